Source: an optimization exercise on an open RTL-to-GDS flow (aim: small area). Production flows keep margins and buffers that such runs may drop.
RTL that was checked went through simulation tests only; none was proved equivalent to the original.
Order is by start time. A run may have started before the one above it ended, and the first run may already hold edits.
Some runs may be left out. An edit can pass the tests and still lose a function that they never use.
No functional check of the RTL was part of runs 2, 4, 5, 9, 10, 13 and 14.
Power is estimated from default activity; no workload was simulated.

<file path="design/flow/run.sh">
#!/bin/bash
# synth_recipe.tcl (not shown) runs the flow's synth.tcl, then flattens the netlist and writes it again
# the make line also repeats each setting of config.mk as NAME=value (left out here)
make -C /OpenROAD-flow-scripts/flow DESIGN_CONFIG=/design/flow/config.mk WORK_HOME=/design/flow/orfs CLKGATE_MAP_FILE= SYNTH_SCRIPT=/design/flow/synth_recipe.tcl finish
</file>
<file path="design/flow/constraint.sdc">
create_clock -name core_clock -period 7.5 [get_ports {pClk}]
set_input_delay 1.5000 -clock core_clock [delete_from_list [all_inputs] [get_ports {pClk}]]
set_output_delay 1.5000 -clock core_clock [all_outputs]
set_load 0.01 [all_outputs]
</file>
<file path="design/flow/design.v">
module current_filter
               (
                pClk ,
                pRst    ,
                pFilterIn,
                pFilterOut
                );
   input                   pClk  ; 
  input                   pRst     ;
  input [15:0] pFilterIn ; 
  output[15:0] pFilterOut;  
  wire [11:0] coeff1 = 12'd2874;
  wire [11:0] coeff2 = 12'd2946;
  wire [11:0] coeff3 = 12'd3011;
  wire [11:0] coeff4 = 12'd3070;
  wire [11:0] coeff5 = 12'd3121;
  wire [11:0] coeff6 = 12'd3165;
  wire [11:0] coeff7 = 12'd3202;
  wire [11:0] coeff8 = 12'd3230;
  wire [11:0] coeff9 = 12'd3251;
  wire [11:0] coeff10 = 12'd3263;
  wire [11:0] coeff11 = 12'd3267;
reg [15:0] delay_pipeline1 ;
reg [15:0] delay_pipeline2 ;
reg [15:0] delay_pipeline3 ;
reg [15:0] delay_pipeline4 ;
reg [15:0] delay_pipeline5 ;
reg [15:0] delay_pipeline6 ;
reg [15:0] delay_pipeline7 ;
reg [15:0] delay_pipeline8 ;
reg [15:0] delay_pipeline9 ;
reg [15:0] delay_pipeline10;
reg [15:0] delay_pipeline11;
reg [15:0] delay_pipeline12;
reg [15:0] delay_pipeline13;
reg [15:0] delay_pipeline14;
reg [15:0] delay_pipeline15;
reg [15:0] delay_pipeline16;
reg [15:0] delay_pipeline17;
reg [15:0] delay_pipeline18;
reg [15:0] delay_pipeline19;
reg [15:0] delay_pipeline20;
always@(posedge pClk )
       if(!pRst)
                begin
                    delay_pipeline1 <= 16'b0 ;
                     delay_pipeline2 <= 16'b0 ;
                     delay_pipeline3 <= 16'b0 ;
                     delay_pipeline4 <= 16'b0 ;
                     delay_pipeline5 <= 16'b0 ;
                     delay_pipeline6 <= 16'b0 ;
                     delay_pipeline7 <= 16'b0 ;
                     delay_pipeline8 <= 16'b0 ;
					 delay_pipeline9 <= 16'b0 ;
					 delay_pipeline10 <= 16'b0 ;
					 delay_pipeline11 <= 16'b0 ;
					 delay_pipeline12 <= 16'b0 ;
					 delay_pipeline13 <= 16'b0 ;
					 delay_pipeline14 <= 16'b0 ;
					 delay_pipeline15 <= 16'b0 ;
					 delay_pipeline16 <= 16'b0 ;
					 delay_pipeline17 <= 16'b0 ;
					 delay_pipeline18 <= 16'b0 ;
					 delay_pipeline19 <= 16'b0 ;
					 delay_pipeline20 <= 16'b0 ;
                end
       else
                begin
                     delay_pipeline1 <= pFilterIn     ;
                     delay_pipeline2 <= delay_pipeline1 ;
                     delay_pipeline3 <= delay_pipeline2 ;
                     delay_pipeline4 <= delay_pipeline3 ;
                     delay_pipeline5 <= delay_pipeline4 ;
                     delay_pipeline6 <= delay_pipeline5 ;
                     delay_pipeline7 <= delay_pipeline6 ;
                     delay_pipeline8 <= delay_pipeline7 ;
					 delay_pipeline9 <= delay_pipeline8 ;
					 delay_pipeline10 <= delay_pipeline9 ;
					 delay_pipeline11 <= delay_pipeline10 ;
					 delay_pipeline12 <= delay_pipeline11 ;
					 delay_pipeline13 <= delay_pipeline12 ;
					 delay_pipeline14 <= delay_pipeline13 ;
					 delay_pipeline15 <= delay_pipeline14 ;
					 delay_pipeline16 <= delay_pipeline15 ;
					 delay_pipeline17 <= delay_pipeline16 ;
					 delay_pipeline18 <= delay_pipeline17 ;
					 delay_pipeline19 <= delay_pipeline18 ;
					 delay_pipeline20 <= delay_pipeline19 ;
                end
reg [16:0] add_data1 ;
reg [16:0] add_data2 ;
reg [16:0] add_data3 ;
reg [16:0] add_data4 ;
reg [16:0] add_data5 ;
reg [16:0] add_data6 ;
reg [16:0] add_data7 ;
reg [16:0] add_data8 ;
reg [16:0] add_data9 ;
reg [16:0] add_data10 ;
reg [16:0] add_data11 ;
always@(posedge pClk ) 
       if(!pRst)
		   begin
           add_data1 <= 16'b0 ;
		   add_data2 <= 16'b0 ;
		   add_data3 <= 16'b0 ;
		   add_data4 <= 16'b0 ;
		   add_data5 <= 16'b0 ;
		   add_data6 <= 16'b0 ;
		   add_data7 <= 16'b0 ;
		   add_data8 <= 16'b0 ;
		   add_data9 <= 16'b0 ;
		   add_data10 <= 16'b0 ;
		   add_data11 <= 16'b0 ;
		   end
       else
	       begin
           add_data1 <= pFilterIn + delay_pipeline20 ;      
		   add_data2 <= delay_pipeline1 + delay_pipeline19 ; 
		   add_data3 <= delay_pipeline2 + delay_pipeline18 ; 
		   add_data4 <= delay_pipeline3 + delay_pipeline17 ; 
		   add_data5 <= delay_pipeline4 + delay_pipeline16 ; 
		   add_data6 <= delay_pipeline5 + delay_pipeline15 ; 
		   add_data7 <= delay_pipeline6 + delay_pipeline14 ; 
		   add_data8 <= delay_pipeline7 + delay_pipeline13 ; 
		   add_data9 <= delay_pipeline8 + delay_pipeline12 ; 
		   add_data10 <= delay_pipeline9 + delay_pipeline11 ; 
		   add_data11 <= {delay_pipeline10[15],delay_pipeline10} ; 
		   end
reg [28:0] multi_data1 ;
reg [28:0] multi_data2 ;
reg [28:0] multi_data3 ;
reg [28:0] multi_data4 ;
reg [28:0] multi_data5 ;
reg [28:0] multi_data6 ;
reg [28:0] multi_data7 ;
reg [28:0] multi_data8 ;
reg [28:0] multi_data9 ;
reg [28:0] multi_data10;
reg [28:0] multi_data11;
always@(posedge pClk) 
       if(!pRst)      
           begin                             
           multi_data1 <= 29'b0 ;
		   multi_data2 <= 29'b0 ;
		   multi_data3 <= 29'b0 ;
		   multi_data4 <= 29'b0 ;
		   multi_data5 <= 29'b0 ;
		   multi_data6 <= 29'b0 ;
		   multi_data7 <= 29'b0 ;
		   multi_data8 <= 29'b0 ;
		   multi_data9 <= 29'b0 ;
		   multi_data10 <= 29'b0 ;
		   multi_data11 <= 29'b0 ;
		   end
       else
	       begin
           multi_data1 <= add_data1*coeff1 ; 
		   multi_data2 <= add_data2*coeff2 ; 
		   multi_data3 <= add_data3*coeff3 ; 
		   multi_data4 <= add_data4*coeff4 ; 
		   multi_data5 <= add_data5*coeff5 ; 
		   multi_data6 <= add_data6*coeff6 ; 
		   multi_data7 <= add_data7*coeff7 ; 
		   multi_data8 <= add_data8*coeff8 ; 
		   multi_data9 <= add_data9*coeff9 ; 
		   multi_data10 <= add_data10*coeff10 ; 
		   multi_data11 <= add_data11*coeff11 ; 
		   end
reg [31:0] multi_add;
always@(posedge pClk) 
       if(!pRst)          
           begin                         
           multi_add <= 32'd0;
		   end
       else
           begin
           multi_add <= multi_data1+multi_data2+multi_data3+multi_data4+multi_data5+multi_data6 
		               +multi_data7+multi_data8+multi_data9+multi_data10+multi_data11;
		   end
assign pFilterOut = multi_add>>16;
endmodule
</file>
<file path="design/flow/config.mk">
export PLATFORM = sky130hd
export DESIGN_NAME = current_filter
export DESIGN_NICKNAME = current_filter
export VERILOG_FILES = /design/flow/design.v
export SDC_FILE = /design/flow/constraint.sdc
export NUM_CORES = 4
export LEC_CHECK = 0
export CAP_MARGIN = 20
export CORE_MARGIN = 2
export CORE_UTILIZATION = 40
export SLEW_MARGIN = 20
</file>
==> results of run 1 <==
[power by group through the flow]
| stage | Clock, mW | Sequential, mW | Combinational, mW |
|---|---|---|---|
| after CTS | 5.07 | 4.62 | 3.35 |
| after floorplan | 0 | 4.66 | 2.30 |
| final | 4.96 | 4.61 | 3.31 |
| after global routing | 5.24 | 4.62 | 3.75 |
| after global placement | 0 | 4.71 | 3.28 |
| after detailed placement | 0 | 4.71 | 3.26 |
[worst paths after layout]
check | slack, ns | startpoint | endpoint
setup reg to reg | 2.06 | multi_data4[15]$_SDFF_PN0_ | multi_add[25]$_SDFF_PN0_
hold / removal | 0.43 | delay_pipeline10[6]$_SDFF_PN0_ | add_data11[6]$_SDFF_PN0_
hold reg to reg | 0.43 | delay_pipeline10[6]$_SDFF_PN0_ | add_data11[6]$_SDFF_PN0_
setup / recovery | 2.06 | multi_data4[15]$_SDFF_PN0_ | multi_add[25]$_SDFF_PN0_
[critical path, stage by stage, from the launching register on]
cell and delay [ns]:
dfxtp_1 0.46, inv_1 0.10, fa_1 0.55, inv_1 0.07
fa_1 0.44, fa_1 0.43, fa_1 0.54, inv_1 0.06
fa_1 0.47, inv_1 0.04, ha_1 0.34, nand2_1 0.08
o21ai_0 0.24, o21ai_0 0.13, a21oi_1 0.47, nor4_1 0.15
o31ai_1 0.37, a21oi_1 0.14, xor2_1 0.15, nor2_1 0.05
[cell usage in the layout, fill, tap and decap left out, types with 29 or more instances in the layout]
cell type / synthesis / layout
nand2b_1: 52 / 52
a211oi_1: 31 / 31
nor3_1: 89 / 89
o21bai_1: 40 / 40
and2_1: 401 / 401
nand2_1: 166 / 166
clkbuf_16: 0 / 95
clkdlybuf4s50_1: 0 / 32
xnor2_1: 167 / 167
fa_1: 912 / 912
dfxtp_1: 819 / 819
xor2_1: 164 / 164
nand4_1: 42 / 42
ha_1: 1214 / 1214
a21oi_1: 271 / 271
nor2_1: 510 / 510
and3_1: 44 / 44
inv_1: 1607 / 1607
nor2b_1: 63 / 63
o21ai_0: 169 / 169
a21o_1: 169 / 169
a31oi_1: 42 / 42
o21a_1: 29 / 29
nand3_1: 93 / 93
[cells by family (layout without fill, tap and decap cells)]
| group | count (synthesis) | after routing | share of synthesized area (%) |
|---|---|---|---|
| flops | 819 | 819 | 22.4 |
| other cells | 0 | 5 | 0 |
| simple gates | 1545 | 1545 | 10.7 |
| fa+ha+maj | 2126 | 2126 | 45.6 |
| buf+inv | 1724 | 1833 | 8.85 |
| xor+xnor | 331 | 331 | 3.96 |
| mux | 8 | 8 | 0.111 |
| compound gates | 942 | 942 | 8.39 |
[flip-flops by register name, indices dropped and copies added, names as in the netlist, 17 cells and up]
| signal | flops |
|---|---|
| multi_data10 | 29 |
| multi_data11 | 29 |
| multi_data3 | 29 |
| multi_data5 | 29 |
| multi_data6 | 29 |
| multi_data9 | 29 |
| multi_data1 | 28 |
| multi_data2 | 28 |
| multi_data4 | 28 |
| multi_data7 | 28 |
| multi_data8 | 28 |
| add_data10 | 17 |
| add_data1 | 17 |
| add_data2 | 17 |
| add_data3 | 17 |
| add_data4 | 17 |
| add_data5 | 17 |
| add_data6 | 17 |
| add_data7 | 17 |
| add_data8 | 17 |
| add_data9 | 17 |
[through the flow]
| step | cell area (um2) | hold WS (ns) | total power, mW | util, % | cells |
|---|---|---|---|---|---|
| 4_1_cts | 79600 | 0.429 | 13.0 | 43.6 | 9989 |
| 2_1_floorplan | 73300 | 0.412 | 6.96 | - | 7495 |
| 3_5_place_dp | 76300 | 0.418 | 7.97 | 41.8 | 9810 |
| 6_report | 79600 | 0.430 | 12.9 | 43.6 | 9994 |
| 3_3_place_gp | 76300 | 0.414 | 7.99 | 41.8 | 9810 |
| 5_1_grt | 79600 | 0.440 | 13.6 | 43.6 | 9990 |
[final cells by class]
cell class | count | area share (%)
clock buffers | 117 | 3.24
diodes | 5 | 0.0157
flip-flops and latches | 819 | 20.6
inverters | 1608 | 7.59
clock inverters | 62 | 0.987
well taps | 2385 | 3.75
multi-input cells | 4952 | 63.3
repair buffers | 46 | 0.559
[routing by layer]
metal / vias to the layer above / GRT usage (%) / share of wire (%)
li1: 23900 / - / -
met1: 24300 / 28.8 / 46
met2: 1011 / 33.7 / 46
met3: 231 / 2.11 / 4.3
met4: 0 / 6.65 / 3.4
met5: - / 0 / 0
==> metrics.md, run 1 <==
| Metric | Value |
|---|---|
| Status | complete, no violations |
| CTS tree | done |
| Number of global-route vias before repair | 51700 |
| PortBufs | 33 |
| Initial core utilization | 40.2% |
| Total GRT Usage | 20.7% |
| Post-synth EDFFs | 0 |
| Power per cell area | 162 mW/mm2 |
| Tmin final | 5.44 ns |
| Yosys top cell area share | 24.9% |
| Clock share of power | 38.5% |
| Cells resized by post-CTS repair | 0 |
| Drt drc | 0 |
| Hold depth | 1 |
| Most frequent cell after synthesis | inv_1 |
| Worst slack, placed | 2.06 ns |
| Area of the multi-input gates | 0.0504 mm2 |
| Setup Viol. Count Final | 0 |
| DR WL/cell | 19.1 um |
| Hold Vio Cnt, Final | 0 |
| Cts bufs inserted | 95 |
| Clock Latency Late Sink | 0.72 ns |
| Async set-reset flop share out of synthesis | 0% |
| Top_reg_cell synth | dfxtp_1 |
| Period utilization | 72.6% |
| Crit. End Element | flop |
| Cell variety after synth | 89 |
| Iteration-0 DRC Markers | 2893 |
| HPWL Detailed | 163000 um |
| First-pass GRT wire length | 297000 um |
| Number of fill cells | 17400 |
| Max transition margin | 40.2% |
| Drt total wl | 191000 um |
| Final max-slew violation count | 0 |
| Largest net degree at the start of global routing | 107 |
| Vias per inst | 4.95 |
| Psw | 4.19 mW |
| Synth area leader | fa_1 |
| Slew of the pin with the lowest slew margin | 0.887 ns |
| Initial antenna violation count | 20 |
| Logic pwr share | 25.7% |
| IO Count | 34 |
| Synth Instances | 7495 |
| Routability Congestion | 0.915 |
| Fmax achieved | 184 MHz |
| First-pass DRT Iterations | 7 |
| Critical path class | flop to flop |
| Syn_area_per_cell | 9.78 um2 |
| Min-delay worst type | flop to flop |
| Setup_tns | 0 ns |
| Row count | 157 |
| Worst Path Required | 8.08 ns |
| Synth Cell Area | 0.0733 mm2 |
| Leakage | 42.0 nW |
| Cell Int Power | 8.69 mW |
| Post-CTS Hold Buffers | 0 |
| R2R depth | 19 |
| Net Sw Frac | 32.5% |
| #FFs+latches synth | 819 |
| Layout cell share with drive strength beyond 1 | 3.04% |
| Clock-pin slew on the worst setup and hold paths | 0.07 ns |
| Post-route ant nets | 0 |
| Via count | 49400 |
| GRT Residual Overflow | 0 |
| Yosys warns | 1 |
| Post-CTS Repair Setup Buffers | 0 |
| Crit path max fanout | 5 |
| Max_cap viols | 0 |
| Clk sink count | 819 |
| Clock tree buffer depth | 3 |
| Die Y | 432 um |
| Top post-synthesis cells by area | fa_1 (25%), dfxtp_1 (22%), ha_1 (21%), inv_1 (8.2%), and2_1 (3.4%) |
| Unrepaired setup endpoints after global routing | false |
| Synth cell count leaders | inv_1 (1607), ha_1 (1214), fa_1 (912) |
| Register area share after synthesis | 22.4% |
| Die Span X | 432 um |
| CP Launch Type | flop |
| PnR worst setup slack | 2.06 ns |
| Clock root cell | clkbuf_16 |
| NumNets Final | 9666 |
| Clock skew | 0.0251 ns |
| Peak VDD IR | 0.183 mV |
| Reg area | 0.0164 mm2 |
| Worst path arrival time | 6.02 ns |
| Die area | 0.187 mm2 |
| Flop pwr share | 35.8% |
| H-tree Lvls | 3 |
| Core box area | 0.182 mm2 |
| Area Growth Syn to Fin | 8.69% |
## Run 2: large edit since run 1, in outline
design/flow/design.v: 182 -> 2256 lines; modules unchanged: 0
  current_filter: edited, 182 -> 2256 lines, shown in part
==> module current_filter as of run 2, first 98 of 2256 lines <==
module current_filter (pClk, pRst, pFilterIn, pFilterOut);
  input         pClk;
  input         pRst;
  input  [15:0] pFilterIn;
  output [15:0] pFilterOut;
  reg [15:0] r1;
  reg [15:0] r2;
  reg [15:0] r3;
  reg [15:0] r4;
  reg [15:0] r5;
  reg [15:0] r6;
  reg [15:0] r7;
  reg [15:0] r8;
  reg [15:0] r9;
  reg [15:0] r10;
  reg [15:0] r11;
  reg [15:0] r12;
  reg [15:0] r13;
  reg [15:0] r14;
  reg [15:0] r15;
  reg [15:0] r16;
  reg [15:0] r17;
  reg [15:0] r18;
  reg [15:0] r19;
  reg [15:0] r20;
  reg [15:0] r21;
  reg [15:0] r22;
  reg [15:0] r23;
  wire s1, c2;
  wire s3, c4;
  wire s5, c6;
  wire s7, c8;
  wire s9, c10;
  wire s11, c12;
  wire s13, c14;
  wire s15, c16;
  wire s17, c18;
  wire s19, c20;
  wire s21, c22;
  wire s23, c24;
  wire s25, c26;
  wire s27, c28;
  wire s29, c30;
  wire s31, c32;
  wire s33, c34;
  wire s35, c36;
  wire s37, c38;
  wire s39, c40;
  wire s41, c42;
  wire s43, c44;
  wire s45, c46;
  wire s47, c48;
  wire s49, c50;
  wire s51, c52;
  wire s53, c54;
  wire s55, c56;
  wire s57, c58;
  wire s59, c60;
  wire s61, c62;
  wire s63, c64;
  wire s65, c66;
  wire s67, c68;
  wire s69, c70;
  wire s71, c72;
  wire s73, c74;
  wire s75, c76;
  wire s77, c78;
  wire s79, c80;
  wire s81, c82;
  wire s83, c84;
  wire s85, c86;
  wire s87, c88;
  wire s89, c90;
  wire s91, c92;
  wire s93, c94;
  wire s95, c96;
  wire s97, c98;
  wire s99, c100;
  wire s101, c102;
  wire s103, c104;
  wire s105, c106;
  wire s107, c108;
  wire s109, c110;
  wire s111, c112;
  wire s113, c114;
  wire s115, c116;
  wire s117, c118;
  wire s119, c120;
  wire s121, c122;
  wire s123, c124;
  wire s125, c126;
  wire s127, c128;
  wire s129, c130;
  wire s131, c132;
  wire s133, c134;
  wire s135, c136;
  wire s137, c138;
  wire s139, c140;
==> metrics.md, run 2 <==
| Metric | Value |
|---|---|
| Post-CTS Repair Setup Buffers | 0 |
| Top_reg_cell synth | dfxtp_1 |
| Die Span X | 278 um |
| Fmax achieved | 151 MHz |
| Worst R2R Start | r2[0]$_SDFF_PN0_ |
| R2R depth | 21 |
| Cell variety after synth | 60 |
| Register area share after synthesis | 30.5% |
| Slew of the pin with the lowest slew margin | 0.990 ns |
| Routability Congestion | 0.843 |
| R2R Setup Slk | 0.88 ns |
| Setup_tns | 0 ns |
| Initial core utilization | 40.3% |
| Crit. End Element | flop |
| Final max-slew violation count | 0 |
| CP Launch Type | flop |
| Total GRT Usage | 17.5% |
| Reg2reg end | wm[9]$_SDFF_PN0_ |
| Die Y | 278 um |
| Post-CTS Hold Buffers | 0 |
| Crit path max fanout | 7 |
| DR WL/cell | 16.4 um |
| Clock root cell | clkbuf_16 |
| Synth cell count leaders | inv_1 (821), fa_1 (632), dfxtp_1 (457) |
| Number of global-route vias before repair | 19300 |
| Top post-synthesis cells by area | fa_1 (42%), dfxtp_1 (31%), inv_1 (10%), ha_1 (4.5%), nand2_1 (2.9%) |
| Antenna cells | 0 |
| Unrepaired setup endpoints after global routing | false |
| Drt total wl | 62900 um |
| PortBufs | 33 |
| NumNets Final | 3577 |
| Clock-pin slew on the worst setup and hold paths | 0.07 ns |
| GRT Residual Overflow | 0 |
| Cts bufs inserted | 50 |
| Most Frequent Cell on Critical Path | fa_1 |
| Hold depth | 1 |
| Tmin final | 6.62 ns |
| IO Count | 34 |
| Clock tree buffer depth | 3 |
| HP Start | r6[14]$_SDFF_PN0_ |
| Yosys warns | 1 |
| Min-delay worst type | flop to flop |
| Layout cell share with drive strength beyond 1 | 4.13% |
| Initial antenna violation count | 0 |
| Syn_area_per_cell | 10.7 um2 |
| H-tree Lvls | 2 |
| Core box area | 0.0743 mm2 |
| Biggest register | s |
| Via count | 17000 |
| Post-route ant nets | 0 |
| Synth Instances | 2799 |
| Most common cell after layout, fill and taps aside | inv_1 |
| Worst path arrival time | 7.08 ns |
| Max transition margin | 34.0% |
| Iteration-0 DRC Markers | 773 |
| Vias per inst | 4.43 |
| Hold Vio Cnt, Final | 0 |
| First-pass DRT Iterations | 5 |
| Yosys top cell area share | 42.2% |
| Area Growth Syn to Fin | 10.2% |
| Drt drc | 0 |
| HPWL Detailed | 50600 um |
| CP cell instances | inv_1 -> fa_1 -> fa_1 -> fa_1 -> inv_1 -> fa_1 -> inv_1 -> fa_1 -> inv_1 -> fa_1 -> fa_1 -> inv_1 -> fa_1 -> fa_1 -> fa_1 -> inv_1 -> fa_1 -> inv_1 -> fa_1 -> fa_1 -> nor2_1 |
| Clock Latency Late Sink | 0.62 ns |
| Status | complete, no violations |
| Most frequent cells in the layout | inv_1 (820), fa_1 (632), dfxtp_1 (457), nand2_1 (233), nor2_1 (229) |
| Critical path class | flop to flop |
| Async set-reset flop share out of synthesis | 0% |
| Largest register FFs | 32 |
| Clk sink count | 457 |
| Row count | 100 |
| Setup Viol. Count Final | 0 |
| #FFs+latches synth | 457 |
| Synth area leader | fa_1 |
| Slowest stage delay, CP | 0.66 ns |
| Period utilization | 88.2% |
| Most frequent cell after synthesis | inv_1 |
| Largest net degree at the start of global routing | 115 |
| Slowest stage cell, crit path | dfxtp_1 |
| Max_cap viols | 0 |
| Synth Cell Area | 0.0300 mm2 |
| CTS tree | done |
| Hold Path Sink | r7[14]$_SDFF_PN1_ |
| Clock skew | 0.0332 ns |
| Cells resized by post-CTS repair | 0 |
| Post-synth EDFFs | 0 |
| Die area | 0.0771 mm2 |
| Largest registers | s (32), vm (27), wm (26) |
| Worst Path Required | 7.96 ns |
| First-pass GRT wire length | 105000 um |
run 2: final cells by class:
type / count / area, um2
Fill cell: 7046 / 41300
Tap cell: 969 / 1210
Clock inverter: 30 / 390
Inverter: 821 / 3090
Sequential cell: 457 / 9150
Clock buffer: 61 / 1360
Multi-Input combinational cell: 1440 / 17400
Timing Repair Buffer: 50 / 462
run 2: cells by family (layout without fill, tap and decap cells):
logic type	after synthesis	in the layout	share of synthesized area (%)
multiplexers	8	8	0.267
AO/OA/AOI/OAI	114	114	2.62
flip-flops	457	457	30.5
XOR/XNOR	17	17	0.497
adder cells (fa/ha/maj)	739	739	46.7
AND/OR/NAND/NOR	562	562	7.88
buffers and inverters	902	962	11.5
run 2: worst max path at each step:
stage,to,cells past startpoint,slack [ns],from
3_5_place_dp,wm[9]$_SDFF_PN0_,21,0.80,r2[0]$_SDFF_PN0_
2_1_floorplan,wm[9]$_SDFF_PN0_,21,1.10,r2[1]$_SDFF_PN0_
6_report,wm[9]$_SDFF_PN0_,21,0.88,r2[0]$_SDFF_PN0_
3_3_place_gp,wm[9]$_SDFF_PN0_,21,0.87,r2[0]$_SDFF_PN0_
4_1_cts,wm[9]$_SDFF_PN0_,21,0.80,r2[0]$_SDFF_PN0_
5_1_grt,wm[9]$_SDFF_PN0_,21,0.48,r2[0]$_SDFF_PN0_
run 2: worst max-delay path, delay by kind of cell, from the launching register on:
family / cells / cell delay (ns)
adders and majority gates: 13 / 5.14
DFF: 1 / 0.66
buffers and inverters: 7 / 0.62
and+or+nand+nor: 1 / 0.04
run 2: per-layer routing:
layer  vias to the layer above  part of all wire (%)  global-route usage, %
li1                       7982                     -                      -
met1                      8657                    45                   23.8
met2                       258                    48                   29.7
met3                        78                   4.3                   2.69
met4                         0                   2.1                   3.89
met5                         -                     0                      0
run 2: metrics by stage:
stage	instance area (um2)	cells	util [%]	setup WS (ns)	hold WS [ns]
after detailed placement	31300	3737	42.1	0.805	0.349
after floorplan	30000	2799	-	1.10	0.343
after global placement	31300	3737	42.1	0.873	0.344
final	33000	3828	44.4	0.883	0.358
after global routing	33000	3828	44.4	0.481	0.369
after CTS	33000	3828	44.4	0.797	0.362
Power of run 2 is left out: the tool's default activity adds up to more than one toggle a clock period on the data nets, which glitch-free logic cannot reach.
==> run 3: too many edits to list; what changed since run 2 <==
design/flow/design.v: 2256 -> 1655 lines; modules unchanged: 0
  current_filter: edited, 2256 -> 1643 lines, shown in part
  cf_fa: new, 6 lines
  cf_ha: new, 6 lines
==> module current_filter, changes in run 3, first 71 of 2324 lines <==
@@ -737,1436 +737,823 @@
   wire s1417, c1418;
   wire s1419, c1420;
   wire s1421, c1422;
+  wire s1423, c1424;
+  wire s1425, c1426;
+  wire s1427, c1428;
+  wire s1429, c1430;
+  wire s1431, c1432;
+  wire s1433, c1434;
+  wire s1435, c1436;
+  wire s1437, c1438;
+  wire s1439, c1440;
+  wire s1441, c1442;
+  wire s1443, c1444;
+  wire s1445, c1446;
+  wire s1447, c1448;
+  wire s1449, c1450;
+  wire s1451, c1452;
+  wire s1453, c1454;
+  wire s1455, c1456;
+  wire s1457, c1458;
+  wire s1459, c1460;
+  wire s1461, c1462;
+  wire s1463, c1464;
+  wire s1465, c1466;
+  wire s1467, c1468;
+  wire s1469, c1470;
+  wire s1471, c1472;
+  wire s1473, c1474;
+  wire s1475, c1476;
+  wire s1477, c1478;
+  wire s1479, c1480;
+  wire s1481, c1482;
+  wire s1483, c1484;
+  wire s1485, c1486;
+  wire s1487, c1488;
+  wire s1489, c1490;
+  wire s1491, c1492;
+  wire s1493, c1494;
+  wire s1495, c1496;
+  wire s1497, c1498;
+  wire s1499, c1500;
+  wire s1501, c1502;
+  wire s1503, c1504;
+  wire s1505, c1506;
+  wire s1507, c1508;
+  wire s1509, c1510;
+  wire s1511, c1512;
+  wire s1513, c1514;
+  wire s1515, c1516;
+  wire s1517, c1518;
+  wire s1519, c1520;
   wire [31:0] sra, srb, snext;
   reg [25:0] wm;
-  reg [2:0] wc;
+  reg [3:0] wc;
   reg [26:0] vm;
   reg [0:0] vc;
   reg [31:0] s;
-  assign s1 = wm[3] ^ ~r1[0];
-  assign c2 = wm[3] & ~r1[0];
-  assign s3 = wm[4] ^ ~r1[1] ^ r2[4];
-  assign c4 = (wm[4] & ~r1[1]) | (wm[4] & r2[4]) | (~r1[1] & r2[4]);
-  assign s5 = r2[0] ^ r3[4];
-  assign c6 = r2[0] | r3[4];
-  assign s7 = r1[2] ^ r2[1] ^ r3[5];
-  assign c8 = (r1[2] & r2[1]) | (r1[2] & r3[5]) | (r2[1] & r3[5]);
-  assign s9 = ~r2[5] ^ r4[4] ^ r5[5];
-  assign c10 = (~r2[5] & r4[4]) | (~r2[5] & r5[5]) | (r4[4] & r5[5]);
-  assign s11 = ~wm[6] ^ r1[3] ^ r1[0];
==> module cf_fa as of run 3 <==
module cf_fa (a, b, c, s, co);
  input a, b, c;
  output s, co;
  assign s = a ^ b ^ c;
  assign co = (a & b) | (a & c) | (b & c);
endmodule
==> module cf_ha as of run 3 <==
module cf_ha (a, b, s, co);
  input a, b;
  output s, co;
  assign s = a ^ b;
  assign co = a & b;
endmodule
--- a/design/flow/config.mk
+++ b/design/flow/config.mk
@@ -9,3 +9,4 @@
 export CORE_MARGIN = 2
 export CORE_UTILIZATION = 40
 export SLEW_MARGIN = 20
+export SYNTH_HIERARCHICAL = 1
==> metrics.md, run 3 <==
| Metric | Value |
|---|---|
| Layout cell share with drive strength beyond 1 | 5.58% |
| IO Count | 34 |
| Post-synth EDFFs | 0 |
| PortBufs | 33 |
| Biggest register | s |
| Total GRT Usage | 17.3% |
| R2R depth | 15 |
| #FFs+latches synth | 458 |
| Async set-reset flop share out of synthesis | 0% |
| Synth Area in XOR/XNOR | 0.624% |
| Synth Cell Area | 0.0281 mm2 |
| Setup Viol. Count Final | 0 |
| Register area share after synthesis | 32.7% |
| Worst R2R Start | r2[1]$_SDFF_PN0_ |
| Largest family of logic cells by synthesized area | adder cells |
| Via count | 14300 |
| Period utilization | 86.2% |
| Clk sink count | 458 |
| Largest register FFs | 32 |
| Drt drc | 0 |
| Post-CTS Hold Buffers | 0 |
| Fin cells | 3018 |
| Post-synthesis compound-gate area fraction | 2.56% |
| Yosys top cell area share | 49.9% |
| Termination of the worst setup path | wm[25]$_SDFF_PN0_ |
| Post-CTS Repair Setup Buffers | 0 |
| Most frequent cell after synthesis | fa_1 |
| Area Growth Syn to Fin | 11.0% |
| Top_reg_cell synth | dfxtp_1 |
| Number of fill cells | 6253 |
| Clock-pin slew on the worst setup and hold paths | 0.06 ns |
| Fmax achieved | 155 MHz |
| Antenna cells | 0 |
| CTS tree | done |
| Top post-synthesis cells by area | fa_1 (50%), dfxtp_1 (33%), ha_1 (4.1%), nand2_1 (2.5%), nor2_1 (2.4%) |
| Worst path arrival time | 6.97 ns |
| Unrepaired setup endpoints after global routing | false |
| Yosys warns | 7 |
| Drt total wl | 57000 um |
| Critical path class | primary input to flop |
| Critical path startpoint | pFilterIn[12] |
| Core box area | 0.0698 mm2 |
| Cts bufs inserted | 49 |
| Row count | 97 |
| Post-synthesis simple-gate area fraction | 8.52% |
| Die Span X | 269 um |
| Initial antenna violation count | 0 |
| Die Y | 269 um |
| Largest registers | s (32), vm (27), wm (26) |
| HPWL Detailed | 44700 um |
| Tmin final | 6.47 ns |
| Cell variety after synth | 50 |
| Most common cell after layout, fill and taps aside | fa_1 |
| Min-delay worst type | flop to flop |
| Clock root cell | clkbuf_16 |
| CP Launch Type | primary input |
| Synth cell count leaders | fa_1 (699), dfxtp_1 (458), nand2_1 (187) |
| First-pass GRT wire length | 94800 um |
| Die area | 0.0723 mm2 |
| Reg area | 0.00917 mm2 |
| Synth Instances | 1992 |
| Largest net degree at the start of global routing | 114 |
| Vias per inst | 4.75 |
| GRT Residual Overflow | 0 |
| Max_cap viols | 0 |
| DR WL/cell | 18.9 um |
| Status | complete, no violations |
| Clock tree buffer depth | 3 |
| Most frequent cells in the layout | fa_1 (699), dfxtp_1 (458), nand2_1 (187), nor2_1 (176), ha_1 (92) |
| Max transition margin | 34.1% |
| Multiplexer share of the synthesized area | 0.250% |
| Final max-slew violation count | 0 |
| Synth area leader | fa_1 |
| Clock Latency Late Sink | 0.61 ns |
| Cells resized by post-CTS repair | 0 |
| H-tree Lvls | 2 |
| Initial core utilization | 40.2% |
| Post-route ant nets | 0 |
| Iteration-0 DRC Markers | 795 |
| Crit. End Element | flop |
| Syn_area_per_cell | 14.1 um2 |
| Slew of the pin with the lowest slew margin | 0.988 ns |
| NumNets Final | 2850 |
| Clock skew | 0.0400 ns |
| First-pass DRT Iterations | 5 |
| Cell count after placement | 2930 |
| R2R Setup Slk | 1.07 ns |
| Hold Vio Cnt, Final | 0 |
| Area of the multi-input gates | 0.0186 mm2 |
| Setup_tns | 0 ns |
| Post-Synth Adder-Cell Area | 54.0% |
| Reg2reg end | wm[9]$_SDFF_PN0_ |
| Crit path max fanout | 3 |
| Number of global-route vias before repair | 17100 |
| Worst Path Required | 8.00 ns |
| Routability Congestion | 0.849 |
-- run 3: cell types whose count changed after synthesis, moves of 9 or more --
cell,change
nor2_1,-53
nand2b_1,+48
ha_1,-15
nand2_1,-46
inv_1,-815
nor3_1,-9
fa_1,+67
and2_1,+39
-- run 3: layout make-up --
type | count | share of cell area [%]
Clock buffer | 68 | 4.42
Clock inverter | 20 | 0.964
Inverter | 7 | 0.100
Multi-Input combinational cell | 1471 | 59.7
Sequential cell | 458 | 29.4
Tap cell | 940 | 3.78
Timing Repair Buffer | 54 | 1.58
-- run 3: worst max-delay path: stages --
cell and delay, ns:
clkdlybuf4s50_1 0.58, fa_1 0.47, fa_1 0.39, fa_1 0.41, fa_1 0.46, fa_1 0.39, fa_1 0.38, ha_1 0.22
fa_1 0.38, fa_1 0.39, fa_1 0.39, fa_1 0.40, fa_1 0.43, and2_1 0.16
-- run 3: per-module statistics from Yosys (local to each module, per instance) --
module	cell area (um2)	cells inside	copies in the design	flip-flops and latches
current_filter	13300	1232	1	458
cf_ha	12.5	1	61	0
cf_fa	20.0	1	699	0
-- run 3: per-layer routing --
metal | track usage [%] | up-vias | wire, um
li1 | - | 6327 | -
met1 | 23.5 | 7729 | 24700
met2 | 29.1 | 190 | 29000
met3 | 2.34 | 83 | 1840
met4 | 4.67 | 0 | 1390
met5 | 0 | - | 0
-- run 3: worst min path at each step --
stage / from / endpoint / slack [ns] / cells past startpoint
floorplan: r12[0]$_SDFF_PN0_ / r13[0]$_SDFF_PN1_ / 0.34 / 1
global placement: r12[13]$_SDFF_PN0_ / r13[13]$_SDFF_PN1_ / 0.35 / 1
detailed placement: r12[14]$_SDFF_PN0_ / r13[14]$_SDFF_PN1_ / 0.35 / 1
CTS: r12[13]$_SDFF_PN0_ / r13[13]$_SDFF_PN1_ / 0.36 / 1
global route: r12[2]$_SDFF_PN0_ / r13[2]$_SDFF_PN1_ / 0.37 / 1
finish: r12[13]$_SDFF_PN0_ / r13[13]$_SDFF_PN1_ / 0.36 / 1
-- run 3: per-stage QoR --
stage / hold WS, ns / util, % / worst slack, ns / instance area, um2
6_report: 0.360 / 44.6 / 1.03 / 31100
5_1_grt: 0.367 / 44.6 / 0.865 / 31100
2_1_floorplan: 0.343 / - / 1.19 / 28100
3_3_place_gp: 0.346 / 42.2 / 0.446 / 29500
4_1_cts: 0.364 / 44.6 / 1.02 / 31100
3_5_place_dp: 0.348 / 42.2 / 0.360 / 29500
-- run 3: cells by family after synthesis --
family | after synthesis
AOI/OAI and AO/OA | 99
adders and majority gates | 791
DFF | 458
muxes | 7
and+or+nand+nor | 529
other | 1
xor gates and xnor gates | 20
buffers and inverters | 87
Power of run 3 is left out for the same reason.
==> run 4: too many edits to list; what changed since run 3 <==
design/flow/design.v: 1655 -> 1535 lines; modules unchanged: 2
  current_filter: edited, 1643 -> 1523 lines, shown in part
==> module current_filter as of run 4, first 98 of 1523 lines <==
module current_filter (pClk, pRst, pFilterIn, pFilterOut);
  input         pClk;
  input         pRst;
  input  [15:0] pFilterIn;
  output [15:0] pFilterOut;
  reg [15:0] r1;
  reg [15:0] r2;
  reg [15:0] r3;
  reg [15:0] r4;
  reg [15:0] r5;
  reg [15:0] r6;
  reg [15:0] r7;
  reg [15:0] r8;
  reg [15:0] r9;
  reg [15:0] r10;
  reg [15:0] r11;
  reg [15:0] r12;
  reg [15:0] r13;
  reg [15:0] r14;
  reg [15:0] r15;
  reg [15:0] r16;
  reg [15:0] r17;
  reg [15:0] r18;
  reg [15:0] r19;
  reg [15:0] r20;
  reg [15:0] r21;
  reg [15:0] r22;
  reg [15:0] r23;
  wire s1, c2;
  wire s3, c4;
  wire s5, c6;
  wire s7, c8;
  wire s9, c10;
  wire s11, c12;
  wire s13, c14;
  wire s15, c16;
  wire s17, c18;
  wire s19, c20;
  wire s21, c22;
  wire s23, c24;
  wire s25, c26;
  wire s27, c28;
  wire s29, c30;
  wire s31, c32;
  wire s33, c34;
  wire s35, c36;
  wire s37, c38;
  wire s39, c40;
  wire s41, c42;
  wire s43, c44;
  wire s45, c46;
  wire s47, c48;
  wire s49, c50;
  wire s51, c52;
  wire s53, c54;
  wire s55, c56;
  wire s57, c58;
  wire s59, c60;
  wire s61, c62;
  wire s63, c64;
  wire s65, c66;
  wire s67, c68;
  wire s69, c70;
  wire s71, c72;
  wire s73, c74;
  wire s75, c76;
  wire s77, c78;
  wire s79, c80;
  wire s81, c82;
  wire s83, c84;
  wire s85, c86;
  wire s87, c88;
  wire s89, c90;
  wire s91, c92;
  wire s93, c94;
  wire s95, c96;
  wire s97, c98;
  wire s99, c100;
  wire s101, c102;
  wire s103, c104;
  wire s105, c106;
  wire s107, c108;
  wire s109, c110;
  wire s111, c112;
  wire s113, c114;
  wire s115, c116;
  wire s117, c118;
  wire s119, c120;
  wire s121, c122;
  wire s123, c124;
  wire s125, c126;
  wire s127, c128;
  wire s129, c130;
  wire s131, c132;
  wire s133, c134;
  wire s135, c136;
  wire s137, c138;
  wire s139, c140;
--- a/design/flow/config.mk
+++ b/design/flow/config.mk
@@ -8,5 +8,6 @@
 export CAP_MARGIN = 20
 export CORE_MARGIN = 2
 export CORE_UTILIZATION = 40
+export CTS_BUF_LIST = sky130_fd_sc_hd__clkbuf_8
 export SLEW_MARGIN = 20
 export SYNTH_HIERARCHICAL = 1
==> metrics.md, run 4 <==
| Metric | Value |
|---|---|
| Status | complete, no violations |
| Via count | 13000 |
| Setup Viol. Count Final | 0 |
| Clk sink count | 460 |
| Cells resized by post-CTS repair | 0 |
| Post-synthesis simple-gate area fraction | 10.1% |
| Largest family of logic cells by synthesized area | adder cells |
| Area of the multi-input gates | 0.0165 mm2 |
| Synth Instances | 1903 |
| CP Launch Type | flop |
| Core box area | 0.0656 mm2 |
| Most frequent cell after synthesis | fa_1 |
| Slew of the pin with the lowest slew margin | 1.01 ns |
| DR WL/cell | 17.6 um |
| Reg area | 0.00921 mm2 |
| Period utilization | 89.8% |
| Area Growth Syn to Fin | 11.2% |
| Post-CTS Repair Setup Buffers | 0 |
| Unrepaired setup endpoints after global routing | false |
| Post-route ant nets | 0 |
| Max transition margin | 33.0% |
| Setup_tns | 0 ns |
| Layout cell share with drive strength beyond 1 | 6.51% |
| Die Y | 261 um |
| Multiplexer share of the synthesized area | 0% |
| WHS | 0.361 ns |
| Number of global-route vias before repair | 15700 |
| Max_cap viols | 0 |
| Worst Path Required | 8.04 ns |
| Syn_area_per_cell | 13.9 um2 |
| Cts bufs inserted | 78 |
| Cell variety after synth | 31 |
| Clock Latency Late Sink | 0.67 ns |
| Most common cell after layout, fill and taps aside | fa_1 |
| Drt total wl | 51500 um |
| Yosys top cell area share | 47.8% |
| Iteration-0 DRC Markers | 482 |
| Crit. End Element | flop |
| Routability Congestion | 0.832 |
| Die Span X | 261 um |
| Fmax achieved | 148 MHz |
| Drt drc | 0 |
| Worst slack, placed | 0.717 ns |
| CTS tree | done |
| Async set-reset flop share out of synthesis | 0% |
| Most frequent cells in the layout | fa_1 (632), dfxtp_1 (460), inv_1 (204), nand2_1 (149), nor2b_1 (148) |
| Synth area leader | fa_1 |
| Biggest register | s |
| Register area share after synthesis | 34.8% |
| Number of fill cells | 5988 |
| Synth Area in XOR/XNOR | 0.430% |
| Largest registers | s (32), vm (27), wm (26) |
| Initial antenna violation count | 1 |
| Critical path class | flop to flop |
| Tmin final | 6.74 ns |
| Row count | 94 |
| Total GRT Usage | 16.6% |
| Synth Cell Area | 0.0265 mm2 |
| GRT Residual Overflow | 0 |
| #FFs+latches synth | 460 |
| Post-Synth Adder-Cell Area | 51.0% |
| Vias per inst | 4.46 |
| Top_reg_cell synth | dfxtp_1 |
| Die area | 0.0683 mm2 |
| First-pass DRT Iterations | 4 |
| Worst path arrival time | 7.28 ns |
| Yosys warns | 7 |
| Clock tree buffer depth | 3 |
| Clock-pin slew on the worst setup and hold paths | 0.06 ns |
| Hold Vio Cnt, Final | 0 |
| Synth cell count leaders | fa_1 (632), dfxtp_1 (460), inv_1 (183) |
| Post-synthesis compound-gate area fraction | 0.260% |
| NumNets Final | 2722 |
| Final max-slew violation count | 0 |
| Post-CTS Hold Buffers | 0 |
| Crit path max fanout | 8 |
| PnR worst setup slack | 0.762 ns |
| PortBufs | 33 |
| Initial core utilization | 40.4% |
| IO Count | 34 |
| Largest net degree at the start of global routing | 233 |
| HPWL Detailed | 40900 um |
| Largest register FFs | 32 |
| Min-delay worst type | flop to flop |
| First-pass GRT wire length | 85800 um |
| Post-synth EDFFs | 0 |
| Top post-synthesis cells by area | fa_1 (48%), dfxtp_1 (35%), nor2b_1 (3.5%), ha_1 (3.3%), and2_1 (3.2%) |
| H-tree Lvls | 3 |
| Clock root cell | clkbuf_8 |
| Clock skew | 0.0466 ns |
## run 4: critical path, cell delays in order, from the launching register on
cell and delay, ns:
dfxtp_1 0.82, fa_1 0.57, fa_1 0.52, inv_1 0.05, fa_1 0.52, fa_1 0.45, fa_1 0.41, fa_1 0.52
inv_1 0.05, fa_1 0.48, inv_1 0.05, fa_1 0.39, fa_1 0.39, fa_1 0.40, fa_1 0.40, fa_1 0.42
and2_1 0.16
## run 4: final timing paths
path	start	to	slack [ns]	depth (start not counted)
max reg2reg	r2[9]$_SDFF_PN1_	wm[14]$_SDFF_PN0_	0.76	16
max	r2[9]$_SDFF_PN1_	wm[14]$_SDFF_PN0_	0.76	16
min reg2reg	r12[14]$_SDFF_PN0_	r13[14]$_SDFF_PN1_	0.36	1
min	r12[14]$_SDFF_PN0_	r13[14]$_SDFF_PN1_	0.36	1
## run 4: kinds of logic after synthesis
logic type,count (synthesis)
AOI/OAI and AO/OA,8
buffers and inverters,234
and+or+nand+nor,486
xor gates and xnor gates,13
other,1
adders and majority gates,701
DFF,460
## run 4: cell type report
class	count	share of cell area, %
clock buffers	94	4.39
flip-flops and latches	460	31.3
diodes	2	0.0170
inverters	183	2.33
clock inverters	40	0.862
repair buffers	47	1.54
well taps	864	3.67
multi-input cells	1233	55.9
## run 4: per-module statistics from Yosys (local to each module, per instance)
module | cells inside | flops+latches | copies in the design | area, um2
current_filter | 1204 | 460 | 1 | 13000
cf_fa | 1 | 0 | 632 | 20.0
cf_ha | 1 | 0 | 67 | 12.5
## run 4: through the flow
step | utilization [%] | instances | cell area (um2)
3_5_place_dp | 42.5 | 2787 | 27900
2_1_floorplan | - | 1927 | 26600
3_3_place_gp | 42.5 | 2787 | 27900
6_report | 44.9 | 2923 | 29500
4_1_cts | 44.9 | 2921 | 29500
5_1_grt | 44.9 | 2923 | 29500
## run 4: routing by layer
layer | track usage, % | vias up | wire length [um]
met2 | 28.2 | 200 | 26500
met1 | 21.5 | 6916 | 21700
met3 | 3.29 | 91 | 2140
met4 | 5.29 | 0 | 1250
li1 | - | 5837 | -
met5 | 0 | - | 0
Power of run 4 is not shown: the default activity estimate is doubtful for this run.
==> inputs of run 5 (changes only) <==
--- a/design/flow/config.mk
+++ b/design/flow/config.mk
@@ -8,6 +8,8 @@
 export CAP_MARGIN = 20
 export CORE_MARGIN = 2
 export CORE_UTILIZATION = 40
-export CTS_BUF_LIST = sky130_fd_sc_hd__clkbuf_8
+export CTS_BUF_LIST = sky130_fd_sc_hd__clkbuf_4 sky130_fd_sc_hd__clkbuf_8
+export CTS_CLUSTER_DIAMETER = 50
+export CTS_CLUSTER_SIZE = 20
 export SLEW_MARGIN = 20
 export SYNTH_HIERARCHICAL = 1
==> metrics.md, run 5 <==
| Metric | Value |
|---|---|
| Met3 WL post-DR | 1930 um |
| Number of fill cells | 6008 |
| Layout cell share with drive strength beyond 1 | 5.23% |
| Yosys warns | 7 |
| Most frequent cells in the layout | fa_1 (632), dfxtp_1 (460), inv_1 (183), nand2_1 (149), nor2b_1 (148) |
| Core box area | 0.0656 mm2 |
| Async set-reset flop share out of synthesis | 0% |
| PortBufs | 33 |
| IO Count | 34 |
| Routability Congestion | 0.832 |
| Die Span X | 261 um |
| Fmax achieved | 148 MHz |
| Top_reg_cell synth | dfxtp_1 |
| Synth cell count leaders | fa_1 (632), dfxtp_1 (460), inv_1 (183) |
| Vias per inst | 4.47 |
| Uppermost layer routed | met4 |
| Total GRT Usage | 16.5% |
| WHS | 0.355 ns |
| Post-synth EDFFs | 0 |
| Synth Area in XOR/XNOR | 0.430% |
| Initial core utilization | 40.4% |
| Synth Instances | 1903 |
| DP Area | 0.0279 mm2 |
| Post-synthesis compound-gate area fraction | 0.260% |
| Largest net degree at the start of global routing | 233 |
| Most Frequent Cell on Critical Path | fa_1 |
| Max transition margin | 31.6% |
| Slew of the pin with the lowest slew margin | 1.03 ns |
| NumNets Final | 2690 |
| R2R depth | 16 |
| Cells resized by post-CTS repair | 0 |
| Most common cell after layout, fill and taps aside | fa_1 |
| Clk sink count | 460 |
| Largest register FFs | 32 |
| Period utilization | 89.8% |
| Setup Viol. Count Final | 0 |
| Clock Latency Late Sink | 0.69 ns |
| Largest registers | s (32), vm (27), wm (26) |
| Most frequent cell after synthesis | fa_1 |
| Register area share after synthesis | 34.8% |
| First-pass GRT wire length | 85300 um |
| Multiplexer share of the synthesized area | 0% |
| Status | complete, no violations |
| Syn_area_per_cell | 13.9 um2 |
| CP cell instances | fa_1 -> fa_1 -> inv_1 -> fa_1 -> fa_1 -> fa_1 -> fa_1 -> inv_1 -> fa_1 -> inv_1 -> fa_1 -> fa_1 -> fa_1 -> fa_1 -> fa_1 -> and2_1 |
| Slowest stage cell, crit path | dfxtp_1 |
| Clock root cell | clkbuf_8 |
| Drt total wl | 51300 um |
| Clock tree buffer depth | 3 |
| Number of global-route vias before repair | 15300 |
| GRT Residual Overflow | 0 |
| Critical path class | flop to flop |
| Wire length on met1 | 21800 um |
| Tmin final | 6.74 ns |
| Final max-slew violation count | 0 |
| Post-CTS Hold Buffers | 0 |
| H-tree Lvls | 2 |
| Synth area leader | fa_1 |
| Die area | 0.0683 mm2 |
| Post-CTS Repair Setup Buffers | 0 |
| Unrepaired setup endpoints after global routing | false |
| Post-synthesis simple-gate area fraction | 10.1% |
| Iteration-0 DRC Markers | 470 |
| Area Growth Syn to Fin | 9.64% |
| Worst path arrival time | 7.31 ns |
| Synth Cell Area | 0.0265 mm2 |
| Clock-pin slew on the worst setup and hold paths | 0.12 ns |
| #FFs+latches synth | 460 |
| Cell variety after synth | 31 |
| Crit path max fanout | 8 |
| Crit. End Element | flop |
| Max_cap viols | 0 |
| Min-delay worst type | flop to flop |
| Biggest register | s |
| HPWL Detailed | 40900 um |
| Initial antenna violation count | 1 |
| Cts bufs inserted | 46 |
| DR WL/cell | 17.8 um |
| Slowest stage delay, CP | 0.84 ns |
| Post-route ant nets | 0 |
| CTS tree | done |
| Hold depth | 1 |
| Hold Vio Cnt, Final | 0 |
| Metal2 WL | 26300 um |
| Drt drc | 0 |
| Worst Path Required | 8.07 ns |
| Via count | 12800 |
| Post-Synth Adder-Cell Area | 51.0% |
| Row count | 94 |
| Final instance area | 0.0290 mm2 |
| Yosys top cell area share | 47.8% |
| Die Y | 261 um |
| Clock skew | 0.0592 ns |
| First-pass DRT Iterations | 5 |
| CP Launch Type | flop |
| Largest family of logic cells by synthesized area | adder cells |
| Setup_tns | 0 ns |
| Top post-synthesis cells by area | fa_1 (48%), dfxtp_1 (35%), nor2b_1 (3.5%), ha_1 (3.3%), and2_1 (3.2%) |
-- run 5: changes by cell type in the layout (fill, tap and decap cells not counted), moves of 5 or more --
cell	previous run	this run
inv_1	204	183
clkbuf_4	0	5
clkbuf_8	94	49
clkinv_2	11	1
-- run 5: metal layers --
layer	global-route usage, %	vias up
met5	0	-
met4	4.47	0
met3	2.81	81
met2	28.3	183
met1	21.7	6816
li1	-	5762
-- run 5: worst max-delay path: cells and delay by family, from the launching register on --
family / cells / cell delay (ns)
fa+ha+maj: 12 / 5.48
flops: 1 / 0.84
simple gates: 1 / 0.17
buf+inv: 3 / 0.16
-- run 5: path summary, 6_finish.rpt --
path                        end               start  slack (ns)
max           wm[14]$_SDFF_PN0_    r2[9]$_SDFF_PN1_        0.76
min          r13[14]$_SDFF_PN1_  r12[14]$_SDFF_PN0_        0.35
max reg2reg   wm[14]$_SDFF_PN0_    r2[9]$_SDFF_PN1_        0.76
min reg2reg  r13[14]$_SDFF_PN1_  r12[14]$_SDFF_PN0_        0.35
-- run 5: area by class of cell --
cell class / count / area, um2 / share of cell area [%]
Sequential cell: 460 / 9210 / 31.7
Clock buffer: 54 / 712 / 2.45
Tap cell: 864 / 1080 / 3.72
Antenna cell: 2 / 5.00 / 0.0172
Inverter: 183 / 687 / 2.37
Timing Repair Buffer: 47 / 453 / 1.56
Multi-Input combinational cell: 1233 / 16500 / 56.7
Clock inverter: 30 / 418 / 1.44
-- run 5: kinds of logic after synthesis --
group / Yosys count
compound gates: 8
xor+xnor: 13
fa+ha+maj: 701
buf+inv: 234
flops: 460
other cells: 1
simple gates: 486
-- run 5: metrics by stage --
stage | cells | util, % | setup slack [ns]
5_1_grt | 2873 | 44.2 | 0.452
4_1_cts | 2871 | 44.2 | 0.689
3_3_place_gp | 2787 | 42.5 | 0.800
2_1_floorplan | 1927 | - | 1.22
6_report | 2873 | 44.2 | 0.763
3_5_place_dp | 2787 | 42.5 | 0.717
-- run 5: per-module statistics from Yosys, one instance, submodules excluded --
module | flip-flops and latches | times used | cells | area [um2]
cf_fa | 0 | 632 | 1 | 20.0
cf_ha | 0 | 67 | 1 | 12.5
current_filter | 460 | 1 | 1204 | 13000
Power of run 5 is not shown: the default activity estimate is doubtful for this run.
--- run 6: outline of the changes from run 5 ---
design/flow/design.v: 1535 -> 1409 lines; modules unchanged: 2
  current_filter: edited, 1523 -> 1397 lines, shown in part
==> module current_filter as of run 6, first 98 of 1397 lines <==
module current_filter (pClk, pRst, pFilterIn, pFilterOut);
  input         pClk;
  input         pRst;
  input  [15:0] pFilterIn;
  output [15:0] pFilterOut;
  reg [15:0] r1;
  reg [15:0] r2;
  reg [15:0] r3;
  reg [15:0] r4;
  reg [15:0] r5;
  reg [15:0] r6;
  reg [15:0] r7;
  reg [15:0] r8;
  reg [15:0] r9;
  reg [15:0] r10;
  reg [15:0] r11;
  reg [15:0] r12;
  reg [15:0] r13;
  reg [15:0] r14;
  reg [15:0] r15;
  reg [15:0] r16;
  reg [15:0] r17;
  reg [15:0] r18;
  reg [15:0] r19;
  reg [15:0] r20;
  reg [15:0] r21;
  reg [15:0] r22;
  reg [15:0] r23;
  wire s1, c2;
  wire s3, c4;
  wire s5, c6;
  wire s7, c8;
  wire s9, c10;
  wire s11, c12;
  wire s13, c14;
  wire s15, c16;
  wire s17, c18;
  wire s19, c20;
  wire s21, c22;
  wire s23, c24;
  wire s25, c26;
  wire s27, c28;
  wire s29, c30;
  wire s31, c32;
  wire s33, c34;
  wire s35, c36;
  wire s37, c38;
  wire s39, c40;
  wire s41, c42;
  wire s43, c44;
  wire s45, c46;
  wire s47, c48;
  wire s49, c50;
  wire s51, c52;
  wire s53, c54;
  wire s55, c56;
  wire s57, c58;
  wire s59, c60;
  wire s61, c62;
  wire s63, c64;
  wire s65, c66;
  wire s67, c68;
  wire s69, c70;
  wire s71, c72;
  wire s73, c74;
  wire s75, c76;
  wire s77, c78;
  wire s79, c80;
  wire s81, c82;
  wire s83, c84;
  wire s85, c86;
  wire s87, c88;
  wire s89, c90;
  wire s91, c92;
  wire s93, c94;
  wire s95, c96;
  wire s97, c98;
  wire s99, c100;
  wire s101, c102;
  wire s103, c104;
  wire s105, c106;
  wire s107, c108;
  wire s109, c110;
  wire s111, c112;
  wire s113, c114;
  wire s115, c116;
  wire s117, c118;
  wire s119, c120;
  wire s121, c122;
  wire s123, c124;
  wire s125, c126;
  wire s127, c128;
  wire s129, c130;
  wire s131, c132;
  wire s133, c134;
  wire s135, c136;
  wire s137, c138;
  wire s139, c140;
--- a/design/flow/config.mk
+++ b/design/flow/config.mk
@@ -8,8 +8,8 @@
 export CAP_MARGIN = 20
 export CORE_MARGIN = 2
 export CORE_UTILIZATION = 40
-export CTS_BUF_LIST = sky130_fd_sc_hd__clkbuf_4 sky130_fd_sc_hd__clkbuf_8
-export CTS_CLUSTER_DIAMETER = 50
-export CTS_CLUSTER_SIZE = 20
+export CTS_BUF_LIST = sky130_fd_sc_hd__clkbuf_16
+export CTS_CLUSTER_DIAMETER = 80
+export CTS_CLUSTER_SIZE = 30
 export SLEW_MARGIN = 20
 export SYNTH_HIERARCHICAL = 1
==> metrics.md, run 6 <==
| Metric | Value |
|---|---|
| Status | complete, no violations |
| Cts bufs inserted | 24 |
| Synth cell count leaders | fa_1 (579), dfxtp_1 (461), inv_1 (185) |
| Clock root cell | clkbuf_16 |
| Antenna cells | 0 |
| Synth Instances | 1844 |
| Drt drc | 0 |
| Setup Viol. Count Final | 0 |
| DR WL/cell | 16.6 um |
| Die Y | 256 um |
| DP Area | 0.0268 mm2 |
| Multiplexer share of the synthesized area | 0% |
| Post-CTS Hold Buffers | 0 |
| Clock skew | 0.0303 ns |
| Max transition margin | 27.9% |
| Initial antenna violation count | 0 |
| Synth Cell Area | 0.0254 mm2 |
| Slew of the pin with the lowest slew margin | 1.08 ns |
| PnR worst setup slack | 1.03 ns |
| Clk sink count | 461 |
| Area Growth Syn to Fin | 8.63% |
| Area of the multi-input gates | 0.0154 mm2 |
| Post-synthesis compound-gate area fraction | 0.270% |
| Layout cell share with drive strength beyond 1 | 3.06% |
| Core box area | 0.0630 mm2 |
| Post-route ant nets | 0 |
| Register area share after synthesis | 36.3% |
| Most Frequent Cell on Critical Path | fa_1 |
| Syn_area_per_cell | 13.8 um2 |
| Worst Path Required | 7.97 ns |
| Slowest stage cell, crit path | dfxtp_1 |
| Die Span X | 256 um |
| Slowest stage delay, CP | 0.45 ns |
| Most frequent cells in the layout | fa_1 (579), dfxtp_1 (461), inv_1 (187), and2_1 (153), nand2b_1 (114) |
| Largest family of logic cells by synthesized area | adder cells |
| CP Launch Type | flop |
| CP cell instances | ha_1 -> fa_1 -> fa_1 -> fa_1 -> fa_1 -> fa_1 -> ha_1 -> fa_1 -> fa_1 -> fa_1 -> fa_1 -> fa_1 -> fa_1 -> fa_1 -> fa_1 -> and2_1 |
| CTS tree | done |
| First-pass GRT wire length | 77300 um |
| Largest net degree at the start of global routing | 275 |
| Yosys top cell area share | 45.6% |
| Biggest register | s |
| Crit path max fanout | 2 |
| Routability Congestion | 0.843 |
| Final max-slew violation count | 0 |
| IO Count | 34 |
| Initial core utilization | 40.4% |
| Clock-pin slew on the worst setup and hold paths | 0.11 ns |
| Reg area | 0.00923 mm2 |
| GRT Residual Overflow | 0 |
| Die area | 0.0656 mm2 |
| PortBufs | 33 |
| Hold Vio Cnt, Final | 0 |
| Total GRT Usage | 15.0% |
| Clock tree buffer depth | 3 |
| Most frequent cell after synthesis | fa_1 |
| Crit. End Element | flop |
| Unrepaired setup endpoints after global routing | false |
| Largest register FFs | 32 |
| Critical path class | flop to flop |
| Drt total wl | 45600 um |
| Number of fill cells | 5740 |
| Iteration-0 DRC Markers | 566 |
| Yosys warns | 7 |
| Via count | 12100 |
| Tmin final | 6.47 ns |
| Post-Synth Adder-Cell Area | 48.5% |
| Vias per inst | 4.42 |
| Row count | 92 |
| Synth Area in XOR/XNOR | 0.448% |
| Most common cell after layout, fill and taps aside | fa_1 |
| Number of global-route vias before repair | 14100 |
| Worst path arrival time | 6.94 ns |
| First-pass DRT Iterations | 4 |
| Clock Latency Late Sink | 0.59 ns |
| H-tree Lvls | 1 |
| Post-CTS Repair Setup Buffers | 0 |
| HPWL Detailed | 36700 um |
| Synth area leader | fa_1 |
| Final instance area | 0.0276 mm2 |
| Setup_tns | 0 ns |
| Post-synthesis simple-gate area fraction | 11.0% |
| Cells resized by post-CTS repair | 0 |
| Fmax achieved | 155 MHz |
| Cell variety after synth | 31 |
| Largest registers | s (32), vm (27), wm (27) |
| Worst slack, placed | 0.463 ns |
| Min-delay worst type | flop to flop |
| Top_reg_cell synth | dfxtp_1 |
| Max_cap viols | 0 |
| #FFs+latches synth | 461 |
| Post-synth EDFFs | 0 |
| NumNets Final | 2536 |
| Period utilization | 86.3% |
| Async set-reset flop share out of synthesis | 0% |
| Top post-synthesis cells by area | fa_1 (46%), dfxtp_1 (36%), and2_1 (3.8%), ha_1 (2.9%), nand2b_1 (2.8%) |
run 6: cell types whose count changed after synthesis, sizes merged, moves of 2 or more:
cell | previous run | this run
nand2b | 34 | 114
fa | 632 | 579
nor2b | 148 | 98
nand2 | 149 | 104
and2 | 137 | 153
ha | 69 | 59
buf | 15 | 11
clkbuf | 36 | 40
inv | 183 | 185
run 6: logic make-up after synthesis:
| family | Yosys count |
|---|---|
| AND/OR/NAND/NOR | 487 |
| AO/OA/AOI/OAI | 8 |
| flip-flops | 461 |
| adder cells (fa/ha/maj) | 638 |
| buffers and inverters | 236 |
| other | 1 |
| XOR/XNOR | 13 |
run 6: critical path, delay by kind of cell (launching register included):
family | cells | cell delay (ns)
adder cells (fa/ha/maj) | 15 | 5.76
flip-flops | 1 | 0.45
AND/OR/NAND/NOR | 1 | 0.17
run 6: per-module statistics from Yosys, one instance, submodules excluded:
module	flops+latches	area (um2)
cf_fa	0	20.0
current_filter	461	13100
cf_ha	0	12.5
run 6: final cells by class:
| cell class | count | area share [%] |
|---|---|---|
| Clock inverter | 18 | 0.801 |
| Multi-Input combinational cell | 1164 | 55.6 |
| Sequential cell | 461 | 33.4 |
| Clock buffer | 25 | 2.26 |
| Tap cell | 846 | 3.83 |
| Timing Repair Buffer | 44 | 1.56 |
| Inverter | 185 | 2.51 |
run 6: worst paths after layout:
| check | slack, ns | endpoint | startpoint | cells after the start |
|---|---|---|---|---|
| setup / recovery | 1.03 | vm[26]$_SDFF_PN0_ | vm[14]$_SDFF_PN0_ | 16 |
| hold / removal | 0.36 | r7[10]$_SDFF_PN1_ | r6[10]$_SDFF_PN0_ | 1 |
| setup reg to reg | 1.03 | vm[26]$_SDFF_PN0_ | vm[14]$_SDFF_PN0_ | 16 |
| hold reg to reg | 0.36 | r7[10]$_SDFF_PN1_ | r6[10]$_SDFF_PN0_ | 1 |
run 6: per-stage QoR:
stage / utilization (%) / hold WS [ns] / cells
2_1_floorplan: - / 0.343 / 1861
3_3_place_gp: 42.6 / 0.345 / 2700
3_5_place_dp: 42.6 / 0.348 / 2700
4_1_cts: 43.9 / 0.365 / 2743
5_1_grt: 43.9 / 0.380 / 2743
6_report: 43.9 / 0.362 / 2743
run 6: metal layers:
layer / global-route usage, % / wire length (um) / up-vias
met5: 0 / 0 / -
met3: 1.90 / 1590 / 43
met4: 2.94 / 879 / 0
met1: 20.8 / 20100 / 6466
met2: 25.5 / 23000 / 123
li1: - / - / 5493
Power of run 6 is not shown: the default activity estimate is doubtful for this run.
==> inputs of run 7 (changes only) <==
--- a/design/flow/config.mk
+++ b/design/flow/config.mk
@@ -8,8 +8,8 @@
 export CAP_MARGIN = 20
 export CORE_MARGIN = 2
 export CORE_UTILIZATION = 40
-export CTS_BUF_LIST = sky130_fd_sc_hd__clkbuf_16
-export CTS_CLUSTER_DIAMETER = 80
-export CTS_CLUSTER_SIZE = 30
+export CTS_BUF_LIST = sky130_fd_sc_hd__clkbuf_8
+export CTS_CLUSTER_DIAMETER = 60
+export CTS_CLUSTER_SIZE = 18
 export SLEW_MARGIN = 20
 export SYNTH_HIERARCHICAL = 1
==> metrics.md, run 7 <==
| Metric | Value |
|---|---|
| Post-synth EDFFs | 0 |
| Area Growth Syn to Fin | 8.62% |
| Met1 Use GR | 21.0% |
| Top_reg_cell synth | dfxtp_1 |
| Final max-slew violation count | 0 |
| Setup_tns | 0 ns |
| Via count | 12300 |
| Largest registers | s (32), vm (27), wm (27) |
| Cell variety after synth | 31 |
| Drt total wl | 46300 um |
| Reg2reg end | vm[26]$_SDFF_PN0_ |
| Reg area | 0.00923 mm2 |
| Clock tree buffer depth | 3 |
| CP cell instances | ha_1 -> fa_1 -> fa_1 -> fa_1 -> fa_1 -> fa_1 -> ha_1 -> fa_1 -> fa_1 -> fa_1 -> fa_1 -> fa_1 -> fa_1 -> fa_1 -> fa_1 -> and2_1 |
| IO Count | 34 |
| Max transition margin | 28.9% |
| Met3 usage | 2.36% |
| Initial core utilization | 40.4% |
| Worst R2R Start | vm[14]$_SDFF_PN0_ |
| Met2 usage | 25.5% |
| NumNets Final | 2552 |
| R2R Setup Slk | 1.01 ns |
| Clock skew | 0.0352 ns |
| Clock Latency Late Sink | 0.65 ns |
| Worst Path Required | 8.04 ns |
| Iteration-0 DRC Markers | 499 |
| Slowest stage cell, crit path | dfxtp_1 |
| Biggest register | s |
| Routability Congestion | 0.843 |
| Critical path class | flop to flop |
| Finished Core Util | 43.9% |
| Crit path max fanout | 2 |
| Clock-pin slew on the worst setup and hold paths | 0.11 ns |
| Slew of the pin with the lowest slew margin | 1.07 ns |
| Largest register FFs | 32 |
| Die Span X | 256 um |
| Fmax achieved | 154 MHz |
| PortBufs | 33 |
| HP Start | r17[13]$_SDFF_PN0_ |
| Number of fill cells | 5760 |
| Hold depth | 1 |
| Vias per inst | 4.43 |
| Tmin final | 6.49 ns |
| Period utilization | 86.6% |
| Clock root cell | clkbuf_8 |
| Post-CTS Repair Setup Buffers | 0 |
| Hold Path Sink | r18[13]$_SDFF_PN1_ |
| Cts bufs inserted | 39 |
| Max_cap viols | 0 |
| Top post-synthesis cells by area | fa_1 (46%), dfxtp_1 (36%), and2_1 (3.8%), ha_1 (2.9%), nand2b_1 (2.8%) |
| Area of the multi-input gates | 0.0154 mm2 |
| Cell count after placement | 2700 |
| First-pass DRT Iterations | 4 |
| Core box area | 0.0630 mm2 |
| CTS tree | done |
| CP Launch Type | flop |
| Synth Cell Area | 0.0254 mm2 |
| Most frequent cells in the layout | fa_1 (579), dfxtp_1 (461), inv_1 (190), and2_1 (153), nand2b_1 (114) |
| Largest net degree at the start of global routing | 275 |
| Initial antenna violation count | 1 |
| GRT Residual Overflow | 0 |
| Most Frequent Cell on Critical Path | fa_1 |
| First-pass GRT wire length | 78100 um |
| Yosys warns | 7 |
| Min-delay worst type | flop to flop |
| Clk sink count | 461 |
| R2R depth | 16 |
| Worst path buffer plus inverter count | 0 |
| Status | complete, no violations |
| DR WL/cell | 16.7 um |
| #FFs+latches synth | 461 |
| HPWL Detailed | 36700 um |
| Syn_area_per_cell | 13.8 um2 |
| Die Y | 256 um |
| Most common cell after layout, fill and taps aside | fa_1 |
| Worst path arrival time | 7.03 ns |
| Die area | 0.0656 mm2 |
| Row count | 92 |
| H-tree Lvls | 2 |
| Synth cell count leaders | fa_1 (579), dfxtp_1 (461), inv_1 (185) |
| Cells resized by post-CTS repair | 0 |
| Post-route ant nets | 0 |
| Setup Viol. Count Final | 0 |
| Unrepaired setup endpoints after global routing | false |
| Yosys top cell area share | 45.6% |
| Synth Instances | 1844 |
| Most frequent cell after synthesis | fa_1 |
| Async set-reset flop share out of synthesis | 0% |
| Global route hottest layer | met2 |
| Register area share after synthesis | 36.3% |
| Fin cells | 2766 |
| Drt drc | 0 |
| Worst path top cell family by delay | adder cells |
| Total GRT Usage | 15.3% |
| Synth area leader | fa_1 |
| Crit. End Element | flop |
| Layout cell share with drive strength beyond 1 | 4.06% |
| Slowest stage delay, CP | 0.46 ns |
| Number of global-route vias before repair | 14300 |
| Hold Vio Cnt, Final | 0 |
| Post-CTS Hold Buffers | 0 |
-- run 7: cell counts after synthesis --
No cell type changed its count.
-- run 7: worst max path at each step --
stage          depth (start not counted)                end         startpoint  slack [ns]
2_1_floorplan                         13  wm[26]$_SDFF_PN1_      pFilterIn[12]        1.13
4_1_cts                               16  vm[26]$_SDFF_PN0_  vm[14]$_SDFF_PN0_        0.94
6_report                              16  vm[26]$_SDFF_PN0_  vm[14]$_SDFF_PN0_        1.01
3_3_place_gp                          14  wm[26]$_SDFF_PN1_      pFilterIn[12]        0.49
3_5_place_dp                          14  wm[26]$_SDFF_PN1_      pFilterIn[12]        0.46
5_1_grt                               16  vm[26]$_SDFF_PN0_  vm[14]$_SDFF_PN0_        0.83
-- run 7: logic make-up after synthesis --
kind of cell    synth area share [%]
other cells                   0.0147
compound gates                 0.270
buf+inv                         3.53
simple gates                    11.0
flops                           36.3
fa+ha+maj                       48.5
xor+xnor                       0.448
-- run 7: per-layer routing --
| metal | share of wire, % | vias to the layer above |
|---|---|---|
| met3 | 3.3 | 54 |
| met2 | 50 | 141 |
| met5 | 0 | - |
| met1 | 45 | 6533 |
| met4 | 2.2 | 0 |
| li1 | - | 5528 |
-- run 7: worst reg2reg max path, delay by kind of cell (launching register included) --
family                   cells  cell delay, ns
adder cells (fa/ha/maj)     15            5.76
flip-flops                   1            0.46
AND/OR/NAND/NOR              1            0.17
-- run 7: area by class of cell --
class / instances / share of cell area, %
Multi-Input combinational cell: 1164 / 55.7
Antenna cell: 1 / 0.00906
Clock buffer: 41 / 2.04
Inverter: 185 / 2.51
Sequential cell: 461 / 33.4
Timing Repair Buffer: 45 / 1.66
Clock inverter: 23 / 0.901
Tap cell: 846 / 3.83
-- run 7: metrics by stage --
| stage | area [um2] | hold slack, ns | worst slack (ns) |
|---|---|---|---|
| finish | 27600 | 0.359 | 1.01 |
| global route | 27600 | 0.368 | 0.827 |
| CTS | 27600 | 0.361 | 0.938 |
| detailed placement | 26800 | 0.348 | 0.463 |
| global placement | 26800 | 0.345 | 0.491 |
| floorplan | 25500 | 0.343 | 1.13 |
-- run 7: per-module statistics from Yosys (local to each module, per instance) --
module / area, um2 / flip-flops and latches / times used / cells
cf_ha: 12.5 / 0 / 57 / 1
cf_fa: 20.0 / 0 / 579 / 1
current_filter: 13100 / 461 / 1 / 1208
Power of run 7 is not shown: the default activity estimate is doubtful for this run.
==> inputs of run 8 (changes only) <==
--- a/design/flow/config.mk
+++ b/design/flow/config.mk
@@ -7,7 +7,7 @@
 export LEC_CHECK = 0
 export CAP_MARGIN = 20
 export CORE_MARGIN = 2
-export CORE_UTILIZATION = 40
+export CORE_UTILIZATION = 65
 export CTS_BUF_LIST = sky130_fd_sc_hd__clkbuf_8
 export CTS_CLUSTER_DIAMETER = 60
 export CTS_CLUSTER_SIZE = 18
==> metrics.md, run 8 <==
| Metric | Value |
|---|---|
| Area Growth Syn to Fin | 6.61% |
| Synth Area in XOR/XNOR | 0.448% |
| Drt total wl | 45800 um |
| Post-route ant nets | 0 |
| Total GRT Usage | 25.2% |
| Tmin final | 6.68 ns |
| Largest family of logic cells by synthesized area | adder cells |
| Min-delay worst type | flop to flop |
| Initial antenna violation count | 0 |
| Max transition margin | 38.8% |
| Clock tree buffer depth | 3 |
| Status | complete, no violations |
| IO Count | 34 |
| Largest registers | s (32), vm (27), wm (27) |
| Most Frequent Cell on Critical Path | fa_1 |
| Worst path arrival time | 7.20 ns |
| Clock Latency Late Sink | 0.63 ns |
| Setup_tns | 0 ns |
| HPWL Detailed | 37100 um |
| Largest net degree at the start of global routing | 171 |
| Yosys top cell area share | 45.6% |
| Max_cap viols | 0 |
| First-pass GRT wire length | 77100 um |
| Clk sink count | 461 |
| Post-CTS Hold Buffers | 0 |
| Multiplexer share of the synthesized area | 0% |
| Biggest register | s |
| Antenna cells | 0 |
| Core box area | 0.0386 mm2 |
| Slew of the pin with the lowest slew margin | 0.918 ns |
| Worst Path Required | 8.01 ns |
| Largest register FFs | 32 |
| Yosys warns | 7 |
| Clock root cell | clkbuf_8 |
| Cells resized by post-CTS repair | 0 |
| Most common cell after layout, fill and taps aside | fa_1 |
| Post-synth EDFFs | 0 |
| Clock-pin slew on the worst setup and hold paths | 0.11 ns |
| PortBufs | 33 |
| Most frequent cell after synthesis | fa_1 |
| Layout cell share with drive strength beyond 1 | 3.87% |
| Setup Viol. Count Final | 0 |
| Via count | 12200 |
| Post-CTS Repair Setup Buffers | 0 |
| Crit. End Element | flop |
| Most frequent cells in the layout | fa_1 (579), dfxtp_1 (461), inv_1 (187), and2_1 (153), nand2b_1 (114) |
| Vias per inst | 5.04 |
| DR WL/cell | 18.8 um |
| Post-synthesis simple-gate area fraction | 11.0% |
| CTS tree | done |
| Post-Synth Adder-Cell Area | 48.5% |
| Period utilization | 89.1% |
| Final max-slew violation count | 0 |
| CP cell instances | fa_1 -> fa_1 -> fa_1 -> fa_1 -> fa_1 -> ha_1 -> fa_1 -> fa_1 -> fa_1 -> fa_1 -> fa_1 -> fa_1 -> fa_1 -> fa_1 -> and2_1 |
| Cell count after placement | 2373 |
| Post-synthesis compound-gate area fraction | 0.270% |
| Crit path max fanout | 6 |
| Synth cell count leaders | fa_1 (579), dfxtp_1 (461), inv_1 (185) |
| Async set-reset flop share out of synthesis | 0% |
| First-pass DRT Iterations | 4 |
| Unrepaired setup endpoints after global routing | false |
| Top_reg_cell synth | dfxtp_1 |
| Routability Congestion | 0.892 |
| Drt drc | 0 |
| Register area share after synthesis | 36.3% |
| Top post-synthesis cells by area | fa_1 (46%), dfxtp_1 (36%), and2_1 (3.8%), ha_1 (2.9%), nand2b_1 (2.8%) |
| Cell variety after synth | 31 |
| Fin cells | 2430 |
| Iteration-0 DRC Markers | 453 |
| Synth Cell Area | 0.0254 mm2 |
| Cts bufs inserted | 36 |
| Number of global-route vias before repair | 14600 |
| NumNets Final | 2549 |
| Synth Instances | 1844 |
| Worst slack, placed | 0.398 ns |
| Die Y | 202 um |
| Slowest stage delay, CP | 0.70 ns |
| WHS | 0.358 ns |
| Clock skew | 0.0262 ns |
| PnR worst setup slack | 0.817 ns |
| Die area | 0.0407 mm2 |
| CP Launch Type | flop |
| #FFs+latches synth | 461 |
| Critical path class | flop to flop |
| Hold Vio Cnt, Final | 0 |
| Synth area leader | fa_1 |
| Slowest stage cell, crit path | dfxtp_1 |
| H-tree Lvls | 2 |
| Fmax achieved | 150 MHz |
| Worst path buffer plus inverter count | 0 |
| Worst path top cell family by delay | adder cells |
| GRT Residual Overflow | 0 |
| Die Span X | 202 um |
| Syn_area_per_cell | 13.8 um2 |
| Initial core utilization | 65.8% |
| Row count | 72 |
[run 8: Yosys stat by module (local to each module, per instance)]
module          cells  cell area, um2  copies in the design  flops+latches
cf_ha               1            12.5                    57              0
cf_fa               1            20.0                   579              0
current_filter   1208           13100                     1            461
[run 8: final timing paths]
path                      startpoint            endpoint  slack, ns  depth (start not counted)
setup / recovery  r13[15]$_SDFF_PN1_   vm[26]$_SDFF_PN0_       0.82                         15
hold / removal     r9[12]$_SDFF_PN0_  r10[12]$_SDFF_PN1_       0.36                          1
setup reg to reg  r13[15]$_SDFF_PN1_   vm[26]$_SDFF_PN0_       0.82                         15
hold reg to reg    r9[12]$_SDFF_PN0_  r10[12]$_SDFF_PN1_       0.36                          1
[run 8: stage by stage]
| step | cell area (um2) | util (%) |
|---|---|---|
| floorplan | 25500 | - |
| global placement | 26400 | 68.2 |
| detailed placement | 26400 | 68.2 |
| CTS | 27100 | 70.2 |
| global route | 27100 | 70.2 |
| finish | 27100 | 70.2 |
[run 8: area by class of cell]
cell class	instances	area [um2]
clock buffer	41	564
clock inverter	16	184
fill	2766	11500
inverter	185	694
multi-input combinational	1164	15400
sequential	461	9230
tap	518	648
timing repair buffer	45	425
[run 8: cell families (layout without fill, tap and decap cells)]
kind of cell,Yosys count,in the layout
fa+ha+maj,638,638
simple gates,487,487
flops,461,461
buf+inv,236,287
xor+xnor,13,13
compound gates,8,8
other cells,1,18
[run 8: layer usage]
layer / up-vias / GRT usage, % / wire, um
li1: 5521 / - / -
met1: 6465 / 33.7 / 18700
met2: 182 / 43.7 / 24000
met3: 71 / 3.40 / 1720
met4: 0 / 7.51 / 1350
met5: - / 0 / 0
Power of run 8 is not shown: the default activity estimate is doubtful for this run.
## Run 9: large edit since run 8, in outline
design/flow/design.v: 1409 -> 1387 lines; modules unchanged: 2
  current_filter: edited, 1397 -> 1370 lines, shown in part
  cf_inv: new, 5 lines
==> module current_filter, changes in run 9, first 27 of 781 lines <==
@@ -671,28 +671,28 @@
   wire [31:0] sres;
   cf_fa us1 (.a(wm[6]), .b(r1[3]), .c(~r1[0]), .s(s1), .co(c2));
   cf_fa us3 (.a(1'b1), .b(wm[7]), .c(r1[4]), .s(s3), .co(c4));
-  cf_fa us5 (.a(r1[1]), .b(r2[7]), .c(r21[7]), .s(s5), .co(c6));
+  cf_fa us5 (.a(r1[1]), .b(r2[7]), .c(~r2[3]), .s(s5), .co(c6));
   cf_fa us7 (.a(wm[8]), .b(r1[5]), .c(~r1[2]), .s(s7), .co(c8));
-  cf_fa us9 (.a(r2[8]), .b(~r2[4]), .c(r21[8]), .s(s9), .co(c10));
+  cf_fa us9 (.a(~r2[8]), .b(r2[4]), .c(r21[8]), .s(s9), .co(c10));
   cf_fa us11 (.a(wm[9]), .b(r1[6]), .c(~r1[3]), .s(s11), .co(c12));
-  cf_fa us13 (.a(r2[9]), .b(~r2[5]), .c(r21[9]), .s(s13), .co(c14));
+  cf_fa us13 (.a(~r2[9]), .b(r2[5]), .c(r21[9]), .s(s13), .co(c14));
   cf_fa us15 (.a(wm[10]), .b(r1[7]), .c(~r1[4]), .s(s15), .co(c16));
-  cf_fa us17 (.a(r2[10]), .b(~r2[6]), .c(r21[10]), .s(s17), .co(c18));
+  cf_fa us17 (.a(~r2[10]), .b(r2[6]), .c(r21[10]), .s(s17), .co(c18));
   cf_fa us19 (.a(wm[11]), .b(r1[8]), .c(~r1[5]), .s(s19), .co(c20));
-  cf_fa us21 (.a(r2[11]), .b(~r2[7]), .c(r21[11]), .s(s21), .co(c22));
+  cf_fa us21 (.a(~r2[11]), .b(r2[7]), .c(r21[11]), .s(s21), .co(c22));
   cf_fa us23 (.a(wm[12]), .b(r1[9]), .c(~r1[6]), .s(s23), .co(c24));
-  cf_fa us25 (.a(r2[12]), .b(~r2[8]), .c(r21[12]), .s(s25), .co(c26));
+  cf_fa us25 (.a(~r2[12]), .b(r2[8]), .c(r21[12]), .s(s25), .co(c26));
   cf_fa us27 (.a(wm[13]), .b(wc[0]), .c(r1[10]), .s(s27), .co(c28));
-  cf_fa us29 (.a(r1[7]), .b(r2[13]), .c(r21[13]), .s(s29), .co(c30));
-  cf_ha us31 (.a(r2[9]), .b(r21[9]), .s(s31), .co(c32));
+  cf_fa us29 (.a(r1[7]), .b(r2[13]), .c(~r2[9]), .s(s29), .co(c30));
+  cf_ha us31 (.a(r21[13]), .b(~r21[9]), .s(s31), .co(c32));
   cf_fa us33 (.a(wm[14]), .b(r1[11]), .c(~r1[8]), .s(s33), .co(c34));
==> module cf_inv as of run 9 <==
module cf_inv (a, y);
  input a;
  output y;
  assign y = ~a;
endmodule
==> metrics.md, run 9 <==
| Metric | Value |
|---|---|
| Status | complete, no violations |
| Critical path class | flop to flop |
| Cells resized by post-CTS repair | 0 |
| DR WL/cell | 19.7 um |
| Synth Cell Area | 0.0250 mm2 |
| Cts bufs inserted | 38 |
| Tmin final | 6.56 ns |
| Worst Path Required | 8.01 ns |
| Initial antenna violation count | 0 |
| R2R Setup Slk | 0.94 ns |
| NumNets Final | 2549 |
| Clock Latency Late Sink | 0.63 ns |
| DP Area | 0.0260 mm2 |
| Clock tree buffer depth | 3 |
| HPWL Detailed | 38100 um |
| Max_cap viols | 0 |
| Most frequent cells in the layout | fa_1 (579), dfxtp_1 (461), inv_1 (187), nand2_1 (135), and2_1 (130) |
| Routability Congestion | 0.958 |
| Slowest stage delay, CP | 0.60 ns |
| Drt drc | 0 |
| Hold Vio Cnt, Final | 0 |
| Iteration-0 DRC Markers | 502 |
| First-pass DRT Iterations | 5 |
| Yosys warns | 7 |
| Crit. End Element | flop |
| Fmax achieved | 152 MHz |
| Unrepaired setup endpoints after global routing | false |
| Yosys top cell area share | 46.3% |
| Die area | 0.0401 mm2 |
| H-tree Lvls | 2 |
| Post-route ant nets | 0 |
| CP Launch Type | flop |
| Post-synth EDFFs | 0 |
| Number of global-route vias before repair | 14600 |
| Clock skew | 0.0312 ns |
| Synth cell count leaders | fa_1 (579), dfxtp_1 (461), inv_1 (184) |
| Synth Instances | 1839 |
| Clock root cell | clkbuf_8 |
| Slew of the pin with the lowest slew margin | 0.870 ns |
| Antenna cells | 0 |
| Syn_area_per_cell | 13.6 um2 |
| Register area share after synthesis | 36.9% |
| #FFs+latches synth | 461 |
| PortBufs | 33 |
| Largest net degree at the start of global routing | 120 |
| Die Y | 200 um |
| Max transition margin | 42.0% |
| Drt total wl | 47800 um |
| Die Span X | 200 um |
| Final max-slew violation count | 0 |
| Most frequent cell after synthesis | fa_1 |
| Setup_tns | 0 ns |
| GRT Residual Overflow | 0 |
| Cell variety after synth | 26 |
| First-pass GRT wire length | 79900 um |
| IO Count | 34 |
| Final instance area | 0.0268 mm2 |
| Post-CTS Hold Buffers | 0 |
| Largest register FFs | 32 |
| Top post-synthesis cells by area | fa_1 (46%), dfxtp_1 (37%), and2_1 (3.2%), ha_1 (2.9%), inv_1 (2.8%) |
| Via count | 12400 |
| Clock-pin slew on the worst setup and hold paths | 0.11 ns |
| Biggest register | s |
| Total GRT Usage | 26.6% |
| CTS tree | done |
| Period utilization | 87.4% |
| Top_reg_cell synth | dfxtp_1 |
| Crit path max fanout | 5 |
| Core box area | 0.0378 mm2 |
| Layout cell share with drive strength beyond 1 | 8.26% |
| Area Growth Syn to Fin | 7.10% |
| Vias per inst | 5.10 |
| Most common cell after layout, fill and taps aside | fa_1 |
| WHS | 0.359 ns |
| Number of fill cells | 2670 |
| Slowest stage cell, crit path | dfxtp_1 |
| CP cell instances | fa_1 -> fa_1 -> fa_1 -> fa_1 -> fa_1 -> ha_1 -> fa_1 -> fa_1 -> fa_1 -> fa_1 -> fa_1 -> fa_1 -> fa_1 -> fa_1 -> and2_1 |
| Min-delay worst type | flop to flop |
| Synth area leader | fa_1 |
| Async set-reset flop share out of synthesis | 0% |
| Largest registers | s (32), vm (27), wm (27) |
| Initial core utilization | 66.3% |
| Setup Viol. Count Final | 0 |
| Clk sink count | 461 |
| Worst path arrival time | 7.07 ns |
| Most Frequent Cell on Critical Path | fa_1 |
| Row count | 71 |
| Post-CTS Repair Setup Buffers | 0 |
[run 9: cell count changes after synthesis, sizes merged, moves of 23 or more]
cell	previous run	this run
and2	153	130
nand2	104	135
nand2b	114	1
nor2	6	122
nor2b	98	0
or2	1	82
[run 9: Yosys stat by module, one instance, submodules excluded]
module / cells inside / flops+latches
cf_fa: 1 / 0
current_filter: 1202 / 461
cf_ha: 1 / 0
cf_inv: 1 / 0
[run 9: logic make-up (layout without fill, tap and decap cells)]
kind of cell	Yosys count	in the layout	share of synthesized area (%)
and+or+nand+nor	485	485	9.63
xor gates and xnor gates	15	15	0.555
buffers and inverters	236	292	3.57
other	1	18	0.0150
adders and majority gates	638	638	49.3
AOI/OAI and AO/OA	3	3	0.105
DFF	461	461	36.9
[run 9: worst paths after layout]
kind	from	cells past startpoint	end
worst max-delay path	r12[15]$_DFF_P_	15	vm[26]$_DFF_P_
worst min-delay path	r9[10]$_DFF_P_	1	r10[10]$_DFF_P_
worst max register to register	r12[15]$_DFF_P_	15	vm[26]$_DFF_P_
worst min register to register	r9[10]$_DFF_P_	1	r10[10]$_DFF_P_
[run 9: routing by layer]
layer  share of wire [%]  GRT usage [%]
met2                  53           46.4
met3                 3.5           3.17
met4                 4.7           12.0
met5                   0              0
met1                  38           33.8
[run 9: critical path: cells and delay by family, from the launching register on]
family	cells	cell delay [ns]
simple gates	1	0.16
flops	1	0.60
fa+ha+maj	14	5.68
[run 9: final cells by class]
type	instances	area [um2]	area share, %
clock buffer	39	537	2.00
tap	511	639	2.38
timing repair buffer	49	452	1.68
clock inverter	20	285	1.06
multi-input combinational	1159	15000	55.8
inverter	184	696	2.59
sequential	461	9230	34.4
[run 9: through the flow]
| step | std cells | worst slack (ns) | utilization [%] |
|---|---|---|---|
| after global placement | 2364 | 0.393 | 68.8 |
| after CTS | 2423 | 0.877 | 71.0 |
| final | 2423 | 0.941 | 71.0 |
| after global routing | 2423 | 0.721 | 71.0 |
| after detailed placement | 2364 | 0.322 | 68.8 |
| after floorplan | 1856 | 0.986 | - |
Power of run 9 is not shown: the default activity estimate is doubtful for this run.
==> inputs of run 10 (changes only) <==
--- a/design/flow/config.mk
+++ b/design/flow/config.mk
@@ -7,7 +7,7 @@
 export LEC_CHECK = 0
 export CAP_MARGIN = 20
 export CORE_MARGIN = 2
-export CORE_UTILIZATION = 65
+export CORE_UTILIZATION = 80
 export CTS_BUF_LIST = sky130_fd_sc_hd__clkbuf_8
 export CTS_CLUSTER_DIAMETER = 60
 export CTS_CLUSTER_SIZE = 18
==> metrics.md, run 10 <==
| Metric | Value |
|---|---|
| Crit. End Element | flop |
| Number of global-route vias before repair | 15600 |
| Most frequent cell after synthesis | fa_1 |
| Initial antenna violation count | 0 |
| Final max-slew violation count | 0 |
| CTS tree | done |
| Fmax achieved | 148 MHz |
| Die Span X | 181 um |
| Vias per inst | 5.57 |
| PnR worst setup slack | 0.765 ns |
| Worst path arrival time | 7.18 ns |
| Routability Congestion | 0.936 |
| Period utilization | 89.8% |
| Hold depth | 1 |
| GRT Residual Overflow | 0 |
| Via count | 12800 |
| #FFs+latches synth | 461 |
| Post-CTS Hold Buffers | 0 |
| Status | complete, no violations |
| Register area share after synthesis | 36.9% |
| HP Start | r9[12]$_DFF_P_ |
| Critical path class | primary input to flop |
| Clock-pin slew on the worst setup and hold paths | 0.10 ns |
| Max transition margin | 39.3% |
| Drt total wl | 49500 um |
| Synth Cell Area | 0.0250 mm2 |
| Hold Vio Cnt, Final | 0 |
| IO Count | 34 |
| Layout cell share with drive strength beyond 1 | 7.88% |
| Largest registers | s (32), vm (27), wm (27) |
| Slew of the pin with the lowest slew margin | 0.910 ns |
| First-pass GRT wire length | 82600 um |
| Syn_area_per_cell | 13.6 um2 |
| Synth Instances | 1839 |
| Max_cap viols | 0 |
| Clock root cell | clkbuf_8 |
| Post-route ant nets | 0 |
| Cts bufs inserted | 36 |
| Synth area leader | fa_1 |
| Min-delay worst type | flop to flop |
| R2R Setup Slk | 0.85 ns |
| Cells resized by post-CTS repair | 0 |
| Die area | 0.0327 mm2 |
| Reg2reg end | vm[26]$_DFF_P_ |
| Clk sink count | 461 |
| Most frequent cells in the layout | fa_1 (579), dfxtp_1 (461), inv_1 (187), nand2_1 (135), and2_1 (130) |
| NumNets Final | 2542 |
| Area Growth Syn to Fin | 6.00% |
| Worst R2R Start | r12[15]$_DFF_P_ |
| Yosys top cell area share | 46.3% |
| Hold Path Sink | r10[12]$_DFF_P_ |
| Setup Viol. Count Final | 0 |
| Tmin final | 6.73 ns |
| Post-CTS Repair Setup Buffers | 0 |
| Unrepaired setup endpoints after global routing | false |
| Antenna cells | 0 |
| Iteration-0 DRC Markers | 719 |
| First-pass DRT Iterations | 5 |
| Worst Path Required | 7.95 ns |
| R2R depth | 15 |
| Synth cell count leaders | fa_1 (579), dfxtp_1 (461), inv_1 (184) |
| H-tree Lvls | 2 |
| Worst slack, placed | 0.208 ns |
| Largest register FFs | 32 |
| Top post-synthesis cells by area | fa_1 (46%), dfxtp_1 (37%), and2_1 (3.2%), ha_1 (2.9%), inv_1 (2.8%) |
| Post-synth EDFFs | 0 |
| Clock tree buffer depth | 3 |
| Die Y | 181 um |
| Clock skew | 0.0551 ns |
| Total GRT Usage | 33.8% |
| DR WL/cell | 21.5 um |
| Drt drc | 0 |
| Most common cell after layout, fill and taps aside | fa_1 |
| Core box area | 0.0307 mm2 |
| Largest net degree at the start of global routing | 117 |
| Top_reg_cell synth | dfxtp_1 |
| Initial core utilization | 81.6% |
| HPWL Detailed | 38700 um |
| Setup_tns | 0 ns |
| Yosys warns | 7 |
| Biggest register | s |
| Async set-reset flop share out of synthesis | 0% |
| CP Launch Type | primary input |
| Row count | 64 |
| PortBufs | 33 |
| Cell variety after synth | 26 |
| Clock Latency Late Sink | 0.60 ns |
| Crit path max fanout | 2 |
[run 10: cell counts after synthesis]
Identical to the previous run, type by type.
[run 10: metrics by stage]
step / instance area [um2] / cells / util (%) / hold slack, ns
finish: 26500 / 2300 / 86.5 / 0.376
global route: 26500 / 2300 / 86.5 / 0.388
CTS: 26500 / 2300 / 86.5 / 0.373
detailed placement: 25800 / 2244 / 84.1 / 0.356
global placement: 25800 / 2244 / 84.1 / 0.353
floorplan: 25100 / 1856 / - / 0.352
[run 10: per-module statistics from Yosys (local to each module, per instance)]
module          times used  area, um2  cells
cf_ha                   57       12.5      1
current_filter           1      12700   1202
cf_fa                  579       20.0      1
cf_inv                   1       3.75      1
[run 10: cell type report]
class / instances / area, um2
Clock buffer: 36 / 495
Clock inverter: 20 / 231
Fill cell: 1464 / 4140
Inverter: 184 / 696
Multi-Input combinational cell: 1159 / 15000
Sequential cell: 461 / 9230
Tap cell: 396 / 495
Timing Repair Buffer: 44 / 414
[run 10: worst max-delay path by stage]
stage                  start  cells after the start        endpoint  slack (ns)
2_1_floorplan  pFilterIn[12]                     13  wm[26]$_DFF_P_        0.99
3_3_place_gp   pFilterIn[12]                     16  wm[26]$_DFF_P_        0.42
3_5_place_dp   pFilterIn[12]                     16  wm[26]$_DFF_P_        0.21
4_1_cts        pFilterIn[12]                     16  wm[26]$_DFF_P_        0.80
5_1_grt        pFilterIn[12]                     16  wm[26]$_DFF_P_        0.63
6_report       pFilterIn[12]                     16  wm[26]$_DFF_P_        0.77
[run 10: critical path, cell delays in order]
cell and delay, ns:
clkdlybuf4s50_1 0.51, fa_1 0.44, fa_1 0.39, inv_1 0.09, fa_1 0.43, inv_1 0.10, fa_1 0.42, ha_1 0.21
fa_1 0.40, fa_1 0.39, fa_1 0.40, fa_1 0.39, fa_1 0.39, fa_1 0.40, fa_1 0.44, or2_2 0.28
[run 10: layer usage]
layer	share of wire (%)	vias to the layer above	global-route usage, %
met5	0	-	0
met4	7.1	0	19.3
met3	3.9	204	4.62
met2	53	361	58.5
met1	36	6754	41.5
li1	-	5497	-
[run 10: kinds of logic after synthesis]
group	synth area share [%]
adders and majority gates	49.3
and+or+nand+nor	9.63
DFF	36.9
buffers and inverters	3.57
xor gates and xnor gates	0.555
AOI/OAI and AO/OA	0.105
other	0.0150
Power of run 10 is not shown: the default activity estimate is doubtful for this run.
==> inputs of run 11 (changes only) <==
--- a/design/flow/design.v
+++ b/design/flow/design.v
@@ -669,163 +669,163 @@
   reg [31:0] s;
   reg [2:0] sc;
   wire [31:0] sres;
-  cf_fa us1 (.a(wm[6]), .b(r1[3]), .c(~r1[0]), .s(s1), .co(c2));
-  cf_fa us3 (.a(1'b1), .b(wm[7]), .c(r1[4]), .s(s3), .co(c4));
-  cf_fa us5 (.a(r1[1]), .b(r2[7]), .c(~r2[3]), .s(s5), .co(c6));
-  cf_fa us7 (.a(wm[8]), .b(r1[5]), .c(~r1[2]), .s(s7), .co(c8));
-  cf_fa us9 (.a(~r2[8]), .b(r2[4]), .c(r21[8]), .s(s9), .co(c10));
-  cf_fa us11 (.a(wm[9]), .b(r1[6]), .c(~r1[3]), .s(s11), .co(c12));
-  cf_fa us13 (.a(~r2[9]), .b(r2[5]), .c(r21[9]), .s(s13), .co(c14));
-  cf_fa us15 (.a(wm[10]), .b(r1[7]), .c(~r1[4]), .s(s15), .co(c16));
-  cf_fa us17 (.a(~r2[10]), .b(r2[6]), .c(r21[10]), .s(s17), .co(c18));
-  cf_fa us19 (.a(wm[11]), .b(r1[8]), .c(~r1[5]), .s(s19), .co(c20));
-  cf_fa us21 (.a(~r2[11]), .b(r2[7]), .c(r21[11]), .s(s21), .co(c22));
-  cf_fa us23 (.a(wm[12]), .b(r1[9]), .c(~r1[6]), .s(s23), .co(c24));
-  cf_fa us25 (.a(~r2[12]), .b(r2[8]), .c(r21[12]), .s(s25), .co(c26));
+  cf_fa us1 (.a(wm[6]), .b(r1[3]), .c(r2[2]), .s(s1), .co(c2));
+  cf_fa us3 (.a(wm[7]), .b(r1[4]), .c(r2[3]), .s(s3), .co(c4));
+  cf_fa us5 (.a(r1[1]), .b(r2[7]), .c(r21[3]), .s(s5), .co(c6));
+  cf_fa us7 (.a(wm[8]), .b(r1[5]), .c(r2[4]), .s(s7), .co(c8));
+  cf_fa us9 (.a(r1[2]), .b(r2[8]), .c(r21[4]), .s(s9), .co(c10));
+  cf_fa us11 (.a(wm[9]), .b(r1[6]), .c(r2[5]), .s(s11), .co(c12));
+  cf_fa us13 (.a(r1[3]), .b(r2[9]), .c(r21[5]), .s(s13), .co(c14));
+  cf_fa us15 (.a(wm[10]), .b(r1[7]), .c(r2[6]), .s(s15), .co(c16));
+  cf_fa us17 (.a(r1[4]), .b(r2[10]), .c(r21[6]), .s(s17), .co(c18));
+  cf_fa us19 (.a(wm[11]), .b(r1[8]), .c(r2[7]), .s(s19), .co(c20));
+  cf_fa us21 (.a(r1[5]), .b(r2[11]), .c(r21[7]), .s(s21), .co(c22));
+  cf_fa us23 (.a(wm[12]), .b(r1[9]), .c(r2[8]), .s(s23), .co(c24));
+  cf_fa us25 (.a(r1[6]), .b(r2[12]), .c(r21[8]), .s(s25), .co(c26));
   cf_fa us27 (.a(wm[13]), .b(wc[0]), .c(r1[10]), .s(s27), .co(c28));
-  cf_fa us29 (.a(r1[7]), .b(r2[13]), .c(~r2[9]), .s(s29), .co(c30));
-  cf_ha us31 (.a(r21[13]), .b(~r21[9]), .s(s31), .co(c32));
-  cf_fa us33 (.a(wm[14]), .b(r1[11]), .c(~r1[8]), .s(s33), .co(c34));
-  cf_fa us35 (.a(~r2[14]), .b(r2[10]), .c(r21[14]), .s(s35), .co(c36));
-  cf_ha us37 (.a(~r21[10]), .b(~r22[11]), .s(s37), .co(c38));
-  cf_fa us39 (.a(wm[15]), .b(r1[12]), .c(~r1[9]), .s(s39), .co(c40));
-  cf_fa us41 (.a(~r2[15]), .b(r2[11]), .c(r21[15]), .s(s41), .co(c42));
-  cf_ha us43 (.a(~r21[11]), .b(~r22[12]), .s(s43), .co(c44));
-  cf_fa us45 (.a(1'b1), .b(wm[16]), .c(r1[13]), .s(s45), .co(c46));
+  cf_fa us29 (.a(r1[7]), .b(r2[13]), .c(r21[9]), .s(s29), .co(c30));
+  cf_ha us31 (.a(r2[9]), .b(r21[13]), .s(s31), .co(c32));
+  cf_fa us33 (.a(wm[14]), .b(r1[11]), .c(r2[10]), .s(s33), .co(c34));
+  cf_fa us35 (.a(r1[8]), .b(r2[14]), .c(r21[10]), .s(s35), .co(c36));
+  cf_ha us37 (.a(r21[14]), .b(~r22[11]), .s(s37), .co(c38));
+  cf_fa us39 (.a(wm[15]), .b(r1[12]), .c(r2[11]), .s(s39), .co(c40));
+  cf_fa us41 (.a(r1[9]), .b(r2[15]), .c(r21[11]), .s(s41), .co(c42));
+  cf_ha us43 (.a(r21[15]), .b(~r22[12]), .s(s43), .co(c44));
+  cf_fa us45 (.a(wm[16]), .b(r1[13]), .c(r2[12]), .s(s45), .co(c46));
   cf_fa us47 (.a(r1[10]), .b(r21[12]), .c(r22[13]), .s(s47), .co(c48));
-  cf_fa us49 (.a(1'b1), .b(wm[17]), .c(r1[14]), .s(s49), .co(c50));
-  cf_ha us51 (.a(~r1[11]), .b(r2[13]), .s(s51), .co(c52));
-  cf_fa us53 (.a(1'b1), .b(wm[18]), .c(r1[15]), .s(s53), .co(c54));
-  cf_ha us55 (.a(~r1[12]), .b(r2[14]), .s(s55), .co(c56));
+  cf_fa us49 (.a(wm[17]), .b(r1[14]), .c(r2[13]), .s(s49), .co(c50));
+  cf_ha us51 (.a(~r1[11]), .b(~r21[13]), .s(s51), .co(c52));
+  cf_fa us53 (.a(wm[18]), .b(r1[15]), .c(r2[14]), .s(s53), .co(c54));
+  cf_ha us55 (.a(~r1[12]), .b(~r21[14]), .s(s55), .co(c56));
   cf_ha us57 (.a(wm[19]), .b(wc[1]), .s(s57), .co(c58));
-  cf_fa us59 (.a(1'b1), .b(wm[4]), .c(r1[1]), .s(s59), .co(c60));
+  cf_fa us59 (.a(wm[4]), .b(r1[1]), .c(r2[0]), .s(s59), .co(c60));
   cf_fa us61 (.a(wm[5]), .b(r1[2]), .c(r2[1]), .s(s61), .co(c62));
-  cf_fa us63 (.a(~r2[6]), .b(r2[2]), .c(r21[6]), .s(s63), .co(c64));
-  cf_fa us65 (.a(r21[2]), .b(r22[3]), .c(~r22[0]), .s(s65), .co(c66));
-  cf_fa us67 (.a(~r21[7]), .b(r21[3]), .c(r22[4]), .s(s67), .co(c68));
-  cf_fa us69 (.a(r22[1]), .b(r23[1]), .c(c2), .s(s69), .co(c70));
-  cf_ha us71 (.a(s3), .b(~s5), .s(s71), .co(c72));
-  cf_fa us73 (.a(r21[4]), .b(r22[5]), .c(~r22[2]), .s(s73), .co(c74));
-  cf_fa us75 (.a(r23[2]), .b(c4), .c(s7), .s(s75), .co(c76));
-  cf_fa us77 (.a(~c6), .b(s9), .c(pFilterIn[2]), .s(s77), .co(c78));
-  cf_fa us79 (.a(r21[5]), .b(r22[6]), .c(~r22[3]), .s(s79), .co(c80));
-  cf_fa us81 (.a(r23[3]), .b(c8), .c(c10), .s(s81), .co(c82));
-  cf_fa us83 (.a(s11), .b(s13), .c(pFilterIn[3]), .s(s83), .co(c84));
-  cf_fa us85 (.a(r21[6]), .b(r22[7]), .c(~r22[4]), .s(s85), .co(c86));
-  cf_fa us87 (.a(r23[4]), .b(c12), .c(c14), .s(s87), .co(c88));
-  cf_fa us89 (.a(s15), .b(s17), .c(pFilterIn[4]), .s(s89), .co(c90));
-  cf_fa us91 (.a(r21[7]), .b(r22[8]), .c(~r22[5]), .s(s91), .co(c92));
-  cf_fa us93 (.a(r23[5]), .b(c16), .c(c18), .s(s93), .co(c94));
-  cf_fa us95 (.a(s19), .b(s21), .c(pFilterIn[5]), .s(s95), .co(c96));
-  cf_fa us97 (.a(r21[8]), .b(r22[9]), .c(~r22[6]), .s(s97), .co(c98));
-  cf_fa us99 (.a(r23[6]), .b(c20), .c(c22), .s(s99), .co(c100));
-  cf_fa us101 (.a(s23), .b(s25), .c(pFilterIn[6]), .s(s101), .co(c102));
+  cf_fa us63 (.a(r1[0]), .b(r2[6]), .c(r21[2]), .s(s63), .co(c64));
+  cf_fa us65 (.a(r21[6]), .b(r22[0]), .c(r23[0]), .s(s65), .co(c66));
+  cf_fa us67 (.a(r21[7]), .b(r22[1]), .c(r23[1]), .s(s67), .co(c68));
+  cf_fa us69 (.a(1'b1), .b(c2), .c(s3), .s(s69), .co(c70));
+  cf_ha us71 (.a(~r22[4]), .b(~s5), .s(s71), .co(c72));
+  cf_fa us73 (.a(r21[8]), .b(r22[2]), .c(r23[2]), .s(s73), .co(c74));
+  cf_fa us75 (.a(r22[5]), .b(c6), .c(s9), .s(s75), .co(c76));
+  cf_fa us77 (.a(c4), .b(s7), .c(pFilterIn[2]), .s(s77), .co(c78));
+  cf_fa us79 (.a(r21[9]), .b(r22[3]), .c(r23[3]), .s(s79), .co(c80));
+  cf_fa us81 (.a(r22[6]), .b(c10), .c(s13), .s(s81), .co(c82));
+  cf_fa us83 (.a(c8), .b(s11), .c(pFilterIn[3]), .s(s83), .co(c84));
+  cf_fa us85 (.a(r21[10]), .b(r22[4]), .c(r23[4]), .s(s85), .co(c86));
+  cf_fa us87 (.a(r22[7]), .b(c14), .c(s17), .s(s87), .co(c88));
+  cf_fa us89 (.a(c12), .b(s15), .c(pFilterIn[4]), .s(s89), .co(c90));
+  cf_fa us91 (.a(r21[11]), .b(r22[5]), .c(r23[5]), .s(s91), .co(c92));
+  cf_fa us93 (.a(r22[8]), .b(c18), .c(s21), .s(s93), .co(c94));
+  cf_fa us95 (.a(c16), .b(s19), .c(pFilterIn[5]), .s(s95), .co(c96));
+  cf_fa us97 (.a(r21[12]), .b(r22[6]), .c(r23[6]), .s(s97), .co(c98));
+  cf_fa us99 (.a(r22[9]), .b(c22), .c(s25), .s(s99), .co(c100));
+  cf_fa us101 (.a(c20), .b(s23), .c(pFilterIn[6]), .s(s101), .co(c102));
   cf_fa us103 (.a(r22[7]), .b(r23[7]), .c(s31), .s(s103), .co(c104));
-  cf_fa us105 (.a(c24), .b(c26), .c(s27), .s(s105), .co(c106));
-  cf_fa us107 (.a(r22[10]), .b(s29), .c(~pFilterIn[7]), .s(s107), .co(c108));
+  cf_fa us105 (.a(r22[10]), .b(c26), .c(s29), .s(s105), .co(c106));
+  cf_fa us107 (.a(c24), .b(s27), .c(pFilterIn[7]), .s(s107), .co(c108));
   cf_fa us109 (.a(r22[8]), .b(r23[8]), .c(c32), .s(s109), .co(c110));
   cf_fa us111 (.a(s37), .b(c28), .c(s33), .s(s111), .co(c112));
-  cf_fa us113 (.a(~c30), .b(s35), .c(pFilterIn[8]), .s(s113), .co(c114));
+  cf_fa us113 (.a(c30), .b(s35), .c(~pFilterIn[8]), .s(s113), .co(c114));
   cf_fa us115 (.a(r22[9]), .b(r23[9]), .c(c38), .s(s115), .co(c116));
-  cf_fa us117 (.a(s43), .b(c34), .c(c36), .s(s117), .co(c118));
-  cf_fa us119 (.a(s39), .b(s41), .c(pFilterIn[9]), .s(s119), .co(c120));
-  cf_fa us121 (.a(r2[12]), .b(r22[10]), .c(r23[10]), .s(s121), .co(c122));
-  cf_fa us123 (.a(c44), .b(c40), .c(c42), .s(s123), .co(c124));
-  cf_fa us125 (.a(s45), .b(~s47), .c(pFilterIn[10]), .s(s125), .co(c126));
-  cf_fa us127 (.a(r21[13]), .b(r22[14]), .c(~r22[11]), .s(s127), .co(c128));
-  cf_fa us129 (.a(r23[11]), .b(s51), .c(c46), .s(s129), .co(c130));
-  cf_fa us131 (.a(~c48), .b(s49), .c(pFilterIn[11]), .s(s131), .co(c132));
-  cf_fa us133 (.a(r21[14]), .b(r22[15]), .c(~r22[12]), .s(s133), .co(c134));
-  cf_fa us135 (.a(r23[12]), .b(c52), .c(s55), .s(s135), .co(c136));
-  cf_fa us137 (.a(c50), .b(s53), .c(pFilterIn[12]), .s(s137), .co(c138));
-  cf_fa us139 (.a(r1[13]), .b(~r2[15]), .c(r21[15]), .s(s139), .co(c140));
-  cf_fa us141 (.a(r22[13]), .b(r23[13]), .c(c56), .s(s141), .co(c142));
-  cf_fa us143 (.a(s57), .b(c54), .c(pFilterIn[13]), .s(s143), .co(c144));
+  cf_fa us117 (.a(s43), .b(c34), .c(s39), .s(s117), .co(c118));
+  cf_fa us119 (.a(c36), .b(s41), .c(~pFilterIn[9]), .s(s119), .co(c120));
+  cf_fa us121 (.a(1'b1), .b(r22[10]), .c(r23[10]), .s(s121), .co(c122));
+  cf_fa us123 (.a(c44), .b(c40), .c(s45), .s(s123), .co(c124));
+  cf_fa us125 (.a(c42), .b(s47), .c(~pFilterIn[10]), .s(s125), .co(c126));
+  cf_fa us127 (.a(1'b1), .b(r22[11]), .c(r23[11]), .s(s127), .co(c128));
+  cf_fa us129 (.a(s51), .b(c46), .c(s49), .s(s129), .co(c130));
+  cf_fa us131 (.a(r22[14]), .b(c48), .c(~pFilterIn[11]), .s(s131), .co(c132));
+  cf_fa us133 (.a(1'b1), .b(r22[12]), .c(r23[12]), .s(s133), .co(c134));
+  cf_fa us135 (.a(c52), .b(s55), .c(c50), .s(s135), .co(c136));
+  cf_fa us137 (.a(~r22[15]), .b(s53), .c(pFilterIn[12]), .s(s137), .co(c138));
+  cf_fa us139 (.a(r2[15]), .b(r22[13]), .c(r23[13]), .s(s139), .co(c140));
+  cf_fa us141 (.a(c56), .b(s57), .c(c54), .s(s141), .co(c142));
+  cf_fa us143 (.a(r1[13]), .b(r21[15]), .c(~pFilterIn[13]), .s(s143), .co(c144));
   cf_fa us145 (.a(wm[20]), .b(r22[14]), .c(r23[14]), .s(s145), .co(c146));
   cf_ha us147 (.a(~r1[14]), .b(c58), .s(s147), .co(c148));
-  cf_fa us149 (.a(1'b1), .b(wm[21]), .c(r22[15]), .s(s149), .co(c150));
-  cf_fa us151 (.a(1'b1), .b(wm[3]), .c(r1[0]), .s(s151), .co(c152));
-  cf_fa us153 (.a(~r2[4]), .b(r2[0]), .c(r21[4]), .s(s153), .co(c154));
-  cf_ha us155 (.a(~r21[0]), .b(~r22[1]), .s(s155), .co(c156));
+  cf_fa us149 (.a(wm[21]), .b(r22[15]), .c(r23[15]), .s(s149), .co(c150));
+  cf_fa us151 (.a(wm[3]), .b(r1[0]), .c(r21[3]), .s(s151), .co(c152));
+  cf_fa us153 (.a(r2[4]), .b(r21[0]), .c(r22[1]), .s(s153), .co(c154));
+  cf_ha us155 (.a(r21[4]), .b(s59), .s(s155), .co(c156));
   cf_fa us157 (.a(r2[5]), .b(r21[1]), .c(r22[2]), .s(s157), .co(c158));
   cf_fa us159 (.a(r21[5]), .b(c60), .c(s61), .s(s159), .co(c160));
-  cf_fa us161 (.a(r23[0]), .b(c62), .c(s63), .s(s161), .co(c162));
-  cf_fa us163 (.a(~s65), .b(s1), .c(pFilterIn[0]), .s(s163), .co(c164));
-  cf_fa us165 (.a(~c64), .b(c66), .c(s67), .s(s165), .co(c166));
-  cf_fa us167 (.a(s71), .b(s69), .c(pFilterIn[1]), .s(s167), .co(c168));
-  cf_fa us169 (.a(c68), .b(s73), .c(~c72), .s(s169), .co(c170));
-  cf_fa us171 (.a(c70), .b(s75), .c(s77), .s(s171), .co(c172));
+  cf_fa us161 (.a(c62), .b(s65), .c(s1), .s(s161), .co(c162));
+  cf_fa us163 (.a(r22[3]), .b(s63), .c(~pFilterIn[0]), .s(s163), .co(c164));
+  cf_fa us165 (.a(c66), .b(s67), .c(s71), .s(s165), .co(c166));
+  cf_fa us167 (.a(~c64), .b(s69), .c(pFilterIn[1]), .s(s167), .co(c168));
+  cf_fa us169 (.a(c68), .b(s73), .c(c72), .s(s169), .co(c170));
+  cf_fa us171 (.a(c70), .b(~s75), .c(s77), .s(s171), .co(c172));
   cf_fa us173 (.a(c74), .b(s79), .c(~c76), .s(s173), .co(c174));
-  cf_fa us175 (.a(s81), .b(c78), .c(s83), .s(s175), .co(c176));
+  cf_fa us175 (.a(~s81), .b(c78), .c(s83), .s(s175), .co(c176));
   cf_fa us177 (.a(c80), .b(s85), .c(~c82), .s(s177), .co(c178));
-  cf_fa us179 (.a(s87), .b(c84), .c(s89), .s(s179), .co(c180));
+  cf_fa us179 (.a(~s87), .b(c84), .c(s89), .s(s179), .co(c180));
   cf_fa us181 (.a(c86), .b(s91), .c(~c88), .s(s181), .co(c182));
-  cf_fa us183 (.a(s93), .b(c90), .c(s95), .s(s183), .co(c184));
+  cf_fa us183 (.a(~s93), .b(c90), .c(s95), .s(s183), .co(c184));
   cf_fa us185 (.a(c92), .b(s97), .c(~c94), .s(s185), .co(c186));
-  cf_fa us187 (.a(s99), .b(c96), .c(s101), .s(s187), .co(c188));
-  cf_fa us189 (.a(s103), .b(c100), .c(s105), .s(s189), .co(c190));
-  cf_fa us191 (.a(c98), .b(~c102), .c(s107), .s(s191), .co(c192));
-  cf_fa us193 (.a(c104), .b(s109), .c(c106), .s(s193), .co(c194));
-  cf_fa us195 (.a(s111), .b(~c108), .c(s113), .s(s195), .co(c196));
+  cf_fa us187 (.a(~s99), .b(c96), .c(s101), .s(s187), .co(c188));
+  cf_fa us189 (.a(c98), .b(s103), .c(~c100), .s(s189), .co(c190));
+  cf_fa us191 (.a(~s105), .b(c102), .c(s107), .s(s191), .co(c192));
+  cf_fa us193 (.a(c104), .b(s109), .c(s111), .s(s193), .co(c194));
+  cf_fa us195 (.a(c106), .b(~c108), .c(s113), .s(s195), .co(c196));
   cf_fa us197 (.a(c110), .b(s115), .c(c112), .s(s197), .co(c198));
-  cf_fa us199 (.a(s117), .b(c114), .c(s119), .s(s199), .co(c200));
+  cf_fa us199 (.a(~s117), .b(c114), .c(s119), .s(s199), .co(c200));
   cf_fa us201 (.a(s121), .b(c116), .c(c118), .s(s201), .co(c202));
-  cf_fa us203 (.a(s123), .b(c120), .c(s125), .s(s203), .co(c204));
-  cf_fa us205 (.a(c122), .b(c124), .c(s129), .s(s205), .co(c206));
-  cf_fa us207 (.a(~s127), .b(c126), .c(s131), .s(s207), .co(c208));
-  cf_fa us209 (.a(c128), .b(s133), .c(~s135), .s(s209), .co(c210));
-  cf_fa us211 (.a(c130), .b(c132), .c(s137), .s(s211), .co(c212));
-  cf_fa us213 (.a(c134), .b(s139), .c(~c136), .s(s213), .co(c214));
-  cf_fa us215 (.a(s141), .b(c138), .c(s143), .s(s215), .co(c216));
-  cf_fa us217 (.a(s145), .b(s147), .c(c142), .s(s217), .co(c218));
-  cf_fa us219 (.a(~c140), .b(pFilterIn[14]), .c(c144), .s(s219), .co(c220));
-  cf_fa us221 (.a(r23[15]), .b(c146), .c(c148), .s(s221), .co(c222));
-  cf_fa us223 (.a(~r1[15]), .b(s149), .c(pFilterIn[15]), .s(s223), .co(c224));
+  cf_fa us203 (.a(~s123), .b(c120), .c(s125), .s(s203), .co(c204));
+  cf_fa us205 (.a(c122), .b(s127), .c(c124), .s(s205), .co(c206));
+  cf_fa us207 (.a(~s129), .b(c126), .c(s131), .s(s207), .co(c208));
+  cf_fa us209 (.a(c128), .b(s133), .c(c130), .s(s209), .co(c210));
+  cf_fa us211 (.a(s135), .b(~c132), .c(s137), .s(s211), .co(c212));
+  cf_fa us213 (.a(c134), .b(s139), .c(c136), .s(s213), .co(c214));
+  cf_fa us215 (.a(s141), .b(c138), .c(~s143), .s(s215), .co(c216));
+  cf_fa us217 (.a(c140), .b(s145), .c(s147), .s(s217), .co(c218));
+  cf_fa us219 (.a(c142), .b(pFilterIn[14]), .c(~c144), .s(s219), .co(c220));
+  cf_fa us221 (.a(c146), .b(c148), .c(s149), .s(s221), .co(c222));
+  cf_fa us223 (.a(1'b1), .b(~r1[15]), .c(pFilterIn[15]), .s(s223), .co(c224));
   cf_ha us225 (.a(wm[22]), .b(c150), .s(s225), .co(c226));
   cf_ha us227 (.a(wm[0]), .b(~r2[0]), .s(s227), .co(c228));
   cf_ha us229 (.a(wm[1]), .b(~r2[1]), .s(s229), .co(c230));
   cf_ha us231 (.a(wm[2]), .b(~r2[2]), .s(s231), .co(c232));
-  cf_fa us233 (.a(r2[3]), .b(~r21[3]), .c(r22[0]), .s(s233), .co(c234));
-  cf_fa us235 (.a(s155), .b(c152), .c(s153), .s(s235), .co(c236));
-  cf_fa us237 (.a(c156), .b(c154), .c(~s157), .s(s237), .co(c238));
+  cf_fa us233 (.a(1'b0), .b(r2[3]), .c(r22[0]), .s(s233), .co(c234));
+  cf_fa us235 (.a(1'b1), .b(c152), .c(s155), .s(s235), .co(c236));
+  cf_fa us237 (.a(c154), .b(s157), .c(~c156), .s(s237), .co(c238));
   cf_fa us239 (.a(~c158), .b(c160), .c(s161), .s(s239), .co(c240));
-  cf_fa us241 (.a(c162), .b(c164), .c(s167), .s(s241), .co(c242));
-  cf_fa us243 (.a(c166), .b(s169), .c(~c168), .s(s243), .co(c244));
-  cf_fa us245 (.a(c170), .b(s173), .c(~c172), .s(s245), .co(c246));
-  cf_fa us247 (.a(c174), .b(s177), .c(~c176), .s(s247), .co(c248));
-  cf_fa us249 (.a(c178), .b(s181), .c(~c180), .s(s249), .co(c250));
-  cf_fa us251 (.a(c182), .b(s185), .c(~c184), .s(s251), .co(c252));
-  cf_fa us253 (.a(~c186), .b(s189), .c(c188), .s(s253), .co(c254));
-  cf_fa us255 (.a(c190), .b(s193), .c(s195), .s(s255), .co(c256));
-  cf_fa us257 (.a(c194), .b(s197), .c(c196), .s(s257), .co(c258));
-  cf_fa us259 (.a(c198), .b(s201), .c(c200), .s(s259), .co(c260));
-  cf_fa us261 (.a(c202), .b(s205), .c(c204), .s(s261), .co(c262));
-  cf_fa us263 (.a(c206), .b(c208), .c(s211), .s(s263), .co(c264));
-  cf_fa us265 (.a(c210), .b(s213), .c(~c212), .s(s265), .co(c266));
-  cf_fa us267 (.a(s217), .b(c216), .c(s219), .s(s267), .co(c268));
-  cf_fa us269 (.a(s221), .b(c218), .c(s223), .s(s269), .co(c270));
+  cf_fa us241 (.a(c162), .b(s165), .c(s167), .s(s241), .co(c242));
+  cf_fa us243 (.a(c166), .b(s169), .c(c168), .s(s243), .co(c244));
+  cf_fa us245 (.a(c170), .b(s173), .c(c172), .s(s245), .co(c246));
+  cf_fa us247 (.a(c174), .b(s177), .c(c176), .s(s247), .co(c248));
+  cf_fa us249 (.a(c178), .b(s181), .c(c180), .s(s249), .co(c250));
+  cf_fa us251 (.a(c182), .b(s185), .c(c184), .s(s251), .co(c252));
+  cf_fa us253 (.a(c186), .b(s189), .c(c188), .s(s253), .co(c254));
+  cf_fa us255 (.a(c190), .b(s193), .c(c192), .s(s255), .co(c256));
+  cf_fa us257 (.a(c194), .b(s197), .c(~c196), .s(s257), .co(c258));
+  cf_fa us259 (.a(c198), .b(s201), .c(~c200), .s(s259), .co(c260));
+  cf_fa us261 (.a(c202), .b(s205), .c(~c204), .s(s261), .co(c262));
+  cf_fa us263 (.a(c206), .b(s209), .c(s211), .s(s263), .co(c264));
+  cf_fa us265 (.a(c210), .b(s213), .c(c212), .s(s265), .co(c266));
+  cf_fa us267 (.a(s217), .b(c214), .c(c216), .s(s267), .co(c268));
+  cf_fa us269 (.a(c218), .b(s221), .c(s223), .s(s269), .co(c270));
   cf_fa us271 (.a(1'b1), .b(s225), .c(c222), .s(s271), .co(c272));
   cf_ha us273 (.a(r21[0]), .b(s227), .s(s273), .co(c274));
   cf_fa us275 (.a(r21[1]), .b(c228), .c(s229), .s(s275), .co(c276));
   cf_fa us277 (.a(r21[2]), .b(c230), .c(s231), .s(s277), .co(c278));
   cf_fa us279 (.a(c232), .b(~s233), .c(s151), .s(s279), .co(c280));
-  cf_fa us281 (.a(~c234), .b(s59), .c(s235), .s(s281), .co(c282));
-  cf_fa us283 (.a(c236), .b(s237), .c(s159), .s(s283), .co(c284));
-  cf_fa us285 (.a(c238), .b(s239), .c(s163), .s(s285), .co(c286));
-  cf_fa us287 (.a(~s165), .b(c240), .c(s241), .s(s287), .co(c288));
-  cf_fa us289 (.a(c242), .b(~s243), .c(s171), .s(s289), .co(c290));
-  cf_fa us291 (.a(c244), .b(~s175), .c(s245), .s(s291), .co(c292));
-  cf_fa us293 (.a(~s179), .b(c246), .c(s247), .s(s293), .co(c294));
-  cf_fa us295 (.a(~s183), .b(c248), .c(s249), .s(s295), .co(c296));
-  cf_fa us297 (.a(~s187), .b(c250), .c(s251), .s(s297), .co(c298));
-  cf_fa us299 (.a(s191), .b(c252), .c(~s253), .s(s299), .co(c300));
-  cf_fa us301 (.a(~c192), .b(c254), .c(s255), .s(s301), .co(c302));
-  cf_fa us303 (.a(s199), .b(c256), .c(s257), .s(s303), .co(c304));
-  cf_fa us305 (.a(s203), .b(c258), .c(s259), .s(s305), .co(c306));
-  cf_fa us307 (.a(s207), .b(c260), .c(s261), .s(s307), .co(c308));
-  cf_fa us309 (.a(~s209), .b(c262), .c(s263), .s(s309), .co(c310));
-  cf_fa us311 (.a(s215), .b(c264), .c(~s265), .s(s311), .co(c312));
-  cf_fa us313 (.a(c214), .b(c266), .c(~s267), .s(s313), .co(c314));
+  cf_fa us281 (.a(c234), .b(s153), .c(~s235), .s(s281), .co(c282));
+  cf_fa us283 (.a(s159), .b(c236), .c(~s237), .s(s283), .co(c284));
+  cf_fa us285 (.a(c238), .b(~s239), .c(s163), .s(s285), .co(c286));
+  cf_fa us287 (.a(c240), .b(~c164), .c(s241), .s(s287), .co(c288));
+  cf_fa us289 (.a(c242), .b(s243), .c(s171), .s(s289), .co(c290));
+  cf_fa us291 (.a(c244), .b(s175), .c(s245), .s(s291), .co(c292));
+  cf_fa us293 (.a(s179), .b(c246), .c(s247), .s(s293), .co(c294));
+  cf_fa us295 (.a(s183), .b(c248), .c(s249), .s(s295), .co(c296));
+  cf_fa us297 (.a(s187), .b(c250), .c(s251), .s(s297), .co(c298));
+  cf_fa us299 (.a(s191), .b(c252), .c(s253), .s(s299), .co(c300));
+  cf_fa us301 (.a(~s195), .b(c254), .c(s255), .s(s301), .co(c302));
+  cf_fa us303 (.a(~s199), .b(c256), .c(s257), .s(s303), .co(c304));
+  cf_fa us305 (.a(~s203), .b(c258), .c(s259), .s(s305), .co(c306));
+  cf_fa us307 (.a(~s207), .b(c260), .c(s261), .s(s307), .co(c308));
+  cf_fa us309 (.a(~c208), .b(c262), .c(s263), .s(s309), .co(c310));
+  cf_fa us311 (.a(s215), .b(c264), .c(s265), .s(s311), .co(c312));
+  cf_fa us313 (.a(s219), .b(c266), .c(s267), .s(s313), .co(c314));
   cf_fa us315 (.a(c220), .b(s269), .c(c268), .s(s315), .co(c316));
   cf_fa us317 (.a(s271), .b(c224), .c(c270), .s(s317), .co(c318));
   cf_fa us319 (.a(wm[23]), .b(c226), .c(c272), .s(s319), .co(c320));
@@ -835,24 +835,24 @@
   cf_fa us327 (.a(c274), .b(s275), .c(s273), .s(s327), .co(c328));
   cf_fa us329 (.a(c276), .b(s277), .c(c328), .s(s329), .co(c330));
   cf_fa us331 (.a(c278), .b(s279), .c(c330), .s(s331), .co(c332));
-  cf_fa us333 (.a(c280), .b(s281), .c(c332), .s(s333), .co(c334));
-  cf_fa us335 (.a(c282), .b(s283), .c(c334), .s(s335), .co(c336));
-  cf_fa us337 (.a(c284), .b(s285), .c(c336), .s(s337), .co(c338));
-  cf_fa us339 (.a(c286), .b(s287), .c(c338), .s(s339), .co(c340));
+  cf_fa us333 (.a(c280), .b(~s281), .c(c332), .s(s333), .co(c334));
+  cf_fa us335 (.a(~c282), .b(s283), .c(c334), .s(s335), .co(c336));
+  cf_fa us337 (.a(c284), .b(~s285), .c(c336), .s(s337), .co(c338));
+  cf_fa us339 (.a(~c286), .b(s287), .c(c338), .s(s339), .co(c340));
   cf_fa us341 (.a(c288), .b(s289), .c(c340), .s(s341), .co(c342));
-  cf_fa us343 (.a(c290), .b(~s291), .c(c342), .s(s343), .co(c344));
-  cf_fa us345 (.a(c292), .b(s293), .c(~c344), .s(s345), .co(c346));
+  cf_fa us343 (.a(c290), .b(s291), .c(c342), .s(s343), .co(c344));
+  cf_fa us345 (.a(c292), .b(s293), .c(c344), .s(s345), .co(c346));
   cf_fa us347 (.a(c294), .b(s295), .c(c346), .s(s347), .co(c348));
   cf_fa us349 (.a(c296), .b(s297), .c(c348), .s(s349), .co(c350));
-  cf_ha us351 (.a(~c298), .b(~s299), .s(s351), .co(c352));
-  cf_fa us353 (.a(~c300), .b(s301), .c(c352), .s(s353), .co(c354));
+  cf_ha us351 (.a(c298), .b(s299), .s(s351), .co(c352));
+  cf_fa us353 (.a(c300), .b(s301), .c(c352), .s(s353), .co(c354));
   cf_fa us355 (.a(c302), .b(s303), .c(c354), .s(s355), .co(c356));
   cf_fa us357 (.a(c304), .b(s305), .c(c356), .s(s357), .co(c358));
   cf_fa us359 (.a(c306), .b(s307), .c(c358), .s(s359), .co(c360));
   cf_fa us361 (.a(c308), .b(s309), .c(c360), .s(s361), .co(c362));
   cf_ha us363 (.a(c310), .b(s311), .s(s363), .co(c364));
-  cf_fa us365 (.a(c312), .b(~s313), .c(c364), .s(s365), .co(c366));
-  cf_fa us367 (.a(~c314), .b(s315), .c(c366), .s(s367), .co(c368));
+  cf_fa us365 (.a(c312), .b(s313), .c(c364), .s(s365), .co(c366));
+  cf_fa us367 (.a(c314), .b(s315), .c(c366), .s(s367), .co(c368));
   cf_fa us369 (.a(c316), .b(s317), .c(c368), .s(s369), .co(c370));
   cf_fa us371 (.a(c318), .b(s319), .c(c370), .s(s371), .co(c372));
   cf_fa us373 (.a(c320), .b(s321), .c(c372), .s(s373), .co(c374));
@@ -1086,24 +1086,24 @@
   cf_fa us829 (.a(s[10]), .b(vm[10]), .c(vc[0]), .s(s829), .co(c830));
   cf_fa us831 (.a(s[11]), .b(vm[11]), .c(r2[8]), .s(s831), .co(c832));
   cf_fa us833 (.a(s[12]), .b(vm[12]), .c(r2[9]), .s(s833), .co(c834));
-  cf_fa us835 (.a(~r2[11]), .b(r2[4]), .c(r2[2]), .s(s835), .co(c836));
+  cf_fa us835 (.a(r2[11]), .b(r2[0]), .c(r23[9]), .s(s835), .co(c836));
   cf_fa us837 (.a(s[13]), .b(vm[13]), .c(r2[10]), .s(s837), .co(c838));
-  cf_fa us839 (.a(~r2[12]), .b(r2[5]), .c(r2[3]), .s(s839), .co(c840));
-  cf_fa us841 (.a(r2[1]), .b(r23[10]), .c(r23[5]), .s(s841), .co(c842));
+  cf_fa us839 (.a(r2[12]), .b(r2[1]), .c(r23[10]), .s(s839), .co(c840));
+  cf_fa us841 (.a(r2[5]), .b(r2[3]), .c(r23[12]), .s(s841), .co(c842));
   cf_fa us843 (.a(s[14]), .b(vm[14]), .c(r2[11]), .s(s843), .co(c844));
-  cf_fa us845 (.a(~r2[13]), .b(r2[6]), .c(r2[4]), .s(s845), .co(c846));
-  cf_fa us847 (.a(r2[2]), .b(r23[11]), .c(r23[6]), .s(s847), .co(c848));
+  cf_fa us845 (.a(r2[13]), .b(r2[2]), .c(r23[11]), .s(s845), .co(c846));
+  cf_fa us847 (.a(r2[6]), .b(r2[4]), .c(r23[13]), .s(s847), .co(c848));
   cf_fa us849 (.a(s[15]), .b(vm[15]), .c(r2[12]), .s(s849), .co(c850));
-  cf_fa us851 (.a(~r2[14]), .b(r2[7]), .c(r2[5]), .s(s851), .co(c852));
-  cf_fa us853 (.a(r2[3]), .b(r23[12]), .c(r23[7]), .s(s853), .co(c854));
+  cf_fa us851 (.a(r2[14]), .b(r2[3]), .c(r23[12]), .s(s851), .co(c852));
+  cf_fa us853 (.a(r2[7]), .b(r2[5]), .c(r23[14]), .s(s853), .co(c854));
   cf_fa us855 (.a(r2[13]), .b(r2[8]), .c(r2[6]), .s(s855), .co(c856));
   cf_fa us857 (.a(r2[15]), .b(r2[4]), .c(r23[13]), .s(s857), .co(c858));
-  cf_fa us859 (.a(~r23[15]), .b(r23[8]), .c(r23[6]), .s(s859), .co(c860));
-  cf_ha us861 (.a(r23[4]), .b(~r12[15]), .s(s861), .co(c862));
+  cf_fa us859 (.a(r23[15]), .b(r23[4]), .c(r13[15]), .s(s859), .co(c860));
+  cf_ha us861 (.a(~r23[8]), .b(~r23[6]), .s(s861), .co(c862));
   cf_fa us863 (.a(s[17]), .b(vm[17]), .c(r2[14]), .s(s863), .co(c864));
-  cf_fa us865 (.a(r2[9]), .b(r2[7]), .c(~r2[5]), .s(s865), .co(c866));
-  cf_fa us867 (.a(r23[14]), .b(r23[9]), .c(r23[7]), .s(s867), .co(c868));
-  cf_fa us869 (.a(r23[5]), .b(r13[15]), .c(c828), .s(s869), .co(c870));
+  cf_fa us865 (.a(r2[5]), .b(r23[14]), .c(r23[9]), .s(s865), .co(c866));
+  cf_fa us867 (.a(r2[9]), .b(r2[7]), .c(r23[5]), .s(s867), .co(c868));
+  cf_fa us869 (.a(r23[7]), .b(r12[15]), .c(~r13[15]), .s(s869), .co(c870));
   cf_fa us871 (.a(s[18]), .b(vm[18]), .c(vc[1]), .s(s871), .co(c872));
   cf_fa us873 (.a(r2[15]), .b(r2[10]), .c(r2[8]), .s(s873), .co(c874));
   cf_fa us875 (.a(r2[6]), .b(r23[15]), .c(r23[10]), .s(s875), .co(c876));
@@ -1118,39 +1118,39 @@
   cf_fa us893 (.a(r2[7]), .b(r2[2]), .c(r2[0]), .s(s893), .co(c894));
   cf_fa us895 (.a(r2[9]), .b(r23[7]), .c(r23[2]), .s(s895), .co(c896));
   cf_ha us897 (.a(r23[9]), .b(~r23[0]), .s(s897), .co(c898));
-  cf_fa us899 (.a(r2[3]), .b(r2[1]), .c(r23[10]), .s(s899), .co(c900));
-  cf_fa us901 (.a(r2[10]), .b(r23[8]), .c(r23[3]), .s(s901), .co(c902));
+  cf_fa us899 (.a(r2[10]), .b(r23[8]), .c(r23[3]), .s(s899), .co(c900));
+  cf_fa us901 (.a(r2[3]), .b(r2[1]), .c(r23[10]), .s(s901), .co(c902));
   cf_fa us903 (.a(~r23[1]), .b(c830), .c(s831), .s(s903), .co(c904));
-  cf_fa us905 (.a(r2[0]), .b(r23[9]), .c(r23[4]), .s(s905), .co(c906));
-  cf_fa us907 (.a(r23[11]), .b(~r23[2]), .c(r23[0]), .s(s907), .co(c908));
-  cf_fa us909 (.a(c832), .b(s833), .c(s835), .s(s909), .co(c910));
-  cf_fa us911 (.a(r23[12]), .b(r23[1]), .c(sc[0]), .s(s911), .co(c912));
-  cf_fa us913 (.a(c834), .b(c836), .c(s837), .s(s913), .co(c914));
-  cf_fa us915 (.a(r23[3]), .b(~s839), .c(s841), .s(s915), .co(c916));
-  cf_fa us917 (.a(r23[13]), .b(~r23[4]), .c(r23[2]), .s(s917), .co(c918));
-  cf_fa us919 (.a(c838), .b(c840), .c(s843), .s(s919), .co(c920));
-  cf_fa us921 (.a(c842), .b(~s845), .c(s847), .s(s921), .co(c922));
-  cf_fa us923 (.a(r23[14]), .b(~r23[5]), .c(r23[3]), .s(s923), .co(c924));
-  cf_fa us925 (.a(c844), .b(c846), .c(s849), .s(s925), .co(c926));
-  cf_fa us927 (.a(c848), .b(~s851), .c(s853), .s(s927), .co(c928));
-  cf_fa us929 (.a(r13[15]), .b(s861), .c(s827), .s(s929), .co(c930));
-  cf_fa us931 (.a(c850), .b(c852), .c(s855), .s(s931), .co(c932));
-  cf_fa us933 (.a(c854), .b(s857), .c(s859), .s(s933), .co(c934));
-  cf_fa us935 (.a(~r12[15]), .b(c862), .c(c856), .s(s935), .co(c936));
-  cf_fa us937 (.a(c858), .b(c860), .c(~s863), .s(s937), .co(c938));
-  cf_fa us939 (.a(s865), .b(~s867), .c(s869), .s(s939), .co(c940));
-  cf_fa us941 (.a(r23[6]), .b(c864), .c(c866), .s(s941), .co(c942));
-  cf_fa us943 (.a(r23[8]), .b(c868), .c(~s871), .s(s943), .co(c944));
-  cf_fa us945 (.a(s873), .b(~s875), .c(c870), .s(s945), .co(c946));
+  cf_fa us905 (.a(r2[4]), .b(r2[2]), .c(r23[11]), .s(s905), .co(c906));
+  cf_fa us907 (.a(r23[4]), .b(r23[2]), .c(s835), .s(s907), .co(c908));
+  cf_fa us909 (.a(r23[0]), .b(c832), .c(s833), .s(s909), .co(c910));
+  cf_fa us911 (.a(r23[5]), .b(r23[3]), .c(c836), .s(s911), .co(c912));
+  cf_fa us913 (.a(r23[1]), .b(sc[0]), .c(c834), .s(s913), .co(c914));
+  cf_fa us915 (.a(s837), .b(~s839), .c(s841), .s(s915), .co(c916));
+  cf_fa us917 (.a(r23[6]), .b(r23[4]), .c(c840), .s(s917), .co(c918));
+  cf_fa us919 (.a(r23[2]), .b(c838), .c(c842), .s(s919), .co(c920));
+  cf_fa us921 (.a(s843), .b(~s845), .c(s847), .s(s921), .co(c922));
+  cf_fa us923 (.a(r23[7]), .b(r23[5]), .c(c846), .s(s923), .co(c924));
+  cf_fa us925 (.a(r23[3]), .b(c844), .c(c848), .s(s925), .co(c926));
+  cf_fa us927 (.a(s849), .b(~s851), .c(s853), .s(s927), .co(c928));
+  cf_fa us929 (.a(s861), .b(s827), .c(c850), .s(s929), .co(c930));
+  cf_fa us931 (.a(r12[15]), .b(c852), .c(s857), .s(s931), .co(c932));
+  cf_fa us933 (.a(c854), .b(s855), .c(s859), .s(s933), .co(c934));
+  cf_fa us935 (.a(c862), .b(c828), .c(c856), .s(s935), .co(c936));
+  cf_fa us937 (.a(c858), .b(s865), .c(s869), .s(s937), .co(c938));
+  cf_fa us939 (.a(c860), .b(s863), .c(s867), .s(s939), .co(c940));
+  cf_fa us941 (.a(r23[8]), .b(c866), .c(c870), .s(s941), .co(c942));
+  cf_fa us943 (.a(r23[6]), .b(c864), .c(c868), .s(s943), .co(c944));
+  cf_fa us945 (.a(s871), .b(s873), .c(~s875), .s(s945), .co(c946));
   cf_fa us947 (.a(r2[7]), .b(r23[11]), .c(r23[9]), .s(s947), .co(c948));
   cf_fa us949 (.a(r2[9]), .b(r23[7]), .c(c872), .s(s949), .co(c950));
   cf_fa us951 (.a(c874), .b(~c876), .c(s877), .s(s951), .co(c952));
-  cf_fa us953 (.a(1'b1), .b(r2[12]), .c(r2[10]), .s(s953), .co(c954));
-  cf_fa us955 (.a(r2[8]), .b(r23[12]), .c(r23[10]), .s(s955), .co(c956));
-  cf_fa us957 (.a(r23[8]), .b(s879), .c(c878), .s(s957), .co(c958));
-  cf_fa us959 (.a(~r2[11]), .b(r2[9]), .c(r23[13]), .s(s959), .co(c960));
-  cf_fa us961 (.a(1'b1), .b(r23[9]), .c(sc[1]), .s(s961), .co(c962));
-  cf_fa us963 (.a(~r23[11]), .b(c880), .c(s881), .s(s963), .co(c964));
+  cf_fa us953 (.a(r2[8]), .b(r23[12]), .c(r23[10]), .s(s953), .co(c954));
+  cf_fa us955 (.a(r2[12]), .b(r2[10]), .c(r23[8]), .s(s955), .co(c956));
+  cf_fa us957 (.a(1'b1), .b(s879), .c(c878), .s(s957), .co(c958));
+  cf_fa us959 (.a(r2[9]), .b(r23[13]), .c(r23[11]), .s(s959), .co(c960));
+  cf_fa us961 (.a(r2[11]), .b(r23[9]), .c(sc[1]), .s(s961), .co(c962));
+  cf_fa us963 (.a(1'b1), .b(c880), .c(s881), .s(s963), .co(c964));
   cf_fa us965 (.a(r2[10]), .b(r23[14]), .c(r23[12]), .s(s965), .co(c966));
   cf_fa us967 (.a(r2[12]), .b(r23[10]), .c(r13[15]), .s(s967), .co(c968));
   cf_fa us969 (.a(~r12[15]), .b(c882), .c(s883), .s(s969), .co(c970));
@@ -1161,7 +1161,7 @@
   cf_fa us979 (.a(r2[12]), .b(r23[14]), .c(~r23[12]), .s(s979), .co(c980));
   cf_fa us981 (.a(s[25]), .b(vm[25]), .c(r2[15]), .s(s981), .co(c982));
   cf_ha us983 (.a(~r2[13]), .b(~r23[15]), .s(s983), .co(c984));
-  cf_fa us985 (.a(~s[26]), .b(vm[26]), .c(r2[14]), .s(s985), .co(c986));
+  cf_fa us985 (.a(s[26]), .b(r23[14]), .c(r13[15]), .s(s985), .co(c986));
   cf_ha us987 (.a(s[27]), .b(~r2[15]), .s(s987), .co(c988));
   cf_fa us989 (.a(s[3]), .b(vm[3]), .c(r2[0]), .s(s989), .co(c990));
   cf_fa us991 (.a(s[4]), .b(vm[4]), .c(r2[1]), .s(s991), .co(c992));
@@ -1172,46 +1172,46 @@
   cf_fa us1001 (.a(r2[5]), .b(~r23[5]), .c(r23[3]), .s(s1001), .co(c1002));
   cf_fa us1003 (.a(s[7]), .b(vm[7]), .c(r2[4]), .s(s1003), .co(c1004));
   cf_fa us1005 (.a(r2[6]), .b(~r23[6]), .c(r23[4]), .s(s1005), .co(c1006));
-  cf_fa us1007 (.a(~r2[7]), .b(r2[0]), .c(r23[7]), .s(s1007), .co(c1008));
-  cf_fa us1009 (.a(r23[5]), .b(r23[0]), .c(~s887), .s(s1009), .co(c1010));
-  cf_fa us1011 (.a(~r23[8]), .b(r23[6]), .c(r23[1]), .s(s1011), .co(c1012));
-  cf_fa us1013 (.a(s891), .b(c888), .c(s889), .s(s1013), .co(c1014));
+  cf_fa us1007 (.a(r2[7]), .b(r23[5]), .c(r23[0]), .s(s1007), .co(c1008));
+  cf_fa us1009 (.a(r2[0]), .b(r23[7]), .c(s887), .s(s1009), .co(c1010));
+  cf_fa us1011 (.a(r23[8]), .b(s891), .c(c888), .s(s1011), .co(c1012));
+  cf_fa us1013 (.a(r23[6]), .b(r23[1]), .c(~s889), .s(s1013), .co(c1014));
   cf_fa us1015 (.a(c892), .b(s897), .c(c890), .s(s1015), .co(c1016));
   cf_fa us1017 (.a(s893), .b(~s895), .c(s829), .s(s1017), .co(c1018));
-  cf_fa us1019 (.a(c898), .b(c894), .c(s899), .s(s1019), .co(c1020));
-  cf_fa us1021 (.a(c896), .b(s901), .c(~s903), .s(s1021), .co(c1022));
-  cf_fa us1023 (.a(~c900), .b(c902), .c(s905), .s(s1023), .co(c1024));
-  cf_fa us1025 (.a(s907), .b(c904), .c(s909), .s(s1025), .co(c1026));
-  cf_fa us1027 (.a(~c906), .b(c908), .c(s911), .s(s1027), .co(c1028));
-  cf_fa us1029 (.a(c910), .b(s913), .c(~s915), .s(s1029), .co(c1030));
-  cf_fa us1031 (.a(c912), .b(s917), .c(c914), .s(s1031), .co(c1032));
-  cf_fa us1033 (.a(c916), .b(~s919), .c(s921), .s(s1033), .co(c1034));
-  cf_fa us1035 (.a(c918), .b(s923), .c(c920), .s(s1035), .co(c1036));
-  cf_fa us1037 (.a(c922), .b(~s925), .c(s927), .s(s1037), .co(c1038));
-  cf_fa us1039 (.a(c924), .b(s929), .c(c926), .s(s1039), .co(c1040));
-  cf_fa us1041 (.a(c928), .b(~s931), .c(s933), .s(s1041), .co(c1042));
-  cf_fa us1043 (.a(c930), .b(c932), .c(s935), .s(s1043), .co(c1044));
-  cf_fa us1045 (.a(c934), .b(s937), .c(~s939), .s(s1045), .co(c1046));
-  cf_fa us1047 (.a(c936), .b(~c938), .c(s941), .s(s1047), .co(c1048));
-  cf_fa us1049 (.a(~s943), .b(c940), .c(s945), .s(s1049), .co(c1050));
-  cf_fa us1051 (.a(s947), .b(~c942), .c(c944), .s(s1051), .co(c1052));
-  cf_fa us1053 (.a(s949), .b(s951), .c(c946), .s(s1053), .co(c1054));
-  cf_fa us1055 (.a(c948), .b(~s953), .c(s955), .s(s1055), .co(c1056));
-  cf_fa us1057 (.a(c950), .b(c952), .c(s957), .s(s1057), .co(c1058));
-  cf_fa us1059 (.a(~c954), .b(c956), .c(s959), .s(s1059), .co(c1060));
-  cf_fa us1061 (.a(s961), .b(c958), .c(s963), .s(s1061), .co(c1062));
-  cf_fa us1063 (.a(c960), .b(~c962), .c(s965), .s(s1063), .co(c1064));
-  cf_fa us1065 (.a(s967), .b(c964), .c(s969), .s(s1065), .co(c1066));
-  cf_fa us1067 (.a(c966), .b(~c968), .c(s971), .s(s1067), .co(c1068));
-  cf_fa us1069 (.a(s973), .b(c970), .c(s975), .s(s1069), .co(c1070));
+  cf_fa us1019 (.a(c898), .b(c894), .c(s901), .s(s1019), .co(c1020));
+  cf_fa us1021 (.a(c896), .b(s899), .c(~s903), .s(s1021), .co(c1022));
+  cf_fa us1023 (.a(c902), .b(s905), .c(c904), .s(s1023), .co(c1024));
+  cf_fa us1025 (.a(c900), .b(s907), .c(~s909), .s(s1025), .co(c1026));
+  cf_fa us1027 (.a(c906), .b(c910), .c(s913), .s(s1027), .co(c1028));
+  cf_fa us1029 (.a(c908), .b(s911), .c(~s915), .s(s1029), .co(c1030));
+  cf_fa us1031 (.a(c914), .b(c916), .c(s919), .s(s1031), .co(c1032));
+  cf_fa us1033 (.a(c912), .b(s917), .c(~s921), .s(s1033), .co(c1034));
+  cf_fa us1035 (.a(c920), .b(c922), .c(s925), .s(s1035), .co(c1036));
+  cf_fa us1037 (.a(c918), .b(s923), .c(~s927), .s(s1037), .co(c1038));
+  cf_fa us1039 (.a(c926), .b(c928), .c(s929), .s(s1039), .co(c1040));
+  cf_fa us1041 (.a(c924), .b(s931), .c(~s933), .s(s1041), .co(c1042));
+  cf_fa us1043 (.a(c930), .b(c934), .c(s935), .s(s1043), .co(c1044));
+  cf_fa us1045 (.a(c932), .b(s937), .c(~s939), .s(s1045), .co(c1046));
+  cf_fa us1047 (.a(c936), .b(c940), .c(s943), .s(s1047), .co(c1048));
+  cf_fa us1049 (.a(c938), .b(s941), .c(~s945), .s(s1049), .co(c1050));
+  cf_fa us1051 (.a(c944), .b(c946), .c(s949), .s(s1051), .co(c1052));
+  cf_fa us1053 (.a(s947), .b(c942), .c(~s951), .s(s1053), .co(c1054));
+  cf_fa us1055 (.a(s955), .b(c950), .c(c952), .s(s1055), .co(c1056));
+  cf_fa us1057 (.a(c948), .b(s953), .c(~s957), .s(s1057), .co(c1058));
+  cf_fa us1059 (.a(c956), .b(s961), .c(c958), .s(s1059), .co(c1060));
+  cf_fa us1061 (.a(c954), .b(s959), .c(~s963), .s(s1061), .co(c1062));
+  cf_fa us1063 (.a(c962), .b(s967), .c(c964), .s(s1063), .co(c1064));
+  cf_fa us1065 (.a(c960), .b(s965), .c(~s969), .s(s1065), .co(c1066));
+  cf_fa us1067 (.a(c968), .b(s973), .c(c970), .s(s1067), .co(c1068));
+  cf_fa us1069 (.a(c966), .b(s971), .c(~s975), .s(s1069), .co(c1070));
   cf_fa us1071 (.a(c974), .b(c886), .c(s977), .s(s1071), .co(c1072));
   cf_fa us1073 (.a(c972), .b(s979), .c(~c976), .s(s1073), .co(c1074));
   cf_fa us1075 (.a(1'b1), .b(r23[13]), .c(s983), .s(s1075), .co(c1076));
   cf_fa us1077 (.a(c978), .b(~c980), .c(s981), .s(s1077), .co(c1078));
-  cf_fa us1079 (.a(r23[14]), .b(r13[15]), .c(c984), .s(s1079), .co(c1080));
-  cf_fa us1081 (.a(r12[15]), .b(~c982), .c(s985), .s(s1081), .co(c1082));
+  cf_fa us1079 (.a(vm[26]), .b(r2[14]), .c(r12[15]), .s(s1079), .co(c1080));
+  cf_fa us1081 (.a(c984), .b(c982), .c(s985), .s(s1081), .co(c1082));
   cf_fa us1083 (.a(1'b1), .b(r23[15]), .c(r13[15]), .s(s1083), .co(c1084));
-  cf_fa us1085 (.a(r12[15]), .b(~s987), .c(c986), .s(s1085), .co(c1086));
+  cf_fa us1085 (.a(~r12[15]), .b(s987), .c(c986), .s(s1085), .co(c1086));
   cf_ha us1087 (.a(s[28]), .b(c988), .s(s1087), .co(c1088));
   cf_ha us1089 (.a(s[1]), .b(vm[1]), .s(s1089), .co(c1090));
   cf_fa us1091 (.a(s[2]), .b(vm[2]), .c(r23[1]), .s(s1091), .co(c1092));
@@ -1220,26 +1220,26 @@
   cf_fa us1097 (.a(c994), .b(c992), .c(s995), .s(s1097), .co(c1098));
   cf_fa us1099 (.a(c996), .b(~c998), .c(s999), .s(s1099), .co(c1100));
   cf_fa us1101 (.a(c1000), .b(~c1002), .c(s1003), .s(s1101), .co(c1102));
-  cf_fa us1103 (.a(c1004), .b(~c1006), .c(s1007), .s(s1103), .co(c1104));
-  cf_fa us1105 (.a(~c1008), .b(s1011), .c(c1010), .s(s1105), .co(c1106));
-  cf_fa us1107 (.a(c1014), .b(s1015), .c(s1017), .s(s1107), .co(c1108));
+  cf_fa us1103 (.a(~c1004), .b(c1006), .c(s1007), .s(s1103), .co(c1104));
+  cf_fa us1105 (.a(~c1008), .b(c1010), .c(s1011), .s(s1105), .co(c1106));
+  cf_fa us1107 (.a(c1012), .b(s1015), .c(s1017), .s(s1107), .co(c1108));
   cf_fa us1109 (.a(c1016), .b(c1018), .c(s1019), .s(s1109), .co(c1110));
-  cf_fa us1111 (.a(~c1020), .b(s1023), .c(c1022), .s(s1111), .co(c1112));
-  cf_fa us1113 (.a(s1027), .b(c1026), .c(s1029), .s(s1113), .co(c1114));
-  cf_fa us1115 (.a(c1028), .b(c1030), .c(s1031), .s(s1115), .co(c1116));
+  cf_fa us1111 (.a(c1020), .b(~c1022), .c(s1023), .s(s1111), .co(c1112));
+  cf_fa us1113 (.a(c1024), .b(~c1026), .c(s1027), .s(s1113), .co(c1114));
+  cf_fa us1115 (.a(c1028), .b(~c1030), .c(s1031), .s(s1115), .co(c1116));
   cf_fa us1117 (.a(c1032), .b(~c1034), .c(s1035), .s(s1117), .co(c1118));
   cf_fa us1119 (.a(c1036), .b(~c1038), .c(s1039), .s(s1119), .co(c1120));
   cf_fa us1121 (.a(c1040), .b(~c1042), .c(s1043), .s(s1121), .co(c1122));
-  cf_fa us1123 (.a(c1044), .b(s1047), .c(s1049), .s(s1123), .co(c1124));
-  cf_fa us1125 (.a(c1048), .b(c1050), .c(s1053), .s(s1125), .co(c1126));
-  cf_fa us1127 (.a(s1055), .b(c1052), .c(~s1057), .s(s1127), .co(c1128));
-  cf_fa us1129 (.a(c1056), .b(s1059), .c(~c1058), .s(s1129), .co(c1130));
-  cf_fa us1131 (.a(c1060), .b(s1063), .c(~c1062), .s(s1131), .co(c1132));
-  cf_fa us1133 (.a(c1064), .b(s1067), .c(~c1066), .s(s1133), .co(c1134));
-  cf_fa us1135 (.a(~c1068), .b(s1071), .c(c1070), .s(s1135), .co(c1136));
+  cf_fa us1123 (.a(c1044), .b(~c1046), .c(s1047), .s(s1123), .co(c1124));
+  cf_fa us1125 (.a(c1048), .b(~c1050), .c(s1051), .s(s1125), .co(c1126));
+  cf_fa us1127 (.a(c1052), .b(~c1054), .c(s1055), .s(s1127), .co(c1128));
+  cf_fa us1129 (.a(c1056), .b(~c1058), .c(s1059), .s(s1129), .co(c1130));
+  cf_fa us1131 (.a(c1060), .b(~c1062), .c(s1063), .s(s1131), .co(c1132));
+  cf_fa us1133 (.a(c1064), .b(~c1066), .c(s1067), .s(s1133), .co(c1134));
+  cf_fa us1135 (.a(s1071), .b(c1068), .c(~c1070), .s(s1135), .co(c1136));
   cf_fa us1137 (.a(s1075), .b(c1072), .c(s1077), .s(s1137), .co(c1138));
-  cf_fa us1139 (.a(c1076), .b(s1079), .c(c1078), .s(s1139), .co(c1140));
-  cf_fa us1141 (.a(s1083), .b(c1080), .c(~c1082), .s(s1141), .co(c1142));
+  cf_fa us1139 (.a(c1076), .b(c1078), .c(s1081), .s(s1139), .co(c1140));
+  cf_fa us1141 (.a(s1083), .b(c1082), .c(s1085), .s(s1141), .co(c1142));
   cf_fa us1143 (.a(1'b1), .b(c1084), .c(s1087), .s(s1143), .co(c1144));
   cf_ha us1145 (.a(s[29]), .b(sc[2]), .s(s1145), .co(c1146));
   cf_ha us1147 (.a(~r2[0]), .b(r23[0]), .s(s1147), .co(c1148));
@@ -1249,27 +1249,27 @@
   cf_fa us1155 (.a(~s997), .b(c1096), .c(s1097), .s(s1155), .co(c1156));
   cf_fa us1157 (.a(~s1001), .b(c1098), .c(s1099), .s(s1157), .co(c1158));
   cf_fa us1159 (.a(~s1005), .b(c1100), .c(s1101), .s(s1159), .co(c1160));
-  cf_fa us1161 (.a(c1102), .b(s1103), .c(~s1009), .s(s1161), .co(c1162));
+  cf_fa us1161 (.a(c1102), .b(~s1103), .c(s1009), .s(s1161), .co(c1162));
   cf_fa us1163 (.a(c1104), .b(s1013), .c(~s1105), .s(s1163), .co(c1164));
-  cf_fa us1165 (.a(c1012), .b(c1106), .c(~s1107), .s(s1165), .co(c1166));
+  cf_fa us1165 (.a(~c1014), .b(c1106), .c(s1107), .s(s1165), .co(c1166));
   cf_fa us1167 (.a(c1108), .b(s1109), .c(~s1021), .s(s1167), .co(c1168));
-  cf_fa us1169 (.a(c1110), .b(s1025), .c(~s1111), .s(s1169), .co(c1170));
-  cf_fa us1171 (.a(c1024), .b(c1112), .c(~s1113), .s(s1171), .co(c1172));
+  cf_fa us1169 (.a(c1110), .b(~s1025), .c(s1111), .s(s1169), .co(c1170));
+  cf_fa us1171 (.a(~s1029), .b(c1112), .c(s1113), .s(s1171), .co(c1172));
   cf_fa us1173 (.a(~s1033), .b(c1114), .c(s1115), .s(s1173), .co(c1174));
   cf_fa us1175 (.a(~s1037), .b(c1116), .c(s1117), .s(s1175), .co(c1176));
   cf_fa us1177 (.a(~s1041), .b(c1118), .c(s1119), .s(s1177), .co(c1178));
   cf_fa us1179 (.a(~s1045), .b(c1120), .c(s1121), .s(s1179), .co(c1180));
-  cf_fa us1181 (.a(~c1046), .b(c1122), .c(s1123), .s(s1181), .co(c1182));
-  cf_fa us1183 (.a(~s1051), .b(c1124), .c(s1125), .s(s1183), .co(c1184));
-  cf_fa us1185 (.a(c1054), .b(~s1127), .c(c1126), .s(s1185), .co(c1186));
+  cf_fa us1181 (.a(~s1049), .b(c1122), .c(s1123), .s(s1181), .co(c1182));
+  cf_fa us1183 (.a(~s1053), .b(c1124), .c(s1125), .s(s1183), .co(c1184));
+  cf_fa us1185 (.a(~s1057), .b(c1126), .c(s1127), .s(s1185), .co(c1186));
   cf_fa us1187 (.a(~s1061), .b(c1128), .c(s1129), .s(s1187), .co(c1188));
   cf_fa us1189 (.a(~s1065), .b(c1130), .c(s1131), .s(s1189), .co(c1190));
   cf_fa us1191 (.a(~s1069), .b(c1132), .c(s1133), .s(s1191), .co(c1192));
-  cf_fa us1193 (.a(s1073), .b(c1134), .c(~s1135), .s(s1193), .co(c1194));
+  cf_fa us1193 (.a(~s1073), .b(c1134), .c(s1135), .s(s1193), .co(c1194));
   cf_fa us1195 (.a(~c1074), .b(s1137), .c(c1136), .s(s1195), .co(c1196));
-  cf_fa us1197 (.a(~s1081), .b(c1138), .c(s1139), .s(s1197), .co(c1198));
-  cf_fa us1199 (.a(~s1085), .b(c1140), .c(s1141), .s(s1199), .co(c1200));
-  cf_fa us1201 (.a(~c1086), .b(s1143), .c(c1142), .s(s1201), .co(c1202));
+  cf_fa us1197 (.a(~s1079), .b(c1138), .c(s1139), .s(s1197), .co(c1198));
+  cf_fa us1199 (.a(~c1080), .b(c1140), .c(s1141), .s(s1199), .co(c1200));
+  cf_fa us1201 (.a(c1086), .b(s1143), .c(c1142), .s(s1201), .co(c1202));
   cf_fa us1203 (.a(s1145), .b(c1088), .c(c1144), .s(s1203), .co(c1204));
   cf_fa us1205 (.a(1'b1), .b(s[30]), .c(c1146), .s(s1205), .co(c1206));
   cf_ha us1207 (.a(s[31]), .b(1'b1), .s(s1207), .co(c1208));
@@ -1282,24 +1282,24 @@
   cf_fa us1221 (.a(c1156), .b(s1157), .c(c1220), .s(s1221), .co(c1222));
   cf_fa us1223 (.a(c1158), .b(s1159), .c(c1222), .s(s1223), .co(c1224));
   cf_fa us1225 (.a(c1160), .b(s1161), .c(c1224), .s(s1225), .co(c1226));
-  cf_fa us1227 (.a(c1162), .b(s1163), .c(c1226), .s(s1227), .co(c1228));
-  cf_fa us1229 (.a(c1164), .b(~s1165), .c(c1228), .s(s1229), .co(c1230));
-  cf_fa us1231 (.a(~c1166), .b(s1167), .c(c1230), .s(s1231), .co(c1232));
+  cf_fa us1227 (.a(c1162), .b(~s1163), .c(c1226), .s(s1227), .co(c1228));
+  cf_fa us1229 (.a(~c1164), .b(s1165), .c(c1228), .s(s1229), .co(c1230));
+  cf_fa us1231 (.a(c1166), .b(s1167), .c(c1230), .s(s1231), .co(c1232));
   cf_fa us1233 (.a(c1168), .b(s1169), .c(c1232), .s(s1233), .co(c1234));
-  cf_ha us1235 (.a(c1170), .b(~s1171), .s(s1235), .co(c1236));
-  cf_fa us1237 (.a(~c1172), .b(s1173), .c(c1236), .s(s1237), .co(c1238));
+  cf_ha us1235 (.a(c1170), .b(s1171), .s(s1235), .co(c1236));
+  cf_fa us1237 (.a(c1172), .b(s1173), .c(c1236), .s(s1237), .co(c1238));
   cf_fa us1239 (.a(c1174), .b(s1175), .c(c1238), .s(s1239), .co(c1240));
   cf_fa us1241 (.a(c1176), .b(s1177), .c(c1240), .s(s1241), .co(c1242));
   cf_fa us1243 (.a(c1178), .b(s1179), .c(c1242), .s(s1243), .co(c1244));
   cf_fa us1245 (.a(c1180), .b(s1181), .c(c1244), .s(s1245), .co(c1246));
   cf_fa us1247 (.a(c1182), .b(s1183), .c(c1246), .s(s1247), .co(c1248));
   cf_fa us1249 (.a(c1184), .b(s1185), .c(c1248), .s(s1249), .co(c1250));
-  cf_ha us1251 (.a(c1186), .b(~s1187), .s(s1251), .co(c1252));
-  cf_fa us1253 (.a(c1188), .b(s1189), .c(~c1252), .s(s1253), .co(c1254));
+  cf_ha us1251 (.a(c1186), .b(s1187), .s(s1251), .co(c1252));
+  cf_fa us1253 (.a(c1188), .b(s1189), .c(c1252), .s(s1253), .co(c1254));
   cf_fa us1255 (.a(c1190), .b(s1191), .c(c1254), .s(s1255), .co(c1256));
   cf_fa us1257 (.a(c1192), .b(s1193), .c(c1256), .s(s1257), .co(c1258));
-  cf_fa us1259 (.a(c1194), .b(~s1195), .c(c1258), .s(s1259), .co(c1260));
-  cf_fa us1261 (.a(c1196), .b(s1197), .c(~c1260), .s(s1261), .co(c1262));
+  cf_fa us1259 (.a(c1194), .b(s1195), .c(c1258), .s(s1259), .co(c1260));
+  cf_fa us1261 (.a(c1196), .b(s1197), .c(c1260), .s(s1261), .co(c1262));
   cf_fa us1263 (.a(c1198), .b(s1199), .c(c1262), .s(s1263), .co(c1264));
   cf_fa us1265 (.a(c1200), .b(s1201), .c(c1264), .s(s1265), .co(c1266));
   cf_ha us1267 (.a(c1202), .b(s1203), .s(s1267), .co(c1268));
@@ -1355,15 +1355,15 @@
   always @(posedge pClk)
     r23 <= {~(r22[15] & pRst), ~(r22[14] & pRst), ~(r22[13] & pRst), ~(r22[12] & pRst), ~(r22[11] & pRst), ~(r22[10] & pRst), ~(r22[9] & pRst), ~(r22[8] & pRst), ~(r22[7] & pRst), ~(r22[6] & pRst), ~(r22[5] & pRst), ~(r22[4] & pRst), ~(r22[3] & pRst), ~(r22[2] & pRst), ~(r22[1] & pRst), ~(r22[0] & pRst)};
   always @(posedge pClk)
-    wm <= {(s377 | rst), (s375 | rst), (s373 | rst), (s371 | rst), (s369 | rst), (s367 | rst), (s365 | rst), (s363 & pRst), (s361 & pRst), (s359 | rst), (s357 | rst), (s355 & pRst), (s353 & pRst), (s351 & pRst), ~(s349 | rst), ~(s347 | rst), ~(s345 | rst), (s343 & pRst), (s341 & pRst), (s339 & pRst), (s337 & pRst), (s335 & pRst), (s333 & pRst), (s331 | rst), (s329 | rst), (s327 & pRst), ~(s273 & pRst)};
+    wm <= {(s377 | rst), (s375 | rst), (s373 | rst), (s371 | rst), (s369 | rst), (s367 | rst), (s365 | rst), (s363 & pRst), (s361 & pRst), (s359 | rst), (s357 | rst), (s355 & pRst), (s353 & pRst), (s351 & pRst), (s349 & pRst), (s347 & pRst), (s345 & pRst), (s343 & pRst), (s341 & pRst), (s339 & pRst), (s337 & pRst), (s335 & pRst), (s333 & pRst), (s331 | rst), (s329 | rst), (s327 & pRst), ~(s273 & pRst)};
   always @(posedge pClk)
-    wc <= {(c362 & pRst), ~(c350 | rst)};
+    wc <= {(c362 & pRst), (c350 & pRst)};
   always @(posedge pClk)
     vm <= {(s825 & pRst), (s823 & pRst), (s821 & pRst), (s819 & pRst), (s817 & pRst), (s815 & pRst), (s813 & pRst), (s811 & pRst), (s809 & pRst), (s807 | rst), (s805 | rst), (s803 & pRst), (s801 & pRst), (s799 & pRst), (s797 | rst), (s795 & pRst), (s793 | rst), (s791 & pRst), (s789 | rst), (s787 & pRst), (s785 & pRst), (s783 & pRst), (s781 & pRst), (s779 | rst), (s777 & pRst), (s775 | rst), (s773 & pRst)};
   always @(posedge pClk)
     vc <= {(c808 & pRst), (c792 & pRst)};
   always @(posedge pClk)
-    s <= {(s1271 & pRst), (s1269 & pRst), (s1267 & pRst), (s1265 & pRst), (s1263 & pRst), (s1261 & pRst), ~(s1259 | rst), ~(s1257 | rst), ~(s1255 | rst), ~(s1253 | rst), (s1251 & pRst), (s1249 & pRst), (s1247 & pRst), (s1245 & pRst), (s1243 & pRst), (s1241 & pRst), (s1239 & pRst), (s1237 & pRst), (s1235 & pRst), (s1233 & pRst), (s1231 & pRst), (s1229 & pRst), (s1227 & pRst), (s1225 & pRst), (s1223 & pRst), (s1221 & pRst), (s1219 & pRst), (s1217 & pRst), (s1215 & pRst), (s1213 & pRst), (s1211 & pRst), (s1209 & pRst)};
+    s <= {(s1271 & pRst), (s1269 & pRst), (s1267 & pRst), (s1265 & pRst), (s1263 & pRst), (s1261 & pRst), (s1259 & pRst), (s1257 & pRst), (s1255 & pRst), (s1253 & pRst), (s1251 & pRst), (s1249 & pRst), (s1247 & pRst), (s1245 & pRst), (s1243 & pRst), (s1241 & pRst), (s1239 & pRst), (s1237 & pRst), (s1235 & pRst), (s1233 & pRst), (s1231 & pRst), (s1229 & pRst), (s1227 & pRst), (s1225 & pRst), (s1223 & pRst), (s1221 & pRst), (s1219 & pRst), (s1217 & pRst), (s1215 & pRst), (s1213 & pRst), (s1211 & pRst), (s1209 & pRst)};
   always @(posedge pClk)
     sc <= {(c1266 & pRst), (c1250 & pRst), (c1234 & pRst)};
   assign pFilterOut = sres[31:16];
==> metrics.md, run 11 <==
| Metric | Value |
|---|---|
| Max_cap viols | 0 |
| Post-route ant nets | 0 |
| Clock tree buffer depth | 3 |
| PortBufs | 33 |
| Syn_area_per_cell | 13.8 um2 |
| Unrepaired setup endpoints after global routing | false |
| Clock root cell | clkbuf_8 |
| Fmax achieved | 149 MHz |
| Status | complete, no violations |
| Reg area | 0.00923 mm2 |
| Period utilization | 89.5% |
| Final max-slew violation count | 0 |
| Top_reg_cell synth | dfxtp_1 |
| Routability Congestion | 0.908 |
| Initial antenna violation count | 0 |
| Drt total wl | 48600 um |
| NumNets Final | 2510 |
| Min-delay worst type | flop to flop |
| Worst Path Required | 7.96 ns |
| Max transition margin | 33.5% |
| First-pass DRT Iterations | 4 |
| Die area | 0.0325 mm2 |
| Drt drc | 0 |
| Hold depth | 1 |
| Crit. End Element | flop |
| Slew of the pin with the lowest slew margin | 0.998 ns |
| Number of global-route vias before repair | 15100 |
| Area Growth Syn to Fin | 6.44% |
| Clk sink count | 461 |
| Most frequent cell after synthesis | fa_1 |
| Setup Viol. Count Final | 0 |
| Layout cell share with drive strength beyond 1 | 8.50% |
| GRT Residual Overflow | 0 |
| Synth area leader | fa_1 |
| Largest registers | s (32), vm (27), wm (27) |
| Critical path class | primary input to flop |
| Clock skew | 0.0376 ns |
| Vias per inst | 5.61 |
| Biggest register | s |
| First-pass GRT wire length | 80300 um |
| Setup_tns | 0 ns |
| Reg2reg end | vm[26]$_DFF_P_ |
| Iteration-0 DRC Markers | 664 |
| HP Start | r9[12]$_DFF_P_ |
| Worst R2R Start | vm[14]$_DFF_P_ |
| Hold Path Sink | r10[12]$_DFF_P_ |
| Post-synth EDFFs | 0 |
| Register area share after synthesis | 37.1% |
| Post-CTS Hold Buffers | 0 |
| Total GRT Usage | 33.0% |
| Via count | 12700 |
| R2R depth | 16 |
| Largest register FFs | 32 |
| Clock-pin slew on the worst setup and hold paths | 0.11 ns |
| R2R Setup Slk | 0.83 ns |
| Top post-synthesis cells by area | fa_1 (47%), dfxtp_1 (37%), and2_1 (3.5%), ha_1 (3.0%), inv_1 (2.2%) |
| Hold Vio Cnt, Final | 0 |
| Crit path max fanout | 2 |
| Cells resized by post-CTS repair | 0 |
| Cts bufs inserted | 36 |
| Async set-reset flop share out of synthesis | 0% |
| Core box area | 0.0306 mm2 |
| Most frequent cells in the layout | fa_1 (579), dfxtp_1 (461), inv_1 (144), and2_1 (138), nand2_1 (135) |
| Area of the multi-input gates | 0.0150 mm2 |
| Yosys top cell area share | 46.6% |
| Most common cell after layout, fill and taps aside | fa_1 |
| Row count | 64 |
| DR WL/cell | 21.5 um |
| CTS tree | done |
| Post-CTS Repair Setup Buffers | 0 |
| Synth Instances | 1799 |
| HPWL Detailed | 37300 um |
| Largest net degree at the start of global routing | 112 |
| Synth cell count leaders | fa_1 (579), dfxtp_1 (461), inv_1 (144) |
| IO Count | 34 |
| H-tree Lvls | 2 |
| Initial core utilization | 81.4% |
| Die Y | 180 um |
| Die Span X | 180 um |
| Tmin final | 6.71 ns |
| Antenna cells | 0 |
| Synth Cell Area | 0.0249 mm2 |
| Clock Latency Late Sink | 0.58 ns |
| Worst path arrival time | 7.18 ns |
| Cell variety after synth | 24 |
| Yosys warns | 7 |
| Number of fill cells | 1442 |
| #FFs+latches synth | 461 |
| CP Launch Type | primary input |
==> run 11: cells by family (layout without fill, tap and decap cells) <==
group / Yosys count / after routing / synth area share, %
adder cells (fa/ha/maj): 638 / 638 / 49.5
AND/OR/NAND/NOR: 482 / 482 / 9.67
flip-flops: 461 / 461 / 37.1
buffers and inverters: 196 / 251 / 2.97
XOR/XNOR: 16 / 16 / 0.563
AO/OA/AOI/OAI: 4 / 4 / 0.166
other: 2 / 18 / 0.0302
==> run 11: worst max-delay path by stage <==
stage | startpoint | endpoint | slack, ns | depth (start not counted)
after floorplan | pFilterIn[12] | wm[26]$_DFF_P_ | 0.99 | 13
after global placement | pFilterIn[11] | wm[26]$_DFF_P_ | 0.40 | 16
after detailed placement | pFilterIn[11] | wm[26]$_DFF_P_ | 0.22 | 16
after CTS | pFilterIn[11] | wm[26]$_DFF_P_ | 0.82 | 16
after global routing | pFilterIn[11] | wm[26]$_DFF_P_ | 0.64 | 16
final | pFilterIn[11] | wm[26]$_DFF_P_ | 0.79 | 16
==> run 11: modules after synthesis, one instance, submodules excluded <==
module,times used,flops+latches,cells inside
cf_fa,579,0,1
cf_ha,57,0,1
cf_inv,1,0,1
current_filter,1,461,1162
==> run 11: cell type report <==
| type | count | share of cell area, % |
|---|---|---|
| Inverter | 144 | 2.05 |
| Tap cell | 396 | 1.87 |
| Clock inverter | 13 | 0.741 |
| Clock buffer | 41 | 2.13 |
| Multi-Input combinational cell | 1158 | 56.6 |
| Sequential cell | 461 | 34.8 |
| Timing Repair Buffer | 53 | 1.82 |
==> run 11: worst max-delay path, cell delays in order <==
cell	delay, ns
clkdlybuf4s50_1	0.52
inv_1	0.09
fa_1	0.36
inv_1	0.08
fa_1	0.43
fa_1	0.42
fa_1	0.49
ha_1	0.21
fa_1	0.38
fa_1	0.40
fa_1	0.39
fa_1	0.39
fa_1	0.40
fa_1	0.40
fa_1	0.44
or2_2	0.28
==> run 11: stage by stage <==
stage,cell area (um2),worst slack (ns),util [%],std cells,hold slack (ns)
2_1_floorplan,25000,0.986,-,1815,0.352
3_3_place_gp,25700,0.400,84.1,2212,0.353
3_5_place_dp,25700,0.217,84.1,2212,0.355
4_1_cts,26500,0.823,86.6,2266,0.375
5_1_grt,26500,0.643,86.6,2266,0.385
6_report,26500,0.788,86.6,2266,0.376
==> run 11: metal layers <==
metal | wire length, um | global-route usage, %
met1 | 18200 | 42.5
met2 | 25600 | 56.4
met3 | 2100 | 4.75
met4 | 2670 | 15.4
met5 | 0 | 0
Power of run 11 is not shown: the default activity estimate is doubtful for this run.
==> inputs of run 12 (changes only) <==
--- a/design/flow/config.mk
+++ b/design/flow/config.mk
@@ -7,9 +7,10 @@
 export LEC_CHECK = 0
 export CAP_MARGIN = 20
 export CORE_MARGIN = 2
-export CORE_UTILIZATION = 80
-export CTS_BUF_LIST = sky130_fd_sc_hd__clkbuf_8
+export CORE_UTILIZATION = 85
+export CTS_BUF_LIST = sky130_fd_sc_hd__clkbuf_16
 export CTS_CLUSTER_DIAMETER = 60
-export CTS_CLUSTER_SIZE = 18
+export CTS_CLUSTER_SIZE = 32
+export GPL_TIMING_DRIVEN = 0
 export SLEW_MARGIN = 20
 export SYNTH_HIERARCHICAL = 1
==> metrics.md, run 12 <==
| Metric | Value |
|---|---|
| Status | aborted with a tool error |
| Synth cell count leaders | fa_1 (579), dfxtp_1 (461), inv_1 (144) |
| Error msg | [ERROR DPL-0033] detailed placement checks failed during check placement. |
| Post-CTS Repair Setup Buffers | 0 |
| Top_reg_cell synth | dfxtp_1 |
| Worst slack, placed | 0.249 ns |
| H-tree Lvls | 1 |
| Row count | 62 |
| Synth area leader | fa_1 |
| Die Span X | 175 um |
| HPWL Detailed | 49400 um |
| Async set-reset flop share out of synthesis | 0% |
| Yosys warns | 7 |
| Clk sink count | 461 |
| Post-synth EDFFs | 0 |
| Top post-synthesis cells by area | fa_1 (47%), dfxtp_1 (37%), and2_1 (3.5%), ha_1 (3.0%), inv_1 (2.2%) |
| #FFs+latches synth | 461 |
| Clock root cell | clkbuf_16 |
| Routability Congestion | 0.930 |
| Yosys top cell area share | 46.6% |
| Cell variety after synth | 24 |
| Synth Cell Area | 0.0249 mm2 |
| Syn_area_per_cell | 13.8 um2 |
| Register area share after synthesis | 37.1% |
| Most frequent cell after synthesis | fa_1 |
| Exit stage | clock tree synthesis |
| Initial core utilization | 86.5% |
| Post-CTS Hold Buffers | 0 |
| Clock tree buffer depth | 3 |
| PortBufs | 33 |
| Synth Instances | 1799 |
| Cells resized by post-CTS repair | 0 |
| Cts bufs inserted | 30 |
| Cell count after placement | 2232 |
| Die Y | 175 um |
| IO Count | 34 |
run 12: cell counts after synthesis:
Identical to the previous run, type by type.
run 12: worst min path at each step:
stage                         startpoint              to  slack [ns]  cells after the start
after detailed placement   r7[4]$_DFF_P_   r8[4]$_DFF_P_        0.36                      1
after floorplan            r9[0]$_DFF_P_  r10[0]$_DFF_P_        0.35                      1
after global placement    r18[2]$_DFF_P_  r19[2]$_DFF_P_        0.35                      1
run 12: cells by family after synthesis:
kind of cell / Yosys count / share of synthesized area (%)
fa+ha+maj: 638 / 49.5
flops: 461 / 37.1
simple gates: 482 / 9.67
other cells: 2 / 0.0302
compound gates: 4 / 0.166
xor+xnor: 16 / 0.563
buf+inv: 196 / 2.97
run 12: Yosys stat by module (local to each module, per instance):
module | flip-flops and latches | cells inside | times used | area [um2]
current_filter | 461 | 1162 | 1 | 12600
cf_fa | 0 | 1 | 579 | 20.0
cf_ha | 0 | 1 | 57 | 12.5
cf_inv | 0 | 1 | 1 | 3.75
run 12: stage by stage:
step | util (%) | instance area, um2 | hold WS [ns]
detailed placement | 89.5 | 25800 | 0.356
global placement | 89.5 | 25800 | 0.353
floorplan | - | 25000 | 0.352
==> run 13: too many edits to list; what changed since run 12 <==
design/flow/design.v: 1387 -> 1339 lines; modules unchanged: 3
  current_filter: edited, 1370 -> 1322 lines, shown in part
==> module current_filter as of run 13, first 98 of 1322 lines <==
module current_filter (pClk, pRst, pFilterIn, pFilterOut);
  input         pClk;
  input         pRst;
  input  [15:0] pFilterIn;
  output [15:0] pFilterOut;
  reg [15:0] r1;
  reg [15:0] r2;
  reg [15:0] r3;
  reg [15:0] r4;
  reg [15:0] r5;
  reg [15:0] r6;
  reg [15:0] r7;
  reg [15:0] r8;
  reg [15:0] r9;
  reg [15:0] r10;
  reg [15:0] r11;
  reg [15:0] r12;
  reg [15:0] r13;
  reg [15:0] r14;
  reg [15:0] r15;
  reg [15:0] r16;
  reg [15:0] r17;
  reg [15:0] r18;
  reg [15:0] r19;
  reg [15:0] r20;
  reg [15:0] r21;
  reg [15:0] r22;
  reg [15:0] r23;
  wire s1, c2;
  wire s3, c4;
  wire s5, c6;
  wire s7, c8;
  wire s9, c10;
  wire s11, c12;
  wire s13, c14;
  wire s15, c16;
  wire s17, c18;
  wire s19, c20;
  wire s21, c22;
  wire s23, c24;
  wire s25, c26;
  wire s27, c28;
  wire s29, c30;
  wire s31, c32;
  wire s33, c34;
  wire s35, c36;
  wire s37, c38;
  wire s39, c40;
  wire s41, c42;
  wire s43, c44;
  wire s45, c46;
  wire s47, c48;
  wire s49, c50;
  wire s51, c52;
  wire s53, c54;
  wire s55, c56;
  wire s57, c58;
  wire s59, c60;
  wire s61, c62;
  wire s63, c64;
  wire s65, c66;
  wire s67, c68;
  wire s69, c70;
  wire s71, c72;
  wire s73, c74;
  wire s75, c76;
  wire s77, c78;
  wire s79, c80;
  wire s81, c82;
  wire s83, c84;
  wire s85, c86;
  wire s87, c88;
  wire s89, c90;
  wire s91, c92;
  wire s93, c94;
  wire s95, c96;
  wire s97, c98;
  wire s99, c100;
  wire s101, c102;
  wire s103, c104;
  wire s105, c106;
  wire s107, c108;
  wire s109, c110;
  wire s111, c112;
  wire s113, c114;
  wire s115, c116;
  wire s117, c118;
  wire s119, c120;
  wire s121, c122;
  wire s123, c124;
  wire s125, c126;
  wire s127, c128;
  wire s129, c130;
  wire s131, c132;
  wire s133, c134;
  wire s135, c136;
  wire s137, c138;
  wire s139, c140;
==> design/flow/config.mk (replaced) <==
export PLATFORM = sky130hd
export DESIGN_NAME = current_filter
export DESIGN_NICKNAME = current_filter
export VERILOG_FILES = /design/flow/design.v
export SDC_FILE = /design/flow/constraint.sdc
export NUM_CORES = 4
export LEC_CHECK = 0
export CAP_MARGIN = 20
export CORE_MARGIN = 2
export CORE_UTILIZATION = 80
export CTS_BUF_LIST = sky130_fd_sc_hd__clkbuf_8
export CTS_CLUSTER_DIAMETER = 45
export CTS_CLUSTER_SIZE = 24
export SLEW_MARGIN = 20
export SYNTH_HIERARCHICAL = 1
==> metrics.md, run 13 <==
| Metric | Value |
|---|---|
| Status | complete, no violations |
| Slowest stage cell, crit path | dfxtp_1 |
| IO Count | 34 |
| Period utilization | 84.5% |
| Worst Path Required | 7.96 ns |
| Unrepaired setup endpoints after global routing | false |
| Hold Vio Cnt, Final | 0 |
| Cells resized by post-CTS repair | 0 |
| Iteration-0 DRC Markers | 793 |
| First-pass DRT Iterations | 5 |
| First-pass GRT wire length | 82100 um |
| NumNets Final | 2422 |
| Post-synth EDFFs | 0 |
| Biggest register | s |
| Slowest stage delay, CP | 0.82 ns |
| Clock skew | 0.0469 ns |
| Die Span X | 179 um |
| Routability Congestion | 0.929 |
| Clock Latency Late Sink | 0.60 ns |
| Cell variety after synth | 24 |
| Number of global-route vias before repair | 15300 |
| Hold depth | 1 |
| Max transition margin | 27.2% |
| R2R depth | 14 |
| DR WL/cell | 22.9 um |
| Vias per inst | 5.73 |
| Synth Cell Area | 0.0244 mm2 |
| Register area share after synthesis | 37.8% |
| Largest register FFs | 32 |
| #FFs+latches synth | 460 |
| Initial antenna violation count | 0 |
| Die Y | 179 um |
| Cts bufs inserted | 41 |
| Largest registers | s (32), vm (27), wm (27) |
| Drt total wl | 50500 um |
| Tmin final | 6.33 ns |
| CTS tree | done |
| Drt drc | 0 |
| Crit path max fanout | 8 |
| Initial core utilization | 81.8% |
| Setup_tns | 0 ns |
| Clock root cell | clkbuf_8 |
| Post-route ant nets | 0 |
| Row count | 63 |
| Antenna cells | 0 |
| Clk sink count | 460 |
| CP Launch Type | flop |
| Total GRT Usage | 35.6% |
| Max_cap viols | 0 |
| Syn_area_per_cell | 14.0 um2 |
| H-tree Lvls | 2 |
| Most frequent cells in the layout | fa_1 (578), dfxtp_1 (460), nand2_1 (148), nor2_1 (135), inv_1 (119) |
| Layout cell share with drive strength beyond 1 | 9.17% |
| Setup Viol. Count Final | 0 |
| Core box area | 0.0298 mm2 |
| Crit. End Element | flop |
| Post-CTS Hold Buffers | 0 |
| Area Growth Syn to Fin | 6.77% |
| Yosys top cell area share | 47.5% |
| Fmax achieved | 158 MHz |
| Number of fill cells | 1330 |
| HPWL Detailed | 38300 um |
| Most Frequent Cell on Critical Path | fa_1 |
| Clock tree buffer depth | 3 |
| PortBufs | 33 |
| Final max-slew violation count | 0 |
| Post-CTS Repair Setup Buffers | 0 |
| Most frequent cell after synthesis | fa_1 |
| Yosys warns | 7 |
| Clock-pin slew on the worst setup and hold paths | 0.13 ns |
| Most common cell after layout, fill and taps aside | fa_1 |
| Largest net degree at the start of global routing | 109 |
| Async set-reset flop share out of synthesis | 0% |
| Top_reg_cell synth | dfxtp_1 |
| Synth Instances | 1740 |
| Min-delay worst type | flop to flop |
| Slew of the pin with the lowest slew margin | 1.09 ns |
| Critical path class | flop to flop |
| Via count | 12700 |
| Synth area leader | fa_1 |
| Synth cell count leaders | fa_1 (578), dfxtp_1 (460), nand2_1 (148) |
| Die area | 0.0319 mm2 |
| GRT Residual Overflow | 0 |
| Top post-synthesis cells by area | fa_1 (47%), dfxtp_1 (38%), and2_1 (2.6%), nand2_1 (2.3%), or2_2 (2.1%) |
| Worst path arrival time | 6.79 ns |
| CP cell instances | fa_1 -> fa_1 -> fa_1 -> fa_1 -> fa_1 -> fa_1 -> fa_1 -> ha_1 -> fa_1 -> fa_1 -> ha_1 -> fa_1 -> fa_1 -> and2_1 |
## run 13: changes by cell type after synthesis, sizes merged, moves of 13 or more
cell and change:
nand2 +13, inv -29, clkbuf -23, ha -24
buf +21, and2 -35, nor2 +20
## run 13: layout make-up
type / count / area (um2) / share of cell area (%)
Multi-Input combinational cell: 1130 / 14600 / 56.0
Timing Repair Buffer: 43 / 407 / 1.56
Clock buffer: 44 / 606 / 2.33
Inverter: 115 / 437 / 1.68
Tap cell: 390 / 488 / 1.87
Sequential cell: 460 / 9210 / 35.4
Clock inverter: 29 / 302 / 1.16
## run 13: layer usage
layer	wire [um]	global-route usage, %	vias up
met5	0	0	-
met4	3860	22.2	0
met3	2040	4.80	217
met2	26900	61.5	414
met1	17700	42.7	6796
li1	-	-	5248
## run 13: critical path, delay by kind of cell, from the launching register on
| family | cells | cell delay (ns) |
|---|---|---|
| adders and majority gates | 13 | 5.20 |
| DFF | 1 | 0.82 |
| and+or+nand+nor | 1 | 0.17 |
## run 13: worst paths after layout
check                                   start              to  slack, ns
worst max register to register  r2[6]$_DFF_P_   s[23]$_DFF_P_       1.17
worst min-delay path            r9[2]$_DFF_P_  r10[2]$_DFF_P_       0.36
worst max-delay path            r2[6]$_DFF_P_   s[23]$_DFF_P_       1.17
worst min register to register  r9[2]$_DFF_P_  r10[2]$_DFF_P_       0.36
## run 13: modules after synthesis, one instance, submodules excluded
module / cells inside / area, um2 / flops+latches
cf_ha: 1 / 12.5 / 0
cf_inv: 1 / 3.75 / 0
cf_fa: 1 / 20.0 / 0
current_filter: 1127 / 12400 / 460
## run 13: per-stage QoR
stage | utilization, % | area, um2 | hold WS (ns) | cells | worst slack, ns
3_5_place_dp | 84.3 | 25100 | 0.355 | 2138 | 1.18
5_1_grt | 87.4 | 26000 | 0.381 | 2211 | 0.967
3_3_place_gp | 84.3 | 25100 | 0.353 | 2138 | 1.27
4_1_cts | 87.4 | 26000 | 0.362 | 2211 | 1.17
6_report | 87.4 | 26000 | 0.364 | 2211 | 1.17
2_1_floorplan | - | 24400 | 0.351 | 1755 | 1.52
## run 13: logic make-up after synthesis
logic type | after synthesis | synth area share, %
fa+ha+maj | 613 | 49.3
simple gates | 479 | 9.57
flops | 460 | 37.8
buf+inv | 165 | 2.64
xor+xnor | 16 | 0.575
compound gates | 5 | 0.144
other cells | 2 | 0.0308
Power of run 13 is not shown: the default activity estimate is doubtful for this run.
==> inputs of run 14 (changes only) <==
--- a/design/flow/config.mk
+++ b/design/flow/config.mk
@@ -8,8 +8,8 @@
 export CAP_MARGIN = 20
 export CORE_MARGIN = 2
 export CORE_UTILIZATION = 80
-export CTS_BUF_LIST = sky130_fd_sc_hd__clkbuf_8
-export CTS_CLUSTER_DIAMETER = 45
-export CTS_CLUSTER_SIZE = 24
+export CTS_BUF_LIST = sky130_fd_sc_hd__clkbuf_16
+export CTS_CLUSTER_DIAMETER = 60
+export CTS_CLUSTER_SIZE = 32
 export SLEW_MARGIN = 20
 export SYNTH_HIERARCHICAL = 1
==> metrics.md, run 14 <==
| Metric | Value |
|---|---|
| Status | complete, no violations |
| Clock Latency Late Sink | 0.59 ns |
| Yosys top cell area share | 47.5% |
| Crit path max fanout | 8 |
| Die Y | 179 um |
| Biggest register | s |
| Fin cells | 2186 |
| Largest net degree at the start of global routing | 109 |
| First-pass DRT Iterations | 5 |
| Top_reg_cell synth | dfxtp_1 |
| Min-delay worst type | flop to flop |
| Synth cell count leaders | fa_1 (578), dfxtp_1 (460), nand2_1 (148) |
| CTS tree | done |
| IO Count | 34 |
| PortBufs | 33 |
| Top post-synthesis cells by area | fa_1 (47%), dfxtp_1 (38%), and2_1 (2.6%), nand2_1 (2.3%), or2_2 (2.1%) |
| Iteration-0 DRC Markers | 832 |
| Initial core utilization | 81.8% |
| Setup_tns | 0 ns |
| Slowest stage delay, CP | 0.71 ns |
| Post-CTS Repair Setup Buffers | 0 |
| Largest registers | s (32), vm (27), wm (27) |
| Clk sink count | 460 |
| Termination of the worst setup path | s[23]$_DFF_P_ |
| Most Frequent Cell on Critical Path | fa_1 |
| Syn_area_per_cell | 14.0 um2 |
| HP Start | r7[3]$_DFF_P_ |
| Post-route ant nets | 0 |
| Worst R2R Start | r2[11]$_DFF_P_ |
| Worst Path Required | 7.98 ns |
| Layout cell share with drive strength beyond 1 | 8.18% |
| Initial antenna violation count | 0 |
| Synth Instances | 1740 |
| Hold depth | 1 |
| Area of the multi-input gates | 0.0146 mm2 |
| Period utilization | 85.1% |
| Max transition margin | 24.4% |
| Slew of the pin with the lowest slew margin | 1.13 ns |
| Fmax achieved | 157 MHz |
| Clock tree buffer depth | 3 |
| Levels on crit path | 15 |
| Number of fill cells | 1242 |
| Worst path top cell family by delay | adder cells |
| Max_cap viols | 0 |
| GRT Residual Overflow | 0 |
| Cell count after placement | 2138 |
| CP cell instances | fa_1 -> fa_1 -> fa_1 -> fa_1 -> fa_1 -> fa_1 -> fa_1 -> ha_1 -> ha_1 -> fa_1 -> fa_1 -> ha_1 -> fa_1 -> fa_1 -> and2_1 |
| Async set-reset flop share out of synthesis | 0% |
| Clock root cell | clkbuf_16 |
| Most frequent cell after synthesis | fa_1 |
| Cell variety after synth | 24 |
| Setup Viol. Count Final | 0 |
| Drt total wl | 55600 um |
| Drt drc | 0 |
| Most frequent cells in the layout | fa_1 (578), dfxtp_1 (460), nand2_1 (148), nor2_1 (135), inv_1 (114) |
| Reg2reg end | s[23]$_DFF_P_ |
| Tmin final | 6.38 ns |
| Hold Vio Cnt, Final | 0 |
| H-tree Lvls | 1 |
| WHS | 0.381 ns |
| Clock skew | 0.0243 ns |
| Worst path arrival time | 6.86 ns |
| Number of global-route vias before repair | 15700 |
| #FFs+latches synth | 460 |
| DR WL/cell | 25.4 um |
| Vias per inst | 5.93 |
| First-pass GRT wire length | 88000 um |
| Reg area | 0.00921 mm2 |
| Post-CTS Hold Buffers | 0 |
| HPWL Detailed | 38300 um |
| R2R Setup Slk | 1.12 ns |
| Crit. End Element | flop |
| R2R depth | 15 |
| Critical path class | flop to flop |
| Antenna cells | 0 |
| Post-synth EDFFs | 0 |
| Synth area leader | fa_1 |
| CP Launch Type | flop |
| Clock-pin slew on the worst setup and hold paths | 0.11 ns |
| Most common cell after layout, fill and taps aside | fa_1 |
| Cells resized by post-CTS repair | 0 |
| Total GRT Usage | 38.7% |
| Final max-slew violation count | 0 |
| Synth Cell Area | 0.0244 mm2 |
| Register area share after synthesis | 37.8% |
| Yosys warns | 7 |
| Worst path buffer plus inverter count | 0 |
| Row count | 63 |
| Core box area | 0.0298 mm2 |
| NumNets Final | 2408 |
| Largest register FFs | 32 |
| Area Growth Syn to Fin | 7.35% |
| Critical path startpoint | r2[11]$_DFF_P_ |
| Via count | 13000 |
| Cts bufs inserted | 27 |
| Finished Core Util | 87.8% |
| Slowest stage cell, crit path | dfxtp_1 |
| Unrepaired setup endpoints after global routing | false |
| Die area | 0.0319 mm2 |
| Routability Congestion | 0.929 |
| Die Span X | 179 um |
## run 14: cell count changes in the layout (fill, tap and decap cells not counted), moves of 4 or more
| cell | before | now |
|---|---|---|
| clkbuf_16 | 0 | 27 |
| clkbuf_8 | 44 | 0 |
| clkinv_16 | 0 | 4 |
| clkinvlp_4 | 5 | 1 |
| inv_1 | 119 | 114 |
| inv_16 | 0 | 5 |
| inv_6 | 5 | 1 |
## run 14: worst min-delay path by stage
| stage | to | slack (ns) |
|---|---|---|
| 3_3_place_gp | r8[12]$_DFF_P_ | 0.35 |
| 5_1_grt | r19[12]$_DFF_P_ | 0.39 |
| 4_1_cts | r8[3]$_DFF_P_ | 0.38 |
| 2_1_floorplan | r10[0]$_DFF_P_ | 0.35 |
| 3_5_place_dp | r8[3]$_DFF_P_ | 0.35 |
| 6_report | r8[3]$_DFF_P_ | 0.38 |
## run 14: worst register-to-register path, cell delays in order (launching register included)
cell and delay, ns:
dfxtp_1 0.71, fa_1 0.55, fa_1 0.45, fa_1 0.45, fa_1 0.51, fa_1 0.40, fa_1 0.39, fa_1 0.39
ha_1 0.23, ha_1 0.21, fa_1 0.39, fa_1 0.39, ha_1 0.21, fa_1 0.38, fa_1 0.46, and2_1 0.19
## run 14: layout make-up
type,instances,share of cell area (%)
clock buffers,27,2.58
clock inverters,21,1.43
inverters,115,1.67
multi-input cells,1130,55.7
flip-flops and latches,460,35.2
well taps,390,1.86
repair buffers,43,1.55
## run 14: kinds of logic (layout without fill, tap and decap cells)
logic type	count (synthesis)	count (layout)	share of synthesized area, %
AOI/OAI and AO/OA	5	5	0.144
xor gates and xnor gates	16	16	0.575
adders and majority gates	613	613	49.3
buffers and inverters	165	206	2.64
DFF	460	460	37.8
other	2	17	0.0308
and+or+nand+nor	479	479	9.57
## run 14: routing by layer
layer  track usage (%)  share of wire, %
met1              45.1                34
met5                 0                 0
met3              5.52               4.4
met4              25.6               8.2
met2              67.3                53
## run 14: Yosys stat by module, one instance, submodules excluded
module	cells	times used	flip-flops and latches	cell area (um2)
cf_fa	1	578	0	20.0
cf_ha	1	34	0	12.5
cf_inv	1	1	0	3.75
current_filter	1127	1	460	12400
## run 14: metrics by stage
step | area, um2 | setup WS (ns)
after floorplan | 24400 | 1.52
after global routing | 26200 | 0.898
after CTS | 26200 | 1.08
final | 26200 | 1.12
after global placement | 25100 | 1.27
after detailed placement | 25100 | 1.18
Power of run 14 is not shown: the default activity estimate is doubtful for this run.
==> run 15: too many edits to list; what changed since run 14 <==
design/flow/design.v: 1339 -> 1333 lines; modules unchanged: 3
  current_filter: edited, 1322 -> 1316 lines, shown in part
==> module current_filter as of run 15, first 98 of 1316 lines <==
module current_filter (pClk, pRst, pFilterIn, pFilterOut);
  input         pClk;
  input         pRst;
  input  [15:0] pFilterIn;
  output [15:0] pFilterOut;
  reg [15:0] r1;
  reg [15:0] r2;
  reg [15:0] r3;
  reg [15:0] r4;
  reg [15:0] r5;
  reg [15:0] r6;
  reg [15:0] r7;
  reg [15:0] r8;
  reg [15:0] r9;
  reg [15:0] r10;
  reg [15:0] r11;
  reg [15:0] r12;
  reg [15:0] r13;
  reg [15:0] r14;
  reg [15:0] r15;
  reg [15:0] r16;
  reg [15:0] r17;
  reg [15:0] r18;
  reg [15:0] r19;
  reg [15:0] r20;
  reg [15:0] r21;
  reg [15:0] r22;
  reg [15:0] r23;
  wire s1, c2;
  wire s3, c4;
  wire s5, c6;
  wire s7, c8;
  wire s9, c10;
  wire s11, c12;
  wire s13, c14;
  wire s15, c16;
  wire s17, c18;
  wire s19, c20;
  wire s21, c22;
  wire s23, c24;
  wire s25, c26;
  wire s27, c28;
  wire s29, c30;
  wire s31, c32;
  wire s33, c34;
  wire s35, c36;
  wire s37, c38;
  wire s39, c40;
  wire s41, c42;
  wire s43, c44;
  wire s45, c46;
  wire s47, c48;
  wire s49, c50;
  wire s51, c52;
  wire s53, c54;
  wire s55, c56;
  wire s57, c58;
  wire s59, c60;
  wire s61, c62;
  wire s63, c64;
  wire s65, c66;
  wire s67, c68;
  wire s69, c70;
  wire s71, c72;
  wire s73, c74;
  wire s75, c76;
  wire s77, c78;
  wire s79, c80;
  wire s81, c82;
  wire s83, c84;
  wire s85, c86;
  wire s87, c88;
  wire s89, c90;
  wire s91, c92;
  wire s93, c94;
  wire s95, c96;
  wire s97, c98;
  wire s99, c100;
  wire s101, c102;
  wire s103, c104;
  wire s105, c106;
  wire s107, c108;
  wire s109, c110;
  wire s111, c112;
  wire s113, c114;
  wire s115, c116;
  wire s117, c118;
  wire s119, c120;
  wire s121, c122;
  wire s123, c124;
  wire s125, c126;
  wire s127, c128;
  wire s129, c130;
  wire s131, c132;
  wire s133, c134;
  wire s135, c136;
  wire s137, c138;
  wire s139, c140;
--- a/design/flow/config.mk
+++ b/design/flow/config.mk
@@ -8,8 +8,8 @@
 export CAP_MARGIN = 20
 export CORE_MARGIN = 2
 export CORE_UTILIZATION = 80
-export CTS_BUF_LIST = sky130_fd_sc_hd__clkbuf_16
+export CTS_BUF_LIST = sky130_fd_sc_hd__clkbuf_8
 export CTS_CLUSTER_DIAMETER = 60
-export CTS_CLUSTER_SIZE = 32
+export CTS_CLUSTER_SIZE = 18
 export SLEW_MARGIN = 20
 export SYNTH_HIERARCHICAL = 1
==> metrics.md, run 15 <==
| Metric | Value |
|---|---|
| Syn_area_per_cell | 14.0 um2 |
| Area Growth Syn to Fin | 5.92% |
| Most common cell after layout, fill and taps aside | fa_1 |
| Biggest register | s |
| Synth cell count leaders | fa_1 (576), dfxtp_1 (458), nand2_1 (149) |
| Period utilization | 83.5% |
| Unrepaired setup endpoints after global routing | false |
| Post-CTS Repair Setup Buffers | 0 |
| Die Span X | 178 um |
| Via count | 12200 |
| DR WL/cell | 21.6 um |
| Max_cap viols | 0 |
| Synth area leader | fa_1 |
| Number of fill cells | 1394 |
| GRT Residual Overflow | 0 |
| Iteration-0 DRC Markers | 653 |
| CP cell instances | fa_1 -> fa_1 -> fa_1 -> fa_1 -> fa_1 -> fa_1 -> fa_1 -> ha_1 -> ha_1 -> fa_1 -> fa_1 -> ha_1 -> fa_1 -> fa_1 -> and2_1 |
| Tmin final | 6.26 ns |
| Top_reg_cell synth | dfxtp_1 |
| Setup Viol. Count Final | 0 |
| Drt drc | 0 |
| Clock Latency Late Sink | 0.58 ns |
| Yosys warns | 7 |
| IO Count | 34 |
| Slowest stage cell, crit path | dfxtp_1 |
| R2R Setup Slk | 1.24 ns |
| Cell variety after synth | 20 |
| H-tree Lvls | 2 |
| Vias per inst | 5.60 |
| First-pass DRT Iterations | 5 |
| Register area share after synthesis | 37.9% |
| Clock tree buffer depth | 3 |
| Post-synth EDFFs | 0 |
| PortBufs | 33 |
| Yosys top cell area share | 47.7% |
| Clock skew | 0.0238 ns |
| Largest net degree at the start of global routing | 196 |
| Largest register FFs | 32 |
| Number of global-route vias before repair | 14700 |
| Cts bufs inserted | 35 |
| Initial antenna violation count | 0 |
| Routability Congestion | 0.909 |
| Hold Vio Cnt, Final | 0 |
| Total GRT Usage | 33.3% |
| Setup_tns | 0 ns |
| Most frequent cell after synthesis | fa_1 |
| Status | complete, no violations |
| Worst Path Required | 7.98 ns |
| Min-delay worst type | flop to flop |
| Most Frequent Cell on Critical Path | fa_1 |
| #FFs+latches synth | 458 |
| Initial core utilization | 81.4% |
| Post-route ant nets | 0 |
| Clock-pin slew on the worst setup and hold paths | 0.10 ns |
| Largest registers | s (32), vm (26), wm (26) |
| Core box area | 0.0297 mm2 |
| HPWL Detailed | 37000 um |
| CTS tree | done |
| First-pass GRT wire length | 77000 um |
| Async set-reset flop share out of synthesis | 0% |
| Crit. End Element | flop |
| NumNets Final | 2398 |
| Slowest stage delay, CP | 0.76 ns |
| Top post-synthesis cells by area | fa_1 (48%), dfxtp_1 (38%), and2_1 (2.6%), nand2_1 (2.3%), nor2_1 (2.1%) |
| Die area | 0.0316 mm2 |
| Critical path class | flop to flop |
| Drt total wl | 46900 um |
| Worst path top cell family by delay | adder cells |
| Final max-slew violation count | 0 |
| Clock root cell | clkbuf_8 |
| Crit path max fanout | 8 |
| Worst path arrival time | 6.74 ns |
| Post-CTS Hold Buffers | 0 |
| Fmax achieved | 160 MHz |
| Synth Cell Area | 0.0242 mm2 |
| Cells resized by post-CTS repair | 0 |
| Synth Instances | 1730 |
| Most frequent cells in the layout | fa_1 (576), dfxtp_1 (458), nand2_1 (149), nor2_1 (136), inv_1 (114) |
| Slew of the pin with the lowest slew margin | 0.845 ns |
| Antenna cells | 0 |
| Max transition margin | 43.6% |
| Die Y | 178 um |
| Row count | 63 |
| Layout cell share with drive strength beyond 1 | 7.73% |
| Worst path buffer plus inverter count | 0 |
| Clk sink count | 458 |
| CP Launch Type | flop |
## run 15: cell count changes after synthesis, moves of 2 or more
cell,delta
nand4_1,+2
and3_1,-2
fa_1,-2
inv_1,-2
nand4_4,-2
dfxtp_1,-2
buf_1,-3
buf_2,-20
clkbuf_1,+23
## run 15: routing by layer
| metal | GRT usage [%] | routed length (um) | up-vias |
|---|---|---|---|
| met4 | 15.3 | 2480 | 0 |
| met5 | 0 | 0 | - |
| met2 | 58.6 | 25200 | 298 |
| li1 | - | - | 5181 |
| met1 | 41.8 | 17500 | 6562 |
| met3 | 4.09 | 1680 | 137 |
## run 15: final cells by class
cell class | count | area (um2) | share of cell area (%)
repair buffers | 38 | 382 | 1.49
well taps | 390 | 488 | 1.91
flip-flops and latches | 458 | 9170 | 35.8
inverters | 113 | 429 | 1.68
clock buffers | 38 | 523 | 2.04
multi-input cells | 1124 | 14500 | 56.4
clock inverters | 14 | 166 | 0.650
## run 15: final timing paths
path,depth (start not counted),to,from
setup / recovery,15,s[23]$_DFF_P_,r2[11]$_DFF_P_
hold / removal,1,r4[4]$_DFF_P_,r3[4]$_DFF_P_
setup reg to reg,15,s[23]$_DFF_P_,r2[11]$_DFF_P_
hold reg to reg,1,r4[4]$_DFF_P_,r3[4]$_DFF_P_
## run 15: per-module statistics from Yosys, one instance, submodules excluded
module	cells	times used	area [um2]	flip-flops and latches
current_filter	1120	1	12200	458
cf_inv	1	1	3.75	0
cf_ha	1	33	12.5	0
cf_fa	1	576	20.0	0
## run 15: kinds of logic after synthesis
| logic type | synth area share, % |
|---|---|
| xor+xnor | 0.579 |
| flops | 37.9 |
| compound gates | 0.0880 |
| buf+inv | 2.53 |
| fa+ha+maj | 49.4 |
| simple gates | 9.41 |
| other cells | 0.0311 |
## run 15: metrics by stage
step           cell area (um2)  instances  util (%)  setup WS [ns]  hold slack [ns]
2_1_floorplan            24200       1745         -           1.52            0.352
3_5_place_dp             24900       2123      83.9           1.20            0.357
5_1_grt                  25600       2175      86.2          0.967            0.372
6_report                 25600       2175      86.2           1.24            0.362
3_3_place_gp             24900       2123      83.9           1.29            0.353
4_1_cts                  25600       2175      86.2           1.20            0.360
Power of run 15 is not shown: the default activity estimate is doubtful for this run.
==> inputs of run 16 (changes only) <==
--- a/design/flow/config.mk
+++ b/design/flow/config.mk
@@ -9,7 +9,7 @@
 export CORE_MARGIN = 2
 export CORE_UTILIZATION = 80
 export CTS_BUF_LIST = sky130_fd_sc_hd__clkbuf_8
-export CTS_CLUSTER_DIAMETER = 60
-export CTS_CLUSTER_SIZE = 18
+export CTS_CLUSTER_DIAMETER = 70
+export CTS_CLUSTER_SIZE = 16
 export SLEW_MARGIN = 20
 export SYNTH_HIERARCHICAL = 1
==> metrics.md, run 16 <==
| Metric | Value |
|---|---|
| Status | complete, no violations |
| Largest registers | s (32), vm (26), wm (26) |
| Fin cells | 2167 |
| Post-Synth Adder-Cell Area | 49.4% |
| Synth area leader | fa_1 |
| Most common cell after layout, fill and taps aside | fa_1 |
| Clock-pin slew on the worst setup and hold paths | 0.10 ns |
| Largest net degree at the start of global routing | 196 |
| Tmin final | 6.25 ns |
| Cell variety after synth | 20 |
| Die Span X | 178 um |
| Area of the multi-input gates | 0.0145 mm2 |
| Slowest stage delay, CP | 0.75 ns |
| WHS | 0.367 ns |
| Routability Congestion | 0.909 |
| Max transition margin | 43.7% |
| Post-CTS Repair Setup Buffers | 0 |
| Largest register FFs | 32 |
| Antenna cells | 0 |
| Fmax achieved | 160 MHz |
| Slew of the pin with the lowest slew margin | 0.844 ns |
| DR WL/cell | 21.4 um |
| Post-synth EDFFs | 0 |
| Final max-slew violation count | 0 |
| Crit. End Element | flop |
| Post-CTS Hold Buffers | 0 |
| PortBufs | 33 |
| Die area | 0.0316 mm2 |
| CP cell instances | fa_1 -> fa_1 -> fa_1 -> fa_1 -> fa_1 -> fa_1 -> fa_1 -> ha_1 -> ha_1 -> fa_1 -> fa_1 -> ha_1 -> fa_1 -> fa_1 -> and2_1 |
| Die Y | 178 um |
| Yosys warns | 7 |
| Worst path arrival time | 6.73 ns |
| Area Growth Syn to Fin | 5.37% |
| Post-route ant nets | 0 |
| Largest family of logic cells by synthesized area | adder cells |
| Yosys top cell area share | 47.7% |
| Cells resized by post-CTS repair | 0 |
| First-pass GRT wire length | 76400 um |
| CTS tree | done |
| Hold Vio Cnt, Final | 0 |
| Cell count after placement | 2123 |
| Setup_tns | 0 ns |
| Unrepaired setup endpoints after global routing | false |
| Drt total wl | 46300 um |
| Min-delay worst type | flop to flop |
| Clk sink count | 458 |
| Clock skew | 0.0212 ns |
| Worst path top cell family by delay | adder cells |
| Initial core utilization | 81.4% |
| Drt drc | 0 |
| GRT Residual Overflow | 0 |
| Most frequent cell after synthesis | fa_1 |
| Iteration-0 DRC Markers | 663 |
| Number of fill cells | 1432 |
| Initial antenna violation count | 0 |
| Syn_area_per_cell | 14.0 um2 |
| Finished Core Util | 85.7% |
| Synth Instances | 1730 |
| Post-synthesis compound-gate area fraction | 0.0880% |
| Cts bufs inserted | 35 |
| Post-synthesis simple-gate area fraction | 9.41% |
| Critical path class | flop to flop |
| First-pass DRT Iterations | 5 |
| Worst path buffer plus inverter count | 0 |
| Worst Path Required | 7.97 ns |
| NumNets Final | 2398 |
| Layout cell share with drive strength beyond 1 | 7.32% |
| IO Count | 34 |
| Row count | 63 |
| Via count | 12100 |
| Clock Latency Late Sink | 0.57 ns |
| Top post-synthesis cells by area | fa_1 (48%), dfxtp_1 (38%), and2_1 (2.6%), nand2_1 (2.3%), nor2_1 (2.1%) |
| CP Launch Type | flop |
| Max_cap viols | 0 |
| Most frequent cells in the layout | fa_1 (576), dfxtp_1 (458), nand2_1 (149), nor2_1 (136), inv_1 (114) |
| Core box area | 0.0297 mm2 |
| Vias per inst | 5.58 |
| Synth Cell Area | 0.0242 mm2 |
| Reg area | 0.00917 mm2 |
| #FFs+latches synth | 458 |
| Total GRT Usage | 32.9% |
| Top_reg_cell synth | dfxtp_1 |
| Slowest stage cell, crit path | dfxtp_1 |
| Period utilization | 83.4% |
| Biggest register | s |
| Crit path max fanout | 8 |
| Synth cell count leaders | fa_1 (576), dfxtp_1 (458), nand2_1 (149) |
| Async set-reset flop share out of synthesis | 0% |
| Setup Viol. Count Final | 0 |
| HPWL Detailed | 37000 um |
| Register area share after synthesis | 37.9% |
| H-tree Lvls | 2 |
| Synth Area in XOR/XNOR | 0.580% |
| Multiplexer share of the synthesized area | 0% |
| Clock tree buffer depth | 3 |
| Number of global-route vias before repair | 14600 |
| Clock root cell | clkbuf_8 |
| Most Frequent Cell on Critical Path | fa_1 |
run 16: cell counts after synthesis:
Identical to the previous run, type by type.
run 16: modules after synthesis (local to each module, per instance):
module / area [um2] / flip-flops and latches / copies in the design / cells
cf_ha: 12.5 / 0 / 33 / 1
cf_inv: 3.75 / 0 / 1 / 1
current_filter: 12200 / 458 / 1 / 1120
cf_fa: 20.0 / 0 / 576 / 1
run 16: worst register-to-register path, cell delays in order (launching register included):
cell and delay [ns]:
dfxtp_1 0.75, fa_1 0.54, fa_1 0.43, fa_1 0.45
fa_1 0.45, fa_1 0.42, fa_1 0.40, fa_1 0.38
ha_1 0.21, ha_1 0.19, fa_1 0.37, fa_1 0.37
ha_1 0.20, fa_1 0.39, fa_1 0.44, and2_1 0.17
run 16: cell type report:
cell class | count | area share [%]
flip-flops and latches | 458 | 36.0
well taps | 390 | 1.92
inverters | 113 | 1.68
multi-input cells | 1124 | 56.7
clock buffers | 37 | 2.00
clock inverters | 7 | 0.182
repair buffers | 38 | 1.50
run 16: per-stage QoR:
stage          instance area [um2]  worst slack [ns]
2_1_floorplan                24200              1.52
3_3_place_gp                 24900              1.29
3_5_place_dp                 24900              1.20
4_1_cts                      25500              1.22
5_1_grt                      25500             0.942
6_report                     25500              1.25
run 16: cell families (layout without fill, tap and decap cells):
| logic type | Yosys count | after routing |
|---|---|---|
| compound gates | 3 | 3 |
| other cells | 2 | 17 |
| buf+inv | 163 | 195 |
| fa+ha+maj | 610 | 610 |
| simple gates | 478 | 478 |
| flops | 458 | 458 |
| xor+xnor | 16 | 16 |
run 16: final timing paths:
| path | cells after the start | endpoint | slack (ns) | startpoint |
|---|---|---|---|---|
| max reg2reg | 15 | s[23]$_DFF_P_ | 1.25 | r2[10]$_DFF_P_ |
| min | 1 | r19[4]$_DFF_P_ | 0.37 | r18[4]$_DFF_P_ |
| min reg2reg | 1 | r19[4]$_DFF_P_ | 0.37 | r18[4]$_DFF_P_ |
| max | 15 | s[23]$_DFF_P_ | 1.25 | r2[10]$_DFF_P_ |
run 16: metal layers:
| metal | part of all wire [%] | vias up | track usage (%) | wire length, um |
|---|---|---|---|---|
| met5 | 0 | - | 0 | 0 |
| met4 | 5.5 | 0 | 14.4 | 2540 |
| met3 | 4.2 | 147 | 4.31 | 1940 |
| met2 | 53 | 307 | 58.0 | 24700 |
| met1 | 37 | 6472 | 41.3 | 17100 |
| li1 | - | 5174 | - | - |
Power of run 16 is not shown: the default activity estimate is doubtful for this run.
==> inputs of run 17 (changes only) <==
--- a/design/flow/config.mk
+++ b/design/flow/config.mk
@@ -10,6 +10,6 @@
 export CORE_UTILIZATION = 80
 export CTS_BUF_LIST = sky130_fd_sc_hd__clkbuf_8
 export CTS_CLUSTER_DIAMETER = 70
-export CTS_CLUSTER_SIZE = 16
+export CTS_CLUSTER_SIZE = 13
 export SLEW_MARGIN = 20
 export SYNTH_HIERARCHICAL = 1
==> metrics.md, run 17 <==
| Metric | Value |
|---|---|
| WHS | 0.362 ns |
| Yosys warns | 7 |
| Min-delay worst type | flop to flop |
| Total GRT Usage | 32.8% |
| Iteration-0 DRC Markers | 633 |
| Slew of the pin with the lowest slew margin | 0.969 ns |
| Setup_tns | 0 ns |
| Clock root cell | clkbuf_8 |
| Synth cell count leaders | fa_1 (576), dfxtp_1 (458), nand2_1 (149) |
| Core box area | 0.0297 mm2 |
| Synth Cell Area | 0.0242 mm2 |
| Cells resized by post-CTS repair | 0 |
| Met3 usage | 4.18% |
| Most frequent cell after synthesis | fa_1 |
| Largest register FFs | 32 |
| Register area share after synthesis | 37.9% |
| Vias per inst | 5.59 |
| Syn_area_per_cell | 14.0 um2 |
| First-pass GRT wire length | 76300 um |
| Fmax achieved | 160 MHz |
| Crit path max fanout | 8 |
| Crit. End Element | flop |
| Largest net degree at the start of global routing | 196 |
| Clk sink count | 458 |
| Post-route ant nets | 0 |
| First-pass DRT Iterations | 5 |
| H-tree Lvls | 2 |
| Clock-pin slew on the worst setup and hold paths | 0.08 ns |
| Cell variety after synth | 20 |
| Final max-slew violation count | 0 |
| GRT Residual Overflow | 0 |
| Die Span X | 178 um |
| Setup Viol. Count Final | 0 |
| Cts bufs inserted | 42 |
| HPWL Detailed | 37000 um |
| NumNets Final | 2405 |
| Post-CTS Repair Setup Buffers | 0 |
| Layout cell share with drive strength beyond 1 | 7.63% |
| Top_reg_cell synth | dfxtp_1 |
| Row count | 63 |
| Most common cell after layout, fill and taps aside | fa_1 |
| Clock tree buffer depth | 3 |
| Hold Vio Cnt, Final | 0 |
| Max_cap viols | 0 |
| Yosys top cell area share | 47.7% |
| IO Count | 34 |
| DR WL/cell | 21.3 um |
| Clock skew | 0.0314 ns |
| #FFs+latches synth | 458 |
| Period utilization | 83.5% |
| Post-CTS Hold Buffers | 0 |
| Worst slack, placed | 1.20 ns |
| Largest registers | s (32), vm (26), wm (26) |
| Via count | 12100 |
| Die Y | 178 um |
| Worst path arrival time | 6.71 ns |
| Top post-synthesis cells by area | fa_1 (48%), dfxtp_1 (38%), and2_1 (2.6%), nand2_1 (2.3%), nor2_1 (2.1%) |
| Met1 Use GR | 41.5% |
| Critical path class | flop to flop |
| PortBufs | 33 |
| Antenna cells | 0 |
| Most frequent cells in the layout | fa_1 (576), dfxtp_1 (458), nand2_1 (149), nor2_1 (136), inv_1 (113) |
| Synth area leader | fa_1 |
| Global route hottest layer | met2 |
| Routability Congestion | 0.909 |
| Drt drc | 0 |
| PnR worst setup slack | 1.24 ns |
| Area Growth Syn to Fin | 5.69% |
| Biggest register | s |
| Post-synth EDFFs | 0 |
| Tmin final | 6.26 ns |
| Number of global-route vias before repair | 14600 |
| CTS tree | done |
| Die area | 0.0316 mm2 |
| Async set-reset flop share out of synthesis | 0% |
| Met2 usage | 58.0% |
| CP Launch Type | flop |
| Unrepaired setup endpoints after global routing | false |
| Max transition margin | 35.4% |
| Initial core utilization | 81.4% |
| Synth Instances | 1730 |
| Worst Path Required | 7.95 ns |
| Clock Latency Late Sink | 0.57 ns |
| Drt total wl | 46200 um |
| Initial antenna violation count | 0 |
| Status | complete, no violations |
## run 17: cell types whose count changed in the layout (fill, tap and decap cells not counted), sizes merged
cell,previous run,this run
clkinvlp,1,2
inv,118,116
clkbuf,37,43
## run 17: per-module statistics from Yosys, one instance, submodules excluded
| module | copies in the design | area, um2 | cells inside | flops+latches |
|---|---|---|---|---|
| cf_ha | 33 | 12.5 | 1 | 0 |
| cf_fa | 576 | 20.0 | 1 | 0 |
| cf_inv | 1 | 3.75 | 1 | 0 |
| current_filter | 1 | 12200 | 1120 | 458 |
## run 17: cell type report
| class | instances | area [um2] |
|---|---|---|
| multi-input cells | 1124 | 14500 |
| inverters | 113 | 429 |
| clock inverters | 6 | 41.3 |
| repair buffers | 38 | 382 |
| flip-flops and latches | 458 | 9170 |
| fillers | 1407 | 4160 |
| well taps | 390 | 488 |
| clock buffers | 43 | 592 |
## run 17: per-stage QoR
step	instances	utilization, %	cell area [um2]
final	2172	86.0	25600
after global routing	2172	86.0	25600
after CTS	2172	86.0	25600
after detailed placement	2123	83.9	24900
after global placement	2123	83.9	24900
after floorplan	1745	-	24200
## run 17: worst paths after layout
path,start,cells after the start,to,slack [ns]
min reg2reg,r3[9]$_DFF_P_,1,r4[9]$_DFF_P_,0.36
max,r2[15]$_DFF_P_,14,s[23]$_DFF_P_,1.24
max reg2reg,r2[15]$_DFF_P_,14,s[23]$_DFF_P_,1.24
min,r3[9]$_DFF_P_,1,r4[9]$_DFF_P_,0.36
## run 17: cells by family (layout without fill, tap and decap cells)
logic type               after synthesis  count (layout)  share of synthesized area [%]
AND/OR/NAND/NOR                      478             478                           9.41
flip-flops                           458             458                           37.9
AO/OA/AOI/OAI                          3               3                         0.0880
other                                  2              17                         0.0311
adder cells (fa/ha/maj)              610             610                           49.4
XOR/XNOR                              16              16                          0.579
buffers and inverters                163             200                           2.53
## run 17: critical path, cell delays in order (launching register included)
cell and delay [ns]:
dfxtp_1 0.72, fa_1 0.54, fa_1 0.53, fa_1 0.46, fa_1 0.50, fa_1 0.40, fa_1 0.41, fa_1 0.44
ha_1 0.22, fa_1 0.37, fa_1 0.37, ha_1 0.20, fa_1 0.39, fa_1 0.44, and2_1 0.17
## run 17: per-layer routing
layer,vias to the layer above,part of all wire (%)
li1,5181,-
met1,6509,37
met2,322,54
met3,131,4.1
met4,0,5.1
met5,-,0
Power of run 17 is not shown: the default activity estimate is doubtful for this run.
==> inputs of run 18 (changes only) <==
--- a/design/flow/config.mk
+++ b/design/flow/config.mk
@@ -9,7 +9,7 @@
 export CORE_MARGIN = 2
 export CORE_UTILIZATION = 80
 export CTS_BUF_LIST = sky130_fd_sc_hd__clkbuf_8
-export CTS_CLUSTER_DIAMETER = 70
-export CTS_CLUSTER_SIZE = 13
+export CTS_CLUSTER_DIAMETER = 150
+export CTS_CLUSTER_SIZE = 16
 export SLEW_MARGIN = 20
 export SYNTH_HIERARCHICAL = 1
==> metrics.md, run 18 <==
| Metric | Value |
|---|---|
| Syn_area_per_cell | 14.0 um2 |
| HPWL Detailed | 37000 um |
| Top post-synthesis cells by area | fa_1 (48%), dfxtp_1 (38%), and2_1 (2.6%), nand2_1 (2.3%), nor2_1 (2.1%) |
| First-pass GRT wire length | 76100 um |
| Synth Cell Area | 0.0242 mm2 |
| Post-route ant nets | 0 |
| Largest registers | s (32), vm (26), wm (26) |
| Crit path max fanout | 8 |
| Area Growth Syn to Fin | 5.14% |
| Slowest stage cell, crit path | dfxtp_1 |
| Die Span X | 178 um |
| Most frequent cell after synthesis | fa_1 |
| Register area share after synthesis | 37.9% |
| Iteration-0 DRC Markers | 696 |
| Max transition margin | 36.7% |
| Worst path top cell family by delay | adder cells |
| Clock skew | 0.0171 ns |
| Most frequent cells in the layout | fa_1 (576), dfxtp_1 (458), nand2_1 (149), nor2_1 (136), inv_1 (112) |
| Yosys top cell area share | 47.7% |
| Die Y | 178 um |
| Yosys warns | 7 |
| Tmin final | 6.25 ns |
| Synth area leader | fa_1 |
| Worst path arrival time | 6.72 ns |
| Unrepaired setup endpoints after global routing | false |
| Antenna cells | 0 |
| Hold Vio Cnt, Final | 0 |
| Clock tree buffer depth | 3 |
| Layout cell share with drive strength beyond 1 | 7.11% |
| Drt drc | 0 |
| Largest net degree at the start of global routing | 196 |
| Post-synth EDFFs | 0 |
| Cells resized by post-CTS repair | 0 |
| Most Frequent Cell on Critical Path | fa_1 |
| Die area | 0.0316 mm2 |
| Worst Path Required | 7.96 ns |
| Slew of the pin with the lowest slew margin | 0.949 ns |
| Total GRT Usage | 32.8% |
| Largest register FFs | 32 |
| Drt total wl | 45900 um |
| Cts bufs inserted | 34 |
| Row count | 63 |
| Core box area | 0.0297 mm2 |
| NumNets Final | 2397 |
| CP cell instances | fa_1 -> fa_1 -> inv_1 -> fa_1 -> inv_1 -> fa_1 -> fa_1 -> fa_1 -> fa_1 -> ha_1 -> ha_1 -> fa_1 -> fa_1 -> ha_1 -> fa_1 -> fa_1 -> and2_1 |
| Biggest register | s |
| Setup Viol. Count Final | 0 |
| Synth cell count leaders | fa_1 (576), dfxtp_1 (458), nand2_1 (149) |
| GRT Residual Overflow | 0 |
| Critical path class | flop to flop |
| H-tree Lvls | 2 |
| Via count | 12000 |
| Clock Latency Late Sink | 0.57 ns |
| Min-delay worst type | flop to flop |
| Final max-slew violation count | 0 |
| Vias per inst | 5.57 |
| HP Start | r15[12]$_DFF_P_ |
| Worst R2R Start | r2[4]$_DFF_P_ |
| Post-CTS Repair Setup Buffers | 0 |
| Slowest stage delay, CP | 0.68 ns |
| Number of global-route vias before repair | 14500 |
| Clk sink count | 458 |
| Critical path startpoint | r2[4]$_DFF_P_ |
| Max_cap viols | 0 |
| Period utilization | 83.4% |
| First-pass DRT Iterations | 5 |
| #FFs+latches synth | 458 |
| Initial core utilization | 81.4% |
| Fmax achieved | 160 MHz |
| Worst path buffer plus inverter count | 2 |
| Initial antenna violation count | 0 |
| CP Launch Type | flop |
| Synth Instances | 1730 |
| Top_reg_cell synth | dfxtp_1 |
| Post-CTS Hold Buffers | 0 |
| IO Count | 34 |
| DR WL/cell | 21.2 um |
| Most common cell after layout, fill and taps aside | fa_1 |
| Crit. End Element | flop |
| Clock-pin slew on the worst setup and hold paths | 0.10 ns |
| Setup_tns | 0 ns |
| Routability Congestion | 0.909 |
| Cell variety after synth | 20 |
| Status | complete, no violations |
| Async set-reset flop share out of synthesis | 0% |
| Clock root cell | clkbuf_8 |
| PortBufs | 33 |
| CTS tree | done |
run 18: cell types whose count changed in the layout (fill, tap and decap cells not counted), sizes merged:
cell | previous run | this run
clkbuf | 43 | 34
inv | 116 | 114
run 18: metal layers:
layer,vias to the layer above,global-route usage [%],part of all wire (%)
met2,291,57.2,53
met5,-,0,0
met4,0,15.7,5.8
met1,6458,41.2,37
met3,141,4.37,3.6
li1,5157,-,-
run 18: stage by stage:
step / instances / util [%] / hold WS (ns) / setup slack, ns / area, um2
after floorplan: 1745 / - / 0.352 / 1.52 / 24200
after global placement: 2123 / 83.9 / 0.353 / 1.29 / 24900
after detailed placement: 2123 / 83.9 / 0.357 / 1.20 / 24900
after CTS: 2161 / 85.6 / 0.373 / 1.20 / 25400
after global routing: 2161 / 85.6 / 0.383 / 0.934 / 25400
final: 2161 / 85.6 / 0.373 / 1.25 / 25400
run 18: cell type report:
cell class              instances  area, um2
multi-input cells            1124      14500
flip-flops and latches        458       9170
fillers                      1439       4290
well taps                     390        488
clock buffers                  34        468
inverters                     113        429
repair buffers                 38        382
clock inverters                 4       32.5
run 18: logic make-up after synthesis:
group           share of synthesized area [%]
fa+ha+maj                                49.4
simple gates                             9.41
flops                                    37.9
buf+inv                                  2.53
xor+xnor                                0.579
compound gates                         0.0880
other cells                            0.0311
run 18: Yosys stat by module (local to each module, per instance):
module	copies in the design	cell area, um2	cells inside	flip-flops and latches
cf_fa	576	20.0	1	0
cf_inv	1	3.75	1	0
cf_ha	33	12.5	1	0
current_filter	1	12200	1120	458
run 18: final timing paths:
kind,end,slack (ns),cells after the start
max,s[23]$_DFF_P_,1.25,17
min,r16[12]$_DFF_P_,0.37,1
max reg2reg,s[23]$_DFF_P_,1.25,17
min reg2reg,r16[12]$_DFF_P_,0.37,1
Power of run 18 is not shown: the default activity estimate is doubtful for this run.
==> inputs of run 19 (changes only) <==
--- a/design/flow/config.mk
+++ b/design/flow/config.mk
@@ -9,7 +9,7 @@
 export CORE_MARGIN = 2
 export CORE_UTILIZATION = 80
 export CTS_BUF_LIST = sky130_fd_sc_hd__clkbuf_8
-export CTS_CLUSTER_DIAMETER = 150
+export CTS_CLUSTER_DIAMETER = 100
 export CTS_CLUSTER_SIZE = 16
 export SLEW_MARGIN = 20
 export SYNTH_HIERARCHICAL = 1
==> metrics.md, run 19 <==
| Metric | Value |
|---|---|
| Routability Congestion | 0.909 |
| Tmin final | 6.25 ns |
| Row count | 63 |
| Clock Latency Late Sink | 0.57 ns |
| HP Start | r15[12]$_DFF_P_ |
| Synth Cell Area | 0.0242 mm2 |
| Slowest stage delay, CP | 0.68 ns |
| Status | complete, no violations |
| Drt drc | 0 |
| Synth area leader | fa_1 |
| Reg area | 0.00917 mm2 |
| Post-route ant nets | 0 |
| Most frequent cell after synthesis | fa_1 |
| Yosys warns | 7 |
| Antenna cells | 0 |
| #FFs+latches synth | 458 |
| Synth cell count leaders | fa_1 (576), dfxtp_1 (458), nand2_1 (149) |
| HPWL Detailed | 37000 um |
| Initial antenna violation count | 0 |
| Number of fill cells | 1439 |
| Slew of the pin with the lowest slew margin | 0.949 ns |
| Critical path class | flop to flop |
| Top_reg_cell synth | dfxtp_1 |
| Critical path startpoint | r2[4]$_DFF_P_ |
| Top post-synthesis cells by area | fa_1 (48%), dfxtp_1 (38%), and2_1 (2.6%), nand2_1 (2.3%), nor2_1 (2.1%) |
| Most frequent cells in the layout | fa_1 (576), dfxtp_1 (458), nand2_1 (149), nor2_1 (136), inv_1 (112) |
| Number of global-route vias before repair | 14500 |
| Max_cap viols | 0 |
| Most Frequent Cell on Critical Path | fa_1 |
| Die area | 0.0316 mm2 |
| Cells resized by post-CTS repair | 0 |
| Post-CTS Repair Setup Buffers | 0 |
| Clock root cell | clkbuf_8 |
| First-pass GRT wire length | 76100 um |
| Worst path arrival time | 6.72 ns |
| Worst Path Required | 7.96 ns |
| Fmax achieved | 160 MHz |
| Layout cell share with drive strength beyond 1 | 7.11% |
| Setup_tns | 0 ns |
| Clock-pin slew on the worst setup and hold paths | 0.10 ns |
| H-tree Lvls | 2 |
| Via count | 12000 |
| First-pass DRT Iterations | 5 |
| Post-synth EDFFs | 0 |
| Slowest stage cell, crit path | dfxtp_1 |
| Async set-reset flop share out of synthesis | 0% |
| Clk sink count | 458 |
| Die Y | 178 um |
| IO Count | 34 |
| Final instance area | 0.0254 mm2 |
| Finished Core Util | 85.6% |
| Clock skew | 0.0171 ns |
| Crit path max fanout | 8 |
| CP Launch Type | flop |
| Max transition margin | 36.7% |
| Hold Vio Cnt, Final | 0 |
| Post-CTS Hold Buffers | 0 |
| Initial core utilization | 81.4% |
| Unrepaired setup endpoints after global routing | false |
| Register area share after synthesis | 37.9% |
| Synth Instances | 1730 |
| Largest register FFs | 32 |
| CTS tree | done |
| NumNets Final | 2397 |
| PortBufs | 33 |
| Core box area | 0.0297 mm2 |
| Cell variety after synth | 20 |
| Largest net degree at the start of global routing | 196 |
| R2R Setup Slk | 1.25 ns |
| Area of the multi-input gates | 0.0145 mm2 |
| Worst R2R Start | r2[4]$_DFF_P_ |
| Iteration-0 DRC Markers | 696 |
| DR WL/cell | 21.2 um |
| Crit. End Element | flop |
| Yosys top cell area share | 47.7% |
| Largest registers | s (32), vm (26), wm (26) |
| Min-delay worst type | flop to flop |
| Setup Viol. Count Final | 0 |
| Die Span X | 178 um |
| Period utilization | 83.4% |
| Most common cell after layout, fill and taps aside | fa_1 |
| Syn_area_per_cell | 14.0 um2 |
| Vias per inst | 5.57 |
| DP Area | 0.0249 mm2 |
| CP cell instances | fa_1 -> fa_1 -> inv_1 -> fa_1 -> inv_1 -> fa_1 -> fa_1 -> fa_1 -> fa_1 -> ha_1 -> ha_1 -> fa_1 -> fa_1 -> ha_1 -> fa_1 -> fa_1 -> and2_1 |
| GRT Residual Overflow | 0 |
| Cts bufs inserted | 34 |
| Clock tree buffer depth | 3 |
| Drt total wl | 45900 um |
| Biggest register | s |
| Total GRT Usage | 32.8% |
| Area Growth Syn to Fin | 5.14% |
| Final max-slew violation count | 0 |
run 19: cell counts in the layout (fill, tap and decap cells not counted):
No cell type changed its count.
run 19: per-module statistics from Yosys, one instance, submodules excluded:
module	area (um2)	flops+latches	times used	cells
current_filter	12200	458	1	1120
cf_fa	20.0	0	576	1
cf_ha	12.5	0	33	1
cf_inv	3.75	0	1	1
run 19: per-stage QoR:
stage	cells	setup WS (ns)	hold WS, ns
final	2161	1.25	0.373
after global routing	2161	0.934	0.383
after CTS	2161	1.20	0.373
after detailed placement	2123	1.20	0.357
after global placement	2123	1.29	0.353
after floorplan	1745	1.52	0.352
run 19: final timing paths:
check / endpoint / cells after the start
hold / removal: r16[12]$_DFF_P_ / 1
hold reg to reg: r16[12]$_DFF_P_ / 1
setup reg to reg: s[23]$_DFF_P_ / 17
setup / recovery: s[23]$_DFF_P_ / 17
run 19: cell families after synthesis:
kind of cell    share of synthesized area (%)
other cells                            0.0311
buf+inv                                  2.53
simple gates                             9.41
compound gates                         0.0880
fa+ha+maj                                49.4
flops                                    37.9
xor+xnor                                0.579
run 19: layout make-up:
class	count	share of cell area [%]
clock buffers	34	1.84
clock inverters	4	0.128
repair buffers	38	1.50
multi-input cells	1124	56.9
flip-flops and latches	458	36.1
inverters	113	1.69
well taps	390	1.92
run 19: per-layer routing:
layer / share of wire [%] / track usage [%]
met1: 37 / 41.2
met2: 53 / 57.2
met3: 3.6 / 4.37
met4: 5.8 / 15.7
met5: 0 / 0
run 19: worst max-delay path: cells and delay by family, from the launching register on:
| family | cells | cell delay (ns) |
|---|---|---|
| adder cells (fa/ha/maj) | 14 | 5.18 |
| buffers and inverters | 2 | 0.13 |
| flip-flops | 1 | 0.68 |
| AND/OR/NAND/NOR | 1 | 0.17 |
Power of run 19 is not shown: the default activity estimate is doubtful for this run.
==> inputs of run 20 (changes only) <==
==> design/flow/flow/run.sh (new file) <==
#!/bin/bash
# The standard layout (standard.sh, all ORFS steps), with the port buffers that
# ORFS's buffer_ports inserts made of the smallest buffer cell instead of its default choice.
set -euo pipefail
bash standard.sh "BUFFER_PORTS_ARGS=-buffer_cell sky130_fd_sc_hd__buf_1" finish > standard.log 2>&1
==> design/flow/standard.sh (new file) <==
#!/bin/bash
# synth_recipe.tcl (not shown) runs the flow's synth.tcl, then flattens the netlist and writes it again
# the make line also repeats each setting of config.mk as NAME=value (left out here)
make -C /OpenROAD-flow-scripts/flow DESIGN_CONFIG=/design/flow/config.mk WORK_HOME=/design/flow/orfs CLKGATE_MAP_FILE= SYNTH_SCRIPT=/design/flow/synth_recipe.tcl "${@:-finish}"
removed: design/flow/run.sh
==> metrics.md, run 20 <==
| Metric | Value |
|---|---|
| Status | complete, no violations |
| Synth cell count leaders | fa_1 (576), dfxtp_1 (458), nand2_1 (149) |
| Slew of the pin with the lowest slew margin | 1.03 ns |
| Post-CTS Repair Setup Buffers | 0 |
| Die Span X | 178 um |
| Iteration-0 DRC Markers | 617 |
| Worst path arrival time | 6.96 ns |
| Max_cap viols | 0 |
| Clock Latency Late Sink | 0.59 ns |
| Clock-pin slew on the worst setup and hold paths | 0.11 ns |
| Area Growth Syn to Fin | 4.38% |
| First-pass GRT wire length | 75600 um |
| Termination of the worst setup path | s[23]$_DFF_P_ |
| Post-CTS Hold Buffers | 0 |
| HPWL Detailed | 35700 um |
| Row count | 63 |
| DP Area | 0.0247 mm2 |
| Unrepaired setup endpoints after global routing | false |
| Initial core utilization | 81.4% |
| Most common cell after layout, fill and taps aside | fa_1 |
| H-tree Lvls | 2 |
| Yosys warns | 7 |
| Cells resized by post-CTS repair | 0 |
| Final max-slew violation count | 0 |
| Setup_tns | 0 ns |
| Cell variety after synth | 20 |
| Largest family of logic cells by synthesized area | adder cells |
| Initial antenna violation count | 0 |
| DR WL/cell | 21.0 um |
| R2R depth | 17 |
| Syn_area_per_cell | 14.0 um2 |
| Most frequent cells in the layout | fa_1 (576), dfxtp_1 (458), nand2_1 (149), nor2_1 (136), inv_1 (113) |
| Tmin final | 6.49 ns |
| R2R Setup Slk | 1.01 ns |
| Crit. End Element | flop |
| Biggest register | s |
| Clock root cell | clkbuf_8 |
| Max transition margin | 31.4% |
| Yosys top cell area share | 47.7% |
| Post-Synth Adder-Cell Area | 49.4% |
| Register area share after synthesis | 37.9% |
| Hold Vio Cnt, Final | 0 |
| Worst Path Required | 7.98 ns |
| Post-synthesis compound-gate area fraction | 0.0880% |
| Total GRT Usage | 32.5% |
| Setup Viol. Count Final | 0 |
| First-pass DRT Iterations | 5 |
| NumNets Final | 2398 |
| Clock skew | 0.0321 ns |
| Worst R2R Start | r2[2]$_DFF_P_ |
| Most frequent cell after synthesis | fa_1 |
| Top_reg_cell synth | dfxtp_1 |
| Top post-synthesis cells by area | fa_1 (48%), dfxtp_1 (38%), and2_1 (2.6%), nand2_1 (2.3%), nor2_1 (2.1%) |
| Clk sink count | 458 |
| Drt drc | 0 |
| Largest registers | s (32), vm (26), wm (26) |
| PortBufs | 33 |
| Multiplexer share of the synthesized area | 0% |
| Post-route ant nets | 0 |
| Critical path class | flop to flop |
| Clock tree buffer depth | 3 |
| Die area | 0.0316 mm2 |
| Final instance area | 0.0252 mm2 |
| Via count | 12000 |
| Cts bufs inserted | 34 |
| IO Count | 34 |
| Crit path max fanout | 8 |
| Async set-reset flop share out of synthesis | 0% |
| #FFs+latches synth | 458 |
| Largest net degree at the start of global routing | 216 |
| Routability Congestion | 0.914 |
| Fmax achieved | 154 MHz |
| Min-delay worst type | flop to flop |
| Post-synth EDFFs | 0 |
| Reg2reg end | s[23]$_DFF_P_ |
| GRT Residual Overflow | 0 |
| Number of global-route vias before repair | 14500 |
| Period utilization | 86.5% |
| Post-synthesis simple-gate area fraction | 9.41% |
| Synth Instances | 1730 |
| Largest register FFs | 32 |
| Layout cell share with drive strength beyond 1 | 7.16% |
| CP Launch Type | flop |
| Vias per inst | 5.57 |
| Critical path startpoint | r2[2]$_DFF_P_ |
| Drt total wl | 45500 um |
| Synth area leader | fa_1 |
| Die Y | 178 um |
| Finished Core Util | 84.9% |
| Synth Cell Area | 0.0242 mm2 |
| Synth Area in XOR/XNOR | 0.580% |
| Core box area | 0.0297 mm2 |
| CTS tree | done |
| Antenna cells | 0 |
run 20: metal layers:
layer | up-vias | GRT usage [%] | part of all wire [%]
met2 | 308 | 56.3 | 54
met5 | - | 0 | 0
met4 | 0 | 15.7 | 5.7
met3 | 149 | 4.07 | 3.7
met1 | 6429 | 41.4 | 37
li1 | 5160 | - | -
run 20: modules after synthesis, one instance, submodules excluded:
| module | cells | flops+latches | copies in the design |
|---|---|---|---|
| cf_fa | 1 | 0 | 576 |
| cf_inv | 1 | 0 | 1 |
| cf_ha | 1 | 0 | 33 |
| current_filter | 1120 | 458 | 1 |
run 20: logic make-up after synthesis:
kind of cell / count (synthesis)
fa+ha+maj: 610
simple gates: 478
xor+xnor: 16
flops: 458
buf+inv: 163
other cells: 2
compound gates: 3
run 20: through the flow:
step / hold WS (ns) / instances / worst slack [ns]
6_report: 0.369 / 2163 / 1.01
5_1_grt: 0.384 / 2163 / 0.743
4_1_cts: 0.363 / 2163 / 0.997
3_5_place_dp: 0.355 / 2124 / 1.07
3_3_place_gp: 0.353 / 2124 / 1.28
2_1_floorplan: 0.352 / 1745 / 1.52
run 20: critical path: stages, from the launching register on:
cell and delay, ns:
dfxtp_1 0.69, fa_1 0.56, fa_1 0.51, inv_1 0.06, fa_1 0.38, inv_1 0.13, fa_1 0.47, fa_1 0.41
fa_1 0.42, fa_1 0.38, ha_1 0.23, ha_1 0.20, fa_1 0.39, fa_1 0.39, ha_1 0.20, fa_1 0.38
fa_1 0.42, and2_1 0.16
run 20: final cells by class:
cell class	count	area, um2
clock buffers	34	468
clock inverters	5	45.0
fillers	1479	4480
inverters	113	429
multi-input cells	1124	14500
flip-flops and latches	458	9170
well taps	390	488
repair buffers	39	185
run 20: how the worst min path moves through the flow:
stage | from | endpoint | cells past startpoint
6_report | r9[10]$_DFF_P_ | r10[10]$_DFF_P_ | 1
3_3_place_gp | r7[13]$_DFF_P_ | r8[13]$_DFF_P_ | 1
4_1_cts | r9[10]$_DFF_P_ | r10[10]$_DFF_P_ | 1
3_5_place_dp | r9[15]$_DFF_P_ | r10[15]$_DFF_P_ | 1
2_1_floorplan | r9[0]$_DFF_P_ | r10[0]$_DFF_P_ | 1
5_1_grt | r9[10]$_DFF_P_ | r10[10]$_DFF_P_ | 1
Power of run 20 is not shown: the default activity estimate is doubtful for this run.
==> run 21: too many edits to list; what changed since run 20 <==
design/flow/design.v: 1333 -> 1231 lines; modules unchanged: 3
  current_filter: edited, 1316 -> 1214 lines, shown in part
==> module current_filter as of run 21, first 98 of 1214 lines <==
module current_filter (pClk, pRst, pFilterIn, pFilterOut);
  input         pClk;
  input         pRst;
  input  [15:0] pFilterIn;
  output [15:0] pFilterOut;
  reg [15:0] r1;
  reg [15:0] r2;
  reg [15:0] r3;
  reg [15:0] r4;
  reg [15:0] r5;
  reg [15:0] r6;
  reg [15:0] r7;
  reg [15:0] r8;
  reg [15:0] r9;
  reg [15:0] r10;
  reg [15:0] r11;
  reg [15:0] r12;
  reg [15:0] r13;
  reg [15:0] r14;
  reg [15:0] r15;
  reg [15:0] r16;
  reg [15:0] r17;
  reg [15:0] r18;
  reg [15:0] r19;
  reg [15:0] r20;
  reg [15:0] r21;
  reg [15:0] r22;
  reg [15:0] r23;
  wire s1, c2;
  wire s3, c4;
  wire s5, c6;
  wire s7, c8;
  wire s9, c10;
  wire s11, c12;
  wire s13, c14;
  wire s15, c16;
  wire s17, c18;
  wire s19, c20;
  wire s21, c22;
  wire s23, c24;
  wire s25, c26;
  wire s27, c28;
  wire s29, c30;
  wire s31, c32;
  wire s33, c34;
  wire s35, c36;
  wire s37, c38;
  wire s39, c40;
  wire s41, c42;
  wire s43, c44;
  wire s45, c46;
  wire s47, c48;
  wire s49, c50;
  wire s51, c52;
  wire s53, c54;
  wire s55, c56;
  wire s57, c58;
  wire s59, c60;
  wire s61, c62;
  wire s63, c64;
  wire s65, c66;
  wire s67, c68;
  wire s69, c70;
  wire s71, c72;
  wire s73, c74;
  wire s75, c76;
  wire s77, c78;
  wire s79, c80;
  wire s81, c82;
  wire s83, c84;
  wire s85, c86;
  wire s87, c88;
  wire s89, c90;
  wire s91, c92;
  wire s93, c94;
  wire s95, c96;
  wire s97, c98;
  wire s99, c100;
  wire s101, c102;
  wire s103, c104;
  wire s105, c106;
  wire s107, c108;
  wire s109, c110;
  wire s111, c112;
  wire s113, c114;
  wire s115, c116;
  wire s117, c118;
  wire s119, c120;
  wire s121, c122;
  wire s123, c124;
  wire s125, c126;
  wire s127, c128;
  wire s129, c130;
  wire s131, c132;
  wire s133, c134;
  wire s135, c136;
  wire s137, c138;
  wire s139, c140;
removed: design/flow/flow/run.sh
removed: design/flow/standard.sh
==> design/flow/run.sh (new file) <==
#!/bin/bash
# synth_recipe.tcl (not shown) runs the flow's synth.tcl, then flattens the netlist and writes it again
# the make line also repeats each setting of config.mk as NAME=value (left out here)
make -C /OpenROAD-flow-scripts/flow DESIGN_CONFIG=/design/flow/config.mk WORK_HOME=/design/flow/orfs CLKGATE_MAP_FILE= SYNTH_SCRIPT=/design/flow/synth_recipe.tcl finish
==> metrics.md, run 21 <==
| Metric | Value |
|---|---|
| Top post-synthesis cells by area | fa_1 (44%), dfxtp_1 (40%), and2_1 (4.6%), or2_2 (2.5%), ha_1 (1.9%) |
| Register area share after synthesis | 40.2% |
| Tmin final | 6.27 ns |
| Slew of the pin with the lowest slew margin | 0.925 ns |
| Post-CTS Repair Setup Buffers | 0 |
| CTS tree | done |
| Setup Viol. Count Final | 0 |
| Synth Area in XOR/XNOR | 0.554% |
| Global route hottest layer | met2 |
| First-pass DRT Iterations | 4 |
| GRT Residual Overflow | 0 |
| Worst Path Required | 7.97 ns |
| Via count | 11600 |
| Largest family of logic cells by synthesized area | adder cells |
| Post-route ant nets | 0 |
| Top_reg_cell synth | dfxtp_1 |
| Layout cell share with drive strength beyond 1 | 8.40% |
| Synth Instances | 1688 |
| Syn_area_per_cell | 14.1 um2 |
| Vias per inst | 5.46 |
| Synth cell count leaders | fa_1 (521), dfxtp_1 (476), and2_1 (175) |
| Critical path class | flop to flop |
| Clock tree buffer depth | 3 |
| Fmax achieved | 160 MHz |
| Die Span X | 176 um |
| Cell variety after synth | 24 |
| Biggest register | s |
| Most common cell after layout, fill and taps aside | fa_1 |
| Iteration-0 DRC Markers | 557 |
| Initial core utilization | 80.7% |
| Post-CTS Hold Buffers | 0 |
| Period utilization | 83.6% |
| H-tree Lvls | 2 |
| #FFs+latches synth | 476 |
| Area of the multi-input gates | 0.0137 mm2 |
| Largest net degree at the start of global routing | 235 |
| Synth Cell Area | 0.0237 mm2 |
| NumNets Final | 2300 |
| Post-synth EDFFs | 0 |
| Row count | 63 |
| Unrepaired setup endpoints after global routing | false |
| Status | complete, no violations |
| Yosys warns | 7 |
| Cell count after placement | 2078 |
| DR WL/cell | 20.7 um |
| Drt total wl | 43900 um |
| Post-synthesis compound-gate area fraction | 0.158% |
| Number of global-route vias before repair | 13900 |
| Final max-slew violation count | 0 |
| CP Launch Type | flop |
| HPWL Detailed | 34800 um |
| Max transition margin | 38.3% |
| Cells resized by post-CTS repair | 0 |
| Clock root cell | clkbuf_8 |
| Number of fill cells | 1437 |
| Min-delay worst type | flop to flop |
| Async set-reset flop share out of synthesis | 0% |
| First-pass GRT wire length | 73000 um |
| PortBufs | 33 |
| Yosys top cell area share | 44.0% |
| Core box area | 0.0294 mm2 |
| Die Y | 176 um |
| Crit. End Element | flop |
| Post-Synth Adder-Cell Area | 45.9% |
| Setup_tns | 0 ns |
| Met1 Use GR | 39.1% |
| Clk sink count | 476 |
| Met2 usage | 55.4% |
| Largest registers | s (32), vm (26), wm (26) |
| Cts bufs inserted | 35 |
| Clock skew | 0.0254 ns |
| Largest register FFs | 32 |
| Clock Latency Late Sink | 0.59 ns |
| Crit path max fanout | 5 |
| Initial antenna violation count | 0 |
| Clock-pin slew on the worst setup and hold paths | 0.10 ns |
| Antenna cells | 0 |
| Worst path arrival time | 6.74 ns |
| Fin cells | 2117 |
| Total GRT Usage | 31.7% |
| Multiplexer share of the synthesized area | 0% |
| IO Count | 34 |
| Most frequent cell after synthesis | fa_1 |
| Synth area leader | fa_1 |
| Reg area | 0.00953 mm2 |
| Most frequent cells in the layout | fa_1 (521), dfxtp_1 (476), and2_1 (175), nand2_1 (115), nor2_1 (99) |
| Die area | 0.0311 mm2 |
| Max_cap viols | 0 |
| Finished Core Util | 84.9% |
| Routability Congestion | 0.886 |
| Area Growth Syn to Fin | 5.24% |
| Drt drc | 0 |
| Post-synthesis simple-gate area fraction | 10.9% |
| Met3 usage | 4.46% |
| Hold Vio Cnt, Final | 0 |
[run 21: cell types whose count changed after synthesis, moves of 3 or more]
| cell | change |
|---|---|
| nand4_1 | -3 |
| or2_2 | +12 |
| dfxtp_1 | +18 |
| nand2_1 | -34 |
| inv_1 | -26 |
| xnor2_1 | -7 |
| fa_1 | -55 |
| nor2_1 | -37 |
| and3_1 | +5 |
| clkbuf_1 | -15 |
| xor2_1 | +6 |
| and2_1 | +73 |
| buf_2 | +17 |
[run 21: per-module statistics from Yosys, one instance, submodules excluded]
module	flops+latches	area, um2	times used	cells
current_filter	476	12900	1	1132
cf_fa	0	20.0	521	1
cf_ha	0	12.5	34	1
cf_inv	0	3.75	1	1
[run 21: path summary, 6_finish.rpt]
path,cells past startpoint,to,slack (ns),from
max,16,s[24]$_DFF_P_,1.23,yv[11]$_DFF_P_
min,1,r19[10]$_DFF_P_,0.38,r18[10]$_DFF_P_
max reg2reg,16,s[24]$_DFF_P_,1.23,yv[11]$_DFF_P_
min reg2reg,1,r19[10]$_DFF_P_,0.38,r18[10]$_DFF_P_
[run 21: metrics by stage]
stage / hold slack, ns / instance area, um2 / setup WS [ns]
detailed placement: 0.356 / 24400 / 0.975
floorplan: 0.351 / 23800 / 1.60
finish: 0.377 / 25000 / 1.23
global placement: 0.353 / 24400 / 1.04
CTS: 0.378 / 25000 / 1.25
global route: 0.382 / 25000 / 1.11
[run 21: cell type report]
| class | instances | area share (%) |
|---|---|---|
| tap | 390 | 1.95 |
| clock inverter | 3 | 0.185 |
| sequential | 476 | 38.2 |
| clock buffer | 36 | 1.98 |
| inverter | 87 | 1.32 |
| multi-input combinational | 1089 | 54.9 |
| timing repair buffer | 36 | 1.47 |
[run 21: routing by layer]
metal	share of wire [%]	vias to the layer above	routed length, um
met1	37	6115	16100
met5	0	-	0
met3	3.8	137	1690
met4	6.0	0	2620
li1	-	5057	-
met2	53	256	23400
[run 21: worst max-delay path, stage by stage (launching register included)]
cell,delay [ns]
dfxtp_1,0.59
fa_1,0.50
fa_1,0.39
fa_1,0.47
fa_1,0.46
fa_1,0.41
ha_1,0.23
fa_1,0.37
fa_1,0.37
ha_1,0.21
fa_1,0.38
fa_1,0.38
fa_1,0.39
ha_1,0.20
ha_1,0.20
fa_1,0.41
and2_1,0.17
[run 21: kinds of logic after synthesis]
logic type	Yosys count
flip-flops	476
AO/OA/AOI/OAI	2
XOR/XNOR	15
buffers and inverters	139
AND/OR/NAND/NOR	497
other	2
adder cells (fa/ha/maj)	557
Power of run 21 is not shown: the default activity estimate is doubtful for this run.
--- run 22: outline of the changes from run 21 ---
design/flow/design.v: 1231 -> 1193 lines; modules unchanged: 3
  current_filter: edited, 1214 -> 1176 lines, shown in part
==> module current_filter as of run 22, first 98 of 1176 lines <==
module current_filter (pClk, pRst, pFilterIn, pFilterOut);
  input         pClk;
  input         pRst;
  input  [15:0] pFilterIn;
  output [15:0] pFilterOut;
  reg [15:0] r1;
  reg [15:0] r2;
  reg [15:0] r3;
  reg [15:0] r4;
  reg [15:0] r5;
  reg [15:0] r6;
  reg [15:0] r7;
  reg [15:0] r8;
  reg [15:0] r9;
  reg [15:0] r10;
  reg [15:0] r11;
  reg [15:0] r12;
  reg [15:0] r13;
  reg [15:0] r14;
  reg [15:0] r15;
  reg [15:0] r16;
  reg [15:0] r17;
  reg [15:0] r18;
  reg [15:0] r19;
  reg [15:0] r20;
  reg [15:0] r21;
  reg [15:0] r22;
  reg [15:0] r23;
  wire s1, c2;
  wire s3, c4;
  wire s5, c6;
  wire s7, c8;
  wire s9, c10;
  wire s11, c12;
  wire s13, c14;
  wire s15, c16;
  wire s17, c18;
  wire s19, c20;
  wire s21, c22;
  wire s23, c24;
  wire s25, c26;
  wire s27, c28;
  wire s29, c30;
  wire s31, c32;
  wire s33, c34;
  wire s35, c36;
  wire s37, c38;
  wire s39, c40;
  wire s41, c42;
  wire s43, c44;
  wire s45, c46;
  wire s47, c48;
  wire s49, c50;
  wire s51, c52;
  wire s53, c54;
  wire s55, c56;
  wire s57, c58;
  wire s59, c60;
  wire s61, c62;
  wire s63, c64;
  wire s65, c66;
  wire s67, c68;
  wire s69, c70;
  wire s71, c72;
  wire s73, c74;
  wire s75, c76;
  wire s77, c78;
  wire s79, c80;
  wire s81, c82;
  wire s83, c84;
  wire s85, c86;
  wire s87, c88;
  wire s89, c90;
  wire s91, c92;
  wire s93, c94;
  wire s95, c96;
  wire s97, c98;
  wire s99, c100;
  wire s101, c102;
  wire s103, c104;
  wire s105, c106;
  wire s107, c108;
  wire s109, c110;
  wire s111, c112;
  wire s113, c114;
  wire s115, c116;
  wire s117, c118;
  wire s119, c120;
  wire s121, c122;
  wire s123, c124;
  wire s125, c126;
  wire s127, c128;
  wire s129, c130;
  wire s131, c132;
  wire s133, c134;
  wire s135, c136;
  wire s137, c138;
  wire s139, c140;
==> metrics.md, run 22 <==
| Metric | Value |
|---|---|
| Via count | 11900 |
| Worst path arrival time | 6.70 ns |
| NumNets Final | 2300 |
| Initial core utilization | 81.8% |
| Most common cell after layout, fill and taps aside | dfxtp_1 |
| Most frequent cell after synthesis | dfxtp_1 |
| Largest net degree at the start of global routing | 247 |
| Synth Cell Area | 0.0236 mm2 |
| Largest register FFs | 32 |
| Fmax achieved | 161 MHz |
| Routability Congestion | 0.849 |
| Total GRT Usage | 31.9% |
| #FFs+latches synth | 495 |
| Slowest stage delay, CP | 0.53 ns |
| Status | complete, no violations |
| Worst Path Required | 7.99 ns |
| Layout cell share with drive strength beyond 1 | 7.33% |
| Clock Latency Late Sink | 0.60 ns |
| Clock root cell | clkbuf_8 |
| CTS tree | done |
| Register area share after synthesis | 42.0% |
| Synth cell count leaders | dfxtp_1 (495), fa_1 (491), nand2_1 (151) |
| Post-synth EDFFs | 0 |
| Max transition margin | 35.1% |
| Initial antenna violation count | 0 |
| DP Area | 0.0243 mm2 |
| Final max-slew violation count | 0 |
| Unrepaired setup endpoints after global routing | false |
| IO Count | 34 |
| DR WL/cell | 20.9 um |
| Met1 Use GR | 39.4% |
| Top_reg_cell synth | dfxtp_1 |
| Setup Viol. Count Final | 0 |
| Antenna cells | 0 |
| Number of global-route vias before repair | 14100 |
| Tmin final | 6.20 ns |
| Cells resized by post-CTS repair | 0 |
| Clock-pin slew on the worst setup and hold paths | 0.12 ns |
| Setup_tns | 0 ns |
| Area Growth Syn to Fin | 5.06% |
| Yosys warns | 7 |
| HPWL Detailed | 34500 um |
| Clock skew | 0.0502 ns |
| Slowest stage cell, crit path | fa_1 |
| Most frequent cells in the layout | dfxtp_1 (495), fa_1 (491), nand2_1 (151), and2_1 (141), nor2_1 (131) |
| Final instance area | 0.0248 mm2 |
| CP cell instances | fa_1 -> fa_1 -> fa_1 -> fa_1 -> fa_1 -> fa_1 -> fa_1 -> ha_1 -> ha_1 -> ha_1 -> fa_1 -> fa_1 -> fa_1 -> fa_1 -> and2_1 |
| Period utilization | 82.7% |
| Drt drc | 0 |
| First-pass GRT wire length | 73500 um |
| Cell variety after synth | 34 |
| Die Y | 176 um |
| GRT Residual Overflow | 0 |
| Drt total wl | 44500 um |
| Row count | 62 |
| Top post-synthesis cells by area | dfxtp_1 (42%), fa_1 (42%), and2_1 (3.7%), ha_1 (2.4%), nand2_1 (2.4%) |
| Synth area leader | dfxtp_1 |
| Synth Instances | 1711 |
| Die Span X | 176 um |
| CP Launch Type | flop |
| Most Frequent Cell on Critical Path | fa_1 |
| PortBufs | 33 |
| Core box area | 0.0289 mm2 |
| Biggest register | s |
| Syn_area_per_cell | 13.8 um2 |
| Post-CTS Hold Buffers | 0 |
| Min-delay worst type | flop to flop |
| Crit path max fanout | 2 |
| Die area | 0.0309 mm2 |
| Met2 usage | 57.9% |
| Post-route ant nets | 0 |
| First-pass DRT Iterations | 5 |
| Clock tree buffer depth | 3 |
| Hold Vio Cnt, Final | 0 |
| Iteration-0 DRC Markers | 633 |
| Cts bufs inserted | 36 |
| Max_cap viols | 0 |
| Yosys top cell area share | 42.0% |
| H-tree Lvls | 2 |
| Slew of the pin with the lowest slew margin | 0.974 ns |
| Met3 usage | 4.03% |
| Crit. End Element | flop |
| Post-CTS Repair Setup Buffers | 0 |
| Global route hottest layer | met2 |
| Vias per inst | 5.57 |
| Largest registers | s (32), vm (26), wm (26) |
| Async set-reset flop share out of synthesis | 0% |
| Clk sink count | 495 |
| Critical path class | flop to flop |
run 22: changes by cell type after synthesis, sizes merged, moves of 10 or more:
cell,previous run,this run
and2,176,142
dfxtp,476,495
fa,521,491
ha,36,46
nand2,115,152
nor2,99,131
or2,93,81
run 22: modules after synthesis (local to each module, per instance):
| module | times used | cells inside | flops+latches |
|---|---|---|---|
| current_filter | 1 | 1177 | 495 |
| cf_fa | 491 | 1 | 0 |
| cf_ha | 42 | 1 | 0 |
| cf_inv | 1 | 1 | 0 |
run 22: metal layers:
metal / vias to the layer above / wire length, um
met3: 137 / 1450
met1: 6315 / 16600
met2: 250 / 24400
met5: - / 0
met4: 0 / 2010
li1: 5153 / -
run 22: critical path: cells and delay by family (launching register included):
family	cells	cell delay, ns
DFF	1	0.45
and+or+nand+nor	1	0.17
adders and majority gates	14	5.46
run 22: area by class of cell:
| cell class | instances | area [um2] |
|---|---|---|
| repair buffers | 36 | 369 |
| well taps | 384 | 480 |
| flip-flops and latches | 495 | 9910 |
| clock buffers | 36 | 495 |
| clock inverters | 3 | 20.0 |
| multi-input cells | 1095 | 13200 |
| inverters | 81 | 309 |
| fillers | 1397 | 4070 |
run 22: logic make-up (layout without fill, tap and decap cells):
| group | after synthesis | in the layout | share of synthesized area, % |
|---|---|---|---|
| flip-flops | 495 | 495 | 42.0 |
| adder cells (fa/ha/maj) | 537 | 537 | 44.1 |
| XOR/XNOR | 11 | 11 | 0.408 |
| multiplexers | 1 | 1 | 0.0424 |
| AO/OA/AOI/OAI | 9 | 9 | 0.260 |
| buffers and inverters | 136 | 156 | 2.28 |
| AND/OR/NAND/NOR | 521 | 521 | 10.9 |
| other | 1 | 16 | 0.0159 |
run 22: per-stage QoR:
| step | util (%) | hold WS, ns | cells | setup slack, ns |
|---|---|---|---|---|
| 6_report | 85.9 | 0.355 | 2130 | 1.30 |
| 5_1_grt | 85.9 | 0.381 | 2130 | 1.15 |
| 4_1_cts | 85.9 | 0.353 | 2130 | 1.28 |
| 3_5_place_dp | 84.1 | 0.355 | 2091 | 0.896 |
| 3_3_place_gp | 84.1 | 0.353 | 2091 | 1.01 |
| 2_1_floorplan | - | 0.351 | 1726 | 1.60 |
run 22: final timing paths:
check / start / end / slack (ns) / cells after the start
hold reg to reg: r22[8]$_DFF_P_ / r23[8]$_DFF_P_ / 0.36 / 1
setup reg to reg: wm[11]$_DFF_P_ / vm[19]$_DFF_P_ / 1.30 / 15
setup / recovery: wm[11]$_DFF_P_ / vm[19]$_DFF_P_ / 1.30 / 15
hold / removal: r22[8]$_DFF_P_ / r23[8]$_DFF_P_ / 0.36 / 1
Power of run 22 is not shown: the default activity estimate is doubtful for this run.
==> inputs of run 23 (changes only) <==
==> design/flow/flow/run.sh (new file) <==
#!/bin/bash
# The standard layout (standard.sh, all ORFS steps), with the port buffers that
# ORFS's buffer_ports inserts made of the smallest buffer cell instead of its default choice.
set -euo pipefail
bash standard.sh "BUFFER_PORTS_ARGS=-buffer_cell sky130_fd_sc_hd__buf_1" finish > standard.log 2>&1
==> design/flow/standard.sh (new file) <==
#!/bin/bash
# synth_recipe.tcl (not shown) runs the flow's synth.tcl, then flattens the netlist and writes it again
# the make line also repeats each setting of config.mk as NAME=value (left out here)
make -C /OpenROAD-flow-scripts/flow DESIGN_CONFIG=/design/flow/config.mk WORK_HOME=/design/flow/orfs CLKGATE_MAP_FILE= SYNTH_SCRIPT=/design/flow/synth_recipe.tcl "${@:-finish}"
removed: design/flow/run.sh
==> metrics.md, run 23 <==
| Metric | Value |
|---|---|
| Period utilization | 82.5% |
| Via count | 11900 |
| Row count | 62 |
| Worst slack, placed | 1.22 ns |
| Initial core utilization | 81.8% |
| Synth Instances | 1711 |
| Area Growth Syn to Fin | 4.28% |
| Drt drc | 0 |
| Critical path class | flop to flop |
| Drt total wl | 44300 um |
| Clk sink count | 495 |
| Synth area leader | dfxtp_1 |
| Yosys top cell area share | 42.0% |
| Number of fill cells | 1446 |
| GRT Residual Overflow | 0 |
| Routability Congestion | 0.901 |
| Final max-slew violation count | 0 |
| Biggest register | s |
| CP Launch Type | flop |
| Post-route ant nets | 0 |
| Die area | 0.0309 mm2 |
| Clock Latency Late Sink | 0.58 ns |
| Async set-reset flop share out of synthesis | 0% |
| H-tree Lvls | 2 |
| IO Count | 34 |
| Wire length on met1 | 16700 um |
| Die Y | 176 um |
| Core box area | 0.0289 mm2 |
| Fmax achieved | 162 MHz |
| Min-delay worst type | flop to flop |
| Hold Vio Cnt, Final | 0 |
| Worst path arrival time | 6.65 ns |
| Post-CTS Hold Buffers | 0 |
| Yosys warns | 7 |
| First-pass GRT wire length | 74000 um |
| Total GRT Usage | 32.0% |
| Most frequent cell after synthesis | dfxtp_1 |
| Top_reg_cell synth | dfxtp_1 |
| Largest net degree at the start of global routing | 153 |
| Clock tree buffer depth | 3 |
| Antenna cells | 0 |
| HPWL Detailed | 34000 um |
| PnR worst setup slack | 1.31 ns |
| Hold depth | 1 |
| CTS tree | done |
| Clock root cell | clkbuf_8 |
| Max transition margin | 27.3% |
| Setup_tns | 0 ns |
| Metal2 WL | 24000 um |
| Max_cap viols | 0 |
| Post-synth EDFFs | 0 |
| Crit. End Element | flop |
| DR WL/cell | 20.8 um |
| Crit path max fanout | 2 |
| Clock-pin slew on the worst setup and hold paths | 0.10 ns |
| Initial antenna violation count | 0 |
| Most frequent cells in the layout | dfxtp_1 (495), fa_1 (491), nand2_1 (151), and2_1 (141), nor2_1 (131) |
| Largest registers | s (32), vm (26), wm (26) |
| Iteration-0 DRC Markers | 701 |
| Cells resized by post-CTS repair | 0 |
| Cell variety after synth | 34 |
| Top post-synthesis cells by area | dfxtp_1 (42%), fa_1 (42%), and2_1 (3.7%), ha_1 (2.4%), nand2_1 (2.4%) |
| Most common cell after layout, fill and taps aside | dfxtp_1 |
| Syn_area_per_cell | 13.8 um2 |
| Vias per inst | 5.56 |
| NumNets Final | 2302 |
| Largest register FFs | 32 |
| Uppermost layer routed | met4 |
| Register area share after synthesis | 42.0% |
| Met3 WL post-DR | 1540 um |
| Synth cell count leaders | dfxtp_1 (495), fa_1 (491), nand2_1 (151) |
| Tmin final | 6.19 ns |
| Slew of the pin with the lowest slew margin | 1.09 ns |
| Die Span X | 176 um |
| First-pass DRT Iterations | 5 |
| Layout cell share with drive strength beyond 1 | 7.49% |
| Number of global-route vias before repair | 14000 |
| Unrepaired setup endpoints after global routing | false |
| Setup Viol. Count Final | 0 |
| Worst Path Required | 7.96 ns |
| Cts bufs inserted | 36 |
| R2R depth | 15 |
| Post-CTS Repair Setup Buffers | 0 |
| Status | complete, no violations |
| PortBufs | 33 |
| Clock skew | 0.0277 ns |
| Synth Cell Area | 0.0236 mm2 |
| #FFs+latches synth | 495 |
## run 23: worst paths after layout
kind / end / startpoint / slack, ns
min: r16[10]$_DFF_P_ / r15[10]$_DFF_P_ / 0.37
max reg2reg: vm[19]$_DFF_P_ / vm[11]$_DFF_P_ / 1.31
min reg2reg: r16[10]$_DFF_P_ / r15[10]$_DFF_P_ / 0.37
max: vm[19]$_DFF_P_ / vm[11]$_DFF_P_ / 1.31
## run 23: cells by family after synthesis
family,share of synthesized area (%)
XOR/XNOR,0.408
flip-flops,42.0
multiplexers,0.0424
AO/OA/AOI/OAI,0.260
buffers and inverters,2.28
adder cells (fa/ha/maj),44.1
other,0.0159
AND/OR/NAND/NOR,10.9
## run 23: metal layers
layer  GRT usage [%]  up-vias
met1            40.3     6294
met2            56.7      273
met3            4.20      126
met4            13.7        0
met5               0        -
li1                -     5158
## run 23: layout make-up
cell class | instances | area, um2 | share of cell area (%)
Multi-Input combinational cell | 1095 | 13200 | 53.7
Sequential cell | 495 | 9910 | 40.3
Inverter | 81 | 309 | 1.26
Clock buffer | 38 | 523 | 2.13
Tap cell | 384 | 480 | 1.95
Timing Repair Buffer | 38 | 165 | 0.671
Clock inverter | 2 | 12.5 | 0.0509
## run 23: worst max-delay path: stages (launching register included)
cell and delay [ns]:
dfxtp_1 0.35, fa_1 0.56, fa_1 0.44, fa_1 0.49
fa_1 0.54, fa_1 0.43, fa_1 0.44, fa_1 0.40
ha_1 0.23, ha_1 0.21, ha_1 0.21, fa_1 0.39
fa_1 0.40, fa_1 0.39, fa_1 0.42, and2_1 0.16
## run 23: per-module statistics from Yosys (local to each module, per instance)
module,area (um2),copies in the design
cf_fa,20.0,491
cf_ha,12.5,42
cf_inv,3.75,1
current_filter,13200,1
## run 23: metrics by stage
step,instance area [um2],hold WS [ns],util [%],instances
after floorplan,23700,0.351,-,1726
after global placement,24100,0.353,83.4,2093
after detailed placement,24100,0.357,83.4,2093
after CTS,24600,0.369,85.3,2133
after global routing,24600,0.379,85.3,2133
final,24600,0.373,85.3,2133
Power of run 23 is not shown: the default activity estimate is doubtful for this run.
--- run 24: outline of the changes from run 23 ---
design/flow/design.v: 1193 -> 1219 lines; modules unchanged: 3
  current_filter: edited, 1176 -> 1202 lines, shown in part
==> module current_filter, changes in run 24, first 53 of 1147 lines <==
@@ -24,8 +24,6 @@
   reg [15:0] r19;
   reg [15:0] r20;
   reg [15:0] r21;
-  reg [15:0] r22;
-  reg [15:0] r23;
   wire s1, c2;
   wire s3, c4;
   wire s5, c6;
@@ -559,6 +557,22 @@
   wire s1061, c1062;
   wire s1063, c1064;
   wire s1065, c1066;
+  wire s1067, c1068;
+  wire s1069, c1070;
+  wire s1071, c1072;
+  wire s1073, c1074;
+  wire s1075, c1076;
+  wire s1077, c1078;
+  wire s1079, c1080;
+  wire s1081, c1082;
+  wire s1083, c1084;
+  wire s1085, c1086;
+  wire s1087, c1088;
+  wire s1089, c1090;
+  wire s1091, c1092;
+  wire s1093, c1094;
+  wire s1095, c1096;
+  wire s1097, c1098;
   reg [25:0] wm;
   reg [1:0] wc;
   reg [25:0] vm;
@@ -568,7 +582,7 @@
   reg [0:0] yc;
   reg [0:0] yc2;
   reg [31:0] s;
-  reg [2:0] sc;
+  reg [1:0] sc;
   wire [31:0] sres;
   cf_fa us1 (.a(pFilterIn[0]), .b(r21[0]), .c(1'b1), .s(s1), .co(c2));
   cf_fa us3 (.a(pFilterIn[1]), .b(r21[1]), .c(c2), .s(s3), .co(c4));
@@ -586,534 +600,550 @@
   cf_fa us27 (.a(pFilterIn[13]), .b(r21[13]), .c(c26), .s(s27), .co(c28));
   cf_fa us29 (.a(pFilterIn[14]), .b(r21[14]), .c(c28), .s(s29), .co(c30));
   cf_fa us31 (.a(pFilterIn[15]), .b(r21[15]), .c(c30), .s(s31), .co(c32));
-  cf_fa us33 (.a(wm[7]), .b(r2[7]), .c(r21[7]), .s(s33), .co(c34));
-  cf_fa us35 (.a(wm[8]), .b(r2[8]), .c(r21[8]), .s(s35), .co(c36));
-  cf_fa us37 (.a(wm[9]), .b(r2[9]), .c(r21[9]), .s(s37), .co(c38));
-  cf_fa us39 (.a(wm[10]), .b(r2[10]), .c(r21[10]), .s(s39), .co(c40));
-  cf_fa us41 (.a(wm[11]), .b(r2[11]), .c(r21[11]), .s(s41), .co(c42));
-  cf_fa us43 (.a(wm[12]), .b(r2[12]), .c(r21[12]), .s(s43), .co(c44));
-  cf_fa us45 (.a(wm[13]), .b(wc[0]), .c(r2[13]), .s(s45), .co(c46));
-  cf_fa us47 (.a(r21[13]), .b(r23[7]), .c(yv[10]), .s(s47), .co(c48));
removed: design/flow/flow/run.sh
removed: design/flow/standard.sh
==> design/flow/run.sh (new file) <==
#!/bin/bash
# synth_recipe.tcl (not shown) runs the flow's synth.tcl, then flattens the netlist and writes it again
# the make line also repeats each setting of config.mk as NAME=value (left out here)
make -C /OpenROAD-flow-scripts/flow DESIGN_CONFIG=/design/flow/config.mk WORK_HOME=/design/flow/orfs CLKGATE_MAP_FILE= SYNTH_SCRIPT=/design/flow/synth_recipe.tcl finish
==> metrics.md, run 24 <==
| Metric | Value |
|---|---|
| HP Start | r7[8]$_DFF_P_ |
| Hold Vio Cnt, Final | 0 |
| Period utilization | 81.7% |
| Most frequent cells in the layout | fa_1 (508), dfxtp_1 (462), and2_1 (171), nand2_1 (118), nor2_1 (102) |
| Worst path arrival time | 6.60 ns |
| Finished Core Util | 85.0% |
| Slowest stage cell, crit path | dfxtp_1 |
| CP cell instances | fa_1 -> fa_1 -> fa_1 -> fa_1 -> ha_1 -> fa_1 -> fa_1 -> ha_1 -> ha_1 -> fa_1 -> ha_1 -> fa_1 -> fa_1 -> ha_1 -> ha_1 -> ha_1 -> and2_1 |
| Crit path max fanout | 6 |
| GRT Residual Overflow | 0 |
| IO Count | 34 |
| Final max-slew violation count | 0 |
| Async set-reset flop share out of synthesis | 0% |
| Largest registers | s (32), vm (26), wm (26) |
| Clock Latency Late Sink | 0.56 ns |
| Core box area | 0.0285 mm2 |
| Top post-synthesis cells by area | fa_1 (44%), dfxtp_1 (40%), and2_1 (4.6%), ha_1 (2.4%), or2_2 (2.2%) |
| Die area | 0.0303 mm2 |
| Most Frequent Cell on Critical Path | fa_1 |
| Number of fill cells | 1405 |
| Synth Instances | 1642 |
| Biggest register | s |
| Clock root cell | clkbuf_8 |
| PortBufs | 33 |
| Critical path startpoint | yv2[11]$_DFF_P_ |
| Setup Viol. Count Final | 0 |
| Cts bufs inserted | 34 |
| Top_reg_cell synth | dfxtp_1 |
| Drt total wl | 42700 um |
| Tmin final | 6.13 ns |
| First-pass DRT Iterations | 6 |
| Worst path buffer plus inverter count | 0 |
| CTS tree | done |
| Clock-pin slew on the worst setup and hold paths | 0.12 ns |
| Synth Cell Area | 0.0231 mm2 |
| Most common cell after layout, fill and taps aside | fa_1 |
| Yosys warns | 7 |
| Routability Congestion | 0.895 |
| Max transition margin | 42.0% |
| Largest family of logic cells by synthesized area | adder cells |
| R2R depth | 17 |
| Initial core utilization | 80.9% |
| #FFs+latches synth | 462 |
| Multiplexer share of the synthesized area | 0% |
| Number of global-route vias before repair | 13600 |
| Post-synthesis simple-gate area fraction | 10.7% |
| Post-CTS Repair Setup Buffers | 0 |
| Post-synthesis compound-gate area fraction | 0.152% |
| Row count | 62 |
| DR WL/cell | 20.7 um |
| Post-route ant nets | 0 |
| Die Span X | 174 um |
| H-tree Lvls | 2 |
| Fmax achieved | 163 MHz |
| Setup_tns | 0 ns |
| Hold depth | 1 |
| Worst R2R Start | yv2[11]$_DFF_P_ |
| Most frequent cell after synthesis | fa_1 |
| Yosys top cell area share | 44.0% |
| Status | complete, no violations |
| Max_cap viols | 0 |
| Fin cells | 2062 |
| Largest net degree at the start of global routing | 102 |
| Vias per inst | 5.48 |
| Via count | 11300 |
| Worst path top cell family by delay | adder cells |
| Cell count after placement | 2025 |
| Synth area leader | fa_1 |
| Cell variety after synth | 20 |
| R2R Setup Slk | 1.37 ns |
| Unrepaired setup endpoints after global routing | false |
| Clk sink count | 462 |
| HPWL Detailed | 33500 um |
| NumNets Final | 2247 |
| WHS | 0.375 ns |
| Iteration-0 DRC Markers | 649 |
| Post-CTS Hold Buffers | 0 |
| Total GRT Usage | 31.6% |
| Slew of the pin with the lowest slew margin | 0.870 ns |
| Clock skew | 0.0295 ns |
| Area Growth Syn to Fin | 5.07% |
| First-pass GRT wire length | 71300 um |
| Post-Synth Adder-Cell Area | 46.4% |
| Post-synth EDFFs | 0 |
| Cells resized by post-CTS repair | 0 |
| Slowest stage delay, CP | 0.66 ns |
| Die Y | 174 um |
| Levels on crit path | 17 |
| Critical path class | flop to flop |
| Clock tree buffer depth | 3 |
| Drt drc | 0 |
| CP Launch Type | flop |
| Worst Path Required | 7.97 ns |
| Synth Area in XOR/XNOR | 0.493% |
| Syn_area_per_cell | 14.1 um2 |
| Layout cell share with drive strength beyond 1 | 7.57% |
| Largest register FFs | 32 |
| Antenna cells | 0 |
| Register area share after synthesis | 40.0% |
| Synth cell count leaders | fa_1 (508), dfxtp_1 (462), and2_1 (171) |
| Min-delay worst type | flop to flop |
| Initial antenna violation count | 0 |
| Crit. End Element | flop |
## run 24: changes by cell type after synthesis, sizes merged, moves of 2 or more
| cell | previous run | this run |
|---|---|---|
| a21oi | 2 | 0 |
| xnor2 | 6 | 9 |
| and2 | 142 | 171 |
| nor2 | 131 | 102 |
| fa | 491 | 508 |
| ha | 46 | 44 |
| clkbuf | 35 | 31 |
| dfxtp | 495 | 462 |
| a31oi | 2 | 0 |
| inv | 81 | 79 |
| nand2 | 152 | 118 |
| nor3b | 3 | 0 |
| and4 | 3 | 1 |
## run 24: logic make-up after synthesis
kind of cell,Yosys count
adders and majority gates,552
and+or+nand+nor,481
DFF,462
buffers and inverters,131
xor gates and xnor gates,13
AOI/OAI and AO/OA,2
other,1
## run 24: routing by layer
layer / track usage (%) / share of wire, %
met1: 39.4 / 37
met2: 55.1 / 53
met3: 4.48 / 4.0
met4: 15.8 / 6.2
met5: 0 / 0
## run 24: final timing paths
| path | to |
|---|---|
| worst max register to register | s[31]$_DFF_P_ |
| worst min-delay path | r8[8]$_DFF_P_ |
| worst min register to register | r8[8]$_DFF_P_ |
| worst max-delay path | s[31]$_DFF_P_ |
## run 24: per-module statistics from Yosys, one instance, submodules excluded
module	cell area [um2]	cells	flip-flops and latches
cf_fa	20.0	1	0
cf_inv	3.75	1	0
current_filter	12400	1092	462
cf_ha	12.5	1	0
## run 24: layout make-up
| cell class | count | area [um2] | area share, % |
|---|---|---|---|
| Clock buffer | 36 | 495 | 2.04 |
| Clock inverter | 1 | 7.51 | 0.0309 |
| Inverter | 79 | 299 | 1.23 |
| Multi-Input combinational cell | 1064 | 13400 | 55.2 |
| Sequential cell | 462 | 9250 | 38.1 |
| Tap cell | 384 | 480 | 1.98 |
| Timing Repair Buffer | 36 | 354 | 1.46 |
## run 24: metrics by stage
step                worst slack [ns]  area (um2)
floorplan                       1.69       23200
global placement                1.25       23800
detailed placement              1.15       23800
CTS                             1.32       24300
global route                    1.14       24300
finish                          1.37       24300
## run 24: worst register-to-register path: stages, from the launching register on
cell     delay, ns
dfxtp_1       0.66
fa_1          0.51
fa_1          0.41
fa_1          0.52
fa_1          0.43
ha_1          0.23
fa_1          0.38
fa_1          0.38
ha_1          0.21
ha_1          0.19
fa_1          0.37
ha_1          0.21
fa_1          0.38
fa_1          0.37
ha_1          0.19
ha_1          0.18
ha_1          0.26
and2_1        0.15
Power of run 24 is not shown: the default activity estimate is doubtful for this run.
==> inputs of run 25 (changes only) <==
==> design/flow/flow/run.sh (new file) <==
#!/bin/bash
# The standard layout (standard.sh, all ORFS steps), with the port buffers that
# ORFS's buffer_ports inserts made of the smallest buffer cell instead of its default choice.
set -euo pipefail
bash standard.sh "BUFFER_PORTS_ARGS=-buffer_cell sky130_fd_sc_hd__buf_1" finish > standard.log 2>&1
==> design/flow/standard.sh (new file) <==
#!/bin/bash
# synth_recipe.tcl (not shown) runs the flow's synth.tcl, then flattens the netlist and writes it again
# the make line also repeats each setting of config.mk as NAME=value (left out here)
make -C /OpenROAD-flow-scripts/flow DESIGN_CONFIG=/design/flow/config.mk WORK_HOME=/design/flow/orfs CLKGATE_MAP_FILE= SYNTH_SCRIPT=/design/flow/synth_recipe.tcl "${@:-finish}"
removed: design/flow/run.sh
==> metrics.md, run 25 <==
| Metric | Value |
|---|---|
| Status | complete, no violations |
| Area Growth Syn to Fin | 4.23% |
| R2R Setup Slk | 1.33 ns |
| Tmin final | 6.17 ns |
| Most frequent cells in the layout | fa_1 (508), dfxtp_1 (462), and2_1 (171), nand2_1 (118), nor2_1 (102) |
| Layout cell share with drive strength beyond 1 | 7.68% |
| Hold Path Sink | r16[8]$_DFF_P_ |
| Min-delay worst type | flop to flop |
| Synth Area in XOR/XNOR | 0.493% |
| Iteration-0 DRC Markers | 604 |
| Drt total wl | 42700 um |
| Number of fill cells | 1442 |
| Post-Synth Adder-Cell Area | 46.4% |
| Multiplexer share of the synthesized area | 0% |
| Cell variety after synth | 20 |
| Post-synth EDFFs | 0 |
| #FFs+latches synth | 462 |
| Biggest register | s |
| HPWL Detailed | 34100 um |
| Clock-pin slew on the worst setup and hold paths | 0.12 ns |
| Initial antenna violation count | 0 |
| IO Count | 34 |
| Max transition margin | 28.4% |
| Hold depth | 1 |
| DR WL/cell | 20.7 um |
| Crit. End Element | flop |
| Most frequent cell after synthesis | fa_1 |
| H-tree Lvls | 2 |
| Largest register FFs | 32 |
| Top_reg_cell synth | dfxtp_1 |
| R2R depth | 17 |
| Clock skew | 0.0408 ns |
| NumNets Final | 2248 |
| Clk sink count | 462 |
| Die area | 0.0303 mm2 |
| Synth Cell Area | 0.0231 mm2 |
| CTS tree | done |
| First-pass GRT wire length | 71500 um |
| Vias per inst | 5.50 |
| Yosys top cell area share | 44.0% |
| PortBufs | 33 |
| Cts bufs inserted | 34 |
| Worst R2R Start | yv2[10]$_DFF_P_ |
| Setup_tns | 0 ns |
| Synth area leader | fa_1 |
| HP Start | r15[8]$_DFF_P_ |
| Post-synthesis compound-gate area fraction | 0.152% |
| Clock Latency Late Sink | 0.60 ns |
| Drt drc | 0 |
| GRT Residual Overflow | 0 |
| Post-CTS Hold Buffers | 0 |
| First-pass DRT Iterations | 4 |
| Worst path arrival time | 6.66 ns |
| Clock root cell | clkbuf_8 |
| Syn_area_per_cell | 14.1 um2 |
| Number of global-route vias before repair | 13600 |
| Die Span X | 174 um |
| Total GRT Usage | 31.6% |
| Core box area | 0.0285 mm2 |
| Post-CTS Repair Setup Buffers | 0 |
| Row count | 62 |
| Most common cell after layout, fill and taps aside | fa_1 |
| Async set-reset flop share out of synthesis | 0% |
| Max_cap viols | 0 |
| Cells resized by post-CTS repair | 0 |
| Yosys warns | 7 |
| Clock tree buffer depth | 3 |
| Setup Viol. Count Final | 0 |
| Worst Path Required | 7.99 ns |
| Post-route ant nets | 0 |
| Antenna cells | 0 |
| Fmax achieved | 162 MHz |
| Largest net degree at the start of global routing | 115 |
| Hold Vio Cnt, Final | 0 |
| Routability Congestion | 0.897 |
| Crit path max fanout | 6 |
| Via count | 11400 |
| Post-synthesis simple-gate area fraction | 10.7% |
| CP Launch Type | flop |
| Initial core utilization | 80.9% |
| Reg2reg end | s[31]$_DFF_P_ |
| Top post-synthesis cells by area | fa_1 (44%), dfxtp_1 (40%), and2_1 (4.6%), ha_1 (2.4%), or2_2 (2.2%) |
| Final max-slew violation count | 0 |
| Period utilization | 82.3% |
| Die Y | 174 um |
| Synth cell count leaders | fa_1 (508), dfxtp_1 (462), and2_1 (171) |
| Synth Instances | 1642 |
| Register area share after synthesis | 40.0% |
| Critical path class | flop to flop |
| Largest family of logic cells by synthesized area | adder cells |
| Largest registers | s (32), vm (26), wm (26) |
| Unrepaired setup endpoints after global routing | false |
| Slew of the pin with the lowest slew margin | 1.07 ns |
-- run 25: layer usage --
metal	wire [um]	part of all wire (%)	global-route usage (%)
met1	15700	37	39.3
met3	1470	3.4	4.00
met5	0	0	0
met4	2500	5.9	15.2
met2	23100	54	55.9
-- run 25: how the worst max path moves through the flow --
stage	from	to	slack, ns	cells after the start
finish	yv2[10]$_DFF_P_	s[31]$_DFF_P_	1.33	17
global route	yv2[10]$_DFF_P_	s[31]$_DFF_P_	1.16	17
CTS	yv2[10]$_DFF_P_	s[31]$_DFF_P_	1.29	17
detailed placement	yv2[10]$_DFF_P_	s[31]$_DFF_P_	1.33	17
global placement	wm[2]$_DFF_P_	vm[10]$_DFF_P_	1.53	14
floorplan	vm[2]$_DFF_P_	vm[10]$_DFF_P_	1.69	14
-- run 25: cell families (layout without fill, tap and decap cells) --
| group | after synthesis | in the layout |
|---|---|---|
| adders and majority gates | 552 | 552 |
| and+or+nand+nor | 481 | 481 |
| DFF | 462 | 462 |
| buffers and inverters | 131 | 154 |
| xor gates and xnor gates | 13 | 13 |
| AOI/OAI and AO/OA | 2 | 2 |
| other | 1 | 16 |
-- run 25: modules after synthesis (local to each module, per instance) --
| module | cells inside | area, um2 | flops+latches |
|---|---|---|---|
| cf_fa | 1 | 20.0 | 0 |
| current_filter | 1092 | 12400 | 462 |
| cf_inv | 1 | 3.75 | 0 |
| cf_ha | 1 | 12.5 | 0 |
-- run 25: layout make-up --
| cell class | count | area (um2) | share of cell area, % |
|---|---|---|---|
| clock buffers | 35 | 482 | 2.00 |
| clock inverters | 3 | 23.8 | 0.0987 |
| inverters | 79 | 299 | 1.24 |
| multi-input cells | 1064 | 13400 | 55.6 |
| flip-flops and latches | 462 | 9250 | 38.4 |
| well taps | 384 | 480 | 2.00 |
| repair buffers | 37 | 158 | 0.655 |
-- run 25: worst max-delay path: stages (launching register included) --
cell	delay, ns
dfxtp_1	0.59
fa_1	0.51
fa_1	0.53
fa_1	0.45
fa_1	0.43
ha_1	0.22
fa_1	0.38
fa_1	0.37
ha_1	0.21
ha_1	0.20
fa_1	0.36
ha_1	0.20
fa_1	0.38
fa_1	0.38
ha_1	0.20
ha_1	0.20
ha_1	0.28
and2_1	0.16
-- run 25: metrics by stage --
stage	hold WS (ns)	utilization (%)	instances	area [um2]	worst slack, ns
3_5_place_dp	0.357	82.6	2026	23600	1.33
2_1_floorplan	0.351	-	1657	23200	1.69
3_3_place_gp	0.353	82.6	2026	23600	1.53
4_1_cts	0.359	84.4	2064	24100	1.29
6_report	0.359	84.4	2064	24100	1.33
5_1_grt	0.381	84.4	2064	24100	1.16
Power of run 25 is not shown: the default activity estimate is doubtful for this run.
==> inputs of run 26 (changes only) <==
--- a/design/flow/design.v
+++ b/design/flow/design.v
@@ -602,69 +602,69 @@
   cf_fa us31 (.a(pFilterIn[15]), .b(r21[15]), .c(c30), .s(s31), .co(c32));
   cf_fa us33 (.a(wm[6]), .b(r2[2]), .c(r2[0]), .s(s33), .co(c34));
   cf_fa us35 (.a(wm[7]), .b(r2[3]), .c(r2[1]), .s(s35), .co(c36));
-  cf_fa us37 (.a(r2[7]), .b(r21[3]), .c(yv[1]), .s(s37), .co(c38));
+  cf_fa us37 (.a(r2[7]), .b(r21[3]), .c(yv[4]), .s(s37), .co(c38));
   cf_fa us39 (.a(wm[8]), .b(r2[4]), .c(r2[2]), .s(s39), .co(c40));
-  cf_fa us41 (.a(r2[8]), .b(r21[4]), .c(yv[2]), .s(s41), .co(c42));
+  cf_fa us41 (.a(r2[8]), .b(r21[4]), .c(yv[5]), .s(s41), .co(c42));
   cf_fa us43 (.a(wm[9]), .b(r2[5]), .c(r2[3]), .s(s43), .co(c44));
-  cf_fa us45 (.a(r2[9]), .b(r21[5]), .c(yv[3]), .s(s45), .co(c46));
+  cf_fa us45 (.a(r2[9]), .b(r21[5]), .c(yv[6]), .s(s45), .co(c46));
   cf_fa us47 (.a(wm[10]), .b(r2[6]), .c(r2[4]), .s(s47), .co(c48));
-  cf_fa us49 (.a(r2[10]), .b(r21[6]), .c(yv[4]), .s(s49), .co(c50));
+  cf_fa us49 (.a(r2[10]), .b(r21[6]), .c(yv[7]), .s(s49), .co(c50));
   cf_fa us51 (.a(wm[11]), .b(r2[7]), .c(r2[5]), .s(s51), .co(c52));
-  cf_fa us53 (.a(r2[11]), .b(r21[7]), .c(yv[5]), .s(s53), .co(c54));
+  cf_fa us53 (.a(r2[11]), .b(r21[7]), .c(yv[8]), .s(s53), .co(c54));
   cf_fa us55 (.a(wm[12]), .b(r2[8]), .c(r2[6]), .s(s55), .co(c56));
-  cf_fa us57 (.a(r2[12]), .b(r21[8]), .c(yv[6]), .s(s57), .co(c58));
+  cf_fa us57 (.a(r2[12]), .b(r21[8]), .c(yv[9]), .s(s57), .co(c58));
   cf_fa us59 (.a(wm[13]), .b(r2[9]), .c(r2[7]), .s(s59), .co(c60));
-  cf_fa us61 (.a(r2[13]), .b(r21[9]), .c(yv[7]), .s(s61), .co(c62));
+  cf_fa us61 (.a(r2[13]), .b(r21[9]), .c(yv[10]), .s(s61), .co(c62));
   cf_fa us63 (.a(wm[14]), .b(wc[0]), .c(r2[10]), .s(s63), .co(c64));
-  cf_fa us65 (.a(r2[14]), .b(r21[10]), .c(yv[8]), .s(s65), .co(c66));
+  cf_fa us65 (.a(r2[14]), .b(r21[10]), .c(yv[11]), .s(s65), .co(c66));
   cf_fa us67 (.a(wm[15]), .b(r2[11]), .c(r2[9]), .s(s67), .co(c68));
-  cf_fa us69 (.a(r2[15]), .b(r21[11]), .c(yv[9]), .s(s69), .co(c70));
+  cf_fa us69 (.a(r2[15]), .b(r21[11]), .c(yv[12]), .s(s69), .co(c70));
   cf_fa us71 (.a(wm[16]), .b(r2[12]), .c(r2[10]), .s(s71), .co(c72));
-  cf_fa us73 (.a(r21[12]), .b(yv[10]), .c(yc[0]), .s(s73), .co(c74));
+  cf_fa us73 (.a(r21[12]), .b(yv[13]), .c(yc[0]), .s(s73), .co(c74));
   cf_fa us75 (.a(wm[17]), .b(r2[13]), .c(r2[11]), .s(s75), .co(c76));
   cf_fa us77 (.a(wm[18]), .b(r2[14]), .c(r2[12]), .s(s77), .co(c78));
   cf_fa us79 (.a(wm[4]), .b(r2[0]), .c(r21[4]), .s(s79), .co(c80));
   cf_fa us81 (.a(wm[5]), .b(r2[1]), .c(r21[5]), .s(s81), .co(c82));
-  cf_fa us83 (.a(r2[6]), .b(r21[2]), .c(yv[0]), .s(s83), .co(c84));
-  cf_fa us85 (.a(r21[6]), .b(yv[3]), .c(yv2[0]), .s(s85), .co(c86));
-  cf_fa us87 (.a(r21[7]), .b(yv[4]), .c(yv2[1]), .s(s87), .co(c88));
+  cf_fa us83 (.a(r2[6]), .b(r21[2]), .c(yv[3]), .s(s83), .co(c84));
+  cf_fa us85 (.a(r21[6]), .b(yv[0]), .c(yv2[0]), .s(s85), .co(c86));
+  cf_fa us87 (.a(r21[7]), .b(yv[1]), .c(yv2[1]), .s(s87), .co(c88));
   cf_fa us89 (.a(1'b1), .b(c34), .c(s35), .s(s89), .co(c90));
-  cf_fa us91 (.a(r21[8]), .b(yv[5]), .c(yv2[2]), .s(s91), .co(c92));
+  cf_fa us91 (.a(r21[8]), .b(yv[2]), .c(yv2[2]), .s(s91), .co(c92));
   cf_fa us93 (.a(c36), .b(~c38), .c(s39), .s(s93), .co(c94));
-  cf_fa us95 (.a(r21[9]), .b(yv[6]), .c(yv2[3]), .s(s95), .co(c96));
+  cf_fa us95 (.a(r21[9]), .b(yv[3]), .c(yv2[3]), .s(s95), .co(c96));
   cf_fa us97 (.a(c40), .b(~c42), .c(s43), .s(s97), .co(c98));
-  cf_fa us99 (.a(r21[10]), .b(yv[7]), .c(yv2[4]), .s(s99), .co(c100));
+  cf_fa us99 (.a(r21[10]), .b(yv[4]), .c(yv2[4]), .s(s99), .co(c100));
   cf_fa us101 (.a(c44), .b(~c46), .c(s47), .s(s101), .co(c102));
-  cf_fa us103 (.a(r21[11]), .b(yv[8]), .c(yv2[5]), .s(s103), .co(c104));
+  cf_fa us103 (.a(r21[11]), .b(yv[5]), .c(yv2[5]), .s(s103), .co(c104));
   cf_fa us105 (.a(c48), .b(~c50), .c(s51), .s(s105), .co(c106));
-  cf_fa us107 (.a(r21[12]), .b(yv[9]), .c(yv2[6]), .s(s107), .co(c108));
+  cf_fa us107 (.a(r21[12]), .b(yv[6]), .c(yv2[6]), .s(s107), .co(c108));
   cf_fa us109 (.a(c52), .b(~c54), .c(s55), .s(s109), .co(c110));
-  cf_fa us111 (.a(r21[13]), .b(yv[10]), .c(yc[0]), .s(s111), .co(c112));
+  cf_fa us111 (.a(r21[13]), .b(yc[0]), .c(yv[7]), .s(s111), .co(c112));
   cf_fa us113 (.a(yv2[7]), .b(c56), .c(s59), .s(s113), .co(c114));
   cf_fa us115 (.a(c58), .b(s61), .c(~pFilterIn[7]), .s(s115), .co(c116));
-  cf_fa us117 (.a(r2[8]), .b(r21[14]), .c(yv[11]), .s(s117), .co(c118));
+  cf_fa us117 (.a(r2[8]), .b(r21[14]), .c(yv[8]), .s(s117), .co(c118));
   cf_fa us119 (.a(yv2[8]), .b(c60), .c(s63), .s(s119), .co(c120));
   cf_fa us121 (.a(c62), .b(s65), .c(~pFilterIn[8]), .s(s121), .co(c122));
-  cf_fa us123 (.a(r21[15]), .b(yv[12]), .c(yv2[9]), .s(s123), .co(c124));
+  cf_fa us123 (.a(r21[15]), .b(yv[9]), .c(yv2[9]), .s(s123), .co(c124));
   cf_fa us125 (.a(c64), .b(~c66), .c(s67), .s(s125), .co(c126));
   cf_fa us127 (.a(~s69), .b(pFilterIn[9]), .c(c118), .s(s127), .co(c128));
-  cf_fa us129 (.a(yv[13]), .b(yv2[10]), .c(yc2[0]), .s(s129), .co(c130));
+  cf_fa us129 (.a(yv[10]), .b(yv2[10]), .c(yc2[0]), .s(s129), .co(c130));
   cf_fa us131 (.a(c68), .b(~c70), .c(s71), .s(s131), .co(c132));
   cf_fa us133 (.a(~s73), .b(pFilterIn[10]), .c(c124), .s(s133), .co(c134));
-  cf_fa us135 (.a(1'b1), .b(yv[14]), .c(yv2[11]), .s(s135), .co(c136));
-  cf_fa us137 (.a(r21[13]), .b(yv[11]), .c(c74), .s(s137), .co(c138));
+  cf_fa us135 (.a(1'b1), .b(yv[11]), .c(yv2[11]), .s(s135), .co(c136));
+  cf_fa us137 (.a(r21[13]), .b(yv[14]), .c(c74), .s(s137), .co(c138));
   cf_fa us139 (.a(c72), .b(s75), .c(pFilterIn[11]), .s(s139), .co(c140));
-  cf_fa us141 (.a(1'b1), .b(yv[15]), .c(yv2[12]), .s(s141), .co(c142));
-  cf_fa us143 (.a(r21[14]), .b(yv[12]), .c(~c76), .s(s143), .co(c144));
+  cf_fa us141 (.a(1'b1), .b(yv[12]), .c(yv2[12]), .s(s141), .co(c142));
+  cf_fa us143 (.a(r21[14]), .b(yv[15]), .c(~c76), .s(s143), .co(c144));
   cf_fa us145 (.a(s77), .b(pFilterIn[12]), .c(c136), .s(s145), .co(c146));
   cf_fa us147 (.a(wm[19]), .b(r2[15]), .c(r2[13]), .s(s147), .co(c148));
-  cf_fa us149 (.a(yv[16]), .b(yv2[13]), .c(c78), .s(s149), .co(c150));
-  cf_fa us151 (.a(r21[15]), .b(yv[13]), .c(~pFilterIn[13]), .s(s151), .co(c152));
+  cf_fa us149 (.a(yv[13]), .b(yv2[13]), .c(c78), .s(s149), .co(c150));
+  cf_fa us151 (.a(r21[15]), .b(yv[16]), .c(~pFilterIn[13]), .s(s151), .co(c152));
   cf_fa us153 (.a(wm[20]), .b(wc[1]), .c(r2[14]), .s(s153), .co(c154));
-  cf_fa us155 (.a(~yv[14]), .b(yv2[14]), .c(pFilterIn[14]), .s(s155), .co(c156));
-  cf_fa us157 (.a(wm[21]), .b(r2[15]), .c(yv2[15]), .s(s157), .co(c158));
-  cf_fa us159 (.a(1'b1), .b(yv[1]), .c(s79), .s(s159), .co(c160));
-  cf_fa us161 (.a(yv[2]), .b(c80), .c(s81), .s(s161), .co(c162));
+  cf_fa us155 (.a(yv[14]), .b(yv2[14]), .c(pFilterIn[14]), .s(s155), .co(c156));
+  cf_fa us157 (.a(wm[21]), .b(r2[15]), .c(yv[15]), .s(s157), .co(c158));
+  cf_fa us159 (.a(r2[4]), .b(r21[0]), .c(yv[1]), .s(s159), .co(c160));
+  cf_fa us161 (.a(r2[5]), .b(r21[1]), .c(yv[2]), .s(s161), .co(c162));
   cf_fa us163 (.a(c82), .b(s85), .c(s33), .s(s163), .co(c164));
   cf_fa us165 (.a(c86), .b(s87), .c(s89), .s(s165), .co(c166));
   cf_fa us167 (.a(c84), .b(s37), .c(~pFilterIn[1]), .s(s167), .co(c168));
@@ -694,16 +694,16 @@
   cf_fa us215 (.a(c144), .b(~c146), .c(s151), .s(s215), .co(c216));
   cf_fa us217 (.a(c148), .b(s153), .c(c150), .s(s217), .co(c218));
   cf_fa us219 (.a(~c152), .b(s155), .c(c214), .s(s219), .co(c220));
-  cf_fa us221 (.a(1'b1), .b(c154), .c(s157), .s(s221), .co(c222));
-  cf_fa us223 (.a(~yv[15]), .b(pFilterIn[15]), .c(c156), .s(s223), .co(c224));
-  cf_fa us225 (.a(wm[22]), .b(yv2[16]), .c(c158), .s(s225), .co(c226));
+  cf_fa us221 (.a(yv2[15]), .b(c154), .c(s157), .s(s221), .co(c222));
+  cf_fa us223 (.a(1'b1), .b(pFilterIn[15]), .c(c156), .s(s223), .co(c224));
+  cf_fa us225 (.a(wm[22]), .b(yv[16]), .c(yv2[16]), .s(s225), .co(c226));
   cf_fa us227 (.a(1'b1), .b(wm[0]), .c(r21[0]), .s(s227), .co(c228));
   cf_fa us229 (.a(wm[1]), .b(~r2[1]), .c(r21[1]), .s(s229), .co(c230));
   cf_fa us231 (.a(wm[2]), .b(~r2[2]), .c(r21[2]), .s(s231), .co(c232));
-  cf_fa us233 (.a(wm[3]), .b(r21[3]), .c(yv[0]), .s(s233), .co(c234));
-  cf_fa us235 (.a(r2[4]), .b(r21[0]), .c(~s159), .s(s235), .co(c236));
-  cf_fa us237 (.a(r2[5]), .b(r21[1]), .c(~c160), .s(s237), .co(c238));
-  cf_fa us239 (.a(c162), .b(s163), .c(pFilterIn[0]), .s(s239), .co(c240));
+  cf_fa us233 (.a(wm[3]), .b(~r2[3]), .c(r21[3]), .s(s233), .co(c234));
+  cf_fa us235 (.a(1'b1), .b(~s159), .c(s79), .s(s235), .co(c236));
+  cf_fa us237 (.a(c160), .b(~c80), .c(s161), .s(s237), .co(c238));
+  cf_fa us239 (.a(c162), .b(s83), .c(~s163), .s(s239), .co(c240));
   cf_fa us241 (.a(c164), .b(s165), .c(~s167), .s(s241), .co(c242));
   cf_fa us243 (.a(c166), .b(s169), .c(s171), .s(s243), .co(c244));
   cf_fa us245 (.a(c170), .b(s173), .c(c172), .s(s245), .co(c246));
@@ -719,12 +719,12 @@
   cf_fa us265 (.a(~c210), .b(s213), .c(c212), .s(s265), .co(c266));
   cf_fa us267 (.a(s217), .b(~c216), .c(s219), .s(s267), .co(c268));
   cf_fa us269 (.a(s221), .b(c218), .c(c220), .s(s269), .co(c270));
-  cf_fa us271 (.a(~yv[16]), .b(c222), .c(s225), .s(s271), .co(c272));
-  cf_fa us273 (.a(~r2[3]), .b(c232), .c(s233), .s(s273), .co(c274));
-  cf_fa us275 (.a(c234), .b(~s235), .c(c274), .s(s275), .co(c276));
-  cf_fa us277 (.a(~s161), .b(c236), .c(s237), .s(s277), .co(c278));
-  cf_fa us279 (.a(s83), .b(c238), .c(~s239), .s(s279), .co(c280));
-  cf_fa us281 (.a(c240), .b(s241), .c(~c280), .s(s281), .co(c282));
+  cf_fa us271 (.a(c158), .b(s225), .c(c222), .s(s271), .co(c272));
+  cf_fa us273 (.a(~yv[0]), .b(c232), .c(s233), .s(s273), .co(c274));
+  cf_fa us275 (.a(c234), .b(s235), .c(c274), .s(s275), .co(c276));
+  cf_fa us277 (.a(s81), .b(c236), .c(~s237), .s(s277), .co(c278));
+  cf_fa us279 (.a(c238), .b(s239), .c(~pFilterIn[0]), .s(s279), .co(c280));
+  cf_fa us281 (.a(c240), .b(~s241), .c(c280), .s(s281), .co(c282));
   cf_fa us283 (.a(~c168), .b(c242), .c(s243), .s(s283), .co(c284));
   cf_fa us285 (.a(s175), .b(c244), .c(s245), .s(s285), .co(c286));
   cf_fa us287 (.a(s179), .b(c246), .c(s247), .s(s287), .co(c288));
@@ -748,10 +748,10 @@
   cf_fa us323 (.a(c230), .b(s231), .c(c322), .s(s323), .co(c324));
   cf_ha us325 (.a(s273), .b(c324), .s(s325), .co(c326));
   cf_ha us327 (.a(s275), .b(c326), .s(s327), .co(c328));
-  cf_fa us329 (.a(c276), .b(~s277), .c(c328), .s(s329), .co(c330));
-  cf_fa us331 (.a(c278), .b(s279), .c(~c330), .s(s331), .co(c332));
-  cf_ha us333 (.a(s281), .b(~c332), .s(s333), .co(c334));
-  cf_fa us335 (.a(c282), .b(s283), .c(c334), .s(s335), .co(c336));
+  cf_fa us329 (.a(c276), .b(s277), .c(c328), .s(s329), .co(c330));
+  cf_fa us331 (.a(c278), .b(~s279), .c(c330), .s(s331), .co(c332));
+  cf_ha us333 (.a(~s281), .b(c332), .s(s333), .co(c334));
+  cf_fa us335 (.a(~c282), .b(s283), .c(c334), .s(s335), .co(c336));
   cf_fa us337 (.a(c284), .b(s285), .c(c336), .s(s337), .co(c338));
   cf_fa us339 (.a(c286), .b(s287), .c(c338), .s(s339), .co(c340));
   cf_fa us341 (.a(c288), .b(s289), .c(c340), .s(s341), .co(c342));
@@ -1179,7 +1179,7 @@
   always @(posedge pClk)
     r21 <= {~(r20[15] & pRst), ~(r20[14] & pRst), ~(r20[13] & pRst), ~(r20[12] & pRst), ~(r20[11] & pRst), ~(r20[10] & pRst), ~(r20[9] & pRst), ~(r20[8] & pRst), ~(r20[7] & pRst), ~(r20[6] & pRst), ~(r20[5] & pRst), ~(r20[4] & pRst), ~(r20[3] & pRst), ~(r20[2] & pRst), ~(r20[1] & pRst), ~(r20[0] & pRst)};
   always @(posedge pClk)
-    wm <= {(s367 | rst), (s365 | rst), (s363 | rst), (s361 | rst), (s359 | rst), (s307 | rst), (s357 & pRst), (s355 & pRst), (s353 | rst), (s351 | rst), (s349 & pRst), (s347 & pRst), (s345 & pRst), (s343 & pRst), (s341 & pRst), (s339 & pRst), (s337 & pRst), (s335 & pRst), (s333 & pRst), ~(s331 | rst), (s329 & pRst), (s327 & pRst), (s325 | rst), (s323 | rst), (s321 & pRst), (s319 | rst)};
+    wm <= {(s367 | rst), (s365 | rst), (s363 | rst), (s361 | rst), (s359 | rst), (s307 | rst), (s357 & pRst), (s355 & pRst), (s353 | rst), (s351 | rst), (s349 & pRst), (s347 & pRst), (s345 & pRst), (s343 & pRst), (s341 & pRst), (s339 & pRst), (s337 & pRst), (s335 & pRst), (s333 & pRst), (s331 & pRst), (s329 & pRst), (s327 & pRst), (s325 | rst), (s323 | rst), (s321 & pRst), (s319 | rst)};
   always @(posedge pClk)
     wc <= {(c358 & pRst), (c346 & pRst)};
   always @(posedge pClk)
@@ -1187,9 +1187,9 @@
   always @(posedge pClk)
     vc <= {(c778 & pRst), (c768 & pRst)};
   always @(posedge pClk)
-    yv <= {(c32 | rst), (s31 & pRst), (s29 & pRst), (s27 & pRst), (s25 & pRst), (s23 & pRst), (s21 & pRst), (s19 & pRst), (s17 & pRst), (s15 & pRst), (s13 & pRst), (s11 & pRst), (s9 & pRst), (s7 & pRst), (s5 & pRst), (s3 & pRst), (s1 & pRst)};
+    yv <= {~(c32 | rst), ~(s31 & pRst), ~(s29 & pRst), ~(s27 & pRst), ~(s25 & pRst), ~(s23 & pRst), ~(s21 & pRst), ~(s19 & pRst), ~(s17 & pRst), ~(s15 & pRst), ~(s13 & pRst), ~(s11 & pRst), ~(s9 & pRst), ~(s7 & pRst), ~(s5 & pRst), ~(s3 & pRst), ~(s1 & pRst)};
   always @(posedge pClk)
-    yv2 <= {(yv[16] | rst), (yv[15] & pRst), (yv[14] & pRst), (yv[13] & pRst), (yv[12] & pRst), (yv[11] & pRst), (yv[10] & pRst), (yv[9] & pRst), (yv[8] & pRst), (yv[7] & pRst), (yv[6] & pRst), (yv[5] & pRst), (yv[4] & pRst), (yv[3] & pRst), (yv[2] & pRst), (yv[1] & pRst), (yv[0] & pRst)};
+    yv2 <= {~(yv[16] & pRst), ~(yv[15] | rst), ~(yv[14] | rst), ~(yv[13] | rst), ~(yv[12] | rst), ~(yv[11] | rst), ~(yv[10] | rst), ~(yv[9] | rst), ~(yv[8] | rst), ~(yv[7] | rst), ~(yv[6] | rst), ~(yv[5] | rst), ~(yv[4] | rst), ~(yv[3] | rst), ~(yv[2] | rst), ~(yv[1] | rst), ~(yv[0] | rst)};
   always @(posedge pClk)
     yc <= {(c20 & pRst)};
   always @(posedge pClk)
--- a/design/flow/config.mk
+++ b/design/flow/config.mk
@@ -10,6 +10,6 @@
 export CORE_UTILIZATION = 80
 export CTS_BUF_LIST = sky130_fd_sc_hd__clkbuf_8
 export CTS_CLUSTER_DIAMETER = 100
-export CTS_CLUSTER_SIZE = 16
+export CTS_CLUSTER_SIZE = 14
 export SLEW_MARGIN = 20
 export SYNTH_HIERARCHICAL = 1
==> metrics.md, run 26 <==
| Metric | Value |
|---|---|
| Largest registers | s (32), vm (26), wm (26) |
| Routability Congestion | 0.925 |
| Layout cell share with drive strength beyond 1 | 7.79% |
| Via count | 11400 |
| Post-route ant nets | 0 |
| IO Count | 34 |
| Yosys warns | 7 |
| Worst path arrival time | 6.61 ns |
| Syn_area_per_cell | 14.0 um2 |
| Clock skew | 0.0270 ns |
| Most frequent cells in the layout | fa_1 (508), dfxtp_1 (462), and2_1 (140), nand2_1 (135), nor2_1 (118) |
| Post-CTS Repair Setup Buffers | 0 |
| Crit. End Element | flop |
| Yosys top cell area share | 44.2% |
| Unrepaired setup endpoints after global routing | false |
| Clock tree buffer depth | 3 |
| Initial core utilization | 80.6% |
| R2R Setup Slk | 1.39 ns |
| Iteration-0 DRC Markers | 625 |
| Top post-synthesis cells by area | fa_1 (44%), dfxtp_1 (40%), and2_1 (3.8%), ha_1 (2.4%), nand2_1 (2.2%) |
| Initial antenna violation count | 0 |
| PortBufs | 33 |
| Period utilization | 81.5% |
| Area of the multi-input gates | 0.0133 mm2 |
| Synth area leader | fa_1 |
| Biggest register | s |
| Cts bufs inserted | 38 |
| Die Span X | 174 um |
| Crit path max fanout | 6 |
| Clock root cell | clkbuf_8 |
| Number of global-route vias before repair | 13600 |
| Antenna cells | 0 |
| DR WL/cell | 20.8 um |
| Hold Vio Cnt, Final | 0 |
| Clock-pin slew on the worst setup and hold paths | 0.10 ns |
| Largest net degree at the start of global routing | 106 |
| Area Growth Syn to Fin | 4.59% |
| Die Y | 174 um |
| H-tree Lvls | 2 |
| First-pass GRT wire length | 71500 um |
| Setup_tns | 0 ns |
| Row count | 62 |
| Total GRT Usage | 31.8% |
| Drt total wl | 43000 um |
| Most frequent cell after synthesis | fa_1 |
| Post-synth EDFFs | 0 |
| Register area share after synthesis | 40.2% |
| Clock Latency Late Sink | 0.59 ns |
| Async set-reset flop share out of synthesis | 0% |
| Cell variety after synth | 20 |
| Synth cell count leaders | fa_1 (508), dfxtp_1 (462), and2_1 (140) |
| Tmin final | 6.11 ns |
| Drt drc | 0 |
| Vias per inst | 5.52 |
| First-pass DRT Iterations | 6 |
| Clk sink count | 462 |
| Core box area | 0.0285 mm2 |
| Slew of the pin with the lowest slew margin | 0.969 ns |
| Die area | 0.0301 mm2 |
| CP Launch Type | flop |
| Synth Instances | 1639 |
| Top_reg_cell synth | dfxtp_1 |
| Critical path class | flop to flop |
| Number of fill cells | 1442 |
| Min-delay worst type | flop to flop |
| Largest register FFs | 32 |
| Final max-slew violation count | 0 |
| GRT Residual Overflow | 0 |
| Worst Path Required | 7.99 ns |
| HPWL Detailed | 33900 um |
| Status | complete, no violations |
| NumNets Final | 2251 |
| Max transition margin | 35.4% |
| #FFs+latches synth | 462 |
| CTS tree | done |
| Max_cap viols | 0 |
| Setup Viol. Count Final | 0 |
| Fmax achieved | 164 MHz |
| Cells resized by post-CTS repair | 0 |
| Most common cell after layout, fill and taps aside | fa_1 |
| Post-CTS Hold Buffers | 0 |
| Reg area | 0.00925 mm2 |
| Synth Cell Area | 0.0230 mm2 |
run 26: cell count changes in the layout (fill, tap and decap cells not counted), sizes merged, moves of 2 or more:
cell    before  now
nor2       102  118
or2         82   80
inv         80   78
nand2      118  135
clkbuf      36   40
and2       171  140
run 26: cell type report:
type                            count  area share [%]
Clock buffer                       39            2.23
Inverter                           77            1.21
Tap cell                          384            2.00
Clock inverter                      2          0.0780
Timing Repair Buffer               38           0.769
Multi-Input combinational cell   1064            55.3
Sequential cell                   462            38.4
run 26: final timing paths:
kind                   startpoint              end  depth (start not counted)
setup / recovery  yv2[10]$_DFF_P_    s[31]$_DFF_P_                         17
hold / removal    r15[14]$_DFF_P_  r16[14]$_DFF_P_                          1
setup reg to reg  yv2[10]$_DFF_P_    s[31]$_DFF_P_                         17
hold reg to reg   r15[14]$_DFF_P_  r16[14]$_DFF_P_                          1
run 26: through the flow:
| step | instance area (um2) | utilization, % | instances | hold slack, ns | worst slack (ns) |
|---|---|---|---|---|---|
| 2_1_floorplan | 23100 | - | 1654 | 0.351 | 1.69 |
| 3_3_place_gp | 23500 | 82.3 | 2024 | 0.352 | 1.48 |
| 3_5_place_dp | 23500 | 82.3 | 2024 | 0.355 | 1.30 |
| 4_1_cts | 24000 | 84.2 | 2065 | 0.375 | 1.38 |
| 5_1_grt | 24100 | 84.3 | 2066 | 0.376 | 1.13 |
| 6_report | 24100 | 84.3 | 2066 | 0.372 | 1.39 |
run 26: routing by layer:
layer	global-route usage (%)	up-vias	wire length, um
met5	0	-	0
li1	-	4930	-
met1	40.1	6056	15800
met3	4.78	143	1770
met2	54.9	281	22900
met4	15.9	0	2510
run 26: kinds of logic after synthesis:
group / after synthesis / share of synthesized area (%)
adders and majority gates: 552 / 46.6
xor gates and xnor gates: 13 / 0.495
AOI/OAI and AO/OA: 2 / 0.152
DFF: 462 / 40.2
other: 1 / 0.0163
and+or+nand+nor: 481 / 10.3
buffers and inverters: 128 / 2.23
run 26: critical path: stages, from the launching register on:
cell and delay [ns]:
dfxtp_1 0.58, fa_1 0.50, fa_1 0.52, fa_1 0.45
fa_1 0.42, ha_1 0.20, fa_1 0.37, fa_1 0.37
ha_1 0.22, ha_1 0.20, fa_1 0.39, ha_1 0.22
fa_1 0.38, fa_1 0.39, ha_1 0.20, ha_1 0.19
ha_1 0.26, and2_1 0.15
run 26: modules after synthesis, one instance, submodules excluded:
module / flops+latches / area, um2 / cells / times used
current_filter: 462 / 12300 / 1089 / 1
cf_fa: 0 / 20.0 / 1 / 508
cf_ha: 0 / 12.5 / 1 / 41
cf_inv: 0 / 3.75 / 1 / 1
Power of run 26 is not shown: the default activity estimate is doubtful for this run.
==> inputs of run 27 (changes only) <==
--- a/design/flow/config.mk
+++ b/design/flow/config.mk
@@ -10,6 +10,6 @@
 export CORE_UTILIZATION = 80
 export CTS_BUF_LIST = sky130_fd_sc_hd__clkbuf_8
 export CTS_CLUSTER_DIAMETER = 100
-export CTS_CLUSTER_SIZE = 14
+export CTS_CLUSTER_SIZE = 16
 export SLEW_MARGIN = 20
 export SYNTH_HIERARCHICAL = 1
==> metrics.md, run 27 <==
| Metric | Value |
|---|---|
| Register area share after synthesis | 40.2% |
| Cell count after placement | 2024 |
| Yosys top cell area share | 44.2% |
| Final max-slew violation count | 0 |
| Async set-reset flop share out of synthesis | 0% |
| Slowest stage delay, CP | 0.60 ns |
| DP Area | 0.0235 mm2 |
| CP cell instances | fa_1 -> fa_1 -> fa_1 -> fa_1 -> ha_1 -> fa_1 -> fa_1 -> ha_1 -> ha_1 -> fa_1 -> ha_1 -> fa_1 -> fa_1 -> ha_1 -> ha_1 -> ha_1 -> and2_1 |
| #FFs+latches synth | 462 |
| Iteration-0 DRC Markers | 603 |
| Crit. End Element | flop |
| Hold Vio Cnt, Final | 0 |
| CP Launch Type | flop |
| Post-route ant nets | 0 |
| Die Y | 174 um |
| Max_cap viols | 0 |
| Final instance area | 0.0240 mm2 |
| Largest register FFs | 32 |
| Clock Latency Late Sink | 0.59 ns |
| Period utilization | 81.4% |
| Synth area leader | fa_1 |
| NumNets Final | 2247 |
| WHS | 0.367 ns |
| Initial core utilization | 80.6% |
| Row count | 62 |
| Via count | 11300 |
| DR WL/cell | 20.7 um |
| GRT Residual Overflow | 0 |
| Routability Congestion | 0.925 |
| Syn_area_per_cell | 14.0 um2 |
| Clock skew | 0.0362 ns |
| Worst Path Required | 7.98 ns |
| Cts bufs inserted | 34 |
| Slowest stage cell, crit path | dfxtp_1 |
| Post-CTS Hold Buffers | 0 |
| Max transition margin | 35.3% |
| Worst path arrival time | 6.59 ns |
| CTS tree | done |
| Setup Viol. Count Final | 0 |
| First-pass GRT wire length | 70800 um |
| Slew of the pin with the lowest slew margin | 0.970 ns |
| Die Span X | 174 um |
| Area Growth Syn to Fin | 4.37% |
| Synth Cell Area | 0.0230 mm2 |
| Clk sink count | 462 |
| Cell variety after synth | 20 |
| Status | complete, no violations |
| Critical path class | flop to flop |
| Top_reg_cell synth | dfxtp_1 |
| Core box area | 0.0285 mm2 |
| Crit path max fanout | 6 |
| Drt drc | 0 |
| Synth cell count leaders | fa_1 (508), dfxtp_1 (462), and2_1 (140) |
| Layout cell share with drive strength beyond 1 | 7.62% |
| H-tree Lvls | 2 |
| Critical path startpoint | yv2[11]$_DFF_P_ |
| PortBufs | 33 |
| Most Frequent Cell on Critical Path | fa_1 |
| Setup_tns | 0 ns |
| First-pass DRT Iterations | 5 |
| Clock root cell | clkbuf_8 |
| Tmin final | 6.10 ns |
| Synth Instances | 1639 |
| Die area | 0.0301 mm2 |
| Total GRT Usage | 31.5% |
| Number of global-route vias before repair | 13400 |
| Most common cell after layout, fill and taps aside | fa_1 |
| Worst R2R Start | yv2[11]$_DFF_P_ |
| HPWL Detailed | 33900 um |
| IO Count | 34 |
| Unrepaired setup endpoints after global routing | false |
| Initial antenna violation count | 0 |
| Clock-pin slew on the worst setup and hold paths | 0.11 ns |
| Antenna cells | 0 |
| Min-delay worst type | flop to flop |
| Post-CTS Repair Setup Buffers | 0 |
| Cells resized by post-CTS repair | 0 |
| Post-synth EDFFs | 0 |
| Vias per inst | 5.48 |
| Yosys warns | 7 |
| Fmax achieved | 164 MHz |
| Fin cells | 2063 |
| Drt total wl | 42700 um |
| Biggest register | s |
| Most frequent cells in the layout | fa_1 (508), dfxtp_1 (462), and2_1 (140), nand2_1 (135), nor2_1 (118) |
| HP Start | r1[11]$_DFF_P_ |
| Largest registers | s (32), vm (26), wm (26) |
| Most frequent cell after synthesis | fa_1 |
| Top post-synthesis cells by area | fa_1 (44%), dfxtp_1 (40%), and2_1 (3.8%), ha_1 (2.4%), nand2_1 (2.2%) |
| Largest net degree at the start of global routing | 106 |
| Clock tree buffer depth | 3 |
run 27: final timing paths:
check,endpoint,slack [ns],cells after the start
worst min register to register,r2[11]$_DFF_P_,0.37,1
worst min-delay path,r2[11]$_DFF_P_,0.37,1
worst max register to register,s[31]$_DFF_P_,1.40,17
worst max-delay path,s[31]$_DFF_P_,1.40,17
run 27: stage by stage:
step                setup slack (ns)  utilization (%)
global route                    1.11             84.1
finish                          1.40             84.1
global placement                1.48             82.3
detailed placement              1.30             82.3
floorplan                       1.69                -
CTS                             1.36             84.0
run 27: routing by layer:
| layer | up-vias | track usage, % | routed length [um] |
|---|---|---|---|
| met1 | 5994 | 39.6 | 15600 |
| met3 | 128 | 4.23 | 1760 |
| li1 | 4922 | - | - |
| met4 | 0 | 14.3 | 2270 |
| met5 | - | 0 | 0 |
| met2 | 267 | 55.4 | 23100 |
run 27: logic make-up (layout without fill, tap and decap cells):
| logic type | after synthesis | in the layout | synth area share [%] |
|---|---|---|---|
| other | 1 | 16 | 0.0163 |
| and+or+nand+nor | 481 | 481 | 10.3 |
| buffers and inverters | 128 | 153 | 2.23 |
| DFF | 462 | 462 | 40.2 |
| AOI/OAI and AO/OA | 2 | 2 | 0.152 |
| adders and majority gates | 552 | 552 | 46.6 |
| xor gates and xnor gates | 13 | 13 | 0.495 |
run 27: Yosys stat by module, one instance, submodules excluded:
module	cells inside	flops+latches	area, um2	times used
cf_ha	1	0	12.5	41
cf_inv	1	0	3.75	1
current_filter	1089	462	12300	1
cf_fa	1	0	20.0	508
run 27: final cells by class:
type / instances / area [um2]
multi-input cells: 1064 / 13300
flip-flops and latches: 462 / 9250
fillers: 1460 / 4530
clock buffers: 35 / 482
well taps: 384 / 480
inverters: 77 / 292
repair buffers: 38 / 185
clock inverters: 3 / 23.8
run 27: critical path, delay by kind of cell (launching register included):
family,cells,cell delay [ns]
and+or+nand+nor,1,0.15
DFF,1,0.60
adders and majority gates,16,5.23
Power of run 27 is not shown: the default activity estimate is doubtful for this run.
==> inputs of run 28 (changes only) <==
==> design/flow/run.sh (new file) <==
#!/bin/bash
# synth_recipe.tcl (not shown) runs the flow's synth.tcl, then flattens the netlist and writes it again
# the make line also repeats each setting of config.mk as NAME=value (left out here)
make -C /OpenROAD-flow-scripts/flow DESIGN_CONFIG=/design/flow/config.mk WORK_HOME=/design/flow/orfs CLKGATE_MAP_FILE= SYNTH_SCRIPT=/design/flow/synth_recipe.tcl finish
removed: design/flow/flow/run.sh
removed: design/flow/standard.sh
==> metrics.md, run 28 <==
| Metric | Value |
|---|---|
| Status | complete, no violations |
| Max_cap viols | 0 |
| Register area share after synthesis | 40.2% |
| CP Launch Type | flop |
| #FFs+latches synth | 462 |
| Largest register FFs | 32 |
| Yosys top cell area share | 44.2% |
| Yosys warns | 7 |
| H-tree Lvls | 2 |
| Via count | 11200 |
| Total GRT Usage | 31.8% |
| Clk sink count | 462 |
| Reg2reg end | s[31]$_DFF_P_ |
| Clock root cell | clkbuf_8 |
| Largest registers | s (32), vm (26), wm (26) |
| GRT Residual Overflow | 0 |
| Crit path max fanout | 6 |
| Critical path class | flop to flop |
| Number of fill cells | 1456 |
| Post-route ant nets | 0 |
| Iteration-0 DRC Markers | 634 |
| Termination of the worst setup path | s[31]$_DFF_P_ |
| Async set-reset flop share out of synthesis | 0% |
| IO Count | 34 |
| Cells resized by post-CTS repair | 0 |
| Min-delay worst type | flop to flop |
| Synth cell count leaders | fa_1 (508), dfxtp_1 (462), and2_1 (140) |
| Drt drc | 0 |
| Top_reg_cell synth | dfxtp_1 |
| Synth area leader | fa_1 |
| Die area | 0.0301 mm2 |
| Max transition margin | 43.9% |
| Period utilization | 81.2% |
| Crit. End Element | flop |
| NumNets Final | 2245 |
| Routability Congestion | 0.926 |
| R2R Setup Slk | 1.41 ns |
| R2R depth | 17 |
| Cts bufs inserted | 34 |
| Clock skew | 0.0529 ns |
| First-pass DRT Iterations | 4 |
| Unrepaired setup endpoints after global routing | false |
| Top post-synthesis cells by area | fa_1 (44%), dfxtp_1 (40%), and2_1 (3.8%), ha_1 (2.4%), nand2_1 (2.2%) |
| Drt total wl | 42800 um |
| Biggest register | s |
| CTS tree | done |
| Most frequent cells in the layout | fa_1 (508), dfxtp_1 (462), and2_1 (140), nand2_1 (135), nor2_1 (118) |
| Fmax achieved | 164 MHz |
| Post-CTS Repair Setup Buffers | 0 |
| Critical path startpoint | yv2[10]$_DFF_P_ |
| Initial core utilization | 80.6% |
| Die Span X | 174 um |
| Synth Instances | 1639 |
| Clock Latency Late Sink | 0.59 ns |
| Largest net degree at the start of global routing | 201 |
| Tmin final | 6.09 ns |
| Antenna cells | 0 |
| Clock-pin slew on the worst setup and hold paths | 0.11 ns |
| Synth Cell Area | 0.0230 mm2 |
| Most common cell after layout, fill and taps aside | fa_1 |
| Final max-slew violation count | 0 |
| Vias per inst | 5.46 |
| Syn_area_per_cell | 14.0 um2 |
| Die Y | 174 um |
| Worst R2R Start | yv2[10]$_DFF_P_ |
| Row count | 62 |
| Post-synth EDFFs | 0 |
| Worst path arrival time | 6.58 ns |
| Worst Path Required | 7.99 ns |
| Core box area | 0.0285 mm2 |
| Clock tree buffer depth | 3 |
| Area Growth Syn to Fin | 5.15% |
| Post-CTS Hold Buffers | 0 |
| PortBufs | 33 |
| Cell variety after synth | 20 |
| Most frequent cell after synthesis | fa_1 |
| Setup_tns | 0 ns |
| Layout cell share with drive strength beyond 1 | 7.46% |
| Initial antenna violation count | 0 |
| First-pass GRT wire length | 71400 um |
| Setup Viol. Count Final | 0 |
| HPWL Detailed | 33400 um |
| Hold Vio Cnt, Final | 0 |
| DR WL/cell | 20.8 um |
| Slew of the pin with the lowest slew margin | 0.841 ns |
| Number of global-route vias before repair | 13600 |
[run 28: final cells by class]
class	instances	area, um2	share of cell area [%]
repair buffers	36	367	1.51
well taps	384	480	1.99
inverters	77	292	1.20
clock buffers	36	495	2.05
multi-input cells	1064	13300	55.0
flip-flops and latches	462	9250	38.2
clock inverters	1	7.51	0.0310
[run 28: how the worst min path moves through the flow]
stage / startpoint / end / slack [ns] / cells after the start
2_1_floorplan: r1[0]$_DFF_P_ / r2[0]$_DFF_P_ / 0.35 / 1
3_3_place_gp: r18[7]$_DFF_P_ / r19[7]$_DFF_P_ / 0.35 / 1
3_5_place_dp: r1[12]$_DFF_P_ / r2[12]$_DFF_P_ / 0.36 / 1
4_1_cts: r9[15]$_DFF_P_ / r10[15]$_DFF_P_ / 0.35 / 1
5_1_grt: r9[15]$_DFF_P_ / r10[15]$_DFF_P_ / 0.37 / 1
6_report: r9[15]$_DFF_P_ / r10[15]$_DFF_P_ / 0.33 / 1
[run 28: kinds of logic (layout without fill, tap and decap cells)]
group / after synthesis / in the layout / share of synthesized area [%]
adder cells (fa/ha/maj): 552 / 552 / 46.6
AND/OR/NAND/NOR: 481 / 481 / 10.3
flip-flops: 462 / 462 / 40.2
buffers and inverters: 128 / 150 / 2.23
XOR/XNOR: 13 / 13 / 0.495
AO/OA/AOI/OAI: 2 / 2 / 0.152
other: 1 / 16 / 0.0163
[run 28: layer usage]
metal	global-route usage [%]	wire length, um
met4	13.7	2140
met5	0	0
met2	56.4	23100
met1	39.6	15800
met3	4.56	1720
[run 28: stage by stage]
step | std cells | hold WS (ns) | area, um2 | setup slack (ns) | util [%]
2_1_floorplan | 1654 | 0.351 | 23100 | 1.69 | -
3_3_place_gp | 2023 | 0.353 | 23700 | 1.11 | 83.0
3_5_place_dp | 2023 | 0.355 | 23700 | 1.09 | 83.0
4_1_cts | 2060 | 0.346 | 24200 | 1.36 | 84.8
5_1_grt | 2060 | 0.370 | 24200 | 1.20 | 84.8
6_report | 2060 | 0.333 | 24200 | 1.41 | 84.8
[run 28: per-module statistics from Yosys, one instance, submodules excluded]
module	area, um2	cells	times used	flip-flops and latches
cf_fa	20.0	1	508	0
cf_inv	3.75	1	1	0
current_filter	12300	1089	1	462
cf_ha	12.5	1	41	0
[run 28: critical path: stages (launching register included)]
cell,delay [ns]
dfxtp_1,0.64
fa_1,0.51
fa_1,0.48
fa_1,0.42
fa_1,0.47
ha_1,0.22
fa_1,0.37
fa_1,0.37
ha_1,0.21
ha_1,0.19
fa_1,0.36
ha_1,0.20
fa_1,0.37
fa_1,0.37
ha_1,0.20
ha_1,0.18
ha_1,0.27
and2_1,0.15
Power of run 28 is not shown: the default activity estimate is doubtful for this run.
==> inputs of run 29 (changes only) <==
==> design/flow/flow/run.sh (new file) <==
#!/bin/bash
# The standard layout (standard.sh, all ORFS steps), with the port buffers that
# ORFS's buffer_ports inserts made of the smallest buffer cell instead of its default choice.
set -euo pipefail
bash standard.sh "BUFFER_PORTS_ARGS=-buffer_cell sky130_fd_sc_hd__buf_1" finish > standard.log 2>&1
==> design/flow/standard.sh (new file) <==
#!/bin/bash
# synth_recipe.tcl (not shown) runs the flow's synth.tcl, then flattens the netlist and writes it again
# the make line also repeats each setting of config.mk as NAME=value (left out here)
make -C /OpenROAD-flow-scripts/flow DESIGN_CONFIG=/design/flow/config.mk WORK_HOME=/design/flow/orfs CLKGATE_MAP_FILE= SYNTH_SCRIPT=/design/flow/synth_recipe.tcl "${@:-finish}"
--- a/design/flow/config.mk
+++ b/design/flow/config.mk
@@ -7,7 +7,7 @@
 export LEC_CHECK = 0
 export CAP_MARGIN = 20
 export CORE_MARGIN = 2
-export CORE_UTILIZATION = 80
+export CORE_UTILIZATION = 84
 export CTS_BUF_LIST = sky130_fd_sc_hd__clkbuf_8
 export CTS_CLUSTER_DIAMETER = 100
 export CTS_CLUSTER_SIZE = 16
removed: design/flow/run.sh
==> metrics.md, run 29 <==
| Metric | Value |
|---|---|
| NumNets Final | 2245 |
| Async set-reset flop share out of synthesis | 0% |
| Synth cell count leaders | fa_1 (508), dfxtp_1 (462), and2_1 (140) |
| Yosys top cell area share | 44.2% |
| Post-CTS Hold Buffers | 0 |
| Max transition margin | 39.9% |
| Most frequent cell after synthesis | fa_1 |
| Die Span X | 170 um |
| Unrepaired setup endpoints after global routing | false |
| Slew of the pin with the lowest slew margin | 0.901 ns |
| Clock skew | 0.0373 ns |
| Max_cap viols | 0 |
| Antenna cells | 0 |
| Synth Cell Area | 0.0230 mm2 |
| Syn_area_per_cell | 14.0 um2 |
| Setup_tns | 0 ns |
| Largest family of logic cells by synthesized area | adder cells |
| Multiplexer share of the synthesized area | 0% |
| GRT Residual Overflow | 0 |
| Iteration-0 DRC Markers | 698 |
| Post-synthesis simple-gate area fraction | 10.3% |
| Row count | 60 |
| Routability Congestion | 0.936 |
| CTS tree | done |
| CP Launch Type | flop |
| Crit path max fanout | 6 |
| Clk sink count | 462 |
| Top post-synthesis cells by area | fa_1 (44%), dfxtp_1 (40%), and2_1 (3.8%), ha_1 (2.4%), nand2_1 (2.2%) |
| #FFs+latches synth | 462 |
| Layout cell share with drive strength beyond 1 | 7.46% |
| Yosys warns | 7 |
| Initial core utilization | 85.4% |
| Post-synth EDFFs | 0 |
| Worst path arrival time | 6.66 ns |
| Post-route ant nets | 0 |
| Number of fill cells | 1094 |
| Fmax achieved | 162 MHz |
| H-tree Lvls | 2 |
| Min-delay worst type | flop to flop |
| Number of global-route vias before repair | 14300 |
| Most frequent cells in the layout | fa_1 (508), dfxtp_1 (462), and2_1 (140), nand2_1 (135), nor2_1 (118) |
| Cts bufs inserted | 34 |
| Top_reg_cell synth | dfxtp_1 |
| Synth Instances | 1639 |
| Clock-pin slew on the worst setup and hold paths | 0.12 ns |
| Clock tree buffer depth | 3 |
| Area Growth Syn to Fin | 3.99% |
| IO Count | 34 |
| Setup Viol. Count Final | 0 |
| Core box area | 0.0270 mm2 |
| Post-CTS Repair Setup Buffers | 0 |
| Die area | 0.0287 mm2 |
| Synth area leader | fa_1 |
| First-pass GRT wire length | 75600 um |
| Post-synthesis compound-gate area fraction | 0.152% |
| Cells resized by post-CTS repair | 0 |
| First-pass DRT Iterations | 5 |
| Register area share after synthesis | 40.2% |
| Reg area | 0.00925 mm2 |
| Largest register FFs | 32 |
| Synth Area in XOR/XNOR | 0.495% |
| Drt drc | 0 |
| Hold Vio Cnt, Final | 0 |
| Worst Path Required | 7.97 ns |
| Status | complete, no violations |
| Fin cells | 2017 |
| Critical path class | flop to flop |
| Tmin final | 6.19 ns |
| Cell variety after synth | 20 |
| PortBufs | 33 |
| Clock root cell | clkbuf_8 |
| Largest registers | s (32), vm (26), wm (26) |
| Die Y | 170 um |
| Vias per inst | 5.82 |
| HPWL Detailed | 35700 um |
| Total GRT Usage | 36.2% |
| Cell count after placement | 1980 |
| Clock Latency Late Sink | 0.57 ns |
| Crit. End Element | flop |
| Largest net degree at the start of global routing | 125 |
| Drt total wl | 46900 um |
| Period utilization | 82.5% |
| Most common cell after layout, fill and taps aside | fa_1 |
| Area of the multi-input gates | 0.0133 mm2 |
| DR WL/cell | 23.3 um |
| Initial antenna violation count | 0 |
| Biggest register | s |
| Final max-slew violation count | 0 |
| Post-Synth Adder-Cell Area | 46.6% |
| Via count | 11700 |
## run 29: cell counts after synthesis
Identical to the previous run, type by type.
## run 29: kinds of logic after synthesis
family	after synthesis
compound gates	2
fa+ha+maj	552
buf+inv	128
simple gates	481
xor+xnor	13
flops	462
other cells	1
## run 29: final timing paths
kind             startpoint              to  slack (ns)  cells after the start
min          r1[13]$_DFF_P_  r2[13]$_DFF_P_        0.37                      1
max reg2reg  yv2[0]$_DFF_P_   s[16]$_DFF_P_        1.31                     18
min reg2reg  r1[13]$_DFF_P_  r2[13]$_DFF_P_        0.37                      1
max          yv2[0]$_DFF_P_   s[16]$_DFF_P_        1.31                     18
## run 29: final cells by class
| class | count | area share [%] |
|---|---|---|
| clock buffer | 36 | 2.07 |
| inverter | 77 | 1.22 |
| sequential | 462 | 38.6 |
| clock inverter | 1 | 0.0314 |
| tap | 341 | 1.78 |
| timing repair buffer | 36 | 0.643 |
| multi-input combinational | 1064 | 55.6 |
## run 29: modules after synthesis (local to each module, per instance)
module / area [um2] / cells / times used / flops+latches
cf_ha: 12.5 / 1 / 41 / 0
current_filter: 12300 / 1089 / 1 / 462
cf_fa: 20.0 / 1 / 508 / 0
cf_inv: 3.75 / 1 / 1 / 0
## run 29: layer usage
metal / part of all wire [%] / GRT usage (%)
met1: 34 / 41.8
met2: 54 / 63.9
met3: 4.1 / 5.08
met4: 8.0 / 23.9
met5: 0 / 0
## run 29: critical path: stages (launching register included)
cell	delay (ns)
dfxtp_1	0.58
fa_1	0.53
ha_1	0.26
fa_1	0.40
ha_1	0.22
fa_1	0.41
fa_1	0.41
fa_1	0.40
fa_1	0.39
ha_1	0.20
ha_1	0.21
fa_1	0.38
ha_1	0.24
ha_1	0.21
fa_1	0.36
ha_1	0.23
ha_1	0.21
ha_1	0.29
and2_1	0.15
## run 29: stage by stage
stage	utilization (%)	hold slack (ns)	area [um2]	worst slack, ns
2_1_floorplan	-	0.351	23100	1.69
5_1_grt	88.8	0.379	23900	1.12
4_1_cts	88.8	0.368	23900	1.28
3_3_place_gp	86.9	0.353	23400	1.44
3_5_place_dp	86.9	0.356	23400	1.34
6_report	88.8	0.365	23900	1.31
Power of run 29 is not shown: the default activity estimate is doubtful for this run.
==> inputs of run 30 (changes only) <==
==> design/flow/config.mk (replaced) <==
export PLATFORM = sky130hd
export DESIGN_NAME = current_filter
export DESIGN_NICKNAME = current_filter
export VERILOG_FILES = /design/flow/design.v
export SDC_FILE = /design/flow/constraint.sdc
export NUM_CORES = 4
export LEC_CHECK = 0
export CAP_MARGIN = 20
export CORE_MARGIN = 2
export CORE_UTILIZATION = 80
export CTS_BUF_LIST = sky130_fd_sc_hd__clkbuf_4
export CTS_CLUSTER_DIAMETER = 60
export CTS_CLUSTER_SIZE = 10
export SLEW_MARGIN = 20
export SYNTH_HIERARCHICAL = 1
==> metrics.md, run 30 <==
| Metric | Value |
|---|---|
| Min-delay worst type | flop to flop |
| Clk sink count | 462 |
| Vias per inst | 5.48 |
| CP cell instances | fa_1 -> fa_1 -> fa_1 -> fa_1 -> ha_1 -> fa_1 -> fa_1 -> ha_1 -> ha_1 -> fa_1 -> ha_1 -> fa_1 -> fa_1 -> ha_1 -> ha_1 -> ha_1 -> and2_1 |
| Core box area | 0.0285 mm2 |
| Slowest stage cell, crit path | dfxtp_1 |
| Largest registers | s (32), vm (26), wm (26) |
| Async set-reset flop share out of synthesis | 0% |
| HPWL Detailed | 33900 um |
| Largest register FFs | 32 |
| Synth Cell Area | 0.0230 mm2 |
| Post-synth EDFFs | 0 |
| Synth cell count leaders | fa_1 (508), dfxtp_1 (462), and2_1 (140) |
| Clock skew | 0.0408 ns |
| Total GRT Usage | 31.5% |
| HP Start | r15[14]$_DFF_P_ |
| Crit path max fanout | 6 |
| Cts bufs inserted | 52 |
| PortBufs | 33 |
| Hold Path Sink | r16[14]$_DFF_P_ |
| Synth Instances | 1639 |
| Worst path buffer plus inverter count | 0 |
| Number of global-route vias before repair | 13700 |
| Post-route ant nets | 0 |
| R2R depth | 17 |
| Register area share after synthesis | 40.2% |
| Die Y | 174 um |
| Slew of the pin with the lowest slew margin | 0.959 ns |
| Row count | 62 |
| Most frequent cells in the layout | fa_1 (508), dfxtp_1 (462), and2_1 (140), nand2_1 (135), nor2_1 (118) |
| Cell variety after synth | 20 |
| Fmax achieved | 163 MHz |
| Worst path arrival time | 6.76 ns |
| Most frequent cell after synthesis | fa_1 |
| DR WL/cell | 20.5 um |
| Most Frequent Cell on Critical Path | fa_1 |
| IO Count | 34 |
| Iteration-0 DRC Markers | 564 |
| #FFs+latches synth | 462 |
| Area Growth Syn to Fin | 4.04% |
| Status | complete, no violations |
| Unrepaired setup endpoints after global routing | false |
| CTS tree | done |
| Syn_area_per_cell | 14.0 um2 |
| Max transition margin | 36.0% |
| Die Span X | 174 um |
| Hold depth | 1 |
| Via count | 11400 |
| Layout cell share with drive strength beyond 1 | 8.65% |
| Clock root cell | clkbuf_4 |
| Cells resized by post-CTS repair | 0 |
| Worst path top cell family by delay | adder cells |
| Yosys warns | 7 |
| GRT Residual Overflow | 0 |
| Drt total wl | 42700 um |
| Drt drc | 0 |
| Top post-synthesis cells by area | fa_1 (44%), dfxtp_1 (40%), and2_1 (3.8%), ha_1 (2.4%), nand2_1 (2.2%) |
| Top_reg_cell synth | dfxtp_1 |
| Clock tree buffer depth | 3 |
| First-pass GRT wire length | 71300 um |
| Post-CTS Hold Buffers | 0 |
| H-tree Lvls | 2 |
| Critical path class | flop to flop |
| First-pass DRT Iterations | 4 |
| Crit. End Element | flop |
| Period utilization | 81.6% |
| Clock-pin slew on the worst setup and hold paths | 0.11 ns |
| Tmin final | 6.12 ns |
| Final max-slew violation count | 0 |
| Biggest register | s |
| Slowest stage delay, CP | 0.59 ns |
| Clock Latency Late Sink | 0.75 ns |
| Most common cell after layout, fill and taps aside | fa_1 |
| Initial antenna violation count | 1 |
| Yosys top cell area share | 44.2% |
| Hold Vio Cnt, Final | 0 |
| Worst Path Required | 8.14 ns |
| NumNets Final | 2265 |
| Setup Viol. Count Final | 0 |
| Setup_tns | 0 ns |
| Post-CTS Repair Setup Buffers | 0 |
| Max_cap viols | 0 |
| CP Launch Type | flop |
| Die area | 0.0301 mm2 |
| Worst R2R Start | yv2[10]$_DFF_P_ |
| Largest net degree at the start of global routing | 106 |
| Reg2reg end | s[31]$_DFF_P_ |
| Synth area leader | fa_1 |
| R2R Setup Slk | 1.38 ns |
| Initial core utilization | 80.6% |
| Routability Congestion | 0.925 |
run 30: cell types whose count changed in the layout (fill, tap and decap cells not counted):
cell / before / now
clkinvlp_4: 1 / 0
clkbuf_4: 1 / 54
clkinv_4: 0 / 1
buf_4: 2 / 4
inv_2: 0 / 2
clkinv_1: 0 / 2
clkbuf_8: 36 / 0
diode_2: 0 / 1
buf_6: 1 / 0
buf_16: 0 / 1
clkinv_2: 0 / 1
run 30: metrics by stage:
step	util, %	setup slack [ns]	area, um2	cells	hold WS, ns
after floorplan	-	1.69	23100	1654	0.351
after global placement	82.3	1.48	23500	2024	0.352
after detailed placement	82.3	1.30	23500	2024	0.355
after CTS	83.8	1.32	23900	2083	0.356
after global routing	83.9	1.08	23900	2085	0.373
final	83.9	1.38	23900	2085	0.367
run 30: cells by family after synthesis:
family / after synthesis / share of synthesized area, %
AOI/OAI and AO/OA: 2 / 0.152
xor gates and xnor gates: 13 / 0.495
adders and majority gates: 552 / 46.6
buffers and inverters: 128 / 2.23
DFF: 462 / 40.2
other: 1 / 0.0163
and+or+nand+nor: 481 / 10.3
run 30: worst reg2reg max path, cell delays in order, from the launching register on:
cell and delay (ns):
dfxtp_1 0.59, fa_1 0.50, fa_1 0.52, fa_1 0.45, fa_1 0.42, ha_1 0.20, fa_1 0.37, fa_1 0.37
ha_1 0.22, ha_1 0.20, fa_1 0.39, ha_1 0.22, fa_1 0.38, fa_1 0.39, ha_1 0.20, ha_1 0.19
ha_1 0.26, and2_1 0.15
run 30: worst max-delay path by stage:
| stage | from | end | slack (ns) | cells past startpoint |
|---|---|---|---|---|
| after floorplan | vm[2]$_DFF_P_ | vm[10]$_DFF_P_ | 1.69 | 14 |
| after global placement | pFilterIn[1] | wm[13]$_DFF_P_ | 1.48 | 16 |
| after detailed placement | pFilterIn[1] | wm[13]$_DFF_P_ | 1.30 | 16 |
| after CTS | yv2[10]$_DFF_P_ | s[31]$_DFF_P_ | 1.32 | 17 |
| after global routing | yv2[10]$_DFF_P_ | s[31]$_DFF_P_ | 1.08 | 17 |
| final | yv2[10]$_DFF_P_ | s[31]$_DFF_P_ | 1.38 | 17 |
run 30: Yosys stat by module (local to each module, per instance):
module          times used  area [um2]  cells inside  flip-flops and latches
current_filter           1       12300          1089                     462
cf_fa                  508        20.0             1                       0
cf_ha                   41        12.5             1                       0
cf_inv                   1        3.75             1                       0
run 30: per-layer routing:
metal,global-route usage (%),routed length [um],up-vias
li1,-,-,4988
met3,4.30,1550,144
met5,0,0,-
met2,54.2,22700,260
met1,40.1,15900,6037
met4,16.2,2530,0
run 30: final cells by class:
type                    instances  area, um2
diodes                          1       2.50
clock inverters                 6       28.8
flip-flops and latches        462       9250
repair buffers                 38        185
clock buffers                  53        398
well taps                     384        480
multi-input cells            1064      13300
fillers                      1472       4600
inverters                      77        292
Power of run 30 is not shown: the default activity estimate is doubtful for this run.
==> inputs of run 31 (changes only) <==
--- a/design/flow/config.mk
+++ b/design/flow/config.mk
@@ -9,7 +9,7 @@
 export CORE_MARGIN = 2
 export CORE_UTILIZATION = 80
 export CTS_BUF_LIST = sky130_fd_sc_hd__clkbuf_4
-export CTS_CLUSTER_DIAMETER = 60
-export CTS_CLUSTER_SIZE = 10
+export CTS_CLUSTER_DIAMETER = 50
+export CTS_CLUSTER_SIZE = 8
 export SLEW_MARGIN = 20
 export SYNTH_HIERARCHICAL = 1
==> metrics.md, run 31 <==
| Metric | Value |
|---|---|
| Initial core utilization | 80.6% |
| Hold depth | 1 |
| Post-route ant nets | 0 |
| Worst path top cell family by delay | adder cells |
| First-pass DRT Iterations | 7 |
| Synth Area in XOR/XNOR | 0.495% |
| Top_reg_cell synth | dfxtp_1 |
| Fmax achieved | 163 MHz |
| Setup Viol. Count Final | 0 |
| Crit path max fanout | 6 |
| Die area | 0.0301 mm2 |
| Period utilization | 82.0% |
| Most frequent cell after synthesis | fa_1 |
| Worst slack, placed | 1.30 ns |
| Layout cell share with drive strength beyond 1 | 9.98% |
| Die Span X | 174 um |
| DR WL/cell | 21.1 um |
| Max_cap viols | 0 |
| Post-CTS Hold Buffers | 0 |
| Initial antenna violation count | 1 |
| PnR worst setup slack | 1.35 ns |
| Synth area leader | fa_1 |
| Crit. End Element | flop |
| Worst Path Required | 8.10 ns |
| Async set-reset flop share out of synthesis | 0% |
| Row count | 62 |
| Biggest register | s |
| Worst path arrival time | 6.75 ns |
| Clock Latency Late Sink | 0.72 ns |
| Min-delay worst type | flop to flop |
| Routability Congestion | 0.925 |
| Final max-slew violation count | 0 |
| CP cell instances | fa_1 -> fa_1 -> fa_1 -> fa_1 -> ha_1 -> fa_1 -> fa_1 -> ha_1 -> ha_1 -> fa_1 -> ha_1 -> fa_1 -> fa_1 -> ha_1 -> ha_1 -> ha_1 -> and2_1 |
| Most frequent cells in the layout | fa_1 (508), dfxtp_1 (462), and2_1 (140), nand2_1 (135), nor2_1 (118) |
| IO Count | 34 |
| Clock skew | 0.0542 ns |
| Post-synth EDFFs | 0 |
| Yosys warns | 7 |
| Number of global-route vias before repair | 13900 |
| Slowest stage delay, CP | 0.58 ns |
| Top post-synthesis cells by area | fa_1 (44%), dfxtp_1 (40%), and2_1 (3.8%), ha_1 (2.4%), nand2_1 (2.2%) |
| Syn_area_per_cell | 14.0 um2 |
| CTS tree | done |
| R2R depth | 17 |
| Hold Path Sink | r16[14]$_DFF_P_ |
| #FFs+latches synth | 462 |
| GRT Residual Overflow | 0 |
| Synth Instances | 1639 |
| Worst path buffer plus inverter count | 0 |
| Unrepaired setup endpoints after global routing | false |
| Cells resized by post-CTS repair | 0 |
| Post-Synth Adder-Cell Area | 46.6% |
| HPWL Detailed | 33900 um |
| First-pass GRT wire length | 73000 um |
| H-tree Lvls | 3 |
| Clock-pin slew on the worst setup and hold paths | 0.10 ns |
| Via count | 11700 |
| Drt total wl | 44600 um |
| Critical path class | flop to flop |
| Drt drc | 0 |
| Tmin final | 6.15 ns |
| Max transition margin | 33.6% |
| R2R Setup Slk | 1.35 ns |
| Iteration-0 DRC Markers | 580 |
| PortBufs | 33 |
| Clk sink count | 462 |
| Post-synthesis simple-gate area fraction | 10.3% |
| Largest registers | s (32), vm (26), wm (26) |
| Cts bufs inserted | 69 |
| Largest net degree at the start of global routing | 106 |
| Core box area | 0.0285 mm2 |
| Hold Vio Cnt, Final | 0 |
| Setup_tns | 0 ns |
| Area Growth Syn to Fin | 5.01% |
| Synth cell count leaders | fa_1 (508), dfxtp_1 (462), and2_1 (140) |
| Cell variety after synth | 20 |
| Slowest stage cell, crit path | dfxtp_1 |
| Die Y | 174 um |
| NumNets Final | 2282 |
| Reg2reg end | s[31]$_DFF_P_ |
| Number of fill cells | 1447 |
| Slew of the pin with the lowest slew margin | 0.996 ns |
| CP Launch Type | flop |
| Status | complete, no violations |
| Most common cell after layout, fill and taps aside | fa_1 |
| Register area share after synthesis | 40.2% |
| Post-CTS Repair Setup Buffers | 0 |
| Most Frequent Cell on Critical Path | fa_1 |
| Multiplexer share of the synthesized area | 0% |
| Total GRT Usage | 32.5% |
| Vias per inst | 5.55 |
| Clock root cell | clkbuf_4 |
| Finished Core Util | 84.7% |
| Synth Cell Area | 0.0230 mm2 |
| HP Start | r15[14]$_DFF_P_ |
| Largest register FFs | 32 |
| Worst R2R Start | yv2[10]$_DFF_P_ |
| Yosys top cell area share | 44.2% |
| Post-synthesis compound-gate area fraction | 0.152% |
| Largest family of logic cells by synthesized area | adder cells |
| Clock tree buffer depth | 3 |
==> run 31: cell counts after synthesis <==
Identical to the previous run, type by type.
==> run 31: metal layers <==
layer	up-vias	share of wire, %	GRT usage (%)
li1	5028	-	-
met1	6187	36	40.0
met2	321	54	56.7
met3	168	3.7	5.35
met4	0	6.0	16.4
met5	-	0	0
==> run 31: per-stage QoR <==
step	std cells	hold slack, ns	instance area [um2]
2_1_floorplan	1654	0.351	23100
3_3_place_gp	2024	0.352	23500
3_5_place_dp	2024	0.355	23500
4_1_cts	2106	0.354	24100
5_1_grt	2108	0.372	24200
6_report	2108	0.368	24200
==> run 31: logic make-up (layout without fill, tap and decap cells) <==
kind of cell	count (synthesis)	after routing
buffers and inverters	128	197
adder cells (fa/ha/maj)	552	552
other	1	17
AND/OR/NAND/NOR	481	481
XOR/XNOR	13	13
AO/OA/AOI/OAI	2	2
flip-flops	462	462
==> run 31: area by class of cell <==
| class | instances | area, um2 | area share (%) |
|---|---|---|---|
| multi-input cells | 1064 | 13300 | 55.1 |
| clock buffers | 72 | 541 | 2.24 |
| clock inverters | 10 | 109 | 0.450 |
| well taps | 384 | 480 | 1.99 |
| flip-flops and latches | 462 | 9250 | 38.3 |
| diodes | 1 | 2.50 | 0.0104 |
| repair buffers | 38 | 185 | 0.766 |
| inverters | 77 | 292 | 1.21 |
==> run 31: how the worst max path moves through the flow <==
stage                    startpoint             end  slack (ns)  cells after the start
global placement       pFilterIn[1]  wm[13]$_DFF_P_        1.48                     16
global route        yv2[10]$_DFF_P_   s[31]$_DFF_P_        1.08                     17
detailed placement     pFilterIn[1]  wm[13]$_DFF_P_        1.30                     16
CTS                 yv2[10]$_DFF_P_   s[31]$_DFF_P_        1.35                     17
floorplan             vm[2]$_DFF_P_  vm[10]$_DFF_P_        1.69                     14
finish              yv2[10]$_DFF_P_   s[31]$_DFF_P_        1.35                     17
==> run 31: modules after synthesis (local to each module, per instance) <==
module | flip-flops and latches | cell area [um2]
cf_inv | 0 | 3.75
cf_ha | 0 | 12.5
current_filter | 462 | 12300
cf_fa | 0 | 20.0
==> run 31: worst reg2reg max path: stages (launching register included) <==
cell and delay, ns:
dfxtp_1 0.58, fa_1 0.50, fa_1 0.52, fa_1 0.45, fa_1 0.42, ha_1 0.20
fa_1 0.37, fa_1 0.37, ha_1 0.22, ha_1 0.20, fa_1 0.39, ha_1 0.21
fa_1 0.39, fa_1 0.39, ha_1 0.21, ha_1 0.20, ha_1 0.26, and2_1 0.15
Power of run 31 is not shown: the default activity estimate is doubtful for this run.
==> inputs of run 32 (changes only) <==
==> design/flow/config.mk (replaced) <==
export PLATFORM = sky130hd
export DESIGN_NAME = current_filter
export DESIGN_NICKNAME = current_filter
export VERILOG_FILES = /design/flow/design.v
export SDC_FILE = /design/flow/constraint.sdc
export NUM_CORES = 4
export LEC_CHECK = 0
export CAP_MARGIN = 20
export CORE_MARGIN = 2
export CORE_UTILIZATION = 82
export CTS_BUF_LIST = sky130_fd_sc_hd__clkbuf_8
export CTS_CLUSTER_DIAMETER = 100
export CTS_CLUSTER_SIZE = 16
export SLEW_MARGIN = 20
export SYNTH_HIERARCHICAL = 1
==> metrics.md, run 32 <==
| Metric | Value |
|---|---|
| Status | complete, no violations |
| Finished Core Util | 86.6% |
| First-pass GRT wire length | 70100 um |
| First-pass DRT Iterations | 4 |
| Syn_area_per_cell | 14.0 um2 |
| PortBufs | 33 |
| Post-route ant nets | 0 |
| Fmax achieved | 164 MHz |
| DP Area | 0.0235 mm2 |
| Clk sink count | 462 |
| Setup_tns | 0 ns |
| Area of the multi-input gates | 0.0133 mm2 |
| CP Launch Type | flop |
| Slew of the pin with the lowest slew margin | 1.03 ns |
| Top post-synthesis cells by area | fa_1 (44%), dfxtp_1 (40%), and2_1 (3.8%), ha_1 (2.4%), nand2_1 (2.2%) |
| Drt total wl | 42600 um |
| Yosys top cell area share | 44.2% |
| Cell variety after synth | 20 |
| Largest registers | s (32), vm (26), wm (26) |
| Largest net degree at the start of global routing | 230 |
| Core box area | 0.0277 mm2 |
| Synth cell count leaders | fa_1 (508), dfxtp_1 (462), and2_1 (140) |
| Crit. End Element | flop |
| Clock skew | 0.0269 ns |
| Top_reg_cell synth | dfxtp_1 |
| Hold Vio Cnt, Final | 0 |
| Worst path arrival time | 6.57 ns |
| Max transition margin | 31.4% |
| Clock Latency Late Sink | 0.56 ns |
| Cells resized by post-CTS repair | 0 |
| Biggest register | s |
| Die Span X | 172 um |
| DR WL/cell | 20.7 um |
| Reg area | 0.00925 mm2 |
| Routability Congestion | 0.928 |
| Via count | 11200 |
| Tmin final | 6.11 ns |
| Worst Path Required | 7.96 ns |
| Clock root cell | clkbuf_8 |
| Crit path max fanout | 2 |
| Initial antenna violation count | 0 |
| HPWL Detailed | 34000 um |
| Antenna cells | 0 |
| Setup Viol. Count Final | 0 |
| Synth Cell Area | 0.0230 mm2 |
| Clock tree buffer depth | 3 |
| Die Y | 172 um |
| Min-delay worst type | flop to flop |
| Post-synth EDFFs | 0 |
| Area Growth Syn to Fin | 4.23% |
| Cts bufs inserted | 34 |
| Most common cell after layout, fill and taps aside | fa_1 |
| Post-CTS Hold Buffers | 0 |
| Most frequent cells in the layout | fa_1 (508), dfxtp_1 (462), and2_1 (140), nand2_1 (135), nor2_1 (118) |
| Register area share after synthesis | 40.2% |
| Row count | 61 |
| #FFs+latches synth | 462 |
| Initial core utilization | 83.1% |
| Async set-reset flop share out of synthesis | 0% |
| H-tree Lvls | 2 |
| Total GRT Usage | 32.7% |
| Die area | 0.0294 mm2 |
| Max_cap viols | 0 |
| Clock-pin slew on the worst setup and hold paths | 0.10 ns |
| Final max-slew violation count | 0 |
| Most frequent cell after synthesis | fa_1 |
| IO Count | 34 |
| Yosys warns | 7 |
| GRT Residual Overflow | 0 |
| Synth area leader | fa_1 |
| Drt drc | 0 |
| Post-CTS Repair Setup Buffers | 0 |
| Critical path class | flop to flop |
| Largest register FFs | 32 |
| CTS tree | done |
| Period utilization | 81.5% |
| Iteration-0 DRC Markers | 618 |
| WHS | 0.367 ns |
| Final instance area | 0.0240 mm2 |
| NumNets Final | 2245 |
| Number of global-route vias before repair | 13400 |
| Number of fill cells | 1261 |
| Vias per inst | 5.47 |
| Synth Instances | 1639 |
| Layout cell share with drive strength beyond 1 | 7.46% |
| Unrepaired setup endpoints after global routing | false |
run 32: cell type report:
class / count / share of cell area [%]
Clock buffer: 36 / 2.07
Clock inverter: 1 / 0.0313
Inverter: 77 / 1.22
Multi-Input combinational cell: 1064 / 55.5
Sequential cell: 462 / 38.6
Tap cell: 378 / 1.97
Timing Repair Buffer: 36 / 0.678
run 32: logic make-up (layout without fill, tap and decap cells):
logic type,count (synthesis),in the layout,synth area share [%]
fa+ha+maj,552,552,46.6
simple gates,481,481,10.3
flops,462,462,40.2
buf+inv,128,150,2.23
xor+xnor,13,13,0.495
compound gates,2,2,0.152
other cells,1,16,0.0163
run 32: final timing paths:
path	start	to	slack [ns]	cells after the start
hold / removal	r1[2]$_DFF_P_	r2[2]$_DFF_P_	0.37	1
setup reg to reg	wm[1]$_DFF_P_	vm[10]$_DFF_P_	1.39	14
hold reg to reg	r1[2]$_DFF_P_	r2[2]$_DFF_P_	0.37	1
setup / recovery	wm[1]$_DFF_P_	vm[10]$_DFF_P_	1.39	14
run 32: metal layers:
metal / routed length, um / vias up / share of wire, % / GRT usage, %
met5: 0 / - / 0 / 0
met4: 2860 / 0 / 6.7 / 17.7
met3: 1660 / 146 / 3.9 / 4.81
met2: 22400 / 252 / 53 / 56.3
met1: 15700 / 5910 / 37 / 40.6
li1: - / 4929 / - / -
run 32: metrics by stage:
| stage | std cells | setup slack, ns |
|---|---|---|
| 2_1_floorplan | 1654 | 1.69 |
| 3_3_place_gp | 2017 | 1.48 |
| 3_5_place_dp | 2017 | 1.36 |
| 4_1_cts | 2054 | 1.35 |
| 5_1_grt | 2054 | 1.19 |
| 6_report | 2054 | 1.39 |
run 32: per-module statistics from Yosys (local to each module, per instance):
| module | flip-flops and latches | cells inside | area [um2] |
|---|---|---|---|
| cf_fa | 0 | 1 | 20.0 |
| cf_ha | 0 | 1 | 12.5 |
| cf_inv | 0 | 1 | 3.75 |
| current_filter | 462 | 1089 | 12300 |
run 32: critical path, cell delays in order (launching register included):
cell     delay [ns]
dfxtp_1        0.41
fa_1           0.48
fa_1           0.46
fa_1           0.56
fa_1           0.44
fa_1           0.43
fa_1           0.39
ha_1           0.22
fa_1           0.40
fa_1           0.41
fa_1           0.39
fa_1           0.41
fa_1           0.40
fa_1           0.44
and2_1         0.16
Power of run 32 is not shown: the default activity estimate is doubtful for this run.
==> inputs of run 33 (changes only) <==
--- a/design/flow/design.v
+++ b/design/flow/design.v
@@ -562,17 +562,6 @@
   wire s1071, c1072;
   wire s1073, c1074;
   wire s1075, c1076;
-  wire s1077, c1078;
-  wire s1079, c1080;
-  wire s1081, c1082;
-  wire s1083, c1084;
-  wire s1085, c1086;
-  wire s1087, c1088;
-  wire s1089, c1090;
-  wire s1091, c1092;
-  wire s1093, c1094;
-  wire s1095, c1096;
-  wire s1097, c1098;
   reg [25:0] wm;
   reg [1:0] wc;
   reg [25:0] vm;
@@ -584,6 +573,7 @@
   reg [31:0] s;
   reg [1:0] sc;
   wire [31:0] sres;
+  wire qb;
   cf_fa us1 (.a(pFilterIn[0]), .b(r21[0]), .c(1'b1), .s(s1), .co(c2));
   cf_fa us3 (.a(pFilterIn[1]), .b(r21[1]), .c(c2), .s(s3), .co(c4));
   cf_fa us5 (.a(pFilterIn[2]), .b(r21[2]), .c(c4), .s(s5), .co(c6));
@@ -978,162 +968,152 @@
   cf_ha us783 (.a(s749), .b(c782), .s(s783), .co(c784));
   cf_ha us785 (.a(s751), .b(c784), .s(s785), .co(c786));
   cf_ha us787 (.a(s753), .b(c786), .s(s787), .co(c788));
-  cf_fa us789 (.a(s[17]), .b(vm[17]), .c(yv2[16]), .s(s789), .co(c790));
-  cf_fa us791 (.a(s[11]), .b(vm[11]), .c(vc[0]), .s(s791), .co(c792));
-  cf_fa us793 (.a(yv2[10]), .b(yc2[0]), .c(yv2[3]), .s(s793), .co(c794));
-  cf_fa us795 (.a(s[12]), .b(vm[12]), .c(yv2[11]), .s(s795), .co(c796));
-  cf_fa us797 (.a(yv2[4]), .b(yv2[3]), .c(yv2[1]), .s(s797), .co(c798));
-  cf_fa us799 (.a(s[13]), .b(vm[13]), .c(yv2[12]), .s(s799), .co(c800));
-  cf_fa us801 (.a(yv2[5]), .b(yv2[4]), .c(yv2[2]), .s(s801), .co(c802));
-  cf_fa us803 (.a(s[14]), .b(vm[14]), .c(yv2[13]), .s(s803), .co(c804));
-  cf_fa us805 (.a(yv2[6]), .b(yv2[5]), .c(yv2[3]), .s(s805), .co(c806));
-  cf_fa us807 (.a(s[15]), .b(vm[15]), .c(yv2[14]), .s(s807), .co(c808));
-  cf_fa us809 (.a(yv2[7]), .b(yv2[6]), .c(yv2[4]), .s(s809), .co(c810));
-  cf_fa us811 (.a(s[16]), .b(vm[16]), .c(yv2[15]), .s(s811), .co(c812));
-  cf_fa us813 (.a(yv2[8]), .b(yv2[7]), .c(yv2[5]), .s(s813), .co(c814));
-  cf_fa us815 (.a(yv2[13]), .b(r12[15]), .c(~r13[15]), .s(s815), .co(c816));
-  cf_fa us817 (.a(yv2[9]), .b(yv2[8]), .c(yv2[6]), .s(s817), .co(c818));
-  cf_fa us819 (.a(r13[15]), .b(sc[0]), .c(s789), .s(s819), .co(c820));
-  cf_fa us821 (.a(yv2[14]), .b(r12[15]), .c(~c812), .s(s821), .co(c822));
-  cf_fa us823 (.a(s[18]), .b(vm[18]), .c(yv2[10]), .s(s823), .co(c824));
-  cf_fa us825 (.a(yc2[0]), .b(yv2[9]), .c(yv2[7]), .s(s825), .co(c826));
-  cf_fa us827 (.a(~yv2[15]), .b(c790), .c(c818), .s(s827), .co(c828));
-  cf_fa us829 (.a(s[19]), .b(vm[19]), .c(vc[1]), .s(s829), .co(c830));
-  cf_fa us831 (.a(yv2[11]), .b(yv2[10]), .c(yc2[0]), .s(s831), .co(c832));
-  cf_fa us833 (.a(~yv2[16]), .b(yv2[8]), .c(c824), .s(s833), .co(c834));
-  cf_fa us835 (.a(s[20]), .b(vm[20]), .c(yv2[12]), .s(s835), .co(c836));
-  cf_fa us837 (.a(1'b1), .b(yv2[11]), .c(yv2[9]), .s(s837), .co(c838));
-  cf_fa us839 (.a(s[21]), .b(vm[21]), .c(yv2[13]), .s(s839), .co(c840));
-  cf_fa us841 (.a(yv2[12]), .b(yv2[10]), .c(yc2[0]), .s(s841), .co(c842));
-  cf_fa us843 (.a(s[22]), .b(vm[22]), .c(yv2[14]), .s(s843), .co(c844));
-  cf_fa us845 (.a(yv2[13]), .b(yv2[11]), .c(r13[15]), .s(s845), .co(c846));
-  cf_fa us847 (.a(s[23]), .b(vm[23]), .c(yv2[15]), .s(s847), .co(c848));
-  cf_fa us849 (.a(yv2[14]), .b(yv2[12]), .c(r13[15]), .s(s849), .co(c850));
-  cf_fa us851 (.a(s[24]), .b(vm[24]), .c(yv2[16]), .s(s851), .co(c852));
-  cf_fa us853 (.a(s[8]), .b(vm[8]), .c(yv2[7]), .s(s853), .co(c854));
-  cf_fa us855 (.a(s[9]), .b(vm[9]), .c(yv2[8]), .s(s855), .co(c856));
-  cf_fa us857 (.a(~yv2[6]), .b(yv2[1]), .c(yv2[0]), .s(s857), .co(c858));
-  cf_fa us859 (.a(s[10]), .b(vm[10]), .c(yv2[9]), .s(s859), .co(c860));
-  cf_fa us861 (.a(~yv2[7]), .b(yv2[2]), .c(yv2[1]), .s(s861), .co(c862));
-  cf_fa us863 (.a(yv2[2]), .b(yv2[0]), .c(s791), .s(s863), .co(c864));
-  cf_fa us865 (.a(~yv2[8]), .b(s793), .c(c860), .s(s865), .co(c866));
-  cf_fa us867 (.a(c792), .b(c794), .c(s795), .s(s867), .co(c868));
-  cf_fa us869 (.a(~yv2[9]), .b(s797), .c(c864), .s(s869), .co(c870));
-  cf_fa us871 (.a(c796), .b(c798), .c(s799), .s(s871), .co(c872));
-  cf_fa us873 (.a(yv2[10]), .b(yc2[0]), .c(~s801), .s(s873), .co(c874));
-  cf_fa us875 (.a(c800), .b(c802), .c(s803), .s(s875), .co(c876));
-  cf_fa us877 (.a(~yv2[11]), .b(s805), .c(c872), .s(s877), .co(c878));
-  cf_fa us879 (.a(c804), .b(c806), .c(s807), .s(s879), .co(c880));
-  cf_fa us881 (.a(~yv2[12]), .b(s809), .c(c876), .s(s881), .co(c882));
-  cf_fa us883 (.a(c808), .b(c810), .c(s811), .s(s883), .co(c884));
-  cf_fa us885 (.a(s813), .b(~s815), .c(c880), .s(s885), .co(c886));
-  cf_fa us887 (.a(c814), .b(s817), .c(s819), .s(s887), .co(c888));
-  cf_fa us889 (.a(c816), .b(s821), .c(~c884), .s(s889), .co(c890));
-  cf_fa us891 (.a(s823), .b(s825), .c(c820), .s(s891), .co(c892));
-  cf_fa us893 (.a(c822), .b(~s827), .c(c890), .s(s893), .co(c894));
-  cf_fa us895 (.a(c826), .b(s829), .c(s831), .s(s895), .co(c896));
-  cf_fa us897 (.a(c828), .b(s833), .c(s895), .s(s897), .co(c898));
-  cf_fa us899 (.a(c830), .b(c832), .c(s835), .s(s899), .co(c900));
-  cf_fa us901 (.a(s837), .b(c834), .c(c896), .s(s901), .co(c902));
-  cf_fa us903 (.a(c836), .b(c838), .c(s839), .s(s903), .co(c904));
-  cf_fa us905 (.a(1'b1), .b(s841), .c(c900), .s(s905), .co(c906));
-  cf_fa us907 (.a(c840), .b(c842), .c(s843), .s(s907), .co(c908));
-  cf_fa us909 (.a(~r12[15]), .b(s845), .c(c904), .s(s909), .co(c910));
-  cf_fa us911 (.a(sc[1]), .b(c844), .c(c846), .s(s911), .co(c912));
-  cf_fa us913 (.a(~r12[15]), .b(s847), .c(s849), .s(s913), .co(c914));
-  cf_fa us915 (.a(yv2[15]), .b(yv2[13]), .c(c848), .s(s915), .co(c916));
-  cf_fa us917 (.a(c850), .b(s851), .c(c912), .s(s917), .co(c918));
-  cf_fa us919 (.a(s[25]), .b(yv2[16]), .c(yv2[14]), .s(s919), .co(c920));
-  cf_fa us921 (.a(1'b1), .b(~vm[25]), .c(c852), .s(s921), .co(c922));
-  cf_fa us923 (.a(s[26]), .b(yv2[15]), .c(r13[15]), .s(s923), .co(c924));
-  cf_fa us925 (.a(1'b1), .b(~r12[15]), .c(c920), .s(s925), .co(c926));
-  cf_fa us927 (.a(s[27]), .b(yv2[16]), .c(r13[15]), .s(s927), .co(c928));
-  cf_fa us929 (.a(s[3]), .b(vm[3]), .c(yv2[2]), .s(s929), .co(c930));
-  cf_fa us931 (.a(s[4]), .b(vm[4]), .c(yv2[3]), .s(s931), .co(c932));
-  cf_fa us933 (.a(s[5]), .b(vm[5]), .c(yv2[4]), .s(s933), .co(c934));
-  cf_fa us935 (.a(s[6]), .b(vm[6]), .c(yv2[5]), .s(s935), .co(c936));
-  cf_fa us937 (.a(s[7]), .b(vm[7]), .c(yv2[6]), .s(s937), .co(c938));
-  cf_fa us939 (.a(~yv2[5]), .b(yv2[0]), .c(s853), .s(s939), .co(c940));
-  cf_fa us941 (.a(c854), .b(s855), .c(s857), .s(s941), .co(c942));
-  cf_fa us943 (.a(c856), .b(c858), .c(s859), .s(s943), .co(c944));
-  cf_fa us945 (.a(c862), .b(s863), .c(s865), .s(s945), .co(c946));
-  cf_fa us947 (.a(c866), .b(s867), .c(s869), .s(s947), .co(c948));
-  cf_fa us949 (.a(c868), .b(s871), .c(c870), .s(s949), .co(c950));
-  cf_fa us951 (.a(~c874), .b(s875), .c(s877), .s(s951), .co(c952));
-  cf_fa us953 (.a(s879), .b(c878), .c(s881), .s(s953), .co(c954));
-  cf_fa us955 (.a(s883), .b(c882), .c(s885), .s(s955), .co(c956));
-  cf_fa us957 (.a(c886), .b(~s889), .c(s887), .s(s957), .co(c958));
-  cf_fa us959 (.a(c888), .b(s891), .c(~s893), .s(s959), .co(c960));
-  cf_fa us961 (.a(c892), .b(s897), .c(~c894), .s(s961), .co(c962));
-  cf_fa us963 (.a(s899), .b(c898), .c(s901), .s(s963), .co(c964));
-  cf_fa us965 (.a(s903), .b(c902), .c(s905), .s(s965), .co(c966));
-  cf_fa us967 (.a(s907), .b(c906), .c(s909), .s(s967), .co(c968));
-  cf_fa us969 (.a(c908), .b(s911), .c(s913), .s(s969), .co(c970));
-  cf_fa us971 (.a(c914), .b(s915), .c(s917), .s(s971), .co(c972));
-  cf_fa us973 (.a(s919), .b(c916), .c(s921), .s(s973), .co(c974));
-  cf_fa us975 (.a(s923), .b(c922), .c(s925), .s(s975), .co(c976));
-  cf_fa us977 (.a(c924), .b(s927), .c(c926), .s(s977), .co(c978));
-  cf_fa us979 (.a(s[1]), .b(vm[1]), .c(yv2[0]), .s(s979), .co(c980));
-  cf_fa us981 (.a(s[2]), .b(vm[2]), .c(yv2[1]), .s(s981), .co(c982));
-  cf_fa us983 (.a(s929), .b(~yv2[0]), .c(c982), .s(s983), .co(c984));
-  cf_fa us985 (.a(~yv2[1]), .b(c930), .c(s931), .s(s985), .co(c986));
-  cf_fa us987 (.a(~yv2[2]), .b(c932), .c(s933), .s(s987), .co(c988));
-  cf_fa us989 (.a(~yv2[3]), .b(c934), .c(s935), .s(s989), .co(c990));
-  cf_fa us991 (.a(~yv2[4]), .b(c936), .c(s937), .s(s991), .co(c992));
-  cf_fa us993 (.a(c938), .b(s939), .c(c992), .s(s993), .co(c994));
-  cf_fa us995 (.a(c940), .b(s941), .c(c994), .s(s995), .co(c996));
-  cf_fa us997 (.a(s861), .b(c942), .c(s943), .s(s997), .co(c998));
-  cf_fa us999 (.a(c944), .b(s945), .c(c998), .s(s999), .co(c1000));
-  cf_fa us1001 (.a(c946), .b(s947), .c(c1000), .s(s1001), .co(c1002));
-  cf_fa us1003 (.a(~s873), .b(c948), .c(s949), .s(s1003), .co(c1004));
-  cf_fa us1005 (.a(c950), .b(s951), .c(c1004), .s(s1005), .co(c1006));
-  cf_fa us1007 (.a(c952), .b(s953), .c(c1006), .s(s1007), .co(c1008));
-  cf_fa us1009 (.a(c954), .b(s955), .c(c1008), .s(s1009), .co(c1010));
-  cf_fa us1011 (.a(c956), .b(s957), .c(c1010), .s(s1011), .co(c1012));
-  cf_fa us1013 (.a(c958), .b(s959), .c(c1012), .s(s1013), .co(c1014));
-  cf_fa us1015 (.a(c960), .b(s961), .c(c1014), .s(s1015), .co(c1016));
-  cf_ha us1017 (.a(s963), .b(c962), .s(s1017), .co(c1018));
-  cf_fa us1019 (.a(c964), .b(s965), .c(c1018), .s(s1019), .co(c1020));
-  cf_fa us1021 (.a(c966), .b(s967), .c(c1020), .s(s1021), .co(c1022));
-  cf_fa us1023 (.a(c910), .b(s969), .c(c968), .s(s1023), .co(c1024));
-  cf_fa us1025 (.a(c970), .b(s971), .c(c1024), .s(s1025), .co(c1026));
-  cf_fa us1027 (.a(c918), .b(s973), .c(c972), .s(s1027), .co(c1028));
-  cf_fa us1029 (.a(c974), .b(s975), .c(c1028), .s(s1029), .co(c1030));
-  cf_fa us1031 (.a(~r12[15]), .b(c976), .c(s977), .s(s1031), .co(c1032));
-  cf_fa us1033 (.a(s[28]), .b(c928), .c(c978), .s(s1033), .co(c1034));
-  cf_fa us1035 (.a(s[29]), .b(1'b1), .c(c1034), .s(s1035), .co(c1036));
-  cf_fa us1037 (.a(s[30]), .b(1'b1), .c(c1036), .s(s1037), .co(c1038));
-  cf_fa us1039 (.a(s[31]), .b(1'b1), .c(c1038), .s(s1039), .co(c1040));
-  cf_ha us1041 (.a(s[0]), .b(vm[0]), .s(s1041), .co(c1042));
+  cf_fa us789 (.a(s[11]), .b(vm[11]), .c(vc[0]), .s(s789), .co(c790));
+  cf_fa us791 (.a(yv2[10]), .b(yc2[0]), .c(yv2[3]), .s(s791), .co(c792));
+  cf_fa us793 (.a(s[12]), .b(vm[12]), .c(yv2[11]), .s(s793), .co(c794));
+  cf_fa us795 (.a(yv2[4]), .b(yv2[3]), .c(yv2[1]), .s(s795), .co(c796));
+  cf_fa us797 (.a(s[13]), .b(vm[13]), .c(yv2[12]), .s(s797), .co(c798));
+  cf_fa us799 (.a(yv2[5]), .b(yv2[4]), .c(yv2[2]), .s(s799), .co(c800));
+  cf_fa us801 (.a(s[14]), .b(vm[14]), .c(yv2[13]), .s(s801), .co(c802));
+  cf_fa us803 (.a(yv2[6]), .b(yv2[5]), .c(yv2[3]), .s(s803), .co(c804));
+  cf_fa us805 (.a(s[15]), .b(vm[15]), .c(yv2[14]), .s(s805), .co(c806));
+  cf_fa us807 (.a(yv2[7]), .b(yv2[6]), .c(yv2[4]), .s(s807), .co(c808));
+  cf_fa us809 (.a(s[16]), .b(vm[16]), .c(yv2[15]), .s(s809), .co(c810));
+  cf_fa us811 (.a(yv2[8]), .b(yv2[7]), .c(yv2[5]), .s(s811), .co(c812));
+  cf_fa us813 (.a(s[17]), .b(vm[17]), .c(yv2[16]), .s(s813), .co(c814));
+  cf_fa us815 (.a(yv2[9]), .b(yv2[8]), .c(yv2[6]), .s(s815), .co(c816));
+  cf_fa us817 (.a(s[18]), .b(vm[18]), .c(yv2[10]), .s(s817), .co(c818));
+  cf_fa us819 (.a(yc2[0]), .b(yv2[9]), .c(yv2[7]), .s(s819), .co(c820));
+  cf_fa us821 (.a(s[19]), .b(vm[19]), .c(vc[1]), .s(s821), .co(c822));
+  cf_fa us823 (.a(yv2[11]), .b(yv2[10]), .c(yc2[0]), .s(s823), .co(c824));
+  cf_fa us825 (.a(s[20]), .b(vm[20]), .c(yv2[12]), .s(s825), .co(c826));
+  cf_fa us827 (.a(s[21]), .b(vm[21]), .c(yv2[13]), .s(s827), .co(c828));
+  cf_fa us829 (.a(s[22]), .b(vm[22]), .c(yv2[14]), .s(s829), .co(c830));
+  cf_fa us831 (.a(s[23]), .b(vm[23]), .c(yv2[15]), .s(s831), .co(c832));
+  cf_fa us833 (.a(s[8]), .b(vm[8]), .c(yv2[7]), .s(s833), .co(c834));
+  cf_fa us835 (.a(s[9]), .b(vm[9]), .c(yv2[8]), .s(s835), .co(c836));
+  cf_fa us837 (.a(~yv2[6]), .b(yv2[1]), .c(yv2[0]), .s(s837), .co(c838));
+  cf_fa us839 (.a(s[10]), .b(vm[10]), .c(yv2[9]), .s(s839), .co(c840));
+  cf_fa us841 (.a(~yv2[7]), .b(yv2[2]), .c(yv2[1]), .s(s841), .co(c842));
+  cf_fa us843 (.a(yv2[2]), .b(yv2[0]), .c(s789), .s(s843), .co(c844));
+  cf_fa us845 (.a(~yv2[8]), .b(s791), .c(c840), .s(s845), .co(c846));
+  cf_fa us847 (.a(c790), .b(c792), .c(s793), .s(s847), .co(c848));
+  cf_fa us849 (.a(~yv2[9]), .b(s795), .c(c844), .s(s849), .co(c850));
+  cf_fa us851 (.a(c794), .b(c796), .c(s797), .s(s851), .co(c852));
+  cf_fa us853 (.a(yv2[10]), .b(yc2[0]), .c(~s799), .s(s853), .co(c854));
+  cf_fa us855 (.a(c798), .b(c800), .c(s801), .s(s855), .co(c856));
+  cf_fa us857 (.a(~yv2[11]), .b(s803), .c(c852), .s(s857), .co(c858));
+  cf_fa us859 (.a(c802), .b(c804), .c(s805), .s(s859), .co(c860));
+  cf_fa us861 (.a(~yv2[12]), .b(s807), .c(c856), .s(s861), .co(c862));
+  cf_fa us863 (.a(c806), .b(c808), .c(s809), .s(s863), .co(c864));
+  cf_fa us865 (.a(~yv2[13]), .b(s811), .c(c860), .s(s865), .co(c866));
+  cf_fa us867 (.a(sc[0]), .b(c810), .c(c812), .s(s867), .co(c868));
+  cf_fa us869 (.a(~yv2[14]), .b(s813), .c(s815), .s(s869), .co(c870));
+  cf_fa us871 (.a(c814), .b(c816), .c(s817), .s(s871), .co(c872));
+  cf_fa us873 (.a(~yv2[15]), .b(s819), .c(c868), .s(s873), .co(c874));
+  cf_fa us875 (.a(yv2[8]), .b(c818), .c(c820), .s(s875), .co(c876));
+  cf_fa us877 (.a(~yv2[16]), .b(s821), .c(s823), .s(s877), .co(c878));
+  cf_fa us879 (.a(1'b1), .b(yv2[11]), .c(yv2[9]), .s(s879), .co(c880));
+  cf_fa us881 (.a(c822), .b(c824), .c(s825), .s(s881), .co(c882));
+  cf_fa us883 (.a(yv2[12]), .b(yv2[10]), .c(yc2[0]), .s(s883), .co(c884));
+  cf_fa us885 (.a(1'b1), .b(c826), .c(s827), .s(s885), .co(c886));
+  cf_fa us887 (.a(1'b1), .b(yv2[13]), .c(yv2[11]), .s(s887), .co(c888));
+  cf_fa us889 (.a(c828), .b(s829), .c(c884), .s(s889), .co(c890));
+  cf_fa us891 (.a(yv2[14]), .b(yv2[12]), .c(sc[1]), .s(s891), .co(c892));
+  cf_fa us893 (.a(1'b1), .b(c830), .c(s831), .s(s893), .co(c894));
+  cf_fa us895 (.a(s[24]), .b(vm[24]), .c(yv2[16]), .s(s895), .co(c896));
+  cf_fa us897 (.a(yv2[15]), .b(yv2[13]), .c(c832), .s(s897), .co(c898));
+  cf_fa us899 (.a(s[25]), .b(yv2[16]), .c(yv2[14]), .s(s899), .co(c900));
+  cf_fa us901 (.a(1'b1), .b(~vm[25]), .c(c896), .s(s901), .co(c902));
+  cf_fa us903 (.a(s[3]), .b(vm[3]), .c(yv2[2]), .s(s903), .co(c904));
+  cf_fa us905 (.a(s[4]), .b(vm[4]), .c(yv2[3]), .s(s905), .co(c906));
+  cf_fa us907 (.a(s[5]), .b(vm[5]), .c(yv2[4]), .s(s907), .co(c908));
+  cf_fa us909 (.a(s[6]), .b(vm[6]), .c(yv2[5]), .s(s909), .co(c910));
+  cf_fa us911 (.a(s[7]), .b(vm[7]), .c(yv2[6]), .s(s911), .co(c912));
+  cf_fa us913 (.a(~yv2[5]), .b(yv2[0]), .c(s833), .s(s913), .co(c914));
+  cf_fa us915 (.a(c834), .b(s835), .c(s837), .s(s915), .co(c916));
+  cf_fa us917 (.a(c836), .b(c838), .c(s839), .s(s917), .co(c918));
+  cf_fa us919 (.a(c842), .b(s843), .c(s845), .s(s919), .co(c920));
+  cf_fa us921 (.a(c846), .b(s847), .c(s849), .s(s921), .co(c922));
+  cf_fa us923 (.a(c848), .b(s851), .c(c850), .s(s923), .co(c924));
+  cf_fa us925 (.a(~c854), .b(s855), .c(s857), .s(s925), .co(c926));
+  cf_fa us927 (.a(s859), .b(c858), .c(s861), .s(s927), .co(c928));
+  cf_fa us929 (.a(s863), .b(c862), .c(s865), .s(s929), .co(c930));
+  cf_fa us931 (.a(c864), .b(s867), .c(s869), .s(s931), .co(c932));
+  cf_fa us933 (.a(c870), .b(s871), .c(s873), .s(s933), .co(c934));
+  cf_fa us935 (.a(c872), .b(s875), .c(s877), .s(s935), .co(c936));
+  cf_fa us937 (.a(s879), .b(c876), .c(c878), .s(s937), .co(c938));
+  cf_fa us939 (.a(c880), .b(s883), .c(c882), .s(s939), .co(c940));
+  cf_fa us941 (.a(s887), .b(c886), .c(s889), .s(s941), .co(c942));
+  cf_fa us943 (.a(c888), .b(s891), .c(c890), .s(s943), .co(c944));
+  cf_fa us945 (.a(c892), .b(s895), .c(c894), .s(s945), .co(c946));
+  cf_fa us947 (.a(s899), .b(c898), .c(s901), .s(s947), .co(c948));
+  cf_fa us949 (.a(s[26]), .b(yv2[15]), .c(c900), .s(s949), .co(c950));
+  cf_fa us951 (.a(s[1]), .b(vm[1]), .c(yv2[0]), .s(s951), .co(c952));
+  cf_fa us953 (.a(s[2]), .b(vm[2]), .c(yv2[1]), .s(s953), .co(c954));
+  cf_fa us955 (.a(s903), .b(~yv2[0]), .c(c954), .s(s955), .co(c956));
+  cf_fa us957 (.a(~yv2[1]), .b(c904), .c(s905), .s(s957), .co(c958));
+  cf_fa us959 (.a(~yv2[2]), .b(c906), .c(s907), .s(s959), .co(c960));
+  cf_fa us961 (.a(~yv2[3]), .b(c908), .c(s909), .s(s961), .co(c962));
+  cf_fa us963 (.a(~yv2[4]), .b(c910), .c(s911), .s(s963), .co(c964));
+  cf_fa us965 (.a(c912), .b(s913), .c(c964), .s(s965), .co(c966));
+  cf_fa us967 (.a(c914), .b(s915), .c(c966), .s(s967), .co(c968));
+  cf_fa us969 (.a(s841), .b(c916), .c(s917), .s(s969), .co(c970));
+  cf_fa us971 (.a(c918), .b(s919), .c(c970), .s(s971), .co(c972));
+  cf_fa us973 (.a(c920), .b(s921), .c(c972), .s(s973), .co(c974));
+  cf_fa us975 (.a(~s853), .b(c922), .c(s923), .s(s975), .co(c976));
+  cf_fa us977 (.a(c924), .b(s925), .c(c976), .s(s977), .co(c978));
+  cf_fa us979 (.a(c926), .b(s927), .c(c978), .s(s979), .co(c980));
+  cf_fa us981 (.a(c928), .b(s929), .c(c980), .s(s981), .co(c982));
+  cf_fa us983 (.a(c866), .b(s931), .c(c930), .s(s983), .co(c984));
+  cf_fa us985 (.a(c932), .b(s933), .c(c984), .s(s985), .co(c986));
+  cf_fa us987 (.a(c874), .b(s935), .c(c934), .s(s987), .co(c988));
+  cf_fa us989 (.a(s881), .b(c936), .c(s937), .s(s989), .co(c990));
+  cf_fa us991 (.a(s885), .b(c938), .c(s939), .s(s991), .co(c992));
+  cf_fa us993 (.a(c940), .b(s941), .c(c992), .s(s993), .co(c994));
+  cf_fa us995 (.a(s893), .b(c942), .c(s943), .s(s995), .co(c996));
+  cf_fa us997 (.a(s897), .b(c944), .c(s945), .s(s997), .co(c998));
+  cf_fa us999 (.a(c946), .b(s947), .c(c998), .s(s999), .co(c1000));
+  cf_fa us1001 (.a(c902), .b(s949), .c(c948), .s(s1001), .co(c1002));
+  cf_fa us1003 (.a(s[27]), .b(yv2[16]), .c(c950), .s(s1003), .co(c1004));
+  cf_fa us1005 (.a(s[28]), .b(1'b1), .c(c1004), .s(s1005), .co(c1006));
+  cf_fa us1007 (.a(s[29]), .b(1'b1), .c(c1006), .s(s1007), .co(c1008));
+  cf_fa us1009 (.a(s[30]), .b(1'b1), .c(c1008), .s(s1009), .co(c1010));
+  cf_fa us1011 (.a(s[31]), .b(1'b1), .c(c1010), .s(s1011), .co(c1012));
+  cf_ha us1013 (.a(s[0]), .b(vm[0]), .s(s1013), .co(c1014));
+  cf_ha us1015 (.a(s951), .b(c1014), .s(s1015), .co(c1016));
+  cf_fa us1017 (.a(c952), .b(s953), .c(c1016), .s(s1017), .co(c1018));
+  cf_ha us1019 (.a(s955), .b(c1018), .s(s1019), .co(c1020));
+  cf_fa us1021 (.a(c956), .b(s957), .c(c1020), .s(s1021), .co(c1022));
+  cf_fa us1023 (.a(c958), .b(s959), .c(c1022), .s(s1023), .co(c1024));
+  cf_fa us1025 (.a(c960), .b(s961), .c(c1024), .s(s1025), .co(c1026));
+  cf_fa us1027 (.a(c962), .b(s963), .c(c1026), .s(s1027), .co(c1028));
+  cf_ha us1029 (.a(s965), .b(c1028), .s(s1029), .co(c1030));
+  cf_ha us1031 (.a(s967), .b(c1030), .s(s1031), .co(c1032));
+  cf_fa us1033 (.a(c968), .b(s969), .c(c1032), .s(s1033), .co(c1034));
+  cf_ha us1035 (.a(s971), .b(c1034), .s(s1035), .co(c1036));
+  cf_ha us1037 (.a(s973), .b(c1036), .s(s1037), .co(c1038));
+  cf_fa us1039 (.a(c974), .b(s975), .c(c1038), .s(s1039), .co(c1040));
+  cf_ha us1041 (.a(s977), .b(c1040), .s(s1041), .co(c1042));
   cf_ha us1043 (.a(s979), .b(c1042), .s(s1043), .co(c1044));
-  cf_fa us1045 (.a(c980), .b(s981), .c(c1044), .s(s1045), .co(c1046));
-  cf_ha us1047 (.a(s983), .b(c1046), .s(s1047), .co(c1048));
-  cf_fa us1049 (.a(c984), .b(s985), .c(c1048), .s(s1049), .co(c1050));
+  cf_ha us1045 (.a(s981), .b(c1044), .s(s1045), .co(c1046));
+  cf_ha us1047 (.a(c982), .b(s983), .s(s1047), .co(c1048));
+  cf_ha us1049 (.a(s985), .b(c1048), .s(s1049), .co(c1050));
   cf_fa us1051 (.a(c986), .b(s987), .c(c1050), .s(s1051), .co(c1052));
   cf_fa us1053 (.a(c988), .b(s989), .c(c1052), .s(s1053), .co(c1054));
   cf_fa us1055 (.a(c990), .b(s991), .c(c1054), .s(s1055), .co(c1056));
   cf_ha us1057 (.a(s993), .b(c1056), .s(s1057), .co(c1058));
-  cf_ha us1059 (.a(s995), .b(c1058), .s(s1059), .co(c1060));
+  cf_ha us1059 (.a(c994), .b(s995), .s(s1059), .co(c1060));
   cf_fa us1061 (.a(c996), .b(s997), .c(c1060), .s(s1061), .co(c1062));
   cf_ha us1063 (.a(s999), .b(c1062), .s(s1063), .co(c1064));
-  cf_ha us1065 (.a(s1001), .b(c1064), .s(s1065), .co(c1066));
+  cf_fa us1065 (.a(c1000), .b(s1001), .c(c1064), .s(s1065), .co(c1066));
   cf_fa us1067 (.a(c1002), .b(s1003), .c(c1066), .s(s1067), .co(c1068));
   cf_ha us1069 (.a(s1005), .b(c1068), .s(s1069), .co(c1070));
   cf_ha us1071 (.a(s1007), .b(c1070), .s(s1071), .co(c1072));
   cf_ha us1073 (.a(s1009), .b(c1072), .s(s1073), .co(c1074));
-  cf_ha us1075 (.a(c1016), .b(s1017), .s(s1075), .co(c1076));
-  cf_ha us1077 (.a(s1019), .b(c1076), .s(s1077), .co(c1078));
-  cf_ha us1079 (.a(s1021), .b(c1078), .s(s1079), .co(c1080));
-  cf_ha us1081 (.a(c1022), .b(s1023), .s(s1081), .co(c1082));
-  cf_ha us1083 (.a(s1025), .b(c1082), .s(s1083), .co(c1084));
-  cf_fa us1085 (.a(c1026), .b(s1027), .c(c1084), .s(s1085), .co(c1086));
-  cf_ha us1087 (.a(s1029), .b(c1086), .s(s1087), .co(c1088));
-  cf_fa us1089 (.a(c1030), .b(s1031), .c(c1088), .s(s1089), .co(c1090));
-  cf_fa us1091 (.a(c1032), .b(s1033), .c(c1090), .s(s1091), .co(c1092));
-  cf_ha us1093 (.a(s1035), .b(c1092), .s(s1093), .co(c1094));
-  cf_ha us1095 (.a(s1037), .b(c1094), .s(s1095), .co(c1096));
-  cf_ha us1097 (.a(s1039), .b(c1096), .s(s1097), .co(c1098));
-  assign sres = s + {1'b0, 1'b0, 1'b0, 1'b0, 1'b0, 1'b0, 1'b0, 1'b0, sc[1], 1'b0, 1'b0, 1'b0, 1'b0, 1'b0, sc[0], 1'b0, 1'b0, 1'b0, 1'b0, 1'b0, 1'b0, 1'b0, 1'b0, 1'b0, 1'b0, 1'b0, 1'b0, 1'b0, 1'b0, 1'b0, 1'b0, 1'b0};
+  cf_ha us1075 (.a(s1011), .b(c1074), .s(s1075), .co(c1076));
+  assign qb = ~r13[15];
+  assign sres = s + {1'b0, 1'b0, 1'b0, 1'b0, 1'b0, 1'b0, 1'b0, 1'b0, sc[1], 1'b0, 1'b0, 1'b0, 1'b0, 1'b0, sc[0], 1'b0, 1'b0, 1'b0, 1'b0, 1'b0, 1'b0, 1'b0, 1'b0, 1'b0, 1'b0, 1'b0, 1'b0, 1'b0, 1'b0, 1'b0, 1'b0, 1'b0} + {4'b0, {12{qb}} & 12'd3267, 16'b0};
   wire rst;
   cf_inv u_rst (.a(pRst), .y(rst));
   always @(posedge pClk)
@@ -1183,7 +1163,7 @@
   always @(posedge pClk)
     wc <= {(c358 & pRst), (c346 & pRst)};
   always @(posedge pClk)
-    vm <= {(s787 & pRst), (s785 & pRst), (s783 & pRst), (s781 & pRst), (s779 & pRst), (s743 & pRst), (s741 & pRst), (s777 & pRst), (s775 | rst), (s773 & pRst), (s771 | rst), (s769 | rst), (s729 | rst), (s727 & pRst), (s725 & pRst), (s767 & pRst), (s765 & pRst), (s763 & pRst), (s761 & pRst), (s759 & pRst), (s757 & pRst), (s755 & pRst), (s709 | rst), (s707 & pRst), (s705 & pRst), (s703 & pRst)};
+    vm <= {(s787 & pRst), (s785 & pRst), (s783 & pRst), (s781 & pRst), (s779 & pRst), (s743 & pRst), (s741 & pRst), (s777 | rst), (s775 & pRst), (s773 | rst), (s771 | rst), (s769 | rst), (s729 | rst), (s727 & pRst), (s725 & pRst), (s767 & pRst), (s765 & pRst), (s763 & pRst), (s761 & pRst), (s759 & pRst), (s757 & pRst), (s755 & pRst), (s709 | rst), (s707 & pRst), (s705 & pRst), (s703 & pRst)};
   always @(posedge pClk)
     vc <= {(c778 & pRst), (c768 & pRst)};
   always @(posedge pClk)
@@ -1195,9 +1175,9 @@
   always @(posedge pClk)
     yc2 <= {(yc[0] & pRst)};
   always @(posedge pClk)
-    s <= {(s1097 & pRst), (s1095 & pRst), (s1093 & pRst), (s1091 & pRst), (s1089 & pRst), (s1087 & pRst), (s1085 & pRst), (s1083 & pRst), (s1081 & pRst), (s1079 & pRst), (s1077 & pRst), (s1075 & pRst), (s1015 & pRst), (s1013 & pRst), (s1011 & pRst), (s1073 & pRst), (s1071 & pRst), (s1069 & pRst), (s1067 & pRst), (s1065 & pRst), (s1063 & pRst), (s1061 & pRst), (s1059 & pRst), (s1057 & pRst), (s1055 & pRst), (s1053 & pRst), (s1051 & pRst), (s1049 & pRst), (s1047 & pRst), (s1045 & pRst), (s1043 & pRst), (s1041 & pRst)};
+    s <= {(s1075 & pRst), (s1073 & pRst), (s1071 & pRst), (s1069 & pRst), (s1067 & pRst), (s1065 & pRst), (s1063 & pRst), (s1061 & pRst), (s1059 & pRst), (s1057 & pRst), (s1055 & pRst), (s1053 & pRst), (s1051 & pRst), (s1049 & pRst), (s1047 & pRst), (s1045 & pRst), (s1043 & pRst), (s1041 & pRst), (s1039 & pRst), (s1037 & pRst), (s1035 & pRst), (s1033 & pRst), (s1031 & pRst), (s1029 & pRst), (s1027 & pRst), (s1025 & pRst), (s1023 & pRst), (s1021 & pRst), (s1019 & pRst), (s1017 & pRst), (s1015 & pRst), (s1013 & pRst)};
   always @(posedge pClk)
-    sc <= {(c1080 & pRst), (c1074 & pRst)};
+    sc <= {(c1058 & pRst), (c1046 & pRst)};
   assign pFilterOut = sres[31:16];
 endmodule
 module cf_fa (a, b, c, s, co);
==> metrics.md, run 33 <==
| Metric | Value |
|---|---|
| Status | complete, no violations |
| Initial core utilization | 83.0% |
| #FFs+latches synth | 462 |
| Register area share after synthesis | 40.3% |
| Vias per inst | 5.60 |
| IO Count | 34 |
| Total GRT Usage | 33.5% |
| HP Start | r1[10]$_DFF_P_ |
| Clock skew | 0.0269 ns |
| Crit. End Element | flop |
| Final max-slew violation count | 0 |
| R2R depth | 14 |
| Row count | 61 |
| Fmax achieved | 164 MHz |
| PortBufs | 33 |
| Biggest register | s |
| Clock-pin slew on the worst setup and hold paths | 0.10 ns |
| Hold depth | 1 |
| Layout cell share with drive strength beyond 1 | 7.46% |
| Met1 Use GR | 40.2% |
| Async set-reset flop share out of synthesis | 0% |
| Met3 usage | 5.25% |
| Largest registers | s (32), vm (26), wm (26) |
| Setup Viol. Count Final | 0 |
| Post-route ant nets | 0 |
| Worst Path Required | 7.97 ns |
| Syn_area_per_cell | 14.0 um2 |
| Tmin final | 6.10 ns |
| Final instance area | 0.0239 mm2 |
| Max transition margin | 27.5% |
| Number of fill cells | 1271 |
| Period utilization | 81.3% |
| Unrepaired setup endpoints after global routing | false |
| Clock root cell | clkbuf_8 |
| DR WL/cell | 21.4 um |
| Cells resized by post-CTS repair | 0 |
| Clock Latency Late Sink | 0.57 ns |
| Hold Path Sink | r2[10]$_DFF_P_ |
| Die Span X | 171 um |
| CTS tree | done |
| Iteration-0 DRC Markers | 600 |
| Synth Cell Area | 0.0229 mm2 |
| Die Y | 171 um |
| Hold Vio Cnt, Final | 0 |
| Top post-synthesis cells by area | fa_1 (44%), dfxtp_1 (40%), and2_1 (3.8%), ha_1 (2.7%), or2_2 (2.2%) |
| Via count | 11500 |
| Yosys top cell area share | 43.8% |
| Post-synth EDFFs | 0 |
| Most frequent cells in the layout | fa_1 (501), dfxtp_1 (462), and2_1 (139), nand2_1 (134), nor2_1 (117) |
| Cell variety after synth | 25 |
| Die area | 0.0293 mm2 |
| Clock tree buffer depth | 3 |
| NumNets Final | 2244 |
| Min-delay worst type | flop to flop |
| DP Area | 0.0234 mm2 |
| Post-CTS Repair Setup Buffers | 0 |
| Met2 usage | 59.5% |
| Clk sink count | 462 |
| Worst R2R Start | vm[2]$_DFF_P_ |
| Synth Instances | 1636 |
| Area Growth Syn to Fin | 4.38% |
| Core box area | 0.0276 mm2 |
| Yosys warns | 7 |
| Largest net degree at the start of global routing | 228 |
| Initial antenna violation count | 1 |
| Most frequent cell after synthesis | fa_1 |
| Post-CTS Hold Buffers | 0 |
| Drt drc | 0 |
| Cts bufs inserted | 34 |
| Reg area | 0.00925 mm2 |
| Synth area leader | fa_1 |
| Synth cell count leaders | fa_1 (501), dfxtp_1 (462), and2_1 (139) |
| Reg2reg end | vm[10]$_DFF_P_ |
| Critical path class | flop to flop |
| Worst path arrival time | 6.56 ns |
| Crit path max fanout | 2 |
| Top_reg_cell synth | dfxtp_1 |
| Area of the multi-input gates | 0.0133 mm2 |
| HPWL Detailed | 34000 um |
| First-pass GRT wire length | 71400 um |
| Global route hottest layer | met2 |
| Slew of the pin with the lowest slew margin | 1.09 ns |
| Drt total wl | 44100 um |
| CP Launch Type | flop |
| Setup_tns | 0 ns |
| Number of global-route vias before repair | 13600 |
| First-pass DRT Iterations | 5 |
| Most common cell after layout, fill and taps aside | fa_1 |
| R2R Setup Slk | 1.41 ns |
| H-tree Lvls | 2 |
| Routability Congestion | 0.915 |
| Largest register FFs | 32 |
| Max_cap viols | 0 |
| GRT Residual Overflow | 0 |
[run 33: cell count changes in the layout (fill, tap and decap cells not counted), sizes merged, moves of 2 or more]
| cell | delta |
|---|---|
| ha | +6 |
| a21oi | +4 |
| nand3 | -2 |
| inv | -7 |
| o21ai | +4 |
| conb | +2 |
| fa | -7 |
[run 33: metrics by stage]
stage	util [%]	setup slack (ns)	hold WS [ns]	std cells
floorplan	-	1.68	0.351	1653
global placement	84.8	1.52	0.353	2017
detailed placement	84.8	1.34	0.357	2017
CTS	86.6	1.38	0.378	2054
global route	86.6	1.24	0.384	2054
finish	86.6	1.41	0.373	2055
[run 33: modules after synthesis (local to each module, per instance)]
module / cell area, um2 / copies in the design
cf_ha: 12.5 / 40
current_filter: 12500 / 1
cf_fa: 20.0 / 498
cf_inv: 3.75 / 1
[run 33: metal layers]
layer	part of all wire, %	vias to the layer above	wire [um]
met4	5.7	0	2510
met5	0	-	0
met2	54	290	24000
li1	-	4950	-
met3	4.0	160	1740
met1	36	6105	15800
[run 33: area by class of cell]
| type | count | area share, % |
|---|---|---|
| flip-flops and latches | 462 | 38.7 |
| clock buffers | 36 | 2.07 |
| inverters | 70 | 1.11 |
| multi-input cells | 1071 | 55.5 |
| repair buffers | 36 | 0.680 |
| diodes | 1 | 0.0105 |
| well taps | 378 | 1.98 |
| clock inverters | 1 | 0.0314 |
[run 33: cells by family (layout without fill, tap and decap cells)]
family                     after synthesis  count (layout)  synth area share (%)
AOI/OAI and AO/OA                       12              12                 0.338
DFF                                    462             462                  40.3
adders and majority gates              551             551                  46.5
and+or+nand+nor                        477             477                  10.3
other                                    1              19                0.0164
buffers and inverters                  120             143                  2.03
xor gates and xnor gates                13              13                 0.497
[run 33: worst max path at each step]
| stage | startpoint | to | slack (ns) |
|---|---|---|---|
| floorplan | vm[11]$_DFF_P_ | vm[18]$_DFF_P_ | 1.68 |
| global placement | vm[2]$_DFF_P_ | vm[10]$_DFF_P_ | 1.52 |
| detailed placement | pFilterIn[1] | wm[13]$_DFF_P_ | 1.34 |
| CTS | vm[2]$_DFF_P_ | vm[10]$_DFF_P_ | 1.38 |
| global route | wm[2]$_DFF_P_ | vm[10]$_DFF_P_ | 1.24 |
| finish | vm[2]$_DFF_P_ | vm[10]$_DFF_P_ | 1.41 |
[run 33: worst max-delay path, stage by stage, from the launching register on]
cell and delay [ns]:
dfxtp_1 0.36, fa_1 0.51, fa_1 0.57, fa_1 0.44, fa_1 0.48, fa_1 0.44, fa_1 0.41, ha_1 0.23
fa_1 0.39, fa_1 0.39, fa_1 0.39, fa_1 0.40, fa_1 0.39, fa_1 0.45, and2_1 0.17
Power of run 33 is not shown: the default activity estimate is doubtful for this run.
==> inputs of run 34 (changes only) <==
--- a/design/flow/config.mk
+++ b/design/flow/config.mk
@@ -8,8 +8,8 @@
 export CAP_MARGIN = 20
 export CORE_MARGIN = 2
 export CORE_UTILIZATION = 82
-export CTS_BUF_LIST = sky130_fd_sc_hd__clkbuf_8
-export CTS_CLUSTER_DIAMETER = 100
-export CTS_CLUSTER_SIZE = 16
+export CTS_BUF_LIST = sky130_fd_sc_hd__clkbuf_4
+export CTS_CLUSTER_DIAMETER = 60
+export CTS_CLUSTER_SIZE = 10
 export SLEW_MARGIN = 20
 export SYNTH_HIERARCHICAL = 1
==> metrics.md, run 34 <==
| Metric | Value |
|---|---|
| First-pass DRT Iterations | 5 |
| Synth cell count leaders | fa_1 (501), dfxtp_1 (462), and2_1 (139) |
| Largest register FFs | 32 |
| Most frequent cells in the layout | fa_1 (501), dfxtp_1 (462), and2_1 (139), nand2_1 (134), nor2_1 (117) |
| Die Span X | 171 um |
| Slew of the pin with the lowest slew margin | 0.993 ns |
| Initial core utilization | 83.0% |
| Post-CTS Hold Buffers | 0 |
| DR WL/cell | 21.3 um |
| Row count | 61 |
| Synth area leader | fa_1 |
| Via count | 11700 |
| Layout cell share with drive strength beyond 1 | 8.65% |
| Routability Congestion | 0.915 |
| Cell count after placement | 2017 |
| Clock-pin slew on the worst setup and hold paths | 0.12 ns |
| Top_reg_cell synth | dfxtp_1 |
| Most frequent cell after synthesis | fa_1 |
| Yosys warns | 7 |
| Number of global-route vias before repair | 13800 |
| NumNets Final | 2263 |
| GRT Residual Overflow | 0 |
| Drt drc | 0 |
| Period utilization | 81.5% |
| Initial antenna violation count | 1 |
| Status | complete, no violations |
| HPWL Detailed | 34000 um |
| Core box area | 0.0276 mm2 |
| Clock tree buffer depth | 3 |
| Crit. End Element | flop |
| Hold Vio Cnt, Final | 0 |
| Die area | 0.0293 mm2 |
| PnR worst setup slack | 1.39 ns |
| CTS tree | done |
| Area Growth Syn to Fin | 4.35% |
| Synth Instances | 1636 |
| Crit path max fanout | 2 |
| Final instance area | 0.0239 mm2 |
| Max_cap viols | 0 |
| First-pass GRT wire length | 72400 um |
| Top post-synthesis cells by area | fa_1 (44%), dfxtp_1 (40%), and2_1 (3.8%), ha_1 (2.7%), or2_2 (2.2%) |
| Critical path class | flop to flop |
| Max transition margin | 33.8% |
| Post-synth EDFFs | 0 |
| DP Area | 0.0234 mm2 |
| Min-delay worst type | flop to flop |
| Tmin final | 6.11 ns |
| Setup_tns | 0 ns |
| Drt total wl | 44300 um |
| #FFs+latches synth | 462 |
| H-tree Lvls | 2 |
| Clock root cell | clkbuf_4 |
| Largest net degree at the start of global routing | 228 |
| Biggest register | s |
| Cells resized by post-CTS repair | 0 |
| CP Launch Type | flop |
| Worst path arrival time | 6.74 ns |
| Reg area | 0.00925 mm2 |
| Die Y | 171 um |
| Total GRT Usage | 33.7% |
| Fin cells | 2079 |
| Number of fill cells | 1272 |
| Cts bufs inserted | 53 |
| Cell variety after synth | 25 |
| Clock skew | 0.0421 ns |
| Setup Viol. Count Final | 0 |
| Vias per inst | 5.61 |
| PortBufs | 33 |
| IO Count | 34 |
| Syn_area_per_cell | 14.0 um2 |
| Worst Path Required | 8.13 ns |
| Async set-reset flop share out of synthesis | 0% |
| Post-route ant nets | 0 |
| Yosys top cell area share | 43.8% |
| Fmax achieved | 164 MHz |
| Iteration-0 DRC Markers | 639 |
| R2R Setup Slk | 1.39 ns |
| Area of the multi-input gates | 0.0133 mm2 |
| Unrepaired setup endpoints after global routing | false |
| Largest registers | s (32), vm (26), wm (26) |
| Most common cell after layout, fill and taps aside | fa_1 |
| Clock Latency Late Sink | 0.75 ns |
| Post-CTS Repair Setup Buffers | 0 |
| Worst slack, placed | 1.34 ns |
| Synth Cell Area | 0.0229 mm2 |
| Clk sink count | 462 |
| Register area share after synthesis | 40.3% |
| Final max-slew violation count | 0 |
## run 34: through the flow
stage	hold slack (ns)	utilization [%]
after CTS	0.371	86.6
after global placement	0.353	84.8
after global routing	0.384	86.6
final	0.364	86.6
after floorplan	0.351	-
after detailed placement	0.357	84.8
## run 34: final cells by class
class / count / share of cell area, %
clock buffers: 55 / 1.73
inverters: 70 / 1.11
well taps: 378 / 1.98
clock inverters: 5 / 0.335
flip-flops and latches: 462 / 38.7
multi-input cells: 1071 / 55.5
repair buffers: 36 / 0.680
diodes: 2 / 0.0209
## run 34: final timing paths
check / startpoint / to / cells after the start
setup / recovery: vm[2]$_DFF_P_ / vm[10]$_DFF_P_ / 14
hold / removal: r1[10]$_DFF_P_ / r2[10]$_DFF_P_ / 1
setup reg to reg: vm[2]$_DFF_P_ / vm[10]$_DFF_P_ / 14
hold reg to reg: r1[10]$_DFF_P_ / r2[10]$_DFF_P_ / 1
## run 34: worst max-delay path, cell delays in order (launching register included)
cell	delay, ns
dfxtp_1	0.36
fa_1	0.51
fa_1	0.57
fa_1	0.44
fa_1	0.48
fa_1	0.44
fa_1	0.41
ha_1	0.23
fa_1	0.39
fa_1	0.39
fa_1	0.39
fa_1	0.40
fa_1	0.39
fa_1	0.44
and2_1	0.16
## run 34: Yosys stat by module, one instance, submodules excluded
| module | area (um2) | cells |
|---|---|---|
| current_filter | 12500 | 1097 |
| cf_fa | 20.0 | 1 |
| cf_ha | 12.5 | 1 |
| cf_inv | 3.75 | 1 |
## run 34: kinds of logic after synthesis
group / Yosys count / share of synthesized area (%)
XOR/XNOR: 13 / 0.497
other: 1 / 0.0164
AO/OA/AOI/OAI: 12 / 0.338
adder cells (fa/ha/maj): 551 / 46.5
buffers and inverters: 120 / 2.03
AND/OR/NAND/NOR: 477 / 10.3
flip-flops: 462 / 40.3
## run 34: routing by layer
metal / vias to the layer above / GRT usage [%] / share of wire [%]
li1: 5007 / - / -
met1: 6157 / 40.9 / 36
met2: 311 / 58.5 / 54
met3: 182 / 5.15 / 4.0
met4: 0 / 19.2 / 6.4
met5: - / 0 / 0
Power of run 34 is not shown: the default activity estimate is doubtful for this run.

## what the ideal ports hide
The results above use ideal ports. As a check the final layouts listed here were re-extracted and re-timed, cells and wires unchanged.
Step 1, drivers: a clkbuf_16 drives pClk and a buf_2 each remaining input, both assumed.
Step 2 also shifts input and output timing later by t, the mid clock arrival at the registers, as if the neighbouring blocks saw the same clock.
Slacks: ideal ports / drivers / drivers and shift; pairs: ideal ports / drivers.
run	t (ns)	setup slack, ns	worst slew at a driven data input, ns
run 1	0.780	2.057 / 2.057 / 2.057	0.05
run 2	0.661	0.883 / 0.883 / 0.883	0.04
run 3	0.649	1.034 / 1.072 / 0.424	0.05
run 4	0.703	0.762 / 0.762 / 0.762	0.05
run 5	0.715	0.763 / 0.763 / 0.763	0.05
run 6	0.633	1.028 / 1.028 / 0.475	0.06
run 7	0.684	1.007 / 1.007 / 0.491	0.06
run 8	0.665	0.817 / 0.817 / 0.425	0.05
run 9	0.665	0.941 / 0.941 / 0.340	0.04
run 10	0.621	0.765 / 0.791 / 0.170	0.05
run 11	0.616	0.788 / 0.805 / 0.189	0.04
run 13	0.627	1.166 / 1.166 / 1.124	0.05
run 14	0.639	1.115 / 1.115 / 1.047	0.05
run 15	0.618	1.240 / 1.240 / 1.193	0.04
run 16	0.607	1.246 / 1.246 / 1.215	0.04
run 17	0.599	1.236 / 1.236 / 1.187	0.04
run 18	0.609	1.245 / 1.245 / 1.197	0.04
run 19	0.609	1.245 / 1.245 / 1.197	0.04
run 20	0.625	1.012 / 1.012 / 1.012	0.04
run 21	0.623	1.231 / 1.231 / 0.964	0.05
run 22	0.629	1.298 / 1.298 / 0.920	0.06
run 23	0.621	1.314 / 1.314 / 1.244	0.06
run 24	0.591	1.372 / 1.372 / 1.153	0.04
run 25	0.624	1.328 / 1.328 / 1.328	0.04
run 26	0.617	1.387 / 1.387 / 1.343	0.05
run 27	0.621	1.396 / 1.396 / 1.350	0.05
run 28	0.615	1.406 / 1.406 / 1.119	0.05
run 29	0.595	1.309 / 1.309 / 1.309	0.04
run 30	0.776	1.380 / 1.380 / 1.367	0.05
run 31	0.742	1.347 / 1.347 / 1.333	0.05
run 32	0.599	1.391 / 1.391 / 1.391	0.05
run 33	0.609	1.405 / 1.405 / 1.305	0.08
run 34	0.774	1.390 / 1.390 / 1.286	0.08
After both steps every run listed still meets setup and hold. The setup slack of run 3, which loses most, moves by +0.038 ns with the drivers and by -0.610 ns with both steps.
